Source: an optimization exercise on an open RTL-to-GDS flow (aim: small area and a short achievable clock period). Production flows keep margins and buffers that such runs may drop.
At most, simulation tests tie the RTL to the original design; equivalence was not proved.
Runs are listed by start time; runs that overlapped did not see each other's results, and the first one shown may already differ from the original design.
The series may have gaps, and a smaller design here may also do less where the tests do not look.
The RTL of runs 12, 18 and 19 was laid out without a check of its function.
Power figures rest on the tool's default switching activity, not on a simulated workload.

## design/flow/config.mk

```make
export PLATFORM = sky130hd
export DESIGN_NAME = ALU
export DESIGN_NICKNAME = ALU
export VERILOG_FILES = /design/flow/design.v
export SDC_FILE = /design/flow/constraint.sdc
export NUM_CORES = 4
export LEC_CHECK = 0
export CAP_MARGIN = 20
export CORE_MARGIN = 2
export CORE_UTILIZATION = 40
export SLEW_MARGIN = 20
```

## design/flow/run.sh

```bash
#!/bin/bash
# synth_recipe.tcl (not shown) runs the flow's synth.tcl, then flattens the netlist and writes it again
# the make line also repeats each setting of config.mk as NAME=value (left out here)
make -C /OpenROAD-flow-scripts/flow DESIGN_CONFIG=/design/flow/config.mk WORK_HOME=/design/flow/orfs CLKGATE_MAP_FILE= SYNTH_SCRIPT=/design/flow/synth_recipe.tcl finish
```

## design/flow/constraint.sdc

```tcl
create_clock -name core_clock -period 110.0 [get_ports {CLK}]
set_input_delay 22.0000 -clock core_clock [delete_from_list [all_inputs] [get_ports {CLK}]]
set_output_delay 22.0000 -clock core_clock [all_outputs]
set_load 0.01 [all_outputs]
```

## design/flow/design.v

```verilog
module ALU #(parameter Data_Width = 8) (
	input wire [Data_Width-1:0]     A, B,
	input wire [3:0]                ALU_FUN,
	input wire                      CLK, RST,
	input wire                      Enable,
	output reg [(2*Data_Width)-1:0] alu_out,
	output reg                      out_valid
);
	reg [(2*Data_Width)-1:0] ALU_OUT;
	reg                      OUT_valid;
	localparam 	ADD 	= 4'h0,
			SUB 	= 4'h1,
			MUL 	= 4'h2,
			DIV 	= 4'h3,
			AND 	= 4'h4,
			OR  	= 4'h5,
			NAND 	= 4'h6,
			NOR 	= 4'h7,
			XOR 	= 4'h8,
			XNOR 	= 4'h9,
			EQUAL	= 4'hA,
			GREATER	= 4'hB,
			LESS	= 4'hC,
			SHIFT_R	= 4'hD,
			SHIFT_L	= 4'hE;
	always@(posedge CLK or negedge RST)
 		begin
   			if(!RST)
     				begin
      					alu_out <= 'b0;
      					out_valid <= 'b0;
     				end
   			else
     				begin
      					alu_out <= ALU_OUT;
      					out_valid <= OUT_valid;
     				end
 		end
	always@(*)
 		begin
			if (Enable)
  				begin  
   					case (ALU_FUN)
   					ADD 	: begin  
							ALU_OUT = A + B;
							OUT_valid = 1'b1;
              				end
   					SUB 	: begin  
							ALU_OUT = A - B;
							OUT_valid = 1'b1;
              				end
   					MUL 	: begin  
							ALU_OUT = A * B;
							OUT_valid = 1'b1;
              				end
   					DIV 	: begin   
							ALU_OUT = (B == 'b0) ? 'b0 : A / B;
							OUT_valid = 1'b1;
             				end
   					AND 	: begin  
							ALU_OUT = A & B;
							OUT_valid = 1'b1;
              				end
   					OR 		: begin  
							ALU_OUT = A | B;
							OUT_valid = 1'b1;
              				end
   					NAND 	: begin  
							ALU_OUT = ~(A & B);
							OUT_valid = 1'b1;
             				end
   					NOR 	: begin  
							ALU_OUT = ~(A | B);
							OUT_valid = 1'b1;
              						end
   					XOR 	: begin  
							ALU_OUT = A ^ B;
							OUT_valid = 1'b1;
              				end
   					XNOR 	: begin  
							ALU_OUT = A ~^ B;
							OUT_valid = 1'b1;
              				end
   					EQUAL 	: begin  
							ALU_OUT = (A==B)?('b1):('b0);
							OUT_valid = 1'b1;
              				end
   					GREATER	: begin  
							ALU_OUT = (A>B)?('b10):('b0);
							OUT_valid = 1'b1; 
              				end
   					LESS 	: begin  
							ALU_OUT = (A<B)?('b11):('b0);
							OUT_valid = 1'b1;
              				end
   					SHIFT_R : begin  
							ALU_OUT = A >> 1;
							OUT_valid = 1'b1;
              				end
   					SHIFT_L	: begin  
							ALU_OUT = A << 1;
							OUT_valid = 1'b1;
              				end
   					default : begin
							ALU_OUT = 'b0;
							OUT_valid = 1'b0;
              				end
					endcase
 				end 
		else
 			begin
    				ALU_OUT = 'b0;
    				OUT_valid = 1'b0;
 			end
	end
endmodule
```

==> out/qor.csv, run 1 <==
stage,metric,value,unit
clocking,path_clk_slew,0.06,ns
global_route,grt.total_usage,23.4,%
route,viasPerCell,6.04,
cells_and_area,fillers,5818,
cells_and_area,n_antenna_cell,0,
setup_path,path_class,in2reg,
route,post_drt_wl_per_cell,17.6,µm
setup_path,cp_common_cell,o21a_1,
worst_hold_path,hp-class,in2async,
logic_synthesis,async_reset_ff_share,100,%
floorplan,die_x,240,µm
placed_design,place_congestion,0.926,
logic_synthesis,ys.flop_type,dfrtp_1,
setup_path,critPathMaxStageDelay,0.58,ns
logic_synthesis,netlist_instances,3158,
floorplan,design.die.area,57600,µm²
route,routed_wirelength,69.5,mm
placed_design,dp_hpwl,55.2,mm
timing,finalHoldViolations,0,
timing,tightest_slew,1.15,ns
clocking,cts.htree.levels,1,
floorplan,start_util,40.4,%
logic_synthesis,ys_seq_area_share,1.91,%
setup_path,cp-start-kind,primary input,
setup_path,slowest_stage,or4_4,
cells_and_area,multiInputGateArea,21300,µm²
route,drc,0,
route,drt_first_pass_iters,6,
placed_design,place_area,23500,µm²
route,ant_nets,0,
cells_and_area,seqCellArea,425,µm²
logic_synthesis,synthesis.area,22300,µm²
setup_path,cp_max_fo,24,
setup_path,worstPathRequired,110.13,ns
clocking,tritoncts,built,
cells_and_area,design_area,24100,µm²
placed_design,io_buffers,39,
global_route,grt_pass1_vias,21969,
setup_path,cp.depth,388,
cells_and_area,drive_gt1_share,9.34,%
timing,post-route-period-util,94.1,%
logic_synthesis,yosysUniqueCellTypes,129,
clocking,cts_buffer_depth,2,
route,drtIter0Drc,1993,
route,vias,23850,
floorplan,die_h,240,µm
floorplan,io_pins,40,
timing,setup_viol,0,
timing,maxSlewHeadroom,22.5,%
setup_path,arrival,103.62,ns
global_route,grt_max_degree,39,
run_status,outcome,no timing/DRC/antenna violations,
clocking,numCtsBuffers,3,
clocking,cts.sinks,17,
floorplan,rows,86,
floorplan,core-area,55100,µm²
setup_path,cp-end-kind,register,
setup_path,path_buf_inv,32,
cells_and_area,syn_to_final_growth,8.35,%
flow_run,drv_cap,0,
cells_and_area,layout.nets,3553,
global_route,grt_pass1_wl,114,mm
logic_synthesis,synth_area_per_cell,7.05,µm²
timing,slew_viol_final,0,
logic_synthesis,synth_edf_count,0,
setup_path,cp_top_family,compound AO/OA/AOI/OAI gates,
global_route,antenna_found_initial,0,
logic_synthesis,ys_ff_latch,17,
global_route,overflow,0,
timing,max_freq,9.66,MHz
logic_synthesis,yosysWarnings,1,
timing,fin_crit,103.49,ns
clocking,clockRootBuffer,clkbuf_16,
metal layers:
layer | track usage [%] | share of wire [%] | vias up
met4 | 4.05 | 1.7 | 0
met5 | 0 | 0 | -
li1 | - | - | 12099
met3 | 1.84 | 4.8 | 82
met2 | 37.9 | 43 | 640
met1 | 34.1 | 50 | 11029
cells in the final DEF (no fill, tap or decap), types with 12 or more instances in the layout:
master,n
a211oi_1,30
a21o_1,67
a21oi_1,178
a31oi_1,55
and2_1,38
and3_1,38
buf_4,71
clkdlybuf4s50_1,35
conb_1,22
dfrtp_1,17
fa_1,38
ha_1,290
inv_1,122
mux2_2,47
mux2i_1,35
nand2_1,283
nand2b_1,34
nand3_1,65
nand4_1,46
nor2_1,345
nor2b_1,40
nor3_1,187
nor4_1,36
o211a_1,15
o211ai_1,40
o21a_1,150
o21ai_0,127
o21ai_1,14
o21bai_1,19
o221ai_1,12
o22ai_1,19
o31ai_1,75
or2_2,35
or3_1,50
xnor2_1,106
xor2_1,54
per-stage QoR:
stage               setup TNS [ns]  util [%]  cells  worst slack (ns)  hold slack, ns
global route                -0.363      43.8   3949            -0.363           22.32
CTS                              0      42.9   3914             0.112           22.28
floorplan                        0         -   3179              8.53           21.70
global placement                 0      42.7   3910              1.32           22.56
finish                           0      43.8   3949              6.51           22.25
detailed placement               0      42.7   3910            0.0646           22.55
synthesized netlist by cell type (66+ instances only):
master   number  share of area [%]
nand2_1     286                4.8
a21o_1       67                2.3
o21a_1      150                5.1
ha_1        290                 16
a21oi_1     185                4.2
nand3_1      66                1.5
xnor2_1     106                4.2
inv_1       123                2.1
nor3_1      189                4.2
nor2_1      350                5.9
o21ai_0     127                2.9
o31ai_1      76                2.6
area by class of cell:
type                            count  area share [%]
Clock buffer                        4           0.327
Inverter                          124            1.93
Multi-Input combinational cell   2945            88.1
Sequential cell                    17            1.76
Tap cell                          748            3.88
Timing Repair Buffer              111            3.95
timing repair:
action / in CTS / in global routing
hold buffers: 0 / 0
setup buffers: 0 / 34
resized for setup: 0 / 51
endpoints found under the setup margin: 0 / 3
cell families (layout without fill, tap and decap cells):
| group | Yosys count | in the layout | synth area share, % |
|---|---|---|---|
| fa+ha+maj | 330 | 330 | 19.8 |
| compound gates | 1025 | 1025 | 33.3 |
| other cells | 1 | 22 | 0.0168 |
| mux | 88 | 88 | 4.37 |
| buf+inv | 218 | 239 | 4.00 |
| simple gates | 1313 | 1314 | 29.8 |
| flops | 17 | 17 | 1.91 |
| xor+xnor | 166 | 166 | 6.73 |
worst max path at each step:
stage	slack, ns	end	start
2_1_floorplan	8.53	alu_out[0]$_DFF_PN0_	A[2]
3_3_place_gp	1.32	alu_out[0]$_DFF_PN0_	B[7]
3_5_place_dp	0.06	alu_out[0]$_DFF_PN0_	B[7]
4_1_cts	0.11	alu_out[0]$_DFF_PN0_	B[7]
5_1_grt	-0.36	alu_out[0]$_DFF_PN0_	A[2]
6_report	6.51	alu_out[0]$_DFF_PN0_	A[2]
flip-flops by register name (all words and copies together), names as in the netlist:
signal     count
alu_out       16
out_valid      1
Power of run 1 is left out: the tool's default activity adds up to more than one toggle a clock period on the data nets, which glitch-free logic cannot reach.
==> inputs of run 2 (changes only) <==
==> design/flow/design.v (replaced) <==
module ALU #(parameter Data_Width = 8) (
	input wire [Data_Width-1:0]     A, B,
	input wire [3:0]                ALU_FUN,
	input wire                      CLK, RST,
	input wire                      Enable,
	output reg [(2*Data_Width)-1:0] alu_out,
	output reg                      out_valid
);
	wire       sub = ALU_FUN[0] | ALU_FUN[3];
	wire [7:0] bx  = B ^ {8{sub}};
	wire [8:0] ac;
	wire [7:0] as;
	assign ac[0] = sub;
	genvar i, j;
	generate
		for (i = 0; i < 8; i = i + 1) begin : g_add
			assign as[i]   = A[i] ^ bx[i] ^ ac[i];
			assign ac[i+1] = (A[i] & bx[i]) | (ac[i] & (A[i] ^ bx[i]));
		end
	endgenerate
	wire geq = ac[8];               
	wire eq  = ~|(A ^ B);
	wire [8:0] ms [0:7];
	wire [7:0] mc [1:7];
	wire [15:0] prod;
	assign ms[0] = {1'b0, A & {8{B[0]}}};
	assign prod[0] = ms[0][0];
	generate
		for (j = 1; j < 8; j = j + 1) begin : g_mrow
			wire [7:0] x = ms[j-1][8:1];
			wire [7:0] y = A & {8{B[j]}};
			for (i = 0; i < 8; i = i + 1) begin : g_mcell
				if (i == 0) begin : g_ha
					assign ms[j][0] = x[0] ^ y[0];
					assign mc[j][0] = x[0] & y[0];
				end else begin : g_fa
					assign ms[j][i] = x[i] ^ y[i] ^ mc[j][i-1];
					assign mc[j][i] = (x[i] & y[i]) | (mc[j][i-1] & (x[i] ^ y[i]));
				end
			end
			assign ms[j][8] = mc[j][7];
			assign prod[j] = ms[j][0];
		end
	endgenerate
	assign prod[15:8] = ms[7][8:1];
	wire [8:0] bz;
	assign bz[8] = 1'b1;
	generate
		for (i = 7; i >= 0; i = i - 1) begin : g_bz
			assign bz[i] = bz[i+1] & ~B[i];
		end
	endgenerate
	wire [7:0] q;
	wire [7:0] r [0:8];
	assign r[8] = 8'd0;
	generate
		for (i = 7; i >= 0; i = i - 1) begin : g_drow
			localparam W = 8 - i;
			wire [W-1:0] t;
			if (W == 1) begin : g_t1
				assign t = A[i];
			end else begin : g_tn
				assign t = {r[i+1][W-2:0], A[i]};
			end
			wire [W:0]   bc;
			wire [W-1:0] d;
			assign bc[0] = 1'b1;
			for (j = 0; j < W; j = j + 1) begin : g_dcell
				assign d[j]    = t[j] ^ ~B[j] ^ bc[j];
				assign bc[j+1] = (t[j] & ~B[j]) | (bc[j] & (t[j] ^ ~B[j]));
			end
			assign q[i] = bz[W] & bc[W];
			if (i > 0) begin : g_mux
				assign r[i] = {{(8-W){1'b0}}, (q[i] ? d : t)};
			end else begin : g_nomux
				assign r[i] = 8'd0;
			end
		end
	endgenerate
	wire bnz = ~bz[0];
	reg [15:0] res;
	reg        vld;
	always @(*) begin
		vld = 1'b1;
		res = 16'd0;
		case (ALU_FUN)
			4'h0: res = {7'd0, ac[8], as};
			4'h1: res = {{8{~ac[8]}}, as};
			4'h2: res = prod;
			4'h3: res = {8'd0, q & {8{bnz}}};
			4'h4: res = {8'd0, A & B};
			4'h5: res = {8'd0, A | B};
			4'h6: res = {8'hFF, ~(A & B)};
			4'h7: res = {8'hFF, ~(A | B)};
			4'h8: res = {8'd0, A ^ B};
			4'h9: res = {8'hFF, ~(A ^ B)};
			4'hA: res = {15'd0, eq};
			4'hB: res = {14'd0, geq & ~eq, 1'b0};
			4'hC: res = {14'd0, ~geq, ~geq};
			4'hD: res = {9'd0, A[7:1]};
			4'hE: res = {7'd0, A, 1'b0};
			default: begin res = 16'd0; vld = 1'b0; end
		endcase
		if (!Enable) begin
			res = 16'd0;
			vld = 1'b0;
		end
	end
	always @(posedge CLK or negedge RST) begin
		if (!RST) begin
			alu_out   <= 16'd0;
			out_valid <= 1'b0;
		end else begin
			alu_out   <= res;
			out_valid <= vld;
		end
	end
endmodule
==> out/qor.csv, run 2 <==
stage,metric,value,unit,change
logic_synthesis,synth_edf_count,0,,unchanged
timing,maxSlewHeadroom,23.9,%,was 22.5%
cells_and_area,largest_register_ffs,16,,unchanged
floorplan,start_util,40.6,%,was 40.4%
logic_synthesis,synth_area_per_cell,8.97,µm²,was 7.05 µm²
timing,slew_viol_final,0,,unchanged
setup_path,path_buf_inv,5,,was 32
route,drtIter0Drc,266,,was 1993
clocking,cts.sinks,17,,unchanged
timing,setup_viol,0,,unchanged
setup_path,worstPathRequired,110.12,ns,was 110.13 ns
cells_and_area,layout.nets,687,,was 3553
run_status,outcome,no timing/DRC/antenna violations,,unchanged
setup_path,cp_common_cell,fa_1,,was o21a_1
cells_and_area,final_cell_mix,"fa_1, nor2_1, ha_1, inv_1",,"was nor2_1, ha_1, nand2_1, nor3_1, a21oi_1"
setup_path,path_class,in2reg,,unchanged
setup_path,cp-start-kind,primary input,,unchanged
timing,fin_setup_tns,0,ns,unchanged
route,vias,3885,,was 23850
setup_path,arrival,36.06,ns,was 103.62 ns
timing,tightest_slew,1.14,ns,was 1.15 ns
setup_path,cp_top_family,adder cells,,was compound AO/OA/AOI/OAI gates
cells_and_area,syn_to_final_growth,13.7,%,was 8.35%
global_route,grt_pass1_vias,3934,,was 21969
logic_synthesis,netlist_instances,510,,was 3158
power_and_ir_drop,p_sw_share,45.6,%,
logic_synthesis,post-synth-top-count-cell,fa_1,,was nor2_1
floorplan,core-area,11300,µm²,was 55100 µm²
power_and_ir_drop,p_int,0.0000349,W,
placed_design,io_buffers,39,,unchanged
logic_synthesis,yosysUniqueCellTypes,59,,was 129
logic_synthesis,async_reset_ff_share,100,%,unchanged
worst_hold_path,hp-class,in2async,,unchanged
clocking,path_clk_slew,0.05,ns,was 0.06 ns
logic_synthesis,synthesis.area,4580,µm²,was 22300 µm²
placed_design,place_congestion,0.916,,was 0.926
logic_synthesis,ys_top_cells_by_area,"fa_1, ha_1, dfrtp_1",,"was ha_1, nor2_1, o21a_1"
global_route,grt.total_usage,22.8,%,was 23.4%
power_and_ir_drop,total_power,0.0000641,W,
cells_and_area,largest-register,alu_out,,unchanged
setup_path,cp_max_fo,15,,was 24
clocking,hold_buffers,0,,unchanged
logic_synthesis,yosysTopAreaCellShare,33.3,%,was 16.3%
floorplan,die_x,111,µm,was 240 µm
route,ant_nets,0,,unchanged
timing,fin_crit,35.94,ns,was 103.49 ns
route,post_drt_wl_per_cell,19.5,µm,was 17.6 µm
timing,max_freq,27.8,MHz,was 9.66 MHz
clocking,numCtsBuffers,3,,unchanged
power_and_ir_drop,p_leak,2.27,nW,
power_and_ir_drop,clockPowerShare,11.7,%,
setup_path,slowest_stage,nor4_4,,was or4_4
clocking,cts_buffer_depth,2,,unchanged
floorplan,rows,39,,was 86
clocking,post_cts_buffers,0,,unchanged
setup_path,setup.worst_path.start,B[7],,was A[2]
global_route,grt_pass1_wl,22.2,mm,was 114 mm
clocking,cts.htree.levels,1,,unchanged
global_route,grt_max_degree,37,,was 39
cells_and_area,top_regs,"alu_out x16, out_valid x1",,unchanged
clocking,tritoncts,built,,unchanged
logic_synthesis,synthTopCellsByCount,"fa_1, nor2_1, ha_1, inv_1, nand2_1",,"was nor2_1, ha_1, nand2_1, nor3_1, a21oi_1"
timing,rsz0062_at_grt,false,,
logic_synthesis,yosysWarnings,1,,unchanged
floorplan,die_h,111,µm,was 240 µm
route,routed_wirelength,13.3,mm,was 69.5 mm
logic_synthesis,ys.flop_type,dfrtp_1,,unchanged
clocking,ctsResizeCount,0,,unchanged
clocking,clockRootBuffer,clkbuf_16,,unchanged
power_and_ir_drop,combinationalPowerShare,77.3,%,
route,viasPerCell,5.68,,was 6.04
timing,post-route-period-util,32.7,%,was 94.1%
floorplan,io_pins,40,,unchanged
power_and_ir_drop,p_sw,0.0000292,W,
route,drc,0,,unchanged
cells_and_area,final_common_cell,fa_1,,was nor2_1
placed_design,dp_hpwl,10.5,mm,was 55.2 mm
cells_and_area,drive_gt1_share,5.18,%,was 9.34%
logic_synthesis,ys_seq_area_share,9.30,%,was 1.91%
power_and_ir_drop,ir_drop,0.0000104,V,
cells_and_area,n_antenna_cell,0,,unchanged
timing,finalHoldViolations,0,,unchanged
logic_synthesis,ys_ff_latch,17,,unchanged
route,drt_first_pass_iters,5,,was 6
logic_synthesis,synth_top_area_cell,fa_1,,was ha_1
setup_path,cp-end-kind,register,,unchanged
power_and_ir_drop,power_frac_seq,11.0,%,
global_route,antenna_found_initial,0,,unchanged
flow_run,drv_cap,0,,unchanged
global_route,overflow,0,,unchanged
floorplan,design.die.area,12300,µm²,was 57600 µm²
power_and_ir_drop,cellPowerDensity,12.3,nW/µm²,
setup_path,critPathMaxStageDelay,0.75,ns,was 0.58 ns
run 2: cell families (layout without fill, tap and decap cells):
group	after synthesis	count (layout)	synth area share, %
xor gates and xnor gates	20	20	3.83
adders and majority gates	122	122	45.8
DFF	17	17	9.30
muxes	11	11	2.54
and+or+nand+nor	163	163	17.0
AOI/OAI and AO/OA	104	104	15.3
buffers and inverters	73	104	6.26
run 2: power by group through the flow:
stage / clock network (W) / logic, W / registers (W)
finish: 0.00000752 / 0.0000495 / 0.00000706
global route: 0.00000796 / 0.0000580 / 0.00000712
CTS: 0.00000777 / 0.0000501 / 0.00000707
detailed placement: 0 / 0.0000499 / 0.00000718
global placement: 0 / 0.0000493 / 0.00000716
floorplan: 0 / 0.0000362 / 0.00000755
run 2: worst paths after layout:
| path | cells after the start | to |
|---|---|---|
| min in group core_clock | 4 | alu_out[14]$_DFF_PN0_ |
| max | 50 | alu_out[0]$_DFF_PN0_ |
| min | 1 | alu_out[11]$_DFF_PN0_ |
| max in group asynchronous | 1 | alu_out[0]$_DFF_PN0_ |
run 2: layout make-up:
class	instances	area, µm²
Multi-Input combinational cell	420	3860
Inverter	52	195
Tap cell	143	179
Timing Repair Buffer	48	458
Sequential cell	17	425
Clock inverter	1	7.51
Fill cell	1134	6070
Clock buffer	3	75.1
run 2: layer usage:
layer	wire length [µm]	global-route usage [%]
met5	0	0
met4	293	7.25
met3	691	1.15
met2	6150	36.2
met1	6190	33.9
run 2: per-stage QoR:
stage          hold slack, ns  setup WS [ns]  instances  utilization (%)  instance area, µm²
2_1_floorplan           21.70          76.03        510                -                4580
3_3_place_gp            22.49          74.35        680             45.4                5120
3_5_place_dp            22.49          73.85        680             45.4                5120
4_1_cts                 22.22          74.09        684             46.2                5200
5_1_grt                 22.27          72.96        684             46.2                5200
6_report                22.18          74.06        684             46.2                5200
==> inputs of run 3 (changes only) <==
==> design/flow/flow/run.sh (new file) <==
#!/bin/bash
# Standard ORFS layout, but with the smallest buffer on every input and output port.
set -euo pipefail
bash standard.sh BUFFER_PORTS_ARGS="-buffer_cell sky130_fd_sc_hd__buf_1" finish > standard_make.log 2>&1
==> design/flow/standard.sh (new file) <==
#!/bin/bash
# synth_recipe.tcl (not shown) runs the flow's synth.tcl, then flattens the netlist and writes it again
# the make line also repeats each setting of config.mk as NAME=value (left out here)
make -C /OpenROAD-flow-scripts/flow DESIGN_CONFIG=/design/flow/config.mk WORK_HOME=/design/flow/orfs CLKGATE_MAP_FILE= SYNTH_SCRIPT=/design/flow/synth_recipe.tcl "${@:-finish}"
removed: design/flow/run.sh
==> out/qor.csv, run 3 <==
stage,metric,value,unit,change
global_route,grt_pass1_vias,4011,,was 3934
logic_synthesis,ys_ff_latch,17,,unchanged
global_route,grt_pass1_wl,22.0,mm,was 22.2 mm
setup_path,arrival,35.61,ns,was 36.06 ns
power_and_ir_drop,p_leak,2.17,nW,was 2.27 nW
floorplan,die_h,111,µm,unchanged
clocking,cts_buffer_depth,2,,unchanged
clocking,post_cts_buffers,0,,unchanged
setup_path,cp-end-kind,register,,unchanged
cells_and_area,drive_gt1_share,4.99,%,was 5.18%
logic_synthesis,synthesis.area,4580,µm²,unchanged
clocking,hold_buffers,0,,unchanged
route,ant_nets,0,,unchanged
clocking,cts.sinks,17,,unchanged
global_route,grt_max_degree,37,,unchanged
logic_synthesis,yosysTopAreaCellShare,33.3,%,unchanged
timing,finalHoldViolations,0,,unchanged
floorplan,die_x,111,µm,unchanged
route,vias,3864,,was 3885
cells_and_area,top_regs,"alu_out x16, out_valid x1",,unchanged
setup_path,cp_top_family,adder cells,,unchanged
logic_synthesis,ys_top_cells_by_area,"fa_1, ha_1, dfrtp_1",,unchanged
floorplan,design.die.area,12300,µm²,unchanged
cells_and_area,final_common_cell,fa_1,,unchanged
timing,fin_crit,35.49,ns,was 35.94 ns
cells_and_area,fin_cells,684,,unchanged
run_status,outcome,no timing/DRC/antenna violations,,unchanged
route,routed_wirelength,13.2,mm,was 13.3 mm
cells_and_area,final_cell_mix,"fa_1, nor2_1, ha_1, inv_1",,unchanged
power_and_ir_drop,total_power,0.0000629,W,was 0.0000641 W
cells_and_area,layout.nets,687,,unchanged
logic_synthesis,synth_top_area_cell,fa_1,,unchanged
cells_and_area,n_antenna_cell,0,,unchanged
timing,holdWs,21.85,ns,was 22.18 ns
floorplan,core-area,11300,µm²,unchanged
global_route,overflow,0,,unchanged
power_and_ir_drop,cellPowerDensity,12.7,nW/µm²,was 12.3 nW/µm²
setup_path,worstPathRequired,110.11,ns,was 110.12 ns
setup_path,path_buf_inv,5,,unchanged
route,drtIter0Drc,250,,was 266
timing,slew_viol_final,0,,unchanged
timing,setup_viol,0,,unchanged
timing,tightest_slew,1.13,ns,was 1.14 ns
timing,max_freq,28.2,MHz,was 27.8 MHz
clocking,clockRootBuffer,clkbuf_16,,unchanged
setup_path,path_class,in2reg,,unchanged
timing,fin_setup_tns,0,ns,unchanged
clocking,path_clk_slew,0.05,ns,about the same
placed_design,io_buffers,39,,unchanged
clocking,numCtsBuffers,3,,unchanged
timing,fin_ws,74.51,ns,was 74.06 ns
route,drt_first_pass_iters,5,,unchanged
worst_hold_path,hp-class,in2async,,unchanged
logic_synthesis,yosysUniqueCellTypes,59,,unchanged
route,post_drt_wl_per_cell,19.4,µm,was 19.5 µm
route,viasPerCell,5.65,,was 5.68
clocking,tritoncts,built,,unchanged
floorplan,io_pins,40,,unchanged
flow_run,drv_cap,0,,unchanged
placed_design,dpl.cell_count,680,,unchanged
logic_synthesis,yosysWarnings,1,,unchanged
floorplan,start_util,40.6,%,unchanged
logic_synthesis,post-synth-top-count-cell,fa_1,,unchanged
timing,rsz0062_at_grt,false,,unchanged
timing,maxSlewHeadroom,24.3,%,was 23.9%
logic_synthesis,synth_edf_count,0,,unchanged
cells_and_area,largest-register,alu_out,,unchanged
setup_path,cp_common_cell,fa_1,,unchanged
setup_path,cp-start-kind,primary input,,unchanged
logic_synthesis,ys_seq_area_share,9.30,%,unchanged
timing,post-route-period-util,32.3,%,was 32.7%
route,drc,0,,unchanged
logic_synthesis,async_reset_ff_share,100,%,unchanged
global_route,antenna_found_initial,0,,unchanged
setup_path,critPathMaxStageDelay,0.73,ns,was 0.75 ns
cells_and_area,syn_to_final_growth,8.31,%,was 13.7%
setup_path,cp_max_fo,15,,unchanged
global_route,grt.total_usage,22.4,%,was 22.8%
placed_design,pre_cts_ws,74.29,ns,was 73.85 ns
logic_synthesis,synth_area_per_cell,8.97,µm²,unchanged
floorplan,rows,39,,unchanged
placed_design,place_congestion,0.934,,was 0.916
logic_synthesis,synthTopCellsByCount,"fa_1, nor2_1, ha_1, inv_1, nand2_1",,unchanged
placed_design,dp_hpwl,10.5,mm,about the same
power_and_ir_drop,ir_drop,0.0000102,V,was 0.0000104 V
cells_and_area,largest_register_ffs,16,,unchanged
clocking,ctsResizeCount,0,,unchanged
clocking,cts.htree.levels,1,,unchanged
logic_synthesis,netlist_instances,510,,unchanged
setup_path,slowest_stage,nor4_4,,unchanged
logic_synthesis,ys.flop_type,dfrtp_1,,unchanged
## run 3: cell counts after synthesis
No cell type changed its count.
## run 3: worst paths after layout
kind                        start                     to  cells after the start
setup / recovery             B[7]   alu_out[0]$_DFF_PN0_                     52
min in group core_clock    Enable    out_valid$_DFF_PN0_                      4
hold / removal                RST  alu_out[12]$_DFF_PN0_                      1
max in group asynchronous     RST   alu_out[8]$_DFF_PN0_                      1
## run 3: routing by layer
metal / global-route usage, % / wire length (µm) / part of all wire, % / vias up
met5: 0 / 0 / 0 / -
met4: 6.00 / 258 / 1.9 / 0
met3: 1.04 / 599 / 4.5 / 17
met2: 36.2 / 6100 / 46 / 129
met1: 33.0 / 6280 / 47 / 1910
li1: - / - / - / 1808
## run 3: kinds of logic after synthesis
family	after synthesis	share of synthesized area, %
simple gates	163	17.0
fa+ha+maj	122	45.8
compound gates	104	15.3
buf+inv	73	6.26
xor+xnor	20	3.83
flops	17	9.30
mux	11	2.54
## run 3: report_power, final
group	internal (W)	switching, W	total, W
combinational	0.0000219	0.0000268	0.0000487
clock	0.00000491	0.00000226	0.00000717
sequential	0.00000691	0.000000143	0.00000705
total	0.0000337	0.0000292	0.0000629
## run 3: area by class of cell
| class | instances | area, µm² |
|---|---|---|
| fillers | 1107 | 6320 |
| multi-input cells | 420 | 3860 |
| flip-flops and latches | 17 | 425 |
| repair buffers | 48 | 214 |
| inverters | 52 | 195 |
| well taps | 143 | 179 |
| clock buffers | 4 | 78.8 |
## run 3: metrics by stage
step / instance area (µm²) / util (%)
after detailed placement: 4880 / 43.3
after floorplan: 4580 / -
after global placement: 4880 / 43.3
after CTS: 4960 / 44.0
after global routing: 4960 / 44.0
final: 4960 / 44.0
==> inputs of run 4 (changes only) <==
==> design/flow/design.v (replaced) <==
module ALU #(parameter Data_Width = 8) (
	input wire [Data_Width-1:0]     A, B,
	input wire [3:0]                ALU_FUN,
	input wire                      CLK, RST,
	input wire                      Enable,
	output reg [(2*Data_Width)-1:0] alu_out,
	output reg                      out_valid
);
	genvar i, j;
	wire       sub = ALU_FUN[0] | ALU_FUN[3];
	wire [7:0] bx  = B ^ {8{sub}};
	wire [8:0] ac;
	wire [7:0] as;
	assign ac[0] = sub;
	generate
		for (i = 0; i < 8; i = i + 1) begin : g_add
			alu_fa u_fa (.a(A[i]), .b(bx[i]), .c(ac[i]), .s(as[i]), .co(ac[i+1]));
		end
	endgenerate
	wire geq = ac[8];               
	wire eq  = ~|as;                
	wire [8:0]  ms [0:7];
	wire [15:0] prod;
	assign ms[0] = {1'b0, A & {8{B[0]}}};
	assign prod[0] = ms[0][0];
	generate
		for (j = 1; j < 8; j = j + 1) begin : g_mrow
			wire [7:0] x = ms[j-1][8:1];
			wire [7:0] y = A & {8{B[j]}};
			wire [8:0] c;
			for (i = 0; i < 8; i = i + 1) begin : g_mcell
				if (i == 0) begin : g_lsb
					alu_ha u_ha (.a(x[0]), .b(y[0]), .s(ms[j][0]), .co(c[1]));
				end else if (j == 1 && i == 7) begin : g_msb
					alu_ha u_ha (.a(y[7]), .b(c[7]), .s(ms[j][7]), .co(c[8]));
				end else begin : g_fa
					alu_fa u_fa (.a(x[i]), .b(y[i]), .c(c[i]), .s(ms[j][i]), .co(c[i+1]));
				end
			end
			assign ms[j][8] = c[8];
			assign prod[j] = ms[j][0];
		end
	endgenerate
	assign prod[15:8] = ms[7][8:1];
	wire [8:0] bz;
	assign bz[8] = 1'b1;
	generate
		for (i = 7; i >= 0; i = i - 1) begin : g_bz
			assign bz[i] = bz[i+1] & ~B[i];
		end
	endgenerate
	wire [7:0] nb = ~B;
	wire [7:0] q;
	wire [7:0] r [1:8];
	assign r[8] = 8'd0;
	generate
		for (i = 7; i >= 0; i = i - 1) begin : g_drow
			localparam W = 8 - i;
			wire [W-1:0] t;
			if (W == 1) begin : g_t1
				assign t = A[i];
			end else begin : g_tn
				assign t = {r[i+1][W-2:0], A[i]};
			end
			wire [W:0]   bc;
			wire [W-1:0] d;
			assign d[0]  = t[0] ^ B[0];
			assign bc[1] = t[0] | nb[0];
			for (j = 1; j < W; j = j + 1) begin : g_dcell
				if (i > 0) begin : g_full
					alu_fa u_fa (.a(t[j]), .b(nb[j]), .c(bc[j]), .s(d[j]), .co(bc[j+1]));
				end else begin : g_carry
					assign d[j] = 1'b0;
					alu_maj u_maj (.a(t[j]), .b(nb[j]), .c(bc[j]), .co(bc[j+1]));
				end
			end
			assign q[i] = bz[W] & bc[W];
			if (i > 0) begin : g_mux
				assign r[i] = {{(8-W){1'b0}}, (q[i] ? d : t)};
			end
		end
	endgenerate
	wire bnz = ~bz[0];
	wire [3:0] F = ALU_FUN;
	wire e = Enable;
	wire sADD = e & (F == 4'h0);
	wire sSUB = e & (F == 4'h1);
	wire sAS  = e & (F[3:1] == 3'b000);
	wire sMUL = e & (F == 4'h2);
	wire sDIV = e & (F == 4'h3) & bnz;
	wire sSHR = e & (F == 4'hD);
	wire sSHL = e & (F == 4'hE);
	wire sHI  = e & ((F == 4'h6) | (F == 4'h7) | (F == 4'h9));
	wire t3  = e & ((F == 4'h4) | (F == 4'h5) | (F == 4'h9));
	wire t12 = e & ((F == 4'h5) | (F == 4'h6) | (F == 4'h8));
	wire t0  = e & ((F == 4'h6) | (F == 4'h7) | (F == 4'h9));
	wire [7:0] lo;
	wire [8:0] ar = {1'b0, A};
	wire [8:0] al = {A, 1'b0};
	generate for (i = 0; i < 8; i = i + 1) begin : g_lo
		alu_lobit u_lo (.a(A[i]), .b(B[i]), .s(as[i]), .p(prod[i]), .q(q[i]), .r(ar[i+1]), .l(al[i]),
			.t3(t3), .t12(t12), .t0(t0), .sas(sAS), .smul(sMUL), .sdiv(sDIV), .sshr(sSHR), .sshl(sSHL),
			.o(lo[i]));
	end endgenerate
	wire [7:0] hi = (prod[15:8] & {8{sMUL}}) | {8{sHI}} | {8{sSUB & ~geq}}
	              | {7'd0, (sADD & geq) | (sSHL & A[7])};
	wire c0 = e & (((F == 4'hA) & eq) | ((F == 4'hC) & ~geq));
	wire c1 = e & (((F == 4'hB) & geq & ~eq) | ((F == 4'hC) & ~geq));
	wire [15:0] res = {hi, lo[7:2], lo[1] | c1, lo[0] | c0};
	wire        vld = e & (F != 4'hF);
	always @(posedge CLK or negedge RST) begin
		if (!RST) begin
			alu_out   <= 16'd0;
			out_valid <= 1'b0;
		end else begin
			alu_out   <= res;
			out_valid <= vld;
		end
	end
endmodule
module alu_fa (input wire a, b, c, output wire s, co);
	assign s  = a ^ b ^ c;
	assign co = (a & b) | (c & (a ^ b));
endmodule
module alu_ha (input wire a, b, output wire s, co);
	assign s  = a ^ b;
	assign co = a & b;
endmodule
module alu_maj (input wire a, b, c, output wire co);
	assign co = (a & b) | (c & (a | b));
endmodule
module alu_lobit (input wire a, b, s, p, q, r, l, t3, t12, t0, sas, smul, sdiv, sshr, sshl,
                  output wire o);
	wire lu = b ? (a ? t3 : t12) : (a ? t12 : t0);
	assign o = lu | (s & sas) | (p & smul) | (q & sdiv) | (r & sshr) | (l & sshl);
endmodule
--- a/design/flow/config.mk
+++ b/design/flow/config.mk
@@ -9,3 +9,5 @@
 export CORE_MARGIN = 2
 export CORE_UTILIZATION = 40
 export SLEW_MARGIN = 20
+export SYNTH_HIERARCHICAL = 1
+export SYNTH_MINIMUM_KEEP_SIZE = 0
==> out/qor.csv, run 4 <==
stage,metric,value,unit,change
run_status,outcome,no timing/DRC/antenna violations,,unchanged
setup_path,cp-start-kind,primary input,,unchanged
clocking,clockRootBuffer,clkbuf_8,,was clkbuf_16
setup_path,path_class,in2reg,,unchanged
timing,max_freq,25.9,MHz,was 28.2 MHz
clocking,numCtsBuffers,3,,unchanged
worst_hold_path,hp-class,in2async,,unchanged
route,viasPerCell,5.68,,was 5.65
cells_and_area,final_cell_mix,"nor2_1, fa_1, buf_1, nand2_1, ha_1",,"was fa_1, nor2_1, ha_1, inv_1"
cells_and_area,fillers,1048,,was 1107
logic_synthesis,synth_area_per_cell,9.54,µm²,was 8.97 µm²
logic_synthesis,post-synth-top-count-cell,nor2_1,,was fa_1
power_and_ir_drop,p_leak,1.93,nW,was 2.17 nW
clocking,path_clk_slew,0.07,ns,was 0.05 ns
route,ant_nets,0,,unchanged
setup_path,worstPathRequired,110.14,ns,was 110.11 ns
logic_synthesis,synth_edf_count,0,,unchanged
timing,holdWs,21.85,ns,about the same
placed_design,place_congestion,0.851,,was 0.934
timing,tightest_slew,1.10,ns,was 1.13 ns
global_route,grt_pass1_wl,18.8,mm,was 22.0 mm
route,routed_wirelength,11.3,mm,was 13.2 mm
timing,fin_crit,38.62,ns,was 35.49 ns
flow_run,drv_cap,0,,unchanged
floorplan,rows,37,,was 39
setup_path,slowest_stage,buf_1,,was nor4_4
timing,fin_setup_tns,0,ns,unchanged
cells_and_area,n_antenna_cell,0,,unchanged
route,drtIter0Drc,331,,was 250
cells_and_area,drive_gt1_share,7.25,%,was 4.99%
clocking,cts.htree.levels,1,,unchanged
route,post_drt_wl_per_cell,18.7,µm,was 19.4 µm
cells_and_area,syn_to_final_growth,8.18,%,was 8.31%
logic_synthesis,yosysTopAreaCellShare,37.3,%,was 33.3%
timing,setup_viol,0,,unchanged
setup_path,critPathMaxStageDelay,0.56,ns,was 0.73 ns
clocking,cts.sinks,17,,unchanged
setup_path,arrival,38.76,ns,was 35.61 ns
cells_and_area,seqCellArea,425,µm²,unchanged
cells_and_area,largest-register,alu_out,,unchanged
floorplan,die_h,106,µm,was 111 µm
logic_synthesis,synthTopCellsByCount,"nor2_1, fa_1, nand2_1, ha_1, inv_1",,"was fa_1, nor2_1, ha_1, inv_1, nand2_1"
clocking,tritoncts,built,,unchanged
setup_path,setup.worst_path.start,A[7],,was B[7]
floorplan,start_util,40.6,%,about the same
clocking,cts_buffer_depth,2,,unchanged
setup_path,cp_max_fo,11,,was 15
logic_synthesis,ys_top_cells_by_area,"fa_1, dfrtp_1, nor2_1",,"was fa_1, ha_1, dfrtp_1"
timing,rsz0062_at_grt,false,,unchanged
route,drt_first_pass_iters,6,,was 5
floorplan,core-area,10200,µm²,was 11300 µm²
setup_path,cp_common_cell,fa_1,,unchanged
cells_and_area,largest_register_ffs,16,,unchanged
global_route,antenna_found_initial,0,,unchanged
global_route,overflow,0,,unchanged
clocking,post_cts_buffers,0,,unchanged
cells_and_area,top_regs,"alu_out x16, out_valid x1",,unchanged
cells_and_area,multiInputGateArea,3530,µm²,was 3860 µm²
placed_design,dp_hpwl,8.89,mm,was 10.5 mm
logic_synthesis,ys.flop_type,dfrtp_1,,unchanged
setup_path,cp-end-kind,register,,unchanged
logic_synthesis,ys_seq_area_share,10.3,%,was 9.30%
timing,post-route-period-util,35.1,%,was 32.3%
route,drc,0,,unchanged
floorplan,design.die.area,11200,µm²,was 12300 µm²
power_and_ir_drop,ir_drop,0.00000695,V,was 0.0000102 V
logic_synthesis,yosysWarnings,7,,was 1
clocking,hold_buffers,0,,unchanged
logic_synthesis,synthesis.area,4130,µm²,was 4580 µm²
logic_synthesis,netlist_instances,433,,was 510
timing,slew_viol_final,0,,unchanged
logic_synthesis,ys_ff_latch,17,,unchanged
cells_and_area,final_common_cell,nor2_1,,was fa_1
logic_synthesis,synth_top_area_cell,fa_1,,unchanged
logic_synthesis,yosysUniqueCellTypes,61,,was 59
placed_design,io_buffers,39,,unchanged
clocking,ctsResizeCount,0,,unchanged
timing,maxSlewHeadroom,26.1,%,was 24.3%
cells_and_area,layout.nets,592,,was 687
timing,finalHoldViolations,0,,unchanged
global_route,grt_max_degree,22,,was 37
logic_synthesis,async_reset_ff_share,100,%,unchanged
route,vias,3439,,was 3864
floorplan,io_pins,40,,unchanged
power_and_ir_drop,cellPowerDensity,13.3,nW/µm²,was 12.7 nW/µm²
floorplan,die_x,106,µm,was 111 µm
global_route,grt_pass1_vias,3561,,was 4011
global_route,grt.total_usage,21.2,%,was 22.4%
[run 4: cell types whose count changed after synthesis, sizes merged, moves of 8 or more]
cell   before  now
nand4       1    9
nand2      39   27
o21ai      16    6
ha         46   22
a31oi      13    3
inv        46   19
and2        2   10
nor2       65   80
a21oi      27    8
[run 4: Yosys stat by module (local to each module, per instance)]
module / cells / copies in the design
alu_maj: 1 / 7
alu_fa: 1 / 77
ALU: 285 / 1
alu_ha: 1 / 8
alu_lobit: 7 / 8
[run 4: cell type report]
| class | count | share of cell area [%] |
|---|---|---|
| clock inverters | 1 | 0.112 |
| well taps | 136 | 3.81 |
| flip-flops and latches | 17 | 9.52 |
| repair buffers | 44 | 4.12 |
| multi-input cells | 373 | 78.9 |
| clock buffers | 3 | 0.924 |
| inverters | 31 | 2.60 |
[run 4: worst max path at each step]
stage / endpoint
after CTS: alu_out[0]$_DFF_PN0_
after detailed placement: alu_out[0]$_DFF_PN0_
after global placement: alu_out[0]$_DFF_PN0_
final: alu_out[0]$_DFF_PN0_
after global routing: alu_out[0]$_DFF_PN0_
after floorplan: alu_out[0]$_DFF_PN0_
[run 4: stage by stage]
stage / area (µm²) / setup slack (ns) / power, W / util (%) / instances
5_1_grt: 4470 / 70.44 / 0.0000672 / 43.9 / 605
3_5_place_dp: 4420 / 71.18 / 0.0000555 / 43.4 / 601
6_report: 4470 / 71.38 / 0.0000594 / 43.9 / 605
2_1_floorplan: 4140 / 72.89 / 0.0000430 / - / 434
3_3_place_gp: 4420 / 71.74 / 0.0000558 / 43.4 / 601
4_1_cts: 4470 / 71.46 / 0.0000606 / 43.9 / 605
[run 4: critical path, delay by kind of cell]
family,cells,cell delay [ns]
buf+inv,5,1.64
fa+ha+maj,29,11.23
compound gates,8,1.29
simple gates,15,2.59
[run 4: routing by layer]
layer  vias up  global-route usage [%]  part of all wire [%]
met5         -                       0                     0
met1      1697                    29.7                    44
met3        22                    2.04                   6.3
li1       1573                       -                     -
met4         0                    7.33                   3.1
met2       147                    34.6                    46
[run 4: cell families (layout without fill, tap and decap cells)]
kind of cell,Yosys count,count (layout),synth area share [%]
DFF,17,17,10.3
xor gates and xnor gates,16,16,3.39
and+or+nand+nor,177,177,20.7
other,1,2,0.0908
buffers and inverters,44,79,4.42
AOI/OAI and AO/OA,64,64,12.9
muxes,8,8,2.33
adders and majority gates,106,106,45.9
[run 4: power breakdown]
group | switching, W | internal [W] | total [W] | leakage, nW
Sequential | 0.000000187 | 0.00000701 | 0.00000720 | 0.226
Combinational | 0.0000258 | 0.0000218 | 0.0000476 | 1.68
Clock | 0.00000205 | 0.00000251 | 0.00000456 | 0.0255
Total | 0.0000281 | 0.0000313 | 0.0000594 | 1.93
==> inputs of run 5 (changes only) <==
==> design/flow/design.v (replaced) <==
module ALU #(parameter Data_Width = 8) (
	input wire [Data_Width-1:0]     A, B,
	input wire [3:0]                ALU_FUN,
	input wire                      CLK, RST,
	input wire                      Enable,
	output reg [(2*Data_Width)-1:0] alu_out,
	output reg                      out_valid
);
	genvar i;
	wire       sub = ALU_FUN[0] | ALU_FUN[3];
	wire [7:0] bx  = B ^ {8{sub}};
	wire [7:0] as;
	wire fs1;
	wire fc2;
	alu_fa u_fa3 (.a(A[0]), .b(bx[0]), .c(sub), .s(fs1), .co(fc2));
	assign as[0] = fs1;
	wire fs4;
	wire fc5;
	alu_fa u_fa6 (.a(A[1]), .b(bx[1]), .c(fc2), .s(fs4), .co(fc5));
	assign as[1] = fs4;
	wire fs7;
	wire fc8;
	alu_fa u_fa9 (.a(A[2]), .b(bx[2]), .c(fc5), .s(fs7), .co(fc8));
	assign as[2] = fs7;
	wire fs10;
	wire fc11;
	alu_fa u_fa12 (.a(A[3]), .b(bx[3]), .c(fc8), .s(fs10), .co(fc11));
	assign as[3] = fs10;
	wire fs13;
	wire fc14;
	alu_fa u_fa15 (.a(A[4]), .b(bx[4]), .c(fc11), .s(fs13), .co(fc14));
	assign as[4] = fs13;
	wire fs16;
	wire fc17;
	alu_fa u_fa18 (.a(A[5]), .b(bx[5]), .c(fc14), .s(fs16), .co(fc17));
	assign as[5] = fs16;
	wire fs19;
	wire fc20;
	alu_fa u_fa21 (.a(A[6]), .b(bx[6]), .c(fc17), .s(fs19), .co(fc20));
	assign as[6] = fs19;
	wire fs22;
	wire fc23;
	alu_fa u_fa24 (.a(A[7]), .b(bx[7]), .c(fc20), .s(fs22), .co(fc23));
	assign as[7] = fs22;
	wire geq = fc23;           
	wire eq  = ~|as;          
	wire [15:0] prod;
	wire pp0_0 = A[0] & B[0];
	wire pp0_1 = A[1] & B[0];
	wire pp0_2 = A[2] & B[0];
	wire pp0_3 = A[3] & B[0];
	wire pp0_4 = A[4] & B[0];
	wire pp0_5 = A[5] & B[0];
	wire pp0_6 = A[6] & B[0];
	wire pp0_7 = A[7] & B[0];
	wire pp1_0 = A[0] & B[1];
	wire pp1_1 = A[1] & B[1];
	wire pp1_2 = A[2] & B[1];
	wire pp1_3 = A[3] & B[1];
	wire pp1_4 = A[4] & B[1];
	wire pp1_5 = A[5] & B[1];
	wire pp1_6 = A[6] & B[1];
	wire pp1_7 = A[7] & B[1];
	wire pp2_0 = A[0] & B[2];
	wire pp2_1 = A[1] & B[2];
	wire pp2_2 = A[2] & B[2];
	wire pp2_3 = A[3] & B[2];
	wire pp2_4 = A[4] & B[2];
	wire pp2_5 = A[5] & B[2];
	wire pp2_6 = A[6] & B[2];
	wire pp2_7 = A[7] & B[2];
	wire pp3_0 = A[0] & B[3];
	wire pp3_1 = A[1] & B[3];
	wire pp3_2 = A[2] & B[3];
	wire pp3_3 = A[3] & B[3];
	wire pp3_4 = A[4] & B[3];
	wire pp3_5 = A[5] & B[3];
	wire pp3_6 = A[6] & B[3];
	wire pp3_7 = A[7] & B[3];
	wire pp4_0 = A[0] & B[4];
	wire pp4_1 = A[1] & B[4];
	wire pp4_2 = A[2] & B[4];
	wire pp4_3 = A[3] & B[4];
	wire pp4_4 = A[4] & B[4];
	wire pp4_5 = A[5] & B[4];
	wire pp4_6 = A[6] & B[4];
	wire pp4_7 = A[7] & B[4];
	wire pp5_0 = A[0] & B[5];
	wire pp5_1 = A[1] & B[5];
	wire pp5_2 = A[2] & B[5];
	wire pp5_3 = A[3] & B[5];
	wire pp5_4 = A[4] & B[5];
	wire pp5_5 = A[5] & B[5];
	wire pp5_6 = A[6] & B[5];
	wire pp5_7 = A[7] & B[5];
	wire pp6_0 = A[0] & B[6];
	wire pp6_1 = A[1] & B[6];
	wire pp6_2 = A[2] & B[6];
	wire pp6_3 = A[3] & B[6];
	wire pp6_4 = A[4] & B[6];
	wire pp6_5 = A[5] & B[6];
	wire pp6_6 = A[6] & B[6];
	wire pp6_7 = A[7] & B[6];
	wire pp7_0 = A[0] & B[7];
	wire pp7_1 = A[1] & B[7];
	wire pp7_2 = A[2] & B[7];
	wire pp7_3 = A[3] & B[7];
	wire pp7_4 = A[4] & B[7];
	wire pp7_5 = A[5] & B[7];
	wire pp7_6 = A[6] & B[7];
	wire pp7_7 = A[7] & B[7];
	wire hs25;
	wire hc26;
	alu_ha u_ha27 (.a(pp0_6), .b(pp1_5), .s(hs25), .co(hc26));
	wire fs28;
	wire fc29;
	alu_fa u_fa30 (.a(pp0_7), .b(pp1_6), .c(pp2_5), .s(fs28), .co(fc29));
	wire hs31;
	wire hc32;
	alu_ha u_ha33 (.a(pp3_4), .b(pp4_3), .s(hs31), .co(hc32));
	wire fs34;
	wire fc35;
	alu_fa u_fa36 (.a(pp1_7), .b(pp2_6), .c(pp3_5), .s(fs34), .co(fc35));
	wire hs37;
	wire hc38;
	alu_ha u_ha39 (.a(pp4_4), .b(pp5_3), .s(hs37), .co(hc38));
	wire fs40;
	wire fc41;
	alu_fa u_fa42 (.a(pp2_7), .b(pp3_6), .c(pp4_5), .s(fs40), .co(fc41));
	wire hs43;
	wire hc44;
	alu_ha u_ha45 (.a(pp0_4), .b(pp1_3), .s(hs43), .co(hc44));
	wire fs46;
	wire fc47;
	alu_fa u_fa48 (.a(pp0_5), .b(pp1_4), .c(pp2_3), .s(fs46), .co(fc47));
	wire hs49;
	wire hc50;
	alu_ha u_ha51 (.a(pp3_2), .b(pp4_1), .s(hs49), .co(hc50));
	wire fs52;
	wire fc53;
	alu_fa u_fa54 (.a(hs25), .b(pp2_4), .c(pp3_3), .s(fs52), .co(fc53));
	wire fs55;
	wire fc56;
	alu_fa u_fa57 (.a(pp4_2), .b(pp5_1), .c(pp6_0), .s(fs55), .co(fc56));
	wire fs58;
	wire fc59;
	alu_fa u_fa60 (.a(hc26), .b(fs28), .c(hs31), .s(fs58), .co(fc59));
	wire fs61;
	wire fc62;
	alu_fa u_fa63 (.a(pp5_2), .b(pp6_1), .c(pp7_0), .s(fs61), .co(fc62));
	wire fs64;
	wire fc65;
	alu_fa u_fa66 (.a(fc29), .b(hc32), .c(fs34), .s(fs64), .co(fc65));
	wire fs67;
	wire fc68;
	alu_fa u_fa69 (.a(hs37), .b(pp6_2), .c(pp7_1), .s(fs67), .co(fc68));
	wire fs70;
	wire fc71;
	alu_fa u_fa72 (.a(fc35), .b(hc38), .c(fs40), .s(fs70), .co(fc71));
	wire fs73;
	wire fc74;
	alu_fa u_fa75 (.a(pp5_4), .b(pp6_3), .c(pp7_2), .s(fs73), .co(fc74));
	wire fs76;
	wire fc77;
	alu_fa u_fa78 (.a(fc41), .b(pp3_7), .c(pp4_6), .s(fs76), .co(fc77));
	wire fs79;
	wire fc80;
	alu_fa u_fa81 (.a(pp5_5), .b(pp6_4), .c(pp7_3), .s(fs79), .co(fc80));
	wire fs82;
	wire fc83;
	alu_fa u_fa84 (.a(pp4_7), .b(pp5_6), .c(pp6_5), .s(fs82), .co(fc83));
	wire hs85;
	wire hc86;
	alu_ha u_ha87 (.a(pp0_3), .b(pp1_2), .s(hs85), .co(hc86));
	wire fs88;
	wire fc89;
	alu_fa u_fa90 (.a(hs43), .b(pp2_2), .c(pp3_1), .s(fs88), .co(fc89));
	wire fs91;
	wire fc92;
	alu_fa u_fa93 (.a(hc44), .b(fs46), .c(hs49), .s(fs91), .co(fc92));
	wire fs94;
	wire fc95;
	alu_fa u_fa96 (.a(fc47), .b(hc50), .c(fs52), .s(fs94), .co(fc95));
	wire fs97;
	wire fc98;
	alu_fa u_fa99 (.a(fc53), .b(fc56), .c(fs58), .s(fs97), .co(fc98));
	wire fs100;
	wire fc101;
	alu_fa u_fa102 (.a(fc59), .b(fc62), .c(fs64), .s(fs100), .co(fc101));
	wire fs103;
	wire fc104;
	alu_fa u_fa105 (.a(fc65), .b(fc68), .c(fs70), .s(fs103), .co(fc104));
	wire fs106;
	wire fc107;
	alu_fa u_fa108 (.a(fc71), .b(fc74), .c(fs76), .s(fs106), .co(fc107));
	wire fs109;
	wire fc110;
	alu_fa u_fa111 (.a(fc77), .b(fc80), .c(fs82), .s(fs109), .co(fc110));
	wire fs112;
	wire fc113;
	alu_fa u_fa114 (.a(fc83), .b(pp5_7), .c(pp6_6), .s(fs112), .co(fc113));
	wire hs115;
	wire hc116;
	alu_ha u_ha117 (.a(pp0_2), .b(pp1_1), .s(hs115), .co(hc116));
	wire fs118;
	wire fc119;
	alu_fa u_fa120 (.a(hs85), .b(pp2_1), .c(pp3_0), .s(fs118), .co(fc119));
	wire fs121;
	wire fc122;
	alu_fa u_fa123 (.a(hc86), .b(fs88), .c(pp4_0), .s(fs121), .co(fc122));
	wire fs124;
	wire fc125;
	alu_fa u_fa126 (.a(fc89), .b(fs91), .c(pp5_0), .s(fs124), .co(fc125));
	wire fs127;
	wire fc128;
	alu_fa u_fa129 (.a(fc92), .b(fs94), .c(fs55), .s(fs127), .co(fc128));
	wire fs130;
	wire fc131;
	alu_fa u_fa132 (.a(fc95), .b(fs97), .c(fs61), .s(fs130), .co(fc131));
	wire fs133;
	wire fc134;
	alu_fa u_fa135 (.a(fc98), .b(fs100), .c(fs67), .s(fs133), .co(fc134));
	wire fs136;
	wire fc137;
	alu_fa u_fa138 (.a(fc101), .b(fs103), .c(fs73), .s(fs136), .co(fc137));
	wire fs139;
	wire fc140;
	alu_fa u_fa141 (.a(fc104), .b(fs106), .c(fs79), .s(fs139), .co(fc140));
	wire fs142;
	wire fc143;
	alu_fa u_fa144 (.a(fc107), .b(fs109), .c(pp7_4), .s(fs142), .co(fc143));
	wire fs145;
	wire fc146;
	alu_fa u_fa147 (.a(fc110), .b(fs112), .c(pp7_5), .s(fs145), .co(fc146));
	wire fs148;
	wire fc149;
	alu_fa u_fa150 (.a(fc113), .b(pp6_7), .c(pp7_6), .s(fs148), .co(fc149));
	assign prod[0] = pp0_0;
	wire hs151;
	wire hc152;
	alu_ha u_ha153 (.a(pp0_1), .b(pp1_0), .s(hs151), .co(hc152));
	assign prod[1] = hs151;
	wire fs154;
	wire fc155;
	alu_fa u_fa156 (.a(hs115), .b(pp2_0), .c(hc152), .s(fs154), .co(fc155));
	assign prod[2] = fs154;
	wire fs157;
	wire fc158;
	alu_fa u_fa159 (.a(hc116), .b(fs118), .c(fc155), .s(fs157), .co(fc158));
	assign prod[3] = fs157;
	wire fs160;
	wire fc161;
	alu_fa u_fa162 (.a(fc119), .b(fs121), .c(fc158), .s(fs160), .co(fc161));
	assign prod[4] = fs160;
	wire fs163;
	wire fc164;
	alu_fa u_fa165 (.a(fc122), .b(fs124), .c(fc161), .s(fs163), .co(fc164));
	assign prod[5] = fs163;
	wire fs166;
	wire fc167;
	alu_fa u_fa168 (.a(fc125), .b(fs127), .c(fc164), .s(fs166), .co(fc167));
	assign prod[6] = fs166;
	wire fs169;
	wire fc170;
	alu_fa u_fa171 (.a(fc128), .b(fs130), .c(fc167), .s(fs169), .co(fc170));
	assign prod[7] = fs169;
	wire fs172;
	wire fc173;
	alu_fa u_fa174 (.a(fc131), .b(fs133), .c(fc170), .s(fs172), .co(fc173));
	assign prod[8] = fs172;
	wire fs175;
	wire fc176;
	alu_fa u_fa177 (.a(fc134), .b(fs136), .c(fc173), .s(fs175), .co(fc176));
	assign prod[9] = fs175;
	wire fs178;
	wire fc179;
	alu_fa u_fa180 (.a(fc137), .b(fs139), .c(fc176), .s(fs178), .co(fc179));
	assign prod[10] = fs178;
	wire fs181;
	wire fc182;
	alu_fa u_fa183 (.a(fc140), .b(fs142), .c(fc179), .s(fs181), .co(fc182));
	assign prod[11] = fs181;
	wire fs184;
	wire fc185;
	alu_fa u_fa186 (.a(fc143), .b(fs145), .c(fc182), .s(fs184), .co(fc185));
	assign prod[12] = fs184;
	wire fs187;
	wire fc188;
	alu_fa u_fa189 (.a(fc146), .b(fs148), .c(fc185), .s(fs187), .co(fc188));
	assign prod[13] = fs187;
	wire fs190;
	wire fc191;
	alu_fa u_fa192 (.a(fc149), .b(pp7_7), .c(fc188), .s(fs190), .co(fc191));
	assign prod[14] = fs190;
	assign prod[15] = fc191;
	wire [8:0] bz;
	assign bz[8] = 1'b1;
	assign bz[7] = bz[8] & ~B[7];
	assign bz[6] = bz[7] & ~B[6];
	assign bz[5] = bz[6] & ~B[5];
	assign bz[4] = bz[5] & ~B[4];
	assign bz[3] = bz[4] & ~B[3];
	assign bz[2] = bz[3] & ~B[2];
	assign bz[1] = bz[2] & ~B[1];
	assign bz[0] = bz[1] & ~B[0];
	wire [7:0] nb = ~B;
	wire [7:0] q;
	wire r7_0;
	assign q[7] = bz[1] & (A[7] | nb[0]);
	assign r7_0 = A[7] & ~q[7];
	wire rc193;
	assign rc193 = A[6] | nb[0];
	wire hs194;
	wire hc195;
	alu_ha u_ha196 (.a(r7_0), .b(nb[1]), .s(hs194), .co(hc195));
	wire cn197;
	alu_aoi u_aoi198 (.a1(hs194), .a2(rc193), .b1(hc195), .y(cn197));
	wire es199;
	alu_xor u_xo200 (.a(hs194), .b(rc193), .y(es199));
	assign q[6] = bz[2] & ~cn197;
	wire r6_201;
	assign r6_201 = ~(q[6] ? (A[6] ^ B[0]) : A[6]);
	wire r6_202;
	assign r6_202 = ~(q[6] ? es199 : r7_0);
	wire rc203;
	assign rc203 = ~A[5] & B[0];
	wire hs204;
	wire hc205;
	alu_ha u_ha206 (.a(r6_201), .b(B[1]), .s(hs204), .co(hc205));
	wire cn207;
	alu_aoi u_aoi208 (.a1(hs204), .a2(rc203), .b1(hc205), .y(cn207));
	wire es209;
	alu_xor u_xo210 (.a(hs204), .b(rc203), .y(es209));
	wire ox211;
	wire oh212;
	alu_xor u_xo213 (.a(r6_202), .b(B[2]), .y(ox211));
	alu_nor u_no214 (.a(r6_202), .b(B[2]), .y(oh212));
	wire oc215;
	alu_aoi u_aoi216 (.a1(ox211), .a2(cn207), .b1(oh212), .y(oc215));
	wire os217;
	alu_xnor u_xn218 (.a(ox211), .b(cn207), .y(os217));
	assign q[5] = bz[3] & ~oc215;
	wire r5_219;
	assign r5_219 = q[5] ? (A[5] ^ B[0]) : A[5];
	wire r5_220;
	assign r5_220 = ~(q[5] ? es209 : r6_201);
	wire r5_221;
	assign r5_221 = ~(q[5] ? os217 : r6_202);
	wire rc222;
	assign rc222 = A[4] | nb[0];
	wire hs223;
	wire hc224;
	alu_ha u_ha225 (.a(r5_219), .b(nb[1]), .s(hs223), .co(hc224));
	wire cn226;
	alu_aoi u_aoi227 (.a1(hs223), .a2(rc222), .b1(hc224), .y(cn226));
	wire es228;
	alu_xor u_xo229 (.a(hs223), .b(rc222), .y(es228));
	wire ox230;
	wire oh231;
	alu_xor u_xo232 (.a(r5_220), .b(nb[2]), .y(ox230));
	alu_nor u_no233 (.a(r5_220), .b(nb[2]), .y(oh231));
	wire oc234;
	alu_aoi u_aoi235 (.a1(ox230), .a2(cn226), .b1(oh231), .y(oc234));
	wire os236;
	alu_xnor u_xn237 (.a(ox230), .b(cn226), .y(os236));
	wire hs238;
	wire hc239;
	alu_ha u_ha240 (.a(r5_221), .b(nb[3]), .s(hs238), .co(hc239));
	wire cn241;
	alu_aoi u_aoi242 (.a1(hs238), .a2(oc234), .b1(hc239), .y(cn241));
	wire es243;
	alu_xor u_xo244 (.a(hs238), .b(oc234), .y(es243));
	assign q[4] = bz[4] & ~cn241;
	wire r4_245;
	assign r4_245 = ~(q[4] ? (A[4] ^ B[0]) : A[4]);
	wire r4_246;
	assign r4_246 = ~(q[4] ? es228 : r5_219);
	wire r4_247;
	assign r4_247 = ~(q[4] ? os236 : r5_220);
	wire r4_248;
	assign r4_248 = ~(q[4] ? es243 : r5_221);
	wire rc249;
	assign rc249 = ~A[3] & B[0];
	wire hs250;
	wire hc251;
	alu_ha u_ha252 (.a(r4_245), .b(B[1]), .s(hs250), .co(hc251));
	wire cn253;
	alu_aoi u_aoi254 (.a1(hs250), .a2(rc249), .b1(hc251), .y(cn253));
	wire es255;
	alu_xor u_xo256 (.a(hs250), .b(rc249), .y(es255));
	wire ox257;
	wire oh258;
	alu_xor u_xo259 (.a(r4_246), .b(B[2]), .y(ox257));
	alu_nor u_no260 (.a(r4_246), .b(B[2]), .y(oh258));
	wire oc261;
	alu_aoi u_aoi262 (.a1(ox257), .a2(cn253), .b1(oh258), .y(oc261));
	wire os263;
	alu_xnor u_xn264 (.a(ox257), .b(cn253), .y(os263));
	wire hs265;
	wire hc266;
	alu_ha u_ha267 (.a(r4_247), .b(B[3]), .s(hs265), .co(hc266));
	wire cn268;
	alu_aoi u_aoi269 (.a1(hs265), .a2(oc261), .b1(hc266), .y(cn268));
	wire es270;
	alu_xor u_xo271 (.a(hs265), .b(oc261), .y(es270));
	wire ox272;
	wire oh273;
	alu_xor u_xo274 (.a(r4_248), .b(B[4]), .y(ox272));
	alu_nor u_no275 (.a(r4_248), .b(B[4]), .y(oh273));
	wire oc276;
	alu_aoi u_aoi277 (.a1(ox272), .a2(cn268), .b1(oh273), .y(oc276));
	wire os278;
	alu_xnor u_xn279 (.a(ox272), .b(cn268), .y(os278));
	assign q[3] = bz[5] & ~oc276;
	wire r3_280;
	assign r3_280 = q[3] ? (A[3] ^ B[0]) : A[3];
	wire r3_281;
	assign r3_281 = ~(q[3] ? es255 : r4_245);
	wire r3_282;
	assign r3_282 = ~(q[3] ? os263 : r4_246);
	wire r3_283;
	assign r3_283 = ~(q[3] ? es270 : r4_247);
	wire r3_284;
	assign r3_284 = ~(q[3] ? os278 : r4_248);
	wire rc285;
	assign rc285 = A[2] | nb[0];
	wire hs286;
	wire hc287;
	alu_ha u_ha288 (.a(r3_280), .b(nb[1]), .s(hs286), .co(hc287));
	wire cn289;
	alu_aoi u_aoi290 (.a1(hs286), .a2(rc285), .b1(hc287), .y(cn289));
	wire es291;
	alu_xor u_xo292 (.a(hs286), .b(rc285), .y(es291));
	wire ox293;
	wire oh294;
	alu_xor u_xo295 (.a(r3_281), .b(nb[2]), .y(ox293));
	alu_nor u_no296 (.a(r3_281), .b(nb[2]), .y(oh294));
	wire oc297;
	alu_aoi u_aoi298 (.a1(ox293), .a2(cn289), .b1(oh294), .y(oc297));
	wire os299;
	alu_xnor u_xn300 (.a(ox293), .b(cn289), .y(os299));
	wire hs301;
	wire hc302;
	alu_ha u_ha303 (.a(r3_282), .b(nb[3]), .s(hs301), .co(hc302));
	wire cn304;
	alu_aoi u_aoi305 (.a1(hs301), .a2(oc297), .b1(hc302), .y(cn304));
	wire es306;
	alu_xor u_xo307 (.a(hs301), .b(oc297), .y(es306));
	wire ox308;
	wire oh309;
	alu_xor u_xo310 (.a(r3_283), .b(nb[4]), .y(ox308));
	alu_nor u_no311 (.a(r3_283), .b(nb[4]), .y(oh309));
	wire oc312;
	alu_aoi u_aoi313 (.a1(ox308), .a2(cn304), .b1(oh309), .y(oc312));
	wire os314;
	alu_xnor u_xn315 (.a(ox308), .b(cn304), .y(os314));
	wire hs316;
	wire hc317;
	alu_ha u_ha318 (.a(r3_284), .b(nb[5]), .s(hs316), .co(hc317));
	wire cn319;
	alu_aoi u_aoi320 (.a1(hs316), .a2(oc312), .b1(hc317), .y(cn319));
	wire es321;
	alu_xor u_xo322 (.a(hs316), .b(oc312), .y(es321));
	assign q[2] = bz[6] & ~cn319;
	wire r2_323;
	assign r2_323 = ~(q[2] ? (A[2] ^ B[0]) : A[2]);
	wire r2_324;
	assign r2_324 = ~(q[2] ? es291 : r3_280);
	wire r2_325;
	assign r2_325 = ~(q[2] ? os299 : r3_281);
	wire r2_326;
	assign r2_326 = ~(q[2] ? es306 : r3_282);
	wire r2_327;
	assign r2_327 = ~(q[2] ? os314 : r3_283);
	wire r2_328;
	assign r2_328 = ~(q[2] ? es321 : r3_284);
	wire rc329;
	assign rc329 = ~A[1] & B[0];
	wire hs330;
	wire hc331;
	alu_ha u_ha332 (.a(r2_323), .b(B[1]), .s(hs330), .co(hc331));
	wire cn333;
	alu_aoi u_aoi334 (.a1(hs330), .a2(rc329), .b1(hc331), .y(cn333));
	wire es335;
	alu_xor u_xo336 (.a(hs330), .b(rc329), .y(es335));
	wire ox337;
	wire oh338;
	alu_xor u_xo339 (.a(r2_324), .b(B[2]), .y(ox337));
	alu_nor u_no340 (.a(r2_324), .b(B[2]), .y(oh338));
	wire oc341;
	alu_aoi u_aoi342 (.a1(ox337), .a2(cn333), .b1(oh338), .y(oc341));
	wire os343;
	alu_xnor u_xn344 (.a(ox337), .b(cn333), .y(os343));
	wire hs345;
	wire hc346;
	alu_ha u_ha347 (.a(r2_325), .b(B[3]), .s(hs345), .co(hc346));
	wire cn348;
	alu_aoi u_aoi349 (.a1(hs345), .a2(oc341), .b1(hc346), .y(cn348));
	wire es350;
	alu_xor u_xo351 (.a(hs345), .b(oc341), .y(es350));
	wire ox352;
	wire oh353;
	alu_xor u_xo354 (.a(r2_326), .b(B[4]), .y(ox352));
	alu_nor u_no355 (.a(r2_326), .b(B[4]), .y(oh353));
	wire oc356;
	alu_aoi u_aoi357 (.a1(ox352), .a2(cn348), .b1(oh353), .y(oc356));
	wire os358;
	alu_xnor u_xn359 (.a(ox352), .b(cn348), .y(os358));
	wire hs360;
	wire hc361;
	alu_ha u_ha362 (.a(r2_327), .b(B[5]), .s(hs360), .co(hc361));
	wire cn363;
	alu_aoi u_aoi364 (.a1(hs360), .a2(oc356), .b1(hc361), .y(cn363));
	wire es365;
	alu_xor u_xo366 (.a(hs360), .b(oc356), .y(es365));
	wire ox367;
	wire oh368;
	alu_xor u_xo369 (.a(r2_328), .b(B[6]), .y(ox367));
	alu_nor u_no370 (.a(r2_328), .b(B[6]), .y(oh368));
	wire oc371;
	alu_aoi u_aoi372 (.a1(ox367), .a2(cn363), .b1(oh368), .y(oc371));
	wire os373;
	alu_xnor u_xn374 (.a(ox367), .b(cn363), .y(os373));
	assign q[1] = bz[7] & ~oc371;
	wire r1_375;
	assign r1_375 = q[1] ? (A[1] ^ B[0]) : A[1];
	wire r1_376;
	assign r1_376 = ~(q[1] ? es335 : r2_323);
	wire r1_377;
	assign r1_377 = ~(q[1] ? os343 : r2_324);
	wire r1_378;
	assign r1_378 = ~(q[1] ? es350 : r2_325);
	wire r1_379;
	assign r1_379 = ~(q[1] ? os358 : r2_326);
	wire r1_380;
	assign r1_380 = ~(q[1] ? es365 : r2_327);
	wire r1_381;
	assign r1_381 = ~(q[1] ? os373 : r2_328);
	wire rc382;
	assign rc382 = A[0] | nb[0];
	wire hs383;
	wire hc384;
	alu_ha u_ha385 (.a(r1_375), .b(nb[1]), .s(hs383), .co(hc384));
	wire cn386;
	alu_aoi u_aoi387 (.a1(hs383), .a2(rc382), .b1(hc384), .y(cn386));
	wire ox388;
	wire oh389;
	alu_xor u_xo390 (.a(r1_376), .b(nb[2]), .y(ox388));
	alu_nor u_no391 (.a(r1_376), .b(nb[2]), .y(oh389));
	wire oc392;
	alu_aoi u_aoi393 (.a1(ox388), .a2(cn386), .b1(oh389), .y(oc392));
	wire hs394;
	wire hc395;
	alu_ha u_ha396 (.a(r1_377), .b(nb[3]), .s(hs394), .co(hc395));
	wire cn397;
	alu_aoi u_aoi398 (.a1(hs394), .a2(oc392), .b1(hc395), .y(cn397));
	wire ox399;
	wire oh400;
	alu_xor u_xo401 (.a(r1_378), .b(nb[4]), .y(ox399));
	alu_nor u_no402 (.a(r1_378), .b(nb[4]), .y(oh400));
	wire oc403;
	alu_aoi u_aoi404 (.a1(ox399), .a2(cn397), .b1(oh400), .y(oc403));
	wire hs405;
	wire hc406;
	alu_ha u_ha407 (.a(r1_379), .b(nb[5]), .s(hs405), .co(hc406));
	wire cn408;
	alu_aoi u_aoi409 (.a1(hs405), .a2(oc403), .b1(hc406), .y(cn408));
	wire ox410;
	wire oh411;
	alu_xor u_xo412 (.a(r1_380), .b(nb[6]), .y(ox410));
	alu_nor u_no413 (.a(r1_380), .b(nb[6]), .y(oh411));
	wire oc414;
	alu_aoi u_aoi415 (.a1(ox410), .a2(cn408), .b1(oh411), .y(oc414));
	wire hs416;
	wire hc417;
	alu_ha u_ha418 (.a(r1_381), .b(nb[7]), .s(hs416), .co(hc417));
	wire cn419;
	alu_aoi u_aoi420 (.a1(hs416), .a2(oc414), .b1(hc417), .y(cn419));
	assign q[0] = ~cn419;
	wire bnz = ~bz[0];
	wire [3:0] F = ALU_FUN;
	wire e = Enable;
	wire sADD = e & (F == 4'h0);
	wire sSUB = e & (F == 4'h1);
	wire sAS  = e & (F[3:1] == 3'b000);
	wire sMUL = e & (F == 4'h2);
	wire sDIV = e & (F == 4'h3) & bnz;
	wire sSHR = e & (F == 4'hD);
	wire sSHL = e & (F == 4'hE);
	wire sHI  = e & ((F == 4'h6) | (F == 4'h7) | (F == 4'h9));
	wire t3  = e & ((F == 4'h4) | (F == 4'h5) | (F == 4'h9));
	wire t12 = e & ((F == 4'h5) | (F == 4'h6) | (F == 4'h8));
	wire t0  = e & ((F == 4'h6) | (F == 4'h7) | (F == 4'h9));
	wire [7:0] lo;
	wire [8:0] ar = {1'b0, A};
	wire [8:0] al = {A, 1'b0};
	generate for (i = 0; i < 8; i = i + 1) begin : g_lo
		alu_lobit u_lo (.a(A[i]), .b(B[i]), .s(as[i]), .p(prod[i]), .q(q[i]), .r(ar[i+1]), .l(al[i]),
			.t3(t3), .t12(t12), .t0(t0), .sas(sAS), .smul(sMUL), .sdiv(sDIV), .sshr(sSHR), .sshl(sSHL),
			.o(lo[i]));
	end endgenerate
	wire [7:0] hi = (prod[15:8] & {8{sMUL}}) | {8{sHI}} | {8{sSUB & ~geq}}
	              | {7'd0, (sADD & geq) | (sSHL & A[7])};
	wire c0 = e & (((F == 4'hA) & eq) | ((F == 4'hC) & ~geq));
	wire c1 = e & (((F == 4'hB) & geq & ~eq) | ((F == 4'hC) & ~geq));
	wire [15:0] res = {hi, lo[7:2], lo[1] | c1, lo[0] | c0};
	wire        vld = e & (F != 4'hF);
	always @(posedge CLK or negedge RST) begin
		if (!RST) begin
			alu_out   <= 16'd0;
			out_valid <= 1'b0;
		end else begin
			alu_out   <= res;
			out_valid <= vld;
		end
	end
endmodule
module alu_fa (input wire a, b, c, output wire s, co);
	assign s  = a ^ b ^ c;
	assign co = (a & b) | (c & (a ^ b));
endmodule
module alu_ha (input wire a, b, output wire s, co);
	assign s  = a ^ b;
	assign co = a & b;
endmodule
module alu_nor (input wire a, b, output wire y);
	assign y = ~(a | b);
endmodule
module alu_aoi (input wire a1, a2, b1, output wire y);
	assign y = ~((a1 & a2) | b1);
endmodule
module alu_xor (input wire a, b, output wire y);
	assign y = a ^ b;
endmodule
module alu_xnor (input wire a, b, output wire y);
	assign y = ~(a ^ b);
endmodule
module alu_nand (input wire a, b, output wire y);
	assign y = ~(a & b);
endmodule
module alu_nor2b (input wire a, b_n, output wire y);
	assign y = ~a & b_n;
endmodule
module alu_lobit (input wire a, b, s, p, q, r, l, t3, t12, t0, sas, smul, sdiv, sshr, sshl,
                  output wire o);
	wire lu = b ? (a ? t3 : t12) : (a ? t12 : t0);
	assign o = lu | (s & sas) | (p & smul) | (q & sdiv) | (r & sshr) | (l & sshl);
endmodule
==> design/flow/flow/run.sh (replaced) <==
#!/bin/bash
# Standard ORFS layout with two changes:
#  - after synthesis, every logic cell is swapped to the smallest cell of its family
#    (flow/downsize.tcl); registers keep the cells synthesis gave them
#  - the smallest buffer (buf_1) on every input and output port
set -euo pipefail
bash standard.sh synth > standard_synth.log 2>&1
export RESULTS=$(pwd)/orfs/results/${FLOW_PLATFORM}/ALU/base
openroad -no_init -exit flow/downsize.tcl > downsize.log 2>&1
bash standard.sh BUFFER_PORTS_ARGS="-buffer_cell sky130_fd_sc_hd__buf_1" finish > standard_finish.log 2>&1
==> design/flow/flow/downsize.tcl (new file) <==
# Swap every non-register cell of the synthesized netlist to the smallest cell of its family
# (same function and pins, lowest drive strength). Timing has a wide margin at this clock
# period; the resizer's repair_design later fixes any slew or capacitance violation.
read_db $::env(RESULTS)/1_synth.odb
set db [ord::get_db]
set fam [dict create]
foreach lib [$db getLibs] {
  foreach m [$lib getMasters] {
    set n [$m getName]
    if {![regexp {^(sky130_fd_sc_hd__[a-z0-9]+)_([0-9]+)$} $n -> base sz]} { continue }
    if {[string match *lpflow* $n] || [string match *probe* $n]} { continue }
    set a [expr {[$m getWidth] * [$m getHeight]}]
    if {![dict exists $fam $base]} {
      dict set fam $base [list $m $a $sz]
    } else {
      lassign [dict get $fam $base] bm ba bsz
      if {$a < $ba || ($a == $ba && $sz > $bsz)} { dict set fam $base [list $m $a $sz] }
    }
  }
}
set swapped 0
foreach inst [[ord::get_db_block] getInsts] {
  set m [$inst getMaster]
  set n [$m getName]
  if {[$m isSequential]} { continue }
  if {![regexp {^(sky130_fd_sc_hd__[a-z0-9]+)_([0-9]+)$} $n -> base sz]} { continue }
  if {![dict exists $fam $base]} { continue }
  set best [lindex [dict get $fam $base] 0]
  if {[$best getName] ne $n} {
    if {[$inst swapMaster $best]} { incr swapped }
  }
}
puts "downsize: swapped $swapped instances"
write_db $::env(RESULTS)/1_synth.odb
==> out/qor.csv, run 5 <==
stage,metric,value,unit,change
run_status,outcome,no timing/DRC/antenna violations,,unchanged
setup_path,cp-end-kind,register,,unchanged
global_route,gr-usage-met3,1.25,%,was 2.04%
setup_path,arrival,36.16,ns,was 38.76 ns
flow_run,drv_cap,0,,unchanged
cells_and_area,n_antenna_cell,0,,unchanged
global_route,grt.total_usage,22.0,%,was 21.2%
floorplan,die_x,105,µm,was 106 µm
setup_path,critPathMaxStageDelay,0.73,ns,was 0.56 ns
timing,post-route-period-util,32.8,%,was 35.1%
placed_design,pre_cts_ws,73.92,ns,was 71.18 ns
power_and_ir_drop,p_sw,0.0000194,W,was 0.0000281 W
cells_and_area,layout.nets,615,,was 592
timing,finalHoldViolations,0,,unchanged
timing,rsz0062_at_grt,false,,unchanged
clocking,ctsResizeCount,0,,unchanged
timing,fin_crit,36.03,ns,was 38.62 ns
logic_synthesis,netlist_instances,459,,was 433
clocking,cts_buffer_depth,2,,unchanged
global_route,met2_usage,36.9,%,was 34.6%
floorplan,start_util,41.5,%,was 40.6%
floorplan,io_pins,40,,unchanged
global_route,grt-busiest-layer,met2,,unchanged
placed_design,dp_hpwl,9.01,mm,was 8.89 mm
timing,max_freq,27.8,MHz,was 25.9 MHz
power_and_ir_drop,cellPowerDensity,9.36,nW/µm²,was 13.3 nW/µm²
floorplan,core-area,9820,µm²,was 10200 µm²
logic_synthesis,synthesis.area,4080,µm²,was 4130 µm²
global_route,grt_pass1_vias,3606,,was 3561
global_route,grt_max_degree,22,,unchanged
worst_hold_path,hp-class,in2async,,unchanged
clocking,path_clk_slew,0.06,ns,was 0.07 ns
setup_path,worstPathRequired,110.12,ns,was 110.14 ns
placed_design,io_buffers,39,,unchanged
timing,slew_viol_final,0,,unchanged
setup_path,cp_common_cell,a21oi_1,,was fa_1
placed_design,place_congestion,0.868,,was 0.851
power_and_ir_drop,ir_drop,0.00000493,V,was 0.00000695 V
clocking,cts.htree.levels,1,,unchanged
timing,fin_ws,73.97,ns,was 71.38 ns
cells_and_area,largest_register_ffs,16,,unchanged
route,drt_first_pass_iters,8,,was 6
setup_path,cp_max_fo,15,,was 11
cells_and_area,final_cell_mix,"nor2_1, fa_1, a21oi_1, buf_1, ha_1",,"was nor2_1, fa_1, buf_1, nand2_1, ha_1"
logic_synthesis,yosysWarnings,7,,unchanged
power_and_ir_drop,power_frac_seq,16.9,%,was 12.1%
global_route,antenna_found_initial,0,,unchanged
global_route,overflow,0,,unchanged
route,viasPerCell,5.69,,was 5.68
power_and_ir_drop,clockPowerShare,10.6,%,was 7.7%
global_route,met1_usage,31.2,%,was 29.7%
cells_and_area,drive_gt1_share,5.61,%,was 7.25%
power_and_ir_drop,p_sw_share,46.6,%,was 47.3%
placed_design,place_area,4410,µm²,was 4420 µm²
timing,maxSlewHeadroom,31.1,%,was 26.1%
setup_path,cp-start-kind,primary input,,unchanged
route,routed_wirelength,11.7,mm,was 11.3 mm
cells_and_area,final_common_cell,nor2_1,,unchanged
clocking,clockRootBuffer,clkbuf_8,,unchanged
power_and_ir_drop,p_leak,1.94,nW,was 1.93 nW
floorplan,design.die.area,11000,µm²,was 11200 µm²
cells_and_area,syn_to_final_growth,9.21,%,was 8.18%
cells_and_area,seqCellArea,425,µm²,unchanged
cells_and_area,fillers,1014,,was 1048
timing,tightest_slew,1.03,ns,was 1.10 ns
cells_and_area,design_area,4450,µm²,was 4470 µm²
route,post_drt_wl_per_cell,18.6,µm,was 18.7 µm
route,drc,0,,unchanged
power_and_ir_drop,p_int,0.0000223,W,was 0.0000313 W
route,vias,3596,,was 3439
global_route,grt_pass1_wl,19.4,mm,was 18.8 mm
clocking,cts.sinks,17,,unchanged
clocking,hold_buffers,0,,unchanged
cells_and_area,largest-register,alu_out,,unchanged
timing,setup_viol,0,,unchanged
clocking,tritoncts,built,,unchanged
logic_synthesis,synth_area_per_cell,8.88,µm²,was 9.54 µm²
cells_and_area,multiInputGateArea,3530,µm²,about the same
route,drtIter0Drc,371,,was 331
floorplan,rows,36,,was 37
cells_and_area,final_util,45.3,%,was 43.9%
clocking,post_cts_buffers,0,,unchanged
power_and_ir_drop,combinationalPowerShare,72.6,%,was 80.2%
clocking,numCtsBuffers,3,,unchanged
setup_path,path_class,in2reg,,unchanged
cells_and_area,top_regs,"alu_out x16, out_valid x1",,unchanged
floorplan,die_h,105,µm,was 106 µm
setup_path,slowest_stage,clkinv_1,,was buf_1
timing,fin_setup_tns,0,ns,unchanged
route,ant_nets,0,,unchanged
[run 5: worst paths after layout]
path	startpoint	depth (start not counted)	end
min in group core_clock	Enable	2	out_valid$_DFF_PN0_
worst max-delay path	B[2]	59	alu_out[0]$_DFF_PN0_
worst min-delay path	RST	1	alu_out[2]$_DFF_PN0_
max in group asynchronous	RST	1	alu_out[4]$_DFF_PN0_
[run 5: stage by stage]
stage / total power, W / instances / hold WS [ns]
floorplan: 0.0000290 / 460 / 21.70
global placement: 0.0000369 / 628 / 22.12
detailed placement: 0.0000374 / 628 / 22.14
CTS: 0.0000419 / 632 / 21.87
global route: 0.0000464 / 632 / 21.92
finish: 0.0000417 / 632 / 21.84
[run 5: cell type report]
cell class	count	share of cell area, %
flip-flops and latches	17	9.55
clock buffers	4	1.01
multi-input cells	409	79.4
well taps	133	3.74
inverters	24	2.02
repair buffers	45	4.30
[run 5: routing by layer]
layer,wire length [µm],up-vias
li1,-,1699
met1,5260,1761
met2,5660,122
met3,589,14
met4,241,0
met5,0,-
[run 5: power groups by stage]
stage / clock, W / combinational, W / sequential [W]
global placement: 0 / 0.0000297 / 0.00000715
floorplan: 0 / 0.0000214 / 0.00000751
detailed placement: 0 / 0.0000302 / 0.00000715
CTS: 0.00000451 / 0.0000304 / 0.00000704
global route: 0.00000486 / 0.0000345 / 0.00000709
finish: 0.00000440 / 0.0000303 / 0.00000703
[run 5: worst max-delay path: cells and delay by family]
kind	cells	cell delay, ns
compound gates	33	5.93
simple gates	15	4.82
buf+inv	4	1.71
fa+ha+maj	5	1.33
xor+xnor	2	0.35
==> inputs of run 6 (changes only) <==
==> design/flow/flow/run.sh (replaced) <==
#!/bin/bash
# Standard ORFS layout with three changes:
#  - after synthesis, every logic cell is swapped to the smallest cell of its family
#    (flow/downsize.tcl); registers keep the cells synthesis gave them
#  - the smallest buffer (buf_1) on every input and output port
#  - after placement, repair_timing with a setup margin (flow/repair.tcl) speeds up the
#    slowest paths again
set -euo pipefail
export RESULTS=$(pwd)/orfs/results/${FLOW_PLATFORM}/ALU/base
export MARGIN=$(cat flow/margin.txt)
bash standard.sh synth > standard_synth.log 2>&1
openroad -no_init -exit flow/downsize.tcl > downsize.log 2>&1
bash standard.sh BUFFER_PORTS_ARGS="-buffer_cell sky130_fd_sc_hd__buf_1" place > standard_place.log 2>&1
openroad -no_init -exit flow/repair.tcl > repair.log 2>&1
bash standard.sh BUFFER_PORTS_ARGS="-buffer_cell sky130_fd_sc_hd__buf_1" finish > standard_finish.log 2>&1
==> design/flow/flow/margin.txt (new file) <==
79
==> design/flow/flow/repair.tcl (new file) <==
# Tighten the slowest paths: resize/buffer until every path has MARGIN ns of setup slack
# (or no move helps), at the design's own clock and constraints.
read_liberty $::env(FLOW_HOME)/platforms/sky130hd/lib/sky130_fd_sc_hd__tt_025C_1v80.lib
read_db $::env(RESULTS)/3_place.odb
read_sdc $::env(RESULTS)/3_place.sdc
source $::env(FLOW_HOME)/platforms/sky130hd/setRC.tcl
estimate_parasitics -placement
report_wns
report_design_area
repair_timing -setup -setup_margin $::env(MARGIN) -skip_last_gasp
report_wns
report_design_area
detailed_place
check_placement
write_db $::env(RESULTS)/3_place.odb
==> out/qor.csv, run 6 <==
stage,metric,value,unit,change
setup_path,worstPathRequired,110.12,ns,about the same
placed_design,io_buffers,39,,unchanged
clocking,post_cts_buffers,0,,unchanged
clocking,numCtsBuffers,3,,unchanged
route,ant_nets,0,,unchanged
flow_run,drv_cap,0,,unchanged
setup_path,critPathMaxStageDelay,0.64,ns,was 0.73 ns
route,drc,0,,unchanged
clocking,cts.htree.levels,1,,unchanged
setup_path,cp_common_cell,a21oi_2,,was a21oi_1
cells_and_area,multiInputGateArea,3670,µm²,was 3530 µm²
floorplan,die_x,105,µm,unchanged
timing,max_freq,30.0,MHz,was 27.8 MHz
cells_and_area,syn_to_final_growth,17.7,%,was 9.21%
cells_and_area,seqCellArea,425,µm²,unchanged
clocking,ctsResizeCount,0,,unchanged
setup_path,arrival,33.46,ns,was 36.16 ns
worst_hold_path,hp-class,in2async,,unchanged
setup_path,setup.worst_path.start,B[7],,was B[2]
timing,maxSlewHeadroom,26.1,%,was 31.1%
route,drt_first_pass_iters,9,,was 8
timing,tightest_slew,1.10,ns,was 1.03 ns
logic_synthesis,synthesis.area,4080,µm²,unchanged
clocking,path_clk_slew,0.06,ns,about the same
route,post_drt_wl_per_cell,18.8,µm,was 18.6 µm
floorplan,die_h,105,µm,unchanged
setup_path,path_class,in2reg,,unchanged
timing,rsz0062_at_grt,false,,unchanged
clocking,clockRootBuffer,clkbuf_8,,unchanged
cells_and_area,final_cell_mix,"nor2_1, fa_1, ha_1, buf_1, xor2_1",,"was nor2_1, fa_1, a21oi_1, buf_1, ha_1"
route,vias,3766,,was 3596
placed_design,place_congestion,0.868,,unchanged
timing,setup_viol,0,,unchanged
cells_and_area,n_antenna_cell,0,,unchanged
route,routed_wirelength,12.3,mm,was 11.7 mm
route,drtIter0Drc,342,,was 371
cells_and_area,final_common_cell,nor2_1,,unchanged
clocking,tritoncts,built,,unchanged
floorplan,rows,36,,unchanged
run_status,outcome,no timing/DRC/antenna violations,,unchanged
cells_and_area,top_regs,"alu_out x16, out_valid x1",,unchanged
global_route,grt_pass1_vias,3931,,was 3606
logic_synthesis,yosysWarnings,7,,unchanged
logic_synthesis,synth_area_per_cell,8.88,µm²,unchanged
global_route,grt_pass1_wl,20.5,mm,was 19.4 mm
cells_and_area,layout.nets,640,,was 615
floorplan,design.die.area,11000,µm²,unchanged
placed_design,dp_hpwl,9.01,mm,unchanged
cells_and_area,drive_gt1_share,16.8,%,was 5.61%
global_route,antenna_found_initial,0,,unchanged
timing,holdWs,21.84,ns,about the same
power_and_ir_drop,ir_drop,0.00000494,V,was 0.00000493 V
power_and_ir_drop,p_leak,2.09,nW,was 1.94 nW
setup_path,cp-start-kind,primary input,,unchanged
global_route,grt.total_usage,23.3,%,was 22.0%
cells_and_area,largest_register_ffs,16,,unchanged
floorplan,io_pins,40,,unchanged
timing,fin_crit,33.34,ns,was 36.03 ns
setup_path,cp_max_fo,11,,was 15
cells_and_area,largest-register,alu_out,,unchanged
route,viasPerCell,5.73,,was 5.69
timing,finalHoldViolations,0,,unchanged
global_route,grt_max_degree,22,,unchanged
cells_and_area,fillers,984,,was 1014
power_and_ir_drop,cellPowerDensity,9.30,nW/µm²,was 9.36 nW/µm²
timing,post-route-period-util,30.3,%,was 32.8%
floorplan,start_util,41.5,%,unchanged
clocking,cts.sinks,17,,unchanged
global_route,overflow,0,,unchanged
logic_synthesis,netlist_instances,459,,unchanged
clocking,hold_buffers,0,,unchanged
setup_path,cp-end-kind,register,,unchanged
setup_path,slowest_stage,or4b_2,,was clkinv_1
clocking,cts_buffer_depth,2,,unchanged
timing,slew_viol_final,0,,unchanged
floorplan,core-area,9820,µm²,unchanged
timing,fin_setup_tns,0,ns,unchanged
-- run 6: cell types whose count changed in the layout (fill, tap and decap cells not counted), sizes merged --
cell,previous run,this run
clkbuf,4,9
clkinv,15,10
clkinvlp,0,5
buf,45,65
-- run 6: metrics by stage --
| stage | worst slack (ns) | std cells | utilization, % | cell area [µm²] | total power, W |
|---|---|---|---|---|---|
| after floorplan | 75.96 | 460 | - | 4080 | 0.0000290 |
| after detailed placement | 73.92 | 628 | 44.9 | 4410 | 0.0000374 |
| after global routing | 75.83 | 657 | 48.9 | 4800 | 0.0000494 |
| final | 76.66 | 657 | 48.9 | 4800 | 0.0000446 |
| after global placement | 73.97 | 628 | 44.8 | 4400 | 0.0000369 |
| after CTS | 76.75 | 657 | 48.9 | 4800 | 0.0000448 |
-- run 6: critical path: cells and delay by family --
family | cells | cell delay [ns]
adders and majority gates | 6 | 1.79
AOI/OAI and AO/OA | 34 | 4.79
and+or+nand+nor | 17 | 4.27
xor gates and xnor gates | 1 | 0.22
buffers and inverters | 3 | 0.34
-- run 6: worst paths after layout --
kind	to	slack, ns
worst max-delay path	alu_out[0]$_DFF_PN0_	76.66
worst min-delay path	alu_out[2]$_DFF_PN0_	21.84
max in group asynchronous	alu_out[4]$_DFF_PN0_	87.64
min in group core_clock	out_valid$_DFF_PN0_	22.10
-- run 6: area by class of cell --
class                      count  share of cell area [%]
inverter                      24                    2.27
multi-input combinational    409                    76.4
sequential                    17                    8.87
clock buffer                   4                   0.939
timing repair buffer          70                    8.03
tap                          133                    3.47
-- run 6: per-layer routing --
layer / share of wire [%] / track usage (%)
met3: 5.0 / 2.37
met1: 44 / 31.2
met5: 0 / 0
met2: 49 / 39.9
met4: 2.5 / 6.38
-- run 6: report_power, final --
part,switching [W],internal [W]
clock network,0.00000183,0.00000256
logic,0.0000187,0.0000145
registers,0.000000146,0.00000688
total,0.0000207,0.0000240
==> inputs of run 7 (changes only) <==
--- a/design/flow/design.v
+++ b/design/flow/design.v
@@ -317,266 +317,266 @@
 	alu_aoi u_aoi198 (.a1(hs194), .a2(rc193), .b1(hc195), .y(cn197));
 	wire es199;
 	alu_xor u_xo200 (.a(hs194), .b(rc193), .y(es199));
-	assign q[6] = bz[2] & ~cn197;
-	wire r6_201;
-	assign r6_201 = ~(q[6] ? (A[6] ^ B[0]) : A[6]);
+	alu_nor2b u_qa201 (.a(cn197), .b_n(bz[2]), .y(q[6]));
 	wire r6_202;
-	assign r6_202 = ~(q[6] ? es199 : r7_0);
-	wire rc203;
-	assign rc203 = ~A[5] & B[0];
-	wire hs204;
-	wire hc205;
-	alu_ha u_ha206 (.a(r6_201), .b(B[1]), .s(hs204), .co(hc205));
-	wire cn207;
-	alu_aoi u_aoi208 (.a1(hs204), .a2(rc203), .b1(hc205), .y(cn207));
-	wire es209;
-	alu_xor u_xo210 (.a(hs204), .b(rc203), .y(es209));
-	wire ox211;
-	wire oh212;
-	alu_xor u_xo213 (.a(r6_202), .b(B[2]), .y(ox211));
-	alu_nor u_no214 (.a(r6_202), .b(B[2]), .y(oh212));
-	wire oc215;
-	alu_aoi u_aoi216 (.a1(ox211), .a2(cn207), .b1(oh212), .y(oc215));
-	wire os217;
-	alu_xnor u_xn218 (.a(ox211), .b(cn207), .y(os217));
-	assign q[5] = bz[3] & ~oc215;
-	wire r5_219;
-	assign r5_219 = q[5] ? (A[5] ^ B[0]) : A[5];
-	wire r5_220;
-	assign r5_220 = ~(q[5] ? es209 : r6_201);
-	wire r5_221;
-	assign r5_221 = ~(q[5] ? os217 : r6_202);
-	wire rc222;
-	assign rc222 = A[4] | nb[0];
-	wire hs223;
-	wire hc224;
-	alu_ha u_ha225 (.a(r5_219), .b(nb[1]), .s(hs223), .co(hc224));
-	wire cn226;
-	alu_aoi u_aoi227 (.a1(hs223), .a2(rc222), .b1(hc224), .y(cn226));
-	wire es228;
-	alu_xor u_xo229 (.a(hs223), .b(rc222), .y(es228));
-	wire ox230;
-	wire oh231;
-	alu_xor u_xo232 (.a(r5_220), .b(nb[2]), .y(ox230));
-	alu_nor u_no233 (.a(r5_220), .b(nb[2]), .y(oh231));
-	wire oc234;
-	alu_aoi u_aoi235 (.a1(ox230), .a2(cn226), .b1(oh231), .y(oc234));
-	wire os236;
-	alu_xnor u_xn237 (.a(ox230), .b(cn226), .y(os236));
-	wire hs238;
-	wire hc239;
-	alu_ha u_ha240 (.a(r5_221), .b(nb[3]), .s(hs238), .co(hc239));
-	wire cn241;
-	alu_aoi u_aoi242 (.a1(hs238), .a2(oc234), .b1(hc239), .y(cn241));
-	wire es243;
-	alu_xor u_xo244 (.a(hs238), .b(oc234), .y(es243));
-	assign q[4] = bz[4] & ~cn241;
-	wire r4_245;
-	assign r4_245 = ~(q[4] ? (A[4] ^ B[0]) : A[4]);
-	wire r4_246;
-	assign r4_246 = ~(q[4] ? es228 : r5_219);
-	wire r4_247;
-	assign r4_247 = ~(q[4] ? os236 : r5_220);
-	wire r4_248;
-	assign r4_248 = ~(q[4] ? es243 : r5_221);
-	wire rc249;
-	assign rc249 = ~A[3] & B[0];
-	wire hs250;
-	wire hc251;
-	alu_ha u_ha252 (.a(r4_245), .b(B[1]), .s(hs250), .co(hc251));
-	wire cn253;
-	alu_aoi u_aoi254 (.a1(hs250), .a2(rc249), .b1(hc251), .y(cn253));
-	wire es255;
-	alu_xor u_xo256 (.a(hs250), .b(rc249), .y(es255));
-	wire ox257;
-	wire oh258;
-	alu_xor u_xo259 (.a(r4_246), .b(B[2]), .y(ox257));
-	alu_nor u_no260 (.a(r4_246), .b(B[2]), .y(oh258));
-	wire oc261;
-	alu_aoi u_aoi262 (.a1(ox257), .a2(cn253), .b1(oh258), .y(oc261));
-	wire os263;
-	alu_xnor u_xn264 (.a(ox257), .b(cn253), .y(os263));
-	wire hs265;
-	wire hc266;
-	alu_ha u_ha267 (.a(r4_247), .b(B[3]), .s(hs265), .co(hc266));
-	wire cn268;
-	alu_aoi u_aoi269 (.a1(hs265), .a2(oc261), .b1(hc266), .y(cn268));
-	wire es270;
-	alu_xor u_xo271 (.a(hs265), .b(oc261), .y(es270));
-	wire ox272;
-	wire oh273;
-	alu_xor u_xo274 (.a(r4_248), .b(B[4]), .y(ox272));
-	alu_nor u_no275 (.a(r4_248), .b(B[4]), .y(oh273));
-	wire oc276;
-	alu_aoi u_aoi277 (.a1(ox272), .a2(cn268), .b1(oh273), .y(oc276));
-	wire os278;
-	alu_xnor u_xn279 (.a(ox272), .b(cn268), .y(os278));
-	assign q[3] = bz[5] & ~oc276;
-	wire r3_280;
-	assign r3_280 = q[3] ? (A[3] ^ B[0]) : A[3];
-	wire r3_281;
-	assign r3_281 = ~(q[3] ? es255 : r4_245);
-	wire r3_282;
-	assign r3_282 = ~(q[3] ? os263 : r4_246);
-	wire r3_283;
-	assign r3_283 = ~(q[3] ? es270 : r4_247);
-	wire r3_284;
-	assign r3_284 = ~(q[3] ? os278 : r4_248);
-	wire rc285;
-	assign rc285 = A[2] | nb[0];
-	wire hs286;
-	wire hc287;
-	alu_ha u_ha288 (.a(r3_280), .b(nb[1]), .s(hs286), .co(hc287));
-	wire cn289;
-	alu_aoi u_aoi290 (.a1(hs286), .a2(rc285), .b1(hc287), .y(cn289));
-	wire es291;
-	alu_xor u_xo292 (.a(hs286), .b(rc285), .y(es291));
-	wire ox293;
-	wire oh294;
-	alu_xor u_xo295 (.a(r3_281), .b(nb[2]), .y(ox293));
-	alu_nor u_no296 (.a(r3_281), .b(nb[2]), .y(oh294));
-	wire oc297;
-	alu_aoi u_aoi298 (.a1(ox293), .a2(cn289), .b1(oh294), .y(oc297));
-	wire os299;
-	alu_xnor u_xn300 (.a(ox293), .b(cn289), .y(os299));
-	wire hs301;
-	wire hc302;
-	alu_ha u_ha303 (.a(r3_282), .b(nb[3]), .s(hs301), .co(hc302));
-	wire cn304;
-	alu_aoi u_aoi305 (.a1(hs301), .a2(oc297), .b1(hc302), .y(cn304));
-	wire es306;
-	alu_xor u_xo307 (.a(hs301), .b(oc297), .y(es306));
-	wire ox308;
-	wire oh309;
-	alu_xor u_xo310 (.a(r3_283), .b(nb[4]), .y(ox308));
-	alu_nor u_no311 (.a(r3_283), .b(nb[4]), .y(oh309));
-	wire oc312;
-	alu_aoi u_aoi313 (.a1(ox308), .a2(cn304), .b1(oh309), .y(oc312));
-	wire os314;
-	alu_xnor u_xn315 (.a(ox308), .b(cn304), .y(os314));
-	wire hs316;
-	wire hc317;
-	alu_ha u_ha318 (.a(r3_284), .b(nb[5]), .s(hs316), .co(hc317));
-	wire cn319;
-	alu_aoi u_aoi320 (.a1(hs316), .a2(oc312), .b1(hc317), .y(cn319));
-	wire es321;
-	alu_xor u_xo322 (.a(hs316), .b(oc312), .y(es321));
-	assign q[2] = bz[6] & ~cn319;
-	wire r2_323;
-	assign r2_323 = ~(q[2] ? (A[2] ^ B[0]) : A[2]);
-	wire r2_324;
-	assign r2_324 = ~(q[2] ? es291 : r3_280);
-	wire r2_325;
-	assign r2_325 = ~(q[2] ? os299 : r3_281);
-	wire r2_326;
-	assign r2_326 = ~(q[2] ? es306 : r3_282);
-	wire r2_327;
-	assign r2_327 = ~(q[2] ? os314 : r3_283);
-	wire r2_328;
-	assign r2_328 = ~(q[2] ? es321 : r3_284);
-	wire rc329;
-	assign rc329 = ~A[1] & B[0];
+	assign r6_202 = ~(q[6] ? (A[6] ^ B[0]) : A[6]);
+	wire r6_203;
+	alu_muxi u_mx204 (.s(q[6]), .a1(es199), .a0(r7_0), .y(r6_203));
+	wire rc205;
+	assign rc205 = ~A[5] & B[0];
+	wire hs206;
+	wire hc207;
+	alu_ha u_ha208 (.a(r6_202), .b(B[1]), .s(hs206), .co(hc207));
+	wire cn209;
+	alu_aoi u_aoi210 (.a1(hs206), .a2(rc205), .b1(hc207), .y(cn209));
+	wire es211;
+	alu_xor u_xo212 (.a(hs206), .b(rc205), .y(es211));
+	wire ox213;
+	wire oh214;
+	alu_xor u_xo215 (.a(r6_203), .b(B[2]), .y(ox213));
+	alu_nor u_no216 (.a(r6_203), .b(B[2]), .y(oh214));
+	wire oc217;
+	alu_aoi u_aoi218 (.a1(ox213), .a2(cn209), .b1(oh214), .y(oc217));
+	wire os219;
+	alu_xnor u_xn220 (.a(ox213), .b(cn209), .y(os219));
+	alu_nor2b u_qa221 (.a(oc217), .b_n(bz[3]), .y(q[5]));
+	wire r5_222;
+	assign r5_222 = q[5] ? (A[5] ^ B[0]) : A[5];
+	wire r5_223;
+	alu_muxi u_mx224 (.s(q[5]), .a1(es211), .a0(r6_202), .y(r5_223));
+	wire r5_225;
+	alu_muxi u_mx226 (.s(q[5]), .a1(os219), .a0(r6_203), .y(r5_225));
+	wire rc227;
+	assign rc227 = A[4] | nb[0];
+	wire hs228;
+	wire hc229;
+	alu_ha u_ha230 (.a(r5_222), .b(nb[1]), .s(hs228), .co(hc229));
+	wire cn231;
+	alu_aoi u_aoi232 (.a1(hs228), .a2(rc227), .b1(hc229), .y(cn231));
+	wire es233;
+	alu_xor u_xo234 (.a(hs228), .b(rc227), .y(es233));
+	wire ox235;
+	wire oh236;
+	alu_xor u_xo237 (.a(r5_223), .b(nb[2]), .y(ox235));
+	alu_nor u_no238 (.a(r5_223), .b(nb[2]), .y(oh236));
+	wire oc239;
+	alu_aoi u_aoi240 (.a1(ox235), .a2(cn231), .b1(oh236), .y(oc239));
+	wire os241;
+	alu_xnor u_xn242 (.a(ox235), .b(cn231), .y(os241));
+	wire hs243;
+	wire hc244;
+	alu_ha u_ha245 (.a(r5_225), .b(nb[3]), .s(hs243), .co(hc244));
+	wire cn246;
+	alu_aoi u_aoi247 (.a1(hs243), .a2(oc239), .b1(hc244), .y(cn246));
+	wire es248;
+	alu_xor u_xo249 (.a(hs243), .b(oc239), .y(es248));
+	alu_nor2b u_qa250 (.a(cn246), .b_n(bz[4]), .y(q[4]));
+	wire r4_251;
+	assign r4_251 = ~(q[4] ? (A[4] ^ B[0]) : A[4]);
+	wire r4_252;
+	alu_muxi u_mx253 (.s(q[4]), .a1(es233), .a0(r5_222), .y(r4_252));
+	wire r4_254;
+	alu_muxi u_mx255 (.s(q[4]), .a1(os241), .a0(r5_223), .y(r4_254));
+	wire r4_256;
+	alu_muxi u_mx257 (.s(q[4]), .a1(es248), .a0(r5_225), .y(r4_256));
+	wire rc258;
+	assign rc258 = ~A[3] & B[0];
+	wire hs259;
+	wire hc260;
+	alu_ha u_ha261 (.a(r4_251), .b(B[1]), .s(hs259), .co(hc260));
+	wire cn262;
+	alu_aoi u_aoi263 (.a1(hs259), .a2(rc258), .b1(hc260), .y(cn262));
+	wire es264;
+	alu_xor u_xo265 (.a(hs259), .b(rc258), .y(es264));
+	wire ox266;
+	wire oh267;
+	alu_xor u_xo268 (.a(r4_252), .b(B[2]), .y(ox266));
+	alu_nor u_no269 (.a(r4_252), .b(B[2]), .y(oh267));
+	wire oc270;
+	alu_aoi u_aoi271 (.a1(ox266), .a2(cn262), .b1(oh267), .y(oc270));
+	wire os272;
+	alu_xnor u_xn273 (.a(ox266), .b(cn262), .y(os272));
+	wire hs274;
+	wire hc275;
+	alu_ha u_ha276 (.a(r4_254), .b(B[3]), .s(hs274), .co(hc275));
+	wire cn277;
+	alu_aoi u_aoi278 (.a1(hs274), .a2(oc270), .b1(hc275), .y(cn277));
+	wire es279;
+	alu_xor u_xo280 (.a(hs274), .b(oc270), .y(es279));
+	wire ox281;
+	wire oh282;
+	alu_xor u_xo283 (.a(r4_256), .b(B[4]), .y(ox281));
+	alu_nor u_no284 (.a(r4_256), .b(B[4]), .y(oh282));
+	wire oc285;
+	alu_aoi u_aoi286 (.a1(ox281), .a2(cn277), .b1(oh282), .y(oc285));
+	wire os287;
+	alu_xnor u_xn288 (.a(ox281), .b(cn277), .y(os287));
+	alu_nor2b u_qa289 (.a(oc285), .b_n(bz[5]), .y(q[3]));
+	wire r3_290;
+	assign r3_290 = q[3] ? (A[3] ^ B[0]) : A[3];
+	wire r3_291;
+	alu_muxi u_mx292 (.s(q[3]), .a1(es264), .a0(r4_251), .y(r3_291));
+	wire r3_293;
+	alu_muxi u_mx294 (.s(q[3]), .a1(os272), .a0(r4_252), .y(r3_293));
+	wire r3_295;
+	alu_muxi u_mx296 (.s(q[3]), .a1(es279), .a0(r4_254), .y(r3_295));
+	wire r3_297;
+	alu_muxi u_mx298 (.s(q[3]), .a1(os287), .a0(r4_256), .y(r3_297));
+	wire rc299;
+	assign rc299 = A[2] | nb[0];
+	wire hs300;
+	wire hc301;
+	alu_ha u_ha302 (.a(r3_290), .b(nb[1]), .s(hs300), .co(hc301));
+	wire cn303;
+	alu_aoi u_aoi304 (.a1(hs300), .a2(rc299), .b1(hc301), .y(cn303));
+	wire es305;
+	alu_xor u_xo306 (.a(hs300), .b(rc299), .y(es305));
+	wire ox307;
+	wire oh308;
+	alu_xor u_xo309 (.a(r3_291), .b(nb[2]), .y(ox307));
+	alu_nor u_no310 (.a(r3_291), .b(nb[2]), .y(oh308));
+	wire oc311;
+	alu_aoi u_aoi312 (.a1(ox307), .a2(cn303), .b1(oh308), .y(oc311));
+	wire os313;
+	alu_xnor u_xn314 (.a(ox307), .b(cn303), .y(os313));
+	wire hs315;
+	wire hc316;
+	alu_ha u_ha317 (.a(r3_293), .b(nb[3]), .s(hs315), .co(hc316));
+	wire cn318;
+	alu_aoi u_aoi319 (.a1(hs315), .a2(oc311), .b1(hc316), .y(cn318));
+	wire es320;
+	alu_xor u_xo321 (.a(hs315), .b(oc311), .y(es320));
+	wire ox322;
+	wire oh323;
+	alu_xor u_xo324 (.a(r3_295), .b(nb[4]), .y(ox322));
+	alu_nor u_no325 (.a(r3_295), .b(nb[4]), .y(oh323));
+	wire oc326;
+	alu_aoi u_aoi327 (.a1(ox322), .a2(cn318), .b1(oh323), .y(oc326));
+	wire os328;
+	alu_xnor u_xn329 (.a(ox322), .b(cn318), .y(os328));
 	wire hs330;
 	wire hc331;
-	alu_ha u_ha332 (.a(r2_323), .b(B[1]), .s(hs330), .co(hc331));
+	alu_ha u_ha332 (.a(r3_297), .b(nb[5]), .s(hs330), .co(hc331));
 	wire cn333;
-	alu_aoi u_aoi334 (.a1(hs330), .a2(rc329), .b1(hc331), .y(cn333));
+	alu_aoi u_aoi334 (.a1(hs330), .a2(oc326), .b1(hc331), .y(cn333));
 	wire es335;
-	alu_xor u_xo336 (.a(hs330), .b(rc329), .y(es335));
-	wire ox337;
-	wire oh338;
-	alu_xor u_xo339 (.a(r2_324), .b(B[2]), .y(ox337));
-	alu_nor u_no340 (.a(r2_324), .b(B[2]), .y(oh338));
-	wire oc341;
-	alu_aoi u_aoi342 (.a1(ox337), .a2(cn333), .b1(oh338), .y(oc341));
-	wire os343;
-	alu_xnor u_xn344 (.a(ox337), .b(cn333), .y(os343));
-	wire hs345;
-	wire hc346;
-	alu_ha u_ha347 (.a(r2_325), .b(B[3]), .s(hs345), .co(hc346));
-	wire cn348;
-	alu_aoi u_aoi349 (.a1(hs345), .a2(oc341), .b1(hc346), .y(cn348));
-	wire es350;
-	alu_xor u_xo351 (.a(hs345), .b(oc341), .y(es350));
-	wire ox352;
-	wire oh353;
-	alu_xor u_xo354 (.a(r2_326), .b(B[4]), .y(ox352));
-	alu_nor u_no355 (.a(r2_326), .b(B[4]), .y(oh353));
-	wire oc356;
-	alu_aoi u_aoi357 (.a1(ox352), .a2(cn348), .b1(oh353), .y(oc356));
-	wire os358;
-	alu_xnor u_xn359 (.a(ox352), .b(cn348), .y(os358));
-	wire hs360;
-	wire hc361;
-	alu_ha u_ha362 (.a(r2_327), .b(B[5]), .s(hs360), .co(hc361));
-	wire cn363;
-	alu_aoi u_aoi364 (.a1(hs360), .a2(oc356), .b1(hc361), .y(cn363));
-	wire es365;
-	alu_xor u_xo366 (.a(hs360), .b(oc356), .y(es365));
-	wire ox367;
-	wire oh368;
-	alu_xor u_xo369 (.a(r2_328), .b(B[6]), .y(ox367));
-	alu_nor u_no370 (.a(r2_328), .b(B[6]), .y(oh368));
-	wire oc371;
-	alu_aoi u_aoi372 (.a1(ox367), .a2(cn363), .b1(oh368), .y(oc371));
-	wire os373;
-	alu_xnor u_xn374 (.a(ox367), .b(cn363), .y(os373));
-	assign q[1] = bz[7] & ~oc371;
-	wire r1_375;
-	assign r1_375 = q[1] ? (A[1] ^ B[0]) : A[1];
-	wire r1_376;
-	assign r1_376 = ~(q[1] ? es335 : r2_323);
-	wire r1_377;
-	assign r1_377 = ~(q[1] ? os343 : r2_324);
-	wire r1_378;
-	assign r1_378 = ~(q[1] ? es350 : r2_325);
-	wire r1_379;
-	assign r1_379 = ~(q[1] ? os358 : r2_326);
-	wire r1_380;
-	assign r1_380 = ~(q[1] ? es365 : r2_327);
-	wire r1_381;
-	assign r1_381 = ~(q[1] ? os373 : r2_328);
-	wire rc382;
-	assign rc382 = A[0] | nb[0];
-	wire hs383;
-	wire hc384;
-	alu_ha u_ha385 (.a(r1_375), .b(nb[1]), .s(hs383), .co(hc384));
-	wire cn386;
-	alu_aoi u_aoi387 (.a1(hs383), .a2(rc382), .b1(hc384), .y(cn386));
-	wire ox388;
-	wire oh389;
-	alu_xor u_xo390 (.a(r1_376), .b(nb[2]), .y(ox388));
-	alu_nor u_no391 (.a(r1_376), .b(nb[2]), .y(oh389));
-	wire oc392;
-	alu_aoi u_aoi393 (.a1(ox388), .a2(cn386), .b1(oh389), .y(oc392));
-	wire hs394;
-	wire hc395;
-	alu_ha u_ha396 (.a(r1_377), .b(nb[3]), .s(hs394), .co(hc395));
-	wire cn397;
-	alu_aoi u_aoi398 (.a1(hs394), .a2(oc392), .b1(hc395), .y(cn397));
-	wire ox399;
-	wire oh400;
-	alu_xor u_xo401 (.a(r1_378), .b(nb[4]), .y(ox399));
-	alu_nor u_no402 (.a(r1_378), .b(nb[4]), .y(oh400));
-	wire oc403;
-	alu_aoi u_aoi404 (.a1(ox399), .a2(cn397), .b1(oh400), .y(oc403));
-	wire hs405;
-	wire hc406;
-	alu_ha u_ha407 (.a(r1_379), .b(nb[5]), .s(hs405), .co(hc406));
-	wire cn408;
-	alu_aoi u_aoi409 (.a1(hs405), .a2(oc403), .b1(hc406), .y(cn408));
-	wire ox410;
-	wire oh411;
-	alu_xor u_xo412 (.a(r1_380), .b(nb[6]), .y(ox410));
-	alu_nor u_no413 (.a(r1_380), .b(nb[6]), .y(oh411));
-	wire oc414;
-	alu_aoi u_aoi415 (.a1(ox410), .a2(cn408), .b1(oh411), .y(oc414));
-	wire hs416;
-	wire hc417;
-	alu_ha u_ha418 (.a(r1_381), .b(nb[7]), .s(hs416), .co(hc417));
-	wire cn419;
-	alu_aoi u_aoi420 (.a1(hs416), .a2(oc414), .b1(hc417), .y(cn419));
-	assign q[0] = ~cn419;
+	alu_xor u_xo336 (.a(hs330), .b(oc326), .y(es335));
+	alu_nor2b u_qa337 (.a(cn333), .b_n(bz[6]), .y(q[2]));
+	wire r2_338;
+	assign r2_338 = ~(q[2] ? (A[2] ^ B[0]) : A[2]);
+	wire r2_339;
+	alu_muxi u_mx340 (.s(q[2]), .a1(es305), .a0(r3_290), .y(r2_339));
+	wire r2_341;
+	alu_muxi u_mx342 (.s(q[2]), .a1(os313), .a0(r3_291), .y(r2_341));
+	wire r2_343;
+	alu_muxi u_mx344 (.s(q[2]), .a1(es320), .a0(r3_293), .y(r2_343));
+	wire r2_345;
+	alu_muxi u_mx346 (.s(q[2]), .a1(os328), .a0(r3_295), .y(r2_345));
+	wire r2_347;
+	alu_muxi u_mx348 (.s(q[2]), .a1(es335), .a0(r3_297), .y(r2_347));
+	wire rc349;
+	assign rc349 = ~A[1] & B[0];
+	wire hs350;
+	wire hc351;
+	alu_ha u_ha352 (.a(r2_338), .b(B[1]), .s(hs350), .co(hc351));
+	wire cn353;
+	alu_aoi u_aoi354 (.a1(hs350), .a2(rc349), .b1(hc351), .y(cn353));
+	wire es355;
+	alu_xor u_xo356 (.a(hs350), .b(rc349), .y(es355));
+	wire ox357;
+	wire oh358;
+	alu_xor u_xo359 (.a(r2_339), .b(B[2]), .y(ox357));
+	alu_nor u_no360 (.a(r2_339), .b(B[2]), .y(oh358));
+	wire oc361;
+	alu_aoi u_aoi362 (.a1(ox357), .a2(cn353), .b1(oh358), .y(oc361));
+	wire os363;
+	alu_xnor u_xn364 (.a(ox357), .b(cn353), .y(os363));
+	wire hs365;
+	wire hc366;
+	alu_ha u_ha367 (.a(r2_341), .b(B[3]), .s(hs365), .co(hc366));
+	wire cn368;
+	alu_aoi u_aoi369 (.a1(hs365), .a2(oc361), .b1(hc366), .y(cn368));
+	wire es370;
+	alu_xor u_xo371 (.a(hs365), .b(oc361), .y(es370));
+	wire ox372;
+	wire oh373;
+	alu_xor u_xo374 (.a(r2_343), .b(B[4]), .y(ox372));
+	alu_nor u_no375 (.a(r2_343), .b(B[4]), .y(oh373));
+	wire oc376;
+	alu_aoi u_aoi377 (.a1(ox372), .a2(cn368), .b1(oh373), .y(oc376));
+	wire os378;
+	alu_xnor u_xn379 (.a(ox372), .b(cn368), .y(os378));
+	wire hs380;
+	wire hc381;
+	alu_ha u_ha382 (.a(r2_345), .b(B[5]), .s(hs380), .co(hc381));
+	wire cn383;
+	alu_aoi u_aoi384 (.a1(hs380), .a2(oc376), .b1(hc381), .y(cn383));
+	wire es385;
+	alu_xor u_xo386 (.a(hs380), .b(oc376), .y(es385));
+	wire ox387;
+	wire oh388;
+	alu_xor u_xo389 (.a(r2_347), .b(B[6]), .y(ox387));
+	alu_nor u_no390 (.a(r2_347), .b(B[6]), .y(oh388));
+	wire oc391;
+	alu_aoi u_aoi392 (.a1(ox387), .a2(cn383), .b1(oh388), .y(oc391));
+	wire os393;
+	alu_xnor u_xn394 (.a(ox387), .b(cn383), .y(os393));
+	alu_nor2b u_qa395 (.a(oc391), .b_n(bz[7]), .y(q[1]));
+	wire r1_396;
+	assign r1_396 = q[1] ? (A[1] ^ B[0]) : A[1];
+	wire r1_397;
+	alu_muxi u_mx398 (.s(q[1]), .a1(es355), .a0(r2_338), .y(r1_397));
+	wire r1_399;
+	alu_muxi u_mx400 (.s(q[1]), .a1(os363), .a0(r2_339), .y(r1_399));
+	wire r1_401;
+	alu_muxi u_mx402 (.s(q[1]), .a1(es370), .a0(r2_341), .y(r1_401));
+	wire r1_403;
+	alu_muxi u_mx404 (.s(q[1]), .a1(os378), .a0(r2_343), .y(r1_403));
+	wire r1_405;
+	alu_muxi u_mx406 (.s(q[1]), .a1(es385), .a0(r2_345), .y(r1_405));
+	wire r1_407;
+	alu_muxi u_mx408 (.s(q[1]), .a1(os393), .a0(r2_347), .y(r1_407));
+	wire rc409;
+	assign rc409 = A[0] | nb[0];
+	wire hs410;
+	wire hc411;
+	alu_ha u_ha412 (.a(r1_396), .b(nb[1]), .s(hs410), .co(hc411));
+	wire cn413;
+	alu_aoi u_aoi414 (.a1(hs410), .a2(rc409), .b1(hc411), .y(cn413));
+	wire ox415;
+	wire oh416;
+	alu_xor u_xo417 (.a(r1_397), .b(nb[2]), .y(ox415));
+	alu_nor u_no418 (.a(r1_397), .b(nb[2]), .y(oh416));
+	wire oc419;
+	alu_aoi u_aoi420 (.a1(ox415), .a2(cn413), .b1(oh416), .y(oc419));
+	wire hs421;
+	wire hc422;
+	alu_ha u_ha423 (.a(r1_399), .b(nb[3]), .s(hs421), .co(hc422));
+	wire cn424;
+	alu_aoi u_aoi425 (.a1(hs421), .a2(oc419), .b1(hc422), .y(cn424));
+	wire ox426;
+	wire oh427;
+	alu_xor u_xo428 (.a(r1_401), .b(nb[4]), .y(ox426));
+	alu_nor u_no429 (.a(r1_401), .b(nb[4]), .y(oh427));
+	wire oc430;
+	alu_aoi u_aoi431 (.a1(ox426), .a2(cn424), .b1(oh427), .y(oc430));
+	wire hs432;
+	wire hc433;
+	alu_ha u_ha434 (.a(r1_403), .b(nb[5]), .s(hs432), .co(hc433));
+	wire cn435;
+	alu_aoi u_aoi436 (.a1(hs432), .a2(oc430), .b1(hc433), .y(cn435));
+	wire ox437;
+	wire oh438;
+	alu_xor u_xo439 (.a(r1_405), .b(nb[6]), .y(ox437));
+	alu_nor u_no440 (.a(r1_405), .b(nb[6]), .y(oh438));
+	wire oc441;
+	alu_aoi u_aoi442 (.a1(ox437), .a2(cn435), .b1(oh438), .y(oc441));
+	wire hs443;
+	wire hc444;
+	alu_ha u_ha445 (.a(r1_407), .b(nb[7]), .s(hs443), .co(hc444));
+	wire cn446;
+	alu_aoi u_aoi447 (.a1(hs443), .a2(oc441), .b1(hc444), .y(cn446));
+	assign q[0] = ~cn446;
 	wire bnz = ~bz[0];
 	wire [3:0] F = ALU_FUN;
 	wire e = Enable;
@@ -635,6 +635,12 @@
 module alu_xnor (input wire a, b, output wire y);
 	assign y = ~(a ^ b);
 endmodule
+module alu_and2 (input wire a, b, output wire y);
+	assign y = a & b;
+endmodule
+module alu_muxi (input wire s, a1, a0, output wire y);
+	assign y = ~(s ? a1 : a0);
+endmodule
 module alu_nand (input wire a, b, output wire y);
 	assign y = ~(a & b);
 endmodule
==> design/flow/flow/run.sh (replaced) <==
#!/bin/bash
# Standard ORFS layout with two changes:
#  - after synthesis, every logic cell is swapped to the smallest cell of its family
#    (flow/downsize.tcl); registers keep the cells synthesis gave them
#  - the smallest buffer (buf_1) on every input and output port
set -euo pipefail
bash standard.sh synth > standard_synth.log 2>&1
export RESULTS=$(pwd)/orfs/results/${FLOW_PLATFORM}/ALU/base
openroad -no_init -exit flow/downsize.tcl > downsize.log 2>&1
bash standard.sh BUFFER_PORTS_ARGS="-buffer_cell sky130_fd_sc_hd__buf_1" finish > standard_finish.log 2>&1
removed: design/flow/flow/margin.txt
removed: design/flow/flow/repair.tcl
==> out/qor.csv, run 7 <==
stage,metric,value,unit,change
setup_path,setup.worst_path.start,B[6],,was B[7]
setup_path,path_class,in2reg,,unchanged
power_and_ir_drop,total_power,0.0000408,W,was 0.0000446 W
clocking,cts.htree.levels,1,,unchanged
logic_synthesis,synth_area_per_cell,9.30,µm²,was 8.88 µm²
logic_synthesis,synthesis.area,3950,µm²,was 4080 µm²
cells_and_area,final_cell_mix,"nor2_1, fa_1, buf_1, ha_1, xor2_1",,"was nor2_1, fa_1, ha_1, buf_1, xor2_1"
timing,fin_crit,34.60,ns,was 33.34 ns
setup_path,slowest_stage,nor2b_1,,was or4b_2
setup_path,path_buf_inv,3,,unchanged
power_and_ir_drop,clockPowerShare,12.2,%,was 9.8%
setup_path,cp.depth,57,,was 61
cells_and_area,largest_register_ffs,16,,unchanged
cells_and_area,n_antenna_cell,0,,unchanged
timing,slew_viol_final,0,,unchanged
cells_and_area,multiInputGateArea,3450,µm²,was 3670 µm²
power_and_ir_drop,cellPowerDensity,9.33,nW/µm²,was 9.30 nW/µm²
route,viasPerCell,5.62,,was 5.73
clocking,tritoncts,built,,unchanged
floorplan,die_h,103,µm,was 105 µm
cells_and_area,fillers,963,,was 984
cells_and_area,final_common_cell,nor2_1,,unchanged
setup_path,cp_common_cell,a21oi_1,,was a21oi_2
floorplan,die_x,103,µm,was 105 µm
route,ant_nets,0,,unchanged
route,vias,3403,,was 3766
timing,rsz0062_at_grt,false,,unchanged
flow_run,drv_cap,0,,unchanged
clocking,clockRootBuffer,clkbuf_8,,unchanged
cells_and_area,largest-register,alu_out,,unchanged
power_and_ir_drop,p_sw_share,46.3,%,about the same
cells_and_area,drive_gt1_share,6.36,%,was 16.8%
timing,tightest_slew,1.05,ns,was 1.10 ns
global_route,grt.total_usage,20.8,%,was 23.3%
clocking,ctsResizeCount,0,,unchanged
floorplan,design.die.area,10700,µm²,was 11000 µm²
logic_synthesis,yosysWarnings,7,,unchanged
clocking,hold_buffers,0,,unchanged
clocking,cts_buffer_depth,2,,unchanged
power_and_ir_drop,p_int,0.0000219,W,was 0.0000240 W
timing,finalHoldViolations,0,,unchanged
floorplan,start_util,40.8,%,was 41.5%
timing,setup_viol,0,,unchanged
power_and_ir_drop,ir_drop,0.00000489,V,was 0.00000494 V
setup_path,cp_max_fo,11,,unchanged
setup_path,arrival,34.74,ns,was 33.46 ns
global_route,grt_pass1_vias,3455,,was 3931
route,drtIter0Drc,222,,was 342
floorplan,core-area,9680,µm²,was 9820 µm²
floorplan,rows,36,,unchanged
run_status,outcome,no timing/DRC/antenna violations,,unchanged
logic_synthesis,netlist_instances,425,,was 459
cells_and_area,syn_to_final_growth,10.5,%,was 17.7%
clocking,post_cts_buffers,0,,unchanged
route,drc,0,,unchanged
setup_path,cp-start-kind,primary input,,unchanged
placed_design,place_congestion,0.849,,was 0.868
clocking,numCtsBuffers,3,,unchanged
global_route,grt_pass1_wl,17.2,mm,was 20.5 mm
cells_and_area,top_regs,"alu_out x16, out_valid x1",,unchanged
cells_and_area,layout.nets,588,,was 640
power_and_ir_drop,p_sw,0.0000189,W,was 0.0000207 W
power_and_ir_drop,combinationalPowerShare,70.6,%,was 74.4%
placed_design,dp_hpwl,8.16,mm,was 9.01 mm
power_and_ir_drop,power_frac_seq,17.2,%,was 15.7%
floorplan,io_pins,40,,unchanged
global_route,grt_max_degree,22,,unchanged
global_route,overflow,0,,unchanged
timing,post-route-period-util,31.5,%,was 30.3%
power_and_ir_drop,p_leak,1.87,nW,was 2.09 nW
timing,maxSlewHeadroom,29.2,%,was 26.1%
route,post_drt_wl_per_cell,17.2,µm,was 18.8 µm
placed_design,io_buffers,39,,unchanged
clocking,path_clk_slew,0.08,ns,was 0.06 ns
route,routed_wirelength,10.4,mm,was 12.3 mm
cells_and_area,seqCellArea,425,µm²,unchanged
setup_path,cp_top_family,compound AO/OA/AOI/OAI gates,,unchanged
setup_path,cp-end-kind,register,,unchanged
worst_hold_path,hp-class,in2async,,unchanged
clocking,cts.sinks,17,,unchanged
route,drt_first_pass_iters,7,,was 9
setup_path,worstPathRequired,110.14,ns,was 110.12 ns
timing,fin_setup_tns,0,ns,unchanged
global_route,antenna_found_initial,0,,unchanged
setup_path,critPathMaxStageDelay,0.72,ns,was 0.64 ns
timing,max_freq,28.9,MHz,was 30.0 MHz
run 7: layout make-up:
class | count | share of cell area [%]
multi-input cells | 383 | 78.8
flip-flops and latches | 17 | 9.73
repair buffers | 47 | 4.75
well taps | 133 | 3.81
inverters | 21 | 1.80
clock buffers | 3 | 0.945
clock inverters | 1 | 0.115
run 7: final timing paths:
| path | endpoint | slack (ns) |
|---|---|---|
| min in group core_clock | out_valid$_DFF_PN0_ | 22.09 |
| max in group asynchronous | alu_out[10]$_DFF_PN0_ | 88.01 |
| worst max-delay path | alu_out[0]$_DFF_PN0_ | 75.40 |
| worst min-delay path | alu_out[2]$_DFF_PN0_ | 21.67 |
run 7: routing by layer:
| layer | track usage, % | share of wire [%] |
|---|---|---|
| met1 | 27.7 | 44 |
| met2 | 36.7 | 49 |
| met3 | 2.28 | 5.2 |
| met4 | 4.05 | 1.4 |
| met5 | 0 | 0 |
run 7: power groups by stage:
stage	combinational, W	clock (W)	sequential, W
4_1_cts	0.0000290	0.00000516	0.00000703
3_3_place_gp	0.0000282	0	0.00000714
5_1_grt	0.0000331	0.00000541	0.00000711
2_1_floorplan	0.0000206	0	0.00000751
6_report	0.0000288	0.00000498	0.00000702
3_5_place_dp	0.0000288	0	0.00000715
run 7: per-stage QoR:
stage          setup slack (ns)  std cells  hold WS [ns]  instance area, µm²  util (%)
5_1_grt                   74.03        605         21.70                4370      45.1
3_3_place_gp              75.79        601         22.17                4320      44.6
6_report                  75.40        605         21.67                4370      45.1
3_5_place_dp              75.27        601         22.19                4320      44.6
4_1_cts                   75.53        605         21.90                4360      45.1
2_1_floorplan             77.46        426         21.70                3960         -
==> inputs of run 8 (changes only) <==
==> design/flow/flow/run.sh (replaced) <==
#!/bin/bash
# Standard ORFS layout with three changes:
#  - after synthesis, every logic cell is swapped to the smallest cell of its family
#    (flow/downsize.tcl); registers keep the cells synthesis gave them
#  - the smallest buffer (buf_1) on every input and output port
#  - after placement, repair_timing with a setup margin (flow/repair.tcl) speeds up the
#    slowest paths again
set -euo pipefail
export RESULTS=$(pwd)/orfs/results/${FLOW_PLATFORM}/ALU/base
export MARGIN=$(cat flow/margin.txt)
bash standard.sh synth > standard_synth.log 2>&1
openroad -no_init -exit flow/downsize.tcl > downsize.log 2>&1
bash standard.sh BUFFER_PORTS_ARGS="-buffer_cell sky130_fd_sc_hd__buf_1" place > standard_place.log 2>&1
openroad -no_init -exit flow/repair.tcl > repair.log 2>&1
bash standard.sh BUFFER_PORTS_ARGS="-buffer_cell sky130_fd_sc_hd__buf_1" finish > standard_finish.log 2>&1
==> design/flow/flow/margin.txt (new file) <==
80
==> design/flow/flow/repair.tcl (new file) <==
# Tighten the slowest paths: resize/buffer until every path has MARGIN ns of setup slack
# (or no move helps), at the design's own clock and constraints.
read_liberty $::env(FLOW_HOME)/platforms/sky130hd/lib/sky130_fd_sc_hd__tt_025C_1v80.lib
read_db $::env(RESULTS)/3_place.odb
read_sdc $::env(RESULTS)/3_place.sdc
source $::env(FLOW_HOME)/platforms/sky130hd/setRC.tcl
estimate_parasitics -placement
report_wns
report_design_area
repair_timing -setup -setup_margin $::env(MARGIN) -skip_last_gasp -sequence sizeup,swap
report_wns
report_design_area
detailed_place
check_placement
write_db $::env(RESULTS)/3_place.odb
==> out/qor.csv, run 8 <==
stage,metric,value,unit,change
floorplan,io_pins,40,,unchanged
floorplan,rows,36,,unchanged
clocking,numCtsBuffers,3,,unchanged
setup_path,path_class,in2reg,,unchanged
route,vias,3486,,was 3403
timing,slew_viol_final,0,,unchanged
clocking,hold_buffers,0,,unchanged
timing,rsz0062_at_grt,false,,unchanged
global_route,antenna_found_initial,0,,unchanged
route,wl_met3,678,µm,was 543 µm
timing,tightest_slew,1.05,ns,about the same
clocking,clockRootBuffer,clkbuf_8,,unchanged
clocking,path_clk_slew,0.08,ns,about the same
setup_path,critPathMaxStageDelay,0.43,ns,was 0.72 ns
worst_hold_path,hp-class,in2async,,unchanged
placed_design,dp_hpwl,8.16,mm,unchanged
route,ant_nets,0,,unchanged
clocking,tritoncts,built,,unchanged
clocking,cts_buffer_depth,2,,unchanged
timing,finalHoldViolations,0,,unchanged
cells_and_area,final_common_cell,nor2_1,,unchanged
setup_path,slowest_stage,or3_4,,was nor2b_1
clocking,cts.sinks,17,,unchanged
setup_path,arrival,32.00,ns,was 34.74 ns
run_status,outcome,no timing/DRC/antenna violations,,unchanged
global_route,grt_pass1_vias,3601,,was 3455
cells_and_area,layout.nets,588,,unchanged
global_route,grt_pass1_wl,18.3,mm,was 17.2 mm
setup_path,cp-end-kind,register,,unchanged
logic_synthesis,netlist_instances,425,,unchanged
placed_design,place_congestion,0.849,,unchanged
cells_and_area,design_area,4780,µm²,was 4370 µm²
route,drt_first_pass_iters,7,,unchanged
route,drc,0,,unchanged
logic_synthesis,synth_area_per_cell,9.30,µm²,unchanged
timing,fin_crit,31.86,ns,was 34.60 ns
setup_path,cp_top_family,compound AO/OA/AOI/OAI gates,,unchanged
route,routed_wirelength,11.0,mm,was 10.4 mm
cells_and_area,largest-register,alu_out,,unchanged
route,top_layer,met4,,unchanged
setup_path,cp-start-kind,primary input,,unchanged
floorplan,design.die.area,10700,µm²,unchanged
setup_path,cp_common_cell,a21oi_2,,was a21oi_1
cells_and_area,top_regs,"alu_out x16, out_valid x1",,unchanged
timing,max_freq,31.4,MHz,was 28.9 MHz
logic_synthesis,synthesis.area,3950,µm²,unchanged
global_route,overflow,0,,unchanged
cells_and_area,largest_register_ffs,16,,unchanged
setup_path,worstPathRequired,110.14,ns,about the same
route,viasPerCell,5.76,,was 5.62
timing,holdWs,21.67,ns,about the same
setup_path,path_buf_inv,3,,unchanged
floorplan,die_h,103,µm,unchanged
cells_and_area,drive_gt1_share,18.6,%,was 6.36%
clocking,post_cts_buffers,0,,unchanged
route,drtIter0Drc,240,,was 222
route,wl_met1,4.57,mm,was 4.63 mm
power_and_ir_drop,cellPowerDensity,9.14,nW/µm²,was 9.33 nW/µm²
global_route,grt_max_degree,22,,unchanged
route,post_drt_wl_per_cell,18.1,µm,was 17.2 µm
logic_synthesis,yosysWarnings,7,,unchanged
cells_and_area,n_antenna_cell,0,,unchanged
timing,fin_setup_tns,0,ns,unchanged
placed_design,io_buffers,39,,unchanged
route,dr_wl_met2,5.56,mm,was 5.11 mm
cells_and_area,syn_to_final_growth,21.0,%,was 10.5%
floorplan,die_x,103,µm,unchanged
timing,post-route-period-util,29.0,%,was 31.5%
timing,maxSlewHeadroom,29.4,%,was 29.2%
flow_run,drv_cap,0,,unchanged
clocking,cts.htree.levels,1,,unchanged
placed_design,place_area,4320,µm²,unchanged
power_and_ir_drop,ir_drop,0.00000492,V,was 0.00000489 V
global_route,grt.total_usage,22.1,%,was 20.8%
timing,setup_viol,0,,unchanged
clocking,ctsResizeCount,0,,unchanged
floorplan,start_util,40.8,%,unchanged
floorplan,core-area,9680,µm²,unchanged
power_and_ir_drop,p_leak,1.95,nW,was 1.87 nW
setup_path,cp_max_fo,9,,was 11
cells_and_area,final_cell_mix,"nor2_1, fa_1, buf_1, ha_1, xor2_1",,unchanged
cells_and_area,fillers,918,,was 963
run 8: cell types whose count changed in the layout (fill, tap and decap cells not counted), sizes merged:
| cell | previous run | this run |
|---|---|---|
| clkinv | 8 | 7 |
| clkinvlp | 0 | 1 |
run 8: final timing paths:
path,depth (start not counted),endpoint,slack (ns),from
min in group core_clock,2,out_valid$_DFF_PN0_,22.08,Enable
worst min-delay path,1,alu_out[2]$_DFF_PN0_,21.67,RST
max in group asynchronous,1,alu_out[10]$_DFF_PN0_,88.01,RST
worst max-delay path,62,alu_out[0]$_DFF_PN0_,78.14,B[5]
run 8: layout make-up:
type / count / area (µm²) / share of cell area [%]
Inverter: 21 / 82.6 / 1.73
Sequential cell: 17 / 425 / 8.89
Tap cell: 133 / 166 / 3.48
Timing Repair Buffer: 47 / 226 / 4.73
Clock inverter: 1 / 5.00 / 0.105
Multi-Input combinational cell: 383 / 3840 / 80.2
Clock buffer: 3 / 41.3 / 0.863
run 8: routing by layer:
| layer | vias up | track usage (%) |
|---|---|---|
| li1 | 1579 | - |
| met3 | 17 | 1.88 |
| met4 | 0 | 3.74 |
| met2 | 137 | 39.4 |
| met5 | - | 0 |
| met1 | 1753 | 29.9 |
run 8: metrics by stage:
step	total power (W)	setup WS, ns	std cells	util [%]
6_report	0.0000437	78.14	605	49.4
5_1_grt	0.0000487	77.41	605	49.4
4_1_cts	0.0000443	78.16	605	49.3
3_5_place_dp	0.0000360	75.27	601	44.6
3_3_place_gp	0.0000353	75.79	601	44.6
2_1_floorplan	0.0000281	77.46	426	-
run 8: report_power, final:
group | switching [W] | internal, W
Combinational | 0.0000179 | 0.0000139
Sequential | 0.000000150 | 0.00000687
Clock | 0.00000240 | 0.00000252
==> inputs of run 9 (changes only) <==
==> design/flow/flow/run.sh (replaced) <==
#!/bin/bash
# Standard ORFS layout with two changes:
#  - after synthesis, every logic cell is swapped to the smallest cell of its family
#    (flow/downsize.tcl); registers keep the cells synthesis gave them
#  - the smallest buffer (buf_1) on every input and output port
set -euo pipefail
bash standard.sh synth > standard_synth.log 2>&1
export RESULTS=$(pwd)/orfs/results/${FLOW_PLATFORM}/ALU/base
KEEP_FANOUT=6 openroad -no_init -exit flow/downsize.tcl > downsize.log 2>&1
bash standard.sh BUFFER_PORTS_ARGS="-buffer_cell sky130_fd_sc_hd__buf_1" finish > standard_finish.log 2>&1
--- a/design/flow/flow/downsize.tcl
+++ b/design/flow/flow/downsize.tcl
@@ -1,5 +1,6 @@
 # Swap every non-register cell of the synthesized netlist to the smallest cell of its family
-# (same function and pins, lowest drive strength). Timing has a wide margin at this clock
+# (same function and pins, lowest drive strength), except cells driving KEEP_FANOUT or
+# more loads. Timing has a wide margin at this clock
 # period; the resizer's repair_design later fixes any slew or capacitance violation.
 read_db $::env(RESULTS)/1_synth.odb
 set db [ord::get_db]
@@ -25,6 +26,14 @@
   if {[$m isSequential]} { continue }
   if {![regexp {^(sky130_fd_sc_hd__[a-z0-9]+)_([0-9]+)$} $n -> base sz]} { continue }
   if {![dict exists $fam $base]} { continue }
+  # keep the drive strength synthesis chose for cells driving many loads
+  set fo 0
+  foreach it [$inst getITerms] {
+    if {[$it isOutputSignal] && [$it getNet] ne "NULL"} {
+      set fo [expr {max($fo, [llength [[$it getNet] getITerms]] - 1)}]
+    }
+  }
+  if {$fo >= $::env(KEEP_FANOUT)} { continue }
   set best [lindex [dict get $fam $base] 0]
   if {[$best getName] ne $n} {
     if {[$inst swapMaster $best]} { incr swapped }
removed: design/flow/flow/margin.txt
removed: design/flow/flow/repair.tcl
==> out/qor.csv, run 9 <==
stage,metric,value,unit,change
clocking,clockRootBuffer,clkbuf_8,,unchanged
floorplan,die_x,104,µm,was 103 µm
route,wl_met1,4.60,mm,was 4.57 mm
clocking,cts.htree.levels,1,,unchanged
floorplan,start_util,41.3,%,was 40.8%
route,drtIter0Drc,205,,was 240
cells_and_area,drive_gt1_share,5.74,%,was 18.6%
clocking,tritoncts,built,,unchanged
clocking,hold_buffers,0,,unchanged
global_route,grt_max_degree,22,,unchanged
setup_path,cp_common_cell,a21oi_1,,was a21oi_2
cells_and_area,final_util,45.1,%,was 49.4%
route,top_layer,met4,,unchanged
global_route,grt_pass1_wl,18.2,mm,was 18.3 mm
route,ant_nets,0,,unchanged
floorplan,rows,36,,unchanged
floorplan,core-area,9770,µm²,was 9680 µm²
timing,maxSlewHeadroom,18.5,%,was 29.4%
setup_path,slowest_stage,or3_1,,was or3_4
route,routed_wirelength,10.6,mm,was 11.0 mm
power_and_ir_drop,ir_drop,0.00000490,V,was 0.00000492 V
timing,fin_setup_tns,0,ns,unchanged
floorplan,io_pins,40,,unchanged
placed_design,io_buffers,39,,unchanged
floorplan,die_h,104,µm,was 103 µm
timing,rsz0062_at_grt,false,,unchanged
timing,post-route-period-util,30.5,%,was 29.0%
cells_and_area,layout.nets,586,,was 588
route,drt_first_pass_iters,5,,was 7
cells_and_area,top_regs,"alu_out x16, out_valid x1",,unchanged
cells_and_area,n_antenna_cell,0,,unchanged
clocking,path_clk_slew,0.08,ns,about the same
cells_and_area,fillers,971,,was 918
cells_and_area,largest-register,alu_out,,unchanged
setup_path,path_class,in2reg,,unchanged
cells_and_area,syn_to_final_growth,9.26,%,was 21.0%
power_and_ir_drop,total_power,0.0000408,W,was 0.0000437 W
floorplan,design.die.area,10900,µm²,was 10700 µm²
global_route,antenna_found_initial,0,,unchanged
timing,holdWs,21.67,ns,about the same
setup_path,worstPathRequired,110.13,ns,was 110.14 ns
logic_synthesis,synth_area_per_cell,9.50,µm²,was 9.30 µm²
setup_path,arrival,33.66,ns,was 32.00 ns
clocking,cts_buffer_depth,2,,unchanged
placed_design,dp_hpwl,8.50,mm,was 8.16 mm
route,post_drt_wl_per_cell,17.7,µm,was 18.1 µm
timing,tightest_slew,1.21,ns,was 1.05 ns
cells_and_area,final_cell_mix,"nor2_1, fa_1, buf_1, ha_1, xor2_1",,unchanged
route,dr_wl_met2,5.34,mm,was 5.56 mm
placed_design,pre_cts_ws,76.20,ns,was 75.27 ns
route,drc,0,,unchanged
global_route,grt.total_usage,20.7,%,was 22.1%
clocking,ctsResizeCount,0,,unchanged
clocking,cts.sinks,17,,unchanged
power_and_ir_drop,p_leak,1.90,nW,was 1.95 nW
run_status,outcome,no timing/DRC/antenna violations,,unchanged
timing,max_freq,29.8,MHz,was 31.4 MHz
setup_path,setup.worst_path.start,B[6],,was B[5]
logic_synthesis,yosysWarnings,7,,unchanged
clocking,numCtsBuffers,3,,unchanged
timing,slew_viol_final,0,,unchanged
timing,finalHoldViolations,0,,unchanged
route,viasPerCell,5.59,,was 5.76
power_and_ir_drop,cellPowerDensity,9.24,nW/µm²,was 9.14 nW/µm²
placed_design,place_congestion,0.871,,was 0.849
global_route,overflow,0,,unchanged
timing,fin_crit,33.53,ns,was 31.86 ns
timing,setup_viol,0,,unchanged
flow_run,drv_cap,0,,unchanged
cells_and_area,largest_register_ffs,16,,unchanged
clocking,post_cts_buffers,0,,unchanged
setup_path,cp-end-kind,register,,unchanged
logic_synthesis,synthesis.area,4040,µm²,was 3950 µm²
worst_hold_path,hp-class,in2async,,unchanged
logic_synthesis,netlist_instances,425,,unchanged
setup_path,cp-start-kind,primary input,,unchanged
setup_path,cp_max_fo,11,,was 9
route,wl_met3,585,µm,was 678 µm
setup_path,critPathMaxStageDelay,0.56,ns,was 0.43 ns
cells_and_area,final_common_cell,nor2_1,,unchanged
route,vias,3373,,was 3486
timing,fin_ws,76.47,ns,was 78.14 ns
global_route,grt_pass1_vias,3607,,was 3601
[run 9: where the power goes]
| part | leakage, nW | total (W) | internal [W] | switching [W] |
|---|---|---|---|---|
| clock | 0.0255 | 0.00000486 | 0.00000252 | 0.00000234 |
| sequential | 0.226 | 0.00000701 | 0.00000687 | 0.000000146 |
| combinational | 1.64 | 0.0000289 | 0.0000125 | 0.0000164 |
| total | 1.90 | 0.0000408 | 0.0000219 | 0.0000189 |
[run 9: worst max path at each step]
stage / depth (start not counted) / to / slack (ns)
global placement: 62 / alu_out[0]$_DFF_PN0_ / 76.59
global route: 62 / alu_out[0]$_DFF_PN0_ / 75.29
CTS: 62 / alu_out[0]$_DFF_PN0_ / 76.45
detailed placement: 62 / alu_out[0]$_DFF_PN0_ / 76.20
finish: 62 / alu_out[0]$_DFF_PN0_ / 76.47
floorplan: 61 / alu_out[0]$_DFF_PN0_ / 78.19
[run 9: worst max-delay path: cells and delay by family]
kind                       cells  cell delay [ns]
AOI/OAI and AO/OA             37             5.93
buffers and inverters          3             0.43
and+or+nand+nor               15             3.13
adders and majority gates      7             2.15
[run 9: stage by stage]
stage,cell area [µm²],cells
finish,4410,603
global route,4410,603
CTS,4410,603
detailed placement,4370,599
global placement,4370,599
floorplan,4040,426
[run 9: final cells by class]
type	instances	area (µm²)	share of cell area, %
well taps	133	166	3.77
multi-input cells	383	3500	79.4
inverters	21	78.8	1.79
clock inverters	1	5.00	0.113
clock buffers	3	41.3	0.936
repair buffers	45	193	4.37
flip-flops and latches	17	425	9.64
[run 9: per-layer routing]
layer	vias up	track usage [%]
met3	14	2.32
met5	-	0
met2	99	36.7
met1	1688	27.0
li1	1572	-
met4	0	4.73
==> inputs of run 10 (changes only) <==
==> design/flow/flow/run.sh (replaced) <==
#!/bin/bash
# Standard ORFS layout with three changes:
#  - after synthesis, every logic cell driving fewer than 6 loads is swapped to the smallest
#    cell of its family (flow/downsize.tcl); registers keep the cells synthesis gave them
#  - the smallest buffer (buf_1) on every input and output port
#  - after placement, repair_timing (gate sizing only) with a setup margin from
#    flow/margin.txt speeds up the slowest paths again (flow/repair.tcl)
set -euo pipefail
export RESULTS=$(pwd)/orfs/results/${FLOW_PLATFORM}/ALU/base
export MARGIN=$(cat flow/margin.txt)
bash standard.sh synth > standard_synth.log 2>&1
KEEP_FANOUT=6 openroad -no_init -exit flow/downsize.tcl > downsize.log 2>&1
bash standard.sh BUFFER_PORTS_ARGS="-buffer_cell sky130_fd_sc_hd__buf_1" place > standard_place.log 2>&1
openroad -no_init -exit flow/repair.tcl > repair.log 2>&1
bash standard.sh BUFFER_PORTS_ARGS="-buffer_cell sky130_fd_sc_hd__buf_1" finish > standard_finish.log 2>&1
==> design/flow/flow/margin.txt (new file) <==
78
==> design/flow/flow/repair.tcl (new file) <==
# Tighten the slowest paths: resize/buffer until every path has MARGIN ns of setup slack
# (or no move helps), at the design's own clock and constraints.
read_liberty $::env(FLOW_HOME)/platforms/sky130hd/lib/sky130_fd_sc_hd__tt_025C_1v80.lib
read_db $::env(RESULTS)/3_place.odb
read_sdc $::env(RESULTS)/3_place.sdc
source $::env(FLOW_HOME)/platforms/sky130hd/setRC.tcl
estimate_parasitics -placement
report_wns
report_design_area
repair_timing -setup -setup_margin $::env(MARGIN) -skip_last_gasp -sequence sizeup,swap
report_wns
report_design_area
detailed_place
check_placement
write_db $::env(RESULTS)/3_place.odb
==> out/qor.csv, run 10 <==
stage,metric,value,unit,change
placed_design,dp_hpwl,8.50,mm,unchanged
power_and_ir_drop,p_leak,1.94,nW,was 1.90 nW
power_and_ir_drop,ir_drop,0.00000490,V,about the same
power_and_ir_drop,cellPowerDensity,9.18,nW/µm²,was 9.24 nW/µm²
cells_and_area,largest-register,alu_out,,unchanged
route,vias,3423,,was 3373
setup_path,cp-start-kind,primary input,,unchanged
cells_and_area,n_antenna_cell,0,,unchanged
floorplan,rows,36,,unchanged
route,post_drt_wl_per_cell,18.1,µm,was 17.7 µm
route,ant_nets,0,,unchanged
cells_and_area,top_regs,"alu_out x16, out_valid x1",,unchanged
clocking,cts.sinks,17,,unchanged
setup_path,cp-end-kind,register,,unchanged
cells_and_area,fillers,949,,was 971
logic_synthesis,yosysWarnings,7,,unchanged
clocking,path_clk_slew,0.08,ns,about the same
clocking,clockRootBuffer,clkbuf_8,,unchanged
cells_and_area,design_area,4640,µm²,was 4410 µm²
floorplan,io_pins,40,,unchanged
cells_and_area,seqCellArea,425,µm²,unchanged
logic_synthesis,synth_area_per_cell,9.50,µm²,unchanged
clocking,cts.htree.levels,1,,unchanged
floorplan,start_util,41.3,%,unchanged
cells_and_area,drive_gt1_share,15.3,%,was 5.74%
global_route,grt_pass1_vias,3734,,was 3607
worst_hold_path,hp-class,in2async,,unchanged
floorplan,design.die.area,10900,µm²,unchanged
placed_design,io_buffers,39,,unchanged
cells_and_area,final_common_cell,nor2_1,,unchanged
timing,tightest_slew,1.13,ns,was 1.21 ns
placed_design,dpl.cell_count,599,,unchanged
cells_and_area,syn_to_final_growth,15.0,%,was 9.26%
global_route,grt_pass1_wl,18.7,mm,was 18.2 mm
floorplan,die_x,104,µm,unchanged
cells_and_area,fin_cells,603,,unchanged
logic_synthesis,netlist_instances,425,,unchanged
route,routed_wirelength,10.9,mm,was 10.6 mm
route,drt_first_pass_iters,4,,was 5
timing,post-route-period-util,29.0,%,was 30.5%
timing,maxSlewHeadroom,23.9,%,was 18.5%
placed_design,place_area,4370,µm²,unchanged
placed_design,pre_cts_ws,76.20,ns,unchanged
clocking,numCtsBuffers,3,,unchanged
cells_and_area,multiInputGateArea,3720,µm²,was 3500 µm²
global_route,overflow,0,,unchanged
clocking,post_cts_buffers,0,,unchanged
run_status,outcome,no timing/DRC/antenna violations,,unchanged
timing,finalHoldViolations,0,,unchanged
global_route,grt.total_usage,21.1,%,was 20.7%
floorplan,die_h,104,µm,unchanged
setup_path,cp_max_fo,9,,was 11
clocking,tritoncts,built,,unchanged
cells_and_area,final_cell_mix,"nor2_1, fa_1, ha_1, buf_1, xor2_1",,"was nor2_1, fa_1, buf_1, ha_1, xor2_1"
global_route,antenna_found_initial,0,,unchanged
route,drtIter0Drc,234,,was 205
timing,max_freq,31.4,MHz,was 29.8 MHz
logic_synthesis,synthesis.area,4040,µm²,unchanged
setup_path,worstPathRequired,110.14,ns,was 110.13 ns
timing,fin_ws,78.14,ns,was 76.47 ns
floorplan,core-area,9770,µm²,unchanged
timing,slew_viol_final,0,,unchanged
placed_design,place_congestion,0.871,,unchanged
cells_and_area,largest_register_ffs,16,,unchanged
cells_and_area,final_util,47.5,%,was 45.1%
timing,fin_setup_tns,0,ns,unchanged
setup_path,critPathMaxStageDelay,0.45,ns,was 0.56 ns
route,viasPerCell,5.68,,was 5.59
clocking,cts_buffer_depth,2,,unchanged
timing,setup_viol,0,,unchanged
setup_path,cp_common_cell,a21oi_2,,was a21oi_1
clocking,ctsResizeCount,0,,unchanged
flow_run,drv_cap,0,,unchanged
route,drc,0,,unchanged
setup_path,path_class,in2reg,,unchanged
global_route,grt_max_degree,22,,unchanged
timing,rsz0062_at_grt,false,,unchanged
setup_path,slowest_stage,or3_4,,was or3_1
clocking,hold_buffers,0,,unchanged
setup_path,arrival,31.99,ns,was 33.66 ns
timing,fin_crit,31.86,ns,was 33.53 ns
cells_and_area,layout.nets,586,,unchanged
run 10: how the worst max path moves through the flow:
stage | depth (start not counted) | startpoint | endpoint
2_1_floorplan | 61 | B[6] | alu_out[0]$_DFF_PN0_
3_3_place_gp | 62 | B[6] | alu_out[0]$_DFF_PN0_
3_5_place_dp | 62 | B[6] | alu_out[0]$_DFF_PN0_
4_1_cts | 62 | B[5] | alu_out[0]$_DFF_PN0_
5_1_grt | 59 | B[5] | alu_out[0]$_DFF_PN0_
6_report | 62 | B[5] | alu_out[0]$_DFF_PN0_
run 10: layout make-up:
cell class	count	area share, %
multi-input cells	383	80.1
inverters	21	1.78
flip-flops and latches	17	9.16
well taps	133	3.58
repair buffers	45	4.37
clock inverters	1	0.108
clock buffers	3	0.889
run 10: stage by stage:
| step | hold slack (ns) | power, W |
|---|---|---|
| after global placement | 22.17 | 0.0000353 |
| after CTS | 21.90 | 0.0000432 |
| after floorplan | 21.70 | 0.0000285 |
| final | 21.66 | 0.0000426 |
| after detailed placement | 22.18 | 0.0000364 |
| after global routing | 21.71 | 0.0000472 |
run 10: critical path: cells and delay by family:
family	cells	cell delay (ns)
adder cells (fa/ha/maj)	7	2.05
buffers and inverters	3	0.31
AND/OR/NAND/NOR	15	2.57
AO/OA/AOI/OAI	37	5.03
run 10: layer usage:
metal | vias up | share of wire [%] | global-route usage, %
li1 | 1573 | - | -
met1 | 1718 | 43 | 27.3
met2 | 110 | 50 | 37.4
met3 | 22 | 5.3 | 2.38
met4 | 0 | 1.6 | 5.89
met5 | - | 0 | 0
run 10: where the power goes:
| part | switching, W | internal (W) |
|---|---|---|
| sequential | 0.000000146 | 0.00000687 |
| clock | 0.00000238 | 0.00000252 |
| combinational | 0.0000175 | 0.0000133 |
==> inputs of run 11 (changes only) <==
==> design/flow/flow/margin.txt (replaced) <==
77
==> out/qor.csv, run 11 <==
stage,metric,value,unit,change
power_and_ir_drop,cellPowerDensity,9.20,nW/µm²,was 9.18 nW/µm²
logic_synthesis,yosysWarnings,7,,unchanged
setup_path,path_class,in2reg,,unchanged
timing,fin_setup_tns,0,ns,unchanged
global_route,grt_pass1_vias,3613,,was 3734
timing,fin_crit,32.70,ns,was 31.86 ns
setup_path,worstPathRequired,110.14,ns,about the same
clocking,clockRootBuffer,clkbuf_8,,unchanged
cells_and_area,largest_register_ffs,16,,unchanged
cells_and_area,drive_gt1_share,7.87,%,was 15.3%
placed_design,dpl.cell_count,599,,unchanged
floorplan,die_h,104,µm,unchanged
cells_and_area,largest-register,alu_out,,unchanged
clocking,cts.htree.levels,1,,unchanged
worst_hold_path,hp-class,in2async,,unchanged
power_and_ir_drop,total_power,0.0000410,W,was 0.0000426 W
setup_path,slowest_stage,or3_4,,unchanged
global_route,grt_pass1_wl,18.2,mm,was 18.7 mm
power_and_ir_drop,p_leak,1.91,nW,was 1.94 nW
timing,setup_viol,0,,unchanged
floorplan,rows,36,,unchanged
placed_design,dp_hpwl,8.50,mm,unchanged
global_route,overflow,0,,unchanged
placed_design,place_congestion,0.871,,unchanged
setup_path,arrival,32.83,ns,was 31.99 ns
timing,tightest_slew,1.18,ns,was 1.13 ns
route,viasPerCell,5.60,,was 5.68
logic_synthesis,synthesis.area,4040,µm²,unchanged
route,vias,3379,,was 3423
setup_path,cp_common_cell,a21oi_1,,was a21oi_2
route,routed_wirelength,10.6,mm,was 10.9 mm
logic_synthesis,netlist_instances,425,,unchanged
floorplan,die_x,104,µm,unchanged
route,ant_nets,0,,unchanged
timing,maxSlewHeadroom,21.0,%,was 23.9%
route,drc,0,,unchanged
floorplan,io_pins,40,,unchanged
clocking,numCtsBuffers,3,,unchanged
cells_and_area,fillers,964,,was 949
global_route,grt_max_degree,22,,unchanged
cells_and_area,final_cell_mix,"nor2_1, fa_1, ha_1, buf_1, xor2_1",,unchanged
floorplan,start_util,41.3,%,unchanged
cells_and_area,multiInputGateArea,3540,µm²,was 3720 µm²
cells_and_area,top_regs,"alu_out x16, out_valid x1",,unchanged
clocking,tritoncts,built,,unchanged
cells_and_area,n_antenna_cell,0,,unchanged
power_and_ir_drop,ir_drop,0.00000490,V,about the same
route,drtIter0Drc,211,,was 234
cells_and_area,fin_cells,603,,unchanged
timing,finalHoldViolations,0,,unchanged
timing,max_freq,30.6,MHz,was 31.4 MHz
clocking,path_clk_slew,0.08,ns,about the same
clocking,hold_buffers,0,,unchanged
clocking,post_cts_buffers,0,,unchanged
setup_path,cp-start-kind,primary input,,unchanged
logic_synthesis,synth_area_per_cell,9.50,µm²,unchanged
cells_and_area,final_common_cell,nor2_1,,unchanged
timing,holdWs,21.66,ns,about the same
placed_design,place_area,4370,µm²,unchanged
run_status,outcome,no timing/DRC/antenna violations,,unchanged
global_route,grt.total_usage,20.7,%,was 21.1%
route,drt_first_pass_iters,6,,was 4
setup_path,critPathMaxStageDelay,0.46,ns,was 0.45 ns
cells_and_area,seqCellArea,425,µm²,unchanged
global_route,antenna_found_initial,0,,unchanged
floorplan,design.die.area,10900,µm²,unchanged
floorplan,core-area,9770,µm²,unchanged
clocking,cts.sinks,17,,unchanged
flow_run,drv_cap,0,,unchanged
placed_design,io_buffers,39,,unchanged
cells_and_area,syn_to_final_growth,10.3,%,was 15.0%
clocking,cts_buffer_depth,2,,unchanged
cells_and_area,design_area,4460,µm²,was 4640 µm²
cells_and_area,layout.nets,586,,unchanged
setup_path,cp_max_fo,9,,unchanged
setup_path,cp-end-kind,register,,unchanged
clocking,ctsResizeCount,0,,unchanged
timing,slew_viol_final,0,,unchanged
timing,post-route-period-util,29.7,%,was 29.0%
timing,rsz0062_at_grt,false,,unchanged
route,post_drt_wl_per_cell,17.6,µm,was 18.1 µm
## run 11: final timing paths
check	from	to	slack, ns
min	RST	alu_out[2]$_DFF_PN0_	21.66
max in group asynchronous	RST	alu_out[10]$_DFF_PN0_	88.02
min in group core_clock	Enable	out_valid$_DFF_PN0_	22.09
max	B[7]	alu_out[0]$_DFF_PN0_	77.30
## run 11: per-stage QoR
stage	utilization [%]	worst slack [ns]
floorplan	-	78.19
global placement	44.7	76.59
detailed placement	44.7	76.20
CTS	45.6	77.27
global route	45.6	76.19
finish	45.6	77.30
## run 11: layer usage
| layer | track usage (%) | part of all wire (%) |
|---|---|---|
| met5 | 0 | 0 |
| met4 | 5.60 | 1.9 |
| met3 | 2.51 | 5.2 |
| met2 | 36.1 | 49 |
| met1 | 27.0 | 44 |
## run 11: worst max-delay path, delay by kind of cell
family | cells | cell delay (ns)
AO/OA/AOI/OAI | 37 | 5.82
AND/OR/NAND/NOR | 15 | 2.39
adder cells (fa/ha/maj) | 7 | 2.19
buffers and inverters | 3 | 0.40
## run 11: area by class of cell
class	instances	share of cell area (%)
tap	133	3.73
inverter	21	1.85
timing repair buffer	45	4.38
multi-input combinational	383	79.4
clock buffer	3	0.927
clock inverter	1	0.112
sequential	17	9.55
## run 11: report_power, final
part / switching, W / leakage (nW) / internal, W
Clock: 0.00000237 / 0.0255 / 0.00000252
Sequential: 0.000000146 / 0.226 / 0.00000687
Combinational: 0.0000165 / 1.65 / 0.0000126
==> inputs of run 12 (changes only) <==
--- a/design/flow/design.v
+++ b/design/flow/design.v
@@ -310,273 +310,318 @@
 	assign r7_0 = A[7] & ~q[7];
 	wire rc193;
 	assign rc193 = A[6] | nb[0];
-	wire hs194;
-	wire hc195;
-	alu_ha u_ha196 (.a(r7_0), .b(nb[1]), .s(hs194), .co(hc195));
+	wire e194;
+	wire e195;
+	wire e196;
+	assign e194 = nb[1] & rc193;
+	assign e195 = nb[1] | rc193;
+	assign e196 = nb[1] ^ rc193;
 	wire cn197;
-	alu_aoi u_aoi198 (.a1(hs194), .a2(rc193), .b1(hc195), .y(cn197));
+	alu_aoi u_aoi198 (.a1(r7_0), .a2(e195), .b1(e194), .y(cn197));
 	wire es199;
-	alu_xor u_xo200 (.a(hs194), .b(rc193), .y(es199));
+	alu_xor u_xo200 (.a(r7_0), .b(e196), .y(es199));
 	alu_nor2b u_qa201 (.a(cn197), .b_n(bz[2]), .y(q[6]));
 	wire r6_202;
-	assign r6_202 = ~(q[6] ? (A[6] ^ B[0]) : A[6]);
-	wire r6_203;
-	alu_muxi u_mx204 (.s(q[6]), .a1(es199), .a0(r7_0), .y(r6_203));
-	wire rc205;
-	assign rc205 = ~A[5] & B[0];
-	wire hs206;
-	wire hc207;
-	alu_ha u_ha208 (.a(r6_202), .b(B[1]), .s(hs206), .co(hc207));
-	wire cn209;
-	alu_aoi u_aoi210 (.a1(hs206), .a2(rc205), .b1(hc207), .y(cn209));
-	wire es211;
-	alu_xor u_xo212 (.a(hs206), .b(rc205), .y(es211));
-	wire ox213;
-	wire oh214;
-	alu_xor u_xo215 (.a(r6_203), .b(B[2]), .y(ox213));
-	alu_nor u_no216 (.a(r6_203), .b(B[2]), .y(oh214));
-	wire oc217;
-	alu_aoi u_aoi218 (.a1(ox213), .a2(cn209), .b1(oh214), .y(oc217));
-	wire os219;
-	alu_xnor u_xn220 (.a(ox213), .b(cn209), .y(os219));
-	alu_nor2b u_qa221 (.a(oc217), .b_n(bz[3]), .y(q[5]));
-	wire r5_222;
-	assign r5_222 = q[5] ? (A[5] ^ B[0]) : A[5];
-	wire r5_223;
-	alu_muxi u_mx224 (.s(q[5]), .a1(es211), .a0(r6_202), .y(r5_223));
+	wire u203;
+	wire u204;
+	assign u203 = A[6] ^ B[0];
+	assign u204 = A[6];
+	alu_muxi u_mx205 (.s(q[6]), .a1(u203), .a0(u204), .y(r6_202));
+	wire r6_206;
+	alu_muxi u_mx207 (.s(q[6]), .a1(es199), .a0(r7_0), .y(r6_206));
+	wire rc208;
+	assign rc208 = ~A[5] & B[0];
+	wire e209;
+	wire e210;
+	wire e211;
+	assign e209 = B[1] & rc208;
+	assign e210 = B[1] | rc208;
+	assign e211 = B[1] ^ rc208;
+	wire cn212;
+	alu_aoi u_aoi213 (.a1(r6_202), .a2(e210), .b1(e209), .y(cn212));
+	wire es214;
+	alu_xor u_xo215 (.a(r6_202), .b(e211), .y(es214));
+	wire ox216;
+	wire oh217;
+	alu_xor u_xo218 (.a(r6_206), .b(B[2]), .y(ox216));
+	alu_nor u_no219 (.a(r6_206), .b(B[2]), .y(oh217));
+	wire oc220;
+	alu_aoi u_aoi221 (.a1(ox216), .a2(cn212), .b1(oh217), .y(oc220));
+	wire os222;
+	alu_xnor u_xn223 (.a(ox216), .b(cn212), .y(os222));
+	alu_nor2b u_qa224 (.a(oc220), .b_n(bz[3]), .y(q[5]));
 	wire r5_225;
-	alu_muxi u_mx226 (.s(q[5]), .a1(os219), .a0(r6_203), .y(r5_225));
-	wire rc227;
-	assign rc227 = A[4] | nb[0];
-	wire hs228;
-	wire hc229;
-	alu_ha u_ha230 (.a(r5_222), .b(nb[1]), .s(hs228), .co(hc229));
-	wire cn231;
-	alu_aoi u_aoi232 (.a1(hs228), .a2(rc227), .b1(hc229), .y(cn231));
-	wire es233;
-	alu_xor u_xo234 (.a(hs228), .b(rc227), .y(es233));
-	wire ox235;
-	wire oh236;
-	alu_xor u_xo237 (.a(r5_223), .b(nb[2]), .y(ox235));
-	alu_nor u_no238 (.a(r5_223), .b(nb[2]), .y(oh236));
-	wire oc239;
-	alu_aoi u_aoi240 (.a1(ox235), .a2(cn231), .b1(oh236), .y(oc239));
-	wire os241;
-	alu_xnor u_xn242 (.a(ox235), .b(cn231), .y(os241));
-	wire hs243;
-	wire hc244;
-	alu_ha u_ha245 (.a(r5_225), .b(nb[3]), .s(hs243), .co(hc244));
-	wire cn246;
-	alu_aoi u_aoi247 (.a1(hs243), .a2(oc239), .b1(hc244), .y(cn246));
-	wire es248;
-	alu_xor u_xo249 (.a(hs243), .b(oc239), .y(es248));
-	alu_nor2b u_qa250 (.a(cn246), .b_n(bz[4]), .y(q[4]));
-	wire r4_251;
-	assign r4_251 = ~(q[4] ? (A[4] ^ B[0]) : A[4]);
-	wire r4_252;
-	alu_muxi u_mx253 (.s(q[4]), .a1(es233), .a0(r5_222), .y(r4_252));
-	wire r4_254;
-	alu_muxi u_mx255 (.s(q[4]), .a1(os241), .a0(r5_223), .y(r4_254));
-	wire r4_256;
-	alu_muxi u_mx257 (.s(q[4]), .a1(es248), .a0(r5_225), .y(r4_256));
-	wire rc258;
-	assign rc258 = ~A[3] & B[0];
-	wire hs259;
-	wire hc260;
-	alu_ha u_ha261 (.a(r4_251), .b(B[1]), .s(hs259), .co(hc260));
-	wire cn262;
-	alu_aoi u_aoi263 (.a1(hs259), .a2(rc258), .b1(hc260), .y(cn262));
-	wire es264;
-	alu_xor u_xo265 (.a(hs259), .b(rc258), .y(es264));
-	wire ox266;
-	wire oh267;
-	alu_xor u_xo268 (.a(r4_252), .b(B[2]), .y(ox266));
-	alu_nor u_no269 (.a(r4_252), .b(B[2]), .y(oh267));
-	wire oc270;
-	alu_aoi u_aoi271 (.a1(ox266), .a2(cn262), .b1(oh267), .y(oc270));
-	wire os272;
-	alu_xnor u_xn273 (.a(ox266), .b(cn262), .y(os272));
-	wire hs274;
-	wire hc275;
-	alu_ha u_ha276 (.a(r4_254), .b(B[3]), .s(hs274), .co(hc275));
-	wire cn277;
-	alu_aoi u_aoi278 (.a1(hs274), .a2(oc270), .b1(hc275), .y(cn277));
-	wire es279;
-	alu_xor u_xo280 (.a(hs274), .b(oc270), .y(es279));
-	wire ox281;
-	wire oh282;
-	alu_xor u_xo283 (.a(r4_256), .b(B[4]), .y(ox281));
-	alu_nor u_no284 (.a(r4_256), .b(B[4]), .y(oh282));
-	wire oc285;
-	alu_aoi u_aoi286 (.a1(ox281), .a2(cn277), .b1(oh282), .y(oc285));
-	wire os287;
-	alu_xnor u_xn288 (.a(ox281), .b(cn277), .y(os287));
-	alu_nor2b u_qa289 (.a(oc285), .b_n(bz[5]), .y(q[3]));
-	wire r3_290;
-	assign r3_290 = q[3] ? (A[3] ^ B[0]) : A[3];
-	wire r3_291;
-	alu_muxi u_mx292 (.s(q[3]), .a1(es264), .a0(r4_251), .y(r3_291));
-	wire r3_293;
-	alu_muxi u_mx294 (.s(q[3]), .a1(os272), .a0(r4_252), .y(r3_293));
-	wire r3_295;
-	alu_muxi u_mx296 (.s(q[3]), .a1(es279), .a0(r4_254), .y(r3_295));
-	wire r3_297;
-	alu_muxi u_mx298 (.s(q[3]), .a1(os287), .a0(r4_256), .y(r3_297));
-	wire rc299;
-	assign rc299 = A[2] | nb[0];
-	wire hs300;
-	wire hc301;
-	alu_ha u_ha302 (.a(r3_290), .b(nb[1]), .s(hs300), .co(hc301));
-	wire cn303;
-	alu_aoi u_aoi304 (.a1(hs300), .a2(rc299), .b1(hc301), .y(cn303));
-	wire es305;
-	alu_xor u_xo306 (.a(hs300), .b(rc299), .y(es305));
-	wire ox307;
-	wire oh308;
-	alu_xor u_xo309 (.a(r3_291), .b(nb[2]), .y(ox307));
-	alu_nor u_no310 (.a(r3_291), .b(nb[2]), .y(oh308));
-	wire oc311;
-	alu_aoi u_aoi312 (.a1(ox307), .a2(cn303), .b1(oh308), .y(oc311));
-	wire os313;
-	alu_xnor u_xn314 (.a(ox307), .b(cn303), .y(os313));
-	wire hs315;
-	wire hc316;
-	alu_ha u_ha317 (.a(r3_293), .b(nb[3]), .s(hs315), .co(hc316));
-	wire cn318;
-	alu_aoi u_aoi319 (.a1(hs315), .a2(oc311), .b1(hc316), .y(cn318));
-	wire es320;
-	alu_xor u_xo321 (.a(hs315), .b(oc311), .y(es320));
-	wire ox322;
-	wire oh323;
-	alu_xor u_xo324 (.a(r3_295), .b(nb[4]), .y(ox322));
-	alu_nor u_no325 (.a(r3_295), .b(nb[4]), .y(oh323));
-	wire oc326;
-	alu_aoi u_aoi327 (.a1(ox322), .a2(cn318), .b1(oh323), .y(oc326));
-	wire os328;
-	alu_xnor u_xn329 (.a(ox322), .b(cn318), .y(os328));
-	wire hs330;
-	wire hc331;
-	alu_ha u_ha332 (.a(r3_297), .b(nb[5]), .s(hs330), .co(hc331));
-	wire cn333;
-	alu_aoi u_aoi334 (.a1(hs330), .a2(oc326), .b1(hc331), .y(cn333));
-	wire es335;
-	alu_xor u_xo336 (.a(hs330), .b(oc326), .y(es335));
-	alu_nor2b u_qa337 (.a(cn333), .b_n(bz[6]), .y(q[2]));
-	wire r2_338;
-	assign r2_338 = ~(q[2] ? (A[2] ^ B[0]) : A[2]);
-	wire r2_339;
-	alu_muxi u_mx340 (.s(q[2]), .a1(es305), .a0(r3_290), .y(r2_339));
-	wire r2_341;
-	alu_muxi u_mx342 (.s(q[2]), .a1(os313), .a0(r3_291), .y(r2_341));
-	wire r2_343;
-	alu_muxi u_mx344 (.s(q[2]), .a1(es320), .a0(r3_293), .y(r2_343));
-	wire r2_345;
-	alu_muxi u_mx346 (.s(q[2]), .a1(os328), .a0(r3_295), .y(r2_345));
-	wire r2_347;
-	alu_muxi u_mx348 (.s(q[2]), .a1(es335), .a0(r3_297), .y(r2_347));
-	wire rc349;
-	assign rc349 = ~A[1] & B[0];
-	wire hs350;
-	wire hc351;
-	alu_ha u_ha352 (.a(r2_338), .b(B[1]), .s(hs350), .co(hc351));
-	wire cn353;
-	alu_aoi u_aoi354 (.a1(hs350), .a2(rc349), .b1(hc351), .y(cn353));
-	wire es355;
-	alu_xor u_xo356 (.a(hs350), .b(rc349), .y(es355));
-	wire ox357;
-	wire oh358;
-	alu_xor u_xo359 (.a(r2_339), .b(B[2]), .y(ox357));
-	alu_nor u_no360 (.a(r2_339), .b(B[2]), .y(oh358));
-	wire oc361;
-	alu_aoi u_aoi362 (.a1(ox357), .a2(cn353), .b1(oh358), .y(oc361));
-	wire os363;
-	alu_xnor u_xn364 (.a(ox357), .b(cn353), .y(os363));
-	wire hs365;
-	wire hc366;
-	alu_ha u_ha367 (.a(r2_341), .b(B[3]), .s(hs365), .co(hc366));
+	wire u226;
+	wire u227;
+	assign u226 = ~(A[5] ^ B[0]);
+	assign u227 = ~A[5];
+	alu_muxi u_mx228 (.s(q[5]), .a1(u226), .a0(u227), .y(r5_225));
+	wire r5_229;
+	alu_muxi u_mx230 (.s(q[5]), .a1(es214), .a0(r6_202), .y(r5_229));
+	wire r5_231;
+	alu_muxi u_mx232 (.s(q[5]), .a1(os222), .a0(r6_206), .y(r5_231));
+	wire rc233;
+	assign rc233 = A[4] | nb[0];
+	wire e234;
+	wire e235;
+	wire e236;
+	assign e234 = nb[1] & rc233;
+	assign e235 = nb[1] | rc233;
+	assign e236 = nb[1] ^ rc233;
+	wire cn237;
+	alu_aoi u_aoi238 (.a1(r5_225), .a2(e235), .b1(e234), .y(cn237));
+	wire es239;
+	alu_xor u_xo240 (.a(r5_225), .b(e236), .y(es239));
+	wire ox241;
+	wire oh242;
+	alu_xor u_xo243 (.a(r5_229), .b(nb[2]), .y(ox241));
+	alu_nor u_no244 (.a(r5_229), .b(nb[2]), .y(oh242));
+	wire oc245;
+	alu_aoi u_aoi246 (.a1(ox241), .a2(cn237), .b1(oh242), .y(oc245));
+	wire os247;
+	alu_xnor u_xn248 (.a(ox241), .b(cn237), .y(os247));
+	wire hs249;
+	wire hc250;
+	alu_ha u_ha251 (.a(r5_231), .b(nb[3]), .s(hs249), .co(hc250));
+	wire cn252;
+	alu_aoi u_aoi253 (.a1(hs249), .a2(oc245), .b1(hc250), .y(cn252));
+	wire es254;
+	alu_xor u_xo255 (.a(hs249), .b(oc245), .y(es254));
+	alu_nor2b u_qa256 (.a(cn252), .b_n(bz[4]), .y(q[4]));
+	wire r4_257;
+	wire u258;
+	wire u259;
+	assign u258 = A[4] ^ B[0];
+	assign u259 = A[4];
+	alu_muxi u_mx260 (.s(q[4]), .a1(u258), .a0(u259), .y(r4_257));
+	wire r4_261;
+	alu_muxi u_mx262 (.s(q[4]), .a1(es239), .a0(r5_225), .y(r4_261));
+	wire r4_263;
+	alu_muxi u_mx264 (.s(q[4]), .a1(os247), .a0(r5_229), .y(r4_263));
+	wire r4_265;
+	alu_muxi u_mx266 (.s(q[4]), .a1(es254), .a0(r5_231), .y(r4_265));
+	wire rc267;
+	assign rc267 = ~A[3] & B[0];
+	wire e268;
+	wire e269;
+	wire e270;
+	assign e268 = B[1] & rc267;
+	assign e269 = B[1] | rc267;
+	assign e270 = B[1] ^ rc267;
+	wire cn271;
+	alu_aoi u_aoi272 (.a1(r4_257), .a2(e269), .b1(e268), .y(cn271));
+	wire es273;
+	alu_xor u_xo274 (.a(r4_257), .b(e270), .y(es273));
+	wire ox275;
+	wire oh276;
+	alu_xor u_xo277 (.a(r4_261), .b(B[2]), .y(ox275));
+	alu_nor u_no278 (.a(r4_261), .b(B[2]), .y(oh276));
+	wire oc279;
+	alu_aoi u_aoi280 (.a1(ox275), .a2(cn271), .b1(oh276), .y(oc279));
+	wire os281;
+	alu_xnor u_xn282 (.a(ox275), .b(cn271), .y(os281));
+	wire hs283;
+	wire hc284;
+	alu_ha u_ha285 (.a(r4_263), .b(B[3]), .s(hs283), .co(hc284));
+	wire cn286;
+	alu_aoi u_aoi287 (.a1(hs283), .a2(oc279), .b1(hc284), .y(cn286));
+	wire es288;
+	alu_xor u_xo289 (.a(hs283), .b(oc279), .y(es288));
+	wire ox290;
+	wire oh291;
+	alu_xor u_xo292 (.a(r4_265), .b(B[4]), .y(ox290));
+	alu_nor u_no293 (.a(r4_265), .b(B[4]), .y(oh291));
+	wire oc294;
+	alu_aoi u_aoi295 (.a1(ox290), .a2(cn286), .b1(oh291), .y(oc294));
+	wire os296;
+	alu_xnor u_xn297 (.a(ox290), .b(cn286), .y(os296));
+	alu_nor2b u_qa298 (.a(oc294), .b_n(bz[5]), .y(q[3]));
+	wire r3_299;
+	wire u300;
+	wire u301;
+	assign u300 = ~(A[3] ^ B[0]);
+	assign u301 = ~A[3];
+	alu_muxi u_mx302 (.s(q[3]), .a1(u300), .a0(u301), .y(r3_299));
+	wire r3_303;
+	alu_muxi u_mx304 (.s(q[3]), .a1(es273), .a0(r4_257), .y(r3_303));
+	wire r3_305;
+	alu_muxi u_mx306 (.s(q[3]), .a1(os281), .a0(r4_261), .y(r3_305));
+	wire r3_307;
+	alu_muxi u_mx308 (.s(q[3]), .a1(es288), .a0(r4_263), .y(r3_307));
+	wire r3_309;
+	alu_muxi u_mx310 (.s(q[3]), .a1(os296), .a0(r4_265), .y(r3_309));
+	wire rc311;
+	assign rc311 = A[2] | nb[0];
+	wire e312;
+	wire e313;
+	wire e314;
+	assign e312 = nb[1] & rc311;
+	assign e313 = nb[1] | rc311;
+	assign e314 = nb[1] ^ rc311;
+	wire cn315;
+	alu_aoi u_aoi316 (.a1(r3_299), .a2(e313), .b1(e312), .y(cn315));
+	wire es317;
+	alu_xor u_xo318 (.a(r3_299), .b(e314), .y(es317));
+	wire ox319;
+	wire oh320;
+	alu_xor u_xo321 (.a(r3_303), .b(nb[2]), .y(ox319));
+	alu_nor u_no322 (.a(r3_303), .b(nb[2]), .y(oh320));
+	wire oc323;
+	alu_aoi u_aoi324 (.a1(ox319), .a2(cn315), .b1(oh320), .y(oc323));
+	wire os325;
+	alu_xnor u_xn326 (.a(ox319), .b(cn315), .y(os325));
+	wire hs327;
+	wire hc328;
+	alu_ha u_ha329 (.a(r3_305), .b(nb[3]), .s(hs327), .co(hc328));
+	wire cn330;
+	alu_aoi u_aoi331 (.a1(hs327), .a2(oc323), .b1(hc328), .y(cn330));
+	wire es332;
+	alu_xor u_xo333 (.a(hs327), .b(oc323), .y(es332));
+	wire ox334;
+	wire oh335;
+	alu_xor u_xo336 (.a(r3_307), .b(nb[4]), .y(ox334));
+	alu_nor u_no337 (.a(r3_307), .b(nb[4]), .y(oh335));
+	wire oc338;
+	alu_aoi u_aoi339 (.a1(ox334), .a2(cn330), .b1(oh335), .y(oc338));
+	wire os340;
+	alu_xnor u_xn341 (.a(ox334), .b(cn330), .y(os340));
+	wire hs342;
+	wire hc343;
+	alu_ha u_ha344 (.a(r3_309), .b(nb[5]), .s(hs342), .co(hc343));
+	wire cn345;
+	alu_aoi u_aoi346 (.a1(hs342), .a2(oc338), .b1(hc343), .y(cn345));
+	wire es347;
+	alu_xor u_xo348 (.a(hs342), .b(oc338), .y(es347));
+	alu_nor2b u_qa349 (.a(cn345), .b_n(bz[6]), .y(q[2]));
+	wire r2_350;
+	wire u351;
+	wire u352;
+	assign u351 = A[2] ^ B[0];
+	assign u352 = A[2];
+	alu_muxi u_mx353 (.s(q[2]), .a1(u351), .a0(u352), .y(r2_350));
+	wire r2_354;
+	alu_muxi u_mx355 (.s(q[2]), .a1(es317), .a0(r3_299), .y(r2_354));
+	wire r2_356;
+	alu_muxi u_mx357 (.s(q[2]), .a1(os325), .a0(r3_303), .y(r2_356));
+	wire r2_358;
+	alu_muxi u_mx359 (.s(q[2]), .a1(es332), .a0(r3_305), .y(r2_358));
+	wire r2_360;
+	alu_muxi u_mx361 (.s(q[2]), .a1(os340), .a0(r3_307), .y(r2_360));
+	wire r2_362;
+	alu_muxi u_mx363 (.s(q[2]), .a1(es347), .a0(r3_309), .y(r2_362));
+	wire rc364;
+	assign rc364 = ~A[1] & B[0];
+	wire e365;
+	wire e366;
+	wire e367;
+	assign e365 = B[1] & rc364;
+	assign e366 = B[1] | rc364;
+	assign e367 = B[1] ^ rc364;
 	wire cn368;
-	alu_aoi u_aoi369 (.a1(hs365), .a2(oc361), .b1(hc366), .y(cn368));
+	alu_aoi u_aoi369 (.a1(r2_350), .a2(e366), .b1(e365), .y(cn368));
 	wire es370;
-	alu_xor u_xo371 (.a(hs365), .b(oc361), .y(es370));
+	alu_xor u_xo371 (.a(r2_350), .b(e367), .y(es370));
 	wire ox372;
 	wire oh373;
-	alu_xor u_xo374 (.a(r2_343), .b(B[4]), .y(ox372));
-	alu_nor u_no375 (.a(r2_343), .b(B[4]), .y(oh373));
+	alu_xor u_xo374 (.a(r2_354), .b(B[2]), .y(ox372));
+	alu_nor u_no375 (.a(r2_354), .b(B[2]), .y(oh373));
 	wire oc376;
 	alu_aoi u_aoi377 (.a1(ox372), .a2(cn368), .b1(oh373), .y(oc376));
 	wire os378;
 	alu_xnor u_xn379 (.a(ox372), .b(cn368), .y(os378));
 	wire hs380;
 	wire hc381;
-	alu_ha u_ha382 (.a(r2_345), .b(B[5]), .s(hs380), .co(hc381));
+	alu_ha u_ha382 (.a(r2_356), .b(B[3]), .s(hs380), .co(hc381));
 	wire cn383;
 	alu_aoi u_aoi384 (.a1(hs380), .a2(oc376), .b1(hc381), .y(cn383));
 	wire es385;
 	alu_xor u_xo386 (.a(hs380), .b(oc376), .y(es385));
 	wire ox387;
 	wire oh388;
-	alu_xor u_xo389 (.a(r2_347), .b(B[6]), .y(ox387));
-	alu_nor u_no390 (.a(r2_347), .b(B[6]), .y(oh388));
+	alu_xor u_xo389 (.a(r2_358), .b(B[4]), .y(ox387));
+	alu_nor u_no390 (.a(r2_358), .b(B[4]), .y(oh388));
 	wire oc391;
 	alu_aoi u_aoi392 (.a1(ox387), .a2(cn383), .b1(oh388), .y(oc391));
 	wire os393;
 	alu_xnor u_xn394 (.a(ox387), .b(cn383), .y(os393));
-	alu_nor2b u_qa395 (.a(oc391), .b_n(bz[7]), .y(q[1]));
-	wire r1_396;
-	assign r1_396 = q[1] ? (A[1] ^ B[0]) : A[1];
-	wire r1_397;
-	alu_muxi u_mx398 (.s(q[1]), .a1(es355), .a0(r2_338), .y(r1_397));
-	wire r1_399;
-	alu_muxi u_mx400 (.s(q[1]), .a1(os363), .a0(r2_339), .y(r1_399));
-	wire r1_401;
-	alu_muxi u_mx402 (.s(q[1]), .a1(es370), .a0(r2_341), .y(r1_401));
-	wire r1_403;
-	alu_muxi u_mx404 (.s(q[1]), .a1(os378), .a0(r2_343), .y(r1_403));
-	wire r1_405;
-	alu_muxi u_mx406 (.s(q[1]), .a1(es385), .a0(r2_345), .y(r1_405));
-	wire r1_407;
-	alu_muxi u_mx408 (.s(q[1]), .a1(os393), .a0(r2_347), .y(r1_407));
-	wire rc409;
-	assign rc409 = A[0] | nb[0];
-	wire hs410;
-	wire hc411;
-	alu_ha u_ha412 (.a(r1_396), .b(nb[1]), .s(hs410), .co(hc411));
-	wire cn413;
-	alu_aoi u_aoi414 (.a1(hs410), .a2(rc409), .b1(hc411), .y(cn413));
-	wire ox415;
-	wire oh416;
-	alu_xor u_xo417 (.a(r1_397), .b(nb[2]), .y(ox415));
-	alu_nor u_no418 (.a(r1_397), .b(nb[2]), .y(oh416));
-	wire oc419;
-	alu_aoi u_aoi420 (.a1(ox415), .a2(cn413), .b1(oh416), .y(oc419));
-	wire hs421;
-	wire hc422;
-	alu_ha u_ha423 (.a(r1_399), .b(nb[3]), .s(hs421), .co(hc422));
-	wire cn424;
-	alu_aoi u_aoi425 (.a1(hs421), .a2(oc419), .b1(hc422), .y(cn424));
-	wire ox426;
-	wire oh427;
-	alu_xor u_xo428 (.a(r1_401), .b(nb[4]), .y(ox426));
-	alu_nor u_no429 (.a(r1_401), .b(nb[4]), .y(oh427));
-	wire oc430;
-	alu_aoi u_aoi431 (.a1(ox426), .a2(cn424), .b1(oh427), .y(oc430));
-	wire hs432;
-	wire hc433;
-	alu_ha u_ha434 (.a(r1_403), .b(nb[5]), .s(hs432), .co(hc433));
-	wire cn435;
-	alu_aoi u_aoi436 (.a1(hs432), .a2(oc430), .b1(hc433), .y(cn435));
-	wire ox437;
-	wire oh438;
-	alu_xor u_xo439 (.a(r1_405), .b(nb[6]), .y(ox437));
-	alu_nor u_no440 (.a(r1_405), .b(nb[6]), .y(oh438));
-	wire oc441;
-	alu_aoi u_aoi442 (.a1(ox437), .a2(cn435), .b1(oh438), .y(oc441));
-	wire hs443;
-	wire hc444;
-	alu_ha u_ha445 (.a(r1_407), .b(nb[7]), .s(hs443), .co(hc444));
-	wire cn446;
-	alu_aoi u_aoi447 (.a1(hs443), .a2(oc441), .b1(hc444), .y(cn446));
-	assign q[0] = ~cn446;
+	wire hs395;
+	wire hc396;
+	alu_ha u_ha397 (.a(r2_360), .b(B[5]), .s(hs395), .co(hc396));
+	wire cn398;
+	alu_aoi u_aoi399 (.a1(hs395), .a2(oc391), .b1(hc396), .y(cn398));
+	wire es400;
+	alu_xor u_xo401 (.a(hs395), .b(oc391), .y(es400));
+	wire ox402;
+	wire oh403;
+	alu_xor u_xo404 (.a(r2_362), .b(B[6]), .y(ox402));
+	alu_nor u_no405 (.a(r2_362), .b(B[6]), .y(oh403));
+	wire oc406;
+	alu_aoi u_aoi407 (.a1(ox402), .a2(cn398), .b1(oh403), .y(oc406));
+	wire os408;
+	alu_xnor u_xn409 (.a(ox402), .b(cn398), .y(os408));
+	alu_nor2b u_qa410 (.a(oc406), .b_n(bz[7]), .y(q[1]));
+	wire r1_411;
+	wire u412;
+	wire u413;
+	assign u412 = ~(A[1] ^ B[0]);
+	assign u413 = ~A[1];
+	alu_muxi u_mx414 (.s(q[1]), .a1(u412), .a0(u413), .y(r1_411));
+	wire r1_415;
+	alu_muxi u_mx416 (.s(q[1]), .a1(es370), .a0(r2_350), .y(r1_415));
+	wire r1_417;
+	alu_muxi u_mx418 (.s(q[1]), .a1(os378), .a0(r2_354), .y(r1_417));
+	wire r1_419;
+	alu_muxi u_mx420 (.s(q[1]), .a1(es385), .a0(r2_356), .y(r1_419));
+	wire r1_421;
+	alu_muxi u_mx422 (.s(q[1]), .a1(os393), .a0(r2_358), .y(r1_421));
+	wire r1_423;
+	alu_muxi u_mx424 (.s(q[1]), .a1(es400), .a0(r2_360), .y(r1_423));
+	wire r1_425;
+	alu_muxi u_mx426 (.s(q[1]), .a1(os408), .a0(r2_362), .y(r1_425));
+	wire rc427;
+	assign rc427 = A[0] | nb[0];
+	wire e428;
+	wire e429;
+	wire e430;
+	assign e428 = nb[1] & rc427;
+	assign e429 = nb[1] | rc427;
+	assign e430 = nb[1] ^ rc427;
+	wire cn431;
+	alu_aoi u_aoi432 (.a1(r1_411), .a2(e429), .b1(e428), .y(cn431));
+	wire ox433;
+	wire oh434;
+	alu_xor u_xo435 (.a(r1_415), .b(nb[2]), .y(ox433));
+	alu_nor u_no436 (.a(r1_415), .b(nb[2]), .y(oh434));
+	wire oc437;
+	alu_aoi u_aoi438 (.a1(ox433), .a2(cn431), .b1(oh434), .y(oc437));
+	wire hs439;
+	wire hc440;
+	alu_ha u_ha441 (.a(r1_417), .b(nb[3]), .s(hs439), .co(hc440));
+	wire cn442;
+	alu_aoi u_aoi443 (.a1(hs439), .a2(oc437), .b1(hc440), .y(cn442));
+	wire ox444;
+	wire oh445;
+	alu_xor u_xo446 (.a(r1_419), .b(nb[4]), .y(ox444));
+	alu_nor u_no447 (.a(r1_419), .b(nb[4]), .y(oh445));
+	wire oc448;
+	alu_aoi u_aoi449 (.a1(ox444), .a2(cn442), .b1(oh445), .y(oc448));
+	wire hs450;
+	wire hc451;
+	alu_ha u_ha452 (.a(r1_421), .b(nb[5]), .s(hs450), .co(hc451));
+	wire cn453;
+	alu_aoi u_aoi454 (.a1(hs450), .a2(oc448), .b1(hc451), .y(cn453));
+	wire ox455;
+	wire oh456;
+	alu_xor u_xo457 (.a(r1_423), .b(nb[6]), .y(ox455));
+	alu_nor u_no458 (.a(r1_423), .b(nb[6]), .y(oh456));
+	wire oc459;
+	alu_aoi u_aoi460 (.a1(ox455), .a2(cn453), .b1(oh456), .y(oc459));
+	wire hs461;
+	wire hc462;
+	alu_ha u_ha463 (.a(r1_425), .b(nb[7]), .s(hs461), .co(hc462));
+	wire cn464;
+	alu_aoi u_aoi465 (.a1(hs461), .a2(oc459), .b1(hc462), .y(cn464));
+	assign q[0] = ~cn464;
 	wire bnz = ~bz[0];
 	wire [3:0] F = ALU_FUN;
 	wire e = Enable;
==> design/flow/flow/run.sh (replaced) <==
#!/bin/bash
# Standard ORFS layout with two changes:
#  - after synthesis, every logic cell is swapped to the smallest cell of its family
#    (flow/downsize.tcl); registers keep the cells synthesis gave them
#  - the smallest buffer (buf_1) on every input and output port
set -euo pipefail
bash standard.sh synth > standard_synth.log 2>&1
export RESULTS=$(pwd)/orfs/results/${FLOW_PLATFORM}/ALU/base
KEEP_FANOUT=6 openroad -no_init -exit flow/downsize.tcl > downsize.log 2>&1
bash standard.sh BUFFER_PORTS_ARGS="-buffer_cell sky130_fd_sc_hd__buf_1" finish > standard_finish.log 2>&1
removed: design/flow/flow/margin.txt
removed: design/flow/flow/repair.tcl
==> out/qor.csv, run 12 <==
stage,metric,value,unit,change
placed_design,place_congestion,0.939,,was 0.871
cells_and_area,n_antenna_cell,0,,unchanged
setup_path,critPathMaxStageDelay,0.44,ns,was 0.46 ns
flow_run,drv_cap,0,,unchanged
clocking,ctsResizeCount,0,,unchanged
floorplan,io_pins,40,,unchanged
clocking,cts.sinks,17,,unchanged
timing,fin_ws,77.55,ns,was 77.30 ns
clocking,numCtsBuffers,3,,unchanged
timing,tightest_slew,1.09,ns,was 1.18 ns
logic_synthesis,synthesis.area,4150,µm²,was 4040 µm²
floorplan,die_x,106,µm,was 104 µm
timing,setup_viol,0,,unchanged
placed_design,dpl.cell_count,619,,was 599
power_and_ir_drop,cellPowerDensity,9.02,nW/µm²,was 9.20 nW/µm²
timing,slew_viol_final,0,,unchanged
timing,fin_crit,32.45,ns,was 32.70 ns
setup_path,worstPathRequired,110.14,ns,about the same
setup_path,slowest_stage,buf_1,,was or3_4
timing,fin_setup_tns,0,ns,unchanged
route,drt_first_pass_iters,5,,was 6
global_route,antenna_found_initial,0,,unchanged
global_route,met2_usage,37.4,%,was 36.1%
setup_path,path_class,in2reg,,unchanged
logic_synthesis,synth_area_per_cell,9.43,µm²,was 9.50 µm²
cells_and_area,syn_to_final_growth,10.0,%,was 10.3%
floorplan,rows,37,,was 36
clocking,post_cts_buffers,0,,unchanged
floorplan,start_util,40.7,%,was 41.3%
cells_and_area,final_util,44.8,%,was 45.6%
route,vias,3449,,was 3379
global_route,grt-busiest-layer,met2,,unchanged
run_status,outcome,no timing/DRC/antenna violations,,unchanged
setup_path,cp-start-kind,primary input,,unchanged
timing,post-route-period-util,29.5,%,was 29.7%
timing,max_freq,30.8,MHz,was 30.6 MHz
logic_synthesis,netlist_instances,440,,was 425
route,routed_wirelength,11.1,mm,was 10.6 mm
global_route,grt_max_degree,22,,unchanged
floorplan,die_h,106,µm,was 104 µm
timing,finalHoldViolations,0,,unchanged
timing,rsz0062_at_grt,false,,unchanged
route,drtIter0Drc,237,,was 211
global_route,grt_pass1_vias,3536,,was 3613
clocking,hold_buffers,0,,unchanged
cells_and_area,layout.nets,609,,was 586
cells_and_area,largest_register_ffs,16,,unchanged
timing,maxSlewHeadroom,26.9,%,was 21.0%
setup_path,cp_max_fo,9,,unchanged
route,viasPerCell,5.53,,was 5.60
power_and_ir_drop,ir_drop,0.00000520,V,was 0.00000490 V
global_route,grt_pass1_wl,18.8,mm,was 18.2 mm
global_route,overflow,0,,unchanged
setup_path,cp_common_cell,a21oi_1,,unchanged
setup_path,arrival,32.60,ns,was 32.83 ns
floorplan,core-area,10200,µm²,was 9770 µm²
worst_hold_path,hp-class,in2async,,unchanged
cells_and_area,fillers,1023,,was 964
clocking,clockRootBuffer,clkbuf_8,,unchanged
placed_design,pre_cts_ws,77.43,ns,was 76.20 ns
clocking,path_clk_slew,0.09,ns,was 0.08 ns
floorplan,design.die.area,11200,µm²,was 10900 µm²
power_and_ir_drop,p_leak,2.01,nW,was 1.91 nW
clocking,tritoncts,built,,unchanged
global_route,grt.total_usage,21.3,%,was 20.7%
clocking,cts.htree.levels,1,,unchanged
cells_and_area,largest-register,alu_out,,unchanged
cells_and_area,final_common_cell,nor2_1,,unchanged
cells_and_area,top_regs,"alu_out x16, out_valid x1",,unchanged
clocking,cts_buffer_depth,2,,unchanged
route,drc,0,,unchanged
placed_design,io_buffers,39,,unchanged
global_route,met1_usage,28.3,%,was 27.0%
logic_synthesis,yosysWarnings,7,,unchanged
placed_design,dp_hpwl,8.76,mm,was 8.50 mm
route,ant_nets,0,,unchanged
global_route,gr-usage-met3,2.84,%,was 2.51%
cells_and_area,final_cell_mix,"nor2_1, fa_1, ha_1, buf_1, xor2_1",,unchanged
setup_path,cp-end-kind,register,,unchanged
route,post_drt_wl_per_cell,17.8,µm,was 17.6 µm
cells_and_area,fin_cells,624,,was 603
cells_and_area,drive_gt1_share,8.81,%,was 7.87%
run 12: cell types whose count changed in the layout (fill, tap and decap cells not counted), sizes merged, moves of 2 or more:
cell	previous run	this run
nor2	65	62
mux2i	22	29
buf	42	48
o21ai	3	0
a211o	0	2
inv	14	27
nand2	15	13
a21oi	31	28
ha	36	41
clkbuf	6	4
run 12: metal layers:
layer | part of all wire [%] | wire length (µm) | vias up
li1 | - | - | 1607
met4 | 0.80 | 89 | 0
met5 | 0 | 0 | -
met1 | 43 | 4790 | 1714
met2 | 50 | 5580 | 121
met3 | 5.9 | 653 | 7
run 12: final cells by class:
class	count	area, µm²	area share, %
sequential	17	425	9.32
clock buffer	3	41.3	0.904
timing repair buffer	49	226	4.96
clock inverter	1	5.00	0.110
tap	136	170	3.73
inverter	34	128	2.80
multi-input combinational	384	3570	78.2
run 12: critical path, delay by kind of cell:
| kind | cells | cell delay, ns |
|---|---|---|
| xor gates and xnor gates | 5 | 1.08 |
| buffers and inverters | 5 | 1.01 |
| AOI/OAI and AO/OA | 25 | 3.83 |
| and+or+nand+nor | 7 | 1.96 |
| adders and majority gates | 2 | 0.53 |
| muxes | 6 | 2.17 |
run 12: how the worst max path moves through the flow:
stage,startpoint,to,slack [ns],cells past startpoint
after floorplan,B[6],alu_out[0]$_DFF_PN0_,79.18,48
after global placement,A[6],alu_out[0]$_DFF_PN0_,77.96,50
after detailed placement,A[6],alu_out[0]$_DFF_PN0_,77.43,50
after CTS,A[6],alu_out[0]$_DFF_PN0_,77.69,50
after global routing,A[6],alu_out[0]$_DFF_PN0_,76.61,50
final,A[6],alu_out[0]$_DFF_PN0_,77.55,50
run 12: stage by stage:
stage	total power [W]	instance area, µm²	hold WS (ns)
finish	0.0000412	4570	21.66
global route	0.0000457	4570	21.69
CTS	0.0000417	4550	21.91
detailed placement	0.0000363	4500	22.21
global placement	0.0000357	4500	22.19
floorplan	0.0000284	4150	21.70
run 12: report_power, final:
group / total, W / switching [W] / internal, W
registers: 0.00000701 / 0.000000144 / 0.00000686
clock network: 0.00000515 / 0.00000262 / 0.00000253
logic: 0.0000290 / 0.0000165 / 0.0000125
==> inputs of run 13 (changes only) <==
==> design/flow/design.v: back to that of run 7 <==
==> design/flow/flow/run.sh (replaced) <==
#!/bin/bash
# Standard ORFS layout with three changes:
#  - after synthesis, every logic cell is swapped to the smallest cell of its family
#    (flow/downsize.tcl); registers keep the cells synthesis gave them
#  - the smallest buffer (buf_1) on every input and output port
#  - after placement, repair_timing with a setup margin (flow/repair.tcl) speeds up the
#    slowest paths again
set -euo pipefail
export RESULTS=$(pwd)/orfs/results/${FLOW_PLATFORM}/ALU/base
export MARGIN=$(cat flow/margin.txt)
bash standard.sh synth > standard_synth.log 2>&1
openroad -no_init -exit flow/downsize.tcl > downsize.log 2>&1
bash standard.sh BUFFER_PORTS_ARGS="-buffer_cell sky130_fd_sc_hd__buf_1" place > standard_place.log 2>&1
openroad -no_init -exit flow/repair.tcl > repair.log 2>&1
bash standard.sh BUFFER_PORTS_ARGS="-buffer_cell sky130_fd_sc_hd__buf_1" finish > standard_finish.log 2>&1
--- a/design/flow/flow/downsize.tcl
+++ b/design/flow/flow/downsize.tcl
@@ -1,6 +1,5 @@
 # Swap every non-register cell of the synthesized netlist to the smallest cell of its family
-# (same function and pins, lowest drive strength), except cells driving KEEP_FANOUT or
-# more loads. Timing has a wide margin at this clock
+# (same function and pins, lowest drive strength). Timing has a wide margin at this clock
 # period; the resizer's repair_design later fixes any slew or capacitance violation.
 read_db $::env(RESULTS)/1_synth.odb
 set db [ord::get_db]
@@ -26,14 +25,6 @@
   if {[$m isSequential]} { continue }
   if {![regexp {^(sky130_fd_sc_hd__[a-z0-9]+)_([0-9]+)$} $n -> base sz]} { continue }
   if {![dict exists $fam $base]} { continue }
-  # keep the drive strength synthesis chose for cells driving many loads
-  set fo 0
-  foreach it [$inst getITerms] {
-    if {[$it isOutputSignal] && [$it getNet] ne "NULL"} {
-      set fo [expr {max($fo, [llength [[$it getNet] getITerms]] - 1)}]
-    }
-  }
-  if {$fo >= $::env(KEEP_FANOUT)} { continue }
   set best [lindex [dict get $fam $base] 0]
   if {[$best getName] ne $n} {
     if {[$inst swapMaster $best]} { incr swapped }
==> design/flow/flow/margin.txt (new file) <==
77
==> design/flow/flow/repair.tcl (new file) <==
# Tighten the slowest paths: resize/buffer until every path has MARGIN ns of setup slack
# (or no move helps), at the design's own clock and constraints.
read_liberty $::env(FLOW_HOME)/platforms/sky130hd/lib/sky130_fd_sc_hd__tt_025C_1v80.lib
read_db $::env(RESULTS)/3_place.odb
read_sdc $::env(RESULTS)/3_place.sdc
source $::env(FLOW_HOME)/platforms/sky130hd/setRC.tcl
estimate_parasitics -placement
report_wns
report_design_area
repair_timing -setup -setup_margin $::env(MARGIN) -skip_last_gasp -sequence sizeup,swap
report_wns
report_design_area
detailed_place
check_placement
write_db $::env(RESULTS)/3_place.odb
--- a/design/flow/config.mk
+++ b/design/flow/config.mk
@@ -7,7 +7,8 @@
 export LEC_CHECK = 0
 export CAP_MARGIN = 20
 export CORE_MARGIN = 2
-export CORE_UTILIZATION = 40
+export CORE_UTILIZATION = 55
+export CTS_BUF_LIST = sky130_fd_sc_hd__clkbuf_4
 export SLEW_MARGIN = 20
 export SYNTH_HIERARCHICAL = 1
 export SYNTH_MINIMUM_KEEP_SIZE = 0
==> out/qor.csv, run 13 <==
stage,metric,value,unit,change
run_status,outcome,no timing/DRC/antenna violations,,unchanged
floorplan,rows,30,,was 37
route,drtIter0Drc,183,,was 237
timing,holdWs,21.52,ns,was 21.66 ns
timing,finalHoldViolations,0,,unchanged
power_and_ir_drop,p_leak,1.89,nW,was 2.01 nW
setup_path,cp-start-kind,primary input,,unchanged
timing,post-route-period-util,29.8,%,was 29.5%
clocking,numCtsBuffers,3,,unchanged
logic_synthesis,synth_area_per_cell,9.30,µm²,was 9.43 µm²
timing,max_freq,30.5,MHz,was 30.8 MHz
cells_and_area,n_antenna_cell,0,,unchanged
cells_and_area,drive_gt1_share,8.44,%,was 8.81%
timing,setup_viol,0,,unchanged
cells_and_area,fillers,632,,was 1023
route,ant_nets,0,,unchanged
floorplan,die_x,88.8,µm,was 106 µm
power_and_ir_drop,ir_drop,0.00000615,V,was 0.00000520 V
placed_design,place_congestion,0.867,,was 0.939
global_route,grt_pass1_wl,17.2,mm,was 18.8 mm
floorplan,io_pins,40,,unchanged
floorplan,design.die.area,7880,µm²,was 11200 µm²
timing,fin_crit,32.82,ns,was 32.45 ns
clocking,cts.sinks,17,,unchanged
cells_and_area,layout.nets,590,,was 609
worst_hold_path,hp-class,in2async,,unchanged
clocking,path_clk_slew,0.12,ns,was 0.09 ns
clocking,cts_buffer_depth,2,,unchanged
cells_and_area,largest_register_ffs,16,,unchanged
cells_and_area,largest-register,alu_out,,unchanged
cells_and_area,final_cell_mix,"nor2_1, fa_1, buf_1, ha_1, xor2_1",,"was nor2_1, fa_1, ha_1, buf_1, xor2_1"
placed_design,dp_hpwl,8.09,mm,was 8.76 mm
clocking,cts.htree.levels,1,,unchanged
logic_synthesis,synthesis.area,3950,µm²,was 4150 µm²
clocking,post_cts_buffers,0,,unchanged
setup_path,arrival,33.02,ns,was 32.60 ns
timing,tightest_slew,1.05,ns,was 1.09 ns
floorplan,die_h,88.8,µm,was 106 µm
timing,slew_viol_final,0,,unchanged
route,post_drt_wl_per_cell,18.1,µm,was 17.8 µm
placed_design,io_buffers,39,,unchanged
placed_design,dpl.cell_count,565,,was 619
global_route,grt_pass1_vias,3486,,was 3536
clocking,hold_buffers,0,,unchanged
setup_path,cp_max_fo,9,,unchanged
cells_and_area,top_regs,"alu_out x16, out_valid x1",,unchanged
timing,fin_setup_tns,0,ns,unchanged
flow_run,drv_cap,0,,unchanged
global_route,grt.total_usage,28.5,%,was 21.3%
global_route,grt_max_degree,22,,unchanged
floorplan,core-area,6870,µm²,was 10200 µm²
setup_path,path_class,in2reg,,unchanged
route,vias,3366,,was 3449
cells_and_area,final_common_cell,nor2_1,,unchanged
route,routed_wirelength,10.3,mm,was 11.1 mm
setup_path,critPathMaxStageDelay,0.46,ns,was 0.44 ns
placed_design,pre_cts_ws,75.35,ns,was 77.43 ns
cells_and_area,syn_to_final_growth,10.5,%,was 10.0%
power_and_ir_drop,cellPowerDensity,8.98,nW/µm²,was 9.02 nW/µm²
logic_synthesis,netlist_instances,425,,was 440
logic_synthesis,yosysWarnings,7,,unchanged
clocking,ctsResizeCount,0,,unchanged
setup_path,cp_common_cell,a21oi_1,,unchanged
clocking,clockRootBuffer,clkbuf_4,,was clkbuf_8
clocking,tritoncts,built,,unchanged
floorplan,start_util,57.6,%,was 40.7%
setup_path,slowest_stage,or3_4,,was buf_1
route,drt_first_pass_iters,5,,unchanged
global_route,antenna_found_initial,0,,unchanged
timing,maxSlewHeadroom,29.4,%,was 26.9%
setup_path,cp-end-kind,register,,unchanged
route,drc,0,,unchanged
global_route,overflow,0,,unchanged
setup_path,worstPathRequired,110.19,ns,was 110.14 ns
timing,rsz0062_at_grt,false,,unchanged
route,viasPerCell,5.91,,was 5.53
timing,fin_ws,77.18,ns,was 77.55 ns
cells_and_area,fin_cells,570,,was 624
[run 13: cell count changes in the layout (fill, tap and decap cells not counted), moves of 4 or more]
cell     delta
ha_1        -5
inv_1       -6
inv_2       -7
mux2i_1     -7
nor2_1      +4
nor2b_1     -4
[run 13: layer usage]
metal  GRT usage (%)  wire, µm
met2            49.1      5150
met4            5.37       140
met5               0         0
met3            4.01       482
met1            38.5      4570
[run 13: final cells by class]
| class | count | area [µm²] | share of cell area (%) |
|---|---|---|---|
| clock buffer | 3 | 22.5 | 0.515 |
| clock inverter | 1 | 5.00 | 0.115 |
| inverter | 21 | 82.6 | 1.89 |
| multi-input combinational | 383 | 3490 | 79.8 |
| sequential | 17 | 425 | 9.74 |
| tap | 96 | 120 | 2.75 |
| timing repair buffer | 49 | 228 | 5.21 |
[run 13: power by group]
part	switching, W	internal [W]	total (W)	leakage [nW]
clock	0.00000236	0.00000136	0.00000372	0.0177
sequential	0.000000142	0.00000686	0.00000700	0.226
combinational	0.0000161	0.0000124	0.0000285	1.65
[run 13: critical path, delay by kind of cell]
kind                       cells  cell delay, ns
AOI/OAI and AO/OA             37            5.93
buffers and inverters          3            0.43
adders and majority gates      7            2.20
and+or+nand+nor               15            2.45
[run 13: final timing paths]
check                      cells past startpoint                    end  slack, ns   start
worst max-delay path                          62   alu_out[0]$_DFF_PN0_      77.18    B[7]
worst min-delay path                           1   alu_out[3]$_DFF_PN0_      21.52     RST
max in group asynchronous                      2  alu_out[11]$_DFF_PN0_      88.07     RST
min in group core_clock                        2    out_valid$_DFF_PN0_      22.03  Enable
[run 13: through the flow]
step                util (%)  power (W)  cell area (µm²)
floorplan                  -  0.0000281             3960
global placement        62.2  0.0000348             4270
detailed placement      62.2  0.0000355             4270
CTS                     63.4  0.0000397             4360
global route            63.6  0.0000439             4370
finish                  63.6  0.0000392             4370
==> inputs of run 14 (changes only) <==
--- a/design/flow/config.mk
+++ b/design/flow/config.mk
@@ -7,8 +7,7 @@
 export LEC_CHECK = 0
 export CAP_MARGIN = 20
 export CORE_MARGIN = 2
-export CORE_UTILIZATION = 55
-export CTS_BUF_LIST = sky130_fd_sc_hd__clkbuf_4
+export CORE_UTILIZATION = 40
 export SLEW_MARGIN = 20
 export SYNTH_HIERARCHICAL = 1
 export SYNTH_MINIMUM_KEEP_SIZE = 0
==> out/qor.csv, run 14 <==
stage,metric,value,unit,change
timing,slew_viol_final,0,,unchanged
clocking,tritoncts,built,,unchanged
timing,fin_crit,32.77,ns,was 32.82 ns
timing,setup_viol,0,,unchanged
global_route,grt_max_degree,22,,unchanged
cells_and_area,top_regs,"alu_out x16, out_valid x1",,unchanged
cells_and_area,final_cell_mix,"nor2_1, fa_1, buf_1, ha_1, xor2_1",,unchanged
placed_design,place_area,4320,µm²,was 4270 µm²
run_status,outcome,no timing/DRC/antenna violations,,unchanged
clocking,post_cts_buffers,0,,unchanged
clocking,ctsResizeCount,0,,unchanged
global_route,antenna_found_initial,0,,unchanged
floorplan,core-area,9680,µm²,was 6870 µm²
floorplan,io_pins,40,,unchanged
setup_path,slowest_stage,or3_4,,unchanged
floorplan,die_h,103,µm,was 88.8 µm
timing,post-route-period-util,29.8,%,about the same
setup_path,cp-start-kind,primary input,,unchanged
route,routed_wirelength,10.5,mm,was 10.3 mm
cells_and_area,syn_to_final_growth,11.9,%,was 10.5%
timing,maxSlewHeadroom,30.3,%,was 29.4%
timing,max_freq,30.5,MHz,about the same
setup_path,path_buf_inv,3,,unchanged
floorplan,design.die.area,10700,µm²,was 7880 µm²
clocking,cts.sinks,17,,unchanged
clocking,numCtsBuffers,3,,unchanged
clocking,path_clk_slew,0.08,ns,was 0.12 ns
cells_and_area,layout.nets,588,,was 590
placed_design,place_congestion,0.849,,was 0.867
setup_path,cp-end-kind,register,,unchanged
clocking,cts_buffer_depth,2,,unchanged
worst_hold_path,hp-class,in2async,,unchanged
cells_and_area,largest-register,alu_out,,unchanged
setup_path,cp.depth,62,,unchanged
timing,rsz0062_at_grt,false,,unchanged
setup_path,cp_common_cell,a21oi_1,,unchanged
setup_path,path_class,in2reg,,unchanged
route,vias,3382,,was 3366
setup_path,worstPathRequired,110.14,ns,was 110.19 ns
clocking,cts.htree.levels,1,,unchanged
route,drc,0,,unchanged
global_route,grt_pass1_vias,3449,,was 3486
global_route,overflow,0,,unchanged
placed_design,io_buffers,39,,unchanged
setup_path,arrival,32.91,ns,was 33.02 ns
floorplan,rows,36,,was 30
clocking,clockRootBuffer,clkbuf_8,,was clkbuf_4
route,ant_nets,0,,unchanged
cells_and_area,seqCellArea,425,µm²,unchanged
cells_and_area,fillers,958,,was 632
power_and_ir_drop,ir_drop,0.00000499,V,was 0.00000615 V
route,post_drt_wl_per_cell,17.3,µm,was 18.1 µm
cells_and_area,multiInputGateArea,3500,µm²,was 3490 µm²
setup_path,cp_top_family,compound AO/OA/AOI/OAI gates,,unchanged
floorplan,start_util,40.8,%,was 57.6%
timing,holdWs,21.67,ns,was 21.52 ns
logic_synthesis,synth_area_per_cell,9.30,µm²,unchanged
logic_synthesis,yosysWarnings,7,,unchanged
logic_synthesis,netlist_instances,425,,unchanged
timing,fin_setup_tns,0,ns,unchanged
global_route,grt_pass1_wl,17.4,mm,was 17.2 mm
cells_and_area,drive_gt1_share,8.47,%,was 8.44%
route,drt_first_pass_iters,7,,was 5
timing,tightest_slew,1.04,ns,was 1.05 ns
power_and_ir_drop,p_leak,1.89,nW,about the same
route,viasPerCell,5.59,,was 5.91
clocking,hold_buffers,0,,unchanged
logic_synthesis,synthesis.area,3950,µm²,unchanged
placed_design,dp_hpwl,8.16,mm,was 8.09 mm
power_and_ir_drop,cellPowerDensity,9.28,nW/µm²,was 8.98 nW/µm²
global_route,grt.total_usage,21.0,%,was 28.5%
floorplan,die_x,103,µm,was 88.8 µm
cells_and_area,design_area,4430,µm²,was 4370 µm²
cells_and_area,largest_register_ffs,16,,unchanged
cells_and_area,final_common_cell,nor2_1,,unchanged
cells_and_area,n_antenna_cell,0,,unchanged
timing,finalHoldViolations,0,,unchanged
route,drtIter0Drc,224,,was 183
setup_path,critPathMaxStageDelay,0.49,ns,was 0.46 ns
flow_run,drv_cap,0,,unchanged
setup_path,cp_max_fo,9,,unchanged
[run 14: report_power, final]
group / leakage [nW] / switching [W] / internal (W)
logic: 1.64 / 0.0000165 / 0.0000126
registers: 0.226 / 0.000000151 / 0.00000687
clock network: 0.0255 / 0.00000242 / 0.00000252
total: 1.89 / 0.0000190 / 0.0000220
[run 14: layout make-up]
cell class	instances	share of cell area [%]
inverter	21	1.78
sequential	17	9.61
clock buffer	3	0.933
clock inverter	1	0.113
multi-input combinational	383	79.1
tap	133	3.76
timing repair buffer	47	4.72
[run 14: layer usage]
metal	part of all wire, %	track usage (%)	vias up
li1	-	-	1580
met5	0	0	-
met2	49	37.0	117
met3	5.1	1.88	13
met1	45	28.5	1672
met4	1.5	3.44	0
[run 14: through the flow]
stage	cells	setup WS, ns	power [W]	utilization, %
2_1_floorplan	426	77.46	0.0000281	-
3_3_place_gp	601	75.79	0.0000353	44.6
3_5_place_dp	601	75.27	0.0000360	44.6
4_1_cts	605	77.25	0.0000415	45.6
5_1_grt	605	76.06	0.0000459	45.7
6_report	605	77.23	0.0000411	45.7
[run 14: worst max-delay path by stage]
stage,start,end
global route,B[5],alu_out[0]$_DFF_PN0_
global placement,B[6],alu_out[0]$_DFF_PN0_
floorplan,B[6],alu_out[0]$_DFF_PN0_
detailed placement,B[6],alu_out[0]$_DFF_PN0_
CTS,B[5],alu_out[0]$_DFF_PN0_
finish,B[5],alu_out[0]$_DFF_PN0_
==> inputs of run 15 (changes only) <==
--- a/design/flow/design.v
+++ b/design/flow/design.v
@@ -310,273 +310,318 @@
 	assign r7_0 = A[7] & ~q[7];
 	wire rc193;
 	assign rc193 = A[6] | nb[0];
-	wire hs194;
-	wire hc195;
-	alu_ha u_ha196 (.a(r7_0), .b(nb[1]), .s(hs194), .co(hc195));
+	wire e194;
+	wire e195;
+	wire e196;
+	assign e194 = nb[1] & rc193;
+	assign e195 = nb[1] | rc193;
+	assign e196 = nb[1] ^ rc193;
 	wire cn197;
-	alu_aoi u_aoi198 (.a1(hs194), .a2(rc193), .b1(hc195), .y(cn197));
+	alu_aoi u_aoi198 (.a1(r7_0), .a2(e195), .b1(e194), .y(cn197));
 	wire es199;
-	alu_xor u_xo200 (.a(hs194), .b(rc193), .y(es199));
+	alu_xor u_xo200 (.a(r7_0), .b(e196), .y(es199));
 	alu_nor2b u_qa201 (.a(cn197), .b_n(bz[2]), .y(q[6]));
 	wire r6_202;
-	assign r6_202 = ~(q[6] ? (A[6] ^ B[0]) : A[6]);
-	wire r6_203;
-	alu_muxi u_mx204 (.s(q[6]), .a1(es199), .a0(r7_0), .y(r6_203));
-	wire rc205;
-	assign rc205 = ~A[5] & B[0];
-	wire hs206;
-	wire hc207;
-	alu_ha u_ha208 (.a(r6_202), .b(B[1]), .s(hs206), .co(hc207));
-	wire cn209;
-	alu_aoi u_aoi210 (.a1(hs206), .a2(rc205), .b1(hc207), .y(cn209));
-	wire es211;
-	alu_xor u_xo212 (.a(hs206), .b(rc205), .y(es211));
-	wire ox213;
-	wire oh214;
-	alu_xor u_xo215 (.a(r6_203), .b(B[2]), .y(ox213));
-	alu_nor u_no216 (.a(r6_203), .b(B[2]), .y(oh214));
-	wire oc217;
-	alu_aoi u_aoi218 (.a1(ox213), .a2(cn209), .b1(oh214), .y(oc217));
-	wire os219;
-	alu_xnor u_xn220 (.a(ox213), .b(cn209), .y(os219));
-	alu_nor2b u_qa221 (.a(oc217), .b_n(bz[3]), .y(q[5]));
-	wire r5_222;
-	assign r5_222 = q[5] ? (A[5] ^ B[0]) : A[5];
-	wire r5_223;
-	alu_muxi u_mx224 (.s(q[5]), .a1(es211), .a0(r6_202), .y(r5_223));
+	wire u203;
+	wire u204;
+	assign u203 = A[6] ^ B[0];
+	assign u204 = A[6];
+	alu_muxi u_mx205 (.s(q[6]), .a1(u203), .a0(u204), .y(r6_202));
+	wire r6_206;
+	alu_muxi u_mx207 (.s(q[6]), .a1(es199), .a0(r7_0), .y(r6_206));
+	wire rc208;
+	assign rc208 = ~A[5] & B[0];
+	wire e209;
+	wire e210;
+	wire e211;
+	assign e209 = B[1] & rc208;
+	assign e210 = B[1] | rc208;
+	assign e211 = B[1] ^ rc208;
+	wire cn212;
+	alu_aoi u_aoi213 (.a1(r6_202), .a2(e210), .b1(e209), .y(cn212));
+	wire es214;
+	alu_xor u_xo215 (.a(r6_202), .b(e211), .y(es214));
+	wire ox216;
+	wire oh217;
+	alu_xor u_xo218 (.a(r6_206), .b(B[2]), .y(ox216));
+	alu_nor u_no219 (.a(r6_206), .b(B[2]), .y(oh217));
+	wire oc220;
+	alu_aoi u_aoi221 (.a1(ox216), .a2(cn212), .b1(oh217), .y(oc220));
+	wire os222;
+	alu_xnor u_xn223 (.a(ox216), .b(cn212), .y(os222));
+	alu_nor2b u_qa224 (.a(oc220), .b_n(bz[3]), .y(q[5]));
 	wire r5_225;
-	alu_muxi u_mx226 (.s(q[5]), .a1(os219), .a0(r6_203), .y(r5_225));
-	wire rc227;
-	assign rc227 = A[4] | nb[0];
-	wire hs228;
-	wire hc229;
-	alu_ha u_ha230 (.a(r5_222), .b(nb[1]), .s(hs228), .co(hc229));
-	wire cn231;
-	alu_aoi u_aoi232 (.a1(hs228), .a2(rc227), .b1(hc229), .y(cn231));
-	wire es233;
-	alu_xor u_xo234 (.a(hs228), .b(rc227), .y(es233));
-	wire ox235;
-	wire oh236;
-	alu_xor u_xo237 (.a(r5_223), .b(nb[2]), .y(ox235));
-	alu_nor u_no238 (.a(r5_223), .b(nb[2]), .y(oh236));
-	wire oc239;
-	alu_aoi u_aoi240 (.a1(ox235), .a2(cn231), .b1(oh236), .y(oc239));
-	wire os241;
-	alu_xnor u_xn242 (.a(ox235), .b(cn231), .y(os241));
-	wire hs243;
-	wire hc244;
-	alu_ha u_ha245 (.a(r5_225), .b(nb[3]), .s(hs243), .co(hc244));
-	wire cn246;
-	alu_aoi u_aoi247 (.a1(hs243), .a2(oc239), .b1(hc244), .y(cn246));
-	wire es248;
-	alu_xor u_xo249 (.a(hs243), .b(oc239), .y(es248));
-	alu_nor2b u_qa250 (.a(cn246), .b_n(bz[4]), .y(q[4]));
-	wire r4_251;
-	assign r4_251 = ~(q[4] ? (A[4] ^ B[0]) : A[4]);
-	wire r4_252;
-	alu_muxi u_mx253 (.s(q[4]), .a1(es233), .a0(r5_222), .y(r4_252));
-	wire r4_254;
-	alu_muxi u_mx255 (.s(q[4]), .a1(os241), .a0(r5_223), .y(r4_254));
-	wire r4_256;
-	alu_muxi u_mx257 (.s(q[4]), .a1(es248), .a0(r5_225), .y(r4_256));
-	wire rc258;
-	assign rc258 = ~A[3] & B[0];
-	wire hs259;
-	wire hc260;
-	alu_ha u_ha261 (.a(r4_251), .b(B[1]), .s(hs259), .co(hc260));
-	wire cn262;
-	alu_aoi u_aoi263 (.a1(hs259), .a2(rc258), .b1(hc260), .y(cn262));
-	wire es264;
-	alu_xor u_xo265 (.a(hs259), .b(rc258), .y(es264));
-	wire ox266;
-	wire oh267;
-	alu_xor u_xo268 (.a(r4_252), .b(B[2]), .y(ox266));
-	alu_nor u_no269 (.a(r4_252), .b(B[2]), .y(oh267));
-	wire oc270;
-	alu_aoi u_aoi271 (.a1(ox266), .a2(cn262), .b1(oh267), .y(oc270));
-	wire os272;
-	alu_xnor u_xn273 (.a(ox266), .b(cn262), .y(os272));
-	wire hs274;
-	wire hc275;
-	alu_ha u_ha276 (.a(r4_254), .b(B[3]), .s(hs274), .co(hc275));
-	wire cn277;
-	alu_aoi u_aoi278 (.a1(hs274), .a2(oc270), .b1(hc275), .y(cn277));
-	wire es279;
-	alu_xor u_xo280 (.a(hs274), .b(oc270), .y(es279));
-	wire ox281;
-	wire oh282;
-	alu_xor u_xo283 (.a(r4_256), .b(B[4]), .y(ox281));
-	alu_nor u_no284 (.a(r4_256), .b(B[4]), .y(oh282));
-	wire oc285;
-	alu_aoi u_aoi286 (.a1(ox281), .a2(cn277), .b1(oh282), .y(oc285));
-	wire os287;
-	alu_xnor u_xn288 (.a(ox281), .b(cn277), .y(os287));
-	alu_nor2b u_qa289 (.a(oc285), .b_n(bz[5]), .y(q[3]));
-	wire r3_290;
-	assign r3_290 = q[3] ? (A[3] ^ B[0]) : A[3];
-	wire r3_291;
-	alu_muxi u_mx292 (.s(q[3]), .a1(es264), .a0(r4_251), .y(r3_291));
-	wire r3_293;
-	alu_muxi u_mx294 (.s(q[3]), .a1(os272), .a0(r4_252), .y(r3_293));
-	wire r3_295;
-	alu_muxi u_mx296 (.s(q[3]), .a1(es279), .a0(r4_254), .y(r3_295));
-	wire r3_297;
-	alu_muxi u_mx298 (.s(q[3]), .a1(os287), .a0(r4_256), .y(r3_297));
-	wire rc299;
-	assign rc299 = A[2] | nb[0];
-	wire hs300;
-	wire hc301;
-	alu_ha u_ha302 (.a(r3_290), .b(nb[1]), .s(hs300), .co(hc301));
-	wire cn303;
-	alu_aoi u_aoi304 (.a1(hs300), .a2(rc299), .b1(hc301), .y(cn303));
-	wire es305;
-	alu_xor u_xo306 (.a(hs300), .b(rc299), .y(es305));
-	wire ox307;
-	wire oh308;
-	alu_xor u_xo309 (.a(r3_291), .b(nb[2]), .y(ox307));
-	alu_nor u_no310 (.a(r3_291), .b(nb[2]), .y(oh308));
-	wire oc311;
-	alu_aoi u_aoi312 (.a1(ox307), .a2(cn303), .b1(oh308), .y(oc311));
-	wire os313;
-	alu_xnor u_xn314 (.a(ox307), .b(cn303), .y(os313));
-	wire hs315;
-	wire hc316;
-	alu_ha u_ha317 (.a(r3_293), .b(nb[3]), .s(hs315), .co(hc316));
-	wire cn318;
-	alu_aoi u_aoi319 (.a1(hs315), .a2(oc311), .b1(hc316), .y(cn318));
-	wire es320;
-	alu_xor u_xo321 (.a(hs315), .b(oc311), .y(es320));
-	wire ox322;
-	wire oh323;
-	alu_xor u_xo324 (.a(r3_295), .b(nb[4]), .y(ox322));
-	alu_nor u_no325 (.a(r3_295), .b(nb[4]), .y(oh323));
-	wire oc326;
-	alu_aoi u_aoi327 (.a1(ox322), .a2(cn318), .b1(oh323), .y(oc326));
-	wire os328;
-	alu_xnor u_xn329 (.a(ox322), .b(cn318), .y(os328));
-	wire hs330;
-	wire hc331;
-	alu_ha u_ha332 (.a(r3_297), .b(nb[5]), .s(hs330), .co(hc331));
-	wire cn333;
-	alu_aoi u_aoi334 (.a1(hs330), .a2(oc326), .b1(hc331), .y(cn333));
-	wire es335;
-	alu_xor u_xo336 (.a(hs330), .b(oc326), .y(es335));
-	alu_nor2b u_qa337 (.a(cn333), .b_n(bz[6]), .y(q[2]));
-	wire r2_338;
-	assign r2_338 = ~(q[2] ? (A[2] ^ B[0]) : A[2]);
-	wire r2_339;
-	alu_muxi u_mx340 (.s(q[2]), .a1(es305), .a0(r3_290), .y(r2_339));
-	wire r2_341;
-	alu_muxi u_mx342 (.s(q[2]), .a1(os313), .a0(r3_291), .y(r2_341));
-	wire r2_343;
-	alu_muxi u_mx344 (.s(q[2]), .a1(es320), .a0(r3_293), .y(r2_343));
-	wire r2_345;
-	alu_muxi u_mx346 (.s(q[2]), .a1(os328), .a0(r3_295), .y(r2_345));
-	wire r2_347;
-	alu_muxi u_mx348 (.s(q[2]), .a1(es335), .a0(r3_297), .y(r2_347));
-	wire rc349;
-	assign rc349 = ~A[1] & B[0];
-	wire hs350;
-	wire hc351;
-	alu_ha u_ha352 (.a(r2_338), .b(B[1]), .s(hs350), .co(hc351));
-	wire cn353;
-	alu_aoi u_aoi354 (.a1(hs350), .a2(rc349), .b1(hc351), .y(cn353));
-	wire es355;
-	alu_xor u_xo356 (.a(hs350), .b(rc349), .y(es355));
-	wire ox357;
-	wire oh358;
-	alu_xor u_xo359 (.a(r2_339), .b(B[2]), .y(ox357));
-	alu_nor u_no360 (.a(r2_339), .b(B[2]), .y(oh358));
-	wire oc361;
-	alu_aoi u_aoi362 (.a1(ox357), .a2(cn353), .b1(oh358), .y(oc361));
-	wire os363;
-	alu_xnor u_xn364 (.a(ox357), .b(cn353), .y(os363));
-	wire hs365;
-	wire hc366;
-	alu_ha u_ha367 (.a(r2_341), .b(B[3]), .s(hs365), .co(hc366));
+	wire u226;
+	wire u227;
+	assign u226 = ~(A[5] ^ B[0]);
+	assign u227 = ~A[5];
+	alu_muxi u_mx228 (.s(q[5]), .a1(u226), .a0(u227), .y(r5_225));
+	wire r5_229;
+	alu_muxi u_mx230 (.s(q[5]), .a1(es214), .a0(r6_202), .y(r5_229));
+	wire r5_231;
+	alu_muxi u_mx232 (.s(q[5]), .a1(os222), .a0(r6_206), .y(r5_231));
+	wire rc233;
+	assign rc233 = A[4] | nb[0];
+	wire e234;
+	wire e235;
+	wire e236;
+	assign e234 = nb[1] & rc233;
+	assign e235 = nb[1] | rc233;
+	assign e236 = nb[1] ^ rc233;
+	wire cn237;
+	alu_aoi u_aoi238 (.a1(r5_225), .a2(e235), .b1(e234), .y(cn237));
+	wire es239;
+	alu_xor u_xo240 (.a(r5_225), .b(e236), .y(es239));
+	wire ox241;
+	wire oh242;
+	alu_xor u_xo243 (.a(r5_229), .b(nb[2]), .y(ox241));
+	alu_nor u_no244 (.a(r5_229), .b(nb[2]), .y(oh242));
+	wire oc245;
+	alu_aoi u_aoi246 (.a1(ox241), .a2(cn237), .b1(oh242), .y(oc245));
+	wire os247;
+	alu_xnor u_xn248 (.a(ox241), .b(cn237), .y(os247));
+	wire hs249;
+	wire hc250;
+	alu_ha u_ha251 (.a(r5_231), .b(nb[3]), .s(hs249), .co(hc250));
+	wire cn252;
+	alu_aoi u_aoi253 (.a1(hs249), .a2(oc245), .b1(hc250), .y(cn252));
+	wire es254;
+	alu_xor u_xo255 (.a(hs249), .b(oc245), .y(es254));
+	alu_nor2b u_qa256 (.a(cn252), .b_n(bz[4]), .y(q[4]));
+	wire r4_257;
+	wire u258;
+	wire u259;
+	assign u258 = A[4] ^ B[0];
+	assign u259 = A[4];
+	alu_muxi u_mx260 (.s(q[4]), .a1(u258), .a0(u259), .y(r4_257));
+	wire r4_261;
+	alu_muxi u_mx262 (.s(q[4]), .a1(es239), .a0(r5_225), .y(r4_261));
+	wire r4_263;
+	alu_muxi u_mx264 (.s(q[4]), .a1(os247), .a0(r5_229), .y(r4_263));
+	wire r4_265;
+	alu_muxi u_mx266 (.s(q[4]), .a1(es254), .a0(r5_231), .y(r4_265));
+	wire rc267;
+	assign rc267 = ~A[3] & B[0];
+	wire e268;
+	wire e269;
+	wire e270;
+	assign e268 = B[1] & rc267;
+	assign e269 = B[1] | rc267;
+	assign e270 = B[1] ^ rc267;
+	wire cn271;
+	alu_aoi u_aoi272 (.a1(r4_257), .a2(e269), .b1(e268), .y(cn271));
+	wire es273;
+	alu_xor u_xo274 (.a(r4_257), .b(e270), .y(es273));
+	wire ox275;
+	wire oh276;
+	alu_xor u_xo277 (.a(r4_261), .b(B[2]), .y(ox275));
+	alu_nor u_no278 (.a(r4_261), .b(B[2]), .y(oh276));
+	wire oc279;
+	alu_aoi u_aoi280 (.a1(ox275), .a2(cn271), .b1(oh276), .y(oc279));
+	wire os281;
+	alu_xnor u_xn282 (.a(ox275), .b(cn271), .y(os281));
+	wire hs283;
+	wire hc284;
+	alu_ha u_ha285 (.a(r4_263), .b(B[3]), .s(hs283), .co(hc284));
+	wire cn286;
+	alu_aoi u_aoi287 (.a1(hs283), .a2(oc279), .b1(hc284), .y(cn286));
+	wire es288;
+	alu_xor u_xo289 (.a(hs283), .b(oc279), .y(es288));
+	wire ox290;
+	wire oh291;
+	alu_xor u_xo292 (.a(r4_265), .b(B[4]), .y(ox290));
+	alu_nor u_no293 (.a(r4_265), .b(B[4]), .y(oh291));
+	wire oc294;
+	alu_aoi u_aoi295 (.a1(ox290), .a2(cn286), .b1(oh291), .y(oc294));
+	wire os296;
+	alu_xnor u_xn297 (.a(ox290), .b(cn286), .y(os296));
+	alu_nor2b u_qa298 (.a(oc294), .b_n(bz[5]), .y(q[3]));
+	wire r3_299;
+	wire u300;
+	wire u301;
+	assign u300 = ~(A[3] ^ B[0]);
+	assign u301 = ~A[3];
+	alu_muxi u_mx302 (.s(q[3]), .a1(u300), .a0(u301), .y(r3_299));
+	wire r3_303;
+	alu_muxi u_mx304 (.s(q[3]), .a1(es273), .a0(r4_257), .y(r3_303));
+	wire r3_305;
+	alu_muxi u_mx306 (.s(q[3]), .a1(os281), .a0(r4_261), .y(r3_305));
+	wire r3_307;
+	alu_muxi u_mx308 (.s(q[3]), .a1(es288), .a0(r4_263), .y(r3_307));
+	wire r3_309;
+	alu_muxi u_mx310 (.s(q[3]), .a1(os296), .a0(r4_265), .y(r3_309));
+	wire rc311;
+	assign rc311 = A[2] | nb[0];
+	wire e312;
+	wire e313;
+	wire e314;
+	assign e312 = nb[1] & rc311;
+	assign e313 = nb[1] | rc311;
+	assign e314 = nb[1] ^ rc311;
+	wire cn315;
+	alu_aoi u_aoi316 (.a1(r3_299), .a2(e313), .b1(e312), .y(cn315));
+	wire es317;
+	alu_xor u_xo318 (.a(r3_299), .b(e314), .y(es317));
+	wire ox319;
+	wire oh320;
+	alu_xor u_xo321 (.a(r3_303), .b(nb[2]), .y(ox319));
+	alu_nor u_no322 (.a(r3_303), .b(nb[2]), .y(oh320));
+	wire oc323;
+	alu_aoi u_aoi324 (.a1(ox319), .a2(cn315), .b1(oh320), .y(oc323));
+	wire os325;
+	alu_xnor u_xn326 (.a(ox319), .b(cn315), .y(os325));
+	wire hs327;
+	wire hc328;
+	alu_ha u_ha329 (.a(r3_305), .b(nb[3]), .s(hs327), .co(hc328));
+	wire cn330;
+	alu_aoi u_aoi331 (.a1(hs327), .a2(oc323), .b1(hc328), .y(cn330));
+	wire es332;
+	alu_xor u_xo333 (.a(hs327), .b(oc323), .y(es332));
+	wire ox334;
+	wire oh335;
+	alu_xor u_xo336 (.a(r3_307), .b(nb[4]), .y(ox334));
+	alu_nor u_no337 (.a(r3_307), .b(nb[4]), .y(oh335));
+	wire oc338;
+	alu_aoi u_aoi339 (.a1(ox334), .a2(cn330), .b1(oh335), .y(oc338));
+	wire os340;
+	alu_xnor u_xn341 (.a(ox334), .b(cn330), .y(os340));
+	wire hs342;
+	wire hc343;
+	alu_ha u_ha344 (.a(r3_309), .b(nb[5]), .s(hs342), .co(hc343));
+	wire cn345;
+	alu_aoi u_aoi346 (.a1(hs342), .a2(oc338), .b1(hc343), .y(cn345));
+	wire es347;
+	alu_xor u_xo348 (.a(hs342), .b(oc338), .y(es347));
+	alu_nor2b u_qa349 (.a(cn345), .b_n(bz[6]), .y(q[2]));
+	wire r2_350;
+	wire u351;
+	wire u352;
+	assign u351 = A[2] ^ B[0];
+	assign u352 = A[2];
+	alu_muxi u_mx353 (.s(q[2]), .a1(u351), .a0(u352), .y(r2_350));
+	wire r2_354;
+	alu_muxi u_mx355 (.s(q[2]), .a1(es317), .a0(r3_299), .y(r2_354));
+	wire r2_356;
+	alu_muxi u_mx357 (.s(q[2]), .a1(os325), .a0(r3_303), .y(r2_356));
+	wire r2_358;
+	alu_muxi u_mx359 (.s(q[2]), .a1(es332), .a0(r3_305), .y(r2_358));
+	wire r2_360;
+	alu_muxi u_mx361 (.s(q[2]), .a1(os340), .a0(r3_307), .y(r2_360));
+	wire r2_362;
+	alu_muxi u_mx363 (.s(q[2]), .a1(es347), .a0(r3_309), .y(r2_362));
+	wire rc364;
+	assign rc364 = ~A[1] & B[0];
+	wire e365;
+	wire e366;
+	wire e367;
+	assign e365 = B[1] & rc364;
+	assign e366 = B[1] | rc364;
+	assign e367 = B[1] ^ rc364;
 	wire cn368;
-	alu_aoi u_aoi369 (.a1(hs365), .a2(oc361), .b1(hc366), .y(cn368));
+	alu_aoi u_aoi369 (.a1(r2_350), .a2(e366), .b1(e365), .y(cn368));
 	wire es370;
-	alu_xor u_xo371 (.a(hs365), .b(oc361), .y(es370));
+	alu_xor u_xo371 (.a(r2_350), .b(e367), .y(es370));
 	wire ox372;
 	wire oh373;
-	alu_xor u_xo374 (.a(r2_343), .b(B[4]), .y(ox372));
-	alu_nor u_no375 (.a(r2_343), .b(B[4]), .y(oh373));
+	alu_xor u_xo374 (.a(r2_354), .b(B[2]), .y(ox372));
+	alu_nor u_no375 (.a(r2_354), .b(B[2]), .y(oh373));
 	wire oc376;
 	alu_aoi u_aoi377 (.a1(ox372), .a2(cn368), .b1(oh373), .y(oc376));
 	wire os378;
 	alu_xnor u_xn379 (.a(ox372), .b(cn368), .y(os378));
 	wire hs380;
 	wire hc381;
-	alu_ha u_ha382 (.a(r2_345), .b(B[5]), .s(hs380), .co(hc381));
+	alu_ha u_ha382 (.a(r2_356), .b(B[3]), .s(hs380), .co(hc381));
 	wire cn383;
 	alu_aoi u_aoi384 (.a1(hs380), .a2(oc376), .b1(hc381), .y(cn383));
 	wire es385;
 	alu_xor u_xo386 (.a(hs380), .b(oc376), .y(es385));
 	wire ox387;
 	wire oh388;
-	alu_xor u_xo389 (.a(r2_347), .b(B[6]), .y(ox387));
-	alu_nor u_no390 (.a(r2_347), .b(B[6]), .y(oh388));
+	alu_xor u_xo389 (.a(r2_358), .b(B[4]), .y(ox387));
+	alu_nor u_no390 (.a(r2_358), .b(B[4]), .y(oh388));
 	wire oc391;
 	alu_aoi u_aoi392 (.a1(ox387), .a2(cn383), .b1(oh388), .y(oc391));
 	wire os393;
 	alu_xnor u_xn394 (.a(ox387), .b(cn383), .y(os393));
-	alu_nor2b u_qa395 (.a(oc391), .b_n(bz[7]), .y(q[1]));
-	wire r1_396;
-	assign r1_396 = q[1] ? (A[1] ^ B[0]) : A[1];
-	wire r1_397;
-	alu_muxi u_mx398 (.s(q[1]), .a1(es355), .a0(r2_338), .y(r1_397));
-	wire r1_399;
-	alu_muxi u_mx400 (.s(q[1]), .a1(os363), .a0(r2_339), .y(r1_399));
-	wire r1_401;
-	alu_muxi u_mx402 (.s(q[1]), .a1(es370), .a0(r2_341), .y(r1_401));
-	wire r1_403;
-	alu_muxi u_mx404 (.s(q[1]), .a1(os378), .a0(r2_343), .y(r1_403));
-	wire r1_405;
-	alu_muxi u_mx406 (.s(q[1]), .a1(es385), .a0(r2_345), .y(r1_405));
-	wire r1_407;
-	alu_muxi u_mx408 (.s(q[1]), .a1(os393), .a0(r2_347), .y(r1_407));
-	wire rc409;
-	assign rc409 = A[0] | nb[0];
-	wire hs410;
-	wire hc411;
-	alu_ha u_ha412 (.a(r1_396), .b(nb[1]), .s(hs410), .co(hc411));
-	wire cn413;
-	alu_aoi u_aoi414 (.a1(hs410), .a2(rc409), .b1(hc411), .y(cn413));
-	wire ox415;
-	wire oh416;
-	alu_xor u_xo417 (.a(r1_397), .b(nb[2]), .y(ox415));
-	alu_nor u_no418 (.a(r1_397), .b(nb[2]), .y(oh416));
-	wire oc419;
-	alu_aoi u_aoi420 (.a1(ox415), .a2(cn413), .b1(oh416), .y(oc419));
-	wire hs421;
-	wire hc422;
-	alu_ha u_ha423 (.a(r1_399), .b(nb[3]), .s(hs421), .co(hc422));
-	wire cn424;
-	alu_aoi u_aoi425 (.a1(hs421), .a2(oc419), .b1(hc422), .y(cn424));
-	wire ox426;
-	wire oh427;
-	alu_xor u_xo428 (.a(r1_401), .b(nb[4]), .y(ox426));
-	alu_nor u_no429 (.a(r1_401), .b(nb[4]), .y(oh427));
-	wire oc430;
-	alu_aoi u_aoi431 (.a1(ox426), .a2(cn424), .b1(oh427), .y(oc430));
-	wire hs432;
-	wire hc433;
-	alu_ha u_ha434 (.a(r1_403), .b(nb[5]), .s(hs432), .co(hc433));
-	wire cn435;
-	alu_aoi u_aoi436 (.a1(hs432), .a2(oc430), .b1(hc433), .y(cn435));
-	wire ox437;
-	wire oh438;
-	alu_xor u_xo439 (.a(r1_405), .b(nb[6]), .y(ox437));
-	alu_nor u_no440 (.a(r1_405), .b(nb[6]), .y(oh438));
-	wire oc441;
-	alu_aoi u_aoi442 (.a1(ox437), .a2(cn435), .b1(oh438), .y(oc441));
-	wire hs443;
-	wire hc444;
-	alu_ha u_ha445 (.a(r1_407), .b(nb[7]), .s(hs443), .co(hc444));
-	wire cn446;
-	alu_aoi u_aoi447 (.a1(hs443), .a2(oc441), .b1(hc444), .y(cn446));
-	assign q[0] = ~cn446;
+	wire hs395;
+	wire hc396;
+	alu_ha u_ha397 (.a(r2_360), .b(B[5]), .s(hs395), .co(hc396));
+	wire cn398;
+	alu_aoi u_aoi399 (.a1(hs395), .a2(oc391), .b1(hc396), .y(cn398));
+	wire es400;
+	alu_xor u_xo401 (.a(hs395), .b(oc391), .y(es400));
+	wire ox402;
+	wire oh403;
+	alu_xor u_xo404 (.a(r2_362), .b(B[6]), .y(ox402));
+	alu_nor u_no405 (.a(r2_362), .b(B[6]), .y(oh403));
+	wire oc406;
+	alu_aoi u_aoi407 (.a1(ox402), .a2(cn398), .b1(oh403), .y(oc406));
+	wire os408;
+	alu_xnor u_xn409 (.a(ox402), .b(cn398), .y(os408));
+	alu_nor2b u_qa410 (.a(oc406), .b_n(bz[7]), .y(q[1]));
+	wire r1_411;
+	wire u412;
+	wire u413;
+	assign u412 = ~(A[1] ^ B[0]);
+	assign u413 = ~A[1];
+	alu_muxi u_mx414 (.s(q[1]), .a1(u412), .a0(u413), .y(r1_411));
+	wire r1_415;
+	alu_muxi u_mx416 (.s(q[1]), .a1(es370), .a0(r2_350), .y(r1_415));
+	wire r1_417;
+	alu_muxi u_mx418 (.s(q[1]), .a1(os378), .a0(r2_354), .y(r1_417));
+	wire r1_419;
+	alu_muxi u_mx420 (.s(q[1]), .a1(es385), .a0(r2_356), .y(r1_419));
+	wire r1_421;
+	alu_muxi u_mx422 (.s(q[1]), .a1(os393), .a0(r2_358), .y(r1_421));
+	wire r1_423;
+	alu_muxi u_mx424 (.s(q[1]), .a1(es400), .a0(r2_360), .y(r1_423));
+	wire r1_425;
+	alu_muxi u_mx426 (.s(q[1]), .a1(os408), .a0(r2_362), .y(r1_425));
+	wire rc427;
+	assign rc427 = A[0] | nb[0];
+	wire e428;
+	wire e429;
+	wire e430;
+	assign e428 = nb[1] & rc427;
+	assign e429 = nb[1] | rc427;
+	assign e430 = nb[1] ^ rc427;
+	wire cn431;
+	alu_aoi u_aoi432 (.a1(r1_411), .a2(e429), .b1(e428), .y(cn431));
+	wire ox433;
+	wire oh434;
+	alu_xor u_xo435 (.a(r1_415), .b(nb[2]), .y(ox433));
+	alu_nor u_no436 (.a(r1_415), .b(nb[2]), .y(oh434));
+	wire oc437;
+	alu_aoi u_aoi438 (.a1(ox433), .a2(cn431), .b1(oh434), .y(oc437));
+	wire hs439;
+	wire hc440;
+	alu_ha u_ha441 (.a(r1_417), .b(nb[3]), .s(hs439), .co(hc440));
+	wire cn442;
+	alu_aoi u_aoi443 (.a1(hs439), .a2(oc437), .b1(hc440), .y(cn442));
+	wire ox444;
+	wire oh445;
+	alu_xor u_xo446 (.a(r1_419), .b(nb[4]), .y(ox444));
+	alu_nor u_no447 (.a(r1_419), .b(nb[4]), .y(oh445));
+	wire oc448;
+	alu_aoi u_aoi449 (.a1(ox444), .a2(cn442), .b1(oh445), .y(oc448));
+	wire hs450;
+	wire hc451;
+	alu_ha u_ha452 (.a(r1_421), .b(nb[5]), .s(hs450), .co(hc451));
+	wire cn453;
+	alu_aoi u_aoi454 (.a1(hs450), .a2(oc448), .b1(hc451), .y(cn453));
+	wire ox455;
+	wire oh456;
+	alu_xor u_xo457 (.a(r1_423), .b(nb[6]), .y(ox455));
+	alu_nor u_no458 (.a(r1_423), .b(nb[6]), .y(oh456));
+	wire oc459;
+	alu_aoi u_aoi460 (.a1(ox455), .a2(cn453), .b1(oh456), .y(oc459));
+	wire hs461;
+	wire hc462;
+	alu_ha u_ha463 (.a(r1_425), .b(nb[7]), .s(hs461), .co(hc462));
+	wire cn464;
+	alu_aoi u_aoi465 (.a1(hs461), .a2(oc459), .b1(hc462), .y(cn464));
+	assign q[0] = ~cn464;
 	wire bnz = ~bz[0];
 	wire [3:0] F = ALU_FUN;
 	wire e = Enable;
@@ -594,16 +639,23 @@
 	wire [7:0] lo;
 	wire [8:0] ar = {1'b0, A};
 	wire [8:0] al = {A, 1'b0};
+	wire c0 = e & (((F == 4'hA) & eq) | ((F == 4'hC) & ~geq));
+	wire c1 = e & (((F == 4'hB) & geq & ~eq) | ((F == 4'hC) & ~geq));
+	wire [7:0] lr;
+	alu_lorestx u_lr0 (.a(A[0]), .b(B[0]), .s(as[0]), .p(prod[0]), .r(ar[1]), .l(al[0]), .x(c0),
+		.t3(t3), .t12(t12), .t0(t0), .sas(sAS), .smul(sMUL), .sshr(sSHR), .sshl(sSHL), .o(lr[0]));
+	alu_lorestx u_lr1 (.a(A[1]), .b(B[1]), .s(as[1]), .p(prod[1]), .r(ar[2]), .l(al[1]), .x(c1),
+		.t3(t3), .t12(t12), .t0(t0), .sas(sAS), .smul(sMUL), .sshr(sSHR), .sshl(sSHL), .o(lr[1]));
+	generate for (i = 2; i < 8; i = i + 1) begin : g_lr
+		alu_lorest u_lr (.a(A[i]), .b(B[i]), .s(as[i]), .p(prod[i]), .r(ar[i+1]), .l(al[i]),
+			.t3(t3), .t12(t12), .t0(t0), .sas(sAS), .smul(sMUL), .sshr(sSHR), .sshl(sSHL), .o(lr[i]));
+	end endgenerate
 	generate for (i = 0; i < 8; i = i + 1) begin : g_lo
-		alu_lobit u_lo (.a(A[i]), .b(B[i]), .s(as[i]), .p(prod[i]), .q(q[i]), .r(ar[i+1]), .l(al[i]),
-			.t3(t3), .t12(t12), .t0(t0), .sas(sAS), .smul(sMUL), .sdiv(sDIV), .sshr(sSHR), .sshl(sSHL),
-			.o(lo[i]));
+		alu_ao21 u_lo (.a1(q[i]), .a2(sDIV), .b1(lr[i]), .y(lo[i]));
 	end endgenerate
 	wire [7:0] hi = (prod[15:8] & {8{sMUL}}) | {8{sHI}} | {8{sSUB & ~geq}}
 	              | {7'd0, (sADD & geq) | (sSHL & A[7])};
-	wire c0 = e & (((F == 4'hA) & eq) | ((F == 4'hC) & ~geq));
-	wire c1 = e & (((F == 4'hB) & geq & ~eq) | ((F == 4'hC) & ~geq));
-	wire [15:0] res = {hi, lo[7:2], lo[1] | c1, lo[0] | c0};
+	wire [15:0] res = {hi, lo};
 	wire        vld = e & (F != 4'hF);
 	always @(posedge CLK or negedge RST) begin
 		if (!RST) begin
@@ -647,8 +699,16 @@
 module alu_nor2b (input wire a, b_n, output wire y);
 	assign y = ~a & b_n;
 endmodule
-module alu_lobit (input wire a, b, s, p, q, r, l, t3, t12, t0, sas, smul, sdiv, sshr, sshl,
-                  output wire o);
+module alu_lorest (input wire a, b, s, p, r, l, t3, t12, t0, sas, smul, sshr, sshl,
+                   output wire o);
+	wire lu = b ? (a ? t3 : t12) : (a ? t12 : t0);
+	assign o = lu | (s & sas) | (p & smul) | (r & sshr) | (l & sshl);
+endmodule
+module alu_lorestx (input wire a, b, s, p, r, l, x, t3, t12, t0, sas, smul, sshr, sshl,
+                    output wire o);
 	wire lu = b ? (a ? t3 : t12) : (a ? t12 : t0);
-	assign o = lu | (s & sas) | (p & smul) | (q & sdiv) | (r & sshr) | (l & sshl);
+	assign o = lu | (s & sas) | (p & smul) | (r & sshr) | (l & sshl) | x;
+endmodule
+module alu_ao21 (input wire a1, a2, b1, output wire y);
+	assign y = (a1 & a2) | b1;
 endmodule
==> design/flow/flow/margin.txt (replaced) <==
79
==> out/qor.csv, run 15 <==
stage,metric,value,unit,change
floorplan,io_pins,40,,unchanged
clocking,hold_buffers,0,,unchanged
floorplan,design.die.area,11100,µm²,was 10700 µm²
clocking,tritoncts,built,,unchanged
cells_and_area,drive_gt1_share,14.5,%,was 8.47%
setup_path,critPathMaxStageDelay,0.39,ns,was 0.49 ns
logic_synthesis,netlist_instances,448,,was 425
clocking,cts.htree.levels,1,,unchanged
clocking,path_clk_slew,0.07,ns,was 0.08 ns
setup_path,cp_max_fo,10,,was 9
route,drtIter0Drc,200,,was 224
placed_design,dp_hpwl,8.88,mm,was 8.16 mm
floorplan,start_util,41.6,%,was 40.8%
timing,finalHoldViolations,0,,unchanged
logic_synthesis,synthesis.area,4100,µm²,was 3950 µm²
route,ant_nets,0,,unchanged
clocking,post_cts_buffers,0,,unchanged
cells_and_area,largest_register_ffs,16,,unchanged
cells_and_area,final_cell_mix,"nor2_1, fa_1, ha_1, buf_1, xor2_1",,"was nor2_1, fa_1, buf_1, ha_1, xor2_1"
timing,fin_setup_tns,0,ns,unchanged
timing,fin_crit,30.91,ns,was 32.77 ns
cells_and_area,seqCellArea,425,µm²,unchanged
route,routed_wirelength,11.5,mm,was 10.5 mm
cells_and_area,multiInputGateArea,3720,µm²,was 3500 µm²
timing,rsz0062_at_grt,false,,unchanged
global_route,grt_pass1_wl,19.2,mm,was 17.4 mm
worst_hold_path,hp-class,in2async,,unchanged
global_route,grt.total_usage,21.7,%,was 21.0%
cells_and_area,fillers,958,,unchanged
cells_and_area,largest-register,alu_out,,unchanged
placed_design,place_congestion,0.920,,was 0.849
timing,setup_viol,0,,unchanged
cells_and_area,top_regs,"alu_out x16, out_valid x1",,unchanged
setup_path,worstPathRequired,110.15,ns,was 110.14 ns
global_route,grt_pass1_vias,3831,,was 3449
cells_and_area,final_common_cell,nor2_1,,unchanged
clocking,ctsResizeCount,0,,unchanged
timing,post-route-period-util,28.1,%,was 29.8%
route,post_drt_wl_per_cell,18.4,µm,was 17.3 µm
power_and_ir_drop,ir_drop,0.00000584,V,was 0.00000499 V
global_route,antenna_found_initial,1,,was 0
power_and_ir_drop,cellPowerDensity,8.90,nW/µm²,was 9.28 nW/µm²
global_route,overflow,0,,unchanged
route,viasPerCell,5.67,,was 5.59
clocking,numCtsBuffers,3,,unchanged
setup_path,arrival,31.06,ns,was 32.91 ns
flow_run,drv_cap,0,,unchanged
timing,maxSlewHeadroom,28.0,%,was 30.3%
cells_and_area,n_antenna_cell,0,,unchanged
cells_and_area,syn_to_final_growth,13.9,%,was 11.9%
run_status,outcome,no timing/DRC/antenna violations,,unchanged
route,drc,0,,unchanged
cells_and_area,layout.nets,611,,was 588
setup_path,path_class,in2reg,,unchanged
clocking,cts.sinks,17,,unchanged
global_route,grt_max_degree,22,,unchanged
route,vias,3533,,was 3382
timing,holdWs,21.88,ns,was 21.67 ns
power_and_ir_drop,p_leak,2.04,nW,was 1.89 nW
floorplan,die_h,105,µm,was 103 µm
floorplan,rows,36,,unchanged
clocking,cts_buffer_depth,2,,unchanged
setup_path,cp-end-kind,register,,unchanged
timing,tightest_slew,1.07,ns,was 1.04 ns
clocking,clockRootBuffer,clkbuf_8,,unchanged
floorplan,die_x,105,µm,was 103 µm
timing,max_freq,32.4,MHz,was 30.5 MHz
floorplan,core-area,9860,µm²,was 9680 µm²
logic_synthesis,synth_area_per_cell,9.16,µm²,was 9.30 µm²
logic_synthesis,yosysWarnings,7,,unchanged
route,drt_first_pass_iters,4,,was 7
timing,slew_viol_final,0,,unchanged
setup_path,cp_common_cell,a21oi_2,,was a21oi_1
placed_design,io_buffers,39,,unchanged
setup_path,slowest_stage,mux2i_2,,was or3_4
power_and_ir_drop,total_power,0.0000416,W,was 0.0000411 W
setup_path,cp-start-kind,primary input,,unchanged
-- run 15: changes by cell type in the layout (fill, tap and decap cells not counted), moves of 5 or more --
cell	previous run	this run
a21oi_2	0	16
a21oi_1	31	17
a22oi_1	0	12
a31oi_1	0	9
a21o_1	7	15
a221oi_1	8	0
and2_1	17	10
nand3_1	9	2
a222oi_1	8	2
inv_2	14	20
buf_1	37	32
buf_4	8	3
ha_1	36	41
-- run 15: through the flow --
stage          std cells  utilization, %  setup slack [ns]  instance area [µm²]
2_1_floorplan        449               -             78.83                 4110
3_3_place_gp         619            44.9             77.44                 4430
3_5_place_dp         619            44.9             76.60                 4430
4_1_cts              623            47.4             79.15                 4670
5_1_grt              623            47.4             78.49                 4670
6_report             623            47.4             79.09                 4670
-- run 15: critical path, delay by kind of cell --
family	cells	cell delay, ns
multiplexers	6	2.04
buffers and inverters	4	0.45
AO/OA/AOI/OAI	25	3.53
AND/OR/NAND/NOR	8	2.00
XOR/XNOR	5	1.05
-- run 15: cell type report --
cell class | count | share of cell area, %
Multi-Input combinational cell | 394 | 79.5
Sequential cell | 17 | 9.11
Timing Repair Buffer | 42 | 3.94
Tap cell | 133 | 3.56
Inverter | 33 | 2.89
Clock buffer | 4 | 0.964
-- run 15: how the worst max path moves through the flow --
stage,cells after the start,slack (ns),endpoint,startpoint
detailed placement,48,76.60,alu_out[0]$_DFF_PN0_,B[5]
global placement,48,77.44,alu_out[0]$_DFF_PN0_,B[5]
CTS,48,79.15,alu_out[0]$_DFF_PN0_,B[5]
finish,48,79.09,alu_out[0]$_DFF_PN0_,B[5]
global route,45,78.49,alu_out[0]$_DFF_PN0_,A[7]
floorplan,47,78.83,alu_out[0]$_DFF_PN0_,B[5]
-- run 15: power by group --
group / total (W) / internal (W) / switching [W] / leakage, nW
logic: 0.0000298 / 0.0000128 / 0.0000170 / 1.79
clock network: 0.00000468 / 0.00000257 / 0.00000211 / 0.0228
registers: 0.00000706 / 0.00000688 / 0.000000184 / 0.226
-- run 15: metal layers --
layer / GRT usage (%) / part of all wire [%]
met5: 0 / 0.11
met4: 6.10 / 1.9
met3: 2.66 / 5.8
met2: 38.1 / 49
met1: 28.0 / 43
==> inputs of run 16 (changes only) <==
==> design/flow/flow/margin.txt (replaced) <==
78
==> out/qor.csv, run 16 <==
stage,metric,value,unit,change
run_status,outcome,no timing/DRC/antenna violations,,unchanged
cells_and_area,drive_gt1_share,7.55,%,was 14.5%
route,post_drt_wl_per_cell,18.1,µm,was 18.4 µm
clocking,clockRootBuffer,clkbuf_8,,unchanged
timing,fin_ws,78.18,ns,was 79.09 ns
cells_and_area,layout.nets,611,,unchanged
global_route,grt-busiest-layer,met2,,unchanged
timing,maxSlewHeadroom,28.7,%,was 28.0%
clocking,cts_buffer_depth,2,,unchanged
setup_path,worstPathRequired,110.15,ns,about the same
setup_path,cp_top_family,compound AO/OA/AOI/OAI gates,,unchanged
global_route,antenna_found_initial,1,,unchanged
cells_and_area,final_util,45.7,%,was 47.4%
cells_and_area,syn_to_final_growth,9.82,%,was 13.9%
clocking,path_clk_slew,0.07,ns,about the same
route,routed_wirelength,11.3,mm,was 11.5 mm
route,ant_nets,0,,unchanged
floorplan,rows,36,,unchanged
clocking,hold_buffers,0,,unchanged
global_route,grt_pass1_wl,18.9,mm,was 19.2 mm
setup_path,critPathMaxStageDelay,0.38,ns,was 0.39 ns
setup_path,slowest_stage,mux2i_1,,was mux2i_2
global_route,gr-usage-met3,2.41,%,was 2.66%
flow_run,drv_cap,0,,unchanged
setup_path,cp_max_fo,10,,unchanged
power_and_ir_drop,p_leak,2.01,nW,was 2.04 nW
power_and_ir_drop,ir_drop,0.00000585,V,was 0.00000584 V
power_and_ir_drop,cellPowerDensity,8.91,nW/µm²,was 8.90 nW/µm²
timing,post-route-period-util,28.9,%,was 28.1%
cells_and_area,multiInputGateArea,3570,µm²,was 3720 µm²
cells_and_area,fin_cells,623,,unchanged
timing,finalHoldViolations,0,,unchanged
timing,holdWs,21.87,ns,was 21.88 ns
clocking,cts.sinks,17,,unchanged
worst_hold_path,hp-class,in2async,,unchanged
logic_synthesis,netlist_instances,448,,unchanged
placed_design,dp_hpwl,8.88,mm,unchanged
setup_path,cp-start-kind,primary input,,unchanged
route,drtIter0Drc,182,,was 200
route,viasPerCell,5.53,,was 5.67
cells_and_area,largest-register,alu_out,,unchanged
placed_design,pre_cts_ws,76.60,ns,unchanged
setup_path,cp-end-kind,register,,unchanged
cells_and_area,final_cell_mix,"nor2_1, fa_1, ha_1, buf_1, a21oi_1",,"was nor2_1, fa_1, ha_1, buf_1, xor2_1"
floorplan,die_x,105,µm,unchanged
cells_and_area,largest_register_ffs,16,,unchanged
route,drt_first_pass_iters,4,,unchanged
route,drc,0,,unchanged
placed_design,io_buffers,39,,unchanged
clocking,cts.htree.levels,1,,unchanged
placed_design,place_congestion,0.920,,unchanged
global_route,grt_pass1_vias,3761,,was 3831
timing,fin_setup_tns,0,ns,unchanged
timing,max_freq,31.4,MHz,was 32.4 MHz
setup_path,path_buf_inv,4,,unchanged
global_route,met1_usage,28.0,%,about the same
global_route,met2_usage,37.2,%,was 38.1%
floorplan,core-area,9860,µm²,unchanged
cells_and_area,top_regs,"alu_out x16, out_valid x1",,unchanged
clocking,tritoncts,built,,unchanged
timing,tightest_slew,1.06,ns,was 1.07 ns
logic_synthesis,synth_area_per_cell,9.16,µm²,unchanged
cells_and_area,fillers,969,,was 958
setup_path,path_class,in2reg,,unchanged
floorplan,die_h,105,µm,unchanged
timing,setup_viol,0,,unchanged
clocking,post_cts_buffers,0,,unchanged
global_route,grt.total_usage,21.3,%,was 21.7%
floorplan,io_pins,40,,unchanged
setup_path,arrival,31.96,ns,was 31.06 ns
route,vias,3448,,was 3533
cells_and_area,n_antenna_cell,0,,unchanged
logic_synthesis,yosysWarnings,7,,unchanged
cells_and_area,final_common_cell,nor2_1,,unchanged
placed_design,dpl.cell_count,619,,unchanged
timing,fin_crit,31.82,ns,was 30.91 ns
floorplan,design.die.area,11100,µm²,unchanged
global_route,overflow,0,,unchanged
logic_synthesis,synthesis.area,4100,µm²,unchanged
cells_and_area,seqCellArea,425,µm²,unchanged
clocking,ctsResizeCount,0,,unchanged
clocking,numCtsBuffers,3,,unchanged
timing,rsz0062_at_grt,false,,unchanged
setup_path,cp_common_cell,a21oi_1,,was a21oi_2
global_route,grt_max_degree,22,,unchanged
floorplan,start_util,41.6,%,unchanged
timing,slew_viol_final,0,,unchanged
## run 16: area by class of cell
class                      count  share of cell area [%]
multi-input combinational    394                    79.2
sequential                    17                    9.44
timing repair buffer          42                    3.86
tap                          133                    3.69
inverter                      33                    2.83
clock buffer                   4                    1.00
## run 16: how the worst max path moves through the flow
| stage | end | cells after the start | start |
|---|---|---|---|
| 5_1_grt | alu_out[0]$_DFF_PN0_ | 48 | B[5] |
| 4_1_cts | alu_out[0]$_DFF_PN0_ | 48 | B[5] |
| 3_5_place_dp | alu_out[0]$_DFF_PN0_ | 48 | B[5] |
| 2_1_floorplan | alu_out[0]$_DFF_PN0_ | 47 | B[5] |
| 3_3_place_gp | alu_out[0]$_DFF_PN0_ | 48 | B[5] |
| 6_report | alu_out[0]$_DFF_PN0_ | 48 | B[5] |
## run 16: stage by stage
step	area [µm²]	power (W)
floorplan	4110	0.0000282
global placement	4430	0.0000350
detailed placement	4430	0.0000358
CTS	4510	0.0000408
global route	4510	0.0000454
finish	4510	0.0000402
## run 16: power by group
group / leakage [nW] / internal [W] / total (W) / switching [W]
registers: 0.226 / 0.00000688 / 0.00000706 / 0.000000188
logic: 1.76 / 0.0000122 / 0.0000284 / 0.0000162
clock network: 0.0228 / 0.00000257 / 0.00000470 / 0.00000213
total: 2.01 / 0.0000216 / 0.0000402 / 0.0000185
## run 16: metal layers
layer  vias to the layer above  wire (µm)
li1                       1616          -
met1                      1716       4900
met2                        99       5560
met3                        15        607
met4                         2        185
met5                         -         13
==> inputs of run 17 (changes only) <==
==> design/flow/flow/margin.txt (replaced) <==
77.5
==> out/qor.csv, run 17 <==
stage,metric,value,unit,change
logic_synthesis,synth_area_per_cell,9.16,µm²,unchanged
setup_path,cp-start-kind,primary input,,unchanged
cells_and_area,fillers,973,,was 969
timing,fin_setup_tns,0,ns,unchanged
setup_path,arrival,32.41,ns,was 31.96 ns
cells_and_area,top_regs,"alu_out x16, out_valid x1",,unchanged
logic_synthesis,synthesis.area,4100,µm²,unchanged
setup_path,critPathMaxStageDelay,0.44,ns,was 0.38 ns
global_route,antenna_found_initial,1,,unchanged
worst_hold_path,hp-class,in2async,,unchanged
setup_path,cp-end-kind,register,,unchanged
clocking,tritoncts,built,,unchanged
clocking,hold_buffers,0,,unchanged
timing,fin_crit,32.26,ns,was 31.82 ns
clocking,numCtsBuffers,3,,unchanged
cells_and_area,multiInputGateArea,3560,µm²,was 3570 µm²
route,drt_first_pass_iters,4,,unchanged
cells_and_area,design_area,4490,µm²,was 4510 µm²
cells_and_area,drive_gt1_share,6.73,%,was 7.55%
cells_and_area,n_antenna_cell,0,,unchanged
cells_and_area,final_cell_mix,"nor2_1, fa_1, ha_1, buf_1, a21oi_1",,unchanged
clocking,cts_buffer_depth,2,,unchanged
floorplan,die_h,105,µm,unchanged
global_route,grt_pass1_vias,3747,,was 3761
placed_design,place_area,4430,µm²,unchanged
route,routed_wirelength,11.2,mm,was 11.3 mm
floorplan,start_util,41.6,%,unchanged
timing,max_freq,31.0,MHz,was 31.4 MHz
route,post_drt_wl_per_cell,18.0,µm,was 18.1 µm
clocking,post_cts_buffers,0,,unchanged
placed_design,dp_hpwl,8.88,mm,unchanged
timing,finalHoldViolations,0,,unchanged
clocking,cts.htree.levels,1,,unchanged
clocking,ctsResizeCount,0,,unchanged
placed_design,io_buffers,39,,unchanged
power_and_ir_drop,p_leak,2.00,nW,was 2.01 nW
placed_design,place_congestion,0.920,,unchanged
global_route,grt.total_usage,21.3,%,about the same
setup_path,cp_max_fo,9,,was 10
cells_and_area,syn_to_final_growth,9.55,%,was 9.82%
timing,fin_ws,77.74,ns,was 78.18 ns
setup_path,cp_common_cell,a21oi_1,,unchanged
run_status,outcome,no timing/DRC/antenna violations,,unchanged
global_route,grt_pass1_wl,18.9,mm,unchanged
clocking,path_clk_slew,0.07,ns,about the same
timing,slew_viol_final,0,,unchanged
placed_design,pre_cts_ws,76.60,ns,unchanged
power_and_ir_drop,cellPowerDensity,8.91,nW/µm²,about the same
cells_and_area,final_common_cell,nor2_1,,unchanged
setup_path,worstPathRequired,110.15,ns,about the same
logic_synthesis,yosysWarnings,7,,unchanged
logic_synthesis,netlist_instances,448,,unchanged
floorplan,die_x,105,µm,unchanged
clocking,clockRootBuffer,clkbuf_8,,unchanged
route,drtIter0Drc,232,,was 182
floorplan,design.die.area,11100,µm²,unchanged
route,drc,0,,unchanged
setup_path,slowest_stage,buf_1,,was mux2i_1
timing,holdWs,21.87,ns,about the same
route,ant_nets,0,,unchanged
power_and_ir_drop,ir_drop,0.00000584,V,was 0.00000585 V
cells_and_area,largest-register,alu_out,,unchanged
timing,setup_viol,0,,unchanged
floorplan,io_pins,40,,unchanged
timing,post-route-period-util,29.3,%,was 28.9%
flow_run,drv_cap,0,,unchanged
global_route,overflow,0,,unchanged
floorplan,core-area,9860,µm²,unchanged
floorplan,rows,36,,unchanged
global_route,grt_max_degree,22,,unchanged
cells_and_area,final_util,45.6,%,was 45.7%
setup_path,path_class,in2reg,,unchanged
clocking,cts.sinks,17,,unchanged
cells_and_area,largest_register_ffs,16,,unchanged
timing,rsz0062_at_grt,false,,unchanged
timing,maxSlewHeadroom,27.8,%,was 28.7%
route,vias,3438,,was 3448
cells_and_area,layout.nets,611,,unchanged
cells_and_area,seqCellArea,425,µm²,unchanged
timing,tightest_slew,1.07,ns,was 1.06 ns
route,viasPerCell,5.52,,was 5.53
## run 17: critical path, delay by kind of cell
kind	cells	cell delay (ns)
AO/OA/AOI/OAI	23	3.55
multiplexers	6	2.18
AND/OR/NAND/NOR	6	1.95
XOR/XNOR	6	1.26
buffers and inverters	4	0.91
adder cells (fa/ha/maj)	2	0.52
## run 17: final timing paths
| check | slack (ns) | to | start |
|---|---|---|---|
| setup / recovery | 77.74 | alu_out[0]$_DFF_PN0_ | A[6] |
| hold / removal | 21.87 | alu_out[10]$_DFF_PN0_ | RST |
| max in group asynchronous | 87.54 | alu_out[3]$_DFF_PN0_ | RST |
| min in group core_clock | 22.15 | out_valid$_DFF_PN0_ | Enable |
## run 17: through the flow
stage / power [W] / instances
2_1_floorplan: 0.0000282 / 449
6_report: 0.0000400 / 623
5_1_grt: 0.0000453 / 623
3_3_place_gp: 0.0000350 / 619
4_1_cts: 0.0000408 / 623
3_5_place_dp: 0.0000358 / 619
## run 17: where the power goes
part / switching (W) / leakage (nW) / total (W) / internal [W]
registers: 0.000000176 / 0.226 / 0.00000705 / 0.00000688
clock network: 0.00000211 / 0.0228 / 0.00000469 / 0.00000257
logic: 0.0000162 / 1.75 / 0.0000283 / 0.0000121
total: 0.0000184 / 2.00 / 0.0000400 / 0.0000216
## run 17: layer usage
metal	track usage, %	part of all wire (%)	up-vias
met5	0	0.12	-
met4	5.81	2.0	2
met3	2.41	5.8	18
met2	37.1	49	95
met1	28.0	43	1706
li1	-	-	1617
## run 17: cell type report
| cell class | count | area share, % |
|---|---|---|
| Tap cell | 133 | 3.70 |
| Inverter | 33 | 2.84 |
| Clock buffer | 4 | 1.00 |
| Timing Repair Buffer | 42 | 3.79 |
| Multi-Input combinational cell | 394 | 79.2 |
| Sequential cell | 17 | 9.47 |
==> inputs of run 18 (changes only) <==
--- a/design/flow/design.v
+++ b/design/flow/design.v
@@ -316,312 +316,348 @@
 	assign e194 = nb[1] & rc193;
 	assign e195 = nb[1] | rc193;
 	assign e196 = nb[1] ^ rc193;
-	wire cn197;
-	alu_aoi u_aoi198 (.a1(r7_0), .a2(e195), .b1(e194), .y(cn197));
-	wire es199;
-	alu_xor u_xo200 (.a(r7_0), .b(e196), .y(es199));
-	alu_nor2b u_qa201 (.a(cn197), .b_n(bz[2]), .y(q[6]));
-	wire r6_202;
-	wire u203;
-	wire u204;
-	assign u203 = A[6] ^ B[0];
-	assign u204 = A[6];
-	alu_muxi u_mx205 (.s(q[6]), .a1(u203), .a0(u204), .y(r6_202));
-	wire r6_206;
-	alu_muxi u_mx207 (.s(q[6]), .a1(es199), .a0(r7_0), .y(r6_206));
-	wire rc208;
-	assign rc208 = ~A[5] & B[0];
-	wire e209;
-	wire e210;
+	wire nbz197;
+	assign nbz197 = ~bz[2];
+	wire qy198;
+	wire e199;
+	wire e200;
+	assign e199 = e194 & bz[2];
+	assign e200 = e195 & bz[2];
+	alu_aoi u_aoi201 (.a1(r7_0), .a2(e200), .b1(e199), .y(qy198));
+	wire es202;
+	alu_xor u_xo203 (.a(r7_0), .b(e196), .y(es202));
+	assign q[6] = ~qy198;
+	wire r6_204;
+	wire u205;
+	wire u206;
+	assign u205 = A[6] ^ B[0];
+	assign u206 = A[6];
+	alu_muxi u_mx207 (.s(qy198), .a1(u206), .a0(u205), .y(r6_204));
+	wire r6_208;
+	alu_muxi u_mx209 (.s(qy198), .a1(r7_0), .a0(es202), .y(r6_208));
+	wire rc210;
+	assign rc210 = ~A[5] & B[0];
 	wire e211;
-	assign e209 = B[1] & rc208;
-	assign e210 = B[1] | rc208;
-	assign e211 = B[1] ^ rc208;
-	wire cn212;
-	alu_aoi u_aoi213 (.a1(r6_202), .a2(e210), .b1(e209), .y(cn212));
-	wire es214;
-	alu_xor u_xo215 (.a(r6_202), .b(e211), .y(es214));
-	wire ox216;
-	wire oh217;
-	alu_xor u_xo218 (.a(r6_206), .b(B[2]), .y(ox216));
-	alu_nor u_no219 (.a(r6_206), .b(B[2]), .y(oh217));
-	wire oc220;
-	alu_aoi u_aoi221 (.a1(ox216), .a2(cn212), .b1(oh217), .y(oc220));
-	wire os222;
-	alu_xnor u_xn223 (.a(ox216), .b(cn212), .y(os222));
-	alu_nor2b u_qa224 (.a(oc220), .b_n(bz[3]), .y(q[5]));
-	wire r5_225;
-	wire u226;
-	wire u227;
-	assign u226 = ~(A[5] ^ B[0]);
-	assign u227 = ~A[5];
-	alu_muxi u_mx228 (.s(q[5]), .a1(u226), .a0(u227), .y(r5_225));
-	wire r5_229;
-	alu_muxi u_mx230 (.s(q[5]), .a1(es214), .a0(r6_202), .y(r5_229));
+	wire e212;
+	wire e213;
+	assign e211 = B[1] & rc210;
+	assign e212 = B[1] | rc210;
+	assign e213 = B[1] ^ rc210;
+	wire nbz214;
+	assign nbz214 = ~bz[3];
+	wire cn215;
+	alu_aoi u_aoi216 (.a1(r6_204), .a2(e212), .b1(e211), .y(cn215));
+	wire es217;
+	alu_xor u_xo218 (.a(r6_204), .b(e213), .y(es217));
+	wire qy219;
+	wire ls220;
+	wire ox221;
+	wire oh222;
+	alu_xor u_xo223 (.a(r6_208), .b(B[2]), .y(ox221));
+	alu_nor u_no224 (.a(r6_208), .b(B[2]), .y(oh222));
+	alu_xnor u_xn225 (.a(ox221), .b(cn215), .y(ls220));
+	wire qx226;
+	wire qg227;
+	alu_and2 u_qa228 (.a(cn215), .b(bz[3]), .y(qx226));
+	alu_and2 u_qa229 (.a(oh222), .b(bz[3]), .y(qg227));
+	alu_aoi u_aoi230 (.a1(ox221), .a2(qx226), .b1(qg227), .y(qy219));
+	assign q[5] = ~qy219;
 	wire r5_231;
-	alu_muxi u_mx232 (.s(q[5]), .a1(os222), .a0(r6_206), .y(r5_231));
-	wire rc233;
-	assign rc233 = A[4] | nb[0];
-	wire e234;
-	wire e235;
-	wire e236;
-	assign e234 = nb[1] & rc233;
-	assign e235 = nb[1] | rc233;
-	assign e236 = nb[1] ^ rc233;
-	wire cn237;
-	alu_aoi u_aoi238 (.a1(r5_225), .a2(e235), .b1(e234), .y(cn237));
-	wire es239;
-	alu_xor u_xo240 (.a(r5_225), .b(e236), .y(es239));
-	wire ox241;
-	wire oh242;
-	alu_xor u_xo243 (.a(r5_229), .b(nb[2]), .y(ox241));
-	alu_nor u_no244 (.a(r5_229), .b(nb[2]), .y(oh242));
-	wire oc245;
-	alu_aoi u_aoi246 (.a1(ox241), .a2(cn237), .b1(oh242), .y(oc245));
-	wire os247;
-	alu_xnor u_xn248 (.a(ox241), .b(cn237), .y(os247));
-	wire hs249;
-	wire hc250;
-	alu_ha u_ha251 (.a(r5_231), .b(nb[3]), .s(hs249), .co(hc250));
-	wire cn252;
-	alu_aoi u_aoi253 (.a1(hs249), .a2(oc245), .b1(hc250), .y(cn252));
-	wire es254;
-	alu_xor u_xo255 (.a(hs249), .b(oc245), .y(es254));
-	alu_nor2b u_qa256 (.a(cn252), .b_n(bz[4]), .y(q[4]));
-	wire r4_257;
-	wire u258;
-	wire u259;
-	assign u258 = A[4] ^ B[0];
-	assign u259 = A[4];
-	alu_muxi u_mx260 (.s(q[4]), .a1(u258), .a0(u259), .y(r4_257));
-	wire r4_261;
-	alu_muxi u_mx262 (.s(q[4]), .a1(es239), .a0(r5_225), .y(r4_261));
-	wire r4_263;
-	alu_muxi u_mx264 (.s(q[4]), .a1(os247), .a0(r5_229), .y(r4_263));
-	wire r4_265;
-	alu_muxi u_mx266 (.s(q[4]), .a1(es254), .a0(r5_231), .y(r4_265));
-	wire rc267;
-	assign rc267 = ~A[3] & B[0];
-	wire e268;
-	wire e269;
-	wire e270;
-	assign e268 = B[1] & rc267;
-	assign e269 = B[1] | rc267;
-	assign e270 = B[1] ^ rc267;
-	wire cn271;
-	alu_aoi u_aoi272 (.a1(r4_257), .a2(e269), .b1(e268), .y(cn271));
-	wire es273;
-	alu_xor u_xo274 (.a(r4_257), .b(e270), .y(es273));
-	wire ox275;
-	wire oh276;
-	alu_xor u_xo277 (.a(r4_261), .b(B[2]), .y(ox275));
-	alu_nor u_no278 (.a(r4_261), .b(B[2]), .y(oh276));
-	wire oc279;
-	alu_aoi u_aoi280 (.a1(ox275), .a2(cn271), .b1(oh276), .y(oc279));
-	wire os281;
-	alu_xnor u_xn282 (.a(ox275), .b(cn271), .y(os281));
-	wire hs283;
-	wire hc284;
-	alu_ha u_ha285 (.a(r4_263), .b(B[3]), .s(hs283), .co(hc284));
-	wire cn286;
-	alu_aoi u_aoi287 (.a1(hs283), .a2(oc279), .b1(hc284), .y(cn286));
-	wire es288;
-	alu_xor u_xo289 (.a(hs283), .b(oc279), .y(es288));
-	wire ox290;
-	wire oh291;
-	alu_xor u_xo292 (.a(r4_265), .b(B[4]), .y(ox290));
-	alu_nor u_no293 (.a(r4_265), .b(B[4]), .y(oh291));
-	wire oc294;
-	alu_aoi u_aoi295 (.a1(ox290), .a2(cn286), .b1(oh291), .y(oc294));
-	wire os296;
-	alu_xnor u_xn297 (.a(ox290), .b(cn286), .y(os296));
-	alu_nor2b u_qa298 (.a(oc294), .b_n(bz[5]), .y(q[3]));
-	wire r3_299;
-	wire u300;
-	wire u301;
-	assign u300 = ~(A[3] ^ B[0]);
-	assign u301 = ~A[3];
-	alu_muxi u_mx302 (.s(q[3]), .a1(u300), .a0(u301), .y(r3_299));
-	wire r3_303;
-	alu_muxi u_mx304 (.s(q[3]), .a1(es273), .a0(r4_257), .y(r3_303));
-	wire r3_305;
-	alu_muxi u_mx306 (.s(q[3]), .a1(os281), .a0(r4_261), .y(r3_305));
-	wire r3_307;
-	alu_muxi u_mx308 (.s(q[3]), .a1(es288), .a0(r4_263), .y(r3_307));
-	wire r3_309;
-	alu_muxi u_mx310 (.s(q[3]), .a1(os296), .a0(r4_265), .y(r3_309));
-	wire rc311;
-	assign rc311 = A[2] | nb[0];
-	wire e312;
-	wire e313;
-	wire e314;
-	assign e312 = nb[1] & rc311;
-	assign e313 = nb[1] | rc311;
-	assign e314 = nb[1] ^ rc311;
-	wire cn315;
-	alu_aoi u_aoi316 (.a1(r3_299), .a2(e313), .b1(e312), .y(cn315));
-	wire es317;
-	alu_xor u_xo318 (.a(r3_299), .b(e314), .y(es317));
-	wire ox319;
-	wire oh320;
-	alu_xor u_xo321 (.a(r3_303), .b(nb[2]), .y(ox319));
-	alu_nor u_no322 (.a(r3_303), .b(nb[2]), .y(oh320));
-	wire oc323;
-	alu_aoi u_aoi324 (.a1(ox319), .a2(cn315), .b1(oh320), .y(oc323));
-	wire os325;
-	alu_xnor u_xn326 (.a(ox319), .b(cn315), .y(os325));
-	wire hs327;
-	wire hc328;
-	alu_ha u_ha329 (.a(r3_305), .b(nb[3]), .s(hs327), .co(hc328));
+	wire u232;
+	wire u233;
+	assign u232 = ~(A[5] ^ B[0]);
+	assign u233 = ~A[5];
+	alu_muxi u_mx234 (.s(qy219), .a1(u233), .a0(u232), .y(r5_231));
+	wire r5_235;
+	alu_muxi u_mx236 (.s(qy219), .a1(r6_204), .a0(es217), .y(r5_235));
+	wire r5_237;
+	alu_muxi u_mx238 (.s(qy219), .a1(r6_208), .a0(ls220), .y(r5_237));
+	wire rc239;
+	assign rc239 = A[4] | nb[0];
+	wire e240;
+	wire e241;
+	wire e242;
+	assign e240 = nb[1] & rc239;
+	assign e241 = nb[1] | rc239;
+	assign e242 = nb[1] ^ rc239;
+	wire nbz243;
+	assign nbz243 = ~bz[4];
+	wire cn244;
+	alu_aoi u_aoi245 (.a1(r5_231), .a2(e241), .b1(e240), .y(cn244));
+	wire es246;
+	alu_xor u_xo247 (.a(r5_231), .b(e242), .y(es246));
+	wire ox248;
+	wire oh249;
+	alu_xor u_xo250 (.a(r5_235), .b(nb[2]), .y(ox248));
+	alu_nor u_no251 (.a(r5_235), .b(nb[2]), .y(oh249));
+	wire oc252;
+	alu_aoi u_aoi253 (.a1(ox248), .a2(cn244), .b1(oh249), .y(oc252));
+	wire os254;
+	alu_xnor u_xn255 (.a(ox248), .b(cn244), .y(os254));
+	wire qy256;
+	wire ls257;
+	wire hs258;
+	wire hc259;
+	alu_ha u_ha260 (.a(r5_237), .b(nb[3]), .s(hs258), .co(hc259));
+	alu_xor u_xo261 (.a(hs258), .b(oc252), .y(ls257));
+	wire qx262;
+	wire qg263;
+	alu_and2 u_qa264 (.a(hs258), .b(bz[4]), .y(qx262));
+	alu_and2 u_qa265 (.a(hc259), .b(bz[4]), .y(qg263));
+	alu_aoi u_aoi266 (.a1(qx262), .a2(oc252), .b1(qg263), .y(qy256));
+	assign q[4] = ~qy256;
+	wire r4_267;
+	wire u268;
+	wire u269;
+	assign u268 = A[4] ^ B[0];
+	assign u269 = A[4];
+	alu_muxi u_mx270 (.s(qy256), .a1(u269), .a0(u268), .y(r4_267));
+	wire r4_271;
+	alu_muxi u_mx272 (.s(qy256), .a1(r5_231), .a0(es246), .y(r4_271));
+	wire r4_273;
+	alu_muxi u_mx274 (.s(qy256), .a1(r5_235), .a0(os254), .y(r4_273));
+	wire r4_275;
+	alu_muxi u_mx276 (.s(qy256), .a1(r5_237), .a0(ls257), .y(r4_275));
+	wire rc277;
+	assign rc277 = ~A[3] & B[0];
+	wire e278;
+	wire e279;
+	wire e280;
+	assign e278 = B[1] & rc277;
+	assign e279 = B[1] | rc277;
+	assign e280 = B[1] ^ rc277;
+	wire nbz281;
+	assign nbz281 = ~bz[5];
+	wire cn282;
+	alu_aoi u_aoi283 (.a1(r4_267), .a2(e279), .b1(e278), .y(cn282));
+	wire es284;
+	alu_xor u_xo285 (.a(r4_267), .b(e280), .y(es284));
+	wire ox286;
+	wire oh287;
+	alu_xor u_xo288 (.a(r4_271), .b(B[2]), .y(ox286));
+	alu_nor u_no289 (.a(r4_271), .b(B[2]), .y(oh287));
+	wire oc290;
+	alu_aoi u_aoi291 (.a1(ox286), .a2(cn282), .b1(oh287), .y(oc290));
+	wire os292;
+	alu_xnor u_xn293 (.a(ox286), .b(cn282), .y(os292));
+	wire hs294;
+	wire hc295;
+	alu_ha u_ha296 (.a(r4_273), .b(B[3]), .s(hs294), .co(hc295));
+	wire cn297;
+	alu_aoi u_aoi298 (.a1(hs294), .a2(oc290), .b1(hc295), .y(cn297));
+	wire es299;
+	alu_xor u_xo300 (.a(hs294), .b(oc290), .y(es299));
+	wire qy301;
+	wire ls302;
+	wire ox303;
+	wire oh304;
+	alu_xor u_xo305 (.a(r4_275), .b(B[4]), .y(ox303));
+	alu_nor u_no306 (.a(r4_275), .b(B[4]), .y(oh304));
+	alu_xnor u_xn307 (.a(ox303), .b(cn297), .y(ls302));
+	wire qx308;
+	wire qg309;
+	alu_and2 u_qa310 (.a(ox303), .b(bz[5]), .y(qx308));
+	alu_and2 u_qa311 (.a(oh304), .b(bz[5]), .y(qg309));
+	alu_aoi u_aoi312 (.a1(qx308), .a2(cn297), .b1(qg309), .y(qy301));
+	assign q[3] = ~qy301;
+	wire r3_313;
+	wire u314;
+	wire u315;
+	assign u314 = ~(A[3] ^ B[0]);
+	assign u315 = ~A[3];
+	alu_muxi u_mx316 (.s(qy301), .a1(u315), .a0(u314), .y(r3_313));
+	wire r3_317;
+	alu_muxi u_mx318 (.s(qy301), .a1(r4_267), .a0(es284), .y(r3_317));
+	wire r3_319;
+	alu_muxi u_mx320 (.s(qy301), .a1(r4_271), .a0(os292), .y(r3_319));
+	wire r3_321;
+	alu_muxi u_mx322 (.s(qy301), .a1(r4_273), .a0(es299), .y(r3_321));
+	wire r3_323;
+	alu_muxi u_mx324 (.s(qy301), .a1(r4_275), .a0(ls302), .y(r3_323));
+	wire rc325;
+	assign rc325 = A[2] | nb[0];
+	wire e326;
+	wire e327;
+	wire e328;
+	assign e326 = nb[1] & rc325;
+	assign e327 = nb[1] | rc325;
+	assign e328 = nb[1] ^ rc325;
+	wire nbz329;
+	assign nbz329 = ~bz[6];
 	wire cn330;
-	alu_aoi u_aoi331 (.a1(hs327), .a2(oc323), .b1(hc328), .y(cn330));
+	alu_aoi u_aoi331 (.a1(r3_313), .a2(e327), .b1(e326), .y(cn330));
 	wire es332;
-	alu_xor u_xo333 (.a(hs327), .b(oc323), .y(es332));
+	alu_xor u_xo333 (.a(r3_313), .b(e328), .y(es332));
 	wire ox334;
 	wire oh335;
-	alu_xor u_xo336 (.a(r3_307), .b(nb[4]), .y(ox334));
-	alu_nor u_no337 (.a(r3_307), .b(nb[4]), .y(oh335));
+	alu_xor u_xo336 (.a(r3_317), .b(nb[2]), .y(ox334));
+	alu_nor u_no337 (.a(r3_317), .b(nb[2]), .y(oh335));
 	wire oc338;
 	alu_aoi u_aoi339 (.a1(ox334), .a2(cn330), .b1(oh335), .y(oc338));
 	wire os340;
 	alu_xnor u_xn341 (.a(ox334), .b(cn330), .y(os340));
 	wire hs342;
 	wire hc343;
-	alu_ha u_ha344 (.a(r3_309), .b(nb[5]), .s(hs342), .co(hc343));
+	alu_ha u_ha344 (.a(r3_319), .b(nb[3]), .s(hs342), .co(hc343));
 	wire cn345;
 	alu_aoi u_aoi346 (.a1(hs342), .a2(oc338), .b1(hc343), .y(cn345));
 	wire es347;
 	alu_xor u_xo348 (.a(hs342), .b(oc338), .y(es347));
-	alu_nor2b u_qa349 (.a(cn345), .b_n(bz[6]), .y(q[2]));
-	wire r2_350;
-	wire u351;
-	wire u352;
-	assign u351 = A[2] ^ B[0];
-	assign u352 = A[2];
-	alu_muxi u_mx353 (.s(q[2]), .a1(u351), .a0(u352), .y(r2_350));
-	wire r2_354;
-	alu_muxi u_mx355 (.s(q[2]), .a1(es317), .a0(r3_299), .y(r2_354));
-	wire r2_356;
-	alu_muxi u_mx357 (.s(q[2]), .a1(os325), .a0(r3_303), .y(r2_356));
-	wire r2_358;
-	alu_muxi u_mx359 (.s(q[2]), .a1(es332), .a0(r3_305), .y(r2_358));
-	wire r2_360;
-	alu_muxi u_mx361 (.s(q[2]), .a1(os340), .a0(r3_307), .y(r2_360));
-	wire r2_362;
-	alu_muxi u_mx363 (.s(q[2]), .a1(es347), .a0(r3_309), .y(r2_362));
-	wire rc364;
-	assign rc364 = ~A[1] & B[0];
-	wire e365;
-	wire e366;
-	wire e367;
-	assign e365 = B[1] & rc364;
-	assign e366 = B[1] | rc364;
-	assign e367 = B[1] ^ rc364;
-	wire cn368;
-	alu_aoi u_aoi369 (.a1(r2_350), .a2(e366), .b1(e365), .y(cn368));
-	wire es370;
-	alu_xor u_xo371 (.a(r2_350), .b(e367), .y(es370));
-	wire ox372;
-	wire oh373;
-	alu_xor u_xo374 (.a(r2_354), .b(B[2]), .y(ox372));
-	alu_nor u_no375 (.a(r2_354), .b(B[2]), .y(oh373));
-	wire oc376;
-	alu_aoi u_aoi377 (.a1(ox372), .a2(cn368), .b1(oh373), .y(oc376));
-	wire os378;
-	alu_xnor u_xn379 (.a(ox372), .b(cn368), .y(os378));
-	wire hs380;
-	wire hc381;
-	alu_ha u_ha382 (.a(r2_356), .b(B[3]), .s(hs380), .co(hc381));
-	wire cn383;
-	alu_aoi u_aoi384 (.a1(hs380), .a2(oc376), .b1(hc381), .y(cn383));
-	wire es385;
-	alu_xor u_xo386 (.a(hs380), .b(oc376), .y(es385));
-	wire ox387;
-	wire oh388;
-	alu_xor u_xo389 (.a(r2_358), .b(B[4]), .y(ox387));
-	alu_nor u_no390 (.a(r2_358), .b(B[4]), .y(oh388));
-	wire oc391;
-	alu_aoi u_aoi392 (.a1(ox387), .a2(cn383), .b1(oh388), .y(oc391));
-	wire os393;
-	alu_xnor u_xn394 (.a(ox387), .b(cn383), .y(os393));
-	wire hs395;
-	wire hc396;
-	alu_ha u_ha397 (.a(r2_360), .b(B[5]), .s(hs395), .co(hc396));
-	wire cn398;
-	alu_aoi u_aoi399 (.a1(hs395), .a2(oc391), .b1(hc396), .y(cn398));
-	wire es400;
-	alu_xor u_xo401 (.a(hs395), .b(oc391), .y(es400));
-	wire ox402;
-	wire oh403;
-	alu_xor u_xo404 (.a(r2_362), .b(B[6]), .y(ox402));
-	alu_nor u_no405 (.a(r2_362), .b(B[6]), .y(oh403));
-	wire oc406;
-	alu_aoi u_aoi407 (.a1(ox402), .a2(cn398), .b1(oh403), .y(oc406));
-	wire os408;
-	alu_xnor u_xn409 (.a(ox402), .b(cn398), .y(os408));
-	alu_nor2b u_qa410 (.a(oc406), .b_n(bz[7]), .y(q[1]));
-	wire r1_411;
-	wire u412;
-	wire u413;
-	assign u412 = ~(A[1] ^ B[0]);
-	assign u413 = ~A[1];
-	alu_muxi u_mx414 (.s(q[1]), .a1(u412), .a0(u413), .y(r1_411));
-	wire r1_415;
-	alu_muxi u_mx416 (.s(q[1]), .a1(es370), .a0(r2_350), .y(r1_415));
-	wire r1_417;
-	alu_muxi u_mx418 (.s(q[1]), .a1(os378), .a0(r2_354), .y(r1_417));
-	wire r1_419;
-	alu_muxi u_mx420 (.s(q[1]), .a1(es385), .a0(r2_356), .y(r1_419));
-	wire r1_421;
-	alu_muxi u_mx422 (.s(q[1]), .a1(os393), .a0(r2_358), .y(r1_421));
-	wire r1_423;
-	alu_muxi u_mx424 (.s(q[1]), .a1(es400), .a0(r2_360), .y(r1_423));
-	wire r1_425;
-	alu_muxi u_mx426 (.s(q[1]), .a1(os408), .a0(r2_362), .y(r1_425));
-	wire rc427;
-	assign rc427 = A[0] | nb[0];
-	wire e428;
-	wire e429;
-	wire e430;
-	assign e428 = nb[1] & rc427;
-	assign e429 = nb[1] | rc427;
-	assign e430 = nb[1] ^ rc427;
-	wire cn431;
-	alu_aoi u_aoi432 (.a1(r1_411), .a2(e429), .b1(e428), .y(cn431));
-	wire ox433;
-	wire oh434;
-	alu_xor u_xo435 (.a(r1_415), .b(nb[2]), .y(ox433));
-	alu_nor u_no436 (.a(r1_415), .b(nb[2]), .y(oh434));
-	wire oc437;
-	alu_aoi u_aoi438 (.a1(ox433), .a2(cn431), .b1(oh434), .y(oc437));
-	wire hs439;
-	wire hc440;
-	alu_ha u_ha441 (.a(r1_417), .b(nb[3]), .s(hs439), .co(hc440));
-	wire cn442;
-	alu_aoi u_aoi443 (.a1(hs439), .a2(oc437), .b1(hc440), .y(cn442));
-	wire ox444;
-	wire oh445;
-	alu_xor u_xo446 (.a(r1_419), .b(nb[4]), .y(ox444));
-	alu_nor u_no447 (.a(r1_419), .b(nb[4]), .y(oh445));
-	wire oc448;
-	alu_aoi u_aoi449 (.a1(ox444), .a2(cn442), .b1(oh445), .y(oc448));
-	wire hs450;
-	wire hc451;
-	alu_ha u_ha452 (.a(r1_421), .b(nb[5]), .s(hs450), .co(hc451));
+	wire ox349;
+	wire oh350;
+	alu_xor u_xo351 (.a(r3_321), .b(nb[4]), .y(ox349));
+	alu_nor u_no352 (.a(r3_321), .b(nb[4]), .y(oh350));
+	wire oc353;
+	alu_aoi u_aoi354 (.a1(ox349), .a2(cn345), .b1(oh350), .y(oc353));
+	wire os355;
+	alu_xnor u_xn356 (.a(ox349), .b(cn345), .y(os355));
+	wire qy357;
+	wire ls358;
+	wire hs359;
+	wire hc360;
+	alu_ha u_ha361 (.a(r3_323), .b(nb[5]), .s(hs359), .co(hc360));
+	alu_xor u_xo362 (.a(hs359), .b(oc353), .y(ls358));
+	wire qx363;
+	wire qg364;
+	alu_and2 u_qa365 (.a(hs359), .b(bz[6]), .y(qx363));
+	alu_and2 u_qa366 (.a(hc360), .b(bz[6]), .y(qg364));
+	alu_aoi u_aoi367 (.a1(qx363), .a2(oc353), .b1(qg364), .y(qy357));
+	assign q[2] = ~qy357;
+	wire r2_368;
+	wire u369;
+	wire u370;
+	assign u369 = A[2] ^ B[0];
+	assign u370 = A[2];
+	alu_muxi u_mx371 (.s(qy357), .a1(u370), .a0(u369), .y(r2_368));
+	wire r2_372;
+	alu_muxi u_mx373 (.s(qy357), .a1(r3_313), .a0(es332), .y(r2_372));
+	wire r2_374;
+	alu_muxi u_mx375 (.s(qy357), .a1(r3_317), .a0(os340), .y(r2_374));
+	wire r2_376;
+	alu_muxi u_mx377 (.s(qy357), .a1(r3_319), .a0(es347), .y(r2_376));
+	wire r2_378;
+	alu_muxi u_mx379 (.s(qy357), .a1(r3_321), .a0(os355), .y(r2_378));
+	wire r2_380;
+	alu_muxi u_mx381 (.s(qy357), .a1(r3_323), .a0(ls358), .y(r2_380));
+	wire rc382;
+	assign rc382 = ~A[1] & B[0];
+	wire e383;
+	wire e384;
+	wire e385;
+	assign e383 = B[1] & rc382;
+	assign e384 = B[1] | rc382;
+	assign e385 = B[1] ^ rc382;
+	wire nbz386;
+	assign nbz386 = ~bz[7];
+	wire cn387;
+	alu_aoi u_aoi388 (.a1(r2_368), .a2(e384), .b1(e383), .y(cn387));
+	wire es389;
+	alu_xor u_xo390 (.a(r2_368), .b(e385), .y(es389));
+	wire ox391;
+	wire oh392;
+	alu_xor u_xo393 (.a(r2_372), .b(B[2]), .y(ox391));
+	alu_nor u_no394 (.a(r2_372), .b(B[2]), .y(oh392));
+	wire oc395;
+	alu_aoi u_aoi396 (.a1(ox391), .a2(cn387), .b1(oh392), .y(oc395));
+	wire os397;
+	alu_xnor u_xn398 (.a(ox391), .b(cn387), .y(os397));
+	wire hs399;
+	wire hc400;
+	alu_ha u_ha401 (.a(r2_374), .b(B[3]), .s(hs399), .co(hc400));
+	wire cn402;
+	alu_aoi u_aoi403 (.a1(hs399), .a2(oc395), .b1(hc400), .y(cn402));
+	wire es404;
+	alu_xor u_xo405 (.a(hs399), .b(oc395), .y(es404));
+	wire ox406;
+	wire oh407;
+	alu_xor u_xo408 (.a(r2_376), .b(B[4]), .y(ox406));
+	alu_nor u_no409 (.a(r2_376), .b(B[4]), .y(oh407));
+	wire oc410;
+	alu_aoi u_aoi411 (.a1(ox406), .a2(cn402), .b1(oh407), .y(oc410));
+	wire os412;
+	alu_xnor u_xn413 (.a(ox406), .b(cn402), .y(os412));
+	wire hs414;
+	wire hc415;
+	alu_ha u_ha416 (.a(r2_378), .b(B[5]), .s(hs414), .co(hc415));
+	wire cn417;
+	alu_aoi u_aoi418 (.a1(hs414), .a2(oc410), .b1(hc415), .y(cn417));
+	wire es419;
+	alu_xor u_xo420 (.a(hs414), .b(oc410), .y(es419));
+	wire qy421;
+	wire ls422;
+	wire ox423;
+	wire oh424;
+	alu_xor u_xo425 (.a(r2_380), .b(B[6]), .y(ox423));
+	alu_nor u_no426 (.a(r2_380), .b(B[6]), .y(oh424));
+	alu_xnor u_xn427 (.a(ox423), .b(cn417), .y(ls422));
+	wire qx428;
+	wire qg429;
+	alu_and2 u_qa430 (.a(ox423), .b(bz[7]), .y(qx428));
+	alu_and2 u_qa431 (.a(oh424), .b(bz[7]), .y(qg429));
+	alu_aoi u_aoi432 (.a1(qx428), .a2(cn417), .b1(qg429), .y(qy421));
+	assign q[1] = ~qy421;
+	wire r1_433;
+	wire u434;
+	wire u435;
+	assign u434 = ~(A[1] ^ B[0]);
+	assign u435 = ~A[1];
+	alu_muxi u_mx436 (.s(qy421), .a1(u435), .a0(u434), .y(r1_433));
+	wire r1_437;
+	alu_muxi u_mx438 (.s(qy421), .a1(r2_368), .a0(es389), .y(r1_437));
+	wire r1_439;
+	alu_muxi u_mx440 (.s(qy421), .a1(r2_372), .a0(os397), .y(r1_439));
+	wire r1_441;
+	alu_muxi u_mx442 (.s(qy421), .a1(r2_374), .a0(es404), .y(r1_441));
+	wire r1_443;
+	alu_muxi u_mx444 (.s(qy421), .a1(r2_376), .a0(os412), .y(r1_443));
+	wire r1_445;
+	alu_muxi u_mx446 (.s(qy421), .a1(r2_378), .a0(es419), .y(r1_445));
+	wire r1_447;
+	alu_muxi u_mx448 (.s(qy421), .a1(r2_380), .a0(ls422), .y(r1_447));
+	wire rc449;
+	assign rc449 = A[0] | nb[0];
+	wire e450;
+	wire e451;
+	wire e452;
+	assign e450 = nb[1] & rc449;
+	assign e451 = nb[1] | rc449;
+	assign e452 = nb[1] ^ rc449;
 	wire cn453;
-	alu_aoi u_aoi454 (.a1(hs450), .a2(oc448), .b1(hc451), .y(cn453));
+	alu_aoi u_aoi454 (.a1(r1_433), .a2(e451), .b1(e450), .y(cn453));
 	wire ox455;
 	wire oh456;
-	alu_xor u_xo457 (.a(r1_423), .b(nb[6]), .y(ox455));
-	alu_nor u_no458 (.a(r1_423), .b(nb[6]), .y(oh456));
+	alu_xor u_xo457 (.a(r1_437), .b(nb[2]), .y(ox455));
+	alu_nor u_no458 (.a(r1_437), .b(nb[2]), .y(oh456));
 	wire oc459;
 	alu_aoi u_aoi460 (.a1(ox455), .a2(cn453), .b1(oh456), .y(oc459));
 	wire hs461;
 	wire hc462;
-	alu_ha u_ha463 (.a(r1_425), .b(nb[7]), .s(hs461), .co(hc462));
+	alu_ha u_ha463 (.a(r1_439), .b(nb[3]), .s(hs461), .co(hc462));
 	wire cn464;
 	alu_aoi u_aoi465 (.a1(hs461), .a2(oc459), .b1(hc462), .y(cn464));
-	assign q[0] = ~cn464;
+	wire ox466;
+	wire oh467;
+	alu_xor u_xo468 (.a(r1_441), .b(nb[4]), .y(ox466));
+	alu_nor u_no469 (.a(r1_441), .b(nb[4]), .y(oh467));
+	wire oc470;
+	alu_aoi u_aoi471 (.a1(ox466), .a2(cn464), .b1(oh467), .y(oc470));
+	wire hs472;
+	wire hc473;
+	alu_ha u_ha474 (.a(r1_443), .b(nb[5]), .s(hs472), .co(hc473));
+	wire cn475;
+	alu_aoi u_aoi476 (.a1(hs472), .a2(oc470), .b1(hc473), .y(cn475));
+	wire ox477;
+	wire oh478;
+	alu_xor u_xo479 (.a(r1_445), .b(nb[6]), .y(ox477));
+	alu_nor u_no480 (.a(r1_445), .b(nb[6]), .y(oh478));
+	wire oc481;
+	alu_aoi u_aoi482 (.a1(ox477), .a2(cn475), .b1(oh478), .y(oc481));
+	wire hs483;
+	wire hc484;
+	alu_ha u_ha485 (.a(r1_447), .b(nb[7]), .s(hs483), .co(hc484));
+	wire cn486;
+	alu_aoi u_aoi487 (.a1(hs483), .a2(oc481), .b1(hc484), .y(cn486));
+	assign q[0] = ~cn486;
 	wire bnz = ~bz[0];
 	wire [3:0] F = ALU_FUN;
 	wire e = Enable;
@@ -687,6 +723,9 @@
 module alu_xnor (input wire a, b, output wire y);
 	assign y = ~(a ^ b);
 endmodule
+module alu_or2 (input wire a, b, output wire y);
+	assign y = a | b;
+endmodule
 module alu_and2 (input wire a, b, output wire y);
 	assign y = a & b;
 endmodule
==> design/flow/flow/margin.txt (replaced) <==
78
==> out/qor.csv, run 18 <==
stage,metric,value,unit,change
run_status,outcome,no timing/DRC/antenna violations,,unchanged
cells_and_area,seqCellArea,425,µm²,unchanged
timing,rsz0062_at_grt,false,,unchanged
global_route,antenna_found_initial,0,,was 1
clocking,cts.sinks,17,,unchanged
cells_and_area,syn_to_final_growth,9.58,%,was 9.55%
timing,maxSlewHeadroom,24.5,%,was 27.8%
clocking,numCtsBuffers,3,,unchanged
flow_run,drv_cap,0,,unchanged
setup_path,cp-end-kind,register,,unchanged
timing,tightest_slew,1.12,ns,was 1.07 ns
power_and_ir_drop,ir_drop,0.00000498,V,was 0.00000584 V
clocking,clockRootBuffer,clkbuf_8,,unchanged
cells_and_area,largest-register,alu_out,,unchanged
floorplan,design.die.area,11300,µm²,was 11100 µm²
route,drtIter0Drc,173,,was 232
power_and_ir_drop,cellPowerDensity,8.97,nW/µm²,was 8.91 nW/µm²
timing,slew_viol_final,0,,unchanged
cells_and_area,final_cell_mix,"nor2_1, fa_1, ha_1, buf_1, inv_2",,"was nor2_1, fa_1, ha_1, buf_1, a21oi_1"
global_route,grt_pass1_vias,3669,,was 3747
logic_synthesis,yosysWarnings,7,,unchanged
timing,fin_crit,31.72,ns,was 32.26 ns
clocking,ctsResizeCount,0,,unchanged
cells_and_area,multiInputGateArea,3610,µm²,was 3560 µm²
clocking,tritoncts,built,,unchanged
logic_synthesis,synth_area_per_cell,9.11,µm²,was 9.16 µm²
logic_synthesis,netlist_instances,459,,was 448
route,drc,0,,unchanged
timing,holdWs,21.70,ns,was 21.87 ns
global_route,overflow,0,,unchanged
global_route,grt_max_degree,22,,unchanged
clocking,post_cts_buffers,0,,unchanged
setup_path,worstPathRequired,110.16,ns,was 110.15 ns
route,viasPerCell,5.44,,was 5.52
setup_path,critPathMaxStageDelay,0.51,ns,was 0.44 ns
timing,fin_ws,78.28,ns,was 77.74 ns
cells_and_area,n_antenna_cell,0,,unchanged
clocking,cts_buffer_depth,2,,unchanged
cells_and_area,final_common_cell,nor2_1,,unchanged
placed_design,place_congestion,0.876,,was 0.920
route,drt_first_pass_iters,5,,was 4
setup_path,cp_common_cell,a21oi_1,,unchanged
global_route,grt.total_usage,20.6,%,was 21.3%
placed_design,dp_hpwl,8.49,mm,was 8.88 mm
timing,finalHoldViolations,0,,unchanged
setup_path,slowest_stage,a21oi_2,,was buf_1
route,post_drt_wl_per_cell,17.2,µm,was 18.0 µm
logic_synthesis,synthesis.area,4180,µm²,was 4100 µm²
clocking,path_clk_slew,0.08,ns,was 0.07 ns
cells_and_area,largest_register_ffs,16,,unchanged
placed_design,io_buffers,39,,unchanged
power_and_ir_drop,p_leak,2.27,nW,was 2.00 nW
clocking,hold_buffers,0,,unchanged
floorplan,die_h,106,µm,was 105 µm
setup_path,cp_max_fo,10,,was 9
floorplan,start_util,40.9,%,was 41.6%
cells_and_area,top_regs,"alu_out x16, out_valid x1",,unchanged
clocking,cts.htree.levels,1,,unchanged
floorplan,core-area,10200,µm²,was 9860 µm²
route,ant_nets,0,,unchanged
cells_and_area,fillers,1048,,was 973
global_route,grt_pass1_wl,18.4,mm,was 18.9 mm
floorplan,die_x,106,µm,was 105 µm
placed_design,pre_cts_ws,77.01,ns,was 76.60 ns
setup_path,cp_top_family,compound AO/OA/AOI/OAI gates,,unchanged
floorplan,io_pins,40,,unchanged
cells_and_area,layout.nets,622,,was 611
timing,fin_setup_tns,0,ns,unchanged
setup_path,cp-start-kind,primary input,,unchanged
route,vias,3465,,was 3438
cells_and_area,drive_gt1_share,9.58,%,was 6.73%
setup_path,path_buf_inv,3,,was 4
floorplan,rows,37,,was 36
setup_path,path_class,in2reg,,unchanged
timing,setup_viol,0,,unchanged
timing,max_freq,31.5,MHz,was 31.0 MHz
route,routed_wirelength,10.9,mm,was 11.2 mm
setup_path,arrival,31.87,ns,was 32.41 ns
timing,post-route-period-util,28.8,%,was 29.3%
worst_hold_path,hp-class,in2async,,unchanged
[run 18: worst paths after layout]
kind / startpoint / endpoint / slack (ns) / cells past startpoint
max: B[6] / alu_out[0]$_DFF_PN0_ / 78.28 / 43
min: RST / alu_out[7]$_DFF_PN0_ / 21.70 / 1
max in group asynchronous: RST / alu_out[0]$_DFF_PN0_ / 87.93 / 1
min in group core_clock: Enable / out_valid$_DFF_PN0_ / 22.11 / 2
[run 18: layout make-up]
class / instances / area share (%)
multi-input cells: 397 / 78.7
repair buffers: 44 / 4.07
inverters: 39 / 3.20
well taps: 136 / 3.71
flip-flops and latches: 17 / 9.29
clock buffers: 4 / 0.983
[run 18: through the flow]
step	util, %	std cells	power (W)	cell area [µm²]
after floorplan	-	460	0.0000289	4180
after CTS	44.8	637	0.0000418	4580
after detailed placement	44.2	633	0.0000362	4520
final	44.8	637	0.0000411	4580
after global placement	44.2	633	0.0000355	4520
after global routing	44.8	637	0.0000460	4580
[run 18: metal layers]
layer  vias to the layer above  global-route usage (%)  part of all wire, %
met5                         -                       0                    0
met4                         0                    4.32                  1.8
met3                        21                    3.00                  5.3
met2                       103                    36.3                   48
met1                      1698                    27.0                   45
li1                       1643                       -                    -
[run 18: where the power goes]
| part | switching [W] | internal [W] | leakage (nW) |
|---|---|---|---|
| logic | 0.0000162 | 0.0000126 | 2.02 |
| clock network | 0.00000270 | 0.00000259 | 0.0228 |
| registers | 0.000000201 | 0.00000687 | 0.226 |
| total | 0.0000191 | 0.0000220 | 2.27 |
==> inputs of run 19 (changes only) <==
==> design/flow/flow/margin.txt (replaced) <==
79
==> out/qor.csv, run 19 <==
stage,metric,value,unit,change
clocking,ctsResizeCount,0,,unchanged
cells_and_area,fin_cells,637,,unchanged
timing,rsz0062_at_grt,false,,unchanged
setup_path,cp_top_family,compound AO/OA/AOI/OAI gates,,unchanged
power_and_ir_drop,clockPowerShare,12.7,%,was 12.9%
setup_path,arrival,31.01,ns,was 31.87 ns
setup_path,cp-end-kind,register,,unchanged
clocking,tritoncts,built,,unchanged
clocking,clockRootBuffer,clkbuf_8,,unchanged
global_route,grt_max_degree,22,,unchanged
placed_design,dpl.cell_count,633,,unchanged
cells_and_area,layout.nets,622,,unchanged
logic_synthesis,synthesis.area,4180,µm²,unchanged
power_and_ir_drop,power_frac_seq,16.9,%,was 17.2%
global_route,overflow,0,,unchanged
setup_path,cp_max_fo,9,,was 10
timing,tightest_slew,1.13,ns,was 1.12 ns
clocking,cts.htree.levels,1,,unchanged
cells_and_area,top_regs,"alu_out x16, out_valid x1",,unchanged
cells_and_area,largest-register,alu_out,,unchanged
global_route,grt.total_usage,21.1,%,was 20.6%
route,viasPerCell,5.40,,was 5.44
run_status,outcome,no timing/DRC/antenna violations,,unchanged
timing,post-route-period-util,28.0,%,was 28.8%
flow_run,drv_cap,0,,unchanged
setup_path,slowest_stage,buf_1,,was a21oi_2
cells_and_area,multiInputGateArea,3720,µm²,was 3610 µm²
timing,maxSlewHeadroom,24.1,%,was 24.5%
cells_and_area,largest_register_ffs,16,,unchanged
clocking,cts_buffer_depth,2,,unchanged
cells_and_area,n_antenna_cell,0,,unchanged
cells_and_area,syn_to_final_growth,12.4,%,was 9.58%
floorplan,start_util,40.9,%,unchanged
floorplan,rows,37,,unchanged
power_and_ir_drop,ir_drop,0.00000498,V,about the same
timing,max_freq,32.4,MHz,was 31.5 MHz
timing,setup_viol,0,,unchanged
route,vias,3438,,was 3465
clocking,post_cts_buffers,0,,unchanged
global_route,grt_pass1_wl,18.8,mm,was 18.4 mm
route,ant_nets,0,,unchanged
setup_path,path_class,in2reg,,unchanged
cells_and_area,fillers,1035,,was 1048
timing,fin_crit,30.85,ns,was 31.72 ns
timing,fin_setup_tns,0,ns,unchanged
power_and_ir_drop,p_sw,0.0000196,W,was 0.0000191 W
route,drtIter0Drc,184,,was 173
power_and_ir_drop,p_sw_share,46.8,%,was 46.4%
global_route,antenna_found_initial,0,,unchanged
route,drc,0,,unchanged
worst_hold_path,hp-class,in2async,,unchanged
cells_and_area,final_common_cell,nor2_1,,unchanged
route,routed_wirelength,11.1,mm,was 10.9 mm
power_and_ir_drop,p_int,0.0000223,W,was 0.0000220 W
floorplan,core-area,10200,µm²,unchanged
cells_and_area,seqCellArea,425,µm²,unchanged
floorplan,io_pins,40,,unchanged
clocking,numCtsBuffers,3,,unchanged
global_route,grt_pass1_vias,3747,,was 3669
clocking,hold_buffers,0,,unchanged
power_and_ir_drop,combinationalPowerShare,70.4,%,was 69.9%
setup_path,cp-start-kind,primary input,,unchanged
cells_and_area,drive_gt1_share,12.8,%,was 9.58%
logic_synthesis,yosysWarnings,7,,unchanged
power_and_ir_drop,p_leak,2.27,nW,about the same
clocking,cts.sinks,17,,unchanged
timing,slew_viol_final,0,,unchanged
floorplan,die_h,106,µm,unchanged
placed_design,place_congestion,0.876,,unchanged
logic_synthesis,synth_area_per_cell,9.11,µm²,unchanged
setup_path,worstPathRequired,110.16,ns,about the same
timing,finalHoldViolations,0,,unchanged
setup_path,path_buf_inv,5,,was 3
floorplan,design.die.area,11300,µm²,unchanged
power_and_ir_drop,cellPowerDensity,8.92,nW/µm²,was 8.97 nW/µm²
setup_path,critPathMaxStageDelay,0.47,ns,was 0.51 ns
route,post_drt_wl_per_cell,17.4,µm,was 17.2 µm
setup_path,cp_common_cell,a21oi_1,,unchanged
timing,holdWs,21.70,ns,about the same
placed_design,dp_hpwl,8.49,mm,unchanged
route,drt_first_pass_iters,4,,was 5
placed_design,io_buffers,39,,unchanged
floorplan,die_x,106,µm,unchanged
clocking,path_clk_slew,0.08,ns,about the same
cells_and_area,final_cell_mix,"nor2_1, fa_1, ha_1, inv_2, buf_1",,"was nor2_1, fa_1, ha_1, buf_1, inv_2"
logic_synthesis,netlist_instances,459,,unchanged
## run 19: power groups by stage
stage                clock (W)  combinational (W)  sequential (W)
floorplan                    0          0.0000214      0.00000752
global placement             0          0.0000283      0.00000719
detailed placement           0          0.0000290      0.00000721
CTS                 0.00000550          0.0000300      0.00000708
global route        0.00000572          0.0000339      0.00000712
finish              0.00000531          0.0000295      0.00000706
## run 19: cell type report
type	count	area share, %
Clock buffer	4	0.959
Sequential cell	17	9.06
Multi-Input combinational cell	397	79.2
Inverter	39	3.12
Timing Repair Buffer	44	4.05
Tap cell	136	3.62
## run 19: per-stage QoR
step	utilization (%)	power [W]	setup WS [ns]	area (µm²)
finish	45.9	0.0000419	79.15	4700
global route	45.9	0.0000468	78.42	4700
CTS	45.9	0.0000426	79.15	4700
detailed placement	44.2	0.0000362	77.01	4520
global placement	44.2	0.0000355	77.69	4520
floorplan	-	0.0000289	78.97	4180
## run 19: worst max path at each step
stage,cells after the start,startpoint,to
after detailed placement,42,B[1],alu_out[0]$_DFF_PN0_
after CTS,44,A[6],alu_out[0]$_DFF_PN0_
after global routing,43,A[6],alu_out[0]$_DFF_PN0_
after global placement,42,B[1],alu_out[0]$_DFF_PN0_
final,43,A[6],alu_out[0]$_DFF_PN0_
after floorplan,42,B[6],alu_out[0]$_DFF_PN0_
## run 19: per-layer routing
metal | part of all wire [%] | GRT usage [%] | vias up
li1 | - | - | 1643
met2 | 49 | 37.2 | 72
met3 | 5.0 | 3.31 | 13
met5 | 0 | 0 | -
met1 | 45 | 27.2 | 1710
met4 | 1.3 | 4.70 | 0
==> inputs of run 20 (changes only) <==
==> design/flow/design.v: back to that of run 15 <==
==> design/flow/flow/margin.txt (replaced) <==
78
--- a/design/flow/config.mk
+++ b/design/flow/config.mk
@@ -8,6 +8,8 @@
 export CAP_MARGIN = 20
 export CORE_MARGIN = 2
 export CORE_UTILIZATION = 40
+export CTS_CLUSTER_DIAMETER = 500
+export CTS_CLUSTER_SIZE = 30
 export SLEW_MARGIN = 20
 export SYNTH_HIERARCHICAL = 1
 export SYNTH_MINIMUM_KEEP_SIZE = 0
==> out/qor.csv, run 20 <==
stage,metric,value,unit,change
setup_path,cp_max_fo,10,,was 9
setup_path,cp_common_cell,a21oi_1,,unchanged
setup_path,cp-end-kind,register,,unchanged
cells_and_area,final_cell_mix,"nor2_1, fa_1, ha_1, buf_1, a21oi_1",,"was nor2_1, fa_1, ha_1, inv_2, buf_1"
route,vias,3448,,was 3438
clocking,tritoncts,built,,unchanged
cells_and_area,top_regs,"alu_out x16, out_valid x1",,unchanged
cells_and_area,n_antenna_cell,0,,unchanged
cells_and_area,final_common_cell,nor2_1,,unchanged
clocking,hold_buffers,0,,unchanged
placed_design,pre_cts_ws,76.60,ns,was 77.01 ns
clocking,cts.htree.levels,1,,unchanged
setup_path,cp-start-kind,primary input,,unchanged
placed_design,io_buffers,39,,unchanged
timing,slew_viol_final,0,,unchanged
worst_hold_path,hp-class,in2async,,unchanged
route,ant_nets,0,,unchanged
cells_and_area,largest-register,alu_out,,unchanged
logic_synthesis,synth_area_per_cell,9.16,µm²,was 9.11 µm²
cells_and_area,layout.nets,611,,was 622
setup_path,worstPathRequired,110.15,ns,was 110.16 ns
timing,rsz0062_at_grt,false,,unchanged
setup_path,critPathMaxStageDelay,0.38,ns,was 0.47 ns
power_and_ir_drop,cellPowerDensity,8.91,nW/µm²,was 8.92 nW/µm²
setup_path,path_class,in2reg,,unchanged
route,routed_wirelength,11.3,mm,was 11.1 mm
clocking,cts_buffer_depth,2,,unchanged
cells_and_area,design_area,4510,µm²,was 4700 µm²
floorplan,die_h,105,µm,was 106 µm
cells_and_area,fillers,969,,was 1035
cells_and_area,final_util,45.7,%,was 45.9%
placed_design,place_congestion,0.920,,was 0.876
power_and_ir_drop,p_leak,2.01,nW,was 2.27 nW
clocking,numCtsBuffers,3,,unchanged
timing,fin_ws,78.18,ns,was 79.15 ns
cells_and_area,syn_to_final_growth,9.82,%,was 12.4%
logic_synthesis,synthesis.area,4100,µm²,was 4180 µm²
route,drtIter0Drc,182,,was 184
power_and_ir_drop,ir_drop,0.00000585,V,was 0.00000498 V
timing,maxSlewHeadroom,28.7,%,was 24.1%
clocking,path_clk_slew,0.07,ns,was 0.08 ns
floorplan,start_util,41.6,%,was 40.9%
clocking,clockRootBuffer,clkbuf_8,,unchanged
timing,post-route-period-util,28.9,%,was 28.0%
logic_synthesis,yosysWarnings,7,,unchanged
global_route,antenna_found_initial,1,,was 0
floorplan,rows,36,,was 37
power_and_ir_drop,total_power,0.0000402,W,was 0.0000419 W
floorplan,core-area,9860,µm²,was 10200 µm²
timing,fin_setup_tns,0,ns,unchanged
global_route,overflow,0,,unchanged
route,drc,0,,unchanged
timing,setup_viol,0,,unchanged
clocking,cts.sinks,17,,unchanged
setup_path,arrival,31.96,ns,was 31.01 ns
timing,fin_crit,31.82,ns,was 30.85 ns
flow_run,drv_cap,0,,unchanged
floorplan,io_pins,40,,unchanged
cells_and_area,drive_gt1_share,7.55,%,was 12.8%
run_status,outcome,no timing/DRC/antenna violations,,unchanged
global_route,grt.total_usage,21.3,%,was 21.1%
placed_design,place_area,4430,µm²,was 4520 µm²
route,drt_first_pass_iters,4,,unchanged
timing,tightest_slew,1.06,ns,was 1.13 ns
setup_path,slowest_stage,mux2i_1,,was buf_1
placed_design,dp_hpwl,8.88,mm,was 8.49 mm
cells_and_area,largest_register_ffs,16,,unchanged
global_route,grt_max_degree,22,,unchanged
clocking,post_cts_buffers,0,,unchanged
floorplan,design.die.area,11100,µm²,was 11300 µm²
global_route,grt_pass1_wl,18.9,mm,was 18.8 mm
timing,finalHoldViolations,0,,unchanged
timing,max_freq,31.4,MHz,was 32.4 MHz
logic_synthesis,netlist_instances,448,,was 459
clocking,ctsResizeCount,0,,unchanged
floorplan,die_x,105,µm,was 106 µm
route,viasPerCell,5.53,,was 5.40
global_route,grt_pass1_vias,3761,,was 3747
route,post_drt_wl_per_cell,18.1,µm,was 17.4 µm
[run 20: worst max path at each step]
| stage | startpoint | to | slack [ns] | cells past startpoint |
|---|---|---|---|---|
| after detailed placement | B[5] | alu_out[0]$_DFF_PN0_ | 76.60 | 48 |
| after CTS | B[5] | alu_out[0]$_DFF_PN0_ | 78.22 | 48 |
| after global routing | B[5] | alu_out[0]$_DFF_PN0_ | 77.28 | 48 |
| after global placement | B[5] | alu_out[0]$_DFF_PN0_ | 77.44 | 48 |
| after floorplan | B[5] | alu_out[0]$_DFF_PN0_ | 78.83 | 47 |
| final | B[5] | alu_out[0]$_DFF_PN0_ | 78.18 | 48 |
[run 20: worst max-delay path: cells and delay by family]
family	cells	cell delay, ns
xor+xnor	6	1.26
buf+inv	4	0.59
mux	6	2.13
compound gates	24	3.88
simple gates	8	2.07
[run 20: where the power goes]
group / switching (W) / leakage (nW) / internal (W)
registers: 0.000000188 / 0.226 / 0.00000688
logic: 0.0000162 / 1.76 / 0.0000122
clock network: 0.00000213 / 0.0228 / 0.00000257
total: 0.0000185 / 2.01 / 0.0000216
[run 20: cell type report]
class                   count  area [µm²]  area share (%)
clock buffers               4        45.0            1.00
repair buffers             42         174            3.86
inverters                  33         128            2.83
flip-flops and latches     17         425            9.44
multi-input cells         394        3570            79.2
well taps                 133         166            3.69
[run 20: stage by stage]
step / hold WS, ns / std cells
global placement: 22.14 / 619
detailed placement: 22.18 / 619
CTS: 21.90 / 623
floorplan: 21.70 / 449
finish: 21.87 / 623
global route: 21.95 / 623
[run 20: layer usage]
layer	global-route usage, %	vias to the layer above	part of all wire (%)
li1	-	1616	-
met4	5.81	2	1.6
met5	0	-	0.12
met1	28.0	1716	43
met3	2.41	15	5.4
met2	37.2	99	49
==> inputs of run 21 (changes only) <==
--- a/design/flow/config.mk
+++ b/design/flow/config.mk
@@ -7,9 +7,8 @@
 export LEC_CHECK = 0
 export CAP_MARGIN = 20
 export CORE_MARGIN = 2
-export CORE_UTILIZATION = 40
-export CTS_CLUSTER_DIAMETER = 500
-export CTS_CLUSTER_SIZE = 30
+export CORE_UTILIZATION = 65
+export PLACE_DENSITY = 0.75
 export SLEW_MARGIN = 20
 export SYNTH_HIERARCHICAL = 1
 export SYNTH_MINIMUM_KEEP_SIZE = 0
==> out/qor.csv, run 21 <==
stage,metric,value,unit,change
timing,maxSlewHeadroom,29.4,%,was 28.7%
floorplan,io_pins,40,,unchanged
cells_and_area,drive_gt1_share,6.94,%,was 7.55%
logic_synthesis,synthesis.area,4100,µm²,unchanged
route,vias,3563,,was 3448
global_route,grt_max_degree,22,,unchanged
cells_and_area,n_antenna_cell,0,,unchanged
power_and_ir_drop,power_frac_seq,17.6,%,about the same
setup_path,cp_common_cell,a21oi_1,,unchanged
logic_synthesis,netlist_instances,448,,unchanged
timing,setup_viol,0,,unchanged
setup_path,slowest_stage,buf_1,,was mux2i_1
route,post_drt_wl_per_cell,18.5,µm,was 18.1 µm
route,drc,0,,unchanged
clocking,clockRootBuffer,clkbuf_8,,unchanged
floorplan,core-area,6030,µm²,was 9860 µm²
worst_hold_path,hp-class,in2async,,unchanged
logic_synthesis,synth_area_per_cell,9.16,µm²,unchanged
clocking,post_cts_buffers,0,,unchanged
logic_synthesis,yosysWarnings,7,,unchanged
cells_and_area,largest-register,alu_out,,unchanged
route,drt_first_pass_iters,6,,was 4
power_and_ir_drop,p_sw_share,46.2,%,was 46.1%
timing,fin_setup_tns,0,ns,unchanged
power_and_ir_drop,clockPowerShare,11.3,%,was 11.7%
placed_design,place_congestion,0.908,,was 0.920
timing,rsz0062_at_grt,false,,unchanged
clocking,cts.sinks,17,,unchanged
global_route,grt_pass1_wl,17.4,mm,was 18.9 mm
cells_and_area,final_common_cell,nor2_1,,unchanged
timing,finalHoldViolations,0,,unchanged
setup_path,path_class,in2reg,,unchanged
cells_and_area,top_regs,"alu_out x16, out_valid x1",,unchanged
power_and_ir_drop,total_power,0.0000403,W,was 0.0000402 W
floorplan,design.die.area,6960,µm²,was 11100 µm²
timing,slew_viol_final,0,,unchanged
cells_and_area,syn_to_final_growth,7.81,%,was 9.82%
setup_path,cp_top_family,compound AO/OA/AOI/OAI gates,,unchanged
timing,holdWs,21.85,ns,was 21.87 ns
clocking,ctsResizeCount,0,,unchanged
global_route,grt.total_usage,31.2,%,was 21.3%
power_and_ir_drop,p_leak,2.00,nW,was 2.01 nW
timing,tightest_slew,1.05,ns,was 1.06 ns
floorplan,start_util,68.1,%,was 41.6%
power_and_ir_drop,cellPowerDensity,9.11,nW/µm²,was 8.91 nW/µm²
setup_path,critPathMaxStageDelay,0.44,ns,was 0.38 ns
setup_path,cp-start-kind,primary input,,unchanged
flow_run,drv_cap,0,,unchanged
setup_path,cp-end-kind,register,,unchanged
power_and_ir_drop,combinationalPowerShare,71.1,%,was 70.7%
setup_path,worstPathRequired,110.15,ns,about the same
placed_design,io_buffers,39,,unchanged
route,drtIter0Drc,265,,was 182
cells_and_area,largest_register_ffs,16,,unchanged
placed_design,dp_hpwl,8.21,mm,was 8.88 mm
power_and_ir_drop,p_int,0.0000217,W,was 0.0000216 W
cells_and_area,final_util,73.4,%,was 45.7%
floorplan,die_h,83.4,µm,was 105 µm
floorplan,die_x,83.4,µm,was 105 µm
setup_path,path_buf_inv,4,,unchanged
timing,max_freq,31.3,MHz,was 31.4 MHz
route,ant_nets,0,,unchanged
clocking,tritoncts,built,,unchanged
setup_path,arrival,32.07,ns,was 31.96 ns
clocking,numCtsBuffers,3,,unchanged
clocking,cts_buffer_depth,2,,unchanged
setup_path,cp_max_fo,9,,was 10
clocking,hold_buffers,0,,unchanged
global_route,grt_pass1_vias,3601,,was 3761
clocking,cts.htree.levels,1,,unchanged
run_status,outcome,no timing/DRC/antenna violations,,unchanged
global_route,overflow,0,,unchanged
global_route,antenna_found_initial,0,,was 1
placed_design,dpl.cell_count,561,,was 619
timing,fin_crit,31.93,ns,was 31.82 ns
cells_and_area,final_cell_mix,"nor2_1, fa_1, ha_1, buf_1, a21oi_1",,unchanged
cells_and_area,fin_cells,565,,was 623
route,routed_wirelength,10.5,mm,was 11.3 mm
clocking,path_clk_slew,0.07,ns,about the same
floorplan,rows,28,,was 36
cells_and_area,layout.nets,611,,unchanged
power_and_ir_drop,ir_drop,0.00000863,V,was 0.00000585 V
route,viasPerCell,6.31,,was 5.53
timing,post-route-period-util,29.0,%,was 28.9%
power_and_ir_drop,p_sw,0.0000186,W,was 0.0000185 W
## run 21: worst paths after layout
kind | startpoint | end | slack [ns] | cells past startpoint
setup / recovery | A[6] | alu_out[0]$_DFF_PN0_ | 78.07 | 47
hold / removal | RST | out_valid$_DFF_PN0_ | 21.85 | 1
max in group asynchronous | RST | alu_out[3]$_DFF_PN0_ | 87.61 | 1
min in group core_clock | Enable | out_valid$_DFF_PN0_ | 22.13 | 2
## run 21: power by group through the flow
stage / clock [W] / sequential, W / combinational [W]
6_report: 0.00000456 / 0.00000707 / 0.0000287
5_1_grt: 0.00000518 / 0.00000711 / 0.0000327
4_1_cts: 0.00000476 / 0.00000706 / 0.0000289
3_5_place_dp: 0 / 0.00000718 / 0.0000287
3_3_place_gp: 0 / 0.00000718 / 0.0000273
2_1_floorplan: 0 / 0.00000751 / 0.0000207
## run 21: final cells by class
cell class                      count  area [µm²]
Fill cell                         458        1600
Clock buffer                        3        41.3
Clock inverter                      1        5.00
Timing Repair Buffer               42         170
Tap cell                           75        93.8
Inverter                           33         128
Multi-Input combinational cell    394        3560
Sequential cell                    17         425
## run 21: per-stage QoR
stage	worst slack [ns]	cell area, µm²
2_1_floorplan	78.83	4110
3_3_place_gp	77.55	4360
3_5_place_dp	77.02	4360
4_1_cts	78.21	4420
5_1_grt	77.18	4420
6_report	78.07	4420
## run 21: metal layers
| layer | global-route usage [%] | routed length, µm |
|---|---|---|
| met5 | 0 | 0 |
| met4 | 10.9 | 419 |
| met3 | 4.37 | 543 |
| met2 | 53.4 | 5080 |
| met1 | 40.6 | 4430 |

[port drivers added, routing unchanged]
Ports are ideal in the flow. The routed layouts listed here were re-timed in OpenROAD. Step 1 (the two cells are an assumption about what drives the block):
set clk [get_ports {CLK}]
set_driving_cell -lib_cell sky130_fd_sc_hd__clkbuf_16 $clk
set_driving_cell -lib_cell sky130_fd_sc_hd__buf_2 [delete_from_list [all_inputs] $clk]
Step 2 times the ports against the registers' clock, not the clock port: input delays grow and output delays shrink by t, the midpoint of the rising clock arrivals with the driver on. a / b / c = ideal / step 1 / step 2; a / b = the first two.
run | t (ns) | setup WS [ns] | worst setup path at the end | latest minus earliest clock arrival (ns)
run 1 | 0.300 | 6.514 / 6.531 / 6.231 | input to register | 0.007 / 0.007
run 2 | 0.286 | 74.062 / 74.073 / 73.787 | input to register | 0.002 / 0.002
run 3 | 0.276 | 74.507 / 74.516 / 74.240 | input to register | 0.004 / 0.004
run 4 | 0.273 | 71.379 / 71.380 / 71.107 | input to register | 0.005 / 0.004
run 5 | 0.264 | 73.966 / 73.962 / 73.698 | input to register | 0.002 / 0.002
run 6 | 0.264 | 76.664 / 76.663 / 76.399 | input to register | 0.002 / 0.003
run 7 | 0.282 | 75.399 / 75.406 / 75.124 | input to register | 0.010 / 0.010
run 8 | 0.283 | 78.139 / 78.136 / 77.853 | input to register | 0.011 / 0.012
run 9 | 0.278 | 76.472 / 76.478 / 76.200 | input to register | 0.009 / 0.009
run 10 | 0.279 | 78.144 / 78.149 / 77.870 | input to register | 0.011 / 0.011
run 11 | 0.279 | 77.302 / 77.309 / 77.030 | input to register | 0.010 / 0.010
run 12 | 0.292 | 77.548 / 77.555 / 77.263 | input to register | 0.012 / 0.012
run 13 | 0.330 | 77.178 / 77.184 / 76.855 | input to register | 0.010 / 0.009
run 14 | 0.281 | 77.232 / 77.239 / 76.958 | input to register | 0.012 / 0.011
run 15 | 0.281 | 79.090 / 79.083 / 78.801 | input to register | 0.005 / 0.005
run 16 | 0.282 | 78.184 / 78.192 / 77.909 | input to register | 0.005 / 0.005
run 17 | 0.282 | 77.742 / 77.744 / 77.461 | input to register | 0.005 / 0.005
run 18 | 0.293 | 78.283 / 78.294 / 78.001 | input to register | 0.005 / 0.004
run 19 | 0.293 | 79.146 / 79.146 / 78.852 | input to register | 0.005 / 0.005
run 20 | 0.282 | 78.184 / 78.192 / 77.909 | input to register | 0.005 / 0.005
run 21 | 0.270 | 78.074 / 78.075 / 77.805 | input to register | 0.005 / 0.005
After both steps every run listed still meets setup and hold. The setup slack of run 13, which loses most, moves by +0.006 ns with the drivers and by -0.323 ns with both steps.
